What follows belongs to an exercise in optimizing a design on an open flow for small area, a short achievable clock period and few clock cycles per item; a production flow would make more cautious choices.
RTL that was checked went through simulation tests only; none was proved equivalent to the original.
Order is by start time. A run may have started before the one above it ended, and the first run may already hold edits.
Not every run is shown, and edits may drop behaviour that the tests do not exercise.
For runs 4 to 7, 9, 11 to 13, 18, 21, 29 and 30, only the layout was checked, not whether the RTL still works.
No activity file was given, so power comes from the tool's default toggle rates.

==> design/flow/design.v <==
`default_nettype none
module combinatorial_interp
	#(
		parameter data_width = 16,
		parameter interp_bits = 4
	)
	(
		input  wire signed [data_width  - 1 : 0] base,
		input  wire signed [data_width  - 1 : 0] target,
		input  wire 	   [interp_bits - 1 : 0] frac,
		output wire signed [data_width  - 1 : 0] interpolated
	);
	wire signed [data_width-1:0] diff = target - base;
	wire diff_sign = diff[data_width-1];
	wire [data_width-1:0] diff_mag =
		diff_sign ? -diff : diff;
	wire signed [data_width-1:0] interp_terms [0:interp_bits-1];
	wire signed [data_width-1:0] interp_sums  [0:interp_bits-1];
	genvar i;
	generate
		for (i = 0; i < interp_bits; i = i + 1) begin : gen_interp
			wire [data_width-1:0] mag_term = diff_mag >> (i+1);
			wire signed [data_width-1:0] signed_term =
				diff_sign ? -$signed(mag_term)
						  :  $signed(mag_term);
			assign interp_terms[i] =
				frac[interp_bits-1-i] ? signed_term : 0;
			if (i == 0) begin
				assign interp_sums[i] = base + interp_terms[i];
			end else begin
				assign interp_sums[i] =
					interp_sums[i-1] + interp_terms[i];
			end
		end
	endgenerate
	assign interpolated = interp_sums[interp_bits-1];
endmodule
module sequential_interp #(parameter data_width = 16, parameter interp_bits = 3)
	(
		input wire clk,
		input wire reset,
		input  wire start,
		output reg out_valid,
		input wire signed [data_width - 1 : 0] base,
		input wire signed [data_width - 1 : 0] target,
		input wire signed [interp_bits - 1 : 0] frac,
		output reg signed [data_width - 1 : 0] interpolated
	);
	wire signed [data_width - 1 : 0] diff = target - base;
	reg signed [data_width - 1 : 0] interp_sum;
	localparam index_width = $clog2(interp_bits);
	reg [index_width - 1 : 0] index;
	reg signed  [data_width  - 1 : 0] diff_latched;
	reg 		[interp_bits - 1 : 0] frac_latched;
	reg busy;
	integer i;
	always @(posedge clk) begin
		out_valid <= 0;
		if (reset) begin
			index <= (interp_bits - 1);
			interpolated <= 0;
			interp_sum <= 0;
			busy <= 0;
		end
		else begin
			if (start & !busy) begin
				busy <= 1;
				interp_sum  <= base + (frac[interp_bits - 1] ? (diff >>> 1) : 0);
				if (diff[data_width-1])begin
					diff_latched <= -(((-diff) >> 2));
				end else begin
					diff_latched <= diff >> 2;
				end
				frac_latched <= frac;
				index <= (interp_bits - 2);
			end
			else if (busy) begin
				if (index == 0) begin
					interpolated <= interp_sum + (frac_latched[0] ? diff_latched : 0);
					busy <= 0;
					out_valid <= 1;
				end
				else begin
					interp_sum <= interp_sum + (frac_latched[index] ? diff_latched : 0);
					if (diff_latched[data_width-1]) begin
						diff_latched <= -(((-diff_latched) >> 1));
					end else begin
						diff_latched <= diff_latched >> 1;
					end
					index <= index - 1;
				end
			end
		end
	end
endmodule
`default_nettype wire
`default_nettype none
module sin_2pi_lut_16 (
		input wire clk,
		input wire reset,
		input wire read,
		output reg valid,
		input wire signed [15:0] x,
		output reg signed [15:0] base_sample,
		output reg signed [15:0] next_sample,
		output wire [4 - 1 : 0] frac
	);
	reg signed [15:0] sin_lut[0:2047];
	initial begin
		$readmemh("sin_q15_full.hex", sin_lut);
	end
	wire [10:0] base_index = x[14:4];
	wire [10:0] next_index = (base_index == 2047) ? 0 : base_index + 1;
	assign frac = x[3:0];
	reg [10:0] read_addr;
	reg [15:0] read_result;
	reg wait_one;
	reg [3:0] state;
	always @(posedge clk) begin
		read_result <= sin_lut[read_addr];
		wait_one <= 0;
		valid <= 0;
		if (reset) begin
			state <= 0;
		end
		else begin
			case (state)
				0: begin
					if (read) begin
						valid <= 0;
						read_addr <= base_index;
						state <= 1;
						wait_one <= 1;
					end
				end
				1: begin
					if (!wait_one) begin
						base_sample <= read_result;
						read_addr <= next_index;
						state <= 2;
						wait_one <= 1;
					end
				end
				2: begin
					if (!wait_one) begin
						next_sample <= read_result;
						state <= 0;
						valid <= 1;
					end
				end
			endcase
		end
	end
endmodule
module tanh_4_lut_16 (
		input wire clk,
		input wire reset,
		input wire read,
		output reg valid,
		input wire signed [15:0] x,
		output reg [15:0] base_sample,
		output reg [15:0] next_sample,
		output wire [4 - 1 : 0] frac
	);
	reg signed [15:0] tanh_lut[0:2047];
	initial begin
		$readmemh("tanh_q15.hex", tanh_lut);
	end
	wire signed [15:0] x_index = x + 16'sh8000;
	wire [10:0] base_index = x_index[15:5];
	wire [10:0] next_index = (base_index == 2047) ? 2047 : base_index + 1;
	assign frac = x[4:1];
	reg [10:0] read_addr;
	reg [15:0] read_result;
	reg wait_one;
	reg [3:0] state;
	always @(posedge clk) begin
		read_result <= tanh_lut[read_addr];
		wait_one <= 0;
		if (reset) begin
			state <= 0;
			valid <= 0;
		end
		else begin
			valid <= 0;
			case (state)
				0: begin
					if (read) begin
						read_addr <= base_index;
						state <= 1;
						wait_one <= 1;
					end
				end
				1: begin
					if (!wait_one) begin
						base_sample <= read_result;
						read_addr <= next_index;
						state <= 2;
						wait_one <= 1;
					end
				end
				2: begin
					if (!wait_one) begin
						next_sample <= read_result;
						state <= 0;
						valid <= 1;
					end
				end
			endcase
		end
	end
endmodule
`default_nettype wire
`default_nettype none
module lut_master #(parameter data_width = 16) (
		input wire clk,
		input wire reset,
		input wire req,
		input wire [8 - 1 : 0] lut_handle,
		input wire [data_width - 1 : 0] req_arg,
		output reg [data_width - 1 : 0] data_out,
		output reg valid,
		output reg invalid_request
	);
	reg [7:0] state;
	reg [8 - 1 : 0] lut_handle_latched;
	reg [data_width - 1 : 0] req_arg_latched;
	reg [data_width - 1 : 0] base_sample;
	reg [data_width - 1 : 0] next_sample;
	reg [4 - 1 : 0] frac;
	wire signed [data_width - 1 : 0] interpolated;
	reg  interp_start;
	wire interp_valid;
	wire [data_width - 1 : 0] tanh_base_sample;
	wire [data_width - 1 : 0] tanh_next_sample;
	wire [4 - 1 : 0] tanh_frac;
	reg tanh_read;
	wire tanh_valid;
	wire [data_width - 1 : 0] sin_base_sample;
	wire [data_width - 1 : 0] sin_next_sample;
	wire [4 - 1 : 0] sin_frac;
	reg sin_read;
	wire sin_valid;
	sequential_interp #(.data_width(data_width), .interp_bits(4)) interp (
		.clk(clk),
		.reset(reset),
		.base(base_sample),
		.target(next_sample),
		.frac(frac),
		.interpolated(interpolated),
		.start(interp_start),
		.out_valid(interp_valid)
	);
	reg wait_one;
	always @(posedge clk) begin
		wait_one <= 0;
		tanh_read <= 0;
		sin_read  <= 0;
		valid <= 0;
		if (reset) begin
			invalid_request <= 0;
			valid <= 0;
			interp_start <= 0;
			state <= 0;
		end
		else begin
			case (state)
				0: begin
					if (!wait_one && req) begin
						lut_handle_latched 	<= lut_handle;
						req_arg_latched 	<= req_arg;
						state <= 1;
					end
				end
				1: begin
					case (lut_handle_latched)
						0: begin
							sin_read <= 1;
							state <= 2;
							wait_one <= 1;
						end
						1: begin
							tanh_read <= 1;
							state <= 3;
							wait_one <= 1;
						end
						default: begin
							invalid_request <= 1;
						end
					endcase
				end
				2: begin
					sin_read <= 0;
					if (!wait_one && sin_valid) begin
						base_sample <= sin_base_sample;
						next_sample <= sin_next_sample;
						frac <= sin_frac;
						interp_start <= 1;
						state <= 5;
					end
				end
				3: begin
					tanh_read <= 0;
					if (!wait_one && tanh_valid) begin
						base_sample <= tanh_base_sample;
						next_sample <= tanh_next_sample;
						frac <= tanh_frac;
						interp_start <= 1;
						state <= 5;
					end
				end
				5: begin
					interp_start <= 0;
					state <= 6;
				end
				6: begin
					if (interp_valid) begin
						data_out <= interpolated;
						valid <= 1;
						state <= 0;
						wait_one <= 1;
					end
				end
				7: begin
					data_out <= interpolated;
					valid <= 1;
					state <= 0;
					wait_one <= 1;
				end
				8: begin
				end
			endcase
		end	
	end
	sin_2pi_lut_16 sin_lut (
		.clk(clk),
		.reset(reset),
		.x(req_arg_latched),
		.base_sample(sin_base_sample),
		.next_sample(sin_next_sample),
		.frac(sin_frac),
		.read(sin_read),
		.valid(sin_valid)
	);
	tanh_4_lut_16 tanh_lut (
		.clk(clk),
		.reset(reset),
		.x(req_arg_latched),
		.base_sample(tanh_base_sample),
		.next_sample(tanh_next_sample),
		.frac(tanh_frac),
		.read(tanh_read),
		.valid(tanh_valid)
	);
endmodule
`default_nettype wire
==> design/flow/sin_q15_full.hex <==
0000
0065
00C9
012E
0192
01F7
025B
02C0
0324
0389
03ED
0452
04B6
051B
057F
05E3
0648
06AC
0711
0775
07D9
083E
08A2
0906
096A
09CF
0A33
0A97
0AFB
0B5F
0BC4
0C28
0C8C
0CF0
0D54
0DB8
0E1C
0E80
0EE3
0F47
0FAB
100F
1072
10D6
113A
119D
1201
1264
12C8
132B
138F
13F2
1455
14B9
151C
157F
15E2
1645
16A8
170B
176E
17D0
1833
1896
18F9
195B
19BE
1A20
1A82
1AE5
1B47
1BA9
1C0B
1C6D
1CCF
1D31
1D93
1DF5
1E57
1EB8
1F1A
1F7B
1FDD
203E
209F
2100
2161
21C2
2223
2284
22E5
2346
23A6
2407
2467
24C8
2528
2588
25E8
2648
26A8
2708
2767
27C7
2826
2886
28E5
2944
29A3
2A02
2A61
2AC0
2B1F
2B7D
2BDC
2C3A
2C99
2CF7
2D55
2DB3
2E11
2E6E
2ECC
2F2A
2F87
2FE4
3041
309E
30FB
3158
31B5
3211
326E
32CA
3326
3383
33DF
343A
3496
34F2
354D
35A8
3604
365F
36BA
3715
376F
37CA
3824
387E
38D9
3933
398C
39E6
3A40
3A99
3AF2
3B4C
3BA5
3BFE
3C56
3CAF
3D07
3D60
3DB8
3E10
3E68
3EBF
3F17
3F6E
3FC5
401D
4073
40CA
4121
4177
41CE
4224
427A
42D0
4325
437B
43D0
4425
447A
44CF
4524
4578
45CD
4621
4675
46C9
471C
4770
47C3
4816
4869
48BC
490F
4961
49B4
4A06
4A58
4AA9
4AFB
4B4C
4B9D
4BEE
4C3F
4C90
4CE0
4D31
4D81
4DD1
4E20
4E70
4EBF
4F0E
4F5D
4FAC
4FFB
5049
5097
50E5
5133
5181
51CE
521B
5268
52B5
5302
534E
539B
53E7
5432
547E
54C9
5515
5560
55AA
55F5
563F
568A
56D3
571D
5767
57B0
57F9
5842
588B
58D3
591C
5964
59AC
59F3
5A3B
5A82
5AC9
5B0F
5B56
5B9C
5BE2
5C28
5C6E
5CB3
5CF9
5D3E
5D82
5DC7
5E0B
5E4F
5E93
5ED7
5F1A
5F5D
5FA0
5FE3
6025
6068
60AA
60EB
612D
616E
61AF
61F0
6231
6271
62B1
62F1
6331
6370
63AF
63EE
642D
646C
64AA
64E8
6525
6563
65A0
65DD
661A
6656
6693
66CF
670A
6746
6781
67BC
67F7
6832
686C
68A6
68E0
6919
6952
698B
69C4
69FD
6A35
6A6D
6AA4
6ADC
6B13
6B4A
6B81
6BB7
6BED
6C23
6C59
6C8E
6CC3
6CF8
6D2D
6D61
6D95
6DC9
6DFD
6E30
6E63
6E96
6EC8
6EFB
6F2C
6F5E
6F90
6FC1
6FF2
7022
7053
7083
70B2
70E2
7111
7140
716F
719D
71CB
71F9
7227
7254
7281
72AE
72DB
7307
7333
735E
738A
73B5
73E0
740A
7435
745F
7488
74B2
74DB
7504
752D
7555
757D
75A5
75CC
75F3
761A
7641
7667
768D
76B3
76D8
76FE
7722
7747
776B
778F
77B3
77D7
77FA
781D
783F
7862
7884
78A5
78C7
78E8
7909
7929
794A
796A
7989
79A9
79C8
79E6
7A05
7A23
7A41
7A5F
7A7C
7A99
7AB6
7AD2
7AEE
7B0A
7B26
7B41
7B5C
7B77
7B91
7BAB
7BC5
7BDE
7BF8
7C10
7C29
7C41
7C59
7C71
7C88
7C9F
7CB6
7CCD
7CE3
7CF9
7D0E
7D24
7D39
7D4D
7D62
7D76
7D89
7D9D
7DB0
7DC3
7DD5
7DE8
7DFA
7E0B
7E1D
7E2E
7E3E
7E4F
7E5F
7E6F
7E7E
7E8D
7E9C
7EAB
7EB9
7EC7
7ED5
7EE2
7EEF
7EFC
7F09
7F15
7F21
7F2C
7F37
7F42
7F4D
7F57
7F61
7F6B
7F74
7F7D
7F86
7F8F
7F97
7F9F
7FA6
7FAD
7FB4
7FBB
7FC1
7FC7
7FCD
7FD2
7FD8
7FDC
7FE1
7FE5
7FE9
7FEC
7FF0
7FF3
7FF5
7FF7
7FF9
7FFB
7FFD
7FFE
7FFE
7FFF
7FFF
7FFF
7FFE
7FFE
7FFD
7FFB
7FF9
7FF7
7FF5
7FF3
7FF0
7FEC
7FE9
7FE5
7FE1
7FDC
7FD8
7FD2
7FCD
7FC7
7FC1
7FBB
7FB4
7FAD
7FA6
7F9F
7F97
7F8F
7F86
7F7D
7F74
7F6B
7F61
7F57
7F4D
7F42
7F37
7F2C
7F21
7F15
7F09
7EFC
7EEF
7EE2
7ED5
7EC7
7EB9
7EAB
7E9C
7E8D
7E7E
7E6F
7E5F
7E4F
7E3E
7E2E
7E1D
7E0B
7DFA
7DE8
7DD5
7DC3
7DB0
7D9D
7D89
7D76
7D62
7D4D
7D39
7D24
7D0E
7CF9
7CE3
7CCD
7CB6
7C9F
7C88
7C71
7C59
7C41
7C29
7C10
7BF8
7BDE
7BC5
7BAB
7B91
7B77
7B5C
7B41
7B26
7B0A
7AEE
7AD2
7AB6
7A99
7A7C
7A5F
7A41
7A23
7A05
79E6
79C8
79A9
7989
796A
794A
7929
7909
78E8
78C7
78A5
7884
7862
783F
781D
77FA
77D7
77B3
778F
776B
7747
7722
76FE
76D8
76B3
768D
7667
7641
761A
75F3
75CC
75A5
757D
7555
752D
7504
74DB
74B2
7488
745F
7435
740A
73E0
73B5
738A
735E
7333
7307
72DB
72AE
7281
7254
7227
71F9
71CB
719D
716F
7140
7111
70E2
70B2
7083
7053
7022
6FF2
6FC1
6F90
6F5E
6F2C
6EFB
6EC8
6E96
6E63
6E30
6DFD
6DC9
6D95
6D61
6D2D
6CF8
6CC3
6C8E
6C59
6C23
6BED
6BB7
6B81
6B4A
6B13
6ADC
6AA4
6A6D
6A35
69FD
69C4
698B
6952
6919
68E0
68A6
686C
6832
67F7
67BC
6781
6746
670A
66CF
6693
6656
661A
65DD
65A0
6563
6525
64E8
64AA
646C
642D
63EE
63AF
6370
6331
62F1
62B1
6271
6231
61F0
61AF
616E
612D
60EB
60AA
6068
6025
5FE3
5FA0
5F5D
5F1A
5ED7
5E93
5E4F
5E0B
5DC7
5D82
5D3E
5CF9
5CB3
5C6E
5C28
5BE2
5B9C
5B56
5B0F
5AC9
5A82
5A3B
59F3
59AC
5964
591C
58D3
588B
5842
57F9
57B0
5767
571D
56D3
568A
563F
55F5
55AA
5560
5515
54C9
547E
5432
53E7
539B
534E
5302
52B5
5268
521B
51CE
5181
5133
50E5
5097
5049
4FFB
4FAC
4F5D
4F0E
4EBF
4E70
4E20
4DD1
4D81
4D31
4CE0
4C90
4C3F
4BEE
4B9D
4B4C
4AFB
4AA9
4A58
4A06
49B4
4961
490F
48BC
4869
4816
47C3
4770
471C
46C9
4675
4621
45CD
4578
4524
44CF
447A
4425
43D0
437B
4325
42D0
427A
4224
41CE
4177
4121
40CA
4073
401D
3FC5
3F6E
3F17
3EBF
3E68
3E10
3DB8
3D60
3D07
3CAF
3C56
3BFE
3BA5
3B4C
3AF2
3A99
3A40
39E6
398C
3933
38D9
387E
3824
37CA
376F
3715
36BA
365F
3604
35A8
354D
34F2
3496
343A
33DF
3383
3326
32CA
326E
3211
31B5
3158
30FB
309E
3041
2FE4
2F87
2F2A
2ECC
2E6E
2E11
2DB3
2D55
2CF7
2C99
2C3A
2BDC
2B7D
2B1F
2AC0
2A61
2A02
29A3
2944
28E5
2886
2826
27C7
2767
2708
26A8
2648
25E8
2588
2528
24C8
2467
2407
23A6
2346
22E5
2284
2223
21C2
2161
2100
209F
203E
1FDD
1F7B
1F1A
1EB8
1E57
1DF5
1D93
1D31
1CCF
1C6D
1C0B
1BA9
1B47
1AE5
1A82
1A20
19BE
195B
18F9
1896
1833
17D0
176E
170B
16A8
1645
15E2
157F
151C
14B9
1455
13F2
138F
132B
12C8
1264
1201
119D
113A
10D6
1072
100F
0FAB
0F47
0EE3
0E80
0E1C
0DB8
0D54
0CF0
0C8C
0C28
0BC4
0B5F
0AFB
0A97
0A33
09CF
096A
0906
08A2
083E
07D9
0775
0711
06AC
0648
05E3
057F
051B
04B6
0452
03ED
0389
0324
02C0
025B
01F7
0192
012E
00C9
0065
0000
FF9B
FF37
FED2
FE6E
FE09
FDA5
FD40
FCDC
FC77
FC13
FBAE
FB4A
FAE5
FA81
FA1D
F9B8
F954
F8EF
F88B
F827
F7C2
F75E
F6FA
F696
F631
F5CD
F569
F505
F4A1
F43C
F3D8
F374
F310
F2AC
F248
F1E4
F180
F11D
F0B9
F055
EFF1
EF8E
EF2A
EEC6
EE63
EDFF
ED9C
ED38
ECD5
EC71
EC0E
EBAB
EB47
EAE4
EA81
EA1E
E9BB
E958
E8F5
E892
E830
E7CD
E76A
E707
E6A5
E642
E5E0
E57E
E51B
E4B9
E457
E3F5
E393
E331
E2CF
E26D
E20B
E1A9
E148
E0E6
E085
E023
DFC2
DF61
DF00
DE9F
DE3E
DDDD
DD7C
DD1B
DCBA
DC5A
DBF9
DB99
DB38
DAD8
DA78
DA18
D9B8
D958
D8F8
D899
D839
D7DA
D77A
D71B
D6BC
D65D
D5FE
D59F
D540
D4E1
D483
D424
D3C6
D367
D309
D2AB
D24D
D1EF
D192
D134
D0D6
D079
D01C
CFBF
CF62
CF05
CEA8
CE4B
CDEF
CD92
CD36
CCDA
CC7D
CC21
CBC6
CB6A
CB0E
CAB3
CA58
C9FC
C9A1
C946
C8EB
C891
C836
C7DC
C782
C727
C6CD
C674
C61A
C5C0
C567
C50E
C4B4
C45B
C402
C3AA
C351
C2F9
C2A0
C248
C1F0
C198
C141
C0E9
C092
C03B
BFE3
BF8D
BF36
BEDF
BE89
BE32
BDDC
BD86
BD30
BCDB
BC85
BC30
BBDB
BB86
BB31
BADC
BA88
BA33
B9DF
B98B
B937
B8E4
B890
B83D
B7EA
B797
B744
B6F1
B69F
B64C
B5FA
B5A8
B557
B505
B4B4
B463
B412
B3C1
B370
B320
B2CF
B27F
B22F
B1E0
B190
B141
B0F2
B0A3
B054
B005
AFB7
AF69
AF1B
AECD
AE7F
AE32
ADE5
AD98
AD4B
ACFE
ACB2
AC65
AC19
ABCE
AB82
AB37
AAEB
AAA0
AA56
AA0B
A9C1
A976
A92D
A8E3
A899
A850
A807
A7BE
A775
A72D
A6E4
A69C
A654
A60D
A5C5
A57E
A537
A4F1
A4AA
A464
A41E
A3D8
A392
A34D
A307
A2C2
A27E
A239
A1F5
A1B1
A16D
A129
A0E6
A0A3
A060
A01D
9FDB
9F98
9F56
9F15
9ED3
9E92
9E51
9E10
9DCF
9D8F
9D4F
9D0F
9CCF
9C90
9C51
9C12
9BD3
9B94
9B56
9B18
9ADB
9A9D
9A60
9A23
99E6
99AA
996D
9931
98F6
98BA
987F
9844
9809
97CE
9794
975A
9720
96E7
96AE
9675
963C
9603
95CB
9593
955C
9524
94ED
94B6
947F
9449
9413
93DD
93A7
9372
933D
9308
92D3
929F
926B
9237
9203
91D0
919D
916A
9138
9105
90D4
90A2
9070
903F
900E
8FDE
8FAD
8F7D
8F4E
8F1E
8EEF
8EC0
8E91
8E63
8E35
8E07
8DD9
8DAC
8D7F
8D52
8D25
8CF9
8CCD
8CA2
8C76
8C4B
8C20
8BF6
8BCB
8BA1
8B78
8B4E
8B25
8AFC
8AD3
8AAB
8A83
8A5B
8A34
8A0D
89E6
89BF
8999
8973
894D
8928
8902
88DE
88B9
8895
8871
884D
8829
8806
87E3
87C1
879E
877C
875B
8739
8718
86F7
86D7
86B6
8696
8677
8657
8638
861A
85FB
85DD
85BF
85A1
8584
8567
854A
852E
8512
84F6
84DA
84BF
84A4
8489
846F
8455
843B
8422
8408
83F0
83D7
83BF
83A7
838F
8378
8361
834A
8333
831D
8307
82F2
82DC
82C7
82B3
829E
828A
8277
8263
8250
823D
822B
8218
8206
81F5
81E3
81D2
81C2
81B1
81A1
8191
8182
8173
8164
8155
8147
8139
812B
811E
8111
8104
80F7
80EB
80DF
80D4
80C9
80BE
80B3
80A9
809F
8095
808C
8083
807A
8071
8069
8061
805A
8053
804C
8045
803F
8039
8033
802E
8028
8024
801F
801B
8017
8014
8010
800D
800B
8009
8007
8005
8003
8002
8002
8001
8001
8001
8002
8002
8003
8005
8007
8009
800B
800D
8010
8014
8017
801B
801F
8024
8028
802E
8033
8039
803F
8045
804C
8053
805A
8061
8069
8071
807A
8083
808C
8095
809F
80A9
80B3
80BE
80C9
80D4
80DF
80EB
80F7
8104
8111
811E
812B
8139
8147
8155
8164
8173
8182
8191
81A1
81B1
81C2
81D2
81E3
81F5
8206
8218
822B
823D
8250
8263
8277
828A
829E
82B3
82C7
82DC
82F2
8307
831D
8333
834A
8361
8378
838F
83A7
83BF
83D7
83F0
8408
8422
843B
8455
846F
8489
84A4
84BF
84DA
84F6
8512
852E
854A
8567
8584
85A1
85BF
85DD
85FB
861A
8638
8657
8677
8696
86B6
86D7
86F7
8718
8739
875B
877C
879E
87C1
87E3
8806
8829
884D
8871
8895
88B9
88DE
8902
8928
894D
8973
8999
89BF
89E6
8A0D
8A34
8A5B
8A83
8AAB
8AD3
8AFC
8B25
8B4E
8B78
8BA1
8BCB
8BF6
8C20
8C4B
8C76
8CA2
8CCD
8CF9
8D25
8D52
8D7F
8DAC
8DD9
8E07
8E35
8E63
8E91
8EC0
8EEF
8F1E
8F4E
8F7D
8FAD
8FDE
900E
903F
9070
90A2
90D4
9105
9138
916A
919D
91D0
9203
9237
926B
929F
92D3
9308
933D
9372
93A7
93DD
9413
9449
947F
94B6
94ED
9524
955C
9593
95CB
9603
963C
9675
96AE
96E7
9720
975A
9794
97CE
9809
9844
987F
98BA
98F6
9931
996D
99AA
99E6
9A23
9A60
9A9D
9ADB
9B18
9B56
9B94
9BD3
9C12
9C51
9C90
9CCF
9D0F
9D4F
9D8F
9DCF
9E10
9E51
9E92
9ED3
9F15
9F56
9F98
9FDB
A01D
A060
A0A3
A0E6
A129
A16D
A1B1
A1F5
A239
A27E
A2C2
A307
A34D
A392
A3D8
A41E
A464
A4AA
A4F1
A537
A57E
A5C5
A60D
A654
A69C
A6E4
A72D
A775
A7BE
A807
A850
A899
A8E3
A92D
A976
A9C1
AA0B
AA56
AAA0
AAEB
AB37
AB82
ABCE
AC19
AC65
ACB2
ACFE
AD4B
AD98
ADE5
AE32
AE7F
AECD
AF1B
AF69
AFB7
B005
B054
B0A3
B0F2
B141
B190
B1E0
B22F
B27F
B2CF
B320
B370
B3C1
B412
B463
B4B4
B505
B557
B5A8
B5FA
B64C
B69F
B6F1
B744
B797
B7EA
B83D
B890
B8E4
B937
B98B
B9DF
BA33
BA88
BADC
BB31
BB86
BBDB
BC30
BC85
BCDB
BD30
BD86
BDDC
BE32
BE89
BEDF
BF36
BF8D
BFE3
C03B
C092
C0E9
C141
C198
C1F0
C248
C2A0
C2F9
C351
C3AA
C402
C45B
C4B4
C50E
C567
C5C0
C61A
C674
C6CD
C727
C782
C7DC
C836
C891
C8EB
C946
C9A1
C9FC
CA58
CAB3
CB0E
CB6A
CBC6
CC21
CC7D
CCDA
CD36
CD92
CDEF
CE4B
CEA8
CF05
CF62
CFBF
D01C
D079
D0D6
D134
D192
D1EF
D24D
D2AB
D309
D367
D3C6
D424
D483
D4E1
D540
D59F
D5FE
D65D
D6BC
D71B
D77A
D7DA
D839
D899
D8F8
D958
D9B8
DA18
DA78
DAD8
DB38
DB99
DBF9
DC5A
DCBA
DD1B
DD7C
DDDD
DE3E
DE9F
DF00
DF61
DFC2
E023
E085
E0E6
E148
E1A9
E20B
E26D
E2CF
E331
E393
E3F5
E457
E4B9
E51B
E57E
E5E0
E642
E6A5
E707
E76A
E7CD
E830
E892
E8F5
E958
E9BB
EA1E
EA81
EAE4
EB47
EBAB
EC0E
EC71
ECD5
ED38
ED9C
EDFF
EE63
EEC6
EF2A
EF8E
EFF1
F055
F0B9
F11D
F180
F1E4
F248
F2AC
F310
F374
F3D8
F43C
F4A1
F505
F569
F5CD
F631
F696
F6FA
F75E
F7C2
F827
F88B
F8EF
F954
F9B8
FA1D
FA81
FAE5
FB4A
FBAE
FC13
FC77
FCDC
FD40
FDA5
FE09
FE6E
FED2
FF37
FF9B
==> design/flow/tanh_q15.hex <==
8017
8017
8017
8017
8018
8018
8018
8018
8018
8019
8019
8019
8019
8019
801A
801A
801A
801A
801A
801A
801B
801B
801B
801B
801C
801C
801C
801C
801C
801D
801D
801D
801D
801D
801E
801E
801E
801E
801F
801F
801F
801F
8020
8020
8020
8020
8020
8021
8021
8021
8021
8022
8022
8022
8023
8023
8023
8023
8024
8024
8024
8024
8025
8025
8025
8026
8026
8026
8026
8027
8027
8027
8028
8028
8028
8028
8029
8029
8029
802A
802A
802A
802B
802B
802B
802C
802C
802C
802D
802D
802D
802E
802E
802E
802F
802F
8030
8030
8030
8031
8031
8031
8032
8032
8033
8033
8033
8034
8034
8034
8035
8035
8036
8036
8037
8037
8037
8038
8038
8039
8039
803A
803A
803A
803B
803B
803C
803C
803D
803D
803E
803E
803F
803F
8040
8040
8041
8041
8042
8042
8043
8043
8044
8044
8045
8045
8046
8046
8047
8047
8048
8048
8049
804A
804A
804B
804B
804C
804C
804D
804E
804E
804F
804F
8050
8051
8051
8052
8053
8053
8054
8055
8055
8056
8056
8057
8058
8059
8059
805A
805B
805B
805C
805D
805D
805E
805F
8060
8060
8061
8062
8063
8063
8064
8065
8066
8066
8067
8068
8069
806A
806B
806B
806C
806D
806E
806F
8070
8070
8071
8072
8073
8074
8075
8076
8077
8078
8079
8079
807A
807B
807C
807D
807E
807F
8080
8081
8082
8083
8084
8085
8086
8087
8088
808A
808B
808C
808D
808E
808F
8090
8091
8092
8093
8095
8096
8097
8098
8099
809A
809C
809D
809E
809F
80A1
80A2
80A3
80A4
80A6
80A7
80A8
80A9
80AB
80AC
80AD
80AF
80B0
80B2
80B3
80B4
80B6
80B7
80B9
80BA
80BB
80BD
80BE
80C0
80C1
80C3
80C4
80C6
80C7
80C9
80CB
80CC
80CE
80CF
80D1
80D3
80D4
80D6
80D7
80D9
80DB
80DD
80DE
80E0
80E2
80E4
80E5
80E7
80E9
80EB
80ED
80EE
80F0
80F2
80F4
80F6
80F8
80FA
80FC
80FE
8100
8102
8104
8106
8108
810A
810C
810E
8110
8112
8114
8116
8118
811B
811D
811F
8121
8124
8126
8128
812A
812D
812F
8131
8134
8136
8139
813B
813E
8140
8142
8145
8148
814A
814D
814F
8152
8154
8157
815A
815C
815F
8162
8165
8167
816A
816D
8170
8173
8176
8179
817B
817E
8181
8184
8187
818A
818E
8191
8194
8197
819A
819D
81A0
81A4
81A7
81AA
81AE
81B1
81B4
81B8
81BB
81BE
81C2
81C5
81C9
81CD
81D0
81D4
81D7
81DB
81DF
81E2
81E6
81EA
81EE
81F2
81F5
81F9
81FD
8201
8205
8209
820D
8211
8215
821A
821E
8222
8226
822A
822F
8233
8237
823C
8240
8245
8249
824E
8252
8257
825C
8260
8265
826A
826F
8273
8278
827D
8282
8287
828C
8291
8296
829B
82A1
82A6
82AB
82B0
82B6
82BB
82C1
82C6
82CB
82D1
82D7
82DC
82E2
82E8
82ED
82F3
82F9
82FF
8305
830B
8311
8317
831D
8323
8329
8330
8336
833C
8343
8349
8350
8356
835D
8364
836A
8371
8378
837F
8386
838D
8394
839B
83A2
83A9
83B0
83B7
83BF
83C6
83CE
83D5
83DD
83E4
83EC
83F4
83FC
8404
840B
8413
841B
8424
842C
8434
843C
8445
844D
8456
845E
8467
846F
8478
8481
848A
8493
849C
84A5
84AE
84B7
84C0
84CA
84D3
84DD
84E6
84F0
84FA
8503
850D
8517
8521
852B
8535
8540
854A
8554
855F
8569
8574
857F
858A
8594
859F
85AA
85B6
85C1
85CC
85D7
85E3
85EE
85FA
8606
8611
861D
8629
8635
8642
864E
865A
8667
8673
8680
868C
8699
86A6
86B3
86C0
86CD
86DB
86E8
86F6
8703
8711
871F
872C
873A
8749
8757
8765
8773
8782
8791
879F
87AE
87BD
87CC
87DB
87EB
87FA
8809
8819
8829
8839
8849
8859
8869
8879
888A
889A
88AB
88BC
88CD
88DE
88EF
8900
8912
8923
8935
8947
8959
896B
897D
898F
89A2
89B4
89C7
89DA
89ED
8A00
8A13
8A27
8A3A
8A4E
8A62
8A76
8A8A
8A9E
8AB3
8AC7
8ADC
8AF1
8B06
8B1B
8B30
8B46
8B5B
8B71
8B87
8B9D
8BB3
8BCA
8BE0
8BF7
8C0E
8C25
8C3C
8C54
8C6B
8C83
8C9B
8CB3
8CCB
8CE3
8CFC
8D15
8D2E
8D47
8D60
8D79
8D93
8DAD
8DC7
8DE1
8DFB
8E16
8E30
8E4B
8E66
8E82
8E9D
8EB9
8ED5
8EF1
8F0D
8F29
8F46
8F63
8F80
8F9D
8FBA
8FD8
8FF6
9014
9032
9050
906F
908E
90AD
90CC
90EC
910C
912B
914C
916C
918D
91AD
91CE
91F0
9211
9233
9255
9277
9299
92BC
92DF
9302
9325
9349
936C
9390
93B5
93D9
93FE
9423
9448
946D
9493
94B9
94DF
9506
952C
9553
957B
95A2
95CA
95F2
961A
9643
966B
9694
96BE
96E7
9711
973B
9766
9790
97BB
97E6
9812
983E
986A
9896
98C3
98EF
991D
994A
9978
99A6
99D4
9A03
9A31
9A61
9A90
9AC0
9AF0
9B20
9B51
9B82
9BB3
9BE5
9C16
9C49
9C7B
9CAE
9CE1
9D14
9D48
9D7C
9DB0
9DE5
9E1A
9E4F
9E85
9EBB
9EF1
9F28
9F5E
9F96
9FCD
A005
A03D
A076
A0AF
A0E8
A121
A15B
A195
A1D0
A20B
A246
A281
A2BD
A2F9
A336
A373
A3B0
A3EE
A42C
A46A
A4A9
A4E8
A527
A567
A5A7
A5E7
A628
A669
A6AA
A6EC
A72E
A771
A7B4
A7F7
A83B
A87F
A8C3
A908
A94D
A992
A9D8
AA1E
AA65
AAAC
AAF3
AB3B
AB83
ABCB
AC14
AC5D
ACA7
ACF1
AD3B
AD86
ADD1
AE1C
AE68
AEB4
AF01
AF4E
AF9B
AFE9
B037
B085
B0D4
B123
B173
B1C3
B213
B264
B2B5
B306
B358
B3AB
B3FD
B450
B4A4
B4F8
B54C
B5A0
B5F5
B64B
B6A0
B6F7
B74D
B7A4
B7FB
B853
B8AB
B903
B95C
B9B5
BA0F
BA69
BAC3
BB1E
BB79
BBD5
BC31
BC8D
BCE9
BD47
BDA4
BE02
BE60
BEBE
BF1D
BF7D
BFDC
C03C
C09D
C0FE
C15F
C1C0
C222
C284
C2E7
C34A
C3AD
C411
C475
C4DA
C53F
C5A4
C609
C66F
C6D6
C73C
C7A3
C80B
C872
C8DA
C943
C9AC
CA15
CA7E
CAE8
CB52
CBBD
CC27
CC93
CCFE
CD6A
CDD6
CE43
CEAF
CF1D
CF8A
CFF8
D066
D0D4
D143
D1B2
D222
D291
D301
D372
D3E2
D453
D4C5
D536
D5A8
D61A
D68D
D6FF
D772
D7E6
D859
D8CD
D941
D9B6
DA2A
DA9F
DB14
DB8A
DC00
DC76
DCEC
DD62
DDD9
DE50
DEC7
DF3F
DFB7
E02F
E0A7
E11F
E198
E211
E28A
E303
E37D
E3F6
E470
E4EB
E565
E5DF
E65A
E6D5
E750
E7CC
E847
E8C3
E93F
E9BB
EA37
EAB3
EB30
EBAD
EC29
ECA6
ED24
EDA1
EE1E
EE9C
EF1A
EF97
F015
F093
F112
F190
F20E
F28D
F30B
F38A
F409
F488
F507
F586
F605
F685
F704
F783
F803
F882
F902
F981
FA01
FA81
FB01
FB81
FC00
FC80
FD00
FD80
FE00
FE80
FF00
FF80
0000
0080
0100
0180
0200
0280
0300
0380
0400
047F
04FF
057F
05FF
067F
06FE
077E
07FD
087D
08FC
097B
09FB
0A7A
0AF9
0B78
0BF7
0C76
0CF5
0D73
0DF2
0E70
0EEE
0F6D
0FEB
1069
10E6
1164
11E2
125F
12DC
135A
13D7
1453
14D0
154D
15C9
1645
16C1
173D
17B9
1834
18B0
192B
19A6
1A21
1A9B
1B15
1B90
1C0A
1C83
1CFD
1D76
1DEF
1E68
1EE1
1F59
1FD1
2049
20C1
2139
21B0
2227
229E
2314
238A
2400
2476
24EC
2561
25D6
264A
26BF
2733
27A7
281A
288E
2901
2973
29E6
2A58
2ACA
2B3B
2BAD
2C1E
2C8E
2CFF
2D6F
2DDE
2E4E
2EBD
2F2C
2F9A
3008
3076
30E3
3151
31BD
322A
3296
3302
336D
33D9
3443
34AE
3518
3582
35EB
3654
36BD
3726
378E
37F5
385D
38C4
392A
3991
39F7
3A5C
3AC1
3B26
3B8B
3BEF
3C53
3CB6
3D19
3D7C
3DDE
3E40
3EA1
3F02
3F63
3FC4
4024
4083
40E3
4142
41A0
41FE
425C
42B9
4317
4373
43CF
442B
4487
44E2
453D
4597
45F1
464B
46A4
46FD
4755
47AD
4805
485C
48B3
4909
4960
49B5
4A0B
4A60
4AB4
4B08
4B5C
4BB0
4C03
4C55
4CA8
4CFA
4D4B
4D9C
4DED
4E3D
4E8D
4EDD
4F2C
4F7B
4FC9
5017
5065
50B2
50FF
514C
5198
51E4
522F
527A
52C5
530F
5359
53A3
53EC
5435
547D
54C5
550D
5554
559B
55E2
5628
566E
56B3
56F8
573D
5781
57C5
5809
584C
588F
58D2
5914
5956
5997
59D8
5A19
5A59
5A99
5AD9
5B18
5B57
5B96
5BD4
5C12
5C50
5C8D
5CCA
5D07
5D43
5D7F
5DBA
5DF5
5E30
5E6B
5EA5
5EDF
5F18
5F51
5F8A
5FC3
5FFB
6033
606A
60A2
60D8
610F
6145
617B
61B1
61E6
621B
6250
6284
62B8
62EC
631F
6352
6385
63B7
63EA
641B
644D
647E
64AF
64E0
6510
6540
6570
659F
65CF
65FD
662C
665A
6688
66B6
66E3
6711
673D
676A
6796
67C2
67EE
681A
6845
6870
689A
68C5
68EF
6919
6942
696C
6995
69BD
69E6
6A0E
6A36
6A5E
6A85
6AAD
6AD4
6AFA
6B21
6B47
6B6D
6B93
6BB8
6BDD
6C02
6C27
6C4B
6C70
6C94
6CB7
6CDB
6CFE
6D21
6D44
6D67
6D89
6DAB
6DCD
6DEF
6E10
6E32
6E53
6E73
6E94
6EB4
6ED5
6EF4
6F14
6F34
6F53
6F72
6F91
6FB0
6FCE
6FEC
700A
7028
7046
7063
7080
709D
70BA
70D7
70F3
710F
712B
7147
7163
717E
719A
71B5
71D0
71EA
7205
721F
7239
7253
726D
7287
72A0
72B9
72D2
72EB
7304
731D
7335
734D
7365
737D
7395
73AC
73C4
73DB
73F2
7409
7420
7436
744D
7463
7479
748F
74A5
74BA
74D0
74E5
74FA
750F
7524
7539
754D
7562
7576
758A
759E
75B2
75C6
75D9
75ED
7600
7613
7626
7639
764C
765E
7671
7683
7695
76A7
76B9
76CB
76DD
76EE
7700
7711
7722
7733
7744
7755
7766
7776
7787
7797
77A7
77B7
77C7
77D7
77E7
77F7
7806
7815
7825
7834
7843
7852
7861
786F
787E
788D
789B
78A9
78B7
78C6
78D4
78E1
78EF
78FD
790A
7918
7925
7933
7940
794D
795A
7967
7974
7980
798D
7999
79A6
79B2
79BE
79CB
79D7
79E3
79EF
79FA
7A06
7A12
7A1D
7A29
7A34
7A3F
7A4A
7A56
7A61
7A6C
7A76
7A81
7A8C
7A97
7AA1
7AAC
7AB6
7AC0
7ACB
7AD5
7ADF
7AE9
7AF3
7AFD
7B06
7B10
7B1A
7B23
7B2D
7B36
7B40
7B49
7B52
7B5B
7B64
7B6D
7B76
7B7F
7B88
7B91
7B99
7BA2
7BAA
7BB3
7BBB
7BC4
7BCC
7BD4
7BDC
7BE5
7BED
7BF5
7BFC
7C04
7C0C
7C14
7C1C
7C23
7C2B
7C32
7C3A
7C41
7C49
7C50
7C57
7C5E
7C65
7C6C
7C73
7C7A
7C81
7C88
7C8F
7C96
7C9C
7CA3
7CAA
7CB0
7CB7
7CBD
7CC4
7CCA
7CD0
7CD7
7CDD
7CE3
7CE9
7CEF
7CF5
7CFB
7D01
7D07
7D0D
7D13
7D18
7D1E
7D24
7D29
7D2F
7D35
7D3A
7D3F
7D45
7D4A
7D50
7D55
7D5A
7D5F
7D65
7D6A
7D6F
7D74
7D79
7D7E
7D83
7D88
7D8D
7D91
7D96
7D9B
7DA0
7DA4
7DA9
7DAE
7DB2
7DB7
7DBB
7DC0
7DC4
7DC9
7DCD
7DD1
7DD6
7DDA
7DDE
7DE2
7DE6
7DEB
7DEF
7DF3
7DF7
7DFB
7DFF
7E03
7E07
7E0B
7E0E
7E12
7E16
7E1A
7E1E
7E21
7E25
7E29
7E2C
7E30
7E33
7E37
7E3B
7E3E
7E42
7E45
7E48
7E4C
7E4F
7E52
7E56
7E59
7E5C
7E60
7E63
7E66
7E69
7E6C
7E6F
7E72
7E76
7E79
7E7C
7E7F
7E82
7E85
7E87
7E8A
7E8D
7E90
7E93
7E96
7E99
7E9B
7E9E
7EA1
7EA4
7EA6
7EA9
7EAC
7EAE
7EB1
7EB3
7EB6
7EB8
7EBB
7EBE
7EC0
7EC2
7EC5
7EC7
7ECA
7ECC
7ECF
7ED1
7ED3
7ED6
7ED8
7EDA
7EDC
7EDF
7EE1
7EE3
7EE5
7EE8
7EEA
7EEC
7EEE
7EF0
7EF2
7EF4
7EF6
7EF8
7EFA
7EFC
7EFE
7F00
7F02
7F04
7F06
7F08
7F0A
7F0C
7F0E
7F10
7F12
7F13
7F15
7F17
7F19
7F1B
7F1C
7F1E
7F20
7F22
7F23
7F25
7F27
7F29
7F2A
7F2C
7F2D
7F2F
7F31
7F32
7F34
7F35
7F37
7F39
7F3A
7F3C
7F3D
7F3F
7F40
7F42
7F43
7F45
7F46
7F47
7F49
7F4A
7F4C
7F4D
7F4E
7F50
7F51
7F53
7F54
7F55
7F57
7F58
7F59
7F5A
7F5C
7F5D
7F5E
7F5F
7F61
7F62
7F63
7F64
7F66
7F67
7F68
7F69
7F6A
7F6B
7F6D
7F6E
7F6F
7F70
7F71
7F72
7F73
7F74
7F75
7F76
7F78
7F79
7F7A
7F7B
7F7C
7F7D
7F7E
7F7F
7F80
7F81
7F82
7F83
7F84
7F85
7F86
7F87
7F87
7F88
7F89
7F8A
7F8B
7F8C
7F8D
7F8E
7F8F
7F90
7F90
7F91
7F92
7F93
7F94
7F95
7F95
7F96
7F97
7F98
7F99
7F9A
7F9A
7F9B
7F9C
7F9D
7F9D
7F9E
7F9F
7FA0
7FA0
7FA1
7FA2
7FA3
7FA3
7FA4
7FA5
7FA5
7FA6
7FA7
7FA7
7FA8
7FA9
7FAA
7FAA
7FAB
7FAB
7FAC
7FAD
7FAD
7FAE
7FAF
7FAF
7FB0
7FB1
7FB1
7FB2
7FB2
7FB3
7FB4
7FB4
7FB5
7FB5
7FB6
7FB6
7FB7
7FB8
7FB8
7FB9
7FB9
7FBA
7FBA
7FBB
7FBB
7FBC
7FBC
7FBD
7FBD
7FBE
7FBE
7FBF
7FBF
7FC0
7FC0
7FC1
7FC1
7FC2
7FC2
7FC3
7FC3
7FC4
7FC4
7FC5
7FC5
7FC6
7FC6
7FC6
7FC7
7FC7
7FC8
7FC8
7FC9
7FC9
7FC9
7FCA
7FCA
7FCB
7FCB
7FCC
7FCC
7FCC
7FCD
7FCD
7FCD
7FCE
7FCE
7FCF
7FCF
7FCF
7FD0
7FD0
7FD0
7FD1
7FD1
7FD2
7FD2
7FD2
7FD3
7FD3
7FD3
7FD4
7FD4
7FD4
7FD5
7FD5
7FD5
7FD6
7FD6
7FD6
7FD7
7FD7
7FD7
7FD8
7FD8
7FD8
7FD8
7FD9
7FD9
7FD9
7FDA
7FDA
7FDA
7FDA
7FDB
7FDB
7FDB
7FDC
7FDC
7FDC
7FDC
7FDD
7FDD
7FDD
7FDD
7FDE
7FDE
7FDE
7FDF
7FDF
7FDF
7FDF
7FE0
7FE0
7FE0
7FE0
7FE0
7FE1
7FE1
7FE1
7FE1
7FE2
7FE2
7FE2
7FE2
7FE3
7FE3
7FE3
7FE3
7FE3
7FE4
7FE4
7FE4
7FE4
7FE4
7FE5
7FE5
7FE5
7FE5
7FE6
7FE6
7FE6
7FE6
7FE6
7FE6
7FE7
7FE7
7FE7
7FE7
7FE7
7FE8
7FE8
7FE8
7FE8
7FE8
7FE9
7FE9
7FE9
==> design/flow/run.sh <==
#!/bin/bash
# synth_recipe.tcl (not shown) runs the flow's synth.tcl, then flattens the netlist and writes it again
# the make line also repeats each setting of config.mk as NAME=value (left out here)
make -C /OpenROAD-flow-scripts/flow DESIGN_CONFIG=/design/flow/config.mk WORK_HOME=/design/flow/orfs CLKGATE_MAP_FILE= SYNTH_SCRIPT=/design/flow/synth_recipe.tcl finish
==> design/flow/config.mk <==
export PLATFORM = sky130hd
export DESIGN_NAME = lut_master
export DESIGN_NICKNAME = lut_master
export VERILOG_FILES = /design/flow/design.v
export SDC_FILE = /design/flow/constraint.sdc
export NUM_CORES = 4
export LEC_CHECK = 0
export CAP_MARGIN = 40
export CORE_MARGIN = 2
export CORE_UTILIZATION = 16
export PLACE_DENSITY = 0.26
export SLEW_MARGIN = 40
export SYNTH_MEMORY_MAX_BITS = 70000
==> design/flow/constraint.sdc <==
create_clock -name core_clock -period 8.0 [get_ports {clk}]
set_input_delay 1.6000 -clock core_clock [delete_from_list [all_inputs] [get_ports {clk}]]
set_output_delay 1.6000 -clock core_clock [all_outputs]
set_load 0.01 [all_outputs]
==> flow_summary.json, run 1 <==
{
  "htreeDepth": 2,
  "die_h_microns": 545,
  "netlist.area_leader.share_pct": 11.7,
  "cts_made_buffers": 41,
  "clock_sinks": 267,
  "dpl_cell_area_sq_um": 53800,
  "place_hpwl_microns": 421000,
  "synth_common_cells": "a21oi_1 (799), nor2_1 (785), nand2_1 (782)",
  "crit_start": "sin_lut.read_addr[0]",
  "tightestPinTransition_ns": 1.06,
  "synth_flop_cell": "edfxtp_1",
  "dr.pass1.iters": 7,
  "wl_per_cell_microns": 52.2,
  "core_sq_um": 291000,
  "clock_skew_ns": 0.0799,
  "drt-met1-wl_microns": 231000,
  "ant_nets": 0,
  "fillers": 33467,
  "cts_root_buf": "clkbuf_16",
  "critPathKind": "flip-flop to flip-flop",
  "grt_pass1_vias": 65387,
  "ir_drop_v": 0.000170,
  "final_layout_size_suffix_gt1_share_pct": 13.6,
  "grt_usage_pct": 36.6,
  "dr_wl_met3_microns": 64900,
  "yosys_warnings": 4,
  "grt-ovfl-total": 0,
  "syn-instance-count": 7162,
  "hp-start": "tanh_lut.read_result[15]",
  "synth.avg_cell_area_sq_um": 6.54,
  "num_rows": 198,
  "fmax_mhz": 164,
  "synth-edff-count": 182,
  "ys_types": 108,
  "ys_top_cells_by_area": "edfxtp_1 (12%), a21oi_1 (8.5%), o21ai_0 (7.5%)",
  "routed_via_density": 6.55,
  "leakagePower_uw": 0.0185,
  "syn_to_final_growth_pct": 18.5,
  "cts.repair.resized": 0,
  "slew_headroom_pct": 28.8,
  "cellPowerDensity_nw_per_um2": 207,
  "fin_area_sq_um": 55500,
  "cp_slowest_stage_delay_ns": 1.05,
  "ys_ff_latch": 267,
  "nets": 7130,
  "hold_path_depth": 0,
  "antenna_found_initial": 100,
  "initial_core_util_pct": 16.1,
  "min_period_ns": 6.12,
  "synthArstFlopShare_pct": 0,
  "cp-end-kind": "flip-flop",
  "wirelength_microns": 573000,
  "postCtsHoldBufs": 0,
  "grt_max_degree": 121,
  "critPathSlowestCell": "ha_1",
  "portBuffers": 44,
  "cp_data_arrival_time_ns": 6.69,
  "multi_input_area_sq_um": 36900,
  "hp-class": "flip-flop to flip-flop",
  "reg2reg_from": "sin_lut.read_addr[0]",
  "routabilityCongestion": 1.08,
  "cts_setup_buffers": 0,
  "hold_violations": 0,
  "r2r_slack_ns": 1.88,
  "cts_buffer_depth": 3,
  "grt_first_pass_wirelength_microns": 729000,
  "die_w_microns": 545,
  "cap_violations": 0,
  "routed.top_layer": "met5",
  "crit_chain": "clkinv_1 -> ha_1 -> buf_4 -> nand2_1 -> a21oi_1 -> nor2_1 -> o2bb2ai_1 -> nand2_1 -> a311oi_1 -> a311oi_1 -> a21oi_1 -> mux2i_1 -> a32o_1",
  "worstSetupStartpointType": "flip-flop",
  "vias": 71887,
  "setup-tns-final_ns": 0,
  "period_share_pct": 76.4,
  "rsz0062_at_grt": "false",
  "drc_errors": 0,
  "cp_max_fo": 21,
  "clk_pin_slew_ns": 0.06,
  "die_area_sq_um": 297000,
  "io_pins": 45,
  "cts_tree": "built",
  "slew_viol_final": 0,
  "ys_seq_area_share_pct": 15.3,
  "regArea_sq_um": 7170,
  "synth_top_area_cell": "edfxtp_1",
  "wl_met2_microns": 229000,
  "reg2regPathDepth": 13,
  "outcome": "no timing/DRC/antenna violations",
  "syn-num-nets": 7322,
  "first_iter_violations": 12693,
  "syn-cell-area_sq_um": 46900,
  "clkLatencyLatePin_ns": 0.66,
  "setup_violations": 0,
  "cp_data_required_time_ns": 8.58,
  "yosysMostFrequentCell": "a21oi_1"
}
==> state kept, by name, indices dropped and copies added (netlist names), 2 cells and up <==
register	count
base_sample	16
data_out	16
frac	4
interp.diff_latched	16
interp.frac_latched	4
interp.index	2
interp.interp_sum	16
interp.interpolated	16
lut_handle_latched	8
next_sample	16
req_arg_latched	16
sin_lut.base_sample	16
sin_lut.next_sample	16
sin_lut.read_addr	11
sin_lut.read_result	16
sin_lut.state	2
state	3
tanh_lut.base_sample	16
tanh_lut.next_sample	16
tanh_lut.read_addr	11
tanh_lut.read_result	16
tanh_lut.state	2
==> cell type report <==
type / instances / share of cell area [%]
antenna: 79 / 0.356
clock buffer: 53 / 2.00
clock inverter: 22 / 0.450
inverter: 89 / 0.628
multi-input combinational: 6011 / 66.4
sequential: 267 / 12.9
tap: 3900 / 8.78
timing repair buffer: 560 / 8.50
==> worst max-delay path, delay by kind of cell, from the launching register on <==
| family | cells | cell delay, ns |
|---|---|---|
| DFF | 1 | 0.35 |
| and+or+nand+nor | 3 | 1.03 |
| AOI/OAI and AO/OA | 6 | 2.30 |
| buffers and inverters | 2 | 1.03 |
| muxes | 1 | 0.25 |
| adders and majority gates | 1 | 1.05 |
==> per-layer routing <==
metal	up-vias	GRT usage, %
met3	1740	12.8
met4	32	26.3
met5	-	0
li1	27048	-
met1	36628	46.0
met2	6439	51.4
==> report_power, final <==
| part | internal, uW | switching (uW) | total (uW) |
|---|---|---|---|
| Sequential | 1610 | 168 | 1780 |
| Combinational | 1670 | 6100 | 7770 |
| Clock | 1090 | 854 | 1940 |
==> layout by cell type, fill, tap and decap left out, types with 39 or more instances in the layout <==
cell type / Yosys / layout
edfxtp_1: 182 / 182
buf_4: 11 / 465
nor2_1: 785 / 732
a311oi_1: 97 / 93
o311ai_0: 96 / 79
inv_1: 78 / 73
o221ai_1: 86 / 85
a32oi_1: 41 / 41
nor3_1: 249 / 229
a221oi_1: 85 / 82
clkbuf_16: 0 / 41
nand2b_1: 103 / 98
dfxtp_1: 85 / 83
clkdlybuf4s50_1: 0 / 43
o31ai_1: 64 / 59
o22ai_1: 87 / 87
nand3_1: 261 / 256
a21oi_1: 799 / 785
a211oi_1: 171 / 162
nand2_1: 782 / 772
nor2b_1: 95 / 79
ha_1: 129 / 126
xnor2_1: 48 / 46
nor2_2: 6 / 51
o2111ai_1: 40 / 39
mux2_2: 43 / 43
and2_1: 86 / 81
and3_1: 45 / 43
o21ai_0: 703 / 674
a31oi_1: 180 / 175
o211ai_1: 133 / 133
o21ai_1: 60 / 72
diode_2: 0 / 79
a21o_1: 49 / 49
==> logic make-up after synthesis <==
| logic type | share of synthesized area [%] |
|---|---|
| flops | 15.3 |
| xor+xnor | 1.64 |
| mux | 2.99 |
| fa+ha+maj | 3.64 |
| compound gates | 43.2 |
| simple gates | 25.2 |
| buf+inv | 8.00 |
==> metrics by stage <==
| stage | setup WS [ns] | util, % | std cells | power (uW) | hold WS, ns |
|---|---|---|---|---|---|
| 6_report | 1.88 | 19.1 | 10981 | 11500 | 0.388 |
| 5_1_grt | 2.07 | 19.0 | 10908 | 11400 | 0.392 |
| 4_1_cts | 2.13 | 19.0 | 10893 | 11000 | 0.387 |
| 3_5_place_dp | 2.14 | 18.5 | 10818 | 8950 | 0.414 |
| 3_3_place_gp | 1.75 | 18.2 | 10800 | 9040 | 0.416 |
| 2_1_floorplan | 3.02 | - | 7162 | 4780 | 0.400 |
==> final timing paths <==
| kind | end |
|---|---|
| setup / recovery | sin_lut.read_result[7] |
| hold / removal | tanh_lut.base_sample[15] |
| setup reg to reg | sin_lut.read_result[7] |
| hold reg to reg | tanh_lut.base_sample[15] |
Testbench counts, summed over its fixed seeds: cycles 168,000, items 12,000.
==> run 2, diff against run 1 <==
==> design/flow/design.v (replaced) <==
`default_nettype none
module lut_eval (
		input  wire [22:0] k,
		input  wire [13:0] c1,
		input  wire [5:0]  c2,
		input  wire [3:0]  t,
		input  wire        mirror,
		output wire [14:0] y,
		output wire [6:0]  lo,
		output wire [14:0] delta
	);
	wire [4:0] tp = {1'b0, t} + {4'd0, mirror};
	reg  [5:0] qp;
	always @(*) begin
		case (tp)
			5'd0: qp = 6'd8;
			5'd1: qp = 6'd15;
			5'd2: qp = 6'd21;
			5'd3: qp = 6'd26;
			5'd4: qp = 6'd30;
			5'd5: qp = 6'd33;
			5'd6: qp = 6'd35;
			5'd7: qp = 6'd36;
			5'd8: qp = 6'd36;
			5'd9: qp = 6'd35;
			5'd10: qp = 6'd33;
			5'd11: qp = 6'd30;
			5'd12: qp = 6'd26;
			5'd13: qp = 6'd21;
			5'd14: qp = 6'd15;
			5'd15: qp = 6'd8;
			5'd16: qp = 6'd0;
			default: qp = 6'd0;
		endcase
	end
	wire [3:0] u = 4'd7 - t;
	wire [22:0] nt_r0 = k;
	wire [22:0] nt_r1 = tp[0] ? {9'b0, c1} : 23'd0;
	wire [22:0] nt_r2 = tp[1] ? {8'b0, c1, 1'b0} : 23'd0;
	wire [22:0] nt_r3 = tp[2] ? {7'b0, c1, 2'b0} : 23'd0;
	wire [22:0] nt_r4 = tp[4] ? {5'b0, c1, 4'b0} : tp[3] ? {6'b0, c1, 3'b0} : 23'd0;
	wire [22:0] nt_r5 = qp[0] ? {17'b0, c2} : 23'd0;
	wire [22:0] nt_r6 = qp[1] ? {16'b0, c2, 1'b0} : 23'd0;
	wire [22:0] nt_r7 = qp[2] ? {15'b0, c2, 2'b0} : 23'd0;
	wire [22:0] nt_r8 = qp[3] ? {14'b0, c2, 3'b0} : 23'd0;
	wire [22:0] nt_r9 = qp[4] ? {13'b0, c2, 4'b0} : 23'd0;
	wire [22:0] nt_r10 = qp[5] ? {12'b0, c2, 5'b0} : 23'd0;
	wire [22:0] nt_c11_s = nt_r1 ^ nt_r10 ^ nt_r2;
	wire [22:0] nt_c11_y = {(nt_r1[21:0] & nt_r10[21:0]) | (nt_r1[21:0] & nt_r2[21:0]) | (nt_r10[21:0] & nt_r2[21:0]), 1'b0};
	wire [22:0] nt_c12_s = nt_r3 ^ nt_r4 ^ nt_r5;
	wire [22:0] nt_c12_y = {(nt_r3[21:0] & nt_r4[21:0]) | (nt_r3[21:0] & nt_r5[21:0]) | (nt_r4[21:0] & nt_r5[21:0]), 1'b0};
	wire [22:0] nt_c13_s = nt_r6 ^ nt_r7 ^ nt_r8;
	wire [22:0] nt_c13_y = {(nt_r6[21:0] & nt_r7[21:0]) | (nt_r6[21:0] & nt_r8[21:0]) | (nt_r7[21:0] & nt_r8[21:0]), 1'b0};
	wire [22:0] nt_c14_s = nt_r9 ^ nt_c11_s ^ nt_c11_y;
	wire [22:0] nt_c14_y = {(nt_r9[21:0] & nt_c11_s[21:0]) | (nt_r9[21:0] & nt_c11_y[21:0]) | (nt_c11_s[21:0] & nt_c11_y[21:0]), 1'b0};
	wire [22:0] nt_c15_s = nt_c12_s ^ nt_c12_y ^ nt_c13_s;
	wire [22:0] nt_c15_y = {(nt_c12_s[21:0] & nt_c12_y[21:0]) | (nt_c12_s[21:0] & nt_c13_s[21:0]) | (nt_c12_y[21:0] & nt_c13_s[21:0]), 1'b0};
	wire [22:0] nt_c16_s = nt_c13_y ^ nt_r0 ^ nt_c14_s;
	wire [22:0] nt_c16_y = {(nt_c13_y[21:0] & nt_r0[21:0]) | (nt_c13_y[21:0] & nt_c14_s[21:0]) | (nt_r0[21:0] & nt_c14_s[21:0]), 1'b0};
	wire [22:0] nt_c17_s = nt_c14_y ^ nt_c15_s ^ nt_c15_y;
	wire [22:0] nt_c17_y = {(nt_c14_y[21:0] & nt_c15_s[21:0]) | (nt_c14_y[21:0] & nt_c15_y[21:0]) | (nt_c15_s[21:0] & nt_c15_y[21:0]), 1'b0};
	wire [22:0] nt_c18_s = nt_c16_s ^ nt_c16_y ^ nt_c17_s;
	wire [22:0] nt_c18_y = {(nt_c16_s[21:0] & nt_c16_y[21:0]) | (nt_c16_s[21:0] & nt_c17_s[21:0]) | (nt_c16_y[21:0] & nt_c17_s[21:0]), 1'b0};
	wire [22:0] nt_c19_s = nt_c17_y ^ nt_c18_s ^ nt_c18_y;
	wire [22:0] nt_c19_y = {(nt_c17_y[21:0] & nt_c18_s[21:0]) | (nt_c17_y[21:0] & nt_c18_y[21:0]) | (nt_c18_s[21:0] & nt_c18_y[21:0]), 1'b0};
	wire [22:0] n = nt_c19_s + nt_c19_y;
	assign y  = n[21:7];
	assign lo = n[6:0];
	wire [14:0] dt_r0 = {1'b0, c1};
	wire [14:0] dt_r1 = u[0] ? {9'b0, c2} : 15'd0;
	wire [14:0] dt_r2 = (u[1] ? {8'b0, c2, 1'b0} : 15'd0) | {14'd0, u[3]};
	wire [14:0] dt_r3 = u[2] ? {7'b0, c2, 2'b0} : 15'd0;
	wire [14:0] dt_r4 = u[3] ? ~{6'b0, c2, 3'b0} : 15'd0;
	wire [14:0] dt_c5_s = dt_r0 ^ dt_r1 ^ dt_r2;
	wire [14:0] dt_c5_y = {(dt_r0[13:0] & dt_r1[13:0]) | (dt_r0[13:0] & dt_r2[13:0]) | (dt_r1[13:0] & dt_r2[13:0]), 1'b0};
	wire [14:0] dt_c6_s = dt_r3 ^ dt_r4 ^ dt_c5_s;
	wire [14:0] dt_c6_y = {(dt_r3[13:0] & dt_r4[13:0]) | (dt_r3[13:0] & dt_c5_s[13:0]) | (dt_r4[13:0] & dt_c5_s[13:0]), 1'b0};
	wire [14:0] dt_c7_s = dt_c5_y ^ dt_c6_s ^ dt_c6_y;
	wire [14:0] dt_c7_y = {(dt_c5_y[13:0] & dt_c6_s[13:0]) | (dt_c5_y[13:0] & dt_c6_y[13:0]) | (dt_c6_s[13:0] & dt_c6_y[13:0]), 1'b0};
	assign delta = dt_c7_s + dt_c7_y;
endmodule
module lut_interp (
		input  wire [14:0] y,
		input  wire [6:0]  lo,
		input  wire [14:0] delta,
		input  wire [3:0]  frac,
		input  wire        mirror,
		input  wire        neg,
		output wire [15:0] interpolated
	);
	wire dneg = mirror ^ neg;
	wire [14:0] dsum = delta + {8'd0, lo ^ {7{mirror}}};
	wire [7:0] d = dsum[14:7];
	wire ee = dneg & frac[3] & d[0];
	reg [15:0] cst;
	always @(*) begin
		case ({mirror, ee, neg})
			3'b000: cst = 16'd0;
			3'b001: cst = -16'sd1;
			3'b010: cst = 16'd1;
			3'b011: cst = 16'd0;
			3'b100: cst = 16'd4;
			3'b101: cst = 16'd3;
			3'b110: cst = 16'd3;
			default: cst = 16'd2;
		endcase
	end
	wire [15:0] gt_r0 = {1'b0, y};
	wire [15:0] gt_r1 = (frac[3] ? {9'b0, d[7:1]} : 16'd0) ^ {16{mirror}};
	wire [15:0] gt_r2 = (frac[2] ? {10'b0, d[7:2]} : 16'd0) ^ {16{mirror}};
	wire [15:0] gt_r3 = (frac[1] ? {11'b0, d[7:3]} : 16'd0) ^ {16{mirror}};
	wire [15:0] gt_r4 = (frac[0] ? {12'b0, d[7:4]} : 16'd0) ^ {16{mirror}};
	wire [15:0] gt_r5 = cst;
	wire [15:0] gt_c6_s = gt_r0 ^ gt_r1 ^ gt_r2;
	wire [15:0] gt_c6_y = {(gt_r0[14:0] & gt_r1[14:0]) | (gt_r0[14:0] & gt_r2[14:0]) | (gt_r1[14:0] & gt_r2[14:0]), 1'b0};
	wire [15:0] gt_c7_s = gt_r3 ^ gt_r4 ^ gt_r5;
	wire [15:0] gt_c7_y = {(gt_r3[14:0] & gt_r4[14:0]) | (gt_r3[14:0] & gt_r5[14:0]) | (gt_r4[14:0] & gt_r5[14:0]), 1'b0};
	wire [15:0] gt_c8_s = gt_c6_s ^ gt_c6_y ^ gt_c7_s;
	wire [15:0] gt_c8_y = {(gt_c6_s[14:0] & gt_c6_y[14:0]) | (gt_c6_s[14:0] & gt_c7_s[14:0]) | (gt_c6_y[14:0] & gt_c7_s[14:0]), 1'b0};
	wire [15:0] gt_c9_s = gt_c7_y ^ gt_c8_s ^ gt_c8_y;
	wire [15:0] gt_c9_y = {(gt_c7_y[14:0] & gt_c8_s[14:0]) | (gt_c7_y[14:0] & gt_c8_y[14:0]) | (gt_c8_s[14:0] & gt_c8_y[14:0]), 1'b0};
	wire [15:0] s = gt_c9_s + gt_c9_y;
	assign interpolated = s ^ {16{neg}};
endmodule
`default_nettype wire
`default_nettype none
module lut_coef_rom (
		input  wire [6:0]  addr,
		output reg  [22:0] k,
		output reg  [13:0] c1,
		output reg  [5:0]  c2
	);
	always @(*) begin
		case (addr)
			7'd0: begin k = 23'h00003a; c1 = 14'd12862; c2 = 6'd2; end
			7'd1: begin k = 23'h03242b; c1 = 14'd12832; c2 = 6'd2; end
			7'd2: begin k = 23'h064627; c1 = 14'd12768; c2 = 6'd4; end
			7'd3: begin k = 23'h0963f3; c1 = 14'd12681; c2 = 6'd7; end
			7'd4: begin k = 23'h0c7c64; c1 = 14'd12558; c2 = 6'd7; end
			7'd5: begin k = 23'h0f8cf0; c1 = 14'd12406; c2 = 6'd9; end
			7'd6: begin k = 23'h129403; c1 = 14'd12219; c2 = 6'd11; end
			7'd7: begin k = 23'h158f20; c1 = 14'd12012; c2 = 6'd15; end
			7'd8: begin k = 23'h187d30; c1 = 14'd11774; c2 = 6'd17; end
			7'd9: begin k = 23'h1b5ca5; c1 = 14'd11501; c2 = 6'd17; end
			7'd10: begin k = 23'h1e2aaa; c1 = 14'd11206; c2 = 6'd20; end
			7'd11: begin k = 23'h20e67b; c1 = 14'd10879; c2 = 6'd21; end
			7'd12: begin k = 23'h238d77; c1 = 14'd10531; c2 = 6'd25; end
			7'd13: begin k = 23'h261f03; c1 = 14'd10155; c2 = 6'd25; end
			7'd14: begin k = 23'h2898d2; c1 = 14'd9758; c2 = 6'd27; end
			7'd15: begin k = 23'h2af9f5; c1 = 14'd9334; c2 = 6'd26; end
			7'd16: begin k = 23'h2d4034; c1 = 14'd8889; c2 = 6'd28; end
			7'd17: begin k = 23'h2f6aa8; c1 = 14'd8418; c2 = 6'd30; end
			7'd18: begin k = 23'h3177ae; c1 = 14'd7934; c2 = 6'd32; end
			7'd19: begin k = 23'h336681; c1 = 14'd7426; c2 = 6'd33; end
			7'd20: begin k = 23'h35357f; c1 = 14'd6899; c2 = 6'd34; end
			7'd21: begin k = 23'h36e3a2; c1 = 14'd6361; c2 = 6'd35; end
			7'd22: begin k = 23'h386ff9; c1 = 14'd5803; c2 = 6'd36; end
			7'd23: begin k = 23'h39d970; c1 = 14'd5235; c2 = 6'd37; end
			7'd24: begin k = 23'h3b1f96; c1 = 14'd4649; c2 = 6'd36; end
			7'd25: begin k = 23'h3c40dc; c1 = 14'd4053; c2 = 6'd38; end
			7'd26: begin k = 23'h3d3cea; c1 = 14'd3453; c2 = 6'd39; end
			7'd27: begin k = 23'h3e1366; c1 = 14'd2841; c2 = 6'd39; end
			7'd28: begin k = 23'h3ec375; c1 = 14'd2220; c2 = 6'd41; end
			7'd29: begin k = 23'h3f4cf5; c1 = 14'd1595; c2 = 6'd41; end
			7'd30: begin k = 23'h3fafa6; c1 = 14'd966; c2 = 6'd39; end
			7'd31: begin k = 23'h3feac0; c1 = 14'd335; c2 = 6'd40; end
			7'd32: begin k = 23'h00003a; c1 = 14'd12862; c2 = 6'd2; end
			7'd33: begin k = 23'h03242b; c1 = 14'd12832; c2 = 6'd2; end
			7'd34: begin k = 23'h064627; c1 = 14'd12768; c2 = 6'd4; end
			7'd35: begin k = 23'h0963f3; c1 = 14'd12681; c2 = 6'd7; end
			7'd36: begin k = 23'h0c7c64; c1 = 14'd12558; c2 = 6'd7; end
			7'd37: begin k = 23'h0f8cf0; c1 = 14'd12406; c2 = 6'd9; end
			7'd38: begin k = 23'h129403; c1 = 14'd12219; c2 = 6'd11; end
			7'd39: begin k = 23'h158f20; c1 = 14'd12012; c2 = 6'd15; end
			7'd40: begin k = 23'h187d30; c1 = 14'd11774; c2 = 6'd17; end
			7'd41: begin k = 23'h1b5ca5; c1 = 14'd11501; c2 = 6'd17; end
			7'd42: begin k = 23'h1e2aaa; c1 = 14'd11206; c2 = 6'd20; end
			7'd43: begin k = 23'h20e67b; c1 = 14'd10879; c2 = 6'd21; end
			7'd44: begin k = 23'h238d77; c1 = 14'd10531; c2 = 6'd25; end
			7'd45: begin k = 23'h261f03; c1 = 14'd10155; c2 = 6'd25; end
			7'd46: begin k = 23'h2898d2; c1 = 14'd9758; c2 = 6'd27; end
			7'd47: begin k = 23'h2af9f5; c1 = 14'd9334; c2 = 6'd26; end
			7'd48: begin k = 23'h2d4034; c1 = 14'd8889; c2 = 6'd28; end
			7'd49: begin k = 23'h2f6aa8; c1 = 14'd8418; c2 = 6'd30; end
			7'd50: begin k = 23'h3177ae; c1 = 14'd7934; c2 = 6'd32; end
			7'd51: begin k = 23'h336681; c1 = 14'd7426; c2 = 6'd33; end
			7'd52: begin k = 23'h35357f; c1 = 14'd6899; c2 = 6'd34; end
			7'd53: begin k = 23'h36e3a2; c1 = 14'd6361; c2 = 6'd35; end
			7'd54: begin k = 23'h386ff9; c1 = 14'd5803; c2 = 6'd36; end
			7'd55: begin k = 23'h39d970; c1 = 14'd5235; c2 = 6'd37; end
			7'd56: begin k = 23'h3b1f96; c1 = 14'd4649; c2 = 6'd36; end
			7'd57: begin k = 23'h3c40dc; c1 = 14'd4053; c2 = 6'd38; end
			7'd58: begin k = 23'h3d3cea; c1 = 14'd3453; c2 = 6'd39; end
			7'd59: begin k = 23'h3e1366; c1 = 14'd2841; c2 = 6'd39; end
			7'd60: begin k = 23'h3ec375; c1 = 14'd2220; c2 = 6'd41; end
			7'd61: begin k = 23'h3f4cf5; c1 = 14'd1595; c2 = 6'd41; end
			7'd62: begin k = 23'h3fafa6; c1 = 14'd966; c2 = 6'd39; end
			7'd63: begin k = 23'h3feac0; c1 = 14'd335; c2 = 6'd40; end
			7'd64: begin k = 23'h7ffffd; c1 = 14'd16368; c2 = 6'd4; end
			7'd65: begin k = 23'h03fe4b; c1 = 14'd16245; c2 = 6'd13; end
			7'd66: begin k = 23'h07f4ed; c1 = 14'd15998; c2 = 6'd19; end
			7'd67: begin k = 23'h0bdbb9; c1 = 14'd15633; c2 = 6'd27; end
			7'd68: begin k = 23'h0fabbb; c1 = 14'd15167; c2 = 6'd33; end
			7'd69: begin k = 23'h135e5f; c1 = 14'd14609; c2 = 6'd38; end
			7'd70: begin k = 23'h16ee0a; c1 = 14'd13971; c2 = 6'd42; end
			7'd71: begin k = 23'h1a55c7; c1 = 14'd13274; c2 = 6'd45; end
			7'd72: begin k = 23'h1d91f1; c1 = 14'd12530; c2 = 6'd47; end
			7'd73: begin k = 23'h209f8d; c1 = 14'd11764; c2 = 6'd48; end
			7'd74: begin k = 23'h237d11; c1 = 14'd10974; c2 = 6'd49; end
			7'd75: begin k = 23'h26296e; c1 = 14'd10187; c2 = 6'd49; end
			7'd76: begin k = 23'h28a49f; c1 = 14'd9416; c2 = 6'd48; end
			7'd77: begin k = 23'h2aefc0; c1 = 14'd8656; c2 = 6'd46; end
			7'd78: begin k = 23'h2d0b3a; c1 = 14'd7931; c2 = 6'd45; end
			7'd79: begin k = 23'h2ef985; c1 = 14'd7235; c2 = 6'd43; end
			7'd80: begin k = 23'h30bc95; c1 = 14'd6579; c2 = 6'd40; end
			7'd81: begin k = 23'h3256bd; c1 = 14'd5962; c2 = 6'd37; end
			7'd82: begin k = 23'h33ca50; c1 = 14'd5391; c2 = 6'd35; end
			7'd83: begin k = 23'h351a5c; c1 = 14'd4859; c2 = 6'd32; end
			7'd84: begin k = 23'h364917; c1 = 14'd4372; c2 = 6'd30; end
			7'd85: begin k = 23'h375989; c1 = 14'd3924; c2 = 6'd28; end
			7'd86: begin k = 23'h384e0c; c1 = 14'd3516; c2 = 6'd25; end
			7'd87: begin k = 23'h392913; c1 = 14'd3145; c2 = 6'd23; end
			7'd88: begin k = 23'h39ed27; c1 = 14'd2808; c2 = 6'd20; end
			7'd89: begin k = 23'h3a9c10; c1 = 14'd2505; c2 = 6'd18; end
			7'd90: begin k = 23'h3b381b; c1 = 14'd2232; c2 = 6'd16; end
			7'd91: begin k = 23'h3bc323; c1 = 14'd1985; c2 = 6'd15; end
			7'd92: begin k = 23'h3c3f05; c1 = 14'd1764; c2 = 6'd12; end
			7'd93: begin k = 23'h3cacea; c1 = 14'd1568; c2 = 6'd11; end
			7'd94: begin k = 23'h3d0e88; c1 = 14'd1393; c2 = 6'd10; end
			7'd95: begin k = 23'h3d6554; c1 = 14'd1233; c2 = 6'd9; end
			7'd96: begin k = 23'h3db21e; c1 = 14'd1095; c2 = 6'd8; end
			7'd97: begin k = 23'h3df641; c1 = 14'd970; c2 = 6'd8; end
			7'd98: begin k = 23'h3e3283; c1 = 14'd862; c2 = 6'd7; end
			7'd99: begin k = 23'h3e6832; c1 = 14'd758; c2 = 6'd7; end
			7'd100: begin k = 23'h3e97a8; c1 = 14'd675; c2 = 6'd4; end
			7'd101: begin k = 23'h3ec18f; c1 = 14'd596; c2 = 6'd4; end
			7'd102: begin k = 23'h3ee697; c1 = 14'd526; c2 = 6'd4; end
			7'd103: begin k = 23'h3f073c; c1 = 14'd467; c2 = 6'd4; end
			7'd104: begin k = 23'h3f2431; c1 = 14'd413; c2 = 6'd4; end
			7'd105: begin k = 23'h3f3e0d; c1 = 14'd364; c2 = 6'd2; end
			7'd106: begin k = 23'h3f54b1; c1 = 14'd321; c2 = 6'd2; end
			7'd107: begin k = 23'h3f688c; c1 = 14'd284; c2 = 6'd3; end
			7'd108: begin k = 23'h3f7a26; c1 = 14'd253; c2 = 6'd2; end
			7'd109: begin k = 23'h3f89a9; c1 = 14'd225; c2 = 6'd3; end
			7'd110: begin k = 23'h3f97a6; c1 = 14'd197; c2 = 6'd2; end
			7'd111: begin k = 23'h3fa3d0; c1 = 14'd174; c2 = 6'd2; end
			7'd112: begin k = 23'h3fae8b; c1 = 14'd154; c2 = 6'd2; end
			7'd113: begin k = 23'h3fb81b; c1 = 14'd138; c2 = 6'd1; end
			7'd114: begin k = 23'h3fc089; c1 = 14'd121; c2 = 6'd1; end
			7'd115: begin k = 23'h3fc7fb; c1 = 14'd105; c2 = 6'd1; end
			7'd116: begin k = 23'h3fce73; c1 = 14'd91; c2 = 6'd2; end
			7'd117: begin k = 23'h3fd45d; c1 = 14'd82; c2 = 6'd0; end
			7'd118: begin k = 23'h3fd964; c1 = 14'd71; c2 = 6'd1; end
			7'd119: begin k = 23'h3fddc1; c1 = 14'd65; c2 = 6'd1; end
			7'd120: begin k = 23'h3fe1cd; c1 = 14'd56; c2 = 6'd1; end
			7'd121: begin k = 23'h3fe558; c1 = 14'd48; c2 = 6'd1; end
			7'd122: begin k = 23'h3fe868; c1 = 14'd45; c2 = 6'd1; end
			7'd123: begin k = 23'h3feb20; c1 = 14'd39; c2 = 6'd1; end
			7'd124: begin k = 23'h3fed9c; c1 = 14'd35; c2 = 6'd0; end
			7'd125: begin k = 23'h3fefc7; c1 = 14'd30; c2 = 6'd0; end
			7'd126: begin k = 23'h3ff191; c1 = 14'd29; c2 = 6'd0; end
			7'd127: begin k = 23'h3ff31f; c1 = 14'd26; c2 = 6'd1; end
			default: begin k = 23'h0; c1 = 14'd0; c2 = 6'd0; end
		endcase
	end
endmodule
`default_nettype wire
`default_nettype none
module lut_master #(parameter data_width = 16) (
		input wire clk,
		input wire reset,
		input wire req,
		input wire [8 - 1 : 0] lut_handle,
		input wire [data_width - 1 : 0] req_arg,
		output wire [data_width - 1 : 0] data_out,
		output reg valid,
		output reg invalid_request
	);
	wire handle_ok = (lut_handle[8 - 1 : 1] == 0);
	wire is_tanh   = lut_handle[0];
	always @(posedge clk) begin
		if (reset) begin
			invalid_request <= 0;
			valid <= 0;
		end
		else begin
			if (req && !handle_ok)
				invalid_request <= 1;
			valid <= req && handle_ok && !invalid_request;
		end
	end
	wire       mirror = is_tanh ? req_arg[15] : req_arg[13];
	wire       neg    = is_tanh ? req_arg[15] : req_arg[14];
	wire [9:0] pair_a = (is_tanh ? req_arg[14:5] : {1'b0, req_arg[12:4]}) ^ {10{mirror}};
	wire [3:0] frac   = is_tanh ? req_arg[4:1] : req_arg[3:0];
	wire [22:0] k;
	wire [13:0] c1;
	wire [5:0]  c2;
	wire [14:0] y;
	wire [6:0]  lo;
	wire [14:0] delta;
	lut_coef_rom coef (.addr({is_tanh, pair_a[9:4]}), .k(k), .c1(c1), .c2(c2));
	lut_eval eval (
		.k(k), .c1(c1), .c2(c2),
		.t(pair_a[3:0]),
		.mirror(mirror),
		.y(y), .lo(lo), .delta(delta)
	);
	reg [14:0] y_r;
	reg [6:0]  lo_r;
	reg [14:0] delta_r;
	reg [3:0]  frac_r;
	reg        mirror_r;
	reg        neg_r;
	always @(posedge clk) begin
		y_r      <= y;
		lo_r     <= lo;
		delta_r  <= delta;
		frac_r   <= frac;
		mirror_r <= mirror;
		neg_r    <= neg;
	end
	lut_interp interp (
		.y(y_r), .lo(lo_r), .delta(delta_r),
		.frac(frac_r),
		.mirror(mirror_r),
		.neg(neg_r),
		.interpolated(data_out)
	);
endmodule
`default_nettype wire
removed: design/flow/sin_q15_full.hex
removed: design/flow/tanh_q15.hex
==> run 2 against run 1 <==
Still clean. Die area fell by 70%. Flip-flop and latch count fell by 222. Synthesized cell count fell by 75%. Final cell count fell by 68%. Critical path depth rose by 16. Non-clock buffer count rose by 124. Maximum frequency fell by 23%. Via count fell by 78%. Count of clock-buffer cells in the layout fell by 47. Worst setup slack got worse by 1.8 ns. Global-route usage fell by 19 points. Clock skew fell by 0.080 ns. Critical endpoint is now y_r[14].
==> flow_summary.json, run 2 <==
{
  "final_layout_size_suffix_gt1_share_pct": 41.8,
  "setup_violations": 0,
  "cp_data_required_time_ns": 8.18,
  "clk_pin_slew_ns": 0.07,
  "holdPathEnd": "valid",
  "vias": 16124,
  "synth-edff-count": 0,
  "first_iter_violations": 1093,
  "io_pins": 45,
  "drc_errors": 0,
  "routabilityCongestion": 0.968,
  "cts_tree": "built",
  "fin_area_sq_um": 22900,
  "portBuffers": 44,
  "synthArstFlopShare_pct": 0,
  "reg2reg_from": "invalid_request",
  "cts_root_buf": "clkbuf_16",
  "cts_buffer_depth": 2,
  "grt_pass1_vias": 16699,
  "syn_to_final_growth_pct": 66.1,
  "postCtsHoldBufs": 0,
  "syn-num-nets": 2130,
  "synth.avg_cell_area_sq_um": 7.60,
  "dpl_cell_area_sq_um": 19600,
  "grt_first_pass_wirelength_microns": 116000,
  "num_rows": 107,
  "final_util_pct": 26.9,
  "fillers": 9423,
  "slew_viol_final": 0,
  "initial_core_util_pct": 16.2,
  "grt_max_degree": 38,
  "core_sq_um": 85300,
  "yosysMostFrequentCell": "nor2_1",
  "worstSetupStartpointType": "primary input",
  "dr.pass1.iters": 5,
  "r2r_slack_ns": 7.31,
  "critPathKind": "primary input to flip-flop",
  "routed_via_density": 4.55,
  "synth_top_area_cell": "fa_1",
  "nets": 2715,
  "regArea_sq_um": 905,
  "yosys_warnings": 4,
  "fmax_mhz": 126,
  "hold_violations": 0,
  "cp_common_cell": "fa_1",
  "hp-start": "invalid_request",
  "reg2regPathDepth": 1,
  "clkLatencyLatePin_ns": 0.30,
  "final_common_cell": "buf_4",
  "critPathSlowestCell": "fa_1",
  "cts_made_buffers": 5,
  "period_share_pct": 98.9,
  "place_hpwl_microns": 66500,
  "ys_types": 91,
  "grt_usage_pct": 17.8,
  "ant_nets": 0,
  "critical-path-top-delay-family": "adder cells",
  "hp-class": "flip-flop to flip-flop",
  "netlist.area_leader.share_pct": 17.7,
  "die_h_microns": 298,
  "slew_headroom_pct": 43.1,
  "min_period_ns": 7.91,
  "rsz0062_at_grt": "true",
  "synth_common_cells": "nor2_1 (182), nand2_1 (176), inv_1 (171)",
  "ys_top_cells_by_area": "fa_1 (18%), ha_1 (15%), dfxtp_1 (6.5%)",
  "cp_data_arrival_time_ns": 8.09,
  "path_buf_inv": 6,
  "wl_per_cell_microns": 22.9,
  "die_area_sq_um": 88600,
  "ys_seq_area_share_pct": 6.53,
  "clock_skew_ns": 0.0000247,
  "clock_sinks": 45,
  "tightestPinTransition_ns": 0.843,
  "outcome": "no timing/DRC/antenna violations",
  "cap_violations": 0,
  "syn-cell-area_sq_um": 13800,
  "grt-ovfl-total": 0,
  "die_w_microns": 298,
  "cp-end-kind": "flip-flop",
  "num_antenna_cells": 0,
  "htreeDepth": 2,
  "r2r_end": "valid",
  "antenna_found_initial": 2,
  "cp_slowest_stage_delay_ns": 0.52,
  "hold_path_depth": 1,
  "ys_ff_latch": 45,
  "multi_input_area_sq_um": 13700,
  "syn-instance-count": 1816,
  "final_cell_mix": "buf_4 (541), nand2_1 (159), nor2_1 (153)",
  "wirelength_microns": 81100,
  "cp_max_fo": 6,
  "synth_flop_cell": "dfxtp_1"
}
## run 2: changes by cell type after synthesis, sizes merged, moves of 118 or more
cell / previous run / this run
a211oi: 171 / 13
clkbuf: 432 / 44
a21oi: 805 / 120
edfxtp: 182 / 0
nand2: 784 / 180
o21ai: 764 / 118
nor3: 256 / 58
buf: 363 / 62
o211ai: 134 / 15
nor2: 791 / 184
a31oi: 180 / 35
nand3: 261 / 46
fa: 4 / 122
## run 2: area by class of cell
class	instances	share of cell area (%)
multi-input cells	1488	60.0
repair buffers	684	26.1
well taps	1144	6.25
flip-flops and latches	45	3.95
inverters	177	3.04
clock buffers	6	0.606
clock inverters	2	0.0601
## run 2: metal layers
layer | global-route usage, % | vias up | part of all wire (%)
li1 | - | 7499 | -
met1 | 23.2 | 8012 | 44
met2 | 29.7 | 469 | 46
met3 | 1.91 | 144 | 4.8
met4 | 7.71 | 0 | 5.1
met5 | 0 | - | 0
## run 2: how the worst max path moves through the flow
| stage | startpoint | endpoint | slack (ns) | depth (start not counted) |
|---|---|---|---|---|
| after global routing | mirror_r | data_out[14] | -0.23 | 31 |
| after floorplan | req_arg[15] | y_r[13] | -0.04 | 30 |
| after detailed placement | req_arg[15] | y_r[14] | -1.21 | 29 |
| final | req_arg[15] | y_r[14] | 0.09 | 29 |
| after global placement | req_arg[15] | y_r[14] | -1.33 | 31 |
| after CTS | mirror_r | data_out[14] | -0.10 | 26 |
## run 2: through the flow
step | setup TNS [ns] | hold WS, ns | cells | setup slack, ns
finish | 0 | 0.454 | 3546 | 0.0874
global route | -1.03 | 0.478 | 3546 | -0.232
CTS | -0.215 | 0.459 | 3472 | -0.105
detailed placement | -18.59 | 0.449 | 3422 | -1.21
global placement | -21.50 | 0.436 | 3422 | -1.33
floorplan | -0.0375 | 0.487 | 1816 | -0.0375
## run 2: what timing repair did
item,CTS,global route
gates cloned,2,6
endpoints found under the setup margin,28,21
pin swaps,90,156
resized for setup,281,265
setup buffers,41,73
## run 2: cell families after synthesis
logic type	Yosys count	share of synthesized area, %
DFF	45	6.53
AOI/OAI and AO/OA	480	23.0
and+or+nand+nor	569	18.6
muxes	22	2.03
buffers and inverters	283	8.46
adders and majority gates	287	32.7
xor gates and xnor gates	130	8.69
Testbench counts for the RTL of run 2, summed over its fixed seeds: cycles 12,008, items 12,000.
Power of run 2 is not shown: default switching activity piles up to over one toggle a cycle in this logic, so the estimate is an artifact.
==> run 3, diff against run 2 <==
--- a/design/flow/design.v
+++ b/design/flow/design.v
@@ -11,71 +11,267 @@
 	);
-	wire [4:0] tp = {1'b0, t} + {4'd0, mirror};
-	reg  [5:0] qp;
+	reg [4:0] tp;
+	reg [5:0] qp;
 	always @(*) begin
-		case (tp)
-			5'd0: qp = 6'd8;
-			5'd1: qp = 6'd15;
-			5'd2: qp = 6'd21;
-			5'd3: qp = 6'd26;
-			5'd4: qp = 6'd30;
-			5'd5: qp = 6'd33;
-			5'd6: qp = 6'd35;
-			5'd7: qp = 6'd36;
-			5'd8: qp = 6'd36;
-			5'd9: qp = 6'd35;
-			5'd10: qp = 6'd33;
-			5'd11: qp = 6'd30;
-			5'd12: qp = 6'd26;
-			5'd13: qp = 6'd21;
-			5'd14: qp = 6'd15;
-			5'd15: qp = 6'd8;
-			5'd16: qp = 6'd0;
-			default: qp = 6'd0;
+		case ({mirror, t})
+			5'd0: begin tp = 5'd0; qp = 6'd8; end
+			5'd1: begin tp = 5'd1; qp = 6'd15; end
+			5'd2: begin tp = 5'd2; qp = 6'd21; end
+			5'd3: begin tp = 5'd3; qp = 6'd26; end
+			5'd4: begin tp = 5'd4; qp = 6'd30; end
+			5'd5: begin tp = 5'd5; qp = 6'd33; end
+			5'd6: begin tp = 5'd6; qp = 6'd35; end
+			5'd7: begin tp = 5'd7; qp = 6'd36; end
+			5'd8: begin tp = 5'd8; qp = 6'd36; end
+			5'd9: begin tp = 5'd9; qp = 6'd35; end
+			5'd10: begin tp = 5'd10; qp = 6'd33; end
+			5'd11: begin tp = 5'd11; qp = 6'd30; end
+			5'd12: begin tp = 5'd12; qp = 6'd26; end
+			5'd13: begin tp = 5'd13; qp = 6'd21; end
+			5'd14: begin tp = 5'd14; qp = 6'd15; end
+			5'd15: begin tp = 5'd15; qp = 6'd8; end
+			5'd16: begin tp = 5'd1; qp = 6'd15; end
+			5'd17: begin tp = 5'd2; qp = 6'd21; end
+			5'd18: begin tp = 5'd3; qp = 6'd26; end
+			5'd19: begin tp = 5'd4; qp = 6'd30; end
+			5'd20: begin tp = 5'd5; qp = 6'd33; end
+			5'd21: begin tp = 5'd6; qp = 6'd35; end
+			5'd22: begin tp = 5'd7; qp = 6'd36; end
+			5'd23: begin tp = 5'd8; qp = 6'd36; end
+			5'd24: begin tp = 5'd9; qp = 6'd35; end
+			5'd25: begin tp = 5'd10; qp = 6'd33; end
+			5'd26: begin tp = 5'd11; qp = 6'd30; end
+			5'd27: begin tp = 5'd12; qp = 6'd26; end
+			5'd28: begin tp = 5'd13; qp = 6'd21; end
+			5'd29: begin tp = 5'd14; qp = 6'd15; end
+			5'd30: begin tp = 5'd15; qp = 6'd8; end
+			5'd31: begin tp = 5'd16; qp = 6'd0; end
+			default: begin tp = 5'd0; qp = 6'd0; end
 		endcase
 	end
-	wire [3:0] u = 4'd7 - t;
-	wire [22:0] nt_r0 = k;
-	wire [22:0] nt_r1 = tp[0] ? {9'b0, c1} : 23'd0;
-	wire [22:0] nt_r2 = tp[1] ? {8'b0, c1, 1'b0} : 23'd0;
-	wire [22:0] nt_r3 = tp[2] ? {7'b0, c1, 2'b0} : 23'd0;
-	wire [22:0] nt_r4 = tp[4] ? {5'b0, c1, 4'b0} : tp[3] ? {6'b0, c1, 3'b0} : 23'd0;
-	wire [22:0] nt_r5 = qp[0] ? {17'b0, c2} : 23'd0;
-	wire [22:0] nt_r6 = qp[1] ? {16'b0, c2, 1'b0} : 23'd0;
-	wire [22:0] nt_r7 = qp[2] ? {15'b0, c2, 2'b0} : 23'd0;
-	wire [22:0] nt_r8 = qp[3] ? {14'b0, c2, 3'b0} : 23'd0;
-	wire [22:0] nt_r9 = qp[4] ? {13'b0, c2, 4'b0} : 23'd0;
-	wire [22:0] nt_r10 = qp[5] ? {12'b0, c2, 5'b0} : 23'd0;
-	wire [22:0] nt_c11_s = nt_r1 ^ nt_r10 ^ nt_r2;
-	wire [22:0] nt_c11_y = {(nt_r1[21:0] & nt_r10[21:0]) | (nt_r1[21:0] & nt_r2[21:0]) | (nt_r10[21:0] & nt_r2[21:0]), 1'b0};
-	wire [22:0] nt_c12_s = nt_r3 ^ nt_r4 ^ nt_r5;
-	wire [22:0] nt_c12_y = {(nt_r3[21:0] & nt_r4[21:0]) | (nt_r3[21:0] & nt_r5[21:0]) | (nt_r4[21:0] & nt_r5[21:0]), 1'b0};
-	wire [22:0] nt_c13_s = nt_r6 ^ nt_r7 ^ nt_r8;
-	wire [22:0] nt_c13_y = {(nt_r6[21:0] & nt_r7[21:0]) | (nt_r6[21:0] & nt_r8[21:0]) | (nt_r7[21:0] & nt_r8[21:0]), 1'b0};
-	wire [22:0] nt_c14_s = nt_r9 ^ nt_c11_s ^ nt_c11_y;
-	wire [22:0] nt_c14_y = {(nt_r9[21:0] & nt_c11_s[21:0]) | (nt_r9[21:0] & nt_c11_y[21:0]) | (nt_c11_s[21:0] & nt_c11_y[21:0]), 1'b0};
-	wire [22:0] nt_c15_s = nt_c12_s ^ nt_c12_y ^ nt_c13_s;
-	wire [22:0] nt_c15_y = {(nt_c12_s[21:0] & nt_c12_y[21:0]) | (nt_c12_s[21:0] & nt_c13_s[21:0]) | (nt_c12_y[21:0] & nt_c13_s[21:0]), 1'b0};
-	wire [22:0] nt_c16_s = nt_c13_y ^ nt_r0 ^ nt_c14_s;
-	wire [22:0] nt_c16_y = {(nt_c13_y[21:0] & nt_r0[21:0]) | (nt_c13_y[21:0] & nt_c14_s[21:0]) | (nt_r0[21:0] & nt_c14_s[21:0]), 1'b0};
-	wire [22:0] nt_c17_s = nt_c14_y ^ nt_c15_s ^ nt_c15_y;
-	wire [22:0] nt_c17_y = {(nt_c14_y[21:0] & nt_c15_s[21:0]) | (nt_c14_y[21:0] & nt_c15_y[21:0]) | (nt_c15_s[21:0] & nt_c15_y[21:0]), 1'b0};
-	wire [22:0] nt_c18_s = nt_c16_s ^ nt_c16_y ^ nt_c17_s;
-	wire [22:0] nt_c18_y = {(nt_c16_s[21:0] & nt_c16_y[21:0]) | (nt_c16_s[21:0] & nt_c17_s[21:0]) | (nt_c16_y[21:0] & nt_c17_s[21:0]), 1'b0};
-	wire [22:0] nt_c19_s = nt_c17_y ^ nt_c18_s ^ nt_c18_y;
-	wire [22:0] nt_c19_y = {(nt_c17_y[21:0] & nt_c18_s[21:0]) | (nt_c17_y[21:0] & nt_c18_y[21:0]) | (nt_c18_s[21:0] & nt_c18_y[21:0]), 1'b0};
-	wire [22:0] n = nt_c19_s + nt_c19_y;
+	wire nt_0_s = k[4] ^ (c1[4] & tp[0]);
+	wire nt_0_c = k[4] & (c1[4] & tp[0]);
+	wire nt_1_s = k[5] ^ (c1[5] & tp[0]) ^ (c1[4] & tp[1]);
+	wire nt_1_c = (k[5] & (c1[5] & tp[0])) | (k[5] & (c1[4] & tp[1])) | ((c1[5] & tp[0]) & (c1[4] & tp[1]));
+	wire nt_2_s = (c1[3] & tp[2]) ^ ((c1[2] & tp[3]) | (c1[1] & tp[4]));
+	wire nt_2_c = (c1[3] & tp[2]) & ((c1[2] & tp[3]) | (c1[1] & tp[4]));
+	wire nt_3_s = k[6] ^ (c1[6] & tp[0]) ^ (c1[5] & tp[1]);
+	wire nt_3_c = (k[6] & (c1[6] & tp[0])) | (k[6] & (c1[5] & tp[1])) | ((c1[6] & tp[0]) & (c1[5] & tp[1]));
+	wire nt_4_s = (c1[4] & tp[2]) ^ ((c1[3] & tp[3]) | (c1[2] & tp[4]));
+	wire nt_4_c = (c1[4] & tp[2]) & ((c1[3] & tp[3]) | (c1[2] & tp[4]));
+	wire nt_5_s = k[7] ^ (c1[7] & tp[0]) ^ (c1[6] & tp[1]);
+	wire nt_5_c = (k[7] & (c1[7] & tp[0])) | (k[7] & (c1[6] & tp[1])) | ((c1[7] & tp[0]) & (c1[6] & tp[1]));
+	wire nt_6_s = k[2] ^ (c1[2] & tp[0]);
+	wire nt_6_c = k[2] & (c1[2] & tp[0]);
+	wire nt_7_s = k[3] ^ (c1[3] & tp[0]) ^ (c1[2] & tp[1]);
+	wire nt_7_c = (k[3] & (c1[3] & tp[0])) | (k[3] & (c1[2] & tp[1])) | ((c1[3] & tp[0]) & (c1[2] & tp[1]));
+	wire nt_8_s = (c1[1] & tp[2]) ^ ((c1[0] & tp[3])) ^ (c2[3] & qp[0]);
+	wire nt_8_c = ((c1[1] & tp[2]) & ((c1[0] & tp[3]))) | ((c1[1] & tp[2]) & (c2[3] & qp[0])) | (((c1[0] & tp[3])) & (c2[3] & qp[0]));
+	wire nt_9_s = (c1[3] & tp[1]) ^ (c1[2] & tp[2]) ^ ((c1[1] & tp[3]) | (c1[0] & tp[4]));
+	wire nt_9_c = ((c1[3] & tp[1]) & (c1[2] & tp[2])) | ((c1[3] & tp[1]) & ((c1[1] & tp[3]) | (c1[0] & tp[4]))) | ((c1[2] & tp[2]) & ((c1[1] & tp[3]) | (c1[0] & tp[4])));
+	wire nt_10_s = (c2[4] & qp[0]) ^ (c2[3] & qp[1]) ^ (c2[2] & qp[2]);
+	wire nt_10_c = ((c2[4] & qp[0]) & (c2[3] & qp[1])) | ((c2[4] & qp[0]) & (c2[2] & qp[2])) | ((c2[3] & qp[1]) & (c2[2] & qp[2]));
+	wire nt_11_s = (c2[1] & qp[3]) ^ (c2[0] & qp[4]);
+	wire nt_11_c = (c2[1] & qp[3]) & (c2[0] & qp[4]);
+	wire nt_12_s = (c2[5] & qp[0]) ^ (c2[4] & qp[1]) ^ (c2[3] & qp[2]);
+	wire nt_12_c = ((c2[5] & qp[0]) & (c2[4] & qp[1])) | ((c2[5] & qp[0]) & (c2[3] & qp[2])) | ((c2[4] & qp[1]) & (c2[3] & qp[2]));
+	wire nt_13_s = (c2[2] & qp[3]) ^ (c2[1] & qp[4]) ^ (c2[0] & qp[5]);
+	wire nt_13_c = ((c2[2] & qp[3]) & (c2[1] & qp[4])) | ((c2[2] & qp[3]) & (c2[0] & qp[5])) | ((c2[1] & qp[4]) & (c2[0] & qp[5]));
+	wire nt_14_s = nt_0_c ^ nt_2_s ^ nt_1_s;
+	wire nt_14_c = (nt_0_c & nt_2_s) | (nt_0_c & nt_1_s) | (nt_2_s & nt_1_s);
+	wire nt_15_s = (c2[5] & qp[1]) ^ (c2[4] & qp[2]) ^ (c2[3] & qp[3]);
+	wire nt_15_c = ((c2[5] & qp[1]) & (c2[4] & qp[2])) | ((c2[5] & qp[1]) & (c2[3] & qp[3])) | ((c2[4] & qp[2]) & (c2[3] & qp[3]));
+	wire nt_16_s = (c2[2] & qp[4]) ^ (c2[1] & qp[5]) ^ nt_2_c;
+	wire nt_16_c = ((c2[2] & qp[4]) & (c2[1] & qp[5])) | ((c2[2] & qp[4]) & nt_2_c) | ((c2[1] & qp[5]) & nt_2_c);
+	wire nt_17_s = nt_4_s ^ nt_1_c ^ nt_3_s;
+	wire nt_17_c = (nt_4_s & nt_1_c) | (nt_4_s & nt_3_s) | (nt_1_c & nt_3_s);
+	wire nt_18_s = (c1[5] & tp[2]) ^ ((c1[4] & tp[3]) | (c1[3] & tp[4])) ^ (c2[5] & qp[2]);
+	wire nt_18_c = ((c1[5] & tp[2]) & ((c1[4] & tp[3]) | (c1[3] & tp[4]))) | ((c1[5] & tp[2]) & (c2[5] & qp[2])) | (((c1[4] & tp[3]) | (c1[3] & tp[4])) & (c2[5] & qp[2]));
+	wire nt_19_s = (c2[4] & qp[3]) ^ (c2[3] & qp[4]) ^ (c2[2] & qp[5]);
+	wire nt_19_c = ((c2[4] & qp[3]) & (c2[3] & qp[4])) | ((c2[4] & qp[3]) & (c2[2] & qp[5])) | ((c2[3] & qp[4]) & (c2[2] & qp[5]));
+	wire nt_20_s = nt_4_c ^ nt_3_c ^ nt_5_s;
+	wire nt_20_c = (nt_4_c & nt_3_c) | (nt_4_c & nt_5_s) | (nt_3_c & nt_5_s);
+	wire nt_21_s = k[8] ^ (c1[8] & tp[0]) ^ (c1[7] & tp[1]);
+	wire nt_21_c = (k[8] & (c1[8] & tp[0])) | (k[8] & (c1[7] & tp[1])) | ((c1[8] & tp[0]) & (c1[7] & tp[1]));
+	wire nt_22_s = (c1[6] & tp[2]) ^ ((c1[5] & tp[3]) | (c1[4] & tp[4])) ^ (c2[5] & qp[3]);
+	wire nt_22_c = ((c1[6] & tp[2]) & ((c1[5] & tp[3]) | (c1[4] & tp[4]))) | ((c1[6] & tp[2]) & (c2[5] & qp[3])) | (((c1[5] & tp[3]) | (c1[4] & tp[4])) & (c2[5] & qp[3]));
+	wire nt_23_s = (c2[4] & qp[4]) ^ (c2[3] & qp[5]) ^ nt_5_c;
+	wire nt_23_c = ((c2[4] & qp[4]) & (c2[3] & qp[5])) | ((c2[4] & qp[4]) & nt_5_c) | ((c2[3] & qp[5]) & nt_5_c);
+	wire nt_24_s = k[9] ^ (c1[9] & tp[0]) ^ (c1[8] & tp[1]);
+	wire nt_24_c = (k[9] & (c1[9] & tp[0])) | (k[9] & (c1[8] & tp[1])) | ((c1[9] & tp[0]) & (c1[8] & tp[1]));
+	wire nt_25_s = (c1[7] & tp[2]) ^ ((c1[6] & tp[3]) | (c1[5] & tp[4])) ^ (c2[5] & qp[4]);
+	wire nt_25_c = ((c1[7] & tp[2]) & ((c1[6] & tp[3]) | (c1[5] & tp[4]))) | ((c1[7] & tp[2]) & (c2[5] & qp[4])) | (((c1[6] & tp[3]) | (c1[5] & tp[4])) & (c2[5] & qp[4]));
+	wire nt_26_s = k[10] ^ (c1[10] & tp[0]) ^ (c1[9] & tp[1]);
+	wire nt_26_c = (k[10] & (c1[10] & tp[0])) | (k[10] & (c1[9] & tp[1])) | ((c1[10] & tp[0]) & (c1[9] & tp[1]));
+	wire nt_27_s = k[1] ^ (c1[1] & tp[0]);
+	wire nt_27_c = k[1] & (c1[1] & tp[0]);
+	wire nt_28_s = (c1[1] & tp[1]) ^ (c1[0] & tp[2]) ^ (c2[2] & qp[0]);
+	wire nt_28_c = ((c1[1] & tp[1]) & (c1[0] & tp[2])) | ((c1[1] & tp[1]) & (c2[2] & qp[0])) | ((c1[0] & tp[2]) & (c2[2] & qp[0]));
+	wire nt_29_s = (c2[1] & qp[1]) ^ (c2[0] & qp[2]);
+	wire nt_29_c = (c2[1] & qp[1]) & (c2[0] & qp[2]);
+	wire nt_30_s = (c2[2] & qp[1]) ^ (c2[1] & qp[2]) ^ (c2[0] & qp[3]);
+	wire nt_30_c = ((c2[2] & qp[1]) & (c2[1] & qp[2])) | ((c2[2] & qp[1]) & (c2[0] & qp[3])) | ((c2[1] & qp[2]) & (c2[0] & qp[3]));
+	wire nt_31_s = nt_6_c ^ nt_7_s ^ nt_8_s;
+	wire nt_31_c = (nt_6_c & nt_7_s) | (nt_6_c & nt_8_s) | (nt_7_s & nt_8_s);
+	wire nt_32_s = nt_11_s ^ nt_0_s ^ nt_7_c;
+	wire nt_32_c = (nt_11_s & nt_0_s) | (nt_11_s & nt_7_c) | (nt_0_s & nt_7_c);
+	wire nt_33_s = nt_8_c ^ nt_9_s ^ nt_10_s;
+	wire nt_33_c = (nt_8_c & nt_9_s) | (nt_8_c & nt_10_s) | (nt_9_s & nt_10_s);
+	wire nt_34_s = nt_11_c ^ nt_9_c ^ nt_10_c;
+	wire nt_34_c = (nt_11_c & nt_9_c) | (nt_11_c & nt_10_c) | (nt_9_c & nt_10_c);
+	wire nt_35_s = nt_12_s ^ nt_13_s ^ nt_14_s;
+	wire nt_35_c = (nt_12_s & nt_13_s) | (nt_12_s & nt_14_s) | (nt_13_s & nt_14_s);
+	wire nt_36_s = nt_12_c ^ nt_13_c ^ nt_15_s;
+	wire nt_36_c = (nt_12_c & nt_13_c) | (nt_12_c & nt_15_s) | (nt_13_c & nt_15_s);
+	wire nt_37_s = nt_16_s ^ nt_14_c ^ nt_17_s;
+	wire nt_37_c = (nt_16_s & nt_14_c) | (nt_16_s & nt_17_s) | (nt_14_c & nt_17_s);
+	wire nt_38_s = nt_15_c ^ nt_18_s ^ nt_19_s;
+	wire nt_38_c = (nt_15_c & nt_18_s) | (nt_15_c & nt_19_s) | (nt_18_s & nt_19_s);
+	wire nt_39_s = nt_16_c ^ nt_17_c ^ nt_20_s;
+	wire nt_39_c = (nt_16_c & nt_17_c) | (nt_16_c & nt_20_s) | (nt_17_c & nt_20_s);
+	wire nt_40_s = nt_18_c ^ nt_19_c ^ nt_21_s;
+	wire nt_40_c = (nt_18_c & nt_19_c) | (nt_18_c & nt_21_s) | (nt_19_c & nt_21_s);
+	wire nt_41_s = nt_22_s ^ nt_20_c ^ nt_23_s;
+	wire nt_41_c = (nt_22_s & nt_20_c) | (nt_22_s & nt_23_s) | (nt_20_c & nt_23_s);
+	wire nt_42_s = (c2[4] & qp[5]) ^ nt_21_c ^ nt_22_c;
+	wire nt_42_c = ((c2[4] & qp[5]) & nt_21_c) | ((c2[4] & qp[5]) & nt_22_c) | (nt_21_c & nt_22_c);
+	wire nt_43_s = nt_24_s ^ nt_25_s ^ nt_23_c;
+	wire nt_43_c = (nt_24_s & nt_25_s) | (nt_24_s & nt_23_c) | (nt_25_s & nt_23_c);
+	wire nt_44_s = (c1[8] & tp[2]) ^ ((c1[7] & tp[3]) | (c1[6] & tp[4])) ^ (c2[5] & qp[5]);
+	wire nt_44_c = ((c1[8] & tp[2]) & ((c1[7] & tp[3]) | (c1[6] & tp[4]))) | ((c1[8] & tp[2]) & (c2[5] & qp[5])) | (((c1[7] & tp[3]) | (c1[6] & tp[4])) & (c2[5] & qp[5]));
+	wire nt_45_s = nt_24_c ^ nt_25_c ^ nt_26_s;
+	wire nt_45_c = (nt_24_c & nt_25_c) | (nt_24_c & nt_26_s) | (nt_25_c & nt_26_s);
+	wire nt_46_s = k[11] ^ (c1[11] & tp[0]) ^ (c1[10] & tp[1]);
+	wire nt_46_c = (k[11] & (c1[11] & tp[0])) | (k[11] & (c1[10] & tp[1])) | ((c1[11] & tp[0]) & (c1[10] & tp[1]));
+	wire nt_47_s = (c1[9] & tp[2]) ^ ((c1[8] & tp[3]) | (c1[7] & tp[4])) ^ nt_26_c;
+	wire nt_47_c = ((c1[9] & tp[2]) & ((c1[8] & tp[3]) | (c1[7] & tp[4]))) | ((c1[9] & tp[2]) & nt_26_c) | (((c1[8] & tp[3]) | (c1[7] & tp[4])) & nt_26_c);
+	wire nt_48_s = k[12] ^ (c1[12] & tp[0]) ^ (c1[11] & tp[1]);
+	wire nt_48_c = (k[12] & (c1[12] & tp[0])) | (k[12] & (c1[11] & tp[1])) | ((c1[12] & tp[0]) & (c1[11] & tp[1]));
+	wire nt_49_s = (c1[10] & tp[2]) ^ ((c1[9] & tp[3]) | (c1[8] & tp[4]));
+	wire nt_49_c = (c1[10] & tp[2]) & ((c1[9] & tp[3]) | (c1[8] & tp[4]));
+	wire nt_50_s = k[13] ^ (c1[13] & tp[0]) ^ (c1[12] & tp[1]);
+	wire nt_50_c = (k[13] & (c1[13] & tp[0])) | (k[13] & (c1[12] & tp[1])) | ((c1[13] & tp[0]) & (c1[12] & tp[1]));
+	wire nt_51_s = (c1[11] & tp[2]) ^ ((c1[10] & tp[3]) | (c1[9] & tp[4]));
+	wire nt_51_c = (c1[11] & tp[2]) & ((c1[10] & tp[3]) | (c1[9] & tp[4]));
+	wire nt_52_s = k[14] ^ (c1[13] & tp[1]) ^ (c1[12] & tp[2]);
+	wire nt_52_c = (k[14] & (c1[13] & tp[1])) | (k[14] & (c1[12] & tp[2])) | ((c1[13] & tp[1]) & (c1[12] & tp[2]));
+	wire nt_53_s = (c1[0] & tp[1]) ^ (c2[1] & qp[0]);
+	wire nt_53_c = (c1[0] & tp[1]) & (c2[1] & qp[0]);
+	wire nt_54_s = nt_27_c ^ nt_29_s ^ nt_6_s;
+	wire nt_54_c = (nt_27_c & nt_29_s) | (nt_27_c & nt_6_s) | (nt_29_s & nt_6_s);
+	wire nt_55_s = nt_29_c ^ nt_28_c ^ nt_30_s;
+	wire nt_55_c = (nt_29_c & nt_28_c) | (nt_29_c & nt_30_s) | (nt_28_c & nt_30_s);
+	wire nt_56_s = nt_30_c ^ nt_31_c ^ nt_32_s;
+	wire nt_56_c = (nt_30_c & nt_31_c) | (nt_30_c & nt_32_s) | (nt_31_c & nt_32_s);
+	wire nt_57_s = nt_32_c ^ nt_33_c ^ nt_34_s;
+	wire nt_57_c = (nt_32_c & nt_33_c) | (nt_32_c & nt_34_s) | (nt_33_c & nt_34_s);
+	wire nt_58_s = nt_34_c ^ nt_36_s ^ nt_35_c;
+	wire nt_58_c = (nt_34_c & nt_36_s) | (nt_34_c & nt_35_c) | (nt_36_s & nt_35_c);
+	wire nt_59_s = nt_36_c ^ nt_38_s ^ nt_37_c;
+	wire nt_59_c = (nt_36_c & nt_38_s) | (nt_36_c & nt_37_c) | (nt_38_s & nt_37_c);
+	wire nt_60_s = nt_38_c ^ nt_40_s ^ nt_39_c;
+	wire nt_60_c = (nt_38_c & nt_40_s) | (nt_38_c & nt_39_c) | (nt_40_s & nt_39_c);
+	wire nt_61_s = nt_40_c ^ nt_42_s ^ nt_41_c;
+	wire nt_61_c = (nt_40_c & nt_42_s) | (nt_40_c & nt_41_c) | (nt_42_s & nt_41_c);
+	wire nt_62_s = nt_44_s ^ nt_42_c ^ nt_45_s;
+	wire nt_62_c = (nt_44_s & nt_42_c) | (nt_44_s & nt_45_s) | (nt_42_c & nt_45_s);
+	wire nt_63_s = nt_44_c ^ nt_46_s ^ nt_45_c;
+	wire nt_63_c = (nt_44_c & nt_46_s) | (nt_44_c & nt_45_c) | (nt_46_s & nt_45_c);
+	wire nt_64_s = nt_49_s ^ nt_46_c ^ nt_48_s;
+	wire nt_64_c = (nt_49_s & nt_46_c) | (nt_49_s & nt_48_s) | (nt_46_c & nt_48_s);
+	wire nt_65_s = nt_49_c ^ nt_51_s ^ nt_48_c;
+	wire nt_65_c = (nt_49_c & nt_51_s) | (nt_49_c & nt_48_c) | (nt_51_s & nt_48_c);
+	wire nt_66_s = ((c1[11] & tp[3]) | (c1[10] & tp[4])) ^ nt_51_c ^ nt_50_c;
+	wire nt_66_c = (((c1[11] & tp[3]) | (c1[10] & tp[4])) & nt_51_c) | (((c1[11] & tp[3]) | (c1[10] & tp[4])) & nt_50_c) | (nt_51_c & nt_50_c);
+	wire nt_67_s = k[15] ^ (c1[13] & tp[2]) ^ ((c1[12] & tp[3]) | (c1[11] & tp[4]));
+	wire nt_67_c = (k[15] & (c1[13] & tp[2])) | (k[15] & ((c1[12] & tp[3]) | (c1[11] & tp[4]))) | ((c1[13] & tp[2]) & ((c1[12] & tp[3]) | (c1[11] & tp[4])));
+	wire nt_68_s = k[0] ^ (c1[0] & tp[0]);
+	wire nt_68_c = k[0] & (c1[0] & tp[0]);
+	wire nt_69_s = (c2[0] & qp[1]) ^ nt_53_s ^ nt_27_s;
+	wire nt_69_c = ((c2[0] & qp[1]) & nt_53_s) | ((c2[0] & qp[1]) & nt_27_s) | (nt_53_s & nt_27_s);
+	wire nt_70_s = nt_53_c ^ nt_28_s ^ nt_54_s;
+	wire nt_70_c = (nt_53_c & nt_28_s) | (nt_53_c & nt_54_s) | (nt_28_s & nt_54_s);
+	wire nt_71_s = nt_54_c ^ nt_55_s ^ nt_31_s;
+	wire nt_71_c = (nt_54_c & nt_55_s) | (nt_54_c & nt_31_s) | (nt_55_s & nt_31_s);
+	wire nt_72_s = nt_55_c ^ nt_33_s ^ nt_56_s;
+	wire nt_72_c = (nt_55_c & nt_33_s) | (nt_55_c & nt_56_s) | (nt_33_s & nt_56_s);
+	wire nt_73_s = nt_56_c ^ nt_57_s ^ nt_35_s;
+	wire nt_73_c = (nt_56_c & nt_57_s) | (nt_56_c & nt_35_s) | (nt_57_s & nt_35_s);
+	wire nt_74_s = nt_57_c ^ nt_37_s ^ nt_58_s;
+	wire nt_74_c = (nt_57_c & nt_37_s) | (nt_57_c & nt_58_s) | (nt_37_s & nt_58_s);
+	wire nt_75_s = nt_39_s ^ nt_58_c ^ nt_59_s;
+	wire nt_75_c = (nt_39_s & nt_58_c) | (nt_39_s & nt_59_s) | (nt_58_c & nt_59_s);
+	wire nt_76_s = nt_41_s ^ nt_59_c ^ nt_60_s;
+	wire nt_76_c = (nt_41_s & nt_59_c) | (nt_41_s & nt_60_s) | (nt_59_c & nt_60_s);
+	wire nt_77_s = nt_43_s ^ nt_60_c ^ nt_61_s;
+	wire nt_77_c = (nt_43_s & nt_60_c) | (nt_43_s & nt_61_s) | (nt_60_c & nt_61_s);
+	wire nt_78_s = nt_62_s ^ nt_43_c ^ nt_61_c;
+	wire nt_78_c = (nt_62_s & nt_43_c) | (nt_62_s & nt_61_c) | (nt_43_c & nt_61_c);
+	wire nt_79_s = nt_47_s ^ nt_62_c ^ nt_63_s;
+	wire nt_79_c = (nt_47_s & nt_62_c) | (nt_47_s & nt_63_s) | (nt_62_c & nt_63_s);
+	wire nt_80_s = nt_64_s ^ nt_47_c ^ nt_63_c;
+	wire nt_80_c = (nt_64_s & nt_47_c) | (nt_64_s & nt_63_c) | (nt_47_c & nt_63_c);
+	wire nt_81_s = nt_50_s ^ nt_64_c ^ nt_65_s;
+	wire nt_81_c = (nt_50_s & nt_64_c) | (nt_50_s & nt_65_s) | (nt_64_c & nt_65_s);
+	wire nt_82_s = nt_52_s ^ nt_65_c ^ nt_66_s;
+	wire nt_82_c = (nt_52_s & nt_65_c) | (nt_52_s & nt_66_s) | (nt_65_c & nt_66_s);
+	wire nt_83_s = nt_67_s ^ nt_52_c ^ nt_66_c;
+	wire nt_83_c = (nt_67_s & nt_52_c) | (nt_67_s & nt_66_c) | (nt_52_c & nt_66_c);
+	wire nt_84_s = k[16] ^ ((c1[13] & tp[3]) | (c1[12] & tp[4])) ^ nt_67_c;
+	wire nt_84_c = (k[16] & ((c1[13] & tp[3]) | (c1[12] & tp[4]))) | (k[16] & nt_67_c) | (((c1[13] & tp[3]) | (c1[12] & tp[4])) & nt_67_c);
+	wire nt_85_s = k[17] ^ ((c1[13] & tp[4]));
+	wire nt_85_c = k[17] & ((c1[13] & tp[4]));
+	wire [22:0] nt_a = {k[22], k[21], k[20], k[19], nt_85_c, nt_84_c, nt_83_c, nt_82_c, nt_81_c, nt_80_c, nt_79_c, nt_78_c, nt_77_c, nt_76_c, nt_75_c, nt_74_c, nt_73_c, nt_72_c, nt_71_c, nt_70_c, nt_69_c, nt_68_c, nt_68_s};
+	wire [22:0] nt_b = {1'b0, 1'b0, 1'b0, 1'b0, k[18], nt_85_s, nt_84_s, nt_83_s, nt_82_s, nt_81_s, nt_80_s, nt_79_s, nt_78_s, nt_77_s, nt_76_s, nt_75_s, nt_74_s, nt_73_s, nt_72_s, nt_71_s, nt_70_s, nt_69_s, (c2[0] & qp[0])};
+	wire [22:0] n = nt_a + nt_b;
 	assign y  = n[21:7];
 	assign lo = n[6:0];
-	wire [14:0] dt_r0 = {1'b0, c1};
-	wire [14:0] dt_r1 = u[0] ? {9'b0, c2} : 15'd0;
-	wire [14:0] dt_r2 = (u[1] ? {8'b0, c2, 1'b0} : 15'd0) | {14'd0, u[3]};
-	wire [14:0] dt_r3 = u[2] ? {7'b0, c2, 2'b0} : 15'd0;
-	wire [14:0] dt_r4 = u[3] ? ~{6'b0, c2, 3'b0} : 15'd0;
-	wire [14:0] dt_c5_s = dt_r0 ^ dt_r1 ^ dt_r2;
-	wire [14:0] dt_c5_y = {(dt_r0[13:0] & dt_r1[13:0]) | (dt_r0[13:0] & dt_r2[13:0]) | (dt_r1[13:0] & dt_r2[13:0]), 1'b0};
-	wire [14:0] dt_c6_s = dt_r3 ^ dt_r4 ^ dt_c5_s;
-	wire [14:0] dt_c6_y = {(dt_r3[13:0] & dt_r4[13:0]) | (dt_r3[13:0] & dt_c5_s[13:0]) | (dt_r4[13:0] & dt_c5_s[13:0]), 1'b0};
-	wire [14:0] dt_c7_s = dt_c5_y ^ dt_c6_s ^ dt_c6_y;
-	wire [14:0] dt_c7_y = {(dt_c5_y[13:0] & dt_c6_s[13:0]) | (dt_c5_y[13:0] & dt_c6_y[13:0]) | (dt_c6_s[13:0] & dt_c6_y[13:0]), 1'b0};
-	assign delta = dt_c7_s + dt_c7_y;
+	wire dt_0_s = t[3] ^ c1[3] ^ (c2[3] & ~t[0]);
+	wire dt_0_c = (t[3] & c1[3]) | (t[3] & (c2[3] & ~t[0])) | (c1[3] & (c2[3] & ~t[0]));
+	wire dt_1_s = c1[4] ^ (c2[4] & ~t[0]) ^ (c2[3] & ~t[1]);
+	wire dt_1_c = (c1[4] & (c2[4] & ~t[0])) | (c1[4] & (c2[3] & ~t[1])) | ((c2[4] & ~t[0]) & (c2[3] & ~t[1]));
+	wire dt_2_s = c1[5] ^ (c2[5] & ~t[0]) ^ (c2[4] & ~t[1]);
+	wire dt_2_c = (c1[5] & (c2[5] & ~t[0])) | (c1[5] & (c2[4] & ~t[1])) | ((c2[5] & ~t[0]) & (c2[4] & ~t[1]));
+	wire dt_3_s = c1[6] ^ (c2[5] & ~t[1]);
+	wire dt_3_c = c1[6] & (c2[5] & ~t[1]);
+	wire dt_4_s = c1[2] ^ (c2[2] & ~t[0]);
+	wire dt_4_c = c1[2] & (c2[2] & ~t[0]);
+	wire dt_5_s = (c2[2] & ~t[1]) ^ (c2[1] & ~t[2]) ^ (~c2[0] & t[3]);
+	wire dt_5_c = ((c2[2] & ~t[1]) & (c2[1] & ~t[2])) | ((c2[2] & ~t[1]) & (~c2[0] & t[3])) | ((c2[1] & ~t[2]) & (~c2[0] & t[3]));
+	wire dt_6_s = (c2[2] & ~t[2]) ^ (~c2[1] & t[3]) ^ dt_0_c;
+	wire dt_6_c = ((c2[2] & ~t[2]) & (~c2[1] & t[3])) | ((c2[2] & ~t[2]) & dt_0_c) | ((~c2[1] & t[3]) & dt_0_c);
+	wire dt_7_s = (c2[3] & ~t[2]) ^ (~c2[2] & t[3]) ^ dt_1_c;
+	wire dt_7_c = ((c2[3] & ~t[2]) & (~c2[2] & t[3])) | ((c2[3] & ~t[2]) & dt_1_c) | ((~c2[2] & t[3]) & dt_1_c);
+	wire dt_8_s = (c2[4] & ~t[2]) ^ (~c2[3] & t[3]) ^ dt_3_s;
+	wire dt_8_c = ((c2[4] & ~t[2]) & (~c2[3] & t[3])) | ((c2[4] & ~t[2]) & dt_3_s) | ((~c2[3] & t[3]) & dt_3_s);
+	wire dt_9_s = c1[7] ^ (c2[5] & ~t[2]) ^ (~c2[4] & t[3]);
+	wire dt_9_c = (c1[7] & (c2[5] & ~t[2])) | (c1[7] & (~c2[4] & t[3])) | ((c2[5] & ~t[2]) & (~c2[4] & t[3]));
+	wire dt_10_s = c1[1] ^ (c2[1] & ~t[0]);
+	wire dt_10_c = c1[1] & (c2[1] & ~t[0]);
+	wire dt_11_s = (c2[1] & ~t[1]) ^ (c2[0] & ~t[2]) ^ dt_4_s;
+	wire dt_11_c = ((c2[1] & ~t[1]) & (c2[0] & ~t[2])) | ((c2[1] & ~t[1]) & dt_4_s) | ((c2[0] & ~t[2]) & dt_4_s);
+	wire dt_12_s = dt_4_c ^ dt_5_s ^ dt_0_s;
+	wire dt_12_c = (dt_4_c & dt_5_s) | (dt_4_c & dt_0_s) | (dt_5_s & dt_0_s);
+	wire dt_13_s = dt_5_c ^ dt_1_s ^ dt_6_s;
+	wire dt_13_c = (dt_5_c & dt_1_s) | (dt_5_c & dt_6_s) | (dt_1_s & dt_6_s);
+	wire dt_14_s = dt_2_s ^ dt_6_c ^ dt_7_s;
+	wire dt_14_c = (dt_2_s & dt_6_c) | (dt_2_s & dt_7_s) | (dt_6_c & dt_7_s);
+	wire dt_15_s = dt_2_c ^ dt_8_s ^ dt_7_c;
+	wire dt_15_c = (dt_2_c & dt_8_s) | (dt_2_c & dt_7_c) | (dt_8_s & dt_7_c);
+	wire dt_16_s = dt_3_c ^ dt_9_s ^ dt_8_c;
+	wire dt_16_c = (dt_3_c & dt_9_s) | (dt_3_c & dt_8_c) | (dt_9_s & dt_8_c);
+	wire dt_17_s = c1[8] ^ (~c2[5] & t[3]) ^ dt_9_c;
+	wire dt_17_c = (c1[8] & (~c2[5] & t[3])) | (c1[8] & dt_9_c) | ((~c2[5] & t[3]) & dt_9_c);
+	wire dt_18_s = t[3] ^ c1[9];
+	wire dt_18_c = t[3] & c1[9];
+	wire dt_19_s = t[3] ^ c1[10];
+	wire dt_19_c = t[3] & c1[10];
+	wire dt_20_s = t[3] ^ c1[11];
+	wire dt_20_c = t[3] & c1[11];
+	wire dt_21_s = t[3] ^ c1[12];
+	wire dt_21_c = t[3] & c1[12];
+	wire dt_22_s = t[3] ^ c1[13];
+	wire dt_22_c = t[3] & c1[13];
+	wire [14:0] dt_a = {dt_22_c, dt_21_c, dt_20_c, dt_19_c, dt_18_c, dt_17_c, dt_16_c, dt_15_c, dt_14_c, dt_13_c, dt_12_c, dt_11_c, dt_10_c, dt_10_s, c1[0]};
+	wire [14:0] dt_b = {t[3], dt_22_s, dt_21_s, dt_20_s, dt_19_s, dt_18_s, dt_17_s, dt_16_s, dt_15_s, dt_14_s, dt_13_s, dt_12_s, dt_11_s, (c2[0] & ~t[1]), (c2[0] & ~t[0])};
+	assign delta = dt_a + dt_b;
 endmodule
@@ -94,30 +290,78 @@
 	wire ee = dneg & frac[3] & d[0];
-	reg [15:0] cst;
-	always @(*) begin
-		case ({mirror, ee, neg})
-			3'b000: cst = 16'd0;
-			3'b001: cst = -16'sd1;
-			3'b010: cst = 16'd1;
-			3'b011: cst = 16'd0;
-			3'b100: cst = 16'd4;
-			3'b101: cst = 16'd3;
-			3'b110: cst = 16'd3;
-			default: cst = 16'd2;
-		endcase
-	end
-	wire [15:0] gt_r0 = {1'b0, y};
-	wire [15:0] gt_r1 = (frac[3] ? {9'b0, d[7:1]} : 16'd0) ^ {16{mirror}};
-	wire [15:0] gt_r2 = (frac[2] ? {10'b0, d[7:2]} : 16'd0) ^ {16{mirror}};
-	wire [15:0] gt_r3 = (frac[1] ? {11'b0, d[7:3]} : 16'd0) ^ {16{mirror}};
-	wire [15:0] gt_r4 = (frac[0] ? {12'b0, d[7:4]} : 16'd0) ^ {16{mirror}};
-	wire [15:0] gt_r5 = cst;
-	wire [15:0] gt_c6_s = gt_r0 ^ gt_r1 ^ gt_r2;
-	wire [15:0] gt_c6_y = {(gt_r0[14:0] & gt_r1[14:0]) | (gt_r0[14:0] & gt_r2[14:0]) | (gt_r1[14:0] & gt_r2[14:0]), 1'b0};
-	wire [15:0] gt_c7_s = gt_r3 ^ gt_r4 ^ gt_r5;
-	wire [15:0] gt_c7_y = {(gt_r3[14:0] & gt_r4[14:0]) | (gt_r3[14:0] & gt_r5[14:0]) | (gt_r4[14:0] & gt_r5[14:0]), 1'b0};
-	wire [15:0] gt_c8_s = gt_c6_s ^ gt_c6_y ^ gt_c7_s;
-	wire [15:0] gt_c8_y = {(gt_c6_s[14:0] & gt_c6_y[14:0]) | (gt_c6_s[14:0] & gt_c7_s[14:0]) | (gt_c6_y[14:0] & gt_c7_s[14:0]), 1'b0};
-	wire [15:0] gt_c9_s = gt_c7_y ^ gt_c8_s ^ gt_c8_y;
-	wire [15:0] gt_c9_y = {(gt_c7_y[14:0] & gt_c8_s[14:0]) | (gt_c7_y[14:0] & gt_c8_y[14:0]) | (gt_c8_s[14:0] & gt_c8_y[14:0]), 1'b0};
-	wire [15:0] s = gt_c9_s + gt_c9_y;
+	wire [15:0] cc = mirror ? (neg ? 16'hff12 : 16'hff13) : (neg ? 16'hffff : 16'h0000);
+	wire gt_0_s = y[0] ^ cc[0];
+	wire gt_0_c = y[0] & cc[0];
+	wire gt_1_s = y[1] ^ cc[1];
+	wire gt_1_c = y[1] & cc[1];
+	wire gt_2_s = y[2] ^ cc[2];
+	wire gt_2_c = y[2] & cc[2];
+	wire gt_3_s = y[3] ^ cc[3];
+	wire gt_3_c = y[3] & cc[3];
+	wire gt_4_s = gt_0_s ^ ((frac[3] & d[1]) ^ mirror) ^ ((frac[2] & d[2]) ^ mirror);
+	wire gt_4_c = (gt_0_s & ((frac[3] & d[1]) ^ mirror)) | (gt_0_s & ((frac[2] & d[2]) ^ mirror)) | (((frac[3] & d[1]) ^ mirror) & ((frac[2] & d[2]) ^ mirror));
+	wire gt_5_s = gt_0_c ^ gt_1_s ^ ((frac[3] & d[2]) ^ mirror);
+	wire gt_5_c = (gt_0_c & gt_1_s) | (gt_0_c & ((frac[3] & d[2]) ^ mirror)) | (gt_1_s & ((frac[3] & d[2]) ^ mirror));
+	wire gt_6_s = ((frac[2] & d[3]) ^ mirror) ^ ((frac[1] & d[4]) ^ mirror);
+	wire gt_6_c = ((frac[2] & d[3]) ^ mirror) & ((frac[1] & d[4]) ^ mirror);
+	wire gt_7_s = gt_1_c ^ gt_2_s ^ ((frac[3] & d[3]) ^ mirror);
+	wire gt_7_c = (gt_1_c & gt_2_s) | (gt_1_c & ((frac[3] & d[3]) ^ mirror)) | (gt_2_s & ((frac[3] & d[3]) ^ mirror));
+	wire gt_8_s = ((frac[2] & d[4]) ^ mirror) ^ ((frac[1] & d[5]) ^ mirror) ^ ((frac[0] & d[6]) ^ mirror);
+	wire gt_8_c = (((frac[2] & d[4]) ^ mirror) & ((frac[1] & d[5]) ^ mirror)) | (((frac[2] & d[4]) ^ mirror) & ((frac[0] & d[6]) ^ mirror)) | (((frac[1] & d[5]) ^ mirror) & ((frac[0] & d[6]) ^ mirror));
+	wire gt_9_s = gt_2_c ^ gt_3_s ^ ((frac[3] & d[4]) ^ mirror);
+	wire gt_9_c = (gt_2_c & gt_3_s) | (gt_2_c & ((frac[3] & d[4]) ^ mirror)) | (gt_3_s & ((frac[3] & d[4]) ^ mirror));
+	wire gt_10_s = ((frac[2] & d[5]) ^ mirror) ^ ((frac[1] & d[6]) ^ mirror) ^ ((frac[0] & d[7]) ^ mirror);
+	wire gt_10_c = (((frac[2] & d[5]) ^ mirror) & ((frac[1] & d[6]) ^ mirror)) | (((frac[2] & d[5]) ^ mirror) & ((frac[0] & d[7]) ^ mirror)) | (((frac[1] & d[6]) ^ mirror) & ((frac[0] & d[7]) ^ mirror));
+	wire gt_11_s = y[4] ^ cc[4] ^ gt_3_c;
+	wire gt_11_c = (y[4] & cc[4]) | (y[4] & gt_3_c) | (cc[4] & gt_3_c);
+	wire gt_12_s = ((frac[3] & d[5]) ^ mirror) ^ ((frac[2] & d[6]) ^ mirror) ^ ((frac[1] & d[7]) ^ mirror);
+	wire gt_12_c = (((frac[3] & d[5]) ^ mirror) & ((frac[2] & d[6]) ^ mirror)) | (((frac[3] & d[5]) ^ mirror) & ((frac[1] & d[7]) ^ mirror)) | (((frac[2] & d[6]) ^ mirror) & ((frac[1] & d[7]) ^ mirror));
+	wire gt_13_s = y[5] ^ cc[5] ^ ((frac[3] & d[6]) ^ mirror);
+	wire gt_13_c = (y[5] & cc[5]) | (y[5] & ((frac[3] & d[6]) ^ mirror)) | (cc[5] & ((frac[3] & d[6]) ^ mirror));
+	wire gt_14_s = ((frac[1] & d[3]) ^ mirror) ^ ((frac[0] & d[4]) ^ mirror);
+	wire gt_14_c = ((frac[1] & d[3]) ^ mirror) & ((frac[0] & d[4]) ^ mirror);
+	wire gt_15_s = ((frac[0] & d[5]) ^ mirror) ^ gt_6_s ^ gt_4_c;
+	wire gt_15_c = (((frac[0] & d[5]) ^ mirror) & gt_6_s) | (((frac[0] & d[5]) ^ mirror) & gt_4_c) | (gt_6_s & gt_4_c);
+	wire gt_16_s = gt_6_c ^ gt_5_c ^ gt_7_s;
+	wire gt_16_c = (gt_6_c & gt_5_c) | (gt_6_c & gt_7_s) | (gt_5_c & gt_7_s);
+	wire gt_17_s = gt_7_c ^ gt_8_c ^ gt_9_s;
+	wire gt_17_c = (gt_7_c & gt_8_c) | (gt_7_c & gt_9_s) | (gt_8_c & gt_9_s);
+	wire gt_18_s = gt_11_s ^ gt_9_c ^ gt_10_c;
+	wire gt_18_c = (gt_11_s & gt_9_c) | (gt_11_s & gt_10_c) | (gt_9_c & gt_10_c);
+	wire gt_19_s = gt_11_c ^ ((frac[2] & d[7]) ^ mirror) ^ gt_12_c;
+	wire gt_19_c = (gt_11_c & ((frac[2] & d[7]) ^ mirror)) | (gt_11_c & gt_12_c) | (((frac[2] & d[7]) ^ mirror) & gt_12_c);
+	wire gt_20_s = y[6] ^ cc[6] ^ ((frac[3] & d[7]) ^ mirror);
+	wire gt_20_c = (y[6] & cc[6]) | (y[6] & ((frac[3] & d[7]) ^ mirror)) | (cc[6] & ((frac[3] & d[7]) ^ mirror));
+	wire gt_21_s = (ee ^ mirror) ^ gt_14_s;
+	wire gt_21_c = (ee ^ mirror) & gt_14_s;
+	wire gt_22_s = gt_14_c ^ gt_5_s ^ gt_15_s;
+	wire gt_22_c = (gt_14_c & gt_5_s) | (gt_14_c & gt_15_s) | (gt_5_s & gt_15_s);
+	wire gt_23_s = gt_8_s ^ gt_15_c ^ gt_16_s;
+	wire gt_23_c = (gt_8_s & gt_15_c) | (gt_8_s & gt_16_s) | (gt_15_c & gt_16_s);
+	wire gt_24_s = gt_10_s ^ gt_16_c ^ gt_17_s;
+	wire gt_24_c = (gt_10_s & gt_16_c) | (gt_10_s & gt_17_s) | (gt_16_c & gt_17_s);
+	wire gt_25_s = gt_12_s ^ gt_17_c ^ gt_18_s;
+	wire gt_25_c = (gt_12_s & gt_17_c) | (gt_12_s & gt_18_s) | (gt_17_c & gt_18_s);
+	wire gt_26_s = gt_13_s ^ gt_18_c ^ gt_19_s;
+	wire gt_26_c = (gt_13_s & gt_18_c) | (gt_13_s & gt_19_s) | (gt_18_c & gt_19_s);
+	wire gt_27_s = gt_20_s ^ gt_13_c ^ gt_19_c;
+	wire gt_27_c = (gt_20_s & gt_13_c) | (gt_20_s & gt_19_c) | (gt_13_c & gt_19_c);
+	wire gt_28_s = y[7] ^ cc[7] ^ gt_20_c;
+	wire gt_28_c = (y[7] & cc[7]) | (y[7] & gt_20_c) | (cc[7] & gt_20_c);
+	wire gt_29_s = y[8] ^ cc[8];
+	wire gt_29_c = y[8] & cc[8];
+	wire gt_30_s = y[9] ^ cc[9];
+	wire gt_30_c = y[9] & cc[9];
+	wire gt_31_s = y[10] ^ cc[10];
+	wire gt_31_c = y[10] & cc[10];
+	wire gt_32_s = y[11] ^ cc[11];
+	wire gt_32_c = y[11] & cc[11];
+	wire gt_33_s = y[12] ^ cc[12];
+	wire gt_33_c = y[12] & cc[12];
+	wire gt_34_s = y[13] ^ cc[13];
+	wire gt_34_c = y[13] & cc[13];
+	wire gt_35_s = y[14] ^ cc[14];
+	wire gt_35_c = y[14] & cc[14];
+	wire [15:0] gt_a = {gt_35_c, gt_34_c, gt_33_c, gt_32_c, gt_31_c, gt_30_c, gt_29_c, gt_28_c, gt_27_c, gt_26_c, gt_25_c, gt_24_c, gt_23_c, gt_22_c, gt_21_c, gt_21_s};
+	wire [15:0] gt_b = {cc[15], gt_35_s, gt_34_s, gt_33_s, gt_32_s, gt_31_s, gt_30_s, gt_29_s, gt_28_s, gt_27_s, gt_26_s, gt_25_s, gt_24_s, gt_23_s, gt_22_s, gt_4_s};
+	wire [15:0] s = gt_a + gt_b;
 	assign interpolated = s ^ {16{neg}};
--- a/design/flow/config.mk
+++ b/design/flow/config.mk
@@ -7,7 +7,8 @@
 export LEC_CHECK = 0
-export CAP_MARGIN = 40
+export ABC_AREA = 1
+export CAP_MARGIN = 20
 export CORE_MARGIN = 2
-export CORE_UTILIZATION = 16
-export PLACE_DENSITY = 0.26
-export SLEW_MARGIN = 40
+export CORE_UTILIZATION = 45
+export PLACE_DENSITY = 0.6
+export SLEW_MARGIN = 20
 export SYNTH_MEMORY_MAX_BITS = 70000
==> run 3 against run 2 <==
Non-clock buffer count shrank 410. Synthesized cell count grew 8.6%. Flip-flop and latch count is the same. Hold slack gained 0.022 ns. Largest cell class unchanged.
==> flow_summary.json, run 3 <==
{
  "drc_errors": 0,
  "tightestPinTransition_ns": 0.978,
  "num_antenna_cells": 0,
  "syn-instance-count": 1972,
  "syn_to_final_growth_pct": 20.9,
  "dr.pass1.iters": 6,
  "final_cell_mix": "nand2_1 (515), inv_1 (249), nand3_1 (220)",
  "syn-num-nets": 2224,
  "hold_violations": 0,
  "outcome": "no timing/DRC/antenna violations",
  "cp_data_required_time_ns": 8.18,
  "worstSetupStartpointType": "primary input",
  "hp-class": "flip-flop to flip-flop",
  "postCtsHoldBufs": 0,
  "critPathSlowestCell": "clkdlybuf4s50_1",
  "fmax_mhz": 129,
  "period_share_pct": 96.7,
  "grt_usage_pct": 42.9,
  "synthArstFlopShare_pct": 0,
  "synth_top_area_cell": "fa_1",
  "critPathKind": "primary input to flip-flop",
  "grt-ovfl-total": 0,
  "portBuffers": 44,
  "clk_pin_slew_ns": 0.07,
  "fin_area_sq_um": 15300,
  "dpl_cell_area_sq_um": 15000,
  "routabilityCongestion": 1.16,
  "synth-edff-count": 0,
  "yosysMostFrequentCell": "nand2_1",
  "cap_violations": 0,
  "place_hpwl_microns": 51200,
  "final_common_cell": "nand2_1",
  "wirelength_microns": 62200,
  "antenna_found_initial": 0,
  "setup_violations": 0,
  "die_w_microns": 172,
  "ys_ff_latch": 45,
  "path_buf_inv": 9,
  "yosys_warnings": 3,
  "cp_max_fo": 7,
  "final_layout_size_suffix_gt1_share_pct": 15.3,
  "clock_sinks": 45,
  "slew_viol_final": 0,
  "cts_tree": "built",
  "wl_per_cell_microns": 24.3,
  "routed_via_density": 5.83,
  "syn-cell-area_sq_um": 12600,
  "ys_top_cells_by_area": "fa_1 (18%), nand2_1 (15%), ha_1 (11%)",
  "cts_buffer_depth": 2,
  "grt_first_pass_wirelength_microns": 92200,
  "grt_max_degree": 36,
  "grt_pass1_vias": 15327,
  "die_area_sq_um": 29500,
  "synth_common_cells": "nand2_1 (522), inv_1 (251), nand3_1 (224)",
  "clock_skew_ns": 0.000141,
  "vias": 14945,
  "core_sq_um": 27700,
  "first_iter_violations": 1451,
  "cts_root_buf": "clkbuf_16",
  "slew_headroom_pct": 34.1,
  "htreeDepth": 2,
  "clkLatencyLatePin_ns": 0.29,
  "synth.avg_cell_area_sq_um": 6.41,
  "cts_made_buffers": 5,
  "initial_core_util_pct": 45.6,
  "nets": 2437,
  "io_pins": 45,
  "ys_seq_area_share_pct": 7.13,
  "min_period_ns": 7.74,
  "die_h_microns": 172,
  "cp_data_arrival_time_ns": 7.92,
  "ant_nets": 0,
  "cp_slowest_stage_delay_ns": 0.50,
  "synth_flop_cell": "dfxtp_1",
  "cp-end-kind": "flip-flop",
  "critical-path-top-delay-family": "adder cells",
  "num_rows": 61,
  "netlist.area_leader.share_pct": 18.1,
  "ys_types": 52
}
run 3: changes by cell type after synthesis, sizes merged, moves of 21 or more:
cell / change
nand2b: -28
xnor2: -66
and2: -21
inv: +96
clkbuf: -35
nand2: +362
nor3: -48
xor2: +24
nand3: +180
ha: -54
run 3: layer usage:
metal  up-vias  share of wire [%]  GRT usage [%]
li1       6805                  -              -
met1      6947                 36           46.6
met2       877                 46           73.1
met3       316                8.0           7.02
met4         0                 10           36.1
met5         -                  0              0
run 3: worst paths after layout:
| path | startpoint | slack [ns] | cells past startpoint | endpoint |
|---|---|---|---|---|
| min | invalid_request | 0.48 | 2 | invalid_request |
| max reg2reg | invalid_request | 7.32 | 3 | valid |
| min reg2reg | invalid_request | 0.48 | 2 | invalid_request |
| max | req_arg[13] | 0.26 | 33 | y_r[10] |
run 3: final cells by class:
class	instances	area (sq um)
Clock buffer	6	139
Clock inverter	2	13.8
Fill cell	2714	12400
Inverter	272	1020
Multi-Input combinational cell	1587	10400
Sequential cell	45	902
Tap cell	378	473
Timing Repair Buffer	274	2310
run 3: cells by family after synthesis:
kind of cell	count (synthesis)	synth area share, %
simple gates	971	32.7
buf+inv	340	11.1
compound gates	303	13.8
fa+ha+maj	225	29.0
xor+xnor	88	6.16
flops	45	7.13
run 3: worst reg2reg max path, delay by kind of cell, from the launching register on:
family | cells | cell delay [ns]
AND/OR/NAND/NOR | 2 | 0.23
buffers and inverters | 1 | 0.06
flip-flops | 1 | 0.31
run 3: repair_timing:
item,CTS,global route
resized for setup,0,35
setup buffers,0,2
endpoints found under the hold margin,0,0
endpoints found under the setup margin,0,20
run 3: through the flow:
step | hold slack [ns] | TNS [ns] | util (%) | cells | worst slack, ns
CTS | 0.480 | 0 | 54.8 | 2562 | 0.140
floorplan | 0.488 | 0 | - | 1972 | 0.886
detailed placement | 0.472 | -0.466 | 54.2 | 2554 | -0.126
finish | 0.476 | 0 | 55.2 | 2564 | 0.262
global route | 0.505 | -0.00256 | 55.2 | 2564 | -0.00256
global placement | 0.464 | -0.0797 | 54.2 | 2554 | -0.0571
Testbench counts for the RTL of run 3, summed over its fixed seeds: cycles 12,008, items 12,000.
Power of run 3 is not shown: the default activity estimate is doubtful for this run.
==> run 4, diff against run 3 <==
--- a/design/flow/design.v
+++ b/design/flow/design.v
@@ -5,4 +5,5 @@
 		input  wire [5:0]  c2,
-		input  wire [3:0]  t,
-		input  wire        mirror,
+		input  wire        is_tanh,
+		input  wire [4:0]  xs,
+		input  wire [4:0]  xt,
 		output wire [14:0] y,
@@ -11,41 +12,80 @@
 	);
-	reg [4:0] tp;
-	reg [5:0] qp;
+	reg [4:0] tp_s, tp_t;
+	reg [5:0] qp_s, qp_t;
+	reg [3:0] tn_s, tn_t;
 	always @(*) begin
-		case ({mirror, t})
-			5'd0: begin tp = 5'd0; qp = 6'd8; end
-			5'd1: begin tp = 5'd1; qp = 6'd15; end
-			5'd2: begin tp = 5'd2; qp = 6'd21; end
-			5'd3: begin tp = 5'd3; qp = 6'd26; end
-			5'd4: begin tp = 5'd4; qp = 6'd30; end
-			5'd5: begin tp = 5'd5; qp = 6'd33; end
-			5'd6: begin tp = 5'd6; qp = 6'd35; end
-			5'd7: begin tp = 5'd7; qp = 6'd36; end
-			5'd8: begin tp = 5'd8; qp = 6'd36; end
-			5'd9: begin tp = 5'd9; qp = 6'd35; end
-			5'd10: begin tp = 5'd10; qp = 6'd33; end
-			5'd11: begin tp = 5'd11; qp = 6'd30; end
-			5'd12: begin tp = 5'd12; qp = 6'd26; end
-			5'd13: begin tp = 5'd13; qp = 6'd21; end
-			5'd14: begin tp = 5'd14; qp = 6'd15; end
-			5'd15: begin tp = 5'd15; qp = 6'd8; end
-			5'd16: begin tp = 5'd1; qp = 6'd15; end
-			5'd17: begin tp = 5'd2; qp = 6'd21; end
-			5'd18: begin tp = 5'd3; qp = 6'd26; end
-			5'd19: begin tp = 5'd4; qp = 6'd30; end
-			5'd20: begin tp = 5'd5; qp = 6'd33; end
-			5'd21: begin tp = 5'd6; qp = 6'd35; end
-			5'd22: begin tp = 5'd7; qp = 6'd36; end
-			5'd23: begin tp = 5'd8; qp = 6'd36; end
-			5'd24: begin tp = 5'd9; qp = 6'd35; end
-			5'd25: begin tp = 5'd10; qp = 6'd33; end
-			5'd26: begin tp = 5'd11; qp = 6'd30; end
-			5'd27: begin tp = 5'd12; qp = 6'd26; end
-			5'd28: begin tp = 5'd13; qp = 6'd21; end
-			5'd29: begin tp = 5'd14; qp = 6'd15; end
-			5'd30: begin tp = 5'd15; qp = 6'd8; end
-			5'd31: begin tp = 5'd16; qp = 6'd0; end
-			default: begin tp = 5'd0; qp = 6'd0; end
+		case (xs)
+			5'd0: begin tp_s = 5'd0; qp_s = 6'd8; tn_s = 4'd15; end
+			5'd1: begin tp_s = 5'd1; qp_s = 6'd15; tn_s = 4'd14; end
+			5'd2: begin tp_s = 5'd2; qp_s = 6'd21; tn_s = 4'd13; end
+			5'd3: begin tp_s = 5'd3; qp_s = 6'd26; tn_s = 4'd12; end
+			5'd4: begin tp_s = 5'd4; qp_s = 6'd30; tn_s = 4'd11; end
+			5'd5: begin tp_s = 5'd5; qp_s = 6'd33; tn_s = 4'd10; end
+			5'd6: begin tp_s = 5'd6; qp_s = 6'd35; tn_s = 4'd9; end
+			5'd7: begin tp_s = 5'd7; qp_s = 6'd36; tn_s = 4'd8; end
+			5'd8: begin tp_s = 5'd8; qp_s = 6'd36; tn_s = 4'd7; end
+			5'd9: begin tp_s = 5'd9; qp_s = 6'd35; tn_s = 4'd6; end
+			5'd10: begin tp_s = 5'd10; qp_s = 6'd33; tn_s = 4'd5; end
+			5'd11: begin tp_s = 5'd11; qp_s = 6'd30; tn_s = 4'd4; end
+			5'd12: begin tp_s = 5'd12; qp_s = 6'd26; tn_s = 4'd3; end
+			5'd13: begin tp_s = 5'd13; qp_s = 6'd21; tn_s = 4'd2; end
+			5'd14: begin tp_s = 5'd14; qp_s = 6'd15; tn_s = 4'd1; end
+			5'd15: begin tp_s = 5'd15; qp_s = 6'd8; tn_s = 4'd0; end
+			5'd16: begin tp_s = 5'd16; qp_s = 6'd0; tn_s = 4'd0; end
+			5'd17: begin tp_s = 5'd15; qp_s = 6'd8; tn_s = 4'd1; end
+			5'd18: begin tp_s = 5'd14; qp_s = 6'd15; tn_s = 4'd2; end
+			5'd19: begin tp_s = 5'd13; qp_s = 6'd21; tn_s = 4'd3; end
+			5'd20: begin tp_s = 5'd12; qp_s = 6'd26; tn_s = 4'd4; end
+			5'd21: begin tp_s = 5'd11; qp_s = 6'd30; tn_s = 4'd5; end
+			5'd22: begin tp_s = 5'd10; qp_s = 6'd33; tn_s = 4'd6; end
+			5'd23: begin tp_s = 5'd9; qp_s = 6'd35; tn_s = 4'd7; end
+			5'd24: begin tp_s = 5'd8; qp_s = 6'd36; tn_s = 4'd8; end
+			5'd25: begin tp_s = 5'd7; qp_s = 6'd36; tn_s = 4'd9; end
+			5'd26: begin tp_s = 5'd6; qp_s = 6'd35; tn_s = 4'd10; end
+			5'd27: begin tp_s = 5'd5; qp_s = 6'd33; tn_s = 4'd11; end
+			5'd28: begin tp_s = 5'd4; qp_s = 6'd30; tn_s = 4'd12; end
+			5'd29: begin tp_s = 5'd3; qp_s = 6'd26; tn_s = 4'd13; end
+			5'd30: begin tp_s = 5'd2; qp_s = 6'd21; tn_s = 4'd14; end
+			5'd31: begin tp_s = 5'd1; qp_s = 6'd15; tn_s = 4'd15; end
+			default: begin tp_s = 5'd0; qp_s = 6'd0; tn_s = 4'd0; end
+		endcase
+		case (xt)
+			5'd0: begin tp_t = 5'd0; qp_t = 6'd8; tn_t = 4'd15; end
+			5'd1: begin tp_t = 5'd1; qp_t = 6'd15; tn_t = 4'd14; end
+			5'd2: begin tp_t = 5'd2; qp_t = 6'd21; tn_t = 4'd13; end
+			5'd3: begin tp_t = 5'd3; qp_t = 6'd26; tn_t = 4'd12; end
+			5'd4: begin tp_t = 5'd4; qp_t = 6'd30; tn_t = 4'd11; end
+			5'd5: begin tp_t = 5'd5; qp_t = 6'd33; tn_t = 4'd10; end
+			5'd6: begin tp_t = 5'd6; qp_t = 6'd35; tn_t = 4'd9; end
+			5'd7: begin tp_t = 5'd7; qp_t = 6'd36; tn_t = 4'd8; end
+			5'd8: begin tp_t = 5'd8; qp_t = 6'd36; tn_t = 4'd7; end
+			5'd9: begin tp_t = 5'd9; qp_t = 6'd35; tn_t = 4'd6; end
+			5'd10: begin tp_t = 5'd10; qp_t = 6'd33; tn_t = 4'd5; end
+			5'd11: begin tp_t = 5'd11; qp_t = 6'd30; tn_t = 4'd4; end
+			5'd12: begin tp_t = 5'd12; qp_t = 6'd26; tn_t = 4'd3; end
+			5'd13: begin tp_t = 5'd13; qp_t = 6'd21; tn_t = 4'd2; end
+			5'd14: begin tp_t = 5'd14; qp_t = 6'd15; tn_t = 4'd1; end
+			5'd15: begin tp_t = 5'd15; qp_t = 6'd8; tn_t = 4'd0; end
+			5'd16: begin tp_t = 5'd16; qp_t = 6'd0; tn_t = 4'd0; end
+			5'd17: begin tp_t = 5'd15; qp_t = 6'd8; tn_t = 4'd1; end
+			5'd18: begin tp_t = 5'd14; qp_t = 6'd15; tn_t = 4'd2; end
+			5'd19: begin tp_t = 5'd13; qp_t = 6'd21; tn_t = 4'd3; end
+			5'd20: begin tp_t = 5'd12; qp_t = 6'd26; tn_t = 4'd4; end
+			5'd21: begin tp_t = 5'd11; qp_t = 6'd30; tn_t = 4'd5; end
+			5'd22: begin tp_t = 5'd10; qp_t = 6'd33; tn_t = 4'd6; end
+			5'd23: begin tp_t = 5'd9; qp_t = 6'd35; tn_t = 4'd7; end
+			5'd24: begin tp_t = 5'd8; qp_t = 6'd36; tn_t = 4'd8; end
+			5'd25: begin tp_t = 5'd7; qp_t = 6'd36; tn_t = 4'd9; end
+			5'd26: begin tp_t = 5'd6; qp_t = 6'd35; tn_t = 4'd10; end
+			5'd27: begin tp_t = 5'd5; qp_t = 6'd33; tn_t = 4'd11; end
+			5'd28: begin tp_t = 5'd4; qp_t = 6'd30; tn_t = 4'd12; end
+			5'd29: begin tp_t = 5'd3; qp_t = 6'd26; tn_t = 4'd13; end
+			5'd30: begin tp_t = 5'd2; qp_t = 6'd21; tn_t = 4'd14; end
+			5'd31: begin tp_t = 5'd1; qp_t = 6'd15; tn_t = 4'd15; end
+			default: begin tp_t = 5'd0; qp_t = 6'd0; tn_t = 4'd0; end
 		endcase
 	end
+	wire [4:0] tp = is_tanh ? tp_t : tp_s;
+	wire [5:0] qp = is_tanh ? qp_t : qp_s;
+	wire [3:0] tn = is_tanh ? tn_t : tn_s;
 	wire nt_0_s = k[4] ^ (c1[4] & tp[0]);
@@ -227,26 +267,26 @@
 	assign lo = n[6:0];
-	wire dt_0_s = t[3] ^ c1[3] ^ (c2[3] & ~t[0]);
-	wire dt_0_c = (t[3] & c1[3]) | (t[3] & (c2[3] & ~t[0])) | (c1[3] & (c2[3] & ~t[0]));
-	wire dt_1_s = c1[4] ^ (c2[4] & ~t[0]) ^ (c2[3] & ~t[1]);
-	wire dt_1_c = (c1[4] & (c2[4] & ~t[0])) | (c1[4] & (c2[3] & ~t[1])) | ((c2[4] & ~t[0]) & (c2[3] & ~t[1]));
-	wire dt_2_s = c1[5] ^ (c2[5] & ~t[0]) ^ (c2[4] & ~t[1]);
-	wire dt_2_c = (c1[5] & (c2[5] & ~t[0])) | (c1[5] & (c2[4] & ~t[1])) | ((c2[5] & ~t[0]) & (c2[4] & ~t[1]));
-	wire dt_3_s = c1[6] ^ (c2[5] & ~t[1]);
-	wire dt_3_c = c1[6] & (c2[5] & ~t[1]);
-	wire dt_4_s = c1[2] ^ (c2[2] & ~t[0]);
-	wire dt_4_c = c1[2] & (c2[2] & ~t[0]);
-	wire dt_5_s = (c2[2] & ~t[1]) ^ (c2[1] & ~t[2]) ^ (~c2[0] & t[3]);
-	wire dt_5_c = ((c2[2] & ~t[1]) & (c2[1] & ~t[2])) | ((c2[2] & ~t[1]) & (~c2[0] & t[3])) | ((c2[1] & ~t[2]) & (~c2[0] & t[3]));
-	wire dt_6_s = (c2[2] & ~t[2]) ^ (~c2[1] & t[3]) ^ dt_0_c;
-	wire dt_6_c = ((c2[2] & ~t[2]) & (~c2[1] & t[3])) | ((c2[2] & ~t[2]) & dt_0_c) | ((~c2[1] & t[3]) & dt_0_c);
-	wire dt_7_s = (c2[3] & ~t[2]) ^ (~c2[2] & t[3]) ^ dt_1_c;
-	wire dt_7_c = ((c2[3] & ~t[2]) & (~c2[2] & t[3])) | ((c2[3] & ~t[2]) & dt_1_c) | ((~c2[2] & t[3]) & dt_1_c);
-	wire dt_8_s = (c2[4] & ~t[2]) ^ (~c2[3] & t[3]) ^ dt_3_s;
-	wire dt_8_c = ((c2[4] & ~t[2]) & (~c2[3] & t[3])) | ((c2[4] & ~t[2]) & dt_3_s) | ((~c2[3] & t[3]) & dt_3_s);
-	wire dt_9_s = c1[7] ^ (c2[5] & ~t[2]) ^ (~c2[4] & t[3]);
-	wire dt_9_c = (c1[7] & (c2[5] & ~t[2])) | (c1[7] & (~c2[4] & t[3])) | ((c2[5] & ~t[2]) & (~c2[4] & t[3]));
-	wire dt_10_s = c1[1] ^ (c2[1] & ~t[0]);
-	wire dt_10_c = c1[1] & (c2[1] & ~t[0]);
-	wire dt_11_s = (c2[1] & ~t[1]) ^ (c2[0] & ~t[2]) ^ dt_4_s;
-	wire dt_11_c = ((c2[1] & ~t[1]) & (c2[0] & ~t[2])) | ((c2[1] & ~t[1]) & dt_4_s) | ((c2[0] & ~t[2]) & dt_4_s);
+	wire dt_0_s = ~tn[3] ^ c1[3] ^ (c2[3] & tn[0]);
+	wire dt_0_c = (~tn[3] & c1[3]) | (~tn[3] & (c2[3] & tn[0])) | (c1[3] & (c2[3] & tn[0]));
+	wire dt_1_s = c1[4] ^ (c2[4] & tn[0]) ^ (c2[3] & tn[1]);
+	wire dt_1_c = (c1[4] & (c2[4] & tn[0])) | (c1[4] & (c2[3] & tn[1])) | ((c2[4] & tn[0]) & (c2[3] & tn[1]));
+	wire dt_2_s = c1[5] ^ (c2[5] & tn[0]) ^ (c2[4] & tn[1]);
+	wire dt_2_c = (c1[5] & (c2[5] & tn[0])) | (c1[5] & (c2[4] & tn[1])) | ((c2[5] & tn[0]) & (c2[4] & tn[1]));
+	wire dt_3_s = c1[6] ^ (c2[5] & tn[1]);
+	wire dt_3_c = c1[6] & (c2[5] & tn[1]);
+	wire dt_4_s = c1[2] ^ (c2[2] & tn[0]);
+	wire dt_4_c = c1[2] & (c2[2] & tn[0]);
+	wire dt_5_s = (c2[2] & tn[1]) ^ (c2[1] & tn[2]) ^ (~c2[0] & ~tn[3]);
+	wire dt_5_c = ((c2[2] & tn[1]) & (c2[1] & tn[2])) | ((c2[2] & tn[1]) & (~c2[0] & ~tn[3])) | ((c2[1] & tn[2]) & (~c2[0] & ~tn[3]));
+	wire dt_6_s = (c2[2] & tn[2]) ^ (~c2[1] & ~tn[3]) ^ dt_0_c;
+	wire dt_6_c = ((c2[2] & tn[2]) & (~c2[1] & ~tn[3])) | ((c2[2] & tn[2]) & dt_0_c) | ((~c2[1] & ~tn[3]) & dt_0_c);
+	wire dt_7_s = (c2[3] & tn[2]) ^ (~c2[2] & ~tn[3]) ^ dt_1_c;
+	wire dt_7_c = ((c2[3] & tn[2]) & (~c2[2] & ~tn[3])) | ((c2[3] & tn[2]) & dt_1_c) | ((~c2[2] & ~tn[3]) & dt_1_c);
+	wire dt_8_s = (c2[4] & tn[2]) ^ (~c2[3] & ~tn[3]) ^ dt_3_s;
+	wire dt_8_c = ((c2[4] & tn[2]) & (~c2[3] & ~tn[3])) | ((c2[4] & tn[2]) & dt_3_s) | ((~c2[3] & ~tn[3]) & dt_3_s);
+	wire dt_9_s = c1[7] ^ (c2[5] & tn[2]) ^ (~c2[4] & ~tn[3]);
+	wire dt_9_c = (c1[7] & (c2[5] & tn[2])) | (c1[7] & (~c2[4] & ~tn[3])) | ((c2[5] & tn[2]) & (~c2[4] & ~tn[3]));
+	wire dt_10_s = c1[1] ^ (c2[1] & tn[0]);
+	wire dt_10_c = c1[1] & (c2[1] & tn[0]);
+	wire dt_11_s = (c2[1] & tn[1]) ^ (c2[0] & tn[2]) ^ dt_4_s;
+	wire dt_11_c = ((c2[1] & tn[1]) & (c2[0] & tn[2])) | ((c2[1] & tn[1]) & dt_4_s) | ((c2[0] & tn[2]) & dt_4_s);
 	wire dt_12_s = dt_4_c ^ dt_5_s ^ dt_0_s;
@@ -261,16 +301,16 @@
 	wire dt_16_c = (dt_3_c & dt_9_s) | (dt_3_c & dt_8_c) | (dt_9_s & dt_8_c);
-	wire dt_17_s = c1[8] ^ (~c2[5] & t[3]) ^ dt_9_c;
-	wire dt_17_c = (c1[8] & (~c2[5] & t[3])) | (c1[8] & dt_9_c) | ((~c2[5] & t[3]) & dt_9_c);
-	wire dt_18_s = t[3] ^ c1[9];
-	wire dt_18_c = t[3] & c1[9];
-	wire dt_19_s = t[3] ^ c1[10];
-	wire dt_19_c = t[3] & c1[10];
-	wire dt_20_s = t[3] ^ c1[11];
-	wire dt_20_c = t[3] & c1[11];
-	wire dt_21_s = t[3] ^ c1[12];
-	wire dt_21_c = t[3] & c1[12];
-	wire dt_22_s = t[3] ^ c1[13];
-	wire dt_22_c = t[3] & c1[13];
+	wire dt_17_s = c1[8] ^ (~c2[5] & ~tn[3]) ^ dt_9_c;
+	wire dt_17_c = (c1[8] & (~c2[5] & ~tn[3])) | (c1[8] & dt_9_c) | ((~c2[5] & ~tn[3]) & dt_9_c);
+	wire dt_18_s = ~tn[3] ^ c1[9];
+	wire dt_18_c = ~tn[3] & c1[9];
+	wire dt_19_s = ~tn[3] ^ c1[10];
+	wire dt_19_c = ~tn[3] & c1[10];
+	wire dt_20_s = ~tn[3] ^ c1[11];
+	wire dt_20_c = ~tn[3] & c1[11];
+	wire dt_21_s = ~tn[3] ^ c1[12];
+	wire dt_21_c = ~tn[3] & c1[12];
+	wire dt_22_s = ~tn[3] ^ c1[13];
+	wire dt_22_c = ~tn[3] & c1[13];
 	wire [14:0] dt_a = {dt_22_c, dt_21_c, dt_20_c, dt_19_c, dt_18_c, dt_17_c, dt_16_c, dt_15_c, dt_14_c, dt_13_c, dt_12_c, dt_11_c, dt_10_c, dt_10_s, c1[0]};
-	wire [14:0] dt_b = {t[3], dt_22_s, dt_21_s, dt_20_s, dt_19_s, dt_18_s, dt_17_s, dt_16_s, dt_15_s, dt_14_s, dt_13_s, dt_12_s, dt_11_s, (c2[0] & ~t[1]), (c2[0] & ~t[0])};
+	wire [14:0] dt_b = {~tn[3], dt_22_s, dt_21_s, dt_20_s, dt_19_s, dt_18_s, dt_17_s, dt_16_s, dt_15_s, dt_14_s, dt_13_s, dt_12_s, dt_11_s, (c2[0] & tn[1]), (c2[0] & tn[0])};
 	assign delta = dt_a + dt_b;
@@ -548,4 +588,5 @@
 		.k(k), .c1(c1), .c2(c2),
-		.t(pair_a[3:0]),
-		.mirror(mirror),
+		.is_tanh(is_tanh),
+		.xs({req_arg[13], req_arg[7:4]}),
+		.xt({req_arg[15], req_arg[8:5]}),
 		.y(y), .lo(lo), .delta(delta)
==> run 4 against run 3 <==
Synthesized area grew 2.1%. Clock skew is essentially flat. Still clean. Critical endpoint is now y_r[4]. Worst setup slack lost 0.029 ns. Die area grew 2.0%. Non-clock buffer count grew 11. Largest cell class unchanged. Count of clock-buffer cells in the layout shrank 1.
==> flow_summary.json, run 4 <==
{
  "grt_pass1_vias": 15126,
  "synth_common_cells": "nand2_1 (541), inv_1 (272), nand3_1 (171)",
  "r2r_slack_ns": 7.35,
  "clock_sinks": 45,
  "grt_first_pass_wirelength_microns": 90100,
  "routed_via_density": 5.93,
  "synth_flop_cell": "dfxtp_1",
  "syn-instance-count": 2033,
  "tightestPinTransition_ns": 0.903,
  "wl_met2_microns": 25700,
  "cp_data_required_time_ns": 8.17,
  "cts_root_buf": "clkbuf_16",
  "slew_headroom_pct": 39.8,
  "netlist.area_leader.share_pct": 17.7,
  "synth_top_area_cell": "fa_1",
  "synthArstFlopShare_pct": 0,
  "dr_wl_met3_microns": 7800,
  "synth_compound_area_share_pct": 15.5,
  "synth-simple-area-share_pct": 30.5,
  "cts_tree": "built",
  "critPathKind": "primary input to flip-flop",
  "holdPathEnd": "invalid_request",
  "instances_no_fill": 2638,
  "hold_path_depth": 2,
  "dpl.cell_count": 2625,
  "cp_data_arrival_time_ns": 7.93,
  "synth_top_family_by_area": "simple AND/OR/NAND/NOR gates",
  "ys_ff_latch": 45,
  "grt_usage_pct": 39.3,
  "drt-met1-wl_microns": 23100,
  "period_share_pct": 97.1,
  "routabilityCongestion": 1.16,
  "wirelength_microns": 60600,
  "hp-start": "invalid_request",
  "syn_to_final_growth_pct": 21.5,
  "hp-class": "flip-flop to flip-flop",
  "die_h_microns": 173,
  "hold_violations": 0,
  "ant_nets": 0,
  "final_common_cell": "nand2_1",
  "cp_max_fo": 6,
  "io_pins": 45,
  "setup_violations": 0,
  "worstSetupStartpointType": "primary input",
  "min_period_ns": 7.77,
  "cap_violations": 0,
  "fmax_mhz": 129,
  "r2r_end": "valid",
  "portBuffers": 44,
  "die_w_microns": 173,
  "grt-ovfl-total": 0,
  "critPathSlowestCell": "fa_1",
  "outcome": "no timing/DRC/antenna violations",
  "slew_viol_final": 0,
  "synthMuxAreaShare_pct": 0,
  "dr.pass1.iters": 7,
  "clk_pin_slew_ns": 0.07,
  "drc_errors": 0,
  "place_hpwl_microns": 49700,
  "cts_made_buffers": 5,
  "synth_fa_ha_area_share_pct": 29.6,
  "die_area_sq_um": 30000,
  "synth_xor_area_share_pct": 6.11,
  "yosys_warnings": 3,
  "clkLatencyLatePin_ns": 0.29,
  "vias": 15648,
  "synth-edff-count": 0,
  "wl_per_cell_microns": 23.0,
  "syn-cell-area_sq_um": 12900,
  "ys_top_cells_by_area": "fa_1 (18%), nand2_1 (16%), ha_1 (12%)",
  "cp_slowest_stage_delay_ns": 0.56,
  "ys_seq_area_share_pct": 6.98,
  "num_rows": 61,
  "yosysMostFrequentCell": "nand2_1",
  "cp-end-kind": "flip-flop",
  "reg2reg_from": "invalid_request",
  "initial_core_util_pct": 46.1,
  "antenna_found_initial": 0,
  "clock_skew_ns": 0.0000262,
  "ys_types": 48,
  "cts_buffer_depth": 2,
  "syn-num-nets": 2297,
  "final_layout_size_suffix_gt1_share_pct": 15.0,
  "nets": 2522,
  "reg2regPathDepth": 3,
  "rsz0062_at_grt": "true",
  "grt_max_degree": 60,
  "core_sq_um": 28000,
  "synth.avg_cell_area_sq_um": 6.35,
  "htreeDepth": 2,
  "postCtsHoldBufs": 0,
  "final_cell_mix": "nand2_1 (536), inv_1 (270), buf_4 (235)",
  "routed.top_layer": "met4",
  "first_iter_violations": 2318
}
-- run 4: critical path: cells and delay by family --
| family | cells | cell delay, ns |
|---|---|---|
| simple gates | 11 | 1.36 |
| fa+ha+maj | 7 | 2.80 |
| xor+xnor | 1 | 0.16 |
| buf+inv | 9 | 1.37 |
| compound gates | 3 | 0.63 |
-- run 4: kinds of logic after synthesis --
logic type | after synthesis
AND/OR/NAND/NOR | 943
buffers and inverters | 365
AO/OA/AOI/OAI | 353
adder cells (fa/ha/maj) | 237
XOR/XNOR | 90
flip-flops | 45
-- run 4: cell type report --
type | count | area (sq um)
Antenna cell | 1 | 2.50
Tap cell | 378 | 473
Fill cell | 2798 | 12300
Clock buffer | 5 | 125
Sequential cell | 45 | 905
Clock inverter | 3 | 68.8
Timing Repair Buffer | 285 | 2310
Multi-Input combinational cell | 1623 | 10700
Inverter | 298 | 1120
-- run 4: worst max path at each step --
stage                startpoint            to  slack [ns]
finish              req_arg[13]        y_r[4]        0.23
global route           mirror_r  data_out[12]       -0.06
CTS                    mirror_r  data_out[12]        0.06
detailed placement   req_arg[8]       y_r[13]       -0.42
global placement     req_arg[8]       y_r[13]       -0.43
floorplan            req_arg[8]       y_r[13]        0.83
-- run 4: metrics by stage --
step           utilization [%]  setup WS [ns]  cell area [sq um]  hold slack [ns]  setup TNS (ns)
2_1_floorplan                -          0.830              12900            0.488               0
3_3_place_gp              54.7         -0.429              15300            0.458           -4.17
3_5_place_dp              54.7         -0.423              15300            0.471           -4.45
4_1_cts                   55.4         0.0585              15500            0.485               0
5_1_grt                   56.0        -0.0562              15700            0.536          -0.139
6_report                  56.0          0.233              15700            0.482               0
-- run 4: layer usage --
layer	GRT usage [%]	vias to the layer above
met2	60.9	1131
met3	11.3	263
met4	20.4	0
met5	0	-
li1	-	7000
met1	49.6	7254
-- run 4: what timing repair did --
item,CTS,global route
pin swaps,0,4
endpoints found under the setup margin,11,21
setup buffers,0,4
gates resized for setup,3,38
Power of run 4 is not shown: the default activity estimate is doubtful for this run.
--- run 5: outline of the changes from run 4 ---
design/flow/design.v: 616 -> 610 lines; modules unchanged: 1
  lut_eval: edited, 316 -> 302 lines, not shown
  lut_interp: edited, 91 -> 99 lines, not shown
  lut_coef_rom: edited, 140 -> 140 lines, not shown
==> run 5 against run 4 <==
Still clean. Die area decreased by 3.7%. Critical path depth increased by 5. Largest cell class unchanged. Critical endpoint is now y_r[14]. Final cell count decreased by 5.7%. Global-route usage increased by 4.9 points. Synthesized area decreased by 3.8%. Utilization increased by 2.3 points.
==> flow_summary.json, run 5 <==
{
  "outcome": "no timing/DRC/antenna violations",
  "synth-edff-count": 0,
  "postCtsHoldBufs": 0,
  "synth_common_cells": "nand2_1 (420), inv_1 (240), nor2_1 (152)",
  "cp_max_fo": 3,
  "wl_per_cell_microns": 25.5,
  "die_w_microns": 170,
  "syn-instance-count": 1847,
  "synth_flop_cell": "dfxtp_1",
  "clock_sinks": 45,
  "cp_data_arrival_time_ns": 8.00,
  "netlist.area_leader.share_pct": 19.0,
  "cp_slowest_stage_delay_ns": 0.54,
  "wirelength_microns": 63500,
  "htreeDepth": 2,
  "portBuffers": 44,
  "grt_usage_pct": 44.1,
  "synth_top_area_cell": "fa_1",
  "grt_first_pass_wirelength_microns": 93400,
  "critPathKind": "primary input to flip-flop",
  "syn-num-nets": 2101,
  "syn-cell-area_sq_um": 12400,
  "clk_pin_slew_ns": 0.06,
  "routed_via_density": 6.00,
  "slew_headroom_pct": 39.3,
  "cts_made_buffers": 5,
  "grt-ovfl-total": 0,
  "tightestPinTransition_ns": 0.907,
  "core_sq_um": 27000,
  "clkLatencyLatePin_ns": 0.29,
  "min_period_ns": 7.81,
  "final_common_cell": "nand2_1",
  "cts_tree": "built",
  "yosys_warnings": 3,
  "drc_errors": 0,
  "fillers": 2505,
  "grt_max_degree": 45,
  "ys_top_cells_by_area": "fa_1 (19%), nand2_1 (13%), ha_1 (11%)",
  "synth.avg_cell_area_sq_um": 6.72,
  "worstSetupStartpointType": "primary input",
  "hp-class": "flip-flop to flip-flop",
  "cp_data_required_time_ns": 8.19,
  "die_area_sq_um": 28900,
  "fmax_mhz": 128,
  "ant_nets": 0,
  "slew_viol_final": 0,
  "die_h_microns": 170,
  "cap_violations": 0,
  "cts_root_buf": "clkbuf_16",
  "clock_skew_ns": 0.000107,
  "routabilityCongestion": 1.19,
  "num_antenna_cells": 0,
  "place_hpwl_microns": 51200,
  "critPathSlowestCell": "fa_1",
  "final_cell_mix": "nand2_1 (410), buf_4 (297), inv_1 (235)",
  "yosysMostFrequentCell": "nand2_1",
  "ys_seq_area_share_pct": 7.26,
  "final_layout_size_suffix_gt1_share_pct": 20.9,
  "ys_types": 61,
  "hold_violations": 0,
  "grt_pass1_vias": 15004,
  "cp-end-kind": "flip-flop",
  "nets": 2400,
  "initial_core_util_pct": 45.9,
  "ys_ff_latch": 45,
  "antenna_found_initial": 0,
  "num_rows": 60,
  "cts_buffer_depth": 2,
  "vias": 14927,
  "setup_violations": 0,
  "period_share_pct": 97.6,
  "syn_to_final_growth_pct": 26.9,
  "io_pins": 45,
  "dr.pass1.iters": 6,
  "setup-tns-final_ns": 0,
  "synthArstFlopShare_pct": 0,
  "first_iter_violations": 1758
}
-- run 5: changes by cell type after synthesis, moves of 8 or more --
| cell | change |
|---|---|
| nand2_1 | -121 |
| inv_1 | -32 |
| nand3_1 | -32 |
| ha_1 | -14 |
| o21ai_0 | -14 |
| buf_6 | +13 |
| nor2_1 | -9 |
| o211ai_1 | -9 |
| a21oi_1 | -8 |
-- run 5: logic make-up after synthesis --
logic type,Yosys count,synth area share (%)
AO/OA/AOI/OAI,356,16.9
XOR/XNOR,90,6.56
adder cells (fa/ha/maj),227,30.0
AND/OR/NAND/NOR,798,27.8
flip-flops,45,7.26
buffers and inverters,331,11.5
-- run 5: cell type report --
| cell class | instances | area, sq um | area share [%] |
|---|---|---|---|
| clock buffer | 6 | 139 | 0.882 |
| clock inverter | 2 | 37.5 | 0.238 |
| inverter | 267 | 1000 | 6.36 |
| multi-input combinational | 1471 | 10300 | 65.4 |
| sequential | 45 | 901 | 5.72 |
| tap | 341 | 427 | 2.71 |
| timing repair buffer | 356 | 2940 | 18.7 |
-- run 5: timing repair --
action	4_1_cts	5_1_grt
setup endpoints to repair	6	16
resized for setup	3	56
buffers inserted	0	11
pin swaps	0	18
-- run 5: through the flow --
step	instance area, sq um	std cells	setup slack, ns	hold slack (ns)	util, %
after global routing	15800	2488	-0.0664	0.541	58.3
after floorplan	12400	1847	0.531	0.488	-
after detailed placement	15300	2469	-0.439	0.473	56.5
after CTS	15400	2477	0.0435	0.482	57.2
after global placement	15300	2469	-0.362	0.461	56.5
final	15800	2488	0.189	0.481	58.3
-- run 5: final timing paths --
check | start | end | slack (ns) | cells after the start
hold / removal | invalid_request | invalid_request | 0.48 | 2
setup reg to reg | invalid_request | valid | 7.35 | 3
hold reg to reg | invalid_request | invalid_request | 0.48 | 2
setup / recovery | req_arg[8] | y_r[14] | 0.19 | 36
-- run 5: worst max-delay path, delay by kind of cell --
family	cells	cell delay, ns
AND/OR/NAND/NOR	13	1.21
buffers and inverters	11	1.51
AO/OA/AOI/OAI	3	0.44
XOR/XNOR	1	0.19
adder cells (fa/ha/maj)	8	3.03
-- run 5: routing by layer --
| layer | GRT usage (%) | up-vias | wire length [microns] |
|---|---|---|---|
| met3 | 9.05 | 321 | 6080 |
| met4 | 37.5 | 0 | 6680 |
| met2 | 72.5 | 972 | 28600 |
| li1 | - | 6605 | - |
| met5 | 0 | - | 0 |
| met1 | 49.0 | 7029 | 22100 |
Power of run 5 is not shown: the default activity estimate is doubtful for this run.
==> run 6, diff against run 5 <==
==> design/flow/flow/run.sh (new file) <==
#!/bin/bash
# Standard layout, with the input and output ports buffered by buf_4 cells
# instead of the delay buffers buffer_ports picks by default.
set -euo pipefail
bash standard.sh "BUFFER_PORTS_ARGS=-buffer_cell sky130_fd_sc_hd__buf_4" finish > make_finish.log 2>&1
==> design/flow/standard.sh (new file) <==
#!/bin/bash
# synth_recipe.tcl (not shown) runs the flow's synth.tcl, then flattens the netlist and writes it again
# the make line also repeats each setting of config.mk as NAME=value (left out here)
make -C /OpenROAD-flow-scripts/flow DESIGN_CONFIG=/design/flow/config.mk WORK_HOME=/design/flow/orfs CLKGATE_MAP_FILE= SYNTH_SCRIPT=/design/flow/synth_recipe.tcl "${@:-finish}"
removed: design/flow/run.sh
==> run 6 against run 5 <==
Utilization shrank 5.4 points. Register-to-register slack barely moved. Synthesized cell count is the same. Final cell count decreased by 5.9%. Critical path depth fell by 9. First-iteration DRC count rose by 1.8%. Global-route usage decreased by 1.5 points. Final area is 9.3% lower. Synthesized area unchanged. Worst setup slack improved by 0.014 ns. Sequential share of layout area up 0.59 points. Critical endpoint is now y_r[5].
==> flow_summary.json, run 6 <==
{
  "final_layout_size_suffix_gt1_share_pct": 15.3,
  "cp_max_fo": 10,
  "syn-num-nets": 2101,
  "outcome": "no timing/DRC/antenna violations",
  "fin_hold_ws_ns": 0.481,
  "grt_usage_pct": 42.6,
  "io_pins": 45,
  "ys_ff_latch": 45,
  "routed_via_density": 6.07,
  "clkLatencyLatePin_ns": 0.29,
  "hp-class": "flip-flop to flip-flop",
  "yosysMostFrequentCell": "nand2_1",
  "wl_per_cell_microns": 26.0,
  "cp_slowest_stage_delay_ns": 0.51,
  "fillers": 2651,
  "tightestPinTransition_ns": 1.30,
  "clk_pin_slew_ns": 0.06,
  "htreeDepth": 2,
  "synth.avg_cell_area_sq_um": 6.72,
  "core_sq_um": 27000,
  "nets": 2253,
  "die_w_microns": 170,
  "syn-cell-area_sq_um": 12400,
  "critPathSlowestCell": "fa_1",
  "fmax_mhz": 128,
  "synth_top_area_cell": "fa_1",
  "cts_buffer_depth": 2,
  "cts_made_buffers": 5,
  "hp-start": "invalid_request",
  "num_rows": 60,
  "clock_sinks": 45,
  "dr.pass1.iters": 8,
  "instances_no_fill": 2342,
  "clock_skew_ns": 0.0000447,
  "setup_violations": 0,
  "dpl.cell_count": 2334,
  "grt-ovfl-total": 0,
  "ys_top_cells_by_area": "fa_1 (19%), nand2_1 (13%), ha_1 (11%)",
  "netlist.area_leader.share_pct": 19.0,
  "synth_compound_area_share_pct": 16.9,
  "yosys_warnings": 3,
  "syn_to_final_growth_pct": 15.1,
  "cp_data_arrival_time_ns": 7.98,
  "worstSetupStartpointType": "primary input",
  "antenna_found_initial": 3,
  "reg2reg_from": "invalid_request",
  "drc_errors": 0,
  "cap_violations": 0,
  "wirelength_microns": 60900,
  "postCtsHoldBufs": 0,
  "initial_core_util_pct": 45.9,
  "final_cell_mix": "nand2_1 (417), inv_1 (240), buf_4 (200)",
  "routabilityCongestion": 1.19,
  "synth_fa_ha_area_share_pct": 30.0,
  "cts_root_buf": "clkbuf_16",
  "syn-instance-count": 1847,
  "crit_start": "lut_handle[0]",
  "die_h_microns": 170,
  "slew_viol_final": 0,
  "grt_first_pass_wirelength_microns": 89200,
  "place_hpwl_microns": 49700,
  "critPathKind": "primary input to flip-flop",
  "die_area_sq_um": 28900,
  "period_share_pct": 97.5,
  "synth-edff-count": 0,
  "ant_nets": 0,
  "grt_pass1_vias": 14112,
  "vias": 14221,
  "synthMuxAreaShare_pct": 0,
  "final_common_cell": "nand2_1",
  "synth-simple-area-share_pct": 27.8,
  "grt_max_degree": 74,
  "portBuffers": 44,
  "slew_headroom_pct": 13.5,
  "cts_tree": "built",
  "min_period_ns": 7.80,
  "synthArstFlopShare_pct": 0,
  "ys_seq_area_share_pct": 7.26,
  "first_iter_violations": 1790,
  "ys_types": 61,
  "cp-end-kind": "flip-flop",
  "synth_common_cells": "nand2_1 (420), inv_1 (240), nor2_1 (152)",
  "synth_flop_cell": "dfxtp_1",
  "hold_violations": 0,
  "synth_xor_area_share_pct": 6.56,
  "cp_data_required_time_ns": 8.18,
  "synth_top_family_by_area": "adder cells"
}
[run 6: worst paths after layout]
| kind | to | slack [ns] | depth (start not counted) |
|---|---|---|---|
| min | invalid_request | 0.48 | 2 |
| max | y_r[5] | 0.20 | 27 |
| max reg2reg | valid | 7.36 | 3 |
| min reg2reg | invalid_request | 0.48 | 2 |
[run 6: worst max-delay path, delay by kind of cell]
family | cells | cell delay (ns)
fa+ha+maj | 7 | 2.69
simple gates | 11 | 2.10
buf+inv | 5 | 0.66
compound gates | 3 | 0.63
xor+xnor | 1 | 0.31
[run 6: kinds of logic after synthesis]
logic type	Yosys count
DFF	45
xor gates and xnor gates	90
AOI/OAI and AO/OA	356
buffers and inverters	331
adders and majority gates	227
and+or+nand+nor	798
[run 6: routing by layer]
layer / GRT usage [%] / share of wire (%) / up-vias / routed length (microns)
met5: 0 / 0.046 / - / 28
met4: 33.3 / 9.9 / 4 / 6000
met3: 7.86 / 9.4 / 283 / 5710
met2: 69.5 / 45 / 925 / 27200
met1: 49.4 / 36 / 6705 / 21900
li1: - / - / 6304 / -
[run 6: area by class of cell]
class / instances / area, sq um / share of cell area, %
tap: 341 / 427 / 2.99
timing repair buffer: 209 / 1680 / 11.8
antenna: 1 / 2.50 / 0.0175
clock buffer: 5 / 125 / 0.876
inverter: 267 / 1000 / 7.02
sequential: 45 / 901 / 6.31
clock inverter: 3 / 25.0 / 0.175
multi-input combinational: 1471 / 10100 / 70.9
[run 6: stage by stage]
step	util, %	setup TNS [ns]	cell area [sq um]	setup WS (ns)
after floorplan	-	0	12400	0.531
after global placement	52.2	-0.00697	14100	-0.00697
after detailed placement	52.2	-0.000956	14100	-0.000956
after CTS	52.8	0	14300	0.257
after global routing	52.9	-0.00538	14300	-0.00538
final	52.9	0	14300	0.203
[run 6: repair_timing]
item / CTS / global route
resized for setup: 0 / 6
endpoints found under the setup margin: 0 / 8
buffers inserted: 0 / 0
Power of run 6 is not shown: the default activity estimate is doubtful for this run.
## Run 7: large edit since run 6, in outline
design/flow/design.v: 610 -> 712 lines; modules unchanged: 0
  lut_eval: edited, 302 -> 396 lines, not shown
  lut_interp: edited, 99 -> 101 lines, not shown
  lut_coef_rom: edited, 140 -> 140 lines, not shown
  lut_master: edited, 63 -> 69 lines, not shown
==> run 7 against run 6 <==
First-iteration DRC count rose by 1.7%. Register-to-register slack hardly changed. Final area fell by 2.2%.
==> flow_summary.json, run 7 <==
{
  "regArea_sq_um": 801,
  "clkLatencyLatePin_ns": 0.30,
  "grt_max_degree": 41,
  "cp-end-kind": "flip-flop",
  "synth.avg_cell_area_sq_um": 6.83,
  "outcome": "no timing/DRC/antenna violations",
  "largest-register": "ya_r",
  "routed_via_density": 6.08,
  "vias": 13754,
  "largest_reg_flops": 16,
  "grt_pass1_vias": 13891,
  "critPathKind": "primary input to flip-flop",
  "synth-edff-count": 0,
  "cts_root_buf": "clkbuf_16",
  "cts_tree": "built",
  "synthArstFlopShare_pct": 0,
  "hp-class": "flip-flop to flip-flop",
  "ys_ff_latch": 40,
  "setup-tns-final_ns": 0,
  "synth_flop_cell": "dfxtp_1",
  "netlist.area_leader.share_pct": 23.7,
  "synth_top_area_cell": "fa_1",
  "hold_violations": 0,
  "syn-num-nets": 2047,
  "worstSetupStartpointType": "primary input",
  "fin_ws_ns": 0.297,
  "multi_input_area_sq_um": 9830,
  "ys_types": 62,
  "period_share_pct": 96.3,
  "syn_to_final_growth_pct": 14.8,
  "io_pins": 45,
  "cap_violations": 0,
  "place_hpwl_microns": 48200,
  "grt-ovfl-total": 0,
  "slew_headroom_pct": 37.8,
  "grt_first_pass_wirelength_microns": 86800,
  "clk_pin_slew_ns": 0.06,
  "yosysMostFrequentCell": "nand2_1",
  "wirelength_microns": 58400,
  "fillers": 2612,
  "dr.pass1.iters": 7,
  "cp_max_fo": 13,
  "nets": 2186,
  "final_layout_size_suffix_gt1_share_pct": 15.3,
  "ys_top_cells_by_area": "fa_1 (24%), nand2_1 (12%), ha_1 (9.7%)",
  "cp_common_cell": "nand2_1",
  "die_area_sq_um": 28400,
  "core_sq_um": 26700,
  "drc_errors": 0,
  "die_w_microns": 168,
  "critPathSlowestCell": "nor3_1",
  "die_h_microns": 168,
  "first_iter_violations": 1821,
  "htreeDepth": 2,
  "cp_slowest_stage_delay_ns": 0.58,
  "final_util_pct": 52.3,
  "cp_data_required_time_ns": 8.19,
  "syn-cell-area_sq_um": 12200,
  "post-place-ws_ns": 0.0709,
  "slew_viol_final": 0,
  "tightestPinTransition_ns": 0.910,
  "cts_buffer_depth": 2,
  "setup_violations": 0,
  "synth_common_cells": "nand2_1 (390), inv_1 (298), nor2_1 (165)",
  "wl_per_cell_microns": 25.8,
  "routabilityCongestion": 1.19,
  "portBuffers": 44,
  "final_common_cell": "nand2_1",
  "num_rows": 60,
  "fmax_mhz": 130,
  "cts_made_buffers": 5,
  "final_cell_mix": "nand2_1 (387), inv_1 (298), buf_4 (191)",
  "ys_seq_area_share_pct": 6.58,
  "syn-instance-count": 1782,
  "ant_nets": 0,
  "yosys_warnings": 3,
  "grt_usage_pct": 41.4,
  "postCtsHoldBufs": 0,
  "cp_data_arrival_time_ns": 7.90,
  "min_period_ns": 7.70,
  "antenna_found_initial": 2,
  "initial_core_util_pct": 45.6,
  "clock_skew_ns": 0.0000197,
  "clock_sinks": 40
}
==> run 7: layout make-up <==
cell class / instances / share of cell area, %
Tap cell: 341 / 3.05
Antenna cell: 2 / 0.0358
Clock inverter: 2 / 0.0895
Inverter: 334 / 8.99
Multi-Input combinational cell: 1344 / 70.3
Sequential cell: 40 / 5.73
Clock buffer: 5 / 0.895
Timing Repair Buffer: 196 / 10.9
==> run 7: repair_timing <==
item,4_1_cts,5_1_grt
buffers inserted,0,1
setup endpoints to repair,0,1
resized for setup,0,11
==> run 7: path summary, 6_finish.rpt <==
kind	from	slack, ns	endpoint	cells after the start
worst max-delay path	lut_handle[0]	0.30	e_r	35
worst min-delay path	invalid_request	0.49	invalid_request	2
worst max register to register	invalid_request	7.36	valid	3
worst min register to register	invalid_request	0.49	invalid_request	2
==> run 7: logic make-up after synthesis <==
logic type / Yosys count / share of synthesized area (%)
compound gates: 326 / 16.9
simple gates: 696 / 23.9
buf+inv: 398 / 13.1
fa+ha+maj: 238 / 33.3
xor+xnor: 84 / 6.17
flops: 40 / 6.58
==> run 7: per-stage QoR <==
step	cells	hold slack [ns]	area, sq um
after CTS	2261	0.497	13900
after detailed placement	2254	0.490	13800
after global placement	2254	0.454	13800
after global routing	2262	0.512	14000
final	2264	0.486	14000
after floorplan	1782	0.488	12200
==> run 7: worst max-delay path, delay by kind of cell <==
kind | cells | cell delay [ns]
fa+ha+maj | 7 | 2.91
xor+xnor | 2 | 0.41
simple gates | 14 | 1.80
buf+inv | 9 | 0.84
compound gates | 3 | 0.32
==> run 7: layer usage <==
metal / global-route usage (%) / wire [microns] / up-vias
met1: 50.5 / 21900 / 6500
met4: 27.3 / 4980 / 2
li1: - / - / 5968
met3: 10.2 / 6050 / 304
met2: 65.4 / 25400 / 980
met5: 0 / 11 / -
Power of run 7 is not shown: the default activity estimate is doubtful for this run.
==> run 8: too many edits to list; what changed since run 7 <==
design/flow/design.v: 712 -> 653 lines; modules unchanged: 1
  lut_eval: edited, 396 -> 337 lines, shown in part
  lut_coef_rom: edited, 140 -> 140 lines, not shown
  lut_master: edited, 69 -> 69 lines
==> module lut_eval, changes in run 8, first 27 of 690 lines <==
@@ -5,3 +5,3 @@
 		input  wire        is_tanh,
-		input  wire [5:0]  xs,
+		input  wire [4:0]  xs,
 		input  wire [4:0]  xt,
@@ -15,308 +15,267 @@
 	);
-	reg [16:0] sel_s, sel_t;
-	reg [22:0] cn_s, cn_t;
-	reg [14:0] cd_s, cd_t;
+	reg [3:0] tp_s, tp_t;
+	reg [4:0] qp_s, qp_t;
+	reg [3:0] tn_s, tn_t;
 	always @(*) begin
 		case (xs)
-			6'd0: begin sel_s = 17'b11110000101001110; cn_s = 23'h7ff791; cd_s = 15'h0; end
-			6'd1: begin sel_s = 17'b11100001000110001; cn_s = 23'h7ffe04; cd_s = 15'h0; end
-			6'd2: begin sel_s = 17'b11010010000000101; cn_s = 23'h7fff81; cd_s = 15'h0; end
-			6'd3: begin sel_s = 17'b11000011000001000; cn_s = 23'h0; cd_s = 15'h0; end
-			6'd4: begin sel_s = 17'b10110100001110000; cn_s = 23'h7ffe04; cd_s = 15'h0; end
-			6'd5: begin sel_s = 17'b10100101001101101; cn_s = 23'h7ffd85; cd_s = 15'h0; end
-			6'd6: begin sel_s = 17'b10010110001101001; cn_s = 23'h7ffe04; cd_s = 15'h0; end
-			6'd7: begin sel_s = 17'b10000111001000110; cn_s = 23'h7fff81; cd_s = 15'h0; end
-			6'd8: begin sel_s = 17'b01111000001000110; cn_s = 23'h7fff81; cd_s = 15'h7e08; end
-			6'd9: begin sel_s = 17'b01101001001101001; cn_s = 23'h7ffe04; cd_s = 15'h7e08; end
-			6'd10: begin sel_s = 17'b01011010001101101; cn_s = 23'h7ffd85; cd_s = 15'h7e08; end
-			6'd11: begin sel_s = 17'b01001011001110000; cn_s = 23'h7ffe04; cd_s = 15'h7e08; end
==> module lut_master, changes in run 8 <==
@@ -38,3 +38,3 @@
 		.is_tanh(is_tanh),
-		.xs({req_arg[14], req_arg[13], req_arg[7:4]}),
+		.xs({req_arg[13], req_arg[7:4]}),
 		.xt({req_arg[15], req_arg[8:5]}),
==> run 8 against run 7 <==
Utilization rose by 0.36 points. Via count fell by 4.9%. Hold slack got worse by 0.0056 ns. Worst setup slack got worse by 0.0076 ns. Synthesized cell count fell by 1.5%. Critical path type unchanged. Largest cell class unchanged. Highest routed layer is now met4.
==> flow_summary.json, run 8 <==
{
  "grt-ovfl-total": 0,
  "cts_root_buf": "clkbuf_16",
  "synth_common_cells": "nand2_1 (492), inv_1 (273), nand3_1 (204)",
  "hp-class": "flip-flop to flip-flop",
  "r2r_slack_ns": 7.29,
  "cap_violations": 0,
  "wirelength_microns": 54900,
  "final_layout_size_suffix_gt1_share_pct": 13.8,
  "cp-end-kind": "flip-flop",
  "critPathSlowestCell": "nor2_1",
  "synth.avg_cell_area_sq_um": 6.58,
  "fmax_mhz": 130,
  "dpl_cell_area_sq_um": 13100,
  "clock_skew_ns": 0.000214,
  "cp_data_required_time_ns": 8.18,
  "tightestPinTransition_ns": 0.723,
  "routed_via_density": 5.91,
  "largest-register": "ya_r",
  "crit_start": "lut_handle[0]",
  "syn_to_final_growth_pct": 14.8,
  "grt_pass1_vias": 12940,
  "drc_errors": 0,
  "hp-start": "invalid_request",
  "vias": 13076,
  "ys_ff_latch": 41,
  "setup_violations": 0,
  "clkLatencyLatePin_ns": 0.28,
  "period_share_pct": 96.4,
  "cp_data_arrival_time_ns": 7.89,
  "htreeDepth": 2,
  "cts_tree": "built",
  "fin_area_sq_um": 13300,
  "hold_violations": 0,
  "dr.pass1.iters": 7,
  "yosys_warnings": 3,
  "grt_usage_pct": 41.0,
  "ant_nets": 0,
  "netlist.area_leader.share_pct": 25.8,
  "synth_top_area_cell": "fa_1",
  "r2r_end": "valid",
  "syn-instance-count": 1755,
  "cp_common_cell": "fa_1",
  "cp-endpoint": "e_r",
  "grt_first_pass_wirelength_microns": 80700,
  "worstSetupStartpointType": "primary input",
  "critPathKind": "primary input to flip-flop",
  "slew_headroom_pct": 51.6,
  "core_sq_um": 25200,
  "cp_max_fo": 16,
  "routabilityCongestion": 1.11,
  "final_common_cell": "nand2_1",
  "syn-num-nets": 1983,
  "die_h_microns": 164,
  "initial_core_util_pct": 45.9,
  "rsz0062_at_grt": "false",
  "synth-edff-count": 0,
  "syn-cell-area_sq_um": 11600,
  "slew_viol_final": 0,
  "portBuffers": 44,
  "reg2reg_from": "invalid_request",
  "io_pins": 45,
  "grt_max_degree": 54,
  "num_rows": 58,
  "antenna_found_initial": 1,
  "ys_top_cells_by_area": "fa_1 (26%), nand2_1 (16%), inv_1 (8.9%)",
  "clock_sinks": 41,
  "ys_types": 51,
  "nets": 2108,
  "die_w_microns": 164,
  "min_period_ns": 7.71,
  "setup-tns-final_ns": 0,
  "die_area_sq_um": 27000,
  "largest_reg_flops": 16,
  "reg2regPathDepth": 3,
  "synth_flop_cell": "dfxtp_1",
  "wl_per_cell_microns": 24.8,
  "ys_seq_area_share_pct": 7.10,
  "synthArstFlopShare_pct": 0,
  "clk_pin_slew_ns": 0.06,
  "cts_made_buffers": 5,
  "first_iter_violations": 1759,
  "cts_buffer_depth": 2,
  "final_cell_mix": "nand2_1 (491), inv_1 (273), nand3_1 (202)",
  "cp_slowest_stage_delay_ns": 0.56,
  "outcome": "no timing/DRC/antenna violations",
  "cts_setup_buffers": 0,
  "yosysMostFrequentCell": "nand2_1",
  "place_hpwl_microns": 45300
}
run 8: how the worst min path moves through the flow:
stage,to,slack (ns),cells after the start
3_5_place_dp,invalid_request,0.48,2
6_report,invalid_request,0.48,2
3_3_place_gp,invalid_request,0.45,2
5_1_grt,invalid_request,0.53,2
2_1_floorplan,invalid_request,0.49,2
4_1_cts,invalid_request,0.49,2
run 8: worst max-delay path: cells and delay by family:
family	cells	cell delay [ns]
adder cells (fa/ha/maj)	9	3.51
XOR/XNOR	1	0.15
buffers and inverters	6	0.68
AO/OA/AOI/OAI	3	0.58
AND/OR/NAND/NOR	8	1.35
run 8: metal layers:
metal  track usage (%)  vias up  share of wire (%)
met5                 0        -                  0
met4              28.5        0                8.5
met3              4.95      265                8.9
met2              66.3      800                 45
met1              51.0     6264                 37
li1                  -     5747                  -
run 8: what timing repair did:
item                                    4_1_cts  5_1_grt
endpoints found under the setup margin        0        1
resized for setup                             0        5
hold buffers                                  0        0
run 8: cell families after synthesis:
family                   count (synthesis)  synth area share [%]
buffers and inverters                  359                  12.9
AO/OA/AOI/OAI                          187                  9.57
XOR/XNOR                                74                  5.61
adder cells (fa/ha/maj)                201                  31.4
AND/OR/NAND/NOR                        893                  33.4
flip-flops                              41                  7.10
run 8: through the flow:
stage,worst slack (ns),utilization (%),std cells,hold slack (ns)
2_1_floorplan,0.579,-,1755,0.488
3_3_place_gp,0.0260,52.0,2203,0.453
3_5_place_dp,0.00498,52.0,2203,0.477
4_1_cts,0.293,52.6,2210,0.486
5_1_grt,0.0108,52.6,2210,0.527
6_report,0.289,52.7,2211,0.480
run 8: area by class of cell:
cell class / count / area, sq um
diodes: 1 / 2.50
clock buffers: 6 / 139
well taps: 330 / 413
fillers: 2535 / 11900
repair buffers: 187 / 1520
flip-flops and latches: 41 / 821
inverters: 290 / 1090
multi-input cells: 1355 / 9270
clock inverters: 1 / 7.51
Testbench counts for the RTL of run 8, summed over its fixed seeds: cycles 12,008, items 12,000.
Power of run 8 is not shown: the default activity estimate is doubtful for this run.
## Run 9: large edit since run 8, in outline
design/flow/design.v: 653 -> 667 lines; modules unchanged: 1
  lut_eval: edited, 337 -> 343 lines, shown in part
  lut_interp: edited, 101 -> 109 lines, not shown
  lut_coef_rom: edited, 140 -> 140 lines, not shown
==> module lut_eval as of run 9, first 38 of 343 lines <==
module lut_eval (
		input  wire [22:0] k,
		input  wire [13:0] c1,
		input  wire [5:0]  c2,
		input  wire        is_tanh,
		input  wire [4:0]  xs,
		input  wire [4:0]  xt,
		input  wire        mirror,
		input  wire        neg,
		output wire [15:0] ya,
		output wire [15:0] yb,
		output wire        c7,
		output wire [7:0]  dh,
		output wire        e
	);
	reg [3:0] tp_s, tp_t;
	reg [4:0] qp_s, qp_t;
	reg [3:0] tn_s, tn_t;
	always @(*) begin
		case (xs)
			5'd0: begin tp_s = 4'd0; qp_s = 5'd0; tn_s = 4'd15; end
			5'd1: begin tp_s = 4'd1; qp_s = 5'd7; tn_s = 4'd14; end
			5'd2: begin tp_s = 4'd2; qp_s = 5'd13; tn_s = 4'd13; end
			5'd3: begin tp_s = 4'd3; qp_s = 5'd18; tn_s = 4'd12; end
			5'd4: begin tp_s = 4'd4; qp_s = 5'd22; tn_s = 4'd11; end
			5'd5: begin tp_s = 4'd5; qp_s = 5'd25; tn_s = 4'd10; end
			5'd6: begin tp_s = 4'd6; qp_s = 5'd27; tn_s = 4'd9; end
			5'd7: begin tp_s = 4'd7; qp_s = 5'd28; tn_s = 4'd8; end
			5'd8: begin tp_s = 4'd8; qp_s = 5'd28; tn_s = 4'd7; end
			5'd9: begin tp_s = 4'd9; qp_s = 5'd27; tn_s = 4'd6; end
			5'd10: begin tp_s = 4'd10; qp_s = 5'd25; tn_s = 4'd5; end
			5'd11: begin tp_s = 4'd11; qp_s = 5'd22; tn_s = 4'd4; end
			5'd12: begin tp_s = 4'd12; qp_s = 5'd18; tn_s = 4'd3; end
			5'd13: begin tp_s = 4'd13; qp_s = 5'd13; tn_s = 4'd2; end
			5'd14: begin tp_s = 4'd14; qp_s = 5'd7; tn_s = 4'd1; end
			5'd15: begin tp_s = 4'd15; qp_s = 5'd0; tn_s = 4'd0; end
			5'd16: begin tp_s = 4'd15; qp_s = 5'd0; tn_s = 4'd0; end
			5'd17: begin tp_s = 4'd14; qp_s = 5'd7; tn_s = 4'd1; end
==> run 9 against run 8 <==
Critical path type unchanged. Die area increased by 1.0%. Flip-flop and latch count is 9 higher. Sequential share of layout area increased by 1.3 points. Utilization up 0.45 points. Final cell count shrank 1.2%. Hold slack worse by 0.0056 ns. Final area is 1.4% higher. Critical path depth rose by 6. Count of clock-buffer cells in the layout down 1. Highest routed layer is now met5. Critical endpoint unchanged. Wire length down 4.2%. Clock skew hardly changed. First-iteration DRC count is 23% lower.
==> flow_summary.json, run 9 <==
{
  "outcome": "no timing/DRC/antenna violations",
  "clock_sinks": 50,
  "worst-path-stages": 33,
  "drc_errors": 0,
  "cts_buffer_depth": 2,
  "ys_ff_latch": 50,
  "portBuffers": 44,
  "ant_nets": 0,
  "cp_slowest_stage_delay_ns": 0.53,
  "yosysMostFrequentCell": "nand2_1",
  "cap_violations": 0,
  "wl_per_cell_microns": 24.1,
  "ys_types": 55,
  "worstSetupStartpointType": "primary input",
  "grt_max_degree": 30,
  "synthArstFlopShare_pct": 0,
  "final_layout_size_suffix_gt1_share_pct": 14.0,
  "post-place-ws_ns": -0.0400,
  "syn_to_final_growth_pct": 15.2,
  "cts_setup_buffers": 0,
  "dr.pass1.iters": 6,
  "cp_common_cell": "nand2_1",
  "netlist.area_leader.share_pct": 22.5,
  "grt_use_met2_pct": 64.8,
  "wirelength_microns": 52600,
  "tightestPinTransition_ns": 0.912,
  "cp_data_arrival_time_ns": 7.90,
  "synth-edff-count": 0,
  "slew_viol_final": 0,
  "clock_skew_ns": 0.0000452,
  "cts_root_buf": "clkbuf_16",
  "io_pins": 45,
  "use_met3_pct": 6.67,
  "synth.avg_cell_area_sq_um": 6.82,
  "critPathSlowestCell": "fa_1",
  "hold_violations": 0,
  "grt-ovfl-total": 0,
  "place_hpwl_microns": 43500,
  "nets": 2116,
  "htreeDepth": 2,
  "r2r_slack_ns": 7.33,
  "yosys_warnings": 3,
  "synth_top_area_cell": "fa_1",
  "rsz0062_at_grt": "false",
  "final_common_cell": "nand2_1",
  "holdPathEnd": "invalid_request",
  "cp-end-kind": "flip-flop",
  "num_rows": 58,
  "hold_path_depth": 2,
  "reg2regPathDepth": 3,
  "cp_max_fo": 17,
  "r2r_end": "valid",
  "vias": 12804,
  "syn-num-nets": 1975,
  "reg2reg_from": "invalid_request",
  "synth_common_cells": "nand2_1 (393), inv_1 (316), nor2_1 (161)",
  "setup_violations": 0,
  "slew_headroom_pct": 38.8,
  "initial_core_util_pct": 46.1,
  "hp-start": "invalid_request",
  "clk_pin_slew_ns": 0.08,
  "cp_data_required_time_ns": 8.21,
  "use_met1_pct": 45.5,
  "period_share_pct": 96.2,
  "grt_most_used_layer": "met2",
  "cts_made_buffers": 5,
  "clkLatencyLatePin_ns": 0.30,
  "final_util_pct": 53.1,
  "cts_tree": "built",
  "die_h_microns": 165,
  "min_period_ns": 7.69,
  "path_buf_inv": 9,
  "setup-tns-final_ns": 0,
  "grt_pass1_vias": 12717,
  "ys_top_cells_by_area": "fa_1 (22%), nand2_1 (13%), ha_1 (11%)",
  "syn-cell-area_sq_um": 11700,
  "die_w_microns": 165,
  "routed_via_density": 5.86,
  "fmax_mhz": 130,
  "hp-class": "flip-flop to flip-flop",
  "synth_flop_cell": "dfxtp_1",
  "num_antenna_cells": 0,
  "final_cell_mix": "nand2_1 (390), inv_1 (316), buf_4 (178)",
  "grt_usage_pct": 38.8,
  "routabilityCongestion": 1.14,
  "ys_seq_area_share_pct": 8.57,
  "fin_ws_ns": 0.308,
  "syn-instance-count": 1713,
  "core_sq_um": 25300,
  "first_iter_violations": 1347,
  "die_area_sq_um": 27200,
  "grt_first_pass_wirelength_microns": 76700,
  "antenna_found_initial": 1,
  "critical-path-top-delay-family": "adder cells",
  "cts.repair.resized": 0,
  "critPathKind": "primary input to flip-flop",
  "postCtsHoldBufs": 0
}
## run 9: cell count changes in the layout (fill, tap and decap cells not counted), moves of 22 or more
cell     delta
nand3_1   -136
nand2_1   -101
ha_1       +52
nor2_1     +46
inv_1      +43
o21ai_0    +40
a21oi_1    +31
nand4_1    -22
## run 9: kinds of logic (layout without fill, tap and decap cells)
kind of cell	after synthesis	in the layout	share of synthesized area (%)
AND/OR/NAND/NOR	689	689	24.8
AO/OA/AOI/OAI	285	285	14.6
adder cells (fa/ha/maj)	235	235	33.6
buffers and inverters	381	523	12.9
XOR/XNOR	73	73	5.48
flip-flops	50	50	8.57
## run 9: layer usage
| layer | vias to the layer above | routed length [microns] |
|---|---|---|
| li1 | 5668 | - |
| met1 | 6125 | 19400 |
| met2 | 750 | 24200 |
| met3 | 259 | 4550 |
| met4 | 2 | 4460 |
| met5 | - | 13 |
## run 9: worst max path at each step
stage                        startpoint  end  slack [ns]
after global placement    lut_handle[0]  e_r       -0.11
after detailed placement  lut_handle[0]  e_r       -0.04
after floorplan             req_arg[15]  e_r        0.30
after CTS                 lut_handle[0]  e_r        0.28
after global routing      lut_handle[0]  e_r        0.02
final                     lut_handle[0]  e_r        0.31
## run 9: worst min-delay path, cell delays in order, from the launching register on
cell and delay (ns):
dfxtp_1 0.31, inv_1 0.06, a21oi_1 0.06
## run 9: final cells by class
type	count	area (sq um)
Inverter	333	1250
Clock inverter	3	47.5
Clock buffer	5	125
Sequential cell	50	1000
Multi-Input combinational cell	1282	9200
Tap cell	330	413
Timing Repair Buffer	182	1420
Fill cell	2447	11900
## run 9: stage by stage
stage / cells / cell area [sq um] / hold WS, ns
floorplan: 1713 / 11700 / 0.488
global placement: 2177 / 13200 / 0.453
finish: 2185 / 13500 / 0.475
CTS: 2185 / 13400 / 0.476
detailed placement: 2177 / 13200 / 0.464
global route: 2185 / 13500 / 0.511
Power of run 9 is left out: the tool's default activity adds up to more than one toggle a clock period on the data nets, which glitch-free logic cannot reach.
## Run 10: large edit since run 9, in outline
design/flow/design.v: 667 -> 653 lines; modules unchanged: 2
  lut_eval: edited, 343 -> 337 lines, not shown
  lut_interp: edited, 109 -> 101 lines, not shown
==> run 10 against run 9 <==
Count of clock-buffer cells in the layout did not move. Hold slack lost 0.0033 ns. Die area down 6.5%. Still clean. Sequential share of layout area down 0.79 points. Wire length is 6.9% lower. Utilization fell by 0.82 points. Synthesized area is 6.7% lower. Synthesized cell count is 5.0% lower. Maximum frequency is 0.83% lower.
==> flow_summary.json, run 10 <==
{
  "outcome": "no timing/DRC/antenna violations",
  "first_iter_violations": 1599,
  "final_layout_size_suffix_gt1_share_pct": 12.7,
  "largest_reg_flops": 16,
  "yosysMostFrequentCell": "nand2_1",
  "clk_pin_slew_ns": 0.06,
  "reg2regPathDepth": 3,
  "cts_tree": "built",
  "cp_max_fo": 18,
  "drc_errors": 0,
  "portBuffers": 44,
  "routabilityCongestion": 1.20,
  "place_hpwl_microns": 40400,
  "critPathKind": "primary input to flip-flop",
  "cts_buffer_depth": 2,
  "critPathSlowestCell": "fa_1",
  "reg2reg_from": "invalid_request",
  "fillers": 2391,
  "initial_core_util_pct": 46.1,
  "vias": 11971,
  "cp-end-kind": "flip-flop",
  "dpl.cell_count": 2040,
  "ys_ff_latch": 41,
  "netlist.area_leader.share_pct": 27.2,
  "cts_made_buffers": 5,
  "final_cell_mix": "nand2_1 (406), inv_1 (271), nor2_1 (154)",
  "cp_slowest_stage_delay_ns": 0.53,
  "syn-cell-area_sq_um": 10900,
  "cp_data_arrival_time_ns": 7.95,
  "syn_to_final_growth_pct": 13.4,
  "r2r_slack_ns": 7.31,
  "dr.pass1.iters": 7,
  "yosys_warnings": 3,
  "fin_ws_ns": 0.244,
  "wl_per_cell_microns": 23.9,
  "hold_path_depth": 2,
  "core_sq_um": 23600,
  "cts_setup_buffers": 0,
  "num_rows": 56,
  "die_area_sq_um": 25500,
  "slew_headroom_pct": 24.7,
  "synth.avg_cell_area_sq_um": 6.69,
  "clkLatencyLatePin_ns": 0.29,
  "ys_seq_area_share_pct": 7.54,
  "io_pins": 45,
  "routed_via_density": 5.85,
  "synth_top_area_cell": "fa_1",
  "cap_violations": 0,
  "synth_flop_cell": "dfxtp_1",
  "largest-register": "ya_r",
  "grt_usage_pct": 38.4,
  "syn-num-nets": 1847,
  "hp-start": "invalid_request",
  "cts_root_buf": "clkbuf_16",
  "min_period_ns": 7.76,
  "ys_top_cells_by_area": "fa_1 (27%), nand2_1 (14%), inv_1 (9.3%)",
  "slew_viol_final": 0,
  "fin_hold_ws_ns": 0.471,
  "grt-ovfl-total": 0,
  "synth-edff-count": 0,
  "htreeDepth": 2,
  "num_antenna_cells": 0,
  "nets": 1948,
  "synthArstFlopShare_pct": 0,
  "ys_types": 51,
  "antenna_found_initial": 0,
  "syn-instance-count": 1627,
  "final_common_cell": "nand2_1",
  "tightestPinTransition_ns": 1.12,
  "crit_start": "lut_handle[0]",
  "die_h_microns": 160,
  "clock_sinks": 41,
  "grt_first_pass_wirelength_microns": 73200,
  "period_share_pct": 97.0,
  "setup_violations": 0,
  "hold_violations": 0,
  "fmax_mhz": 129,
  "clock_skew_ns": 0.00000899,
  "grt_max_degree": 35,
  "cp_data_required_time_ns": 8.19,
  "cp_common_cell": "fa_1",
  "wirelength_microns": 49000,
  "hp-class": "flip-flop to flip-flop",
  "rsz0062_at_grt": "false",
  "holdPathEnd": "invalid_request",
  "synth_common_cells": "nand2_1 (406), inv_1 (271), nor2_1 (155)",
  "worstSetupStartpointType": "primary input",
  "ant_nets": 0,
  "r2r_end": "valid",
  "grt_pass1_vias": 11923,
  "die_w_microns": 160,
  "instances_no_fill": 2048,
  "post-place-ws_ns": -0.0879
}
## run 10: cell types whose count changed after synthesis, sizes merged, moves of 16 or more
cell / previous run / this run
ha: 104 / 45
nand2: 415 / 431
nand3: 67 / 115
inv: 333 / 283
nor2: 178 / 162
a21oi: 82 / 58
buf: 25 / 44
fa: 131 / 148
## run 10: cell type report
| class | count | area (sq um) | area share, % |
|---|---|---|---|
| Clock inverter | 3 | 17.5 | 0.142 |
| Inverter | 286 | 1070 | 8.69 |
| Clock buffer | 5 | 125 | 1.01 |
| Timing Repair Buffer | 151 | 1210 | 9.79 |
| Sequential cell | 41 | 821 | 6.65 |
| Multi-Input combinational cell | 1243 | 8700 | 70.5 |
| Tap cell | 319 | 399 | 3.23 |
## run 10: cell families (layout without fill, tap and decap cells)
logic type	after synthesis	in the layout	synth area share [%]
AO/OA/AOI/OAI	225	225	12.0
XOR/XNOR	76	76	6.28
flip-flops	41	41	7.54
AND/OR/NAND/NOR	749	749	29.1
adder cells (fa/ha/maj)	193	193	32.4
buffers and inverters	343	445	12.7
## run 10: layer usage
metal / global-route usage, % / vias up / routed length, microns
li1: - / 5288 / -
met1: 47.9 / 5750 / 18500
met2: 61.7 / 735 / 22000
met3: 7.87 / 198 / 4890
met4: 22.1 / 0 / 3570
met5: 0 / - / 0
## run 10: timing repair
action,in CTS,in global routing
endpoints found under the setup margin,0,1
hold buffers,0,0
endpoints found under the hold margin,0,0
gates resized for setup,0,3
## run 10: critical path, delay by kind of cell
family / cells / cell delay (ns)
adder cells (fa/ha/maj): 9 / 3.66
AO/OA/AOI/OAI: 2 / 0.43
AND/OR/NAND/NOR: 9 / 1.18
buffers and inverters: 7 / 0.94
XOR/XNOR: 1 / 0.14
## run 10: through the flow
step / setup TNS (ns) / area, sq um / util [%]
6_report: 0 / 12300 / 52.3
5_1_grt: 0 / 12300 / 52.3
4_1_cts: 0 / 12300 / 52.2
3_5_place_dp: -0.0879 / 12200 / 51.6
3_3_place_gp: -0.0331 / 12200 / 51.6
2_1_floorplan: 0 / 10900 / -
## run 10: worst max-delay path by stage
stage	end	slack [ns]	depth (start not counted)
6_report	e_r	0.24	28
5_1_grt	e_r	0.03	29
4_1_cts	e_r	0.21	30
3_5_place_dp	e_r	-0.09	30
3_3_place_gp	e_r	-0.03	28
2_1_floorplan	e_r	0.63	31
Testbench counts for the RTL of run 10, summed over its fixed seeds: cycles 12,008, items 12,000.
Power of run 10 is not shown: the default activity estimate is doubtful for this run.
==> run 11, diff against run 10 <==
--- a/design/flow/design.v
+++ b/design/flow/design.v
@@ -13,4 +13,4 @@
 		output wire        c7,
-		output wire [7:0]  dh,
-		output wire        e
+		output wire [6:0]  lo,
+		output wire [14:0] delta
 	);
@@ -283,2 +283,3 @@
 	assign c7 = s2[7];
+	assign lo = s2[6:0];
 	assign ya = nt_a[22:7];
@@ -333,6 +334,3 @@
 	wire [14:0] dt_b = {~tn[3], 1'b0, 1'b0, 1'b0, 1'b0, 1'b0, dt_16_c, dt_18_c, 1'b0, dt_15_s, dt_14_s, dt_9_s, 1'b0, 1'b0, (c2[0] & tn[0])};
-	wire [14:0] delta = dt_a + dt_b;
-	wire [8:0] s3 = {2'b0, delta[6:0]} + {2'b0, nt_a[6:0]} + {2'b0, nt_b[6:0]};
-	assign dh = delta[14:7];
-	assign e  = s3[7] ^ s2[7];
+	assign delta = dt_a + dt_b;
 endmodule
@@ -342,4 +340,4 @@
 		input  wire        c7,
-		input  wire [7:0]  dh,
-		input  wire        e,
+		input  wire [6:0]  lo,
+		input  wire [14:0] delta,
 		input  wire [3:0]  frac,
@@ -350,3 +348,4 @@
 	wire dneg = mirror ^ neg;
-	wire [7:0] d = dh + {7'd0, e};
+	wire [14:0] dsum = delta + {8'd0, lo};
+	wire [7:0] d = dsum[14:7];
 	wire ee = dneg & frac[3] & d[0];
@@ -615,4 +614,4 @@
 	wire        c7;
-	wire [7:0]  dh;
-	wire        e;
+	wire [6:0]  lo;
+	wire [14:0] delta;
 	lut_coef_rom coef (.addr({is_tanh, pair_a[9:4]}), .k(k), .c1(c1), .c2(c2));
@@ -625,3 +624,3 @@
 		.neg(neg),
-		.ya(ya), .yb(yb), .c7(c7), .dh(dh), .e(e)
+		.ya(ya), .yb(yb), .c7(c7), .lo(lo), .delta(delta)
 	);
@@ -629,4 +628,4 @@
 	reg        c7_r;
-	reg [7:0]  dh_r;
-	reg        e_r;
+	reg [6:0]  lo_r;
+	reg [14:0] delta_r;
 	reg [3:0]  frac_r;
@@ -638,4 +637,4 @@
 		c7_r     <= c7;
-		dh_r     <= dh;
-		e_r      <= e;
+		lo_r     <= lo;
+		delta_r  <= delta;
 		frac_r   <= frac;
@@ -645,3 +644,3 @@
 	lut_interp interp (
-		.ya(ya_r), .yb(yb_r), .c7(c7_r), .dh(dh_r), .e(e_r),
+		.ya(ya_r), .yb(yb_r), .c7(c7_r), .lo(lo_r), .delta(delta_r),
 		.frac(frac_r),
==> run 11 against run 10 <==
Hold slack better by 0.0034 ns. Synthesized area is 8.6% higher. Final area is 3.3% higher. Count of clock-buffer cells in the layout stayed put. Maximum frequency is 3.0% higher. Utilization is 3.1 points lower. Global-route usage is 0.83 points lower. Clock skew is 0.00080 ns higher. Synthesized cell count is 4.4% higher.
==> flow_summary.json, run 11 <==
{
  "grt_max_degree": 38,
  "clk_pin_slew_ns": 0.08,
  "rsz0062_at_grt": "false",
  "dr.pass1.iters": 6,
  "clock_skew_ns": 0.000810,
  "hp-class": "flip-flop to flip-flop",
  "largest-register": "ya_r",
  "antenna_found_initial": 2,
  "syn-cell-area_sq_um": 11800,
  "die_area_sq_um": 27600,
  "yosys_warnings": 3,
  "cp-end-kind": "output pin",
  "outcome": "no timing/DRC/antenna violations",
  "final_layout_size_suffix_gt1_share_pct": 13.4,
  "use_met3_pct": 6.60,
  "cp_slowest_stage_delay_ns": 0.48,
  "clock_sinks": 54,
  "synth-edff-count": 0,
  "syn-num-nets": 1927,
  "cts_buffer_depth": 2,
  "fin_hold_ws_ns": 0.475,
  "grt_most_used_layer": "met2",
  "setup_violations": 0,
  "hold_violations": 0,
  "slew_viol_final": 0,
  "grt_usage_pct": 37.5,
  "synth_top_area_cell": "fa_1",
  "place_hpwl_microns": 42700,
  "grt_first_pass_wirelength_microns": 77300,
  "ant_nets": 0,
  "syn_to_final_growth_pct": 7.86,
  "tightestPinTransition_ns": 0.806,
  "vias": 12369,
  "critPathSlowestCell": "fa_1",
  "core_sq_um": 25900,
  "path_buf_inv": 6,
  "drc_errors": 0,
  "io_pins": 45,
  "period_share_pct": 94.1,
  "synth_common_cells": "nand2_1 (393), inv_1 (281), fa_1 (146)",
  "cts_root_buf": "clkbuf_16",
  "setup-tns-final_ns": 0,
  "synthArstFlopShare_pct": 0,
  "wl_per_cell_microns": 25.0,
  "cp_common_cell": "nand2_1",
  "netlist.area_leader.share_pct": 24.7,
  "routed_via_density": 5.93,
  "cp_data_required_time_ns": 6.40,
  "ys_types": 56,
  "critPathKind": "flip-flop to output pin",
  "die_w_microns": 166,
  "synth_flop_cell": "dfxtp_1",
  "ys_ff_latch": 54,
  "cap_violations": 0,
  "slew_headroom_pct": 46.2,
  "fmax_mhz": 133,
  "ys_top_cells_by_area": "fa_1 (25%), nand2_1 (12%), dfxtp_1 (9.1%)",
  "cp_max_fo": 4,
  "critical-path-top-delay-family": "adder cells",
  "cts_made_buffers": 5,
  "cp_data_arrival_time_ns": 5.93,
  "final_cell_mix": "nand2_1 (392), inv_1 (281), fa_1 (146)",
  "use_met1_pct": 46.1,
  "largest_reg_flops": 16,
  "grt-ovfl-total": 0,
  "clkLatencyLatePin_ns": 0.31,
  "first_iter_violations": 1352,
  "reg2regPathDepth": 3,
  "nets": 1978,
  "die_h_microns": 166,
  "worst-path-stages": 28,
  "ys_seq_area_share_pct": 9.14,
  "worstSetupStartpointType": "flip-flop",
  "initial_core_util_pct": 45.6,
  "htreeDepth": 2,
  "portBuffers": 44,
  "grt_pass1_vias": 12373,
  "cts_setup_buffers": 0,
  "syn-instance-count": 1698,
  "grt_use_met2_pct": 60.5,
  "synth.avg_cell_area_sq_um": 6.96,
  "num_rows": 59,
  "hold_path_depth": 2,
  "cts_tree": "built",
  "routabilityCongestion": 1.12,
  "final_common_cell": "nand2_1",
  "yosysMostFrequentCell": "nand2_1",
  "min_period_ns": 7.53,
  "wirelength_microns": 52200
}
## run 11: cells by family after synthesis
kind of cell / Yosys count / synth area share, %
XOR/XNOR: 67 / 4.96
AND/OR/NAND/NOR: 792 / 30.5
flip-flops: 54 / 9.14
multiplexers: 1 / 0.0847
AO/OA/AOI/OAI: 218 / 11.1
buffers and inverters: 364 / 13.6
adder cells (fa/ha/maj): 202 / 30.6
## run 11: stage by stage
step                      instances  utilization (%)  instance area [sq um]  setup slack [ns]
final                          2086             49.2                  12800             0.472
after global routing           2085             49.2                  12800            0.0384
after CTS                      2085             49.2                  12700             0.386
after detailed placement       2077             48.6                  12600             0.397
after global placement         2077             48.6                  12600             0.366
after floorplan                1698                -                  11800              1.25
## run 11: final cells by class
type,instances,area [sq um]
fill,2620,13200
multi-input combinational,1280,9140
inverter,303,1140
sequential,54,1080
timing repair buffer,105,813
tap,335,419
clock buffer,5,125
clock inverter,3,28.8
antenna,1,2.50
## run 11: repair_timing
item                       CTS  global route
hold buffers                 0             0
setup endpoints to repair    0             2
gates resized for setup      0             1
## run 11: worst register-to-register path: cells and delay by family (launching register included)
kind,cells,cell delay (ns)
flops,1,0.32
buf+inv,1,0.06
simple gates,2,0.20
## run 11: final timing paths
check,startpoint,endpoint,slack (ns)
worst max register to register,invalid_request,valid,7.36
worst min register to register,invalid_request,invalid_request,0.47
worst max-delay path,delta_r[1],data_out[15],0.47
worst min-delay path,invalid_request,invalid_request,0.47
## run 11: routing by layer
layer	share of wire (%)	vias up
met5	0	-
li1	-	5408
met1	38	5936
met2	44	782
met4	9.1	0
met3	9.0	243
Power of run 11 is not shown: the default activity estimate is doubtful for this run.
## Run 12: large edit since run 11, in outline
design/flow/design.v: 652 -> 666 lines; modules unchanged: 2
  lut_eval: edited, 335 -> 341 lines, not shown
  lut_interp: edited, 102 -> 110 lines, not shown
==> run 12 against run 11 <==
Still clean on timing, DRC and antenna. Final area grew 6.5%. Via count grew 5.3%. Wire length grew 1.3%. Synthesized area grew 4.5%. Count of clock-buffer cells in the layout grew 6. Final cell count grew 8.0%. Synthesized cell count grew 8.8%. First-iteration DRC count shrank 8.7%. Hold slack gained 0.0016 ns. Sequential share of layout area grew 0.81 points.
==> flow_summary.json, run 12 <==
{
  "outcome": "no timing/DRC/antenna violations",
  "grt_pass1_vias": 13087,
  "fillers": 2694,
  "antenna_found_initial": 0,
  "clock_sinks": 63,
  "reg2regPathDepth": 3,
  "fmax_mhz": 131,
  "grt_first_pass_wirelength_microns": 79700,
  "hp-start": "invalid_request",
  "synth_top_area_cell": "fa_1",
  "setup-tns-final_ns": 0,
  "syn_to_final_growth_pct": 9.95,
  "final_cell_mix": "nand2_1 (470), inv_1 (294), nand3_1 (168)",
  "cp_data_required_time_ns": 6.40,
  "wirelength_microns": 52800,
  "tightestPinTransition_ns": 0.936,
  "reg2reg_from": "invalid_request",
  "cp-end-kind": "output pin",
  "nets": 2173,
  "worstSetupStartpointType": "flip-flop",
  "ys_top_cells_by_area": "fa_1 (20%), nand2_1 (14%), ha_1 (11%)",
  "num_antenna_cells": 0,
  "hold_path_depth": 2,
  "synth.avg_cell_area_sq_um": 6.69,
  "holdPathEnd": "invalid_request",
  "ys_seq_area_share_pct": 10.2,
  "cts_root_buf": "clkbuf_16",
  "syn-cell-area_sq_um": 12400,
  "place_hpwl_microns": 43300,
  "first_iter_violations": 1234,
  "cts_made_buffers": 9,
  "netlist.area_leader.share_pct": 20.4,
  "syn-instance-count": 1847,
  "initial_core_util_pct": 45.9,
  "die_w_microns": 170,
  "period_share_pct": 95.2,
  "dr.pass1.iters": 6,
  "slew_viol_final": 0,
  "grt_usage_pct": 37.6,
  "setup_violations": 0,
  "ys_ff_latch": 63,
  "synth_common_cells": "nand2_1 (471), inv_1 (294), nand3_1 (168)",
  "synthArstFlopShare_pct": 0,
  "yosysMostFrequentCell": "nand2_1",
  "dpl.cell_count": 2237,
  "slew_headroom_pct": 37.1,
  "min_period_ns": 7.61,
  "htreeDepth": 3,
  "core_sq_um": 27000,
  "die_h_microns": 170,
  "grt_max_degree": 37,
  "wl_per_cell_microns": 23.5,
  "clock_skew_ns": 0.00582,
  "grt-ovfl-total": 0,
  "die_area_sq_um": 28800,
  "cp_data_arrival_time_ns": 6.01,
  "synth_flop_cell": "dfxtp_1",
  "final_common_cell": "nand2_1",
  "io_pins": 45,
  "vias": 13029,
  "num_rows": 60,
  "yosys_warnings": 3,
  "regArea_sq_um": 1260,
  "r2r_slack_ns": 7.34,
  "cts_tree": "built",
  "portBuffers": 44,
  "cap_violations": 0,
  "instances_no_fill": 2252,
  "cp_max_fo": 6,
  "hp-class": "flip-flop to flip-flop",
  "syn-num-nets": 2113,
  "routabilityCongestion": 1.06,
  "drc_errors": 0,
  "routed_via_density": 5.79,
  "ys_types": 53,
  "clkLatencyLatePin_ns": 0.34,
  "r2r_end": "valid",
  "multi_input_area_sq_um": 9600,
  "hold_violations": 0,
  "clk_pin_slew_ns": 0.06,
  "rsz0062_at_grt": "false",
  "ant_nets": 0,
  "critPathKind": "flip-flop to output pin",
  "final_layout_size_suffix_gt1_share_pct": 9.73,
  "cts_buffer_depth": 2,
  "synth-edff-count": 0
}
-- run 12: changes by cell type after synthesis, sizes merged, moves of 4 or more --
cell / change
nand2: +54
buf: -7
o22ai: -5
nor3: +10
o211ai: -16
o21ai: +13
clkbuf: +4
nand3: +21
a21oi: +21
fa: -20
nand4: -9
ha: +57
inv: +8
dfxtp: +9
-- run 12: layout make-up --
class / count / share of cell area, %
Clock buffer: 11 / 1.86
Clock inverter: 4 / 0.331
Inverter: 310 / 8.56
Multi-Input combinational cell: 1416 / 70.6
Sequential cell: 63 / 9.28
Tap cell: 341 / 3.14
Timing Repair Buffer: 107 / 6.19
-- run 12: routing by layer --
layer	track usage (%)	vias up	routed length, microns
met5	0	-	0
met3	4.80	188	3540
met4	25.5	0	4200
li1	-	5927	-
met2	64.0	643	24800
met1	44.2	6271	20300
-- run 12: timing repair --
action	4_1_cts	5_1_grt
gates resized for setup	0	1
buffers inserted	0	0
hold buffers	0	0
endpoints found under the setup margin	0	2
-- run 12: logic make-up (layout without fill, tap and decap cells) --
| family | count (synthesis) | in the layout | synth area share (%) |
|---|---|---|---|
| DFF | 63 | 63 | 10.2 |
| and+or+nand+nor | 871 | 871 | 30.1 |
| adders and majority gates | 239 | 239 | 31.9 |
| AOI/OAI and AO/OA | 235 | 235 | 10.6 |
| xor gates and xnor gates | 71 | 71 | 5.03 |
| buffers and inverters | 368 | 432 | 12.1 |
-- run 12: how the worst max path moves through the flow --
stage	to	slack, ns	from	cells after the start
floorplan	c7_r	1.48	req_arg[15]	31
global placement	c7_r	0.74	lut_handle[0]	29
detailed placement	c7_r	0.59	lut_handle[0]	29
CTS	data_out[14]	0.36	delta_r[5]	25
global route	data_out[14]	0.04	lo_r[5]	25
finish	data_out[14]	0.39	lo_r[5]	25
-- run 12: metrics by stage --
step                      utilization, %  cell area (sq um)  hold slack, ns  setup slack [ns]
after floorplan                        -              12400           0.488              1.48
after global placement              49.3              13300           0.459             0.742
after detailed placement            49.3              13300           0.468             0.588
after CTS                           50.4              13600           0.479             0.357
after global routing                50.4              13600           0.519            0.0394
final                               50.4              13600           0.476             0.386
-- run 12: critical path: stages (launching register included) --
cell	delay, ns
dfxtp_1	0.31
ha_1	0.32
nand2_1	0.06
inv_1	0.07
nand4_1	0.10
nand2_1	0.16
nand2_1	0.07
nand2_1	0.15
nand2_1	0.20
nand2_1	0.24
nand3_1	0.12
xor2_1	0.18
fa_1	0.55
fa_1	0.38
inv_1	0.08
fa_1	0.42
fa_1	0.44
ha_1	0.36
a21oi_1	0.15
a21boi_1	0.31
inv_1	0.07
a21oi_1	0.32
o21ai_0	0.17
xor2_1	0.22
inv_1	0.07
buf_4	0.14
Power of run 12 is not shown: the default activity estimate is doubtful for this run.
--- run 13: outline of the changes from run 12 ---
design/flow/design.v: 666 -> 660 lines; modules unchanged: 2
  lut_eval: edited, 341 -> 339 lines, not shown
  lut_interp: edited, 110 -> 106 lines, not shown
==> run 13 against run 12 <==
Still clean on timing, DRC and antenna. First-iteration DRC count rose by 15%. Count of clock-buffer cells in the layout fell by 2. Wire length is 2.9% lower. Synthesized cell count down 4.1%. Via count fell by 3.6%. Maximum frequency grew 0.75%. Final area is 3.3% lower.
==> flow_summary.json, run 13 <==
{
  "outcome": "no timing/DRC/antenna violations",
  "die_w_microns": 167,
  "largest-register": "ya_r",
  "reg2reg_from": "invalid_request",
  "tightestPinTransition_ns": 0.909,
  "vias": 12556,
  "ys_top_cells_by_area": "fa_1 (24%), nand2_1 (15%), dfxtp_1 (10%)",
  "syn-num-nets": 2007,
  "die_area_sq_um": 28000,
  "ys_ff_latch": 60,
  "grt-ovfl-total": 0,
  "setup_violations": 0,
  "rsz0062_at_grt": "false",
  "netlist.area_leader.share_pct": 23.6,
  "syn-instance-count": 1771,
  "cp-end-kind": "output pin",
  "hold_violations": 0,
  "fmax_mhz": 132,
  "cts_buffer_depth": 2,
  "fin_hold_ws_ns": 0.451,
  "clk_pin_slew_ns": 0.06,
  "hp-start": "invalid_request",
  "clock_skew_ns": 0.00226,
  "wl_per_cell_microns": 23.8,
  "cp_max_fo": 5,
  "multi_input_area_sq_um": 9330,
  "num_antenna_cells": 0,
  "die_h_microns": 167,
  "dr.pass1.iters": 20,
  "worstSetupStartpointType": "flip-flop",
  "routabilityCongestion": 1.15,
  "cts_root_buf": "clkbuf_16",
  "yosysMostFrequentCell": "nand2_1",
  "period_share_pct": 94.5,
  "core_sq_um": 26100,
  "routed_via_density": 5.83,
  "synth_flop_cell": "dfxtp_1",
  "cap_violations": 0,
  "cts_tree": "built",
  "antenna_found_initial": 1,
  "ys_seq_area_share_pct": 9.99,
  "synth.avg_cell_area_sq_um": 6.79,
  "synth_common_cells": "nand2_1 (475), inv_1 (273), nand3_1 (185)",
  "grt_max_degree": 44,
  "portBuffers": 44,
  "critPathSlowestCell": "fa_1",
  "num_rows": 59,
  "holdPathEnd": "valid",
  "grt_first_pass_wirelength_microns": 77400,
  "syn_to_final_growth_pct": 9.33,
  "nets": 2051,
  "critPathKind": "flip-flop to output pin",
  "first_iter_violations": 1416,
  "fin_ws_ns": 0.442,
  "hold_path_depth": 1,
  "regArea_sq_um": 1200,
  "r2r_slack_ns": 7.35,
  "drc_errors": 0,
  "initial_core_util_pct": 46.0,
  "grt_usage_pct": 37.1,
  "htreeDepth": 3,
  "slew_headroom_pct": 39.3,
  "final_common_cell": "nand2_1",
  "final_cell_mix": "nand2_1 (475), inv_1 (273), nand3_1 (185)",
  "clock_sinks": 60,
  "synth_top_area_cell": "fa_1",
  "grt_pass1_vias": 12646,
  "min_period_ns": 7.56,
  "yosys_warnings": 3,
  "r2r_end": "valid",
  "cts_made_buffers": 9,
  "cp_data_arrival_time_ns": 5.96,
  "clkLatencyLatePin_ns": 0.35,
  "syn-cell-area_sq_um": 12000,
  "largest_reg_flops": 16,
  "cp_slowest_stage_delay_ns": 0.55,
  "post-place-ws_ns": 0.571,
  "wirelength_microns": 51300,
  "cp_data_required_time_ns": 6.40,
  "reg2regPathDepth": 1,
  "synthArstFlopShare_pct": 0,
  "fillers": 2651,
  "slew_viol_final": 0,
  "ys_types": 54,
  "postCtsHoldBufs": 0,
  "setup-tns-final_ns": 0,
  "final_layout_size_suffix_gt1_share_pct": 10.4,
  "synth-edff-count": 0,
  "ant_nets": 0,
  "hp-class": "flip-flop to flip-flop",
  "io_pins": 45,
  "place_hpwl_microns": 41300,
  "cp_common_cell": "nand2_1"
}
[run 13: per-layer routing]
metal	part of all wire, %	up-vias	wire (microns)	global-route usage (%)
met2	45	778	23100	61.1
met1	38	5869	19400	45.5
met5	0	-	0	0
met4	7.5	0	3850	22.4
li1	-	5667	-	-
met3	9.5	242	4860	6.62
[run 13: worst max-delay path, delay by kind of cell (launching register included)]
kind | cells | cell delay, ns
adder cells (fa/ha/maj) | 7 | 2.69
AND/OR/NAND/NOR | 10 | 1.31
AO/OA/AOI/OAI | 3 | 0.51
buffers and inverters | 6 | 0.46
flip-flops | 1 | 0.32
XOR/XNOR | 2 | 0.31
[run 13: worst max path at each step]
stage                               to  startpoint
after floorplan            data_out[9]  delta_r[5]
after global placement    data_out[11]  delta_r[4]
after detailed placement  data_out[11]  delta_r[4]
after CTS                 data_out[11]     lo_r[4]
after global routing      data_out[11]     lo_r[6]
final                     data_out[11]     lo_r[6]
[run 13: cells by family after synthesis]
logic type,after synthesis,share of synthesized area [%]
AOI/OAI and AO/OA,217,10.3
DFF,60,9.99
and+or+nand+nor,867,32.0
buffers and inverters,355,12.6
adders and majority gates,209,30.6
xor gates and xnor gates,63,4.59
[run 13: area by class of cell]
cell class | count | area share [%]
clock inverter | 7 | 0.942
inverter | 293 | 8.41
tap | 335 | 3.19
multi-input combinational | 1356 | 71.0
timing repair buffer | 95 | 5.62
sequential | 60 | 9.14
clock buffer | 9 | 1.71
[run 13: per-stage QoR]
step / cell area, sq um / cells / utilization (%)
3_3_place_gp: 12800 / 2139 / 48.9
5_1_grt: 13100 / 2155 / 50.3
6_report: 13100 / 2155 / 50.3
4_1_cts: 13100 / 2155 / 50.2
2_1_floorplan: 12000 / 1771 / -
3_5_place_dp: 12800 / 2139 / 48.9
[run 13: timing repair]
item                       4_1_cts  5_1_grt
buffers inserted                 0        0
resized for setup                0        4
setup endpoints to repair        0        2
Power of run 13 is not shown: the default activity estimate is doubtful for this run.
==> run 14, diff against run 13 <==
==> design/flow/design.v: back to that of run 10 <==
==> design/flow/flow/run.sh (replaced) <==
#!/bin/bash
# Standard layout, with two changes: the input and output ports are buffered
# by buf_4 cells instead of the delay buffers buffer_ports picks by default,
# and synthesis leaves the adders to abc instead of mapping them to the
# platform's full/half adder cells (the registers are the standard ones).
set -euo pipefail
bash standard.sh "BUFFER_PORTS_ARGS=-buffer_cell sky130_fd_sc_hd__buf_4" "ADDER_MAP_FILE=" finish > make_finish.log 2>&1
==> run 14 against run 13 <==
Still clean on timing, DRC and antenna. Utilization shrank 2.0 points. Hold slack gained 0.022 ns. Count of clock-buffer cells in the layout shrank 4. First-iteration DRC count grew 23%. Global-route usage shrank 2.5 points. Final area grew 5.5%. Wire length grew 4.9%. Clock skew shrank 0.0022 ns. Flip-flop and latch count shrank 19. Final cell count grew 38%. Register-to-register slack gained 0.02 ns. Worst setup slack gained 1.2 ns. Largest cell class unchanged.
==> flow_summary.json, run 14 <==
{
  "outcome": "no timing/DRC/antenna violations",
  "nets": 2606,
  "dr.pass1.iters": 6,
  "initial_core_util_pct": 45.6,
  "cts_made_buffers": 5,
  "htreeDepth": 2,
  "grt_first_pass_wirelength_microns": 82500,
  "num_rows": 62,
  "vias": 16517,
  "tightestPinTransition_ns": 1.16,
  "ys_types": 70,
  "io_pins": 45,
  "crit_start": "lut_handle[0]",
  "clock_skew_ns": 0.0000279,
  "grt_pass1_vias": 15119,
  "yosysMostFrequentCell": "nand2_1",
  "synthArstFlopShare_pct": 0,
  "slew_viol_final": 0,
  "portBuffers": 44,
  "hp-start": "invalid_request",
  "setup-tns-final_ns": 0,
  "die_w_microns": 175,
  "ys_seq_area_share_pct": 6.27,
  "dr_wl_met3_microns": 5500,
  "hold_violations": 0,
  "cp_data_required_time_ns": 8.19,
  "antenna_found_initial": 0,
  "syn-cell-area_sq_um": 13100,
  "grt_max_degree": 51,
  "core_sq_um": 28700,
  "largest-register": "ya_r",
  "min_period_ns": 6.34,
  "synth_top_area_cell": "nand2_1",
  "wirelength_microns": 53800,
  "clkLatencyLatePin_ns": 0.30,
  "final_cell_mix": "nand2_1 (1030), nand3_1 (302), inv_1 (270)",
  "critPathKind": "primary input to flip-flop",
  "cp_data_arrival_time_ns": 6.53,
  "cp_max_fo": 45,
  "syn-num-nets": 2590,
  "wl_per_cell_microns": 18.2,
  "setup_violations": 0,
  "period_share_pct": 79.2,
  "yosys_warnings": 3,
  "worstSetupStartpointType": "primary input",
  "ys_top_cells_by_area": "nand2_1 (30%), nand3_1 (12%), inv_1 (7.7%)",
  "clock_sinks": 41,
  "netlist.area_leader.share_pct": 29.5,
  "drt-met1-wl_microns": 22200,
  "grt-ovfl-total": 0,
  "largest_reg_flops": 16,
  "syn-instance-count": 2563,
  "final_common_cell": "nand2_1",
  "synth_flop_cell": "dfxtp_1",
  "place_hpwl_microns": 43600,
  "final_layout_size_suffix_gt1_share_pct": 11.0,
  "postCtsHoldBufs": 0,
  "reg2reg_from": "invalid_request",
  "routabilityCongestion": 1.10,
  "cts_setup_buffers": 0,
  "wl_met2_microns": 23100,
  "first_iter_violations": 1736,
  "die_area_sq_um": 30500,
  "syn_to_final_growth_pct": 5.91,
  "cap_violations": 0,
  "synth.avg_cell_area_sq_um": 5.11,
  "cp-end-kind": "flip-flop",
  "cts_root_buf": "clkbuf_16",
  "cts.repair.resized": 0,
  "cts_buffer_depth": 2,
  "synth-edff-count": 0,
  "routed_via_density": 5.57,
  "ant_nets": 0,
  "fillers": 3208,
  "cts_tree": "built",
  "routed.top_layer": "met4",
  "synth_common_cells": "nand2_1 (1030), nand3_1 (302), inv_1 (270)",
  "rsz0062_at_grt": "false",
  "clk_pin_slew_ns": 0.06,
  "grt_usage_pct": 34.6,
  "fmax_mhz": 158,
  "slew_headroom_pct": 22.4,
  "hp-class": "flip-flop to flip-flop",
  "ys_ff_latch": 41,
  "drc_errors": 0,
  "final_util_pct": 48.3,
  "die_h_microns": 175
}
==> run 14: worst max-delay path: stages <==
cell and delay (ns):
buf_4 0.43, inv_2 0.15, nand2_2 0.11, nand2_2 0.14, nand2_1 0.12, nand2_2 0.37
buf_12 0.34, nand2_1 0.26, nand2_1 0.28, o32ai_1 0.70, nand2_1 0.17, nand3_1 0.21
nor2_1 0.09, a21oi_1 0.21, or2_1 0.18, nand2_1 0.08, xor2_1 0.24, nand2_1 0.11
nand2_1 0.10, o21ai_2 0.08, nand2_1 0.08, nand2_1 0.08, nand2_1 0.08, nand2_2 0.07
nand2_1 0.07, nand2_1 0.07, nand2_1 0.06, nand2_1 0.04
==> run 14: final timing paths <==
check	endpoint	slack [ns]	cells past startpoint
setup / recovery	ya_r[6]	1.66	28
hold / removal	invalid_request	0.47	2
setup reg to reg	valid	7.37	3
hold reg to reg	invalid_request	0.47	2
==> run 14: cell families after synthesis <==
family	Yosys count	synth area share [%]
buffers and inverters	367	12.3
adders and majority gates	1	0.0765
xor gates and xnor gates	154	10.6
and+or+nand+nor	1751	59.0
AOI/OAI and AO/OA	249	11.6
DFF	41	6.27
==> run 14: area by class of cell <==
cell class,instances,area (sq um),area share [%]
diodes,1,2.50,0.0180
repair buffers,73,573,4.13
clock buffers,5,125,0.902
multi-input cells,2155,10700,76.9
inverters,303,1140,8.20
flip-flops and latches,41,821,5.92
well taps,384,480,3.47
clock inverters,3,68.8,0.496
==> run 14: layer usage <==
layer / up-vias / GRT usage (%)
met4: 0 / 17.3
met2: 805 / 55.2
li1: 8157 / -
met3: 185 / 8.49
met5: - / 0
met1: 7370 / 43.5
==> run 14: through the flow <==
| step | cell area, sq um | setup WS (ns) | instances | hold slack, ns |
|---|---|---|---|---|
| 6_report | 13900 | 1.66 | 2965 | 0.473 |
| 5_1_grt | 13900 | 1.24 | 2964 | 0.543 |
| 4_1_cts | 13900 | 1.84 | 2964 | 0.472 |
| 3_5_place_dp | 13700 | 1.53 | 2956 | 0.463 |
| 3_3_place_gp | 13700 | 1.49 | 2956 | 0.456 |
| 2_1_floorplan | 13100 | 3.05 | 2563 | 0.488 |
Testbench counts for the RTL of run 14, summed over its fixed seeds: cycles 12,008, items 12,000.
Power of run 14 is not shown: the default activity estimate is doubtful for this run.
==> run 15, diff against run 14 <==
--- a/design/flow/config.mk
+++ b/design/flow/config.mk
@@ -12,2 +12,3 @@
 export PLACE_DENSITY = 0.6
+export SETUP_SLACK_MARGIN = 1.0
 export SLEW_MARGIN = 20
==> run 15 against run 14 <==
Non-clock buffer count did not move. Synthesized cell count did not move. Via count did not move. Final cell count did not move. Clock skew did not move. Count of clock-buffer cells in the layout did not move. Global-route usage did not move. Wire length did not move. Flip-flop and latch count did not move. Utilization did not move. Maximum frequency did not move.
==> flow_summary.json, run 15 <==
{
  "cts_buffer_depth": 2,
  "synth-edff-count": 0,
  "fillers": 3208,
  "largest-register": "ya_r",
  "die_h_microns": 175,
  "wirelength_microns": 53800,
  "clock_sinks": 41,
  "multi_input_area_sq_um": 10700,
  "cp_data_arrival_time_ns": 6.53,
  "setup-tns-final_ns": 0,
  "slew_headroom_pct": 22.4,
  "cap_violations": 0,
  "yosys_warnings": 3,
  "outcome": "no timing/DRC/antenna violations",
  "die_area_sq_um": 30500,
  "clock_skew_ns": 0.0000279,
  "hold_path_depth": 2,
  "yosysMostFrequentCell": "nand2_1",
  "cts_root_buf": "clkbuf_16",
  "dr.pass1.iters": 6,
  "r2r_end": "valid",
  "period_share_pct": 79.2,
  "syn_to_final_growth_pct": 5.91,
  "clkLatencyLatePin_ns": 0.30,
  "hp-class": "flip-flop to flip-flop",
  "cts.repair.resized": 0,
  "syn-instance-count": 2563,
  "synth_common_cells": "nand2_1 (1030), nand3_1 (302), inv_1 (270)",
  "cts_made_buffers": 5,
  "cp_max_fo": 45,
  "cts_tree": "built",
  "holdPathEnd": "invalid_request",
  "syn-num-nets": 2590,
  "r2r_slack_ns": 7.37,
  "die_w_microns": 175,
  "grt_pass1_vias": 15119,
  "setup_violations": 0,
  "final_common_cell": "nand2_1",
  "synth_flop_cell": "dfxtp_1",
  "synthArstFlopShare_pct": 0,
  "grt_first_pass_wirelength_microns": 82500,
  "worstSetupStartpointType": "primary input",
  "clk_pin_slew_ns": 0.06,
  "grt-ovfl-total": 0,
  "reg2regPathDepth": 3,
  "grt_usage_pct": 34.6,
  "vias": 16517,
  "hold_violations": 0,
  "routed_via_density": 5.57,
  "place_hpwl_microns": 43600,
  "largest_reg_flops": 16,
  "critPathKind": "primary input to flip-flop",
  "rsz0062_at_grt": "false",
  "synth_top_area_cell": "nand2_1",
  "ys_types": 70,
  "syn-cell-area_sq_um": 13100,
  "reg2reg_from": "invalid_request",
  "ant_nets": 0,
  "synth.avg_cell_area_sq_um": 5.11,
  "cp_data_required_time_ns": 8.19,
  "wl_per_cell_microns": 18.2,
  "tightestPinTransition_ns": 1.16,
  "cp-end-kind": "flip-flop",
  "postCtsHoldBufs": 0,
  "initial_core_util_pct": 45.6,
  "antenna_found_initial": 0,
  "nets": 2606,
  "num_rows": 62,
  "netlist.area_leader.share_pct": 29.5,
  "regArea_sq_um": 821,
  "final_layout_size_suffix_gt1_share_pct": 11.0,
  "portBuffers": 44,
  "min_period_ns": 6.34,
  "htreeDepth": 2,
  "first_iter_violations": 1736,
  "core_sq_um": 28700,
  "io_pins": 45,
  "cts_setup_buffers": 0,
  "fmax_mhz": 158,
  "routabilityCongestion": 1.10,
  "slew_viol_final": 0,
  "hp-start": "invalid_request",
  "ys_seq_area_share_pct": 6.27,
  "drc_errors": 0,
  "ys_ff_latch": 41,
  "grt_max_degree": 51,
  "final_cell_mix": "nand2_1 (1030), nand3_1 (302), inv_1 (270)",
  "ys_top_cells_by_area": "nand2_1 (30%), nand3_1 (12%), inv_1 (7.7%)"
}
[run 15: area by class of cell]
class                   count  area share (%)
repair buffers             73            4.13
flip-flops and latches     41            5.92
clock inverters             3           0.496
inverters                 303            8.20
clock buffers               5           0.902
well taps                 384            3.47
multi-input cells        2155            76.9
diodes                      1          0.0180
[run 15: metal layers]
metal	track usage, %	part of all wire [%]	vias to the layer above
li1	-	-	8157
met1	43.5	41	7370
met2	55.2	43	805
met3	8.49	10	185
met4	17.3	5.7	0
met5	0	0	-
[run 15: cell families after synthesis]
family	count (synthesis)	share of synthesized area (%)
flip-flops	41	6.27
AO/OA/AOI/OAI	249	11.6
AND/OR/NAND/NOR	1751	59.0
buffers and inverters	367	12.3
adder cells (fa/ha/maj)	1	0.0765
XOR/XNOR	154	10.6
[run 15: metrics by stage]
step	hold WS [ns]	setup slack, ns	instances	utilization (%)	cell area [sq um]
floorplan	0.488	3.05	2563	-	13100
global placement	0.456	1.49	2956	47.6	13700
detailed placement	0.463	1.53	2956	47.6	13700
CTS	0.472	1.84	2964	48.3	13900
global route	0.543	1.24	2964	48.3	13900
finish	0.473	1.66	2965	48.3	13900
[run 15: worst max-delay path, cell delays in order]
cell and delay [ns]:
buf_4 0.43, inv_2 0.15, nand2_2 0.11, nand2_2 0.14, nand2_1 0.12, nand2_2 0.37, buf_12 0.34, nand2_1 0.26
nand2_1 0.28, o32ai_1 0.70, nand2_1 0.17, nand3_1 0.21, nor2_1 0.09, a21oi_1 0.21, or2_1 0.18, nand2_1 0.08
xor2_1 0.24, nand2_1 0.11, nand2_1 0.10, o21ai_2 0.08, nand2_1 0.08, nand2_1 0.08, nand2_1 0.08, nand2_2 0.07
nand2_1 0.07, nand2_1 0.07, nand2_1 0.06, nand2_1 0.04
[run 15: how the worst max path moves through the flow]
stage | from | end | slack (ns) | cells past startpoint
2_1_floorplan | e_r | data_out[12] | 3.05 | 25
3_3_place_gp | lut_handle[0] | ya_r[7] | 1.49 | 28
3_5_place_dp | lut_handle[0] | ya_r[6] | 1.53 | 28
4_1_cts | lut_handle[0] | ya_r[6] | 1.84 | 28
5_1_grt | lut_handle[0] | e_r | 1.24 | 35
6_report | lut_handle[0] | ya_r[6] | 1.66 | 28
Power of run 15 is not shown: the default activity estimate is doubtful for this run.
==> run 16, diff against run 15 <==
--- a/design/flow/config.mk
+++ b/design/flow/config.mk
@@ -12,3 +12,3 @@
 export PLACE_DENSITY = 0.6
-export SETUP_SLACK_MARGIN = 1.0
+export SETUP_SLACK_MARGIN = 2.0
 export SLEW_MARGIN = 20
==> run 16 against run 15 <==
Still clean on timing, DRC and antenna. Count of clock-buffer cells in the layout is the same. Hold slack about the same. Synthesized area unchanged. Maximum frequency is 12% higher. Register-to-register slack about the same. Non-clock buffer count rose by 9. Final cell count rose by 0.30%. Highest routed layer unchanged.
==> flow_summary.json, run 16 <==
{
  "ys_types": 70,
  "cap_violations": 0,
  "routed_via_density": 5.56,
  "antenna_found_initial": 0,
  "final_layout_size_suffix_gt1_share_pct": 12.4,
  "syn-num-nets": 2590,
  "first_iter_violations": 1795,
  "fmax_mhz": 176,
  "wl_per_cell_microns": 18.2,
  "hold_violations": 0,
  "initial_core_util_pct": 45.6,
  "postCtsHoldBufs": 0,
  "cts_made_buffers": 5,
  "ys_ff_latch": 41,
  "critPathKind": "primary input to flip-flop",
  "reg2regPathDepth": 3,
  "yosysMostFrequentCell": "nand2_1",
  "instances_no_fill": 2974,
  "ys_top_cells_by_area": "nand2_1 (30%), nand3_1 (12%), inv_1 (7.7%)",
  "netlist.area_leader.share_pct": 29.5,
  "dr.pass1.iters": 6,
  "grt-ovfl-total": 0,
  "clk_pin_slew_ns": 0.06,
  "worstSetupStartpointType": "primary input",
  "setup-tns-final_ns": 0,
  "tightestPinTransition_ns": 0.864,
  "reg2reg_from": "invalid_request",
  "final_cell_mix": "nand2_1 (1021), nand3_1 (301), inv_1 (269)",
  "num_rows": 62,
  "largest_reg_flops": 16,
  "cts_tree": "built",
  "cts_root_buf": "clkbuf_16",
  "r2r_slack_ns": 7.37,
  "io_pins": 45,
  "num_antenna_cells": 0,
  "synth-edff-count": 0,
  "fin_ws_ns": 2.33,
  "portBuffers": 44,
  "die_area_sq_um": 30500,
  "synthArstFlopShare_pct": 0,
  "setup_violations": 0,
  "crit_start": "lut_handle[0]",
  "slew_viol_final": 0,
  "routabilityCongestion": 1.10,
  "cts_buffer_depth": 2,
  "htreeDepth": 2,
  "place_hpwl_microns": 43600,
  "grt_pass1_vias": 15126,
  "nets": 2616,
  "post-place-ws_ns": 1.53,
  "slew_headroom_pct": 41.8,
  "core_sq_um": 28700,
  "synth_common_cells": "nand2_1 (1030), nand3_1 (302), inv_1 (270)",
  "grt_usage_pct": 34.6,
  "syn-cell-area_sq_um": 13100,
  "cp_data_arrival_time_ns": 5.87,
  "drc_errors": 0,
  "rsz0062_at_grt": "true",
  "cp-end-kind": "flip-flop",
  "final_common_cell": "nand2_1",
  "fillers": 3188,
  "grt_first_pass_wirelength_microns": 82500,
  "hp-class": "flip-flop to flip-flop",
  "synth_flop_cell": "dfxtp_1",
  "final_util_pct": 49.4,
  "synth_top_area_cell": "nand2_1",
  "vias": 16547,
  "clkLatencyLatePin_ns": 0.30,
  "grt_max_degree": 51,
  "wirelength_microns": 54000,
  "dpl.cell_count": 2956,
  "syn-instance-count": 2563,
  "cp_max_fo": 45,
  "outcome": "no timing/DRC/antenna violations",
  "die_w_microns": 175,
  "synth.avg_cell_area_sq_um": 5.11,
  "largest-register": "ya_r",
  "clock_skew_ns": 0.0000279,
  "ys_seq_area_share_pct": 6.27,
  "cp-endpoint": "ya_r[6]",
  "clock_sinks": 41,
  "die_h_microns": 175,
  "r2r_end": "valid",
  "cp_data_required_time_ns": 8.19,
  "syn_to_final_growth_pct": 8.31,
  "ant_nets": 0,
  "period_share_pct": 70.9,
  "yosys_warnings": 3,
  "min_period_ns": 5.67
}
[run 16: cell types whose count changed in the layout (fill, tap and decap cells not counted), sizes merged]
cell / previous run / this run
inv: 300 / 299
buf: 73 / 82
clkinv: 4 / 3
clkinvlp: 0 / 3
diode: 1 / 0
[run 16: what timing repair did]
action	CTS	global route
gates cloned	1	0
resized for setup	8	45
pin swaps	0	3
endpoints found under the hold margin	0	0
buffers inserted	0	9
setup endpoints to repair	11	27
[run 16: metrics by stage]
| stage | area (sq um) | hold WS (ns) |
|---|---|---|
| final | 14200 | 0.473 |
| after global placement | 13700 | 0.456 |
| after floorplan | 13100 | 0.488 |
| after global routing | 14200 | 0.543 |
| after detailed placement | 13700 | 0.463 |
| after CTS | 13900 | 0.472 |
[run 16: worst min-delay path by stage]
stage	startpoint	to	slack, ns	cells after the start
2_1_floorplan	invalid_request	invalid_request	0.49	2
3_3_place_gp	invalid_request	invalid_request	0.46	2
3_5_place_dp	invalid_request	invalid_request	0.46	2
4_1_cts	invalid_request	invalid_request	0.47	2
5_1_grt	invalid_request	invalid_request	0.54	2
6_report	invalid_request	invalid_request	0.47	2
[run 16: area by class of cell]
type | instances | area [sq um] | area share [%]
Multi-Input combinational cell | 2155 | 10900 | 76.6
Tap cell | 384 | 480 | 3.39
Timing Repair inverter | 1 | 5.00 | 0.0353
Sequential cell | 41 | 821 | 5.79
Clock inverter | 3 | 68.8 | 0.485
Inverter | 303 | 1140 | 8.07
Timing Repair Buffer | 82 | 669 | 4.72
Clock buffer | 5 | 125 | 0.882
[run 16: cells by family (layout without fill, tap and decap cells)]
logic type                 after synthesis  after routing  synth area share (%)
and+or+nand+nor                       1751           1751                  59.0
buffers and inverters                  367            394                  12.3
DFF                                     41             41                  6.27
AOI/OAI and AO/OA                      249            249                  11.6
adders and majority gates                1              1                0.0765
xor gates and xnor gates               154            154                  10.6
[run 16: worst max-delay path, cell delays in order]
cell and delay (ns):
buf_12 0.21, inv_2 0.11, nand2_2 0.08, nand2_2 0.13
nand2_1 0.16, nand2_4 0.26, nor2_8 0.31, nand2_1 0.20
nand3_1 0.11, o21ai_0 0.22, nand3b_1 0.27, o2111ai_1 0.48
or2_2 0.47, nand2_1 0.07, xnor2_1 0.16, nand2_1 0.08
nand2_1 0.06, inv_1 0.04, or2_1 0.22, nand2_1 0.11
xor2_1 0.15, nand2_1 0.09, nand2_1 0.09, nand3b_1 0.10
nand2_1 0.05
[run 16: metal layers]
| metal | vias up | global-route usage (%) | wire, microns |
|---|---|---|---|
| met5 | - | 0 | 0 |
| met3 | 195 | 8.40 | 5460 |
| met4 | 0 | 17.4 | 3060 |
| met2 | 771 | 55.2 | 23300 |
| met1 | 7408 | 43.5 | 22200 |
| li1 | 8173 | - | - |
Power of run 16 is not shown: the default activity estimate is doubtful for this run.
==> run 17, diff against run 16 <==
--- a/design/flow/config.mk
+++ b/design/flow/config.mk
@@ -12,3 +12,3 @@
 export PLACE_DENSITY = 0.6
-export SETUP_SLACK_MARGIN = 2.0
+export SETUP_SLACK_MARGIN = 2.5
 export SLEW_MARGIN = 20
==> run 17 against run 16 <==
Global-route usage grew 0.22 points. Synthesized area is the same. Highest routed layer unchanged. Still clean on timing, DRC and antenna. Worst setup slack gained 0.16 ns. Largest cell class unchanged. Utilization grew 4.6 points.
==> flow_summary.json, run 17 <==
{
  "grt_usage_pct": 34.9,
  "syn-num-nets": 2590,
  "first_iter_violations": 1921,
  "synth_top_area_cell": "nand2_1",
  "dr.pass1.iters": 6,
  "cp_max_fo": 5,
  "num_antenna_cells": 0,
  "rsz0062_at_grt": "true",
  "synth_fa_ha_area_share_pct": 0.0765,
  "tightestPinTransition_ns": 0.936,
  "hold_path_depth": 2,
  "io_pins": 45,
  "setup-tns-final_ns": 0,
  "synth_flop_cell": "dfxtp_1",
  "holdPathEnd": "invalid_request",
  "cts_made_buffers": 5,
  "instances_no_fill": 3045,
  "cap_violations": 0,
  "grt-ovfl-total": 0,
  "ys_ff_latch": 41,
  "clkLatencyLatePin_ns": 0.30,
  "synthArstFlopShare_pct": 0,
  "synth_xor_area_share_pct": 10.6,
  "syn_to_final_growth_pct": 18.5,
  "synth_top_family_by_area": "simple AND/OR/NAND/NOR gates",
  "ys_top_cells_by_area": "nand2_1 (30%), nand3_1 (12%), inv_1 (7.7%)",
  "syn-cell-area_sq_um": 13100,
  "largest-register": "ya_r",
  "period_share_pct": 68.9,
  "cp_data_arrival_time_ns": 3.91,
  "initial_core_util_pct": 45.6,
  "slew_headroom_pct": 36.9,
  "cp_data_required_time_ns": 6.40,
  "portBuffers": 44,
  "synth.avg_cell_area_sq_um": 5.11,
  "wl_per_cell_microns": 18.7,
  "ant_nets": 0,
  "clock_sinks": 41,
  "cts_tree": "built",
  "setup_violations": 0,
  "r2r_end": "valid",
  "worstSetupStartpointType": "flip-flop",
  "htreeDepth": 2,
  "place_hpwl_microns": 43600,
  "num_rows": 62,
  "cts_root_buf": "clkbuf_16",
  "reg2regPathDepth": 3,
  "final_cell_mix": "nand2_1 (964), nand3_1 (290), inv_1 (262)",
  "clock_skew_ns": 0.0000279,
  "vias": 17235,
  "synth-edff-count": 0,
  "die_area_sq_um": 30500,
  "die_w_microns": 175,
  "cp-end-kind": "output pin",
  "min_period_ns": 5.51,
  "critPathSlowestCell": "dfxtp_2",
  "syn-instance-count": 2563,
  "post-place-ws_ns": 1.53,
  "grt_first_pass_wirelength_microns": 83100,
  "r2r_slack_ns": 7.37,
  "cts_buffer_depth": 2,
  "critPathKind": "flip-flop to output pin",
  "netlist.area_leader.share_pct": 29.5,
  "hold_violations": 0,
  "grt_max_degree": 51,
  "final_layout_size_suffix_gt1_share_pct": 19.5,
  "outcome": "no timing/DRC/antenna violations",
  "ys_seq_area_share_pct": 6.27,
  "grt_pass1_vias": 15237,
  "reg2reg_from": "invalid_request",
  "wirelength_microns": 57000,
  "hp-class": "flip-flop to flip-flop",
  "clk_pin_slew_ns": 0.06,
  "cp_slowest_stage_delay_ns": 0.34,
  "core_sq_um": 28700,
  "nets": 2687,
  "largest_reg_flops": 16,
  "die_h_microns": 175,
  "fmax_mhz": 181,
  "slew_viol_final": 0,
  "synthMuxAreaShare_pct": 0,
  "final_common_cell": "nand2_1",
  "drc_errors": 0,
  "ys_types": 70,
  "hp-start": "invalid_request",
  "yosys_warnings": 3,
  "dpl.cell_count": 2956,
  "synth_common_cells": "nand2_1 (1030), nand3_1 (302), inv_1 (270)",
  "fin_ws_ns": 2.49,
  "yosysMostFrequentCell": "nand2_1",
  "fillers": 3056,
  "synth_compound_area_share_pct": 11.6,
  "antenna_found_initial": 0,
  "routabilityCongestion": 1.10,
  "synth-simple-area-share_pct": 59.0,
  "routed_via_density": 5.66
}
==> run 17: cell counts after synthesis <==
No cell type changed its count.
==> run 17: critical path: cells and delay by family (launching register included) <==
| kind | cells | cell delay, ns |
|---|---|---|
| simple gates | 12 | 1.55 |
| buf+inv | 6 | 0.59 |
| flops | 1 | 0.34 |
| xor+xnor | 3 | 0.47 |
| compound gates | 4 | 0.65 |
==> run 17: routing by layer <==
layer,vias to the layer above,share of wire [%],track usage (%)
met4,0,6.1,17.3
met2,930,43,55.9
met5,-,0,0
li1,8318,-,-
met3,252,11,8.16
met1,7735,40,43.8
==> run 17: cell families after synthesis <==
kind of cell,count (synthesis)
buffers and inverters,367
AO/OA/AOI/OAI,249
XOR/XNOR,154
flip-flops,41
AND/OR/NAND/NOR,1751
adder cells (fa/ha/maj),1
==> run 17: worst max-delay path by stage <==
| stage | startpoint | end |
|---|---|---|
| final | e_r | data_out[7] |
| after global routing | e_r | data_out[6] |
| after CTS | lut_handle[0] | e_r |
| after detailed placement | lut_handle[0] | ya_r[6] |
| after global placement | lut_handle[0] | ya_r[7] |
| after floorplan | e_r | data_out[12] |
==> run 17: final cells by class <==
| type | instances | area (sq um) | area share, % |
|---|---|---|---|
| clock inverters | 3 | 68.8 | 0.444 |
| repair buffers | 146 | 1260 | 8.12 |
| flip-flops and latches | 41 | 826 | 5.32 |
| well taps | 384 | 480 | 3.10 |
| inverters | 303 | 1150 | 7.42 |
| repair inverters | 1 | 7.51 | 0.0484 |
| clock buffers | 5 | 125 | 0.807 |
| multi-input cells | 2162 | 11600 | 74.7 |
==> run 17: what timing repair did <==
action / 4_1_cts / 5_1_grt
setup buffers: 13 / 59
hold buffers: 0 / 0
pin swaps: 12 / 45
gates cloned: 1 / 8
setup endpoints to repair: 34 / 34
gates resized for setup: 53 / 192
endpoints found under the hold margin: 0 / 0
==> run 17: per-stage QoR <==
step	util (%)	hold slack, ns	instance area (sq um)
finish	54.0	0.473	15500
global placement	47.6	0.456	13700
CTS	49.4	0.472	14200
global route	54.0	0.543	15500
floorplan	-	0.488	13100
detailed placement	47.6	0.463	13700
Power of run 17 is not shown: the default activity estimate is doubtful for this run.
==> run 18, diff against run 17 <==
--- a/design/flow/design.v
+++ b/design/flow/design.v
@@ -16,80 +16,78 @@
 	);
-	reg [3:0] tp_s, tp_t;
 	reg [4:0] qp_s, qp_t;
-	reg [3:0] tn_s, tn_t;
 	always @(*) begin
 		case (xs)
-			5'd0: begin tp_s = 4'd0; qp_s = 5'd0; tn_s = 4'd15; end
-			5'd1: begin tp_s = 4'd1; qp_s = 5'd7; tn_s = 4'd14; end
-			5'd2: begin tp_s = 4'd2; qp_s = 5'd13; tn_s = 4'd13; end
-			5'd3: begin tp_s = 4'd3; qp_s = 5'd18; tn_s = 4'd12; end
-			5'd4: begin tp_s = 4'd4; qp_s = 5'd22; tn_s = 4'd11; end
-			5'd5: begin tp_s = 4'd5; qp_s = 5'd25; tn_s = 4'd10; end
-			5'd6: begin tp_s = 4'd6; qp_s = 5'd27; tn_s = 4'd9; end
-			5'd7: begin tp_s = 4'd7; qp_s = 5'd28; tn_s = 4'd8; end
-			5'd8: begin tp_s = 4'd8; qp_s = 5'd28; tn_s = 4'd7; end
-			5'd9: begin tp_s = 4'd9; qp_s = 5'd27; tn_s = 4'd6; end
-			5'd10: begin tp_s = 4'd10; qp_s = 5'd25; tn_s = 4'd5; end
-			5'd11: begin tp_s = 4'd11; qp_s = 5'd22; tn_s = 4'd4; end
-			5'd12: begin tp_s = 4'd12; qp_s = 5'd18; tn_s = 4'd3; end
-			5'd13: begin tp_s = 4'd13; qp_s = 5'd13; tn_s = 4'd2; end
-			5'd14: begin tp_s = 4'd14; qp_s = 5'd7; tn_s = 4'd1; end
-			5'd15: begin tp_s = 4'd15; qp_s = 5'd0; tn_s = 4'd0; end
-			5'd16: begin tp_s = 4'd15; qp_s = 5'd0; tn_s = 4'd0; end
-			5'd17: begin tp_s = 4'd14; qp_s = 5'd7; tn_s = 4'd1; end
-			5'd18: begin tp_s = 4'd13; qp_s = 5'd13; tn_s = 4'd2; end
-			5'd19: begin tp_s = 4'd12; qp_s = 5'd18; tn_s = 4'd3; end
-			5'd20: begin tp_s = 4'd11; qp_s = 5'd22; tn_s = 4'd4; end
-			5'd21: begin tp_s = 4'd10; qp_s = 5'd25; tn_s = 4'd5; end
-			5'd22: begin tp_s = 4'd9; qp_s = 5'd27; tn_s = 4'd6; end
-			5'd23: begin tp_s = 4'd8; qp_s = 5'd28; tn_s = 4'd7; end
-			5'd24: begin tp_s = 4'd7; qp_s = 5'd28; tn_s = 4'd8; end
-			5'd25: begin tp_s = 4'd6; qp_s = 5'd27; tn_s = 4'd9; end
-			5'd26: begin tp_s = 4'd5; qp_s = 5'd25; tn_s = 4'd10; end
-			5'd27: begin tp_s = 4'd4; qp_s = 5'd22; tn_s = 4'd11; end
-			5'd28: begin tp_s = 4'd3; qp_s = 5'd18; tn_s = 4'd12; end
-			5'd29: begin tp_s = 4'd2; qp_s = 5'd13; tn_s = 4'd13; end
-			5'd30: begin tp_s = 4'd1; qp_s = 5'd7; tn_s = 4'd14; end
-			5'd31: begin tp_s = 4'd0; qp_s = 5'd0; tn_s = 4'd15; end
-			default: begin tp_s = 4'd0; qp_s = 5'd0; tn_s = 4'd0; end
+			5'd0: qp_s = 5'd0;
+			5'd1: qp_s = 5'd7;
+			5'd2: qp_s = 5'd13;
+			5'd3: qp_s = 5'd18;
+			5'd4: qp_s = 5'd22;
+			5'd5: qp_s = 5'd25;
+			5'd6: qp_s = 5'd27;
+			5'd7: qp_s = 5'd28;
+			5'd8: qp_s = 5'd28;
+			5'd9: qp_s = 5'd27;
+			5'd10: qp_s = 5'd25;
+			5'd11: qp_s = 5'd22;
+			5'd12: qp_s = 5'd18;
+			5'd13: qp_s = 5'd13;
+			5'd14: qp_s = 5'd7;
+			5'd15: qp_s = 5'd0;
+			5'd16: qp_s = 5'd0;
+			5'd17: qp_s = 5'd7;
+			5'd18: qp_s = 5'd13;
+			5'd19: qp_s = 5'd18;
+			5'd20: qp_s = 5'd22;
+			5'd21: qp_s = 5'd25;
+			5'd22: qp_s = 5'd27;
+			5'd23: qp_s = 5'd28;
+			5'd24: qp_s = 5'd28;
+			5'd25: qp_s = 5'd27;
+			5'd26: qp_s = 5'd25;
+			5'd27: qp_s = 5'd22;
+			5'd28: qp_s = 5'd18;
+			5'd29: qp_s = 5'd13;
+			5'd30: qp_s = 5'd7;
+			5'd31: qp_s = 5'd0;
+			default: qp_s = 5'd0;
 		endcase
 		case (xt)
-			5'd0: begin tp_t = 4'd0; qp_t = 5'd0; tn_t = 4'd15; end
-			5'd1: begin tp_t = 4'd1; qp_t = 5'd7; tn_t = 4'd14; end
-			5'd2: begin tp_t = 4'd2; qp_t = 5'd13; tn_t = 4'd13; end
-			5'd3: begin tp_t = 4'd3; qp_t = 5'd18; tn_t = 4'd12; end
-			5'd4: begin tp_t = 4'd4; qp_t = 5'd22; tn_t = 4'd11; end
-			5'd5: begin tp_t = 4'd5; qp_t = 5'd25; tn_t = 4'd10; end
-			5'd6: begin tp_t = 4'd6; qp_t = 5'd27; tn_t = 4'd9; end
-			5'd7: begin tp_t = 4'd7; qp_t = 5'd28; tn_t = 4'd8; end
-			5'd8: begin tp_t = 4'd8; qp_t = 5'd28; tn_t = 4'd7; end
-			5'd9: begin tp_t = 4'd9; qp_t = 5'd27; tn_t = 4'd6; end
-			5'd10: begin tp_t = 4'd10; qp_t = 5'd25; tn_t = 4'd5; end
-			5'd11: begin tp_t = 4'd11; qp_t = 5'd22; tn_t = 4'd4; end
-			5'd12: begin tp_t = 4'd12; qp_t = 5'd18; tn_t = 4'd3; end
-			5'd13: begin tp_t = 4'd13; qp_t = 5'd13; tn_t = 4'd2; end
-			5'd14: begin tp_t = 4'd14; qp_t = 5'd7; tn_t = 4'd1; end
-			5'd15: begin tp_t = 4'd15; qp_t = 5'd0; tn_t = 4'd0; end
-			5'd16: begin tp_t = 4'd15; qp_t = 5'd0; tn_t = 4'd0; end
-			5'd17: begin tp_t = 4'd14; qp_t = 5'd7; tn_t = 4'd1; end
-			5'd18: begin tp_t = 4'd13; qp_t = 5'd13; tn_t = 4'd2; end
-			5'd19: begin tp_t = 4'd12; qp_t = 5'd18; tn_t = 4'd3; end
-			5'd20: begin tp_t = 4'd11; qp_t = 5'd22; tn_t = 4'd4; end
-			5'd21: begin tp_t = 4'd10; qp_t = 5'd25; tn_t = 4'd5; end
-			5'd22: begin tp_t = 4'd9; qp_t = 5'd27; tn_t = 4'd6; end
-			5'd23: begin tp_t = 4'd8; qp_t = 5'd28; tn_t = 4'd7; end
-			5'd24: begin tp_t = 4'd7; qp_t = 5'd28; tn_t = 4'd8; end
-			5'd25: begin tp_t = 4'd6; qp_t = 5'd27; tn_t = 4'd9; end
-			5'd26: begin tp_t = 4'd5; qp_t = 5'd25; tn_t = 4'd10; end
-			5'd27: begin tp_t = 4'd4; qp_t = 5'd22; tn_t = 4'd11; end
-			5'd28: begin tp_t = 4'd3; qp_t = 5'd18; tn_t = 4'd12; end
-			5'd29: begin tp_t = 4'd2; qp_t = 5'd13; tn_t = 4'd13; end
-			5'd30: begin tp_t = 4'd1; qp_t = 5'd7; tn_t = 4'd14; end
-			5'd31: begin tp_t = 4'd0; qp_t = 5'd0; tn_t = 4'd15; end
-			default: begin tp_t = 4'd0; qp_t = 5'd0; tn_t = 4'd0; end
+			5'd0: qp_t = 5'd0;
+			5'd1: qp_t = 5'd7;
+			5'd2: qp_t = 5'd13;
+			5'd3: qp_t = 5'd18;
+			5'd4: qp_t = 5'd22;
+			5'd5: qp_t = 5'd25;
+			5'd6: qp_t = 5'd27;
+			5'd7: qp_t = 5'd28;
+			5'd8: qp_t = 5'd28;
+			5'd9: qp_t = 5'd27;
+			5'd10: qp_t = 5'd25;
+			5'd11: qp_t = 5'd22;
+			5'd12: qp_t = 5'd18;
+			5'd13: qp_t = 5'd13;
+			5'd14: qp_t = 5'd7;
+			5'd15: qp_t = 5'd0;
+			5'd16: qp_t = 5'd0;
+			5'd17: qp_t = 5'd7;
+			5'd18: qp_t = 5'd13;
+			5'd19: qp_t = 5'd18;
+			5'd20: qp_t = 5'd22;
+			5'd21: qp_t = 5'd25;
+			5'd22: qp_t = 5'd27;
+			5'd23: qp_t = 5'd28;
+			5'd24: qp_t = 5'd28;
+			5'd25: qp_t = 5'd27;
+			5'd26: qp_t = 5'd25;
+			5'd27: qp_t = 5'd22;
+			5'd28: qp_t = 5'd18;
+			5'd29: qp_t = 5'd13;
+			5'd30: qp_t = 5'd7;
+			5'd31: qp_t = 5'd0;
+			default: qp_t = 5'd0;
 		endcase
 	end
-	wire [3:0] tp = is_tanh ? tp_t : tp_s;
+	wire [3:0] tp = is_tanh ? xt[3:0] ^ {4{xt[4]}} : xs[3:0] ^ {4{xs[4]}};
 	wire [4:0] qp = is_tanh ? qp_t : qp_s;
-	wire [3:0] tn = is_tanh ? tn_t : tn_s;
+	wire [3:0] tn = ~tp;
 	wire [15:0] cc = mirror ? (neg ? 16'hff12 : 16'hff13) : (neg ? 16'hffff : 16'h0000);
--- a/design/flow/config.mk
+++ b/design/flow/config.mk
@@ -12,3 +12,3 @@
 export PLACE_DENSITY = 0.6
-export SETUP_SLACK_MARGIN = 2.5
+export SETUP_SLACK_MARGIN = 2.0
 export SLEW_MARGIN = 20
==> run 18 against run 17 <==
Still clean. Hold slack gained 0.0017 ns. First-iteration DRC count decreased by 8.0%. Utilization fell by 4.0 points. Non-clock buffer count fell by 59. Clock skew rose by 0.014 ns. Global-route usage rose by 1.2 points. Synthesized area shrank 1.3%.
==> flow_summary.json, run 18 <==
{
  "outcome": "no timing/DRC/antenna violations",
  "yosysMostFrequentCell": "nand2_1",
  "netlist.area_leader.share_pct": 28.2,
  "path_buf_inv": 2,
  "routed_via_density": 5.69,
  "largest-register": "ya_r",
  "final_cell_mix": "nand2_1 (953), nand3_1 (262), inv_1 (228)",
  "cp-end-kind": "flip-flop",
  "syn-instance-count": 2476,
  "routabilityCongestion": 1.13,
  "hp-class": "flip-flop to flip-flop",
  "wirelength_microns": 56800,
  "largest_reg_flops": 16,
  "final_util_pct": 50.0,
  "critPathSlowestCell": "nand2_2",
  "cts_tree": "built",
  "dpl.cell_count": 2864,
  "ir_drop_v": 0.000391,
  "die_w_microns": 173,
  "grt_use_met2_pct": 58.6,
  "clock_sinks": 41,
  "cts_made_buffers": 5,
  "setup_violations": 0,
  "vias": 16489,
  "core_sq_um": 28500,
  "synthArstFlopShare_pct": 0,
  "yosys_warnings": 3,
  "cts_buffer_depth": 2,
  "fin_ws_ns": 2.29,
  "synth_top_area_cell": "nand2_1",
  "ys_types": 68,
  "reg2regPathDepth": 3,
  "post-place-ws_ns": 1.48,
  "nets": 2542,
  "cap_violations": 0,
  "instances_no_fill": 2900,
  "critical-path-top-delay-family": "simple AND/OR/NAND/NOR gates",
  "syn-num-nets": 2503,
  "clk_pin_slew_ns": 0.08,
  "r2r_end": "valid",
  "fin_hold_ws_ns": 0.475,
  "fmax_mhz": 175,
  "initial_core_util_pct": 45.4,
  "cp_slowest_stage_delay_ns": 0.27,
  "antenna_found_initial": 3,
  "grt-ovfl-total": 0,
  "io_pins": 45,
  "final_common_cell": "nand2_1",
  "cellPowerDensity_nw_per_um2": 449,
  "dr.pass1.iters": 6,
  "synth_common_cells": "nand2_1 (971), nand3_1 (264), inv_1 (232)",
  "grt_max_degree": 56,
  "critPathKind": "primary input to flip-flop",
  "die_h_microns": 173,
  "ant_nets": 0,
  "r2r_slack_ns": 7.34,
  "syn-cell-area_sq_um": 12900,
  "final_layout_size_suffix_gt1_share_pct": 14.8,
  "hold_violations": 0,
  "cp_data_arrival_time_ns": 5.89,
  "cp_common_cell": "nand2_1",
  "crit_start": "lut_handle[0]",
  "grt_first_pass_wirelength_microns": 84300,
  "cp_data_required_time_ns": 8.18,
  "ys_ff_latch": 41,
  "cp-endpoint": "dh_r[5]",
  "drc_errors": 0,
  "grt_most_used_layer": "met2",
  "min_period_ns": 5.71,
  "clkLatencyLatePin_ns": 0.32,
  "reg2reg_from": "invalid_request",
  "num_rows": 62,
  "tightestPinTransition_ns": 0.943,
  "period_share_pct": 71.4,
  "grt_pass1_vias": 15122,
  "die_area_sq_um": 30100,
  "rsz0062_at_grt": "true",
  "num_antenna_cells": 0,
  "cp_max_fo": 24,
  "worst-path-stages": 29,
  "ys_top_cells_by_area": "nand2_1 (28%), nand3_1 (10%), xor2_1 (7.5%)",
  "setup-tns-final_ns": 0,
  "place_hpwl_microns": 43500,
  "syn_to_final_growth_pct": 10.2,
  "worstSetupStartpointType": "primary input",
  "use_met1_pct": 45.4,
  "cts_root_buf": "clkbuf_16",
  "ys_seq_area_share_pct": 6.35,
  "wl_per_cell_microns": 19.6,
  "synth_flop_cell": "dfxtp_1",
  "slew_viol_final": 0,
  "synth-edff-count": 0,
  "grt_usage_pct": 36.0,
  "htreeDepth": 2,
  "first_iter_violations": 1768,
  "clock_skew_ns": 0.0140,
  "leakagePower_uw": 0.00786,
  "portBuffers": 44,
  "slew_headroom_pct": 36.4,
  "synth.avg_cell_area_sq_um": 5.22,
  "use_met3_pct": 8.64
}
==> run 18: cell count changes after synthesis, moves of 5 or more <==
cell,delta
buf_6,-11
or2_1,-5
xor2_1,+11
nand3_1,-38
nand2_1,-59
or2_2,+5
inv_1,-38
inv_2,+8
clkbuf_1,+6
a31oi_1,+7
nor2_1,-8
nand2_4,+6
o21ai_0,+14
==> run 18: layout make-up <==
type,count,area [sq um]
multi-input cells,2103,11000
well taps,384,480
clock inverters,3,43.8
flip-flops and latches,41,825
inverters,276,1050
repair buffers,87,673
fillers,3156,14200
repair inverters,1,5.00
clock buffers,5,125
==> run 18: report_power, final <==
part           internal (uW)  total, uW  leakage, uW  switching (uW)
sequential               308        359     0.000344            50.4
combinational           2170       5770      0.00743            3600
clock                    149        257    0.0000842             109
total                   2630       6390      0.00786            3760
==> run 18: worst register-to-register path: stages (launching register included) <==
cell	delay, ns
dfxtp_1	0.32
inv_1	0.06
nand2_1	0.05
nor3_1	0.14
==> run 18: what timing repair did <==
| action | in CTS | in global routing |
|---|---|---|
| cloned | 0 | 6 |
| hold endpoints to repair | 0 | 0 |
| resized for setup | 9 | 87 |
| setup buffers | 2 | 20 |
| setup endpoints to repair | 17 | 32 |
| hold buffers | 0 | 0 |
| pin swaps | 1 | 9 |
==> run 18: cell families (layout without fill, tap and decap cells) <==
group | after synthesis | count (layout) | share of synthesized area, %
AO/OA/AOI/OAI | 269 | 269 | 12.5
flip-flops | 41 | 41 | 6.35
XOR/XNOR | 166 | 166 | 11.5
buffers and inverters | 337 | 372 | 11.5
adder cells (fa/ha/maj) | 1 | 1 | 0.0775
AND/OR/NAND/NOR | 1662 | 1667 | 58.1
==> run 18: how the worst min path moves through the flow <==
| stage | from | endpoint | slack, ns | cells past startpoint |
|---|---|---|---|---|
| after floorplan | invalid_request | invalid_request | 0.49 | 2 |
| after global placement | invalid_request | invalid_request | 0.45 | 2 |
| after detailed placement | invalid_request | invalid_request | 0.47 | 2 |
| after CTS | invalid_request | invalid_request | 0.48 | 2 |
| after global routing | invalid_request | invalid_request | 0.51 | 2 |
| final | invalid_request | invalid_request | 0.47 | 2 |
==> run 18: stage by stage <==
| stage | total power [uW] | area [sq um] |
|---|---|---|
| after floorplan | 4300 | 12900 |
| after global placement | 5590 | 13400 |
| after detailed placement | 5680 | 13400 |
| after CTS | 6020 | 13700 |
| after global routing | 7050 | 14200 |
| final | 6390 | 14200 |
==> run 18: metal layers <==
layer | part of all wire (%) | wire, microns
met4 | 5.3 | 2990
met3 | 11 | 6260
met1 | 41 | 23100
met5 | 0.023 | 13
met2 | 43 | 24500
==> run 19, diff against run 18 <==
==> design/flow/design.v: back to that of run 10 <==
--- a/design/flow/config.mk
+++ b/design/flow/config.mk
@@ -8,3 +8,3 @@
 export ABC_AREA = 1
-export CAP_MARGIN = 20
+export CAP_MARGIN = 10
 export CORE_MARGIN = 2
@@ -13,3 +13,3 @@
 export SETUP_SLACK_MARGIN = 2.0
-export SLEW_MARGIN = 20
+export SLEW_MARGIN = 10
 export SYNTH_MEMORY_MAX_BITS = 70000
==> run 19 against run 18 <==
Still clean. Flip-flop and latch count is the same. Count of clock-buffer cells in the layout is the same. Via count grew 0.35%. Register-to-register slack gained 0.03 ns. Global-route usage shrank 1.4 points. Critical path type unchanged.
==> flow_summary.json, run 19 <==
{
  "antenna_found_initial": 0,
  "clk_pin_slew_ns": 0.06,
  "ant_nets": 0,
  "min_period_ns": 5.67,
  "slew_viol_final": 0,
  "synth-edff-count": 0,
  "final_layout_size_suffix_gt1_share_pct": 12.4,
  "cts_made_buffers": 5,
  "ys_seq_area_share_pct": 6.27,
  "vias": 16547,
  "routed_via_density": 5.56,
  "cp_data_arrival_time_ns": 5.87,
  "grt_max_degree": 51,
  "dpl.cell_count": 2956,
  "cts_root_buf": "clkbuf_16",
  "fillers": 3188,
  "grt-ovfl-total": 0,
  "hp-class": "flip-flop to flip-flop",
  "regArea_sq_um": 821,
  "setup-tns-final_ns": 0,
  "core_sq_um": 28700,
  "largest-register": "ya_r",
  "syn_to_final_growth_pct": 8.31,
  "synth.avg_cell_area_sq_um": 5.11,
  "first_iter_violations": 1795,
  "initial_core_util_pct": 45.6,
  "cap_violations": 0,
  "wirelength_microns": 54000,
  "portBuffers": 44,
  "grt_usage_pct": 34.6,
  "io_pins": 45,
  "ys_types": 70,
  "clock_skew_ns": 0.0000279,
  "worstSetupStartpointType": "primary input",
  "clkLatencyLatePin_ns": 0.30,
  "fmax_mhz": 176,
  "grt_first_pass_wirelength_microns": 82500,
  "period_share_pct": 70.9,
  "syn-cell-area_sq_um": 13100,
  "drc_errors": 0,
  "r2r_slack_ns": 7.37,
  "synth_flop_cell": "dfxtp_1",
  "tightestPinTransition_ns": 0.864,
  "synthArstFlopShare_pct": 0,
  "cp_data_required_time_ns": 8.19,
  "rsz0062_at_grt": "true",
  "multi_input_area_sq_um": 10900,
  "instances_no_fill": 2974,
  "cts_tree": "built",
  "grt_pass1_vias": 15126,
  "final_common_cell": "nand2_1",
  "syn-num-nets": 2590,
  "num_antenna_cells": 0,
  "syn-instance-count": 2563,
  "dr.pass1.iters": 6,
  "die_w_microns": 175,
  "slew_headroom_pct": 41.8,
  "netlist.area_leader.share_pct": 29.5,
  "die_h_microns": 175,
  "synth_top_area_cell": "nand2_1",
  "critPathKind": "primary input to flip-flop",
  "cp_max_fo": 45,
  "cp-end-kind": "flip-flop",
  "final_cell_mix": "nand2_1 (1021), nand3_1 (301), inv_1 (269)",
  "htreeDepth": 2,
  "num_rows": 62,
  "synth_common_cells": "nand2_1 (1030), nand3_1 (302), inv_1 (270)",
  "yosysMostFrequentCell": "nand2_1",
  "routabilityCongestion": 1.10,
  "ys_ff_latch": 41,
  "cts_buffer_depth": 2,
  "place_hpwl_microns": 43600,
  "yosys_warnings": 3,
  "wl_per_cell_microns": 18.2,
  "outcome": "no timing/DRC/antenna violations",
  "largest_reg_flops": 16,
  "ys_top_cells_by_area": "nand2_1 (30%), nand3_1 (12%), inv_1 (7.7%)",
  "hold_violations": 0,
  "clock_sinks": 41,
  "postCtsHoldBufs": 0,
  "nets": 2616,
  "setup_violations": 0,
  "die_area_sq_um": 30500
}
[run 19: per-layer routing]
| layer | part of all wire, % | track usage [%] | vias to the layer above |
|---|---|---|---|
| li1 | - | - | 8173 |
| met1 | 41 | 43.5 | 7408 |
| met2 | 43 | 55.2 | 771 |
| met3 | 10 | 8.40 | 195 |
| met4 | 5.7 | 17.4 | 0 |
| met5 | 0 | 0 | - |
[run 19: area by class of cell]
class,instances,share of cell area (%)
multi-input combinational,2155,76.6
inverter,303,8.07
sequential,41,5.79
timing repair buffer,82,4.72
tap,384,3.39
clock buffer,5,0.882
clock inverter,3,0.485
timing repair inverter,1,0.0353
[run 19: timing repair]
| action | 4_1_cts | 5_1_grt |
|---|---|---|
| gates resized for setup | 8 | 45 |
| cloned | 1 | 0 |
| endpoints found under the setup margin | 11 | 27 |
| setup buffers | 0 | 9 |
| pin swaps | 0 | 3 |
[run 19: logic make-up (layout without fill, tap and decap cells)]
family          after synthesis  count (layout)  synth area share, %
simple gates               1751            1751                 59.0
buf+inv                     367             394                 12.3
compound gates              249             249                 11.6
xor+xnor                    154             154                 10.6
flops                        41              41                 6.27
fa+ha+maj                     1               1               0.0765
[run 19: final timing paths]
path                                   endpoint  depth (start not counted)            start
worst min-delay path            invalid_request                          2  invalid_request
worst max register to register            valid                          3  invalid_request
worst max-delay path                    ya_r[6]                         25    lut_handle[0]
worst min register to register  invalid_request                          2  invalid_request
[run 19: critical path, cell delays in order]
cell and delay [ns]:
buf_12 0.21, inv_2 0.11, nand2_2 0.08, nand2_2 0.13, nand2_1 0.16, nand2_4 0.26
nor2_8 0.31, nand2_1 0.20, nand3_1 0.11, o21ai_0 0.22, nand3b_1 0.27, o2111ai_1 0.48
or2_2 0.47, nand2_1 0.07, xnor2_1 0.16, nand2_1 0.08, nand2_1 0.06, inv_1 0.04
or2_1 0.22, nand2_1 0.11, xor2_1 0.15, nand2_1 0.09, nand2_1 0.09, nand3b_1 0.10
nand2_1 0.05
[run 19: stage by stage]
| step | cell area, sq um | hold WS (ns) | worst slack (ns) | util (%) |
|---|---|---|---|---|
| 4_1_cts | 13900 | 0.472 | 2.01 | 48.5 |
| 3_3_place_gp | 13700 | 0.456 | 1.49 | 47.6 |
| 2_1_floorplan | 13100 | 0.488 | 3.05 | - |
| 5_1_grt | 14200 | 0.543 | 1.93 | 49.4 |
| 3_5_place_dp | 13700 | 0.463 | 1.53 | 47.6 |
| 6_report | 14200 | 0.473 | 2.33 | 49.4 |
Testbench counts for the RTL of run 19, summed over its fixed seeds: cycles 12,008, items 12,000.
Power of run 19 is not shown: the default activity estimate is doubtful for this run.
==> run 20, diff against run 19 <==
--- a/design/flow/config.mk
+++ b/design/flow/config.mk
@@ -8,8 +8,8 @@
 export ABC_AREA = 1
-export CAP_MARGIN = 10
+export CAP_MARGIN = 20
 export CORE_MARGIN = 2
-export CORE_UTILIZATION = 45
-export PLACE_DENSITY = 0.6
+export CORE_UTILIZATION = 55
+export PLACE_DENSITY = 0.65
 export SETUP_SLACK_MARGIN = 2.0
-export SLEW_MARGIN = 10
+export SLEW_MARGIN = 20
 export SYNTH_MEMORY_MAX_BITS = 70000
==> run 20 against run 19 <==
Critical endpoint is now data_out[11]. Wire length increased by 16%. Worst setup slack lost 1.2 ns. Non-clock buffer count up 4. Utilization grew 12 points.
==> flow_summary.json, run 20 <==
{
  "grt_pass1_vias": 15763,
  "reg2reg_from": "invalid_request",
  "grt_usage_pct": 43.6,
  "cap_violations": 0,
  "clk_pin_slew_ns": 0.06,
  "final_cell_mix": "nand2_1 (1006), nand3_1 (299), inv_1 (268)",
  "cp_data_required_time_ns": 6.40,
  "yosysMostFrequentCell": "nand2_1",
  "htreeDepth": 2,
  "hold_violations": 0,
  "grt_max_degree": 35,
  "ys_seq_area_share_pct": 6.27,
  "final_common_cell": "nand2_1",
  "crit_start": "e_r",
  "syn-instance-count": 2563,
  "die_h_microns": 158,
  "dpl.cell_count": 2888,
  "holdPathEnd": "invalid_request",
  "synth_common_cells": "nand2_1 (1030), nand3_1 (302), inv_1 (270)",
  "clock_skew_ns": 0.0000313,
  "cp_max_fo": 5,
  "syn_to_final_growth_pct": 8.93,
  "syn-num-nets": 2590,
  "synth.avg_cell_area_sq_um": 5.11,
  "rsz0062_at_grt": "true",
  "hp-class": "flip-flop to flip-flop",
  "worstSetupStartpointType": "flip-flop",
  "wirelength_microns": 62600,
  "cts_buffer_depth": 2,
  "initial_core_util_pct": 55.9,
  "period_share_pct": 85.5,
  "clkLatencyLatePin_ns": 0.29,
  "routabilityCongestion": 1.13,
  "antenna_found_initial": 0,
  "vias": 18439,
  "dr.pass1.iters": 17,
  "largest_reg_flops": 16,
  "cts_made_buffers": 5,
  "synth-edff-count": 0,
  "slew_viol_final": 0,
  "clock_sinks": 41,
  "die_area_sq_um": 25100,
  "syn-cell-area_sq_um": 13100,
  "yosys_warnings": 3,
  "portBuffers": 44,
  "setup_violations": 0,
  "synth_top_area_cell": "nand2_1",
  "ant_nets": 0,
  "wl_per_cell_microns": 21.5,
  "slew_headroom_pct": 17.4,
  "min_period_ns": 6.84,
  "ys_top_cells_by_area": "nand2_1 (30%), nand3_1 (12%), inv_1 (7.7%)",
  "grt_first_pass_wirelength_microns": 83700,
  "outcome": "no timing/DRC/antenna violations",
  "hp-start": "invalid_request",
  "core_sq_um": 23400,
  "setup-tns-final_ns": 0,
  "r2r_slack_ns": 7.36,
  "postCtsHoldBufs": 0,
  "cts_tree": "built",
  "nets": 2622,
  "die_w_microns": 158,
  "cts_root_buf": "clkbuf_16",
  "place_hpwl_microns": 43900,
  "hold_path_depth": 2,
  "cp_data_arrival_time_ns": 5.24,
  "fillers": 2237,
  "tightestPinTransition_ns": 1.24,
  "reg2regPathDepth": 3,
  "final_layout_size_suffix_gt1_share_pct": 13.9,
  "ys_ff_latch": 41,
  "instances_no_fill": 2916,
  "synthArstFlopShare_pct": 0,
  "grt-ovfl-total": 0,
  "num_rows": 56,
  "largest-register": "ya_r",
  "routed_via_density": 6.32,
  "r2r_end": "valid",
  "first_iter_violations": 3124,
  "synth_flop_cell": "dfxtp_1",
  "ys_types": 70,
  "critPathKind": "flip-flop to output pin",
  "io_pins": 45,
  "netlist.area_leader.share_pct": 29.5,
  "cp-end-kind": "output pin",
  "drc_errors": 0,
  "fmax_mhz": 146
}
run 20: cell counts after synthesis:
Identical to the previous run, type by type.
run 20: repair_timing:
action / in CTS / in global routing
resized for setup: 11 / 88
setup buffers: 0 / 16
pin swaps: 0 / 24
setup endpoints to repair: 12 / 32
gates cloned: 1 / 2
run 20: kinds of logic (layout without fill, tap and decap cells):
group	count (synthesis)	count (layout)	synth area share, %
other	0	1	0
DFF	41	41	6.27
xor gates and xnor gates	154	154	10.6
buffers and inverters	367	398	12.3
AOI/OAI and AO/OA	249	249	11.6
adders and majority gates	1	1	0.0765
and+or+nand+nor	1751	1753	59.0
run 20: cell type report:
type	count	area [sq um]	area share (%)
Antenna cell	1	2.50	0.0175
Clock buffer	5	125	0.877
Clock inverter	3	46.3	0.325
Inverter	303	1150	8.05
Multi-Input combinational cell	2157	11000	77.3
Sequential cell	41	825	5.78
Tap cell	319	399	2.80
Timing Repair Buffer	86	689	4.83
Timing Repair inverter	1	5.00	0.0351
run 20: per-stage QoR:
stage	instance area, sq um	utilization [%]	hold slack, ns	worst slack, ns
5_1_grt	14300	60.9	0.524	0.699
2_1_floorplan	13100	-	0.488	3.05
4_1_cts	13800	58.9	0.487	2.00
3_3_place_gp	13600	57.9	0.454	1.80
6_report	14300	60.9	0.486	1.16
3_5_place_dp	13600	57.9	0.477	1.62
run 20: worst max path at each step:
stage                              end  slack, ns  depth (start not counted)
after floorplan           data_out[12]       3.05                         25
after global placement         ya_r[7]       1.80                         28
after detailed placement           e_r       1.62                         33
after CTS                          e_r       2.00                         34
after global routing      data_out[11]       0.70                         26
final                     data_out[11]       1.16                         27
run 20: worst max-delay path, cell delays in order (launching register included):
cell and delay [ns]:
dfxtp_2 0.35, nand2_2 0.07, inv_2 0.10, nand2_4 0.09, nor2_4 0.20, nand4_1 0.21
nand2_2 0.14, inv_1 0.07, nand2_1 0.25, xor2_1 0.67, inv_1 0.17, o21ai_0 0.30
nand2_1 0.16, nand2_1 0.09, nand2_1 0.08, nand2_1 0.07, nand2_1 0.10, xnor2_2 0.54
or2_2 0.24, nand2_2 0.08, nor3_2 0.22, nand2_1 0.09, nand2_1 0.11, nand3b_1 0.14
nand2_1 0.10, nand2_1 0.05, nand2_1 0.10, buf_4 0.12
run 20: layer usage:
| metal | vias up | share of wire, % | GRT usage [%] |
|---|---|---|---|
| li1 | 8200 | - | - |
| met1 | 8152 | 35 | 52.1 |
| met2 | 1592 | 41 | 69.8 |
| met3 | 489 | 15 | 12.7 |
| met4 | 6 | 8.4 | 25.0 |
| met5 | - | 0.29 | 0 |
Power of run 20 is not shown: the default activity estimate is doubtful for this run.
==> run 21, diff against run 20 <==
--- a/design/flow/design.v
+++ b/design/flow/design.v
@@ -13,4 +13,3 @@
 		output wire        c7,
-		output wire [7:0]  dh,
-		output wire        e
+		output wire [7:0]  d
 	);
@@ -335,4 +334,3 @@
 	wire [8:0] s3 = {2'b0, delta[6:0]} + {2'b0, nt_a[6:0]} + {2'b0, nt_b[6:0]};
-	assign dh = delta[14:7];
-	assign e  = s3[7] ^ s2[7];
+	assign d = delta[14:7] + {7'd0, s3[7] ^ s2[7]};
 endmodule
@@ -342,4 +340,3 @@
 		input  wire        c7,
-		input  wire [7:0]  dh,
-		input  wire        e,
+		input  wire [7:0]  d,
 		input  wire [3:0]  frac,
@@ -350,3 +347,2 @@
 	wire dneg = mirror ^ neg;
-	wire [7:0] d = dh + {7'd0, e};
 	wire ee = dneg & frac[3] & d[0];
@@ -615,4 +611,3 @@
 	wire        c7;
-	wire [7:0]  dh;
-	wire        e;
+	wire [7:0]  d;
 	lut_coef_rom coef (.addr({is_tanh, pair_a[9:4]}), .k(k), .c1(c1), .c2(c2));
@@ -625,3 +620,3 @@
 		.neg(neg),
-		.ya(ya), .yb(yb), .c7(c7), .dh(dh), .e(e)
+		.ya(ya), .yb(yb), .c7(c7), .d(d)
 	);
@@ -629,4 +624,3 @@
 	reg        c7_r;
-	reg [7:0]  dh_r;
-	reg        e_r;
+	reg [7:0]  d_r;
 	reg [3:0]  frac_r;
@@ -638,4 +632,3 @@
 		c7_r     <= c7;
-		dh_r     <= dh;
-		e_r      <= e;
+		d_r      <= d;
 		frac_r   <= frac;
@@ -645,3 +638,3 @@
 	lut_interp interp (
-		.ya(ya_r), .yb(yb_r), .c7(c7_r), .dh(dh_r), .e(e_r),
+		.ya(ya_r), .yb(yb_r), .c7(c7_r), .d(d_r),
 		.frac(frac_r),
--- a/design/flow/config.mk
+++ b/design/flow/config.mk
@@ -10,4 +10,4 @@
 export CORE_MARGIN = 2
-export CORE_UTILIZATION = 55
-export PLACE_DENSITY = 0.65
+export CORE_UTILIZATION = 45
+export PLACE_DENSITY = 0.6
 export SETUP_SLACK_MARGIN = 2.0
==> run 21 against run 20 <==
Worst setup slack gained 0.58 ns. Count of clock-buffer cells in the layout is the same. Clock skew is essentially flat. Largest cell class unchanged. Global-route usage shrank 4.0 points. Sequential share of layout area shrank 0.82 points. Synthesized cell count shrank 2.0%. Register-to-register slack lost 0.04 ns. Highest routed layer unchanged. Via count shrank 1.2%. Critical endpoint is now data_out[15]. Maximum frequency grew 9.3%.
==> flow_summary.json, run 21 <==
{
  "fillers": 2722,
  "tightestPinTransition_ns": 1.08,
  "syn-num-nets": 2539,
  "cp_data_required_time_ns": 6.40,
  "cellPowerDensity_nw_per_um2": 457,
  "regArea_sq_um": 807,
  "vias": 18223,
  "synthMuxAreaShare_pct": 0,
  "synth_top_family_by_area": "simple AND/OR/NAND/NOR gates",
  "min_period_ns": 6.25,
  "grt_pass1_vias": 15547,
  "p_total_uw": 7430,
  "routed_via_density": 5.96,
  "cp-end-kind": "output pin",
  "grt_max_degree": 36,
  "grt_usage_pct": 39.6,
  "r2r_end": "valid",
  "cts_buffer_depth": 2,
  "io_pins": 45,
  "drc_errors": 0,
  "grt_first_pass_wirelength_microns": 88700,
  "synth_xor_area_share_pct": 9.99,
  "outcome": "no timing/DRC/antenna violations",
  "die_w_microns": 172,
  "yosys_warnings": 3,
  "cts_made_buffers": 5,
  "setup-tns-final_ns": 0,
  "htreeDepth": 2,
  "clock_skew_ns": 0.0000513,
  "die_area_sq_um": 29700,
  "synthArstFlopShare_pct": 0,
  "multi_input_area_sq_um": 11700,
  "cts_root_buf": "clkbuf_16",
  "num_rows": 61,
  "cp_data_arrival_time_ns": 4.65,
  "p_int_uw": 3060,
  "fin_ws_ns": 1.75,
  "worstSetupStartpointType": "flip-flop",
  "dr.pass1.iters": 8,
  "ys_ff_latch": 40,
  "clk_pin_slew_ns": 0.08,
  "hold_path_depth": 2,
  "core_sq_um": 27900,
  "reg2regPathDepth": 3,
  "setup_violations": 0,
  "clock_sinks": 40,
  "hp-class": "flip-flop to flip-flop",
  "final_layout_size_suffix_gt1_share_pct": 24.1,
  "post-place-ws_ns": 1.07,
  "hold_violations": 0,
  "final_common_cell": "nand2_1",
  "ir_drop_v": 0.000362,
  "postCtsHoldBufs": 0,
  "routabilityCongestion": 1.12,
  "ys_types": 73,
  "netlist.area_leader.share_pct": 29.6,
  "swShare_pct": 58.9,
  "wl_per_cell_microns": 21.4,
  "r2r_slack_ns": 7.32,
  "reg2reg_from": "invalid_request",
  "cp_common_cell": "nand2_2",
  "synth-simple-area-share_pct": 58.3,
  "synth.avg_cell_area_sq_um": 5.08,
  "ys_top_cells_by_area": "nand2_1 (30%), nand3_1 (11%), inv_1 (7.7%)",
  "p_sw_uw": 4380,
  "synth_common_cells": "nand2_1 (1006), nand3_1 (271), inv_1 (261)",
  "leakagePower_uw": 0.00890,
  "synth_flop_cell": "dfxtp_1",
  "portBuffers": 44,
  "cp_slowest_stage_delay_ns": 0.46,
  "ant_nets": 0,
  "initial_core_util_pct": 45.8,
  "cap_violations": 0,
  "rsz0062_at_grt": "true",
  "syn-cell-area_sq_um": 12800,
  "grt-ovfl-total": 0,
  "antenna_found_initial": 4,
  "first_iter_violations": 2416,
  "synth_compound_area_share_pct": 13.4,
  "critPathKind": "flip-flop to output pin",
  "final_cell_mix": "nand2_1 (901), inv_1 (251), nand3_1 (245)",
  "cts_tree": "built",
  "largest_reg_flops": 16,
  "wirelength_microns": 65600,
  "critPathSlowestCell": "dfxtp_4",
  "synth-edff-count": 0,
  "nets": 2706,
  "clkLatencyLatePin_ns": 0.31,
  "clockPowerShare_pct": 3.4,
  "yosysMostFrequentCell": "nand2_1",
  "p_comb_share_pct": 91.8,
  "fin_hold_ws_ns": 0.485,
  "slew_viol_final": 0,
  "fmax_mhz": 160,
  "cp_max_fo": 6,
  "largest-register": "ya_r",
  "syn-instance-count": 2512,
  "die_h_microns": 172,
  "place_hpwl_microns": 47200,
  "synth_top_area_cell": "nand2_1",
  "holdPathEnd": "invalid_request",
  "slew_headroom_pct": 27.4,
  "power.share.sequential_pct": 4.8,
  "synth_fa_ha_area_share_pct": 0.0784,
  "ys_seq_area_share_pct": 6.27,
  "syn_to_final_growth_pct": 27.3,
  "period_share_pct": 78.2,
  "hp-start": "invalid_request"
}
[run 21: changes by cell type after synthesis, sizes merged, moves of 11 or more]
cell and change:
buf -11, xor2 -18, o21ai +22, nand2 -42
nand3 -34, nor2 +19
[run 21: kinds of logic (layout without fill, tap and decap cells)]
logic type / after synthesis / count (layout)
adder cells (fa/ha/maj): 1 / 1
AND/OR/NAND/NOR: 1681 / 1687
other: 0 / 1
AO/OA/AOI/OAI: 281 / 281
flip-flops: 40 / 40
XOR/XNOR: 144 / 144
buffers and inverters: 365 / 527
[run 21: worst max-delay path: cells and delay by family (launching register included)]
family          cells  cell delay, ns
simple gates       19            2.28
xor+xnor            3            0.52
compound gates      5            0.49
buf+inv             5            0.57
flops               1            0.46
[run 21: repair_timing]
action | CTS | global route
setup endpoints to repair | 23 | 22
hold endpoints to repair | 0 | 0
buffers inserted | 15 | 68
cloned | 2 | 10
pin swaps | 6 | 85
resized for setup | 42 | 349
[run 21: per-layer routing]
layer	track usage, %	share of wire, %
met1	50.6	38
met5	0.870	0.079
met4	19.1	7.1
met3	10.7	14
met2	61.3	41
[run 21: power groups by stage]
stage	sequential (uW)	combinational, uW	clock (uW)
finish	357	6820	252
global route	366	7480	260
CTS	345	5650	252
detailed placement	350	5550	0
global placement	348	5440	0
floorplan	334	3990	0
[run 21: cell type report]
type,count,share of cell area (%)
Antenna cell,1,0.0154
Clock buffer,5,0.770
Clock inverter,3,0.285
Inverter,303,7.26
Multi-Input combinational cell,2113,72.1
Sequential cell,40,4.96
Tap cell,378,2.91
Timing Repair Buffer,214,11.6
Timing Repair inverter,2,0.108
[run 21: worst max path at each step]
stage	from	end	slack, ns	depth (start not counted)
2_1_floorplan	mirror_r	data_out[15]	2.77	28
6_report	mirror_r	data_out[15]	1.75	32
3_5_place_dp	lut_handle[0]	d_r[6]	1.07	39
4_1_cts	mirror_r	data_out[15]	2.00	27
3_3_place_gp	lut_handle[0]	d_r[6]	1.17	39
5_1_grt	d_r[5]	data_out[15]	1.19	26
[run 21: stage by stage]
stage / utilization (%) / cells / instance area [sq um]
CTS: 51.4 / 2980 / 14300
detailed placement: 49.6 / 2955 / 13800
global route: 58.4 / 3059 / 16300
finish: 58.4 / 3059 / 16300
global placement: 49.6 / 2955 / 13800
floorplan: - / 2512 / 12800
==> run 22, diff against run 21 <==
--- a/design/flow/design.v
+++ b/design/flow/design.v
@@ -13,3 +13,4 @@
 		output wire        c7,
-		output wire [7:0]  d
+		output wire [7:0]  dh,
+		output wire        e
 	);
@@ -334,3 +335,4 @@
 	wire [8:0] s3 = {2'b0, delta[6:0]} + {2'b0, nt_a[6:0]} + {2'b0, nt_b[6:0]};
-	assign d = delta[14:7] + {7'd0, s3[7] ^ s2[7]};
+	assign dh = delta[14:7];
+	assign e  = s3[7] ^ s2[7];
 endmodule
@@ -340,3 +342,4 @@
 		input  wire        c7,
-		input  wire [7:0]  d,
+		input  wire [7:0]  dh,
+		input  wire        e,
 		input  wire [3:0]  frac,
@@ -347,2 +350,3 @@
 	wire dneg = mirror ^ neg;
+	wire [7:0] d = dh + {7'd0, e};
 	wire ee = dneg & frac[3] & d[0];
@@ -611,3 +615,4 @@
 	wire        c7;
-	wire [7:0]  d;
+	wire [7:0]  dh;
+	wire        e;
 	lut_coef_rom coef (.addr({is_tanh, pair_a[9:4]}), .k(k), .c1(c1), .c2(c2));
@@ -620,3 +625,3 @@
 		.neg(neg),
-		.ya(ya), .yb(yb), .c7(c7), .d(d)
+		.ya(ya), .yb(yb), .c7(c7), .dh(dh), .e(e)
 	);
@@ -624,3 +629,4 @@
 	reg        c7_r;
-	reg [7:0]  d_r;
+	reg [7:0]  dh_r;
+	reg        e_r;
 	reg [3:0]  frac_r;
@@ -632,3 +638,4 @@
 		c7_r     <= c7;
-		d_r      <= d;
+		dh_r     <= dh;
+		e_r      <= e;
 		frac_r   <= frac;
@@ -638,3 +645,3 @@
 	lut_interp interp (
-		.ya(ya_r), .yb(yb_r), .c7(c7_r), .d(d_r),
+		.ya(ya_r), .yb(yb_r), .c7(c7_r), .dh(dh_r), .e(e_r),
 		.frac(frac_r),
--- a/design/flow/config.mk
+++ b/design/flow/config.mk
@@ -10,4 +10,4 @@
 export CORE_MARGIN = 2
-export CORE_UTILIZATION = 45
-export PLACE_DENSITY = 0.6
+export CORE_UTILIZATION = 35
+export PLACE_DENSITY = 0.45
 export SETUP_SLACK_MARGIN = 2.0
==> run 22 against run 21 <==
Still clean. Die area rose by 31%. Sequential share of layout area is 0.67 points higher. Non-clock buffer count decreased by 102. Critical path depth fell by 3. Flip-flop and latch count up 1. Final cell count grew 0.92%. Via count shrank 8.7%. Count of clock-buffer cells in the layout did not move. Wire length fell by 8.9%. First-iteration DRC count decreased by 44%.
==> flow_summary.json, run 22 <==
{
  "cp_common_cell": "nand2_1",
  "portBuffers": 44,
  "fmax_mhz": 178,
  "ys_types": 70,
  "cap_violations": 0,
  "synth_top_family_by_area": "simple AND/OR/NAND/NOR gates",
  "syn_to_final_growth_pct": 11.3,
  "synth_top_area_cell": "nand2_1",
  "grt_pass1_vias": 15533,
  "fin_hold_ws_ns": 0.481,
  "yosys_warnings": 3,
  "htreeDepth": 2,
  "synthArstFlopShare_pct": 0,
  "wirelength_microns": 59800,
  "rsz0062_at_grt": "false",
  "cp_data_arrival_time_ns": 4.01,
  "first_iter_violations": 1365,
  "io_pins": 45,
  "synth-simple-area-share_pct": 59.0,
  "cp_data_required_time_ns": 6.40,
  "syn-num-nets": 2590,
  "num_antenna_cells": 0,
  "ys_top_cells_by_area": "nand2_1 (30%), nand3_1 (12%), inv_1 (7.7%)",
  "cts_tree": "built",
  "wl_per_cell_microns": 19.4,
  "drc_errors": 0,
  "routabilityCongestion": 1.09,
  "critPathSlowestCell": "dfxtp_1",
  "vias": 16641,
  "synth_compound_area_share_pct": 11.6,
  "ys_ff_latch": 41,
  "grt_usage_pct": 30.7,
  "antenna_found_initial": 1,
  "instances_no_fill": 3087,
  "grt_max_degree": 46,
  "largest_reg_flops": 16,
  "num_rows": 70,
  "place_hpwl_microns": 48900,
  "synth-edff-count": 0,
  "core_sq_um": 36700,
  "die_area_sq_um": 39000,
  "worstSetupStartpointType": "flip-flop",
  "cp-end-kind": "output pin",
  "min_period_ns": 5.61,
  "slew_headroom_pct": 23.5,
  "dr.pass1.iters": 8,
  "synthMuxAreaShare_pct": 0,
  "ant_nets": 0,
  "synth_common_cells": "nand2_1 (1030), nand3_1 (302), inv_1 (270)",
  "nets": 2646,
  "synth_fa_ha_area_share_pct": 0.0765,
  "outcome": "no timing/DRC/antenna violations",
  "cp_slowest_stage_delay_ns": 0.33,
  "grt-ovfl-total": 0,
  "final_common_cell": "nand2_1",
  "slew_viol_final": 0,
  "yosysMostFrequentCell": "nand2_1",
  "setup_violations": 0,
  "critPathKind": "flip-flop to output pin",
  "final_cell_mix": "nand2_1 (1017), nand3_1 (298), inv_1 (269)",
  "largest-register": "ya_r",
  "cts_buffer_depth": 2,
  "grt_first_pass_wirelength_microns": 90800,
  "initial_core_util_pct": 35.7,
  "cts_root_buf": "clkbuf_16",
  "final_layout_size_suffix_gt1_share_pct": 13.7,
  "period_share_pct": 70.1,
  "clkLatencyLatePin_ns": 0.30,
  "hold_violations": 0,
  "die_w_microns": 197,
  "cts_made_buffers": 5,
  "tightestPinTransition_ns": 1.15,
  "syn-cell-area_sq_um": 13100,
  "die_h_microns": 197,
  "ys_seq_area_share_pct": 6.27,
  "routed_via_density": 5.39,
  "syn-instance-count": 2563,
  "netlist.area_leader.share_pct": 29.5,
  "synth_xor_area_share_pct": 10.6,
  "clk_pin_slew_ns": 0.06,
  "fillers": 4171,
  "synth.avg_cell_area_sq_um": 5.11,
  "setup-tns-final_ns": 0,
  "dpl.cell_count": 3056,
  "hp-class": "flip-flop to flip-flop",
  "clock_skew_ns": 0.00611,
  "cp_max_fo": 5,
  "synth_flop_cell": "dfxtp_1",
  "clock_sinks": 41
}
run 22: cell count changes after synthesis, moves of 9 or more:
cell / delta
nand3_1: +31
o21ai_0: -29
nand2_1: +24
nand2_2: +24
nor2_1: -19
or2_1: +15
xor2_1: +15
buf_6: +13
clkbuf_1: -9
inv_1: +9
xnor2_1: -9
run 22: layer usage:
metal  track usage [%]  up-vias  share of wire [%]
met4              13.0        0                4.7
met2              50.9      640                 44
li1                  -     8249                  -
met1              40.3     7620                 44
met5                 0        -                  0
met3              3.62      132                7.1
run 22: cells by family after synthesis:
group                    Yosys count
XOR/XNOR                         154
adder cells (fa/ha/maj)            1
AO/OA/AOI/OAI                    249
AND/OR/NAND/NOR                 1751
buffers and inverters            367
flip-flops                        41
run 22: critical path: cells and delay by family (launching register included):
| family | cells | cell delay (ns) |
|---|---|---|
| buf+inv | 6 | 0.43 |
| flops | 1 | 0.33 |
| xor+xnor | 2 | 0.28 |
| compound gates | 2 | 0.19 |
| simple gates | 19 | 2.48 |
run 22: worst paths after layout:
path,from,slack (ns),end,depth (start not counted)
worst max register to register,invalid_request,7.32,valid,3
worst min register to register,invalid_request,0.48,invalid_request,2
worst min-delay path,invalid_request,0.48,invalid_request,2
worst max-delay path,e_r,2.39,data_out[11],29
run 22: layout make-up:
class                   count  area [sq um]  area share (%)
multi-input cells        2155         11000            75.4
inverters                 303          1140            7.85
repair buffers            112           873            5.99
flip-flops and latches     41           821            5.63
well taps                 468           586            4.02
clock buffers               5           125           0.858
clock inverters             2          35.0           0.240
repair inverters            1          5.00          0.0343
run 22: metrics by stage:
stage,utilization [%],cell area (sq um),worst slack (ns)
2_1_floorplan,-,13100,3.05
3_3_place_gp,37.8,13900,1.41
3_5_place_dp,37.8,13900,1.33
4_1_cts,38.3,14100,2.01
5_1_grt,39.7,14600,1.99
6_report,39.7,14600,2.39
run 22: what timing repair did:
action                                  in CTS  in global routing
endpoints found under the setup margin      24                 32
hold buffers                                 0                  0
endpoints found under the hold margin        0                  0
pin swaps                                    0                  9
gates cloned                                 0                  1
resized for setup                            7                 70
buffers inserted                             0                 23
Testbench counts for the RTL of run 22, summed over its fixed seeds: cycles 12,008, items 12,000.
Power of run 22 is not shown: the default activity estimate is doubtful for this run.
==> run 23, diff against run 22 <==
--- a/design/flow/config.mk
+++ b/design/flow/config.mk
@@ -10,5 +10,5 @@
 export CORE_MARGIN = 2
-export CORE_UTILIZATION = 35
-export PLACE_DENSITY = 0.45
-export SETUP_SLACK_MARGIN = 2.0
+export CORE_UTILIZATION = 45
+export PLACE_DENSITY = 0.6
+export SETUP_SLACK_MARGIN = 2.25
 export SLEW_MARGIN = 20
==> run 23 against run 22 <==
Final cell count shrank 2.4%. Maximum frequency up 0.54%. Count of clock-buffer cells in the layout unchanged. Non-clock buffer count is 5 higher. Worst setup slack improved by 0.030 ns. Sequential share of layout area shrank 0.097 points. Utilization up 12 points. Register-to-register slack gained 0.05 ns. Highest routed layer unchanged.
==> flow_summary.json, run 23 <==
{
  "outcome": "no timing/DRC/antenna violations",
  "ys_top_cells_by_area": "nand2_1 (30%), nand3_1 (12%), inv_1 (7.7%)",
  "grt_first_pass_wirelength_microns": 82600,
  "routabilityCongestion": 1.10,
  "grt_usage_pct": 34.7,
  "slew_headroom_pct": 38.1,
  "grt_max_degree": 51,
  "syn-cell-area_sq_um": 13100,
  "dr.pass1.iters": 6,
  "period_share_pct": 69.7,
  "worstSetupStartpointType": "primary input",
  "cp_max_fo": 45,
  "reg2regPathDepth": 3,
  "critPathKind": "primary input to flip-flop",
  "die_h_microns": 175,
  "dpl.cell_count": 2956,
  "num_antenna_cells": 0,
  "synth_common_cells": "nand2_1 (1030), nand3_1 (302), inv_1 (270)",
  "synth-edff-count": 0,
  "ys_types": 70,
  "portBuffers": 44,
  "ys_ff_latch": 41,
  "routed_via_density": 5.63,
  "htreeDepth": 2,
  "hold_path_depth": 2,
  "synth_flop_cell": "dfxtp_1",
  "min_period_ns": 5.58,
  "syn-num-nets": 2590,
  "first_iter_violations": 1760,
  "vias": 16961,
  "cap_violations": 0,
  "initial_core_util_pct": 45.6,
  "dpl_cell_area_sq_um": 13700,
  "final_common_cell": "nand2_1",
  "largest-register": "ya_r",
  "cp-end-kind": "flip-flop",
  "slew_viol_final": 0,
  "cts_tree": "built",
  "num_rows": 62,
  "postCtsHoldBufs": 0,
  "place_hpwl_microns": 43600,
  "grt-ovfl-total": 0,
  "fillers": 3135,
  "instances_no_fill": 3012,
  "yosys_warnings": 3,
  "antenna_found_initial": 0,
  "nets": 2654,
  "cp_data_arrival_time_ns": 5.77,
  "clock_skew_ns": 0.0000279,
  "netlist.area_leader.share_pct": 29.5,
  "fin_area_sq_um": 14900,
  "die_w_microns": 175,
  "clock_sinks": 41,
  "wirelength_microns": 55600,
  "rsz0062_at_grt": "true",
  "synth.avg_cell_area_sq_um": 5.11,
  "hp-class": "flip-flop to flip-flop",
  "cp_data_required_time_ns": 8.19,
  "final_layout_size_suffix_gt1_share_pct": 15.6,
  "setup_violations": 0,
  "grt_pass1_vias": 15159,
  "ant_nets": 0,
  "cts_made_buffers": 5,
  "cts_root_buf": "clkbuf_16",
  "io_pins": 45,
  "cts_buffer_depth": 2,
  "fmax_mhz": 179,
  "fin_ws_ns": 2.42,
  "syn_to_final_growth_pct": 13.6,
  "clk_pin_slew_ns": 0.06,
  "post-place-ws_ns": 1.53,
  "largest_reg_flops": 16,
  "die_area_sq_um": 30500,
  "syn-instance-count": 2563,
  "drc_errors": 0,
  "core_sq_um": 28700,
  "tightestPinTransition_ns": 0.918,
  "setup-tns-final_ns": 0,
  "wl_per_cell_microns": 18.4,
  "hold_violations": 0,
  "synthArstFlopShare_pct": 0,
  "synth_top_area_cell": "nand2_1",
  "final_cell_mix": "nand2_1 (998), nand3_1 (297), inv_1 (266)",
  "clkLatencyLatePin_ns": 0.30,
  "ys_seq_area_share_pct": 6.27,
  "yosysMostFrequentCell": "nand2_1"
}
run 23: changes by cell type in the layout (fill, tap and decap cells not counted), sizes merged:
cell	previous run	this run
buf	112	117
bufinv	1	2
clkinv	5	3
clkinvlp	2	3
inv	298	299
nand2	1111	1114
run 23: per-stage QoR:
stage / utilization [%] / hold slack, ns
2_1_floorplan: - / 0.488
3_5_place_dp: 47.6 / 0.463
5_1_grt: 51.8 / 0.543
4_1_cts: 48.6 / 0.472
6_report: 51.8 / 0.473
3_3_place_gp: 47.6 / 0.456
run 23: critical path: stages:
cell	delay, ns
buf_16	0.21
nand2_4	0.12
inv_2	0.08
nor2_4	0.04
buf_12	0.14
nand2_1	0.16
nand2_8	0.15
nor2_8	0.26
nand2_1	0.19
nand3_1	0.10
o21ai_0	0.22
nand3b_1	0.29
o2111ai_1	0.49
or2_2	0.47
nand2_1	0.08
xnor2_1	0.16
nand2_1	0.08
nand2_1	0.06
inv_1	0.04
or2_1	0.22
nand2_1	0.11
xor2_1	0.15
nand2_1	0.09
nand2_1	0.08
nand3b_1	0.11
nand2_1	0.05
run 23: what timing repair did:
action | 4_1_cts | 5_1_grt
pin swaps | 1 | 35
endpoints found under the setup margin | 31 | 32
setup buffers | 2 | 42
cloned | 1 | 3
resized for setup | 17 | 123
endpoints found under the hold margin | 0 | 0
run 23: worst paths after layout:
check,from,end,slack [ns]
worst min-delay path,invalid_request,invalid_request,0.47
worst min register to register,invalid_request,invalid_request,0.47
worst max register to register,invalid_request,valid,7.37
worst max-delay path,lut_handle[0],ya_r[6],2.42
run 23: cells by family (layout without fill, tap and decap cells):
kind of cell / count (synthesis) / count (layout) / synth area share, %
compound gates: 249 / 249 / 11.6
simple gates: 1751 / 1754 / 59.0
flops: 41 / 41 / 6.27
xor+xnor: 154 / 154 / 10.6
buf+inv: 367 / 429 / 12.3
fa+ha+maj: 1 / 1 / 0.0765
run 23: area by class of cell:
cell class / count / area (sq um) / area share, %
well taps: 384 / 480 / 3.23
clock buffers: 5 / 125 / 0.841
repair buffers: 117 / 1010 / 6.76
repair inverters: 1 / 7.51 / 0.0505
multi-input cells: 2158 / 11200 / 75.4
inverters: 303 / 1140 / 7.69
flip-flops and latches: 41 / 823 / 5.53
clock inverters: 3 / 68.8 / 0.463
run 23: metal layers:
metal	GRT usage (%)	part of all wire, %
met5	0	0
met4	17.0	5.7
met1	43.9	41
met3	7.76	11
met2	55.6	43
Power of run 23 is not shown: the default activity estimate is doubtful for this run.
==> run 24, diff against run 23 <==
--- a/design/flow/config.mk
+++ b/design/flow/config.mk
@@ -12,3 +12,3 @@
 export PLACE_DENSITY = 0.6
-export SETUP_SLACK_MARGIN = 2.25
+export SETUP_SLACK_MARGIN = 1.75
 export SLEW_MARGIN = 20
==> run 24 against run 23 <==
Synthesized cell count unchanged. Global-route usage about the same. Maximum frequency decreased by 6.9%. Critical path type unchanged. Clock skew unchanged. Still clean on timing, DRC and antenna. Via count decreased by 2.5%. Die area unchanged. Critical endpoint is now e_r. Utilization decreased by 3.1 points. Worst setup slack got worse by 0.42 ns. Synthesized area unchanged. Count of clock-buffer cells in the layout unchanged.
==> flow_summary.json, run 24 <==
{
  "cp_data_arrival_time_ns": 6.19,
  "syn-num-nets": 2590,
  "worstSetupStartpointType": "primary input",
  "synth-edff-count": 0,
  "syn_to_final_growth_pct": 6.82,
  "largest_reg_flops": 16,
  "core_sq_um": 28700,
  "grt_max_degree": 51,
  "r2r_end": "valid",
  "hp-class": "flip-flop to flip-flop",
  "crit_start": "lut_handle[0]",
  "r2r_slack_ns": 7.37,
  "dr.pass1.iters": 6,
  "fin_ws_ns": 2.00,
  "num_rows": 62,
  "clkLatencyLatePin_ns": 0.30,
  "cts_made_buffers": 5,
  "clock_sinks": 41,
  "critPathSlowestCell": "a21oi_1",
  "hold_path_depth": 2,
  "largest-register": "ya_r",
  "nets": 2609,
  "cp_max_fo": 45,
  "vias": 16535,
  "clock_skew_ns": 0.0000279,
  "grt-ovfl-total": 0,
  "hold_violations": 0,
  "synthArstFlopShare_pct": 0,
  "cp_slowest_stage_delay_ns": 0.94,
  "num_antenna_cells": 0,
  "final_common_cell": "nand2_1",
  "portBuffers": 44,
  "cp_common_cell": "nand2_1",
  "dpl.cell_count": 2956,
  "clk_pin_slew_ns": 0.06,
  "netlist.area_leader.share_pct": 29.5,
  "ys_ff_latch": 41,
  "slew_headroom_pct": 18.2,
  "htreeDepth": 2,
  "hp-start": "invalid_request",
  "synth.avg_cell_area_sq_um": 5.11,
  "grt_pass1_vias": 15119,
  "ant_nets": 0,
  "post-place-ws_ns": 1.53,
  "outcome": "no timing/DRC/antenna violations",
  "holdPathEnd": "invalid_request",
  "die_area_sq_um": 30500,
  "final_layout_size_suffix_gt1_share_pct": 11.5,
  "grt_first_pass_wirelength_microns": 82500,
  "postCtsHoldBufs": 0,
  "wl_per_cell_microns": 18.1,
  "ys_seq_area_share_pct": 6.27,
  "slew_viol_final": 0,
  "fmax_mhz": 167,
  "reg2regPathDepth": 3,
  "setup_violations": 0,
  "cts_root_buf": "clkbuf_16",
  "synth_flop_cell": "dfxtp_1",
  "rsz0062_at_grt": "false",
  "reg2reg_from": "invalid_request",
  "min_period_ns": 6.00,
  "cts_buffer_depth": 2,
  "yosys_warnings": 3,
  "tightestPinTransition_ns": 1.23,
  "dpl_cell_area_sq_um": 13700,
  "drc_errors": 0,
  "cp_data_required_time_ns": 8.20,
  "syn-instance-count": 2563,
  "synth_common_cells": "nand2_1 (1030), nand3_1 (302), inv_1 (270)",
  "critical-path-top-delay-family": "simple AND/OR/NAND/NOR gates",
  "place_hpwl_microns": 43600,
  "ys_top_cells_by_area": "nand2_1 (30%), nand3_1 (12%), inv_1 (7.7%)",
  "setup-tns-final_ns": 0,
  "routed_via_density": 5.57,
  "initial_core_util_pct": 45.6,
  "syn-cell-area_sq_um": 13100,
  "yosysMostFrequentCell": "nand2_1",
  "antenna_found_initial": 0,
  "die_w_microns": 175,
  "synth_top_area_cell": "nand2_1",
  "routabilityCongestion": 1.10,
  "fin_area_sq_um": 14000,
  "first_iter_violations": 1714,
  "wirelength_microns": 53800,
  "cp-end-kind": "flip-flop",
  "period_share_pct": 74.9,
  "ys_types": 70,
  "io_pins": 45,
  "die_h_microns": 175,
  "final_cell_mix": "nand2_1 (1027), nand3_1 (302), inv_1 (270)",
  "cts_tree": "built",
  "cap_violations": 0,
  "grt_usage_pct": 34.6,
  "instances_no_fill": 2967,
  "critPathKind": "primary input to flip-flop",
  "path_buf_inv": 3
}
[run 24: cell count changes in the layout (fill, tap and decap cells not counted), moves of 5 or more]
cell | before | now
buf_4 | 106 | 73
nand2_1 | 998 | 1027
nand2_2 | 84 | 65
nor2_1 | 181 | 191
nand2_8 | 11 | 2
o21ai_0 | 62 | 71
a21oi_1 | 62 | 70
a21oi_2 | 12 | 5
buf_12 | 8 | 2
nor2_4 | 15 | 9
o21ai_1 | 35 | 29
nand3_1 | 297 | 302
[run 24: layout make-up]
class,count,area [sq um]
Clock buffer,5,125
Clock inverter,3,68.8
Multi-Input combinational cell,2155,10800
Timing Repair Buffer,76,602
Inverter,303,1140
Tap cell,384,480
Sequential cell,41,821
Fill cell,3202,14700
[run 24: routing by layer]
metal / part of all wire, % / vias to the layer above / GRT usage [%]
met1: 41 / 7337 / 43.5
met2: 43 / 836 / 55.2
met5: 0 / - / 0
met3: 10 / 204 / 8.49
met4: 5.7 / 0 / 17.3
li1: - / 8158 / -
[run 24: what timing repair did]
item                       4_1_cts  5_1_grt
buffers inserted                 0        3
resized for setup                0       21
setup endpoints to repair        0       29
[run 24: kinds of logic after synthesis]
kind of cell / share of synthesized area (%)
xor+xnor: 10.6
fa+ha+maj: 0.0765
compound gates: 11.6
flops: 6.27
simple gates: 59.0
buf+inv: 12.3
[run 24: worst max path at each step]
stage	to	cells after the start
floorplan	data_out[12]	25
global placement	ya_r[7]	28
detailed placement	ya_r[6]	28
CTS	ya_r[6]	28
global route	data_out[11]	25
finish	e_r	31
[run 24: stage by stage]
stage	util, %	hold WS (ns)
after floorplan	-	0.488
after global placement	47.6	0.456
after detailed placement	47.6	0.463
after CTS	48.3	0.472
after global routing	48.7	0.543
final	48.7	0.473
[run 24: worst reg2reg max path, cell delays in order, from the launching register on]
cell,delay [ns]
dfxtp_1,0.31
inv_1,0.06
nand2_1,0.04
nor3_1,0.15
Power of run 24 is not shown: the default activity estimate is doubtful for this run.
==> run 25, diff against run 24 <==
--- a/design/flow/config.mk
+++ b/design/flow/config.mk
@@ -12,4 +12,5 @@
 export PLACE_DENSITY = 0.6
-export SETUP_SLACK_MARGIN = 1.75
+export SETUP_SLACK_MARGIN = 2.0
 export SLEW_MARGIN = 20
 export SYNTH_MEMORY_MAX_BITS = 70000
+export TNS_END_PERCENT = 20
==> run 25 against run 24 <==
Still clean on timing, DRC and antenna. Non-clock buffer count rose by 6. First-iteration DRC count decreased by 5.0%. Die area stayed put. Register-to-register slack is essentially flat. Via count up 0.45%. Synthesized cell count stayed put. Clock skew barely moved. Flip-flop and latch count stayed put. Final cell count up 0.24%. Final area is 1.2% higher. Critical path depth shrank 6. Critical path type unchanged. Critical endpoint is now ya_r[6]. Highest routed layer unchanged.
==> flow_summary.json, run 25 <==
{
  "ys_types": 70,
  "rsz0062_at_grt": "true",
  "grt_first_pass_wirelength_microns": 82500,
  "cp_common_cell": "nand2_1",
  "syn-num-nets": 2590,
  "syn_to_final_growth_pct": 8.14,
  "die_h_microns": 175,
  "drc_errors": 0,
  "final_layout_size_suffix_gt1_share_pct": 12.3,
  "synth_xor_area_share_pct": 10.6,
  "cts_made_buffers": 5,
  "critPathKind": "primary input to flip-flop",
  "synthMuxAreaShare_pct": 0,
  "htreeDepth": 2,
  "ys_seq_area_share_pct": 6.27,
  "crit_start": "lut_handle[0]",
  "slew_viol_final": 0,
  "synth_top_family_by_area": "simple AND/OR/NAND/NOR gates",
  "initial_core_util_pct": 45.6,
  "synth_top_area_cell": "nand2_1",
  "path_buf_inv": 3,
  "r2r_slack_ns": 7.37,
  "period_share_pct": 71.1,
  "synth_flop_cell": "dfxtp_1",
  "setup_violations": 0,
  "critical-path-top-delay-family": "simple AND/OR/NAND/NOR gates",
  "cts_root_buf": "clkbuf_16",
  "grt_usage_pct": 34.6,
  "reg2reg_from": "invalid_request",
  "final_util_pct": 49.3,
  "cp-end-kind": "flip-flop",
  "num_antenna_cells": 0,
  "routabilityCongestion": 1.10,
  "cp_data_arrival_time_ns": 5.88,
  "ant_nets": 0,
  "fillers": 3186,
  "multi_input_area_sq_um": 10800,
  "hold_violations": 0,
  "die_w_microns": 175,
  "cp_slowest_stage_delay_ns": 0.49,
  "io_pins": 45,
  "r2r_end": "valid",
  "yosysMostFrequentCell": "nand2_1",
  "instances_no_fill": 2974,
  "clk_pin_slew_ns": 0.06,
  "wl_per_cell_microns": 18.2,
  "synth_common_cells": "nand2_1 (1030), nand3_1 (302), inv_1 (270)",
  "clock_sinks": 41,
  "setup-tns-final_ns": 0,
  "die_area_sq_um": 30500,
  "nets": 2616,
  "num_rows": 62,
  "cp_data_required_time_ns": 8.19,
  "routed_via_density": 5.58,
  "largest_reg_flops": 16,
  "ys_top_cells_by_area": "nand2_1 (30%), nand3_1 (12%), inv_1 (7.7%)",
  "vias": 16609,
  "min_period_ns": 5.68,
  "dpl.cell_count": 2956,
  "ys_ff_latch": 41,
  "synth-simple-area-share_pct": 59.0,
  "clock_skew_ns": 0.0000282,
  "final_cell_mix": "nand2_1 (1021), nand3_1 (301), inv_1 (269)",
  "grt_pass1_vias": 15112,
  "core_sq_um": 28700,
  "reg2regPathDepth": 3,
  "grt_max_degree": 51,
  "clkLatencyLatePin_ns": 0.30,
  "worstSetupStartpointType": "primary input",
  "synth_fa_ha_area_share_pct": 0.0765,
  "netlist.area_leader.share_pct": 29.5,
  "outcome": "no timing/DRC/antenna violations",
  "tightestPinTransition_ns": 0.909,
  "syn-cell-area_sq_um": 13100,
  "wirelength_microns": 54100,
  "synthArstFlopShare_pct": 0,
  "grt-ovfl-total": 0,
  "synth_compound_area_share_pct": 11.6,
  "critPathSlowestCell": "o2111ai_1",
  "first_iter_violations": 1629,
  "synth-edff-count": 0,
  "final_common_cell": "nand2_1",
  "cp-endpoint": "ya_r[6]",
  "cts_buffer_depth": 2,
  "yosys_warnings": 3,
  "syn-instance-count": 2563,
  "hp-class": "flip-flop to flip-flop",
  "synth.avg_cell_area_sq_um": 5.11,
  "cts_tree": "built",
  "portBuffers": 44,
  "regArea_sq_um": 821,
  "dr.pass1.iters": 6,
  "cp_max_fo": 45,
  "antenna_found_initial": 0,
  "fmax_mhz": 176,
  "postCtsHoldBufs": 0,
  "largest-register": "ya_r",
  "cap_violations": 0,
  "worst-path-stages": 25,
  "slew_headroom_pct": 38.7,
  "place_hpwl_microns": 43600
}
## run 25: cell counts after synthesis
Identical to the previous run, type by type.
## run 25: kinds of logic (layout without fill, tap and decap cells)
group | after synthesis | after routing
AND/OR/NAND/NOR | 1751 | 1751
buffers and inverters | 367 | 394
AO/OA/AOI/OAI | 249 | 249
XOR/XNOR | 154 | 154
flip-flops | 41 | 41
adder cells (fa/ha/maj) | 1 | 1
## run 25: how the worst min path moves through the flow
stage,from,cells after the start,endpoint,slack [ns]
floorplan,invalid_request,2,invalid_request,0.49
global placement,invalid_request,2,invalid_request,0.46
detailed placement,invalid_request,2,invalid_request,0.46
CTS,invalid_request,2,invalid_request,0.47
global route,invalid_request,2,invalid_request,0.54
finish,invalid_request,2,invalid_request,0.47
## run 25: layer usage
metal | share of wire [%] | vias up | wire (microns) | GRT usage, %
li1 | - | 8180 | - | -
met1 | 41 | 7414 | 22100 | 43.5
met4 | 5.8 | 0 | 3120 | 17.3
met3 | 10 | 198 | 5590 | 8.40
met5 | 0 | - | 0 | 0
met2 | 43 | 817 | 23300 | 55.2
## run 25: stage by stage
step | cell area (sq um) | worst slack, ns | hold WS, ns
2_1_floorplan | 13100 | 3.05 | 0.488
3_3_place_gp | 13700 | 1.49 | 0.456
3_5_place_dp | 13700 | 1.53 | 0.463
4_1_cts | 13900 | 1.84 | 0.472
5_1_grt | 14200 | 1.97 | 0.543
6_report | 14200 | 2.32 | 0.473
## run 25: layout make-up
| class | count | area share (%) |
|---|---|---|
| Inverter | 303 | 8.06 |
| Sequential cell | 41 | 5.80 |
| Tap cell | 384 | 3.39 |
| Multi-Input combinational cell | 2155 | 76.6 |
| Clock buffer | 5 | 0.884 |
| Timing Repair inverter | 1 | 0.0354 |
| Clock inverter | 3 | 0.486 |
| Timing Repair Buffer | 82 | 4.73 |
## run 25: worst reg2reg max path, stage by stage (launching register included)
cell and delay [ns]:
dfxtp_1 0.31, inv_1 0.06, nand2_1 0.04, nor3_1 0.15
## run 25: timing repair
item	in CTS	in global routing
resized for setup	1	49
setup buffers	0	9
pin swaps	0	3
gates cloned	0	1
setup endpoints to repair	11	33
Power of run 25 is not shown: the default activity estimate is doubtful for this run.
==> run 26, diff against run 25 <==
--- a/design/flow/flow/run.sh
+++ b/design/flow/flow/run.sh
@@ -6,2 +6,2 @@
 set -euo pipefail
-bash standard.sh "BUFFER_PORTS_ARGS=-buffer_cell sky130_fd_sc_hd__buf_4" "ADDER_MAP_FILE=" finish > make_finish.log 2>&1
+bash standard.sh "BUFFER_PORTS_ARGS=-buffer_cell sky130_fd_sc_hd__buf_2" "ADDER_MAP_FILE=" finish > make_finish.log 2>&1
--- a/design/flow/config.mk
+++ b/design/flow/config.mk
@@ -15,2 +15 @@
 export SYNTH_MEMORY_MAX_BITS = 70000
-export TNS_END_PERCENT = 20
==> run 26 against run 25 <==
Utilization rose by 0.29 points. Critical path depth rose by 8. Critical path type unchanged. Wire length rose by 1.2%. Count of clock-buffer cells in the layout did not move. Global-route usage rose by 0.44 points. Synthesized area did not move. Hold slack improved by 0.0067 ns. Register-to-register slack got worse by 0.02 ns. Via count rose by 1.1%. Die area did not move. Final cell count rose by 0.47%. Still clean.
==> flow_summary.json, run 26 <==
{
  "cp_common_cell": "nand2_1",
  "num_rows": 62,
  "die_w_microns": 175,
  "syn-cell-area_sq_um": 13100,
  "cp_data_required_time_ns": 8.20,
  "hold_path_depth": 2,
  "grt_usage_pct": 35.1,
  "setup-tns-final_ns": 0,
  "cp_data_arrival_time_ns": 5.92,
  "die_h_microns": 175,
  "rsz0062_at_grt": "false",
  "cts_buffer_depth": 2,
  "ys_ff_latch": 41,
  "ys_types": 70,
  "vias": 16786,
  "cp_max_fo": 50,
  "ys_top_cells_by_area": "nand2_1 (30%), nand3_1 (12%), inv_1 (7.7%)",
  "postCtsHoldBufs": 0,
  "clock_skew_ns": 0.0000707,
  "largest-register": "ya_r",
  "synth_common_cells": "nand2_1 (1030), nand3_1 (302), inv_1 (270)",
  "final_layout_size_suffix_gt1_share_pct": 13.2,
  "hp-class": "flip-flop to flip-flop",
  "cts_made_buffers": 5,
  "min_period_ns": 5.72,
  "io_pins": 45,
  "htreeDepth": 2,
  "ys_seq_area_share_pct": 6.27,
  "syn-num-nets": 2590,
  "drc_errors": 0,
  "core_sq_um": 28700,
  "clkLatencyLatePin_ns": 0.29,
  "portBuffers": 44,
  "ant_nets": 0,
  "fmax_mhz": 175,
  "critPathKind": "primary input to flip-flop",
  "reg2regPathDepth": 3,
  "synth-edff-count": 0,
  "initial_core_util_pct": 45.6,
  "nets": 2628,
  "slew_viol_final": 0,
  "critPathSlowestCell": "buf_4",
  "netlist.area_leader.share_pct": 29.5,
  "cp_slowest_stage_delay_ns": 0.56,
  "grt-ovfl-total": 0,
  "grt_max_degree": 51,
  "first_iter_violations": 1634,
  "hold_violations": 0,
  "yosysMostFrequentCell": "nand2_1",
  "final_common_cell": "nand2_1",
  "grt_pass1_vias": 15229,
  "cts_root_buf": "clkbuf_16",
  "place_hpwl_microns": 44000,
  "syn_to_final_growth_pct": 8.78,
  "clock_sinks": 41,
  "synth_flop_cell": "dfxtp_1",
  "wirelength_microns": 54800,
  "synthArstFlopShare_pct": 0,
  "synth.avg_cell_area_sq_um": 5.11,
  "antenna_found_initial": 0,
  "outcome": "no timing/DRC/antenna violations",
  "yosys_warnings": 3,
  "wl_per_cell_microns": 18.3,
  "die_area_sq_um": 30500,
  "grt_first_pass_wirelength_microns": 83500,
  "worstSetupStartpointType": "primary input",
  "tightestPinTransition_ns": 1.02,
  "final_cell_mix": "nand2_1 (1017), nand3_1 (300), inv_1 (267)",
  "routabilityCongestion": 1.04,
  "routed_via_density": 5.62,
  "syn-instance-count": 2563,
  "cts_tree": "built",
  "clk_pin_slew_ns": 0.06,
  "synth_top_area_cell": "nand2_1",
  "slew_headroom_pct": 31.4,
  "setup_violations": 0,
  "largest_reg_flops": 16,
  "cp-end-kind": "flip-flop",
  "dr.pass1.iters": 6,
  "cap_violations": 0,
  "period_share_pct": 71.5
}
-- run 26: cell count changes in the layout (fill, tap and decap cells not counted), sizes merged --
cell and delta:
buf +11, clkinvlp +3, inv -2, clkbuf +1, diode +2, bufinv -1
-- run 26: area by class of cell --
type | count | area [sq um]
fillers | 3147 | 14500
inverters | 303 | 1150
repair buffers | 94 | 647
repair inverters | 1 | 5.00
well taps | 384 | 480
diodes | 2 | 5.00
flip-flops and latches | 41 | 822
clock buffers | 5 | 125
multi-input cells | 2155 | 11000
clock inverters | 3 | 46.3
-- run 26: path summary, 6_finish.rpt --
path	from	end	slack (ns)
setup / recovery	lut_handle[0]	e_r	2.28
hold / removal	invalid_request	invalid_request	0.48
setup reg to reg	invalid_request	valid	7.35
hold reg to reg	invalid_request	invalid_request	0.48
-- run 26: what timing repair did --
action / in CTS / in global routing
pin swaps: 0 / 9
setup buffers: 0 / 20
setup endpoints to repair: 27 / 33
cloned: 1 / 1
resized for setup: 9 / 74
-- run 26: critical path, delay by kind of cell --
kind	cells	cell delay, ns
buffers and inverters	5	1.31
AOI/OAI and AO/OA	2	0.32
and+or+nand+nor	26	2.66
-- run 26: stage by stage --
| stage | setup WS, ns | instances | cell area [sq um] | utilization (%) | hold slack, ns |
|---|---|---|---|---|---|
| floorplan | 3.05 | 2563 | 13100 | - | 0.488 |
| global placement | 1.50 | 2956 | 13500 | 47.1 | 0.451 |
| detailed placement | 1.46 | 2956 | 13500 | 47.1 | 0.470 |
| CTS | 2.03 | 2965 | 13700 | 47.9 | 0.480 |
| global route | 1.99 | 2986 | 14200 | 49.6 | 0.522 |
| finish | 2.28 | 2988 | 14200 | 49.6 | 0.480 |
-- run 26: logic make-up after synthesis --
kind of cell               count (synthesis)  synth area share (%)
DFF                                       41                  6.27
and+or+nand+nor                         1751                  59.0
AOI/OAI and AO/OA                        249                  11.6
buffers and inverters                    367                  12.3
xor gates and xnor gates                 154                  10.6
adders and majority gates                  1                0.0765
-- run 26: layer usage --
layer / GRT usage [%] / share of wire, %
met5: 0 / 0
met4: 17.2 / 5.2
met3: 6.71 / 9.7
met2: 57.3 / 44
met1: 44.2 / 41
Power of run 26 is not shown: the default activity estimate is doubtful for this run.
==> run 27, diff against run 26 <==
--- a/design/flow/flow/run.sh
+++ b/design/flow/flow/run.sh
@@ -6,2 +6,2 @@
 set -euo pipefail
-bash standard.sh "BUFFER_PORTS_ARGS=-buffer_cell sky130_fd_sc_hd__buf_2" "ADDER_MAP_FILE=" finish > make_finish.log 2>&1
+bash standard.sh "BUFFER_PORTS_ARGS=-buffer_cell sky130_fd_sc_hd__buf_4" "ADDER_MAP_FILE=" finish > make_finish.log 2>&1
--- a/design/flow/config.mk
+++ b/design/flow/config.mk
@@ -10,4 +10,4 @@
 export CORE_MARGIN = 2
-export CORE_UTILIZATION = 45
-export PLACE_DENSITY = 0.6
+export CORE_UTILIZATION = 40
+export PLACE_DENSITY = 0.55
 export SETUP_SLACK_MARGIN = 2.0
==> run 27 against run 26 <==
Critical endpoint unchanged. Count of clock-buffer cells in the layout did not move. Utilization shrank 5.3 points. Hold slack better by 0.0016 ns. Still clean. Sequential share of layout area hardly changed. Register-to-register slack about the same. Wire length is 4.3% higher.
==> flow_summary.json, run 27 <==
{
  "hp-class": "flip-flop to flip-flop",
  "ys_types": 70,
  "clk_pin_slew_ns": 0.06,
  "cp_data_arrival_time_ns": 5.92,
  "slew_headroom_pct": 34.1,
  "cp-end-kind": "flip-flop",
  "clock_sinks": 41,
  "synthArstFlopShare_pct": 0,
  "final_cell_mix": "nand2_1 (1019), nand3_1 (300), inv_1 (269)",
  "die_h_microns": 185,
  "grt_usage_pct": 32.8,
  "fmax_mhz": 175,
  "grt_first_pass_wirelength_microns": 85100,
  "final_common_cell": "nand2_1",
  "cp_common_cell": "nand2_1",
  "period_share_pct": 71.5,
  "core_sq_um": 32400,
  "synth_top_area_cell": "nand2_1",
  "ant_nets": 0,
  "critPathKind": "primary input to flip-flop",
  "outcome": "no timing/DRC/antenna violations",
  "critical-path-top-delay-family": "simple AND/OR/NAND/NOR gates",
  "rsz0062_at_grt": "true",
  "drc_errors": 0,
  "cts_root_buf": "clkbuf_16",
  "setup_violations": 0,
  "synth.avg_cell_area_sq_um": 5.11,
  "netlist.area_leader.share_pct": 29.5,
  "clock_skew_ns": 0.0000446,
  "cp_slowest_stage_delay_ns": 0.31,
  "routabilityCongestion": 1.07,
  "path_buf_inv": 4,
  "num_rows": 66,
  "first_iter_violations": 1729,
  "initial_core_util_pct": 40.4,
  "ys_ff_latch": 41,
  "grt_max_degree": 42,
  "cp_data_required_time_ns": 8.19,
  "nets": 2619,
  "yosysMostFrequentCell": "nand2_1",
  "synth_flop_cell": "dfxtp_1",
  "wirelength_microns": 57200,
  "die_w_microns": 185,
  "synth-edff-count": 0,
  "vias": 16511,
  "syn-instance-count": 2563,
  "antenna_found_initial": 2,
  "critPathSlowestCell": "a21oi_4",
  "clkLatencyLatePin_ns": 0.29,
  "cts_tree": "built",
  "slew_viol_final": 0,
  "cap_violations": 0,
  "io_pins": 45,
  "largest-register": "ya_r",
  "tightestPinTransition_ns": 0.978,
  "worstSetupStartpointType": "primary input",
  "cts_buffer_depth": 2,
  "grt_pass1_vias": 14875,
  "htreeDepth": 2,
  "ys_seq_area_share_pct": 6.27,
  "yosys_warnings": 3,
  "grt-ovfl-total": 0,
  "portBuffers": 44,
  "hold_violations": 0,
  "cp_max_fo": 20,
  "dr.pass1.iters": 6,
  "syn-cell-area_sq_um": 13100,
  "largest_reg_flops": 16,
  "die_area_sq_um": 34200,
  "wl_per_cell_microns": 18.8,
  "min_period_ns": 5.72,
  "routed_via_density": 5.44,
  "cts_made_buffers": 5,
  "synth_common_cells": "nand2_1 (1030), nand3_1 (302), inv_1 (270)",
  "syn-num-nets": 2590,
  "final_layout_size_suffix_gt1_share_pct": 12.6,
  "setup-tns-final_ns": 0,
  "place_hpwl_microns": 46100,
  "syn_to_final_growth_pct": 9.46,
  "ys_top_cells_by_area": "nand2_1 (30%), nand3_1 (12%), inv_1 (7.7%)"
}
run 27: cell counts after synthesis:
Identical to the previous run, type by type.
run 27: per-layer routing:
metal | up-vias | global-route usage [%] | part of all wire [%]
met1 | 7479 | 42.4 | 43
met4 | 0 | 13.5 | 4.3
met2 | 689 | 53.7 | 44
met3 | 155 | 5.94 | 8.3
met5 | - | 0 | 0
li1 | 8188 | - | -
run 27: timing repair:
item                                    CTS  global route
cloned                                    0             2
endpoints found under the setup margin   14            30
setup buffers                             0             6
hold buffers                              0             0
resized for setup                         7            57
pin swaps                                 0             3
run 27: cell families (layout without fill, tap and decap cells):
group                      Yosys count  in the layout  synth area share (%)
DFF                                 41             41                  6.27
and+or+nand+nor                   1751           1751                  59.0
adders and majority gates            1              1                0.0765
xor gates and xnor gates           154            154                  10.6
AOI/OAI and AO/OA                  249            249                  11.6
other                                0              1                     0
buffers and inverters              367            397                  12.3
run 27: per-stage QoR:
step / utilization (%) / hold WS (ns) / setup WS, ns / cell area (sq um) / instances
floorplan: - / 0.488 / 3.05 / 13100 / 2563
global placement: 42.6 / 0.453 / 1.61 / 13800 / 3019
detailed placement: 42.6 / 0.470 / 1.58 / 13800 / 3019
CTS: 43.2 / 0.482 / 1.99 / 14000 / 3027
global route: 44.3 / 0.501 / 1.95 / 14300 / 3035
finish: 44.3 / 0.481 / 2.28 / 14300 / 3036
run 27: worst register-to-register path, stage by stage, from the launching register on:
cell     delay [ns]
dfxtp_1        0.31
inv_1          0.07
nand2_1        0.05
nor3_1         0.15
run 27: final timing paths:
check	endpoint	slack, ns	depth (start not counted)	start
worst max-delay path	e_r	2.28	31	lut_handle[0]
worst min-delay path	invalid_request	0.48	2	invalid_request
worst max register to register	valid	7.35	3	invalid_request
worst min register to register	invalid_request	0.48	2	invalid_request
run 27: cell type report:
cell class	instances	area [sq um]
well taps	442	553
clock buffers	5	125
flip-flops and latches	41	821
multi-input cells	2155	10900
inverters	303	1140
diodes	1	2.50
repair buffers	85	713
clock inverters	3	46.3
fillers	3666	18000
repair inverters	1	5.00
Power of run 27 is not shown: the default activity estimate is doubtful for this run.
==> run 28, diff against run 27 <==
--- a/design/flow/config.mk
+++ b/design/flow/config.mk
@@ -10,4 +10,5 @@
 export CORE_MARGIN = 2
-export CORE_UTILIZATION = 40
-export PLACE_DENSITY = 0.55
+export CORE_UTILIZATION = 45
+export GPL_TIMING_DRIVEN = 0
+export PLACE_DENSITY = 0.6
 export SETUP_SLACK_MARGIN = 2.0
==> run 28 against run 27 <==
Highest routed layer is now met5. Utilization rose by 5.4 points. Non-clock buffer count rose by 23. Synthesized area did not move. Worst setup slack got worse by 0.21 ns. First-iteration DRC count rose by 16%. Maximum frequency fell by 3.5%. Sequential share of layout area barely moved. Still clean on timing, DRC and antenna. Wire length rose by 8.3%.
==> flow_summary.json, run 28 <==
{
  "outcome": "no timing/DRC/antenna violations",
  "grt_pass1_vias": 16177,
  "syn-num-nets": 2590,
  "place_hpwl_microns": 49000,
  "tightestPinTransition_ns": 0.839,
  "postCtsHoldBufs": 0,
  "clock_skew_ns": 0.0000626,
  "rsz0062_at_grt": "true",
  "vias": 17587,
  "wirelength_microns": 61900,
  "final_common_cell": "nand2_1",
  "hold_violations": 0,
  "final_cell_mix": "nand2_1 (1022), nand3_1 (300), inv_1 (269)",
  "ys_types": 70,
  "worstSetupStartpointType": "flip-flop",
  "ys_seq_area_share_pct": 6.27,
  "clock_sinks": 41,
  "grt_max_degree": 15,
  "dpl_cell_area_sq_um": 13900,
  "netlist.area_leader.share_pct": 29.5,
  "antenna_found_initial": 1,
  "ys_top_cells_by_area": "nand2_1 (30%), nand3_1 (12%), inv_1 (7.7%)",
  "synthArstFlopShare_pct": 0,
  "cts_tree": "built",
  "die_w_microns": 175,
  "routabilityCongestion": 1.07,
  "dr.pass1.iters": 6,
  "core_sq_um": 28700,
  "critPathKind": "flip-flop to output pin",
  "slew_headroom_pct": 44.1,
  "min_period_ns": 5.93,
  "fillers": 2997,
  "fmax_mhz": 169,
  "synth_common_cells": "nand2_1 (1030), nand3_1 (302), inv_1 (270)",
  "syn-cell-area_sq_um": 13100,
  "initial_core_util_pct": 45.6,
  "cts_buffer_depth": 2,
  "cp-end-kind": "output pin",
  "synth-edff-count": 0,
  "largest-register": "ya_r",
  "cp_max_fo": 5,
  "cp_data_required_time_ns": 6.40,
  "die_h_microns": 175,
  "drc_errors": 0,
  "final_util_pct": 49.7,
  "ant_nets": 0,
  "io_pins": 45,
  "hp-class": "flip-flop to flip-flop",
  "die_area_sq_um": 30500,
  "routed_via_density": 5.86,
  "syn_to_final_growth_pct": 8.87,
  "cp_data_arrival_time_ns": 4.33,
  "yosys_warnings": 3,
  "portBuffers": 39,
  "wl_per_cell_microns": 20.6,
  "yosysMostFrequentCell": "nand2_1",
  "nets": 2641,
  "synth.avg_cell_area_sq_um": 5.11,
  "cap_violations": 0,
  "htreeDepth": 2,
  "slew_viol_final": 0,
  "first_iter_violations": 2002,
  "num_rows": 62,
  "synth_flop_cell": "dfxtp_1",
  "final_layout_size_suffix_gt1_share_pct": 12.7,
  "grt_first_pass_wirelength_microns": 92000,
  "clkLatencyLatePin_ns": 0.30,
  "synth_top_area_cell": "nand2_1",
  "fin_area_sq_um": 14300,
  "ys_ff_latch": 41,
  "cts_root_buf": "clkbuf_16",
  "syn-instance-count": 2563,
  "setup_violations": 0,
  "period_share_pct": 74.1,
  "largest_reg_flops": 16,
  "clk_pin_slew_ns": 0.06,
  "setup-tns-final_ns": 0,
  "cts_made_buffers": 5,
  "grt_usage_pct": 39.3,
  "grt-ovfl-total": 0
}
-- run 28: cell counts after synthesis --
No cell type changed its count.
-- run 28: per-layer routing --
layer / vias up / global-route usage, % / share of wire (%)
met5: - / 0 / 0.021
li1: 8236 / - / -
met1: 8124 / 50.7 / 41
met3: 215 / 6.30 / 9.1
met2: 1010 / 64.2 / 44
met4: 2 / 17.8 / 5.4
-- run 28: worst max-delay path: stages, from the launching register on --
cell and delay [ns]:
dfxtp_1 0.33, nand2_1 0.05, inv_1 0.12, nand2_4 0.09, nor2_4 0.16, nand2_1 0.17
xor2_2 0.37, nor2_1 0.14, maj3_1 0.39, xor2_1 0.18, xnor2_1 0.18, or2_2 0.30
nand3_1 0.12, nand3_2 0.11, o21ai_2 0.20, nand2_2 0.13, o21ai_4 0.21, nand2_1 0.11
o21ai_1 0.18, xor2_1 0.30, buf_4 0.18
-- run 28: cells by family (layout without fill, tap and decap cells) --
logic type                 Yosys count  count (layout)  share of synthesized area [%]
AOI/OAI and AO/OA                  249             249                           11.6
xor gates and xnor gates           154             154                           10.6
adders and majority gates            1               1                         0.0765
buffers and inverters              367             419                           12.3
DFF                                 41              41                           6.27
other                                0               1                              0
and+or+nand+nor                   1751            1751                           59.0
-- run 28: final timing paths --
| check | depth (start not counted) | startpoint | slack (ns) | endpoint |
|---|---|---|---|---|
| setup / recovery | 20 | dh_r[0] | 2.07 | data_out[8] |
| hold / removal | 2 | invalid_request | 0.48 | invalid_request |
| setup reg to reg | 3 | invalid_request | 7.32 | valid |
| hold reg to reg | 2 | invalid_request | 0.48 | invalid_request |
-- run 28: cell type report --
class / count / area [sq um] / area share, %
clock buffers: 5 / 125 / 0.878
plain buffers: 64 / 494 / 3.47
clock inverters: 3 / 43.8 / 0.307
repair buffers: 44 / 343 / 2.41
diodes: 1 / 2.50 / 0.0176
inverters: 303 / 1140 / 8.01
flip-flops and latches: 41 / 822 / 5.77
well taps: 384 / 480 / 3.37
multi-input cells: 2155 / 10800 / 75.8
-- run 28: repair_timing --
item,4_1_cts,5_1_grt
gates resized for setup,4,51
setup buffers,0,5
setup endpoints to repair,9,19
hold endpoints to repair,0,0
pin swaps,0,11
-- run 28: per-stage QoR --
| stage | setup WS (ns) | hold slack [ns] | cells |
|---|---|---|---|
| finish | 2.07 | 0.481 | 3000 |
| global route | 1.82 | 0.530 | 2999 |
| CTS | 2.01 | 0.478 | 2994 |
| detailed placement | 1.92 | 0.463 | 2986 |
| global placement | 2.06 | 0.453 | 2986 |
| floorplan | 3.05 | 0.488 | 2563 |
Power of run 28 is not shown: the default activity estimate is doubtful for this run.
==> run 29, diff against run 28 <==
--- a/design/flow/design.v
+++ b/design/flow/design.v
@@ -283,4 +283,5 @@
 	assign c7 = s2[7];
-	assign ya = nt_a[22:7];
-	assign yb = nt_b[22:7];
+	wire [7:0] yu = nt_a[22:15] + nt_b[22:15];
+	assign ya = {yu, nt_a[14:7]};
+	assign yb = {8'd0, nt_b[14:7]};
 	wire dt_0_s = c1[1] ^ (c2[1] & tn[0]) ^ (c2[0] & tn[1]);
--- a/design/flow/config.mk
+++ b/design/flow/config.mk
@@ -11,3 +11,2 @@
 export CORE_UTILIZATION = 45
-export GPL_TIMING_DRIVEN = 0
 export PLACE_DENSITY = 0.6
==> run 29 against run 28 <==
Maximum frequency increased by 4.0%. Synthesized area decreased by 1.0%. Count of clock-buffer cells in the layout unchanged. Critical path depth increased by 5. Clock skew about the same. Global-route usage decreased by 4.1 points. Highest routed layer is now met4. Wire length decreased by 12%. Final area decreased by 1.3%. Non-clock buffer count decreased by 27. Final cell count decreased by 1.9%. First-iteration DRC count decreased by 12%. Sequential share of layout area decreased by 0.35 points.
==> flow_summary.json, run 29 <==
{
  "htreeDepth": 2,
  "final_layout_size_suffix_gt1_share_pct": 13.3,
  "fin_ws_ns": 2.30,
  "cp_data_arrival_time_ns": 4.10,
  "p_sw_uw": 3630,
  "syn-num-nets": 2557,
  "outcome": "no timing/DRC/antenna violations",
  "synth_common_cells": "nand2_1 (1008), nand3_1 (274), inv_1 (252)",
  "cap_violations": 0,
  "clockPowerShare_pct": 4.4,
  "setup_violations": 0,
  "grt_usage_pct": 35.2,
  "final_common_cell": "nand2_1",
  "reg2reg_from": "invalid_request",
  "instances_no_fill": 2944,
  "io_pins": 45,
  "cts_buffer_depth": 2,
  "num_antenna_cells": 0,
  "syn-cell-area_sq_um": 13000,
  "nets": 2586,
  "grt-ovfl-total": 0,
  "cp_data_required_time_ns": 6.40,
  "hold_path_depth": 2,
  "die_h_microns": 174,
  "core_sq_um": 28500,
  "ys_top_cells_by_area": "nand2_1 (29%), nand3_1 (11%), xor2_1 (7.8%)",
  "drc_errors": 0,
  "clk_pin_slew_ns": 0.08,
  "min_period_ns": 5.70,
  "vias": 16529,
  "dr.pass1.iters": 7,
  "final_cell_mix": "nand2_1 (993), nand3_1 (270), inv_1 (248)",
  "grt_max_degree": 42,
  "largest-register": "ya_r",
  "slew_headroom_pct": 37.4,
  "ir_drop_v": 0.000322,
  "cts_tree": "built",
  "worstSetupStartpointType": "flip-flop",
  "synthArstFlopShare_pct": 0,
  "yosys_warnings": 3,
  "cp-end-kind": "output pin",
  "num_rows": 62,
  "reg2regPathDepth": 3,
  "hp-class": "flip-flop to flip-flop",
  "die_w_microns": 174,
  "post-place-ws_ns": 1.51,
  "cp_max_fo": 12,
  "fillers": 3186,
  "wirelength_microns": 54200,
  "synth_top_area_cell": "nand2_1",
  "critPathKind": "flip-flop to output pin",
  "synth.avg_cell_area_sq_um": 5.12,
  "clock_sinks": 38,
  "crit_start": "mirror_r",
  "synth_flop_cell": "dfxtp_1",
  "largest_reg_flops": 16,
  "syn-instance-count": 2530,
  "cts_made_buffers": 5,
  "synth-edff-count": 0,
  "ys_seq_area_share_pct": 5.87,
  "fmax_mhz": 175,
  "portBuffers": 44,
  "dpl.cell_count": 2925,
  "clock_skew_ns": 0.0000324,
  "cts_root_buf": "clkbuf_16",
  "ant_nets": 0,
  "leakagePower_uw": 0.00796,
  "rsz0062_at_grt": "true",
  "hold_violations": 0,
  "yosysMostFrequentCell": "nand2_1",
  "antenna_found_initial": 0,
  "ys_types": 69,
  "routabilityCongestion": 1.08,
  "slew_viol_final": 0,
  "cellPowerDensity_nw_per_um2": 442,
  "ys_ff_latch": 38,
  "tightestPinTransition_ns": 0.930,
  "initial_core_util_pct": 45.4,
  "setup-tns-final_ns": 0,
  "place_hpwl_microns": 43700,
  "p_int_uw": 2590,
  "hp-start": "invalid_request",
  "grt_pass1_vias": 15165,
  "grt_first_pass_wirelength_microns": 83200,
  "wl_per_cell_microns": 18.4,
  "routed_via_density": 5.61,
  "period_share_pct": 71.3,
  "p_comb_share_pct": 90.3,
  "syn_to_final_growth_pct": 8.58,
  "die_area_sq_um": 30200,
  "first_iter_violations": 1755,
  "power.share.sequential_pct": 5.4,
  "swShare_pct": 58.4,
  "clkLatencyLatePin_ns": 0.29,
  "netlist.area_leader.share_pct": 29.2
}
run 29: power groups by stage:
stage / combinational [uW] / sequential [uW] / clock (uW)
floorplan: 4030 / 320 / 0
global placement: 5280 / 332 / 0
detailed placement: 5380 / 334 / 0
CTS: 5390 / 330 / 276
global route: 6250 / 343 / 284
finish: 5610 / 333 / 273
run 29: path summary, 6_finish.rpt:
check / slack (ns) / end
max: 2.30 / data_out[11]
min: 0.48 / invalid_request
max reg2reg: 7.35 / valid
min reg2reg: 0.48 / invalid_request
run 29: critical path: stages, from the launching register on:
cell        delay (ns)
dfxtp_2           0.66
clkinvlp_4        0.16
buf_4             0.20
buf_4             0.14
xor2_1            0.22
xor2_1            0.17
inv_1             0.07
or2_2             0.30
nand2_1           0.07
nand2_1           0.08
nand2_1           0.11
inv_1             0.06
nor2_2            0.11
xnor2_2           0.14
nor2_1            0.07
o21ai_2           0.18
nand2_2           0.15
o21ai_4           0.23
nand2_1           0.09
nand2_2           0.10
nand2_1           0.06
nand2_1           0.07
nand2_1           0.05
nand2_1           0.05
nand2_1           0.05
buf_4             0.14
run 29: final cells by class:
cell class	instances	area, sq um	area share, %
flip-flops and latches	38	762	5.42
inverters	284	1070	7.63
clock inverters	3	68.8	0.489
repair inverters	1	5.00	0.0356
well taps	384	480	3.42
multi-input cells	2148	10900	77.5
repair buffers	81	653	4.64
clock buffers	5	125	0.889
run 29: cell families after synthesis:
family                   Yosys count  synth area share, %
AO/OA/AOI/OAI                    250                 12.0
flip-flops                        38                 5.87
buffers and inverters            344                 11.6
XOR/XNOR                         154                 10.5
adder cells (fa/ha/maj)            1               0.0773
AND/OR/NAND/NOR                 1743                 60.0
run 29: repair_timing:
| action | CTS | global route |
|---|---|---|
| hold buffers | 0 | 0 |
| pin swaps | 0 | 6 |
| endpoints found under the setup margin | 27 | 36 |
| buffers inserted | 0 | 10 |
| endpoints found under the hold margin | 0 | 0 |
| cloned | 1 | 0 |
| resized for setup | 5 | 61 |
run 29: stage by stage:
stage / area (sq um) / utilization [%] / power, uW / hold WS [ns]
after floorplan: 13000 / - / 4350 / 0.488
after global placement: 13600 / 47.5 / 5610 / 0.453
after detailed placement: 13600 / 47.5 / 5710 / 0.465
after CTS: 13800 / 48.2 / 6000 / 0.476
after global routing: 14100 / 49.3 / 6880 / 0.514
final: 14100 / 49.3 / 6220 / 0.477
run 29: metal layers:
metal / global-route usage [%] / routed length [microns] / vias up
met5: 0 / 0 / -
met4: 19.2 / 3190 / 0
met3: 8.00 / 5690 / 197
met2: 56.1 / 23400 / 798
met1: 43.9 / 22000 / 7445
li1: - / - / 8089
==> run 30, diff against run 29 <==
--- a/design/flow/design.v
+++ b/design/flow/design.v
@@ -283,5 +283,4 @@
 	assign c7 = s2[7];
-	wire [7:0] yu = nt_a[22:15] + nt_b[22:15];
-	assign ya = {yu, nt_a[14:7]};
-	assign yb = {8'd0, nt_b[14:7]};
+	assign ya = nt_a[22:7];
+	assign yb = nt_b[22:7];
 	wire dt_0_s = c1[1] ^ (c2[1] & tn[0]) ^ (c2[0] & tn[1]);
@@ -443,140 +442,119 @@
 module lut_coef_rom (
-		input  wire [6:0]  addr,
-		output reg  [22:0] k,
-		output reg  [13:0] c1,
-		output reg  [5:0]  c2
+		input  wire        is_tanh,
+		input  wire [4:0]  sa,
+		input  wire [5:0]  ta,
+		output wire [22:0] k,
+		output wire [13:0] c1,
+		output wire [5:0]  c2
 	);
+	reg [22:0] ks, kt;
+	reg [13:0] c1s, c1t;
+	reg [5:0]  c2s, c2t;
 	always @(*) begin
-		case (addr)
-			7'd0: begin k = 23'h000038; c1 = 14'd12864; c2 = 6'd2; end
-			7'd1: begin k = 23'h032440; c1 = 14'd12832; c2 = 6'd2; end
-			7'd2: begin k = 23'h064600; c1 = 14'd12772; c2 = 6'd6; end
-			7'd3: begin k = 23'h096420; c1 = 14'd12682; c2 = 6'd7; end
-			7'd4: begin k = 23'h0c7c80; c1 = 14'd12560; c2 = 6'd8; end
-			7'd5: begin k = 23'h0f8d02; c1 = 14'd12408; c2 = 6'd11; end
-			7'd6: begin k = 23'h129400; c1 = 14'd12224; c2 = 6'd13; end
-			7'd7: begin k = 23'h158f80; c1 = 14'd12012; c2 = 6'd16; end
-			7'd8: begin k = 23'h187dc0; c1 = 14'd11773; c2 = 6'd17; end
-			7'd9: begin k = 23'h1b5d30; c1 = 14'd11500; c2 = 6'd17; end
-			7'd10: begin k = 23'h1e2b60; c1 = 14'd11204; c2 = 6'd20; end
-			7'd11: begin k = 23'h20e700; c1 = 14'd10880; c2 = 6'd22; end
-			7'd12: begin k = 23'h238e40; c1 = 14'd10530; c2 = 6'd25; end
-			7'd13: begin k = 23'h261fc0; c1 = 14'd10153; c2 = 6'd26; end
-			7'd14: begin k = 23'h2899c0; c1 = 14'd9757; c2 = 6'd26; end
-			7'd15: begin k = 23'h2afac0; c1 = 14'd9335; c2 = 6'd26; end
-			7'd16: begin k = 23'h2d4100; c1 = 14'd8888; c2 = 6'd29; end
-			7'd17: begin k = 23'h2f6b80; c1 = 14'd8417; c2 = 6'd31; end
-			7'd18: begin k = 23'h3178c0; c1 = 14'd7932; c2 = 6'd32; end
-			7'd19: begin k = 23'h336780; c1 = 14'd7426; c2 = 6'd33; end
-			7'd20: begin k = 23'h353680; c1 = 14'd6898; c2 = 6'd34; end
-			7'd21: begin k = 23'h36e4c2; c1 = 14'd6360; c2 = 6'd35; end
-			7'd22: begin k = 23'h387100; c1 = 14'd5804; c2 = 6'd37; end
-			7'd23: begin k = 23'h39da84; c1 = 14'd5236; c2 = 6'd38; end
-			7'd24: begin k = 23'h3b20c0; c1 = 14'd4648; c2 = 6'd36; end
-			7'd25: begin k = 23'h3c4200; c1 = 14'd4054; c2 = 6'd38; end
-			7'd26: begin k = 23'h3d3e00; c1 = 14'd3454; c2 = 6'd41; end
-			7'd27: begin k = 23'h3e1480; c1 = 14'd2842; c2 = 6'd40; end
-			7'd28: begin k = 23'h3ec4c0; c1 = 14'd2220; c2 = 6'd40; end
-			7'd29: begin k = 23'h3f4e28; c1 = 14'd1600; c2 = 6'd40; end
-			7'd30: begin k = 23'h3fb0a8; c1 = 14'd970; c2 = 6'd40; end
-			7'd31: begin k = 23'h3fec00; c1 = 14'd335; c2 = 6'd40; end
-			7'd32: begin k = 23'h000038; c1 = 14'd12864; c2 = 6'd2; end
-			7'd33: begin k = 23'h032440; c1 = 14'd12832; c2 = 6'd2; end
-			7'd34: begin k = 23'h064600; c1 = 14'd12772; c2 = 6'd6; end
-			7'd35: begin k = 23'h096420; c1 = 14'd12682; c2 = 6'd7; end
-			7'd36: begin k = 23'h0c7c80; c1 = 14'd12560; c2 = 6'd8; end
-			7'd37: begin k = 23'h0f8d02; c1 = 14'd12408; c2 = 6'd11; end
-			7'd38: begin k = 23'h129400; c1 = 14'd12224; c2 = 6'd13; end
-			7'd39: begin k = 23'h158f80; c1 = 14'd12012; c2 = 6'd16; end
-			7'd40: begin k = 23'h187dc0; c1 = 14'd11773; c2 = 6'd17; end
-			7'd41: begin k = 23'h1b5d30; c1 = 14'd11500; c2 = 6'd17; end
-			7'd42: begin k = 23'h1e2b60; c1 = 14'd11204; c2 = 6'd20; end
-			7'd43: begin k = 23'h20e700; c1 = 14'd10880; c2 = 6'd22; end
-			7'd44: begin k = 23'h238e40; c1 = 14'd10530; c2 = 6'd25; end
-			7'd45: begin k = 23'h261fc0; c1 = 14'd10153; c2 = 6'd26; end
-			7'd46: begin k = 23'h2899c0; c1 = 14'd9757; c2 = 6'd26; end
-			7'd47: begin k = 23'h2afac0; c1 = 14'd9335; c2 = 6'd26; end
-			7'd48: begin k = 23'h2d4100; c1 = 14'd8888; c2 = 6'd29; end
-			7'd49: begin k = 23'h2f6b80; c1 = 14'd8417; c2 = 6'd31; end
-			7'd50: begin k = 23'h3178c0; c1 = 14'd7932; c2 = 6'd32; end
-			7'd51: begin k = 23'h336780; c1 = 14'd7426; c2 = 6'd33; end
-			7'd52: begin k = 23'h353680; c1 = 14'd6898; c2 = 6'd34; end
-			7'd53: begin k = 23'h36e4c2; c1 = 14'd6360; c2 = 6'd35; end
-			7'd54: begin k = 23'h387100; c1 = 14'd5804; c2 = 6'd37; end
-			7'd55: begin k = 23'h39da84; c1 = 14'd5236; c2 = 6'd38; end
-			7'd56: begin k = 23'h3b20c0; c1 = 14'd4648; c2 = 6'd36; end
-			7'd57: begin k = 23'h3c4200; c1 = 14'd4054; c2 = 6'd38; end
-			7'd58: begin k = 23'h3d3e00; c1 = 14'd3454; c2 = 6'd41; end
-			7'd59: begin k = 23'h3e1480; c1 = 14'd2842; c2 = 6'd40; end
-			7'd60: begin k = 23'h3ec4c0; c1 = 14'd2220; c2 = 6'd40; end
-			7'd61: begin k = 23'h3f4e28; c1 = 14'd1600; c2 = 6'd40; end
-			7'd62: begin k = 23'h3fb0a8; c1 = 14'd970; c2 = 6'd40; end
-			7'd63: begin k = 23'h3fec00; c1 = 14'd335; c2 = 6'd40; end
-			7'd64: begin k = 23'h00001c; c1 = 14'd16368; c2 = 6'd4; end
-			7'd65: begin k = 23'h03feb0; c1 = 14'd16245; c2 = 6'd13; end
-			7'd66: begin k = 23'h07f580; c1 = 14'd15995; c2 = 6'd20; end
-			7'd67: begin k = 23'h0bdc80; c1 = 14'd15635; c2 = 6'd27; end
-			7'd68: begin k = 23'h0faca0; c1 = 14'd15168; c2 = 6'd34; end
-			7'd69: begin k = 23'h135f80; c1 = 14'd14610; c2 = 6'd38; end
-			7'd70: begin k = 23'h16ef50; c1 = 14'd13972; c2 = 6'd42; end
-			7'd71: begin k = 23'h1a5700; c1 = 14'd13276; c2 = 6'd46; end
-			7'd72: begin k = 23'h1d9344; c1 = 14'd12532; c2 = 6'd48; end
-			7'd73: begin k = 23'h20a100; c1 = 14'd11762; c2 = 6'd49; end
-			7'd74: begin k = 23'h237e84; c1 = 14'd10976; c2 = 6'd49; end
-			7'd75: begin k = 23'h262ae0; c1 = 14'd10188; c2 = 6'd50; end
-			7'd76: begin k = 23'h28a600; c1 = 14'd9416; c2 = 6'd48; end
-			7'd77: begin k = 23'h2af100; c1 = 14'd8656; c2 = 6'd48; end
-			7'd78: begin k = 23'h2d0c80; c1 = 14'd7932; c2 = 6'd46; end
-			7'd79: begin k = 23'h2efac0; c1 = 14'd7236; c2 = 6'd44; end
-			7'd80: begin k = 23'h30bdc0; c1 = 14'd6577; c2 = 6'd42; end
-			7'd81: begin k = 23'h3257c0; c1 = 14'd5964; c2 = 6'd38; end
-			7'd82: begin k = 23'h33cb50; c1 = 14'd5392; c2 = 6'd36; end
-			7'd83: begin k = 23'h351b40; c1 = 14'd4861; c2 = 6'd33; end
-			7'd84: begin k = 23'h364a00; c1 = 14'd4372; c2 = 6'd30; end
-			7'd85: begin k = 23'h375a68; c1 = 14'd3924; c2 = 6'd28; end
-			7'd86: begin k = 23'h384ec0; c1 = 14'd3516; c2 = 6'd26; end
-			7'd87: begin k = 23'h3929c0; c1 = 14'd3147; c2 = 6'd23; end
-			7'd88: begin k = 23'h39ed80; c1 = 14'd2812; c2 = 6'd22; end
-			7'd89: begin k = 23'h3a9c80; c1 = 14'd2506; c2 = 6'd19; end
-			7'd90: begin k = 23'h3b3880; c1 = 14'd2232; c2 = 6'd16; end
-			7'd91: begin k = 23'h3bc380; c1 = 14'd1988; c2 = 6'd15; end
-			7'd92: begin k = 23'h3c3f50; c1 = 14'd1764; c2 = 6'd13; end
-			7'd93: begin k = 23'h3cad40; c1 = 14'd1568; c2 = 6'd11; end
-			7'd94: begin k = 23'h3d0ee0; c1 = 14'd1392; c2 = 6'd10; end
-			7'd95: begin k = 23'h3d6580; c1 = 14'd1233; c2 = 6'd10; end
-			7'd96: begin k = 23'h3db250; c1 = 14'd1096; c2 = 6'd8; end
-			7'd97: begin k = 23'h3df680; c1 = 14'd970; c2 = 6'd8; end
-			7'd98: begin k = 23'h3e3280; c1 = 14'd865; c2 = 6'd8; end
-			7'd99: begin k = 23'h3e6860; c1 = 14'd760; c2 = 6'd6; end
-			7'd100: begin k = 23'h3e97c0; c1 = 14'd673; c2 = 6'd5; end
-			7'd101: begin k = 23'h3ec1a0; c1 = 14'd596; c2 = 6'd5; end
-			7'd102: begin k = 23'h3ee6c0; c1 = 14'd525; c2 = 6'd4; end
-			7'd103: begin k = 23'h3f075c; c1 = 14'd467; c2 = 6'd4; end
-			7'd104: begin k = 23'h3f2450; c1 = 14'd413; c2 = 6'd4; end
-			7'd105: begin k = 23'h3f3e00; c1 = 14'd366; c2 = 6'd3; end
-			7'd106: begin k = 23'h3f54c0; c1 = 14'd321; c2 = 6'd2; end
-			7'd107: begin k = 23'h3f68c0; c1 = 14'd284; c2 = 6'd2; end
-			7'd108: begin k = 23'h3f7a00; c1 = 14'd256; c2 = 6'd1; end
-			7'd109: begin k = 23'h3f89a0; c1 = 14'd226; c2 = 6'd4; end
-			7'd110: begin k = 23'h3f97c0; c1 = 14'd196; c2 = 6'd2; end
-			7'd111: begin k = 23'h3fa3c0; c1 = 14'd176; c2 = 6'd3; end
-			7'd112: begin k = 23'h3fae80; c1 = 14'd155; c2 = 6'd3; end
-			7'd113: begin k = 23'h3fb800; c1 = 14'd144; c2 = 6'd1; end
-			7'd114: begin k = 23'h3fc090; c1 = 14'd121; c2 = 6'd1; end
-			7'd115: begin k = 23'h3fc800; c1 = 14'd108; c2 = 6'd0; end
-			7'd116: begin k = 23'h3fce80; c1 = 14'd92; c2 = 6'd2; end
-			7'd117: begin k = 23'h3fd468; c1 = 14'd81; c2 = 6'd0; end
-			7'd118: begin k = 23'h3fd968; c1 = 14'd72; c2 = 6'd1; end
-			7'd119: begin k = 23'h3fddc0; c1 = 14'd64; c2 = 6'd0; end
-			7'd120: begin k = 23'h3fe1d0; c1 = 14'd56; c2 = 6'd1; end
-			7'd121: begin k = 23'h3fe560; c1 = 14'd48; c2 = 6'd1; end
-			7'd122: begin k = 23'h3fe870; c1 = 14'd44; c2 = 6'd1; end
-			7'd123: begin k = 23'h3feb50; c1 = 14'd36; c2 = 6'd0; end
-			7'd124: begin k = 23'h3feda0; c1 = 14'd35; c2 = 6'd0; end
-			7'd125: begin k = 23'h3fefc8; c1 = 14'd30; c2 = 6'd0; end
-			7'd126: begin k = 23'h3ff188; c1 = 14'd30; c2 = 6'd0; end
-			7'd127: begin k = 23'h3ff340; c1 = 14'd25; c2 = 6'd0; end
-			default: begin k = 23'h0; c1 = 14'd0; c2 = 6'd0; end
+		case (sa)
+			5'd0: begin ks = 23'h000038; c1s = 14'd12864; c2s = 6'd2; end
+			5'd1: begin ks = 23'h032440; c1s = 14'd12832; c2s = 6'd2; end
+			5'd2: begin ks = 23'h064600; c1s = 14'd12772; c2s = 6'd6; end
+			5'd3: begin ks = 23'h096420; c1s = 14'd12682; c2s = 6'd7; end
+			5'd4: begin ks = 23'h0c7c80; c1s = 14'd12560; c2s = 6'd8; end
+			5'd5: begin ks = 23'h0f8d02; c1s = 14'd12408; c2s = 6'd11; end
+			5'd6: begin ks = 23'h129400; c1s = 14'd12224; c2s = 6'd13; end
+			5'd7: begin ks = 23'h158f80; c1s = 14'd12012; c2s = 6'd16; end
+			5'd8: begin ks = 23'h187dc0; c1s = 14'd11773; c2s = 6'd17; end
+			5'd9: begin ks = 23'h1b5d30; c1s = 14'd11500; c2s = 6'd17; end
+			5'd10: begin ks = 23'h1e2b60; c1s = 14'd11204; c2s = 6'd20; end
+			5'd11: begin ks = 23'h20e700; c1s = 14'd10880; c2s = 6'd22; end
+			5'd12: begin ks = 23'h238e40; c1s = 14'd10530; c2s = 6'd25; end
+			5'd13: begin ks = 23'h261fc0; c1s = 14'd10153; c2s = 6'd26; end
+			5'd14: begin ks = 23'h2899c0; c1s = 14'd9757; c2s = 6'd26; end
+			5'd15: begin ks = 23'h2afac0; c1s = 14'd9335; c2s = 6'd26; end
+			5'd16: begin ks = 23'h2d4100; c1s = 14'd8888; c2s = 6'd29; end
+			5'd17: begin ks = 23'h2f6b80; c1s = 14'd8417; c2s = 6'd31; end
+			5'd18: begin ks = 23'h3178c0; c1s = 14'd7932; c2s = 6'd32; end
+			5'd19: begin ks = 23'h336780; c1s = 14'd7426; c2s = 6'd33; end
+			5'd20: begin ks = 23'h353680; c1s = 14'd6898; c2s = 6'd34; end
+			5'd21: begin ks = 23'h36e4c2; c1s = 14'd6360; c2s = 6'd35; end
+			5'd22: begin ks = 23'h387100; c1s = 14'd5804; c2s = 6'd37; end
+			5'd23: begin ks = 23'h39da84; c1s = 14'd5236; c2s = 6'd38; end
+			5'd24: begin ks = 23'h3b20c0; c1s = 14'd4648; c2s = 6'd36; end
+			5'd25: begin ks = 23'h3c4200; c1s = 14'd4054; c2s = 6'd38; end
+			5'd26: begin ks = 23'h3d3e00; c1s = 14'd3454; c2s = 6'd41; end
+			5'd27: begin ks = 23'h3e1480; c1s = 14'd2842; c2s = 6'd40; end
+			5'd28: begin ks = 23'h3ec4c0; c1s = 14'd2220; c2s = 6'd40; end
+			5'd29: begin ks = 23'h3f4e28; c1s = 14'd1600; c2s = 6'd40; end
+			5'd30: begin ks = 23'h3fb0a8; c1s = 14'd970; c2s = 6'd40; end
+			5'd31: begin ks = 23'h3fec00; c1s = 14'd335; c2s = 6'd40; end
+			default: begin ks = 23'h0; c1s = 14'd0; c2s = 6'd0; end
+		endcase
+		case (ta)
+			6'd0: begin kt = 23'h00001c; c1t = 14'd16368; c2t = 6'd4; end
+			6'd1: begin kt = 23'h03feb0; c1t = 14'd16245; c2t = 6'd13; end
+			6'd2: begin kt = 23'h07f580; c1t = 14'd15995; c2t = 6'd20; end
+			6'd3: begin kt = 23'h0bdc80; c1t = 14'd15635; c2t = 6'd27; end
+			6'd4: begin kt = 23'h0faca0; c1t = 14'd15168; c2t = 6'd34; end
+			6'd5: begin kt = 23'h135f80; c1t = 14'd14610; c2t = 6'd38; end
+			6'd6: begin kt = 23'h16ef50; c1t = 14'd13972; c2t = 6'd42; end
+			6'd7: begin kt = 23'h1a5700; c1t = 14'd13276; c2t = 6'd46; end
+			6'd8: begin kt = 23'h1d9344; c1t = 14'd12532; c2t = 6'd48; end
+			6'd9: begin kt = 23'h20a100; c1t = 14'd11762; c2t = 6'd49; end
+			6'd10: begin kt = 23'h237e84; c1t = 14'd10976; c2t = 6'd49; end
+			6'd11: begin kt = 23'h262ae0; c1t = 14'd10188; c2t = 6'd50; end
+			6'd12: begin kt = 23'h28a600; c1t = 14'd9416; c2t = 6'd48; end
+			6'd13: begin kt = 23'h2af100; c1t = 14'd8656; c2t = 6'd48; end
+			6'd14: begin kt = 23'h2d0c80; c1t = 14'd7932; c2t = 6'd46; end
+			6'd15: begin kt = 23'h2efac0; c1t = 14'd7236; c2t = 6'd44; end
+			6'd16: begin kt = 23'h30bdc0; c1t = 14'd6577; c2t = 6'd42; end
+			6'd17: begin kt = 23'h3257c0; c1t = 14'd5964; c2t = 6'd38; end
+			6'd18: begin kt = 23'h33cb50; c1t = 14'd5392; c2t = 6'd36; end
+			6'd19: begin kt = 23'h351b40; c1t = 14'd4861; c2t = 6'd33; end
+			6'd20: begin kt = 23'h364a00; c1t = 14'd4372; c2t = 6'd30; end
+			6'd21: begin kt = 23'h375a68; c1t = 14'd3924; c2t = 6'd28; end
+			6'd22: begin kt = 23'h384ec0; c1t = 14'd3516; c2t = 6'd26; end
+			6'd23: begin kt = 23'h3929c0; c1t = 14'd3147; c2t = 6'd23; end
+			6'd24: begin kt = 23'h39ed80; c1t = 14'd2812; c2t = 6'd22; end
+			6'd25: begin kt = 23'h3a9c80; c1t = 14'd2506; c2t = 6'd19; end
+			6'd26: begin kt = 23'h3b3880; c1t = 14'd2232; c2t = 6'd16; end
+			6'd27: begin kt = 23'h3bc380; c1t = 14'd1988; c2t = 6'd15; end
+			6'd28: begin kt = 23'h3c3f50; c1t = 14'd1764; c2t = 6'd13; end
+			6'd29: begin kt = 23'h3cad40; c1t = 14'd1568; c2t = 6'd11; end
+			6'd30: begin kt = 23'h3d0ee0; c1t = 14'd1392; c2t = 6'd10; end
+			6'd31: begin kt = 23'h3d6580; c1t = 14'd1233; c2t = 6'd10; end
+			6'd32: begin kt = 23'h3db250; c1t = 14'd1096; c2t = 6'd8; end
+			6'd33: begin kt = 23'h3df680; c1t = 14'd970; c2t = 6'd8; end
+			6'd34: begin kt = 23'h3e3280; c1t = 14'd865; c2t = 6'd8; end
+			6'd35: begin kt = 23'h3e6860; c1t = 14'd760; c2t = 6'd6; end
+			6'd36: begin kt = 23'h3e97c0; c1t = 14'd673; c2t = 6'd5; end
+			6'd37: begin kt = 23'h3ec1a0; c1t = 14'd596; c2t = 6'd5; end
+			6'd38: begin kt = 23'h3ee6c0; c1t = 14'd525; c2t = 6'd4; end
+			6'd39: begin kt = 23'h3f075c; c1t = 14'd467; c2t = 6'd4; end
+			6'd40: begin kt = 23'h3f2450; c1t = 14'd413; c2t = 6'd4; end
+			6'd41: begin kt = 23'h3f3e00; c1t = 14'd366; c2t = 6'd3; end
+			6'd42: begin kt = 23'h3f54c0; c1t = 14'd321; c2t = 6'd2; end
+			6'd43: begin kt = 23'h3f68c0; c1t = 14'd284; c2t = 6'd2; end
+			6'd44: begin kt = 23'h3f7a00; c1t = 14'd256; c2t = 6'd1; end
+			6'd45: begin kt = 23'h3f89a0; c1t = 14'd226; c2t = 6'd4; end
+			6'd46: begin kt = 23'h3f97c0; c1t = 14'd196; c2t = 6'd2; end
+			6'd47: begin kt = 23'h3fa3c0; c1t = 14'd176; c2t = 6'd3; end
+			6'd48: begin kt = 23'h3fae80; c1t = 14'd155; c2t = 6'd3; end
+			6'd49: begin kt = 23'h3fb800; c1t = 14'd144; c2t = 6'd1; end
+			6'd50: begin kt = 23'h3fc090; c1t = 14'd121; c2t = 6'd1; end
+			6'd51: begin kt = 23'h3fc800; c1t = 14'd108; c2t = 6'd0; end
+			6'd52: begin kt = 23'h3fce80; c1t = 14'd92; c2t = 6'd2; end
+			6'd53: begin kt = 23'h3fd468; c1t = 14'd81; c2t = 6'd0; end
+			6'd54: begin kt = 23'h3fd968; c1t = 14'd72; c2t = 6'd1; end
+			6'd55: begin kt = 23'h3fddc0; c1t = 14'd64; c2t = 6'd0; end
+			6'd56: begin kt = 23'h3fe1d0; c1t = 14'd56; c2t = 6'd1; end
+			6'd57: begin kt = 23'h3fe560; c1t = 14'd48; c2t = 6'd1; end
+			6'd58: begin kt = 23'h3fe870; c1t = 14'd44; c2t = 6'd1; end
+			6'd59: begin kt = 23'h3feb50; c1t = 14'd36; c2t = 6'd0; end
+			6'd60: begin kt = 23'h3feda0; c1t = 14'd35; c2t = 6'd0; end
+			6'd61: begin kt = 23'h3fefc8; c1t = 14'd30; c2t = 6'd0; end
+			6'd62: begin kt = 23'h3ff188; c1t = 14'd30; c2t = 6'd0; end
+			6'd63: begin kt = 23'h3ff340; c1t = 14'd25; c2t = 6'd0; end
+			default: begin kt = 23'h0; c1t = 14'd0; c2t = 6'd0; end
 		endcase
 	end
+	assign k  = is_tanh ? kt : ks;
+	assign c1 = is_tanh ? c1t : c1s;
+	assign c2 = is_tanh ? c2t : c2s;
 endmodule
@@ -618,3 +596,3 @@
 	wire        e;
-	lut_coef_rom coef (.addr({is_tanh, pair_a[9:4]}), .k(k), .c1(c1), .c2(c2));
+	lut_coef_rom coef (.is_tanh(is_tanh), .sa(req_arg[12:8] ^ {5{req_arg[13]}}), .ta(req_arg[14:9] ^ {6{req_arg[15]}}), .k(k), .c1(c1), .c2(c2));
 	lut_eval eval (
==> run 30 against run 29 <==
Die area shrank 1.6%. Critical path type is now primary input to flip-flop. First-iteration DRC count grew 5.1%. Combinational power shrank 13%. Critical endpoint is now dh_r[4]. Final area shrank 3.1%.
==> flow_summary.json, run 30 <==
{
  "outcome": "no timing/DRC/antenna violations",
  "largest-register": "ya_r",
  "ys_types": 64,
  "leakagePower_uw": 0.00770,
  "num_rows": 61,
  "yosys_warnings": 3,
  "nets": 2593,
  "cp_data_required_time_ns": 8.17,
  "wirelength_microns": 52300,
  "setup_violations": 0,
  "p_sw_uw": 3200,
  "dpl_cell_area_sq_um": 13300,
  "synth_top_family_by_area": "simple AND/OR/NAND/NOR gates",
  "cap_violations": 0,
  "synthMuxAreaShare_pct": 0,
  "cts_root_buf": "clkbuf_16",
  "setup-tns-final_ns": 0,
  "final_cell_mix": "nand2_1 (1057), nand3_1 (280), inv_1 (233)",
  "core_sq_um": 27900,
  "syn-instance-count": 2556,
  "dr.pass1.iters": 6,
  "use_met1_pct": 46.2,
  "ys_seq_area_share_pct": 6.44,
  "cp_slowest_stage_delay_ns": 0.53,
  "p_comb_share_pct": 89.5,
  "swShare_pct": 58.5,
  "p_int_uw": 2270,
  "syn-num-nets": 2583,
  "hp-class": "flip-flop to flip-flop",
  "place_hpwl_microns": 42400,
  "grt_most_used_layer": "met2",
  "cts_buffer_depth": 2,
  "postCtsHoldBufs": 0,
  "portBuffers": 44,
  "cp-end-kind": "flip-flop",
  "critPathKind": "primary input to flip-flop",
  "final_layout_size_suffix_gt1_share_pct": 9.27,
  "fin_ws_ns": 2.25,
  "post-place-ws_ns": 1.79,
  "p_total_uw": 5470,
  "num_antenna_cells": 0,
  "synth_common_cells": "nand2_1 (1066), nand3_1 (281), inv_1 (237)",
  "routed_via_density": 5.66,
  "grt_pass1_vias": 14412,
  "io_pins": 45,
  "synth_flop_cell": "dfxtp_1",
  "fmax_mhz": 174,
  "cp_data_arrival_time_ns": 5.91,
  "yosysMostFrequentCell": "nand2_1",
  "syn_to_final_growth_pct": 6.91,
  "cts_tree": "built",
  "ys_top_cells_by_area": "nand2_1 (31%), nand3_1 (11%), inv_1 (7.0%)",
  "synth_fa_ha_area_share_pct": 0.157,
  "synth-simple-area-share_pct": 58.1,
  "ant_nets": 0,
  "synth.avg_cell_area_sq_um": 4.99,
  "tightestPinTransition_ns": 1.15,
  "final_common_cell": "nand2_1",
  "slew_headroom_pct": 22.4,
  "synthArstFlopShare_pct": 0,
  "use_met3_pct": 5.72,
  "first_iter_violations": 1845,
  "clock_skew_ns": 0.0000208,
  "initial_core_util_pct": 45.8,
  "die_area_sq_um": 29700,
  "period_share_pct": 71.8,
  "grt_first_pass_wirelength_microns": 78500,
  "syn-cell-area_sq_um": 12700,
  "grt_use_met2_pct": 54.4,
  "cp_common_cell": "nand2_1",
  "grt_max_degree": 38,
  "clk_pin_slew_ns": 0.06,
  "netlist.area_leader.share_pct": 31.4,
  "worstSetupStartpointType": "primary input",
  "synth_top_area_cell": "nand2_1",
  "power.share.sequential_pct": 6.3,
  "drc_errors": 0,
  "clock_sinks": 41,
  "min_period_ns": 5.75,
  "grt-ovfl-total": 0,
  "die_w_microns": 172,
  "cts_made_buffers": 5,
  "wl_per_cell_microns": 17.7,
  "hold_violations": 0,
  "htreeDepth": 2,
  "synth-edff-count": 0,
  "rsz0062_at_grt": "false",
  "slew_viol_final": 0,
  "ys_ff_latch": 41,
  "clockPowerShare_pct": 4.2,
  "clkLatencyLatePin_ns": 0.28,
  "synth_compound_area_share_pct": 13.6,
  "routabilityCongestion": 1.08,
  "die_h_microns": 172,
  "fin_area_sq_um": 13600,
  "vias": 16674,
  "critPathSlowestCell": "nor2_1",
  "cellPowerDensity_nw_per_um2": 402,
  "synth_xor_area_share_pct": 10.9,
  "ir_drop_v": 0.000246,
  "grt_usage_pct": 34.4,
  "antenna_found_initial": 0,
  "largest_reg_flops": 16,
  "cp_max_fo": 16
}
-- run 30: cell count changes after synthesis, sizes merged, moves of 9 or more --
cell,change
nand4,-11
or2,+9
xnor2,+18
nor2,-14
nand2,+15
xor2,-18
inv,-21
buf,+11
o21ai,+31
-- run 30: power groups by stage --
stage | logic [uW] | clock network (uW) | registers [uW]
3_3_place_gp | 4640 | 0 | 343
2_1_floorplan | 3540 | 0 | 335
6_report | 4900 | 230 | 344
3_5_place_dp | 4750 | 0 | 345
5_1_grt | 5570 | 239 | 355
4_1_cts | 4770 | 234 | 341
-- run 30: final timing paths --
path                                 startpoint              end  slack [ns]  cells after the start
worst min-delay path            invalid_request  invalid_request        0.47                      2
worst max-delay path                req_arg[15]          dh_r[4]        2.25                     29
worst min register to register  invalid_request  invalid_request        0.47                      2
worst max register to register  invalid_request            valid        7.34                      3
-- run 30: kinds of logic (layout without fill, tap and decap cells) --
group	Yosys count	in the layout
and+or+nand+nor	1740	1740
buffers and inverters	327	338
AOI/OAI and AO/OA	292	292
xor gates and xnor gates	154	154
DFF	41	41
adders and majority gates	2	2
-- run 30: per-layer routing --
metal	vias up	part of all wire [%]
li1	8175	-
met1	7549	43
met2	818	43
met3	132	10
met4	0	4.3
met5	-	0
-- run 30: area by class of cell --
cell class / instances / area, sq um
inverter: 259 / 978
tap: 378 / 473
multi-input combinational: 2188 / 10700
clock inverter: 3 / 46.3
sequential: 41 / 822
timing repair inverter: 1 / 5.00
timing repair buffer: 70 / 526
clock buffer: 5 / 125
fill: 3076 / 14200
-- run 30: repair_timing --
item | 4_1_cts | 5_1_grt
resized for setup | 1 | 31
buffers inserted | 4 | 0
pin swaps | 0 | 3
gates cloned | 1 | 0
endpoints found under the setup margin | 9 | 25
-- run 30: critical path: cells and delay by family --
family,cells,cell delay [ns]
buffers and inverters,3,0.52
XOR/XNOR,1,0.14
AO/OA/AOI/OAI,3,0.64
AND/OR/NAND/NOR,22,3.00
-- run 30: through the flow --
step	util (%)	std cells	hold WS, ns
floorplan	-	2556	0.488
global placement	47.8	2932	0.455
detailed placement	47.8	2932	0.470
CTS	48.6	2945	0.478
global route	48.9	2945	0.509
finish	48.9	2945	0.474
==> run 31, diff against run 30 <==
--- a/design/flow/design.v
+++ b/design/flow/design.v
@@ -587,3 +587,2 @@
 	wire       neg    = is_tanh ? req_arg[15] : req_arg[14];
-	wire [9:0] pair_a = (is_tanh ? req_arg[14:5] : {1'b0, req_arg[12:4]}) ^ {10{mirror}};
 	wire [3:0] frac   = is_tanh ? req_arg[4:1] : req_arg[3:0];
@@ -596,3 +595,8 @@
 	wire        e;
-	lut_coef_rom coef (.is_tanh(is_tanh), .sa(req_arg[12:8] ^ {5{req_arg[13]}}), .ta(req_arg[14:9] ^ {6{req_arg[15]}}), .k(k), .c1(c1), .c2(c2));
+	lut_coef_rom coef (
+		.is_tanh(is_tanh),
+		.sa(req_arg[12:8] ^ {5{req_arg[13]}}),
+		.ta(req_arg[14:9] ^ {6{req_arg[15]}}),
+		.k(k), .c1(c1), .c2(c2)
+	);
 	lut_eval eval (
==> run 31 against run 30 <==
Still clean on timing, DRC and antenna. First-iteration DRC count shrank 0.38%. Count of clock-buffer cells in the layout unchanged. Wire length grew 2.7%. Flip-flop and latch count is the same. Critical path type unchanged. Highest routed layer unchanged.
==> flow_summary.json, run 31 <==
{
  "num_antenna_cells": 0,
  "synth_common_cells": "nand2_1 (1078), nand3_1 (294), inv_1 (242)",
  "fmax_mhz": 176,
  "cp_data_required_time_ns": 8.25,
  "syn-cell-area_sq_um": 13100,
  "dpl.cell_count": 2992,
  "clock_skew_ns": 0.0000441,
  "portBuffers": 44,
  "power.share.sequential_pct": 5.7,
  "ant_nets": 0,
  "synth.avg_cell_area_sq_um": 5.02,
  "p_int_uw": 2500,
  "final_cell_mix": "nand2_1 (1068), nand3_1 (291), inv_1 (242)",
  "largest-register": "ya_r",
  "yosys_warnings": 3,
  "setup_violations": 0,
  "slew_viol_final": 0,
  "vias": 16913,
  "syn_to_final_growth_pct": 6.86,
  "largest_reg_flops": 16,
  "grt_pass1_vias": 15516,
  "cts_tree": "built",
  "io_pins": 45,
  "initial_core_util_pct": 45.7,
  "leakagePower_uw": 0.00791,
  "drc_errors": 0,
  "instances_no_fill": 3005,
  "clock_sinks": 41,
  "place_hpwl_microns": 43800,
  "worstSetupStartpointType": "primary input",
  "cellPowerDensity_nw_per_um2": 431,
  "tightestPinTransition_ns": 0.987,
  "hp-class": "flip-flop to flip-flop",
  "slew_headroom_pct": 33.5,
  "syn-num-nets": 2641,
  "grt_first_pass_wirelength_microns": 82600,
  "ir_drop_v": 0.000344,
  "hold_violations": 0,
  "syn-instance-count": 2614,
  "htreeDepth": 2,
  "cp_data_arrival_time_ns": 5.92,
  "die_area_sq_um": 30500,
  "ys_seq_area_share_pct": 6.25,
  "synth_top_area_cell": "nand2_1",
  "cp-end-kind": "flip-flop",
  "cts_buffer_depth": 2,
  "clk_pin_slew_ns": 0.07,
  "synth-edff-count": 0,
  "ys_types": 66,
  "postCtsHoldBufs": 0,
  "outcome": "no timing/DRC/antenna violations",
  "setup-tns-final_ns": 0,
  "p_comb_share_pct": 89.8,
  "grt_max_degree": 58,
  "path_buf_inv": 5,
  "critical-path-top-delay-family": "simple AND/OR/NAND/NOR gates",
  "dr.pass1.iters": 7,
  "nets": 2647,
  "fin_hold_ws_ns": 0.481,
  "ys_ff_latch": 41,
  "swShare_pct": 58.6,
  "clkLatencyLatePin_ns": 0.30,
  "grt-ovfl-total": 0,
  "cp_common_cell": "nand2_1",
  "num_rows": 62,
  "core_sq_um": 28700,
  "netlist.area_leader.share_pct": 30.8,
  "cp_max_fo": 28,
  "synth_flop_cell": "dfxtp_1",
  "antenna_found_initial": 0,
  "final_common_cell": "nand2_1",
  "period_share_pct": 70.9,
  "routed_via_density": 5.63,
  "grt_usage_pct": 34.4,
  "first_iter_violations": 1838,
  "fillers": 3199,
  "cp_slowest_stage_delay_ns": 0.39,
  "wirelength_microns": 53600,
  "die_h_microns": 175,
  "ys_top_cells_by_area": "nand2_1 (31%), nand3_1 (11%), inv_1 (6.9%)",
  "cap_violations": 0,
  "final_util_pct": 48.9,
  "cts_made_buffers": 5,
  "rsz0062_at_grt": "false",
  "synthArstFlopShare_pct": 0,
  "cts_root_buf": "clkbuf_16",
  "critPathSlowestCell": "a32oi_1",
  "clockPowerShare_pct": 4.5,
  "routabilityCongestion": 1.02,
  "p_sw_uw": 3550,
  "yosysMostFrequentCell": "nand2_1",
  "critPathKind": "primary input to flip-flop",
  "min_period_ns": 5.67,
  "wl_per_cell_microns": 17.8,
  "die_w_microns": 175,
  "final_layout_size_suffix_gt1_share_pct": 10.1
}
==> run 31: cell types whose count changed after synthesis, sizes merged, moves of 4 or more <==
cell | previous run | this run
a21oi | 62 | 77
a31oi | 12 | 7
clkinv | 1 | 6
inv | 258 | 282
nand2 | 1107 | 1125
nand3 | 292 | 302
nand4 | 20 | 28
nor2 | 250 | 254
o21ai | 140 | 118
o22ai | 12 | 8
o31ai | 3 | 10
or2 | 41 | 31
==> run 31: stage by stage <==
step / setup WS, ns / instance area, sq um / power, uW
6_report: 2.33 / 14000 / 6050
3_5_place_dp: 1.90 / 13600 / 5400
5_1_grt: 1.97 / 14000 / 6690
2_1_floorplan: 3.19 / 13100 / 4080
3_3_place_gp: 1.84 / 13600 / 5280
4_1_cts: 2.11 / 13800 / 5690
==> run 31: cell families (layout without fill, tap and decap cells) <==
kind of cell,count (synthesis),in the layout,share of synthesized area [%]
AO/OA/AOI/OAI,285,285,13.0
AND/OR/NAND/NOR,1778,1778,57.7
adder cells (fa/ha/maj),1,1,0.0763
flip-flops,41,41,6.25
XOR/XNOR,152,152,11.3
buffers and inverters,357,364,11.6
==> run 31: path summary, 6_finish.rpt <==
check                                      from              end  slack, ns  cells after the start
worst min-delay path            invalid_request  invalid_request       0.48                      2
worst max register to register  invalid_request            valid       7.35                      3
worst max-delay path                req_arg[15]          dh_r[7]       2.33                     28
worst min register to register  invalid_request  invalid_request       0.48                      2
==> run 31: layer usage <==
| metal | share of wire (%) | routed length, microns | vias to the layer above | global-route usage, % |
|---|---|---|---|---|
| met5 | 0 | 0 | - | 0 |
| met4 | 3.9 | 2070 | 0 | 13.1 |
| met3 | 10 | 5430 | 134 | 8.12 |
| met2 | 43 | 23100 | 755 | 54.6 |
| met1 | 43 | 23000 | 7683 | 45.0 |
| li1 | - | - | 8341 | - |
==> run 31: layout make-up <==
class | instances | area (sq um) | share of cell area [%]
Tap cell | 384 | 480 | 3.43
Inverter | 288 | 1090 | 7.75
Clock inverter | 3 | 68.8 | 0.491
Multi-Input combinational cell | 2216 | 10900 | 77.9
Clock buffer | 5 | 125 | 0.892
Sequential cell | 41 | 823 | 5.87
Timing Repair Buffer | 68 | 518 | 3.69
==> run 31: what timing repair did <==
| action | in CTS | in global routing |
|---|---|---|
| pin swaps | 0 | 6 |
| resized for setup | 2 | 41 |
| endpoints found under the setup margin | 11 | 23 |
| hold endpoints to repair | 0 | 0 |
| setup buffers | 0 | 5 |
==> run 31: worst min-delay path, stage by stage, from the launching register on <==
cell	delay, ns
dfxtp_1	0.32
inv_1	0.07
a21oi_1	0.06
==> run 31: power groups by stage <==
stage / Sequential [uW] / Combinational [uW] / Clock, uW
2_1_floorplan: 334 / 3750 / 0
4_1_cts: 343 / 5070 / 278
5_1_grt: 354 / 6050 / 285
6_report: 344 / 5430 / 273
3_5_place_dp: 347 / 5050 / 0
3_3_place_gp: 345 / 4940 / 0
Testbench counts for the RTL of run 31, summed over its fixed seeds: cycles 12,008, items 12,000.

re-timing with driven ports:
The results above use ideal ports. As a check the final layouts listed here were re-extracted and re-timed, cells and wires unchanged.
Step 1 (the two cells are an assumption about what drives the block):
set clk [get_ports {clk}]
set_driving_cell -lib_cell sky130_fd_sc_hd__clkbuf_16 $clk
set_driving_cell -lib_cell sky130_fd_sc_hd__buf_2 [delete_from_list [all_inputs] $clk]
Step 2 also shifts input and output timing later by t, the mid clock arrival at the registers, as if the neighbouring blocks saw the same clock.
Three values: no drivers, after step 1, after step 2; two values: the first two.
run | t, ns | slack for setup (ns) | slew at the worst register clock pin (ns) | worst data-port slew with drivers (ns) | cell pins on the clock port's net
run 1 | 0.727 | 1.884 / 1.884 / 1.884 | 0.09 / 0.09 | 0.08 | 1
run 2 | 0.348 | 0.087 / 0.051 / -0.252 | 0.07 / 0.07 | 0.05 | 1
run 3 | 0.331 | 0.262 / 0.280 / -0.050 | 0.07 / 0.07 | 0.05 | 1
run 4 | 0.328 | 0.233 / 0.237 / -0.090 | 0.07 / 0.07 | 0.11 | 1
run 5 | 0.331 | 0.189 / 0.206 / -0.125 | 0.07 / 0.07 | 0.04 | 1
run 6 | 0.339 | 0.203 / 0.223 / -0.116 | 0.07 / 0.07 | 0.05 | 1
run 7 | 0.341 | 0.297 / 0.320 / -0.021 | 0.06 / 0.06 | 0.05 | 1
run 8 | 0.322 | 0.289 / 0.308 / -0.014 | 0.06 / 0.06 | 0.04 | 1
run 9 | 0.341 | 0.308 / 0.331 / -0.010 | 0.08 / 0.08 | 0.04 | 1
run 10 | 0.331 | 0.244 / 0.263 / -0.068 | 0.06 / 0.06 | 0.04 | 1
run 11 | 0.356 | 0.472 / 0.425 / 0.279 | 0.08 / 0.08 | 0.04 | 1
run 12 | 0.380 | 0.386 / 0.338 / 0.439 | 0.06 / 0.06 | 0.04 | 1
run 13 | 0.398 | 0.442 / 0.394 / 0.560 | 0.07 / 0.07 | 0.04 | 1
run 14 | 0.356 | 1.662 / 1.692 / 1.336 | 0.08 / 0.08 | 0.04 | 1
run 15 | 0.356 | 1.662 / 1.692 / 1.336 | 0.08 / 0.08 | 0.04 | 1
run 16 | 0.357 | 2.326 / 2.309 / 1.963 | 0.08 / 0.08 | 0.06 | 1
run 17 | 0.358 | 2.490 / 2.437 / 2.129 | 0.08 / 0.08 | 0.21 | 1
run 18 | 0.358 | 2.289 / 2.270 / 1.944 | 0.08 / 0.08 | 0.04 | 1
run 19 | 0.357 | 2.326 / 2.309 / 1.963 | 0.08 / 0.08 | 0.06 | 1
run 20 | 0.351 | 1.162 / 1.112 / 1.463 | 0.08 / 0.08 | 0.04 | 1
run 21 | 0.348 | 1.746 / 1.698 / 1.797 | 0.08 / 0.08 | 0.15 | 1
run 22 | 0.355 | 2.391 / 2.338 / 2.066 | 0.08 / 0.08 | 0.06 | 1
run 23 | 0.352 | 2.421 / 2.386 / 2.034 | 0.08 / 0.08 | 0.08 | 1
run 24 | 0.356 | 2.004 / 2.025 / 1.668 | 0.08 / 0.08 | 0.04 | 1
run 25 | 0.356 | 2.315 / 2.289 / 1.951 | 0.08 / 0.08 | 0.06 | 1
run 26 | 0.334 | 2.279 / 2.286 / 1.953 | 0.06 / 0.06 | 0.04 | 1
run 27 | 0.335 | 2.279 / 2.258 / 1.958 | 0.07 / 0.07 | 0.04 | 1
run 28 | 0.338 | 2.070 / 2.027 / 1.915 | 0.06 / 0.06 | 0.04 | 1
run 29 | 0.354 | 2.298 / 2.245 / 1.946 | 0.08 / 0.08 | 0.06 | 1
run 30 | 0.327 | 2.254 / 2.274 / 1.947 | 0.07 / 0.07 | 0.04 | 1
run 31 | 0.350 | 2.327 / 2.311 / 2.001 | 0.07 / 0.07 | 0.04 | 1
With both steps, setup timing fails in 9 of these runs, where it was met with ideal ports. The setup slack of run 23, which loses most, moves by -0.035 ns with the drivers and by -0.387 ns with both steps.
